This is an optimization exercise on Yosys and OpenROAD, whose aim is small area, a short achievable clock period and few clock cycles per item, not a production implementation. RTL that was checked went through simulation tests only; none was proved equivalent to the original. Runs are listed by start time; runs that overlapped did not see each other's results, and the first one shown may already differ from the original design. Not every run is shown, and edits may drop behaviour that the tests do not exercise. The RTL of runs 5 to 10, 12 to 15, 19, 20 and 23 to 25 was laid out without a check of its function.

<file path="flow/design.v">
module unsigned_mult #(
parameter DWIDTH = 8  
)(
input  [  DWIDTH -1:0] op1    ,  
input  [  DWIDTH -1:0] op2    ,  
output [2*DWIDTH -1:0] result    
); 
assign result = op1 * op2;   
endmodule  
module signed_mult #(
parameter DWIDTH = 8  
)(
input  [  DWIDTH -1:0] op1    ,  
input  [  DWIDTH -1:0] op2    ,  
output [2*DWIDTH -1:0] result    
); 
wire   [  DWIDTH -1:0] abs_op1    ;   
wire   [  DWIDTH -1:0] abs_op2    ;   
wire   [2*DWIDTH -1:0] abs_result ;   
assign abs_op1 = op1[DWIDTH-1] ? (~op1 + 'd1) : op1;  
assign abs_op2 = op2[DWIDTH-1] ? (~op2 + 'd1) : op2;  
unsigned_mult #(
.DWIDTH (DWIDTH)  
)i_unsigned_mult_1(
 .op1    (abs_op1    ),  
 .op2    (abs_op2    ),  
 .result (abs_result )   
);  
assign result = (op1[DWIDTH-1] ^ op2[DWIDTH-1]) ? (~abs_result + 'd1) : abs_result; 
endmodule  
module comp_mult_1 #(
parameter DWIDTH = 8  
)(
input                              clk      ,  
input                              rst_n    ,  
input                              sw_rst   ,  
input                              op_val   ,  
output reg                         op_rdy   ,  
input      [      2*2*DWIDTH -1:0] op_data  ,  
output reg                         res_val  ,  
input                              res_rdy  ,  
output     [2*2*(DWIDTH + 1) -1:0] res_data    
); 
wire op_ld    ;  
reg  op_ld_d1 ;  
reg  op_ld_d2 ;  
reg  op_ld_d3 ;  
reg  op_ld_d4 ;  
reg  [  DWIDTH -1:0] x1 ;  
reg  [  DWIDTH -1:0] x2 ;  
reg  [  DWIDTH -1:0] y1 ;  
reg  [  DWIDTH -1:0] y2 ;  
reg  [  DWIDTH -1:0] mult_op1 ;  
reg  [  DWIDTH -1:0] mult_op2 ;  
wire [2*DWIDTH -1:0] prod     ;  
reg  [2*DWIDTH -1:0] prod_1_reg ;  
reg  [2*DWIDTH -1:0] prod_3_reg ;  
reg  [2*DWIDTH -1:0] xr         ;  
reg  [2*DWIDTH -1:0] yr         ;  
always @(posedge clk or negedge rst_n)
if(~rst_n)            op_rdy <= 1'b1 ; else
if(sw_rst)            op_rdy <= 1'b1 ; else
if(op_val & op_rdy)   op_rdy <= 1'b0 ; else 
if(res_val & res_rdy) op_rdy <= 1'b1 ; 
assign op_ld = op_val & op_rdy;
always @(posedge clk or negedge rst_n)
if(~rst_n) begin 
    op_ld_d1 <= 1'b0;
    op_ld_d2 <= 1'b0;
    op_ld_d3 <= 1'b0;
    op_ld_d4 <= 1'b0;
end else 
if(sw_rst) begin 
    op_ld_d1 <= 1'b0;
    op_ld_d2 <= 1'b0;
    op_ld_d3 <= 1'b0;
    op_ld_d4 <= 1'b0;
end else begin                        
    op_ld_d1 <= op_ld;     
    op_ld_d2 <= op_ld_d1;  
    op_ld_d3 <= op_ld_d2;  
    op_ld_d4 <= op_ld_d3;  
end 
always @(posedge clk or negedge rst_n)
if(~rst_n)    res_val <= 1'b0 ; else  
if(sw_rst)    res_val <= 1'b0 ; else  
if(op_ld_d4)  res_val <= 1'b1 ; else  
if(res_rdy)   res_val <= 1'b0 ;       
always @(posedge clk or negedge rst_n)
if(~rst_n) begin 
    x1 <= 'd0;
    y1 <= 'd0;
    x2 <= 'd0;
    y2 <= 'd0;
end else 
if(sw_rst) begin 
    x1 <= 'd0;
    y1 <= 'd0;
    x2 <= 'd0;
    y2 <= 'd0;
end else 
if(op_ld) begin                        
    x1 <= op_data[4*DWIDTH -1 -: DWIDTH]; 
    y1 <= op_data[3*DWIDTH -1 -: DWIDTH]; 
    x2 <= op_data[2*DWIDTH -1 -: DWIDTH]; 
    y2 <= op_data[1*DWIDTH -1 -: DWIDTH]; 
end 
always @(*)
casex({op_ld_d1, op_ld_d2, op_ld_d3, op_ld_d4})
4'b1xxx: mult_op1 = x1  ;
4'b01xx: mult_op1 = y1  ;
4'b001x: mult_op1 = x1  ;
4'b0001: mult_op1 = x2  ;
default: mult_op1 = 'd0 ;
endcase 
always @(*)
casex({op_ld_d1, op_ld_d2, op_ld_d3, op_ld_d4})
4'b1xxx: mult_op2 = x2  ;
4'b01xx: mult_op2 = y2  ;
4'b001x: mult_op2 = y2  ;
4'b0001: mult_op2 = y1  ;
default: mult_op2 = 'd0 ;
endcase
signed_mult #(
.DWIDTH (DWIDTH)  
) i_signed_mult (
 .op1    (mult_op1),  
 .op2    (mult_op2),  
 .result (prod    )   
);  
always @(posedge clk or negedge rst_n)
if(~rst_n)   prod_1_reg <= 'b0 ; else 
if(sw_rst)   prod_1_reg <= 'b0 ; else 
if(op_ld_d1) prod_1_reg <= prod;           
always @(posedge clk or negedge rst_n)
if(~rst_n)   xr <= 'b0              ; else 
if(sw_rst)   xr <= 'b0              ; else 
if(op_ld_d2) xr <= prod_1_reg - prod;      
always @(posedge clk or negedge rst_n)
if(~rst_n)   prod_3_reg <= 'b0 ; else 
if(sw_rst)   prod_3_reg <= 'b0 ; else 
if(op_ld_d3) prod_3_reg <= prod;           
always @(posedge clk or negedge rst_n)
if(~rst_n)   yr <= 'b0              ; else 
if(sw_rst)   yr <= 'b0              ; else 
if(op_ld_d4) yr <= prod_3_reg + prod;       
assign res_data = {{{'d2{xr[2*DWIDTH-1]}},xr},
                   {{'d2{yr[2*DWIDTH-1]}},yr}};  
endmodule  
module comp_mult_2 #(
parameter DWIDTH = 8  
)(
input                              clk      ,  
input                              rst_n    ,  
input                              sw_rst   ,  
input                              op_val   ,  
output reg                         op_rdy   ,  
input      [      2*2*DWIDTH -1:0] op_data  ,  
output reg                         res_val  ,  
input                              res_rdy  ,  
output     [2*2*(DWIDTH + 1) -1:0] res_data    
); 
wire op_ld    ;  
reg  op_ld_d1 ;  
reg  op_ld_d2 ;  
reg  [  DWIDTH -1:0] x1 ;  
reg  [  DWIDTH -1:0] x2 ;  
reg  [  DWIDTH -1:0] y1 ;  
reg  [  DWIDTH -1:0] y2 ;  
wire [  DWIDTH -1:0] mult0_op2 ;  
wire [  DWIDTH -1:0] mult1_op2 ;  
wire [2*DWIDTH -1:0] prod1 ;  
wire [2*DWIDTH -1:0] prod2 ;  
reg  [ 2*DWIDTH-1:0] xr ;  
reg  [ 2*DWIDTH-1:0] yr ;  
always @(posedge clk or negedge rst_n)
if(~rst_n)            op_rdy <= 1'b1 ; else
if(sw_rst)            op_rdy <= 1'b1 ; else
if(op_val & op_rdy)   op_rdy <= 1'b0 ; else 
if(res_val & res_rdy) op_rdy <= 1'b1 ; 
assign op_ld = op_val & op_rdy;
always @(posedge clk or negedge rst_n)
if(~rst_n) begin 
    op_ld_d1 <= 1'b0;
    op_ld_d2 <= 1'b0;
end else 
if(sw_rst) begin 
    op_ld_d1 <= 1'b0;
    op_ld_d2 <= 1'b0;
end else begin                        
    op_ld_d1 <= op_ld; 
    op_ld_d2 <= op_ld_d1; 
end 
always @(posedge clk or negedge rst_n)
if(~rst_n)    res_val <= 1'b0 ; else  
if(sw_rst)    res_val <= 1'b0 ; else  
if(op_ld_d2)  res_val <= 1'b1 ; else  
if(res_rdy)   res_val <= 1'b0 ;       
always @(posedge clk or negedge rst_n)
if(~rst_n) begin 
    x1 <= 'd0;
    y1 <= 'd0;
    x2 <= 'd0;
    y2 <= 'd0;
end else 
if(sw_rst) begin 
    x1 <= 'd0;
    y1 <= 'd0;
    x2 <= 'd0;
    y2 <= 'd0;
end else 
if(op_ld) begin                        
    x1 <= op_data[4*DWIDTH -1 -: DWIDTH]; 
    y1 <= op_data[3*DWIDTH -1 -: DWIDTH]; 
    x2 <= op_data[2*DWIDTH -1 -: DWIDTH]; 
    y2 <= op_data[1*DWIDTH -1 -: DWIDTH]; 
end 
assign mult0_op2 = op_ld_d1 ? x2 : y2 ;  
assign mult1_op2 = op_ld_d1 ? y2 : x2 ;  
signed_mult #(
.DWIDTH (DWIDTH)  
)i_signed_mult_0(
 .op1    (x1        ),  
 .op2    (mult0_op2 ),  
 .result (prod1     )   
);  
signed_mult #(
.DWIDTH (DWIDTH)  
)i_signed_mult_1(
 .op1    (y1        ),  
 .op2    (mult1_op2 ),  
 .result (prod2     )   
);  
always @(posedge clk or negedge rst_n)
if(~rst_n)   xr <= 'b0             ; else 
if(sw_rst)   xr <= 'b0             ; else 
if(op_ld_d1) xr <= prod1 - prod2 ;       
always @(posedge clk or negedge rst_n)
if(~rst_n)   yr <= 'b0           ; else 
if(sw_rst)   yr <= 'b0           ; else 
if(op_ld_d2) yr <= prod1 + prod2 ;       
assign res_data = {{{'d2{xr[2*DWIDTH-1]}},xr},
                   {{'d2{yr[2*DWIDTH-1]}},yr}};  
endmodule  
module comp_mult_4 #(
parameter DWIDTH = 8  
)(
input                              clk      ,  
input                              rst_n    ,  
input                              sw_rst   ,  
input                              op_val   ,  
output reg                         op_rdy   ,  
input      [      2*2*DWIDTH -1:0] op_data  ,  
output reg                         res_val  ,  
input                              res_rdy  ,  
output     [2*2*(DWIDTH + 1) -1:0] res_data    
); 
wire op_ld;  
wire [  DWIDTH -1:0] x1 ;  
wire [  DWIDTH -1:0] x2 ;  
wire [  DWIDTH -1:0] y1 ;  
wire [  DWIDTH -1:0] y2 ;  
wire [2*DWIDTH -1:0] prod1  ;  
wire [2*DWIDTH -1:0] prod2  ;  
wire [2*DWIDTH -1:0] prod3  ;  
wire [2*DWIDTH -1:0] prod4  ;  
reg  [2*DWIDTH-1 :0] xr ;  
reg  [2*DWIDTH-1 :0] yr ;  
always @(posedge clk or negedge rst_n)
if(~rst_n)            op_rdy <= 1'b1 ; else
if(sw_rst)            op_rdy <= 1'b1 ; else
if(op_val & op_rdy)   op_rdy <= 1'b0 ; else 
if(res_rdy)           op_rdy <= 1'b1 ; 
assign op_ld = op_val & op_rdy;
always @(posedge clk or negedge rst_n)
if(~rst_n)              res_val <= 1'b0 ; else  
if(sw_rst)              res_val <= 1'b0 ; else  
if(op_ld)               res_val <= 1'b1 ; else  
if(res_rdy)             res_val <= 1'b0 ;       
assign x1 = op_data[4*DWIDTH -1 -: DWIDTH]; 
assign y1 = op_data[3*DWIDTH -1 -: DWIDTH]; 
assign x2 = op_data[2*DWIDTH -1 -: DWIDTH]; 
assign y2 = op_data[1*DWIDTH -1 -: DWIDTH]; 
signed_mult #(
.DWIDTH (DWIDTH)  
)i_signed_mult_0(
 .op1    (x1     ),  
 .op2    (x2     ),  
 .result (prod1  )   
);  
signed_mult #(
.DWIDTH (DWIDTH)  
)i_signed_mult_1(
 .op1    (x1     ),  
 .op2    (y2     ),  
 .result (prod2  )   
);  
signed_mult #(
.DWIDTH (DWIDTH)  
)i_signed_mult_2(
 .op1    (x2     ),  
 .op2    (y1     ),  
 .result (prod3  )   
);  
signed_mult #(
.DWIDTH (DWIDTH)  
)i_signed_mult_3(
 .op1    (y1     ),  
 .op2    (y2     ),  
 .result (prod4  )   
);  
always @(posedge clk or negedge rst_n)
if(~rst_n)   xr <= 'b0           ; else 
if(sw_rst)   xr <= 'b0           ; else 
if(op_ld)    xr <= prod1 - prod4 ;       
always @(posedge clk or negedge rst_n)
if(~rst_n)   yr <= 'b0           ; else 
if(sw_rst)   yr <= 'b0           ; else 
if(op_ld)    yr <= prod2 + prod3 ;       
assign res_data = {{{'d2{xr[2*DWIDTH-1]}},xr},
                   {{'d2{yr[2*DWIDTH-1]}},yr}};  
endmodule  
module comp_mult_wrapper #(
parameter DWIDTH  = 8 ,  
parameter NO_MULT = 4    
)(
input                          clk      ,  
input                          rst_n    ,  
input                          sw_rst   ,  
input                          op_val   ,  
output                         op_rdy   ,  
input  [      2*2*DWIDTH -1:0] op_data  ,  
output                         res_val  ,  
input                          res_rdy  ,  
output [2*2*(DWIDTH + 1) -1:0] res_data    
); 
generate 
    if(NO_MULT == 4) begin : GEN_4_MULTS
        comp_mult_4 #(
        .DWIDTH (DWIDTH)  
        )i_comp_mult_4 (
        .clk      (clk      ),  
        .rst_n    (rst_n    ),  
        .sw_rst   (sw_rst   ),  
        .op_val   (op_val   ),  
        .op_rdy   (op_rdy   ),  
        .op_data  (op_data  ),  
        .res_val  (res_val  ),  
        .res_rdy  (res_rdy  ),  
        .res_data (res_data )   
        ); 
    end
    else if(NO_MULT == 2) begin : GEN_2_MULTS
        comp_mult_2 #(
        .DWIDTH (DWIDTH)  
        )i_comp_mult_2 (
        .clk      (clk      ),  
        .rst_n    (rst_n    ),  
        .sw_rst   (sw_rst   ),  
        .op_val   (op_val   ),  
        .op_rdy   (op_rdy   ),  
        .op_data  (op_data  ),  
        .res_val  (res_val  ),  
        .res_rdy  (res_rdy  ),  
        .res_data (res_data )   
        ); 
    end else if(NO_MULT == 1) begin : GEN_1_MULT
        comp_mult_1 #(
        .DWIDTH (DWIDTH)  
        )i_comp_mult_1 (
        .clk      (clk      ),  
        .rst_n    (rst_n    ),  
        .sw_rst   (sw_rst   ),  
        .op_val   (op_val   ),  
        .op_rdy   (op_rdy   ),  
        .op_data  (op_data  ),  
        .res_val  (res_val  ),  
        .res_rdy  (res_rdy  ),  
        .res_data (res_data )   
        ); 
    end
    else begin : ERROR
        initial begin 
            $display("%M ERROR: Invalid number of multipliers, NO_MULT should be 1, 2 or 4 \n");
            $stop;
        end 
    end 
endgenerate 
endmodule  
module comp_mult_top #(
parameter NO_MULT   = 4     ,  
parameter APB_BADDR = 0     ,  
parameter SYS_AW    = 16    ,  
parameter REG_DW    = 16       
)(
input                    clk         ,  
input                    rst_n       ,  
input      [ SYS_AW-1:0] apb_paddr   ,  
input                    apb_psel    ,  
input                    apb_penable ,  
input                    apb_pwrite  ,  
input      [REG_DW -1:0] apb_pwdata  ,  
output                   apb_pready  ,  
output reg [REG_DW -1:0] apb_prdata  ,  
output reg               apb_pslverr ,  
output reg               mem_ce      ,  
output reg               mem_we      ,  
output reg [SYS_AW -1:0] mem_addr    ,  
output reg [     8 -1:0] mem_wr_data ,  
input      [     8 -1:0] mem_rd_data    
);
localparam DWIDTH = 8 ;
localparam IDLE   = 2'b00;  
localparam RD_OPS = 2'b01;  
localparam WORK   = 2'b10;  
localparam WR_RES = 2'b11;  
reg  [       REG_DW -1:0] op1_addr      ;  
reg  [       REG_DW -1:0] op2_addr      ;  
reg  [       REG_DW -1:0] res_addr      ;  
reg  [       REG_DW -1:0] no_op         ;  
reg  [       REG_DW -1:0] cfg_start     ;  
reg  [       REG_DW -1:0] sts_stop      ;  
wire                      wr_op1_addr   ;  
wire                      wr_op2_addr   ;  
wire                      wr_res_addr   ;  
wire                      wr_no_op      ;  
wire                      wr_cfg_start  ;  
wire                      wr_sts_stop   ;  
wire                      rd_sts_stop   ;  
wire                      rd_sts_state  ;  
wire                      sel_regs      ;  
reg                       op_val        ;  
wire                      op_rdy        ;  
wire [   2*2*DWIDTH -1:0] op_data       ;  
wire                      res_val       ;  
reg                       res_rdy       ;  
wire [2*2*(DWIDTH+1)-1:0] res_data      ;  
wire                      set_res_rdy   ;  
reg  [     3*DWIDTH -1:0] data_reg      ;  
reg  [            2 -1:0] sts_cstate    ;  
wire                      start         ;  
wire                      sw_rst        ;  
wire                      byte_rd_done  ;  
wire                      byte_wr_done  ;  
wire                      finish        ;  
wire                      next_op       ;  
reg                       mem_ce_d      ;  
reg                       mem_we_d      ;  
wire                      set_mem_ce    ;  
wire                      set_mem_we    ;  
reg  [            3 -1:0] byte_cnt      ;  
reg  [       REG_DW -1:0] op_cnt        ;  
comp_mult_wrapper #(
.DWIDTH  (DWIDTH  ),  
.NO_MULT (NO_MULT )   
) i_comp_mult_wrapper (
.clk      (clk     ),  
.rst_n    (rst_n   ),  
.sw_rst   (sw_rst  ),  
.op_val   (op_val  ),  
.op_rdy   (op_rdy  ),  
.op_data  (op_data ),  
.res_val  (res_val ),  
.res_rdy  (res_rdy ),  
.res_data (res_data)   
); 
assign apb_pready = 1'b1;  
assign wr_op1_addr  = apb_psel & apb_penable &  apb_pwrite & (apb_paddr == APB_BADDR + 0); 
assign wr_op2_addr  = apb_psel & apb_penable &  apb_pwrite & (apb_paddr == APB_BADDR + 1); 
assign wr_res_addr  = apb_psel & apb_penable &  apb_pwrite & (apb_paddr == APB_BADDR + 2); 
assign wr_no_op     = apb_psel & apb_penable &  apb_pwrite & (apb_paddr == APB_BADDR + 3); 
assign wr_cfg_start = apb_psel & apb_penable &  apb_pwrite & (apb_paddr == APB_BADDR + 4); 
assign wr_sts_stop  = apb_psel & apb_penable &  apb_pwrite & (apb_paddr == APB_BADDR + 5);  
assign rd_sts_stop  = apb_psel & apb_penable & ~apb_pwrite & (apb_paddr == APB_BADDR + 5);  
assign rd_sts_state = apb_psel & apb_penable & ~apb_pwrite & (apb_paddr == APB_BADDR + 6);  
assign sel_regs = wr_op1_addr  |
                  wr_op2_addr  |
                  wr_res_addr  |
                  wr_no_op     |
                  wr_cfg_start |
                  wr_sts_stop  |
                  rd_sts_stop  |
                  rd_sts_state ;
always @(posedge clk or negedge rst_n)
if(~rst_n)        apb_pslverr <= 'd0         ; else   
if(apb_pslverr)   apb_pslverr <= 'd0         ; else   
if(apb_penable)   apb_pslverr <= ~sel_regs   ;        
always @(posedge clk or negedge rst_n)
if(~rst_n)          op1_addr  <= 'd0            ; else  
if(wr_op1_addr)     op1_addr  <= apb_pwdata     ; else  
if(byte_rd_done)    op1_addr  <= op1_addr + 'd2 ;
always @(posedge clk or negedge rst_n)
if(~rst_n)          op2_addr  <= 'd0            ; else  
if(wr_op2_addr)     op2_addr  <= apb_pwdata     ; else  
if(byte_rd_done)    op2_addr  <= op2_addr + 'd2 ;
always @(posedge clk or negedge rst_n)
if(~rst_n)          res_addr  <= 'd0            ; else  
if(wr_res_addr)     res_addr  <= apb_pwdata     ; else  
if(byte_wr_done)    res_addr  <= res_addr + 'd6 ;
always @(posedge clk or negedge rst_n)
if(~rst_n)          no_op     <= 'd0            ; else  
if(wr_no_op)        no_op     <= apb_pwdata     ;       
always @(posedge clk or negedge rst_n)              
if(~rst_n)          cfg_start <= 'd0            ; else  
if(~sw_rst & start) cfg_start <= 'd0            ; else  
if(wr_cfg_start)    cfg_start <= apb_pwdata     ;       
always @(posedge clk or negedge rst_n)        
if(~rst_n)          sts_stop  <= 'd0            ; else  
if(wr_sts_stop)     sts_stop  <= apb_pwdata     ; else  
if(finish)          sts_stop  <= {{REG_DW-1{1'b0}}, 1'b1} ;  
always @(posedge clk or negedge rst_n)
if(~rst_n)          apb_prdata <= 'd0                            ; else  
if(rd_sts_stop)     apb_prdata <= sts_stop                       ; else  
if(rd_sts_state)    apb_prdata <= {{REG_DW-2{1'b0}}, sts_cstate} ;       
assign start  = cfg_start[0] & (no_op > 'd0);
assign sw_rst = cfg_start[1];
always @(posedge clk or negedge rst_n)
if(~rst_n) 
    sts_cstate <= IDLE;      
else if(sw_rst) 
    sts_cstate <= IDLE; 
else begin 
    case(sts_cstate)
        IDLE    : if(start)                 
                    sts_cstate <= RD_OPS;   
                  else
                    sts_cstate <= IDLE;
        RD_OPS  : if(byte_rd_done)  
                    sts_cstate <= WORK;     
                  else 
                    sts_cstate <= RD_OPS;
        WORK    : if(res_val)
                    sts_cstate <= WR_RES;   
                  else 
                    sts_cstate <= WORK;
        default : if(finish) 
                    sts_cstate <= IDLE;     
                  else if(next_op)
                    sts_cstate <= RD_OPS;   
                  else 
                    sts_cstate <= WR_RES;
    endcase 
end   
assign byte_rd_done = (sts_cstate == RD_OPS) & (byte_cnt == 3'd3);   
assign byte_wr_done = (sts_cstate == WR_RES) & (byte_cnt == 3'd5);   
assign next_op      = byte_wr_done & (op_cnt != (no_op - 'd1));      
assign finish       = byte_wr_done & (op_cnt == (no_op - 'd1));      
always @(posedge clk or negedge rst_n)
if(~rst_n)          byte_cnt <= 3'd0            ; else  
if(byte_rd_done)    byte_cnt <= 3'd0            ; else  
if(byte_wr_done)    byte_cnt <= 3'd0            ; else  
if(mem_ce)          byte_cnt <= byte_cnt + 3'd1 ;       
always @(posedge clk or negedge rst_n)
if(~rst_n)          op_cnt <= 'd0          ; else  
if(finish)          op_cnt <= 'd0          ; else  
if(next_op)         op_cnt <= op_cnt + 'd1 ;       
always @(posedge clk or negedge rst_n)
if(~rst_n)          op_val <= 1'b0; else   
if(byte_rd_done)    op_val <= 1'b1; else   
if(op_val & op_rdy) op_val <= 1'b0;        
always @(posedge clk or negedge rst_n)
if(~rst_n)          data_reg <= 'd0; else   
if(mem_ce_d & ~mem_we_d) begin              
    case(byte_cnt)
        3'b001 :    data_reg[3*DWIDTH-1 : 2*DWIDTH] <= mem_rd_data;  
        3'b010 :    data_reg[2*DWIDTH-1 : 1*DWIDTH] <= mem_rd_data;  
        3'b011 :    data_reg[1*DWIDTH-1 : 0       ] <= mem_rd_data;  
        default:    data_reg                        <= data_reg; 
    endcase 
end 
assign op_data = {data_reg, mem_rd_data};  
assign set_res_rdy = (sts_cstate == WR_RES) & (byte_cnt == 3'd4);  
always @(posedge clk or negedge rst_n)
if(~rst_n)       res_rdy <= 1'b0; else   
if(set_res_rdy)  res_rdy <= 1'b1; else   
if(byte_wr_done) res_rdy <= 1'b0;        
always @(*) 
    if(sts_cstate == RD_OPS)
        if(byte_cnt < 3'd2) mem_addr = op1_addr + byte_cnt       ; else  
                            mem_addr = op2_addr + byte_cnt - 'd2 ;       
    else  
                            mem_addr = res_addr + byte_cnt;              
always @(*)
    case(byte_cnt)
        3'b000  : mem_wr_data <= res_data[25:18];           
        3'b001  : mem_wr_data <= res_data[33:26];           
        3'b010  : mem_wr_data <= {6'd0, res_data[35:34]};   
        3'b011  : mem_wr_data <= res_data[ 7:0 ];           
        3'b100  : mem_wr_data <= res_data[15:8 ];           
        default : mem_wr_data <= {6'd0, res_data[17:16]};   
    endcase 
assign set_mem_ce = ((sts_cstate == IDLE)   & start   ) |   
                    ((sts_cstate == WR_RES) & next_op ) |   
                    ((sts_cstate == WORK)   & res_val ) ;   
always @(posedge clk or negedge rst_n)
if(~rst_n)        mem_ce <= 1'b0; else  
if(set_mem_ce)    mem_ce <= 1'b1; else  
if(byte_rd_done | byte_wr_done) 
                  mem_ce <= 1'b0;       
assign set_mem_we = (sts_cstate == WORK) & res_val;  
always @(posedge clk or negedge rst_n)
if(~rst_n)        mem_we <= 1'b0; else     
if(set_mem_we)    mem_we <= 1'b1; else     
if(byte_wr_done)  mem_we <= 1'b0;          
always @(posedge clk or negedge rst_n)
if(~rst_n) mem_ce_d <= 1'b0   ; else       
if(sw_rst) mem_ce_d <= 1'b0   ; else       
           mem_ce_d <= mem_ce ;        
always @(posedge clk or negedge rst_n)    
if(~rst_n) mem_we_d <= 1'b0   ; else       
if(sw_rst) mem_we_d <= 1'b0   ; else       
           mem_we_d <= mem_we ;
endmodule  
</file>
<file path="flow/config.mk">
export PLATFORM = sky130hd
export DESIGN_NAME = comp_mult_top
export DESIGN_NICKNAME = comp_mult_top
export VERILOG_FILES = /design/flow/design.v
export SDC_FILE = /design/flow/constraint.sdc
export NUM_CORES = 4
export LEC_CHECK = 0
export CAP_MARGIN = 20
export CORE_MARGIN = 2
export CORE_UTILIZATION = 40
export SLEW_MARGIN = 20
</file>
<file path="flow/constraint.sdc">
create_clock -name core_clock -period 10.0 [get_ports {clk}]
set_input_delay 2.0000 -clock core_clock [delete_from_list [all_inputs] [get_ports {clk}]]
set_output_delay 2.0000 -clock core_clock [all_outputs]
set_load 0.01 [all_outputs]
</file>
<file path="flow/run.sh">
#!/bin/bash
# synth_recipe.tcl (not shown) runs the flow's synth.tcl, then flattens the netlist and writes it again
# the make line also repeats each setting of config.mk as NAME=value (left out here)
make -C /OpenROAD-flow-scripts/flow DESIGN_CONFIG=/design/flow/config.mk WORK_HOME=/design/flow/orfs CLKGATE_MAP_FILE= SYNTH_SCRIPT=/design/flow/synth_recipe.tcl finish
</file>
==> qor.log, run 1 <==
[outcome] status complete, no violations
[setup_path] dominant delay contributor by cell family on the critical path adder cells
[placed_design] DP HPWL 44.6 mm
[clock_network] Reg clk slew, reported paths 0.08 ns
[drt] initial drt markers 951
[synthesis] Synth warnings 2
[clock_network] number of clock sinks 184
[sta] Slew Limit Fails 0
[synthesis] sequential cell area fraction in the yosys report 0.215
[sta] headroom to the max-slew limit 0.297
[floorplan] Die Footprint 0.0553 mm^2
[sta] Total Neg Setup Slack 0 ns
[drt] Vias 17.6k
[drt] number of search-and-repair iterations in the first detailed-routing pass 5
[flow_run] number of max-cap violations 0
[floorplan] Starting Density 0.406
[floorplan] Chip Height 235 um
[clock_network] count of instances resized after the clock tree is built 0
[synthesis] synth unique cells 85
[layout] total area of multi-input combinational cells 0.0153 mm^2
[setup_path] CP max stage cell sky130_fd_sc_hd__or4b_2
[synthesis] EDFF count, synth 0
[setup_path] critical path required time 10.35 ns
[clock_network] Worst-Skew Late Latency 0.47 ns
[synthesis] Mapped Cells 2497
[setup_path] sort of element at the end of the critical path flop
[drt] Routed Wire Length 56.1 mm
[clock_network] quantity of hold-fixing buffers added after cts 0
[placed_design] placer congestion estimate 0.880
[sta] total setup violations reported at the end of the flow 0
[setup_path] Crit path largest cell delay 0.68 ns
[global_route] total routing resource utilization after global routing 0.204
[drt] wire length per cell after detailed routing 17.3 um
[hold_path] number of cells on the worst hold path 1
[sta] slew of the pin with the lowest slew margin 1.02 ns
[sta] FMAX 108 MHz
[placed_design] port bufs 87
[global_route] vias in the first global route 17.7k
[global_route] largest net degree at the start of global routing 117
[clock_network] number of buffers created by CTS 17
[synthesis] fraction of post-synthesis cell area in the top cell type by area 0.214
[drt] number of vias per cell 5.42
[clock_network] clock tree from TritonCTS yes
[layout] total inserted antenna cells 0
[layout] share of layout cells above drive strength 1 0.0732
[synthesis] Post-Synthesis Mean Instance Area 8.56 um^2
[synthesis] Synth area leaders sky130_fd_sc_hd__dfrtp_1 21%, sky130_fd_sc_hd__fa_1 14%, sky130_fd_sc_hd__ha_1 13%
[setup_path] Max FO, Critical Path 6
[drt] drt drc 0
[synthesis] flops & latches, synth 184
[floorplan] Die X-Extent 235 um
[clock_network] post-CTS setup-driven buffer insertion count 0
[clock_network] H-tree depth 4
[hold_path] worst min path class flop to flop
[layout] Layout Nets 2964
[sta] count of final hold-check violations 0
[floorplan] Core Area 0.0527 mm^2
[setup_path] data arrival at the endpoint of the critical path 9.63 ns
[clock_network] buffer type at the clock tree root sky130_fd_sc_hd__clkbuf_16
[global_route] global-route wire length before repair 91.8 mm
[global_route] initial antenna violation count 0
[sta] setup repair after global routing missed its margin no
[synthesis] Mapped Area 0.0214 mm^2
[synthesis] top flip-flop cell by instance count after synthesis sky130_fd_sc_hd__dfrtp_1
[setup_path] critical path depth 27
[layout] flip-flop count of the largest register, all copies and words added 24
[synthesis] leading cell types by count after synthesis 331 x sky130_fd_sc_hd__nor2_1, 291 x sky130_fd_sc_hd__inv_1, 227 x sky130_fd_sc_hd__ha_1, 183 x sky130_fd_sc_hd__dfrtp_1, 178 x sky130_fd_sc_hd__nand2_1
[clock_network] Max Buffers Root-to-Sink 2
[floorplan] I/O pin cnt 89
[layout] area growth from synthesis to layout 10.7%
[setup_path] worst setup path category input pin to flop
[sta] Setup Skew 0.0189 ns
[synthesis] Synth area leader sky130_fd_sc_hd__dfrtp_1
[floorplan] row cnt 84
[setup_path] cells on worst reg2reg path 27
[layout] # fillers 5129
[drt] remaining number of nets flagged by the antenna check after routing 0
[setup_path] buffers and inverters on the worst path 6
[global_route] overflow left after global routing 0
[sta] share of the clock period used by the worst path after layout 0.928
[layout] register area 0.00461 mm^2
[sta] clock period minus final worst setup slack 9.28 ns
[synthesis] share of flip-flops with an asynchronous set or reset 1.00
[synthesis] most instantiated library cell after synthesis sky130_fd_sc_hd__nor2_1
[setup_path] nature of the critical path startpoint input pin
[synthesis] Post-Synthesis Net Count 2918
final timing paths:
kind / end / start / slack [ns]
max: flop / mem_rd_data[2] / 0.72
max in group asynchronous: op2_addr[15] / rst_n / 6.93
max reg2reg: flop / data_reg[16] / 1.66
min: apb_pslverr / apb_pslverr / 0.43
min reg2reg: apb_pslverr / apb_pslverr / 0.43
min in group asynchronous: no_op[12] / rst_n / 1.59
cell usage in the layout, fill, tap and decap left out, types with 35 or more instances in the layout:
cell type	instances
sky130_fd_sc_hd__nor2_1	330
sky130_fd_sc_hd__inv_1	291
sky130_fd_sc_hd__ha_1	227
sky130_fd_sc_hd__dfrtp_1	183
sky130_fd_sc_hd__nand2_1	178
sky130_fd_sc_hd__xnor2_1	157
sky130_fd_sc_hd__fa_1	149
sky130_fd_sc_hd__o21ai_0	147
sky130_fd_sc_hd__a21oi_1	94
sky130_fd_sc_hd__xor2_1	90
sky130_fd_sc_hd__clkdlybuf4s50_1	86
sky130_fd_sc_hd__mux2_2	45
sky130_fd_sc_hd__nand3_1	40
sky130_fd_sc_hd__a22o_1	40
sky130_fd_sc_hd__buf_4	40
sky130_fd_sc_hd__nor3_1	35
cell families (layout without fill, tap and decap cells):
kind of cell,after synthesis,count (layout),synth area share
xor+xnor,251,251,0.103
simple gates,768,768,0.165
compound gates,470,470,0.145
mux,56,56,0.0288
fa+ha+maj,376,376,0.272
other cells,1,1,0.000175
buf+inv,391,450,0.0703
flops,184,184,0.215
metal layers:
metal  GRT usage  vias to the layer above  wire length, um
li1            -                     8486                -
met1       0.265                     8599            24900
met2       0.343                      388            26400
met3      0.0301                       94             2550
met4      0.0814                        0             2230
met5           0                        -                0
final cells by class:
type                       instances  area share
inverter                         291      0.0461
clock buffer                      17      0.0180
tap                              688      0.0363
clock inverter                    15     0.00798
multi-input combinational       1922       0.648
timing repair buffer             127      0.0496
sequential                       184       0.194
through the flow:
| stage | instances | hold WS [ns] | setup WS, ns | util | cell area [um^2] |
|---|---|---|---|---|---|
| 3_3_place_gp | 3212 | 0.422 | 0.422 | 0.438 | 23100 |
| 6_report | 3244 | 0.433 | 0.724 | 0.450 | 23700 |
| 3_5_place_dp | 3212 | 0.423 | 0.243 | 0.438 | 23100 |
| 4_1_cts | 3244 | 0.434 | 0.725 | 0.450 | 23700 |
| 5_1_grt | 3244 | 0.463 | 0.287 | 0.450 | 23700 |
| 2_1_floorplan | 2497 | 0.438 | 0.918 | - | 21400 |
Testbench counts, summed over its fixed seeds: cycles 16,412, items 1,337.
Power of run 1 is not shown: the default activity estimate is doubtful for this run.
==> inputs of run 2 (changes only) <==
==> flow/design.v (replaced) <==
module comp_mult_top #(
parameter NO_MULT   = 4     ,  
parameter APB_BADDR = 0     ,  
parameter SYS_AW    = 16    ,  
parameter REG_DW    = 16       
)(
input                    clk         ,
input                    rst_n       ,
input      [ SYS_AW-1:0] apb_paddr   ,
input                    apb_psel    ,
input                    apb_penable ,
input                    apb_pwrite  ,
input      [REG_DW -1:0] apb_pwdata  ,
output                   apb_pready  ,
output reg [REG_DW -1:0] apb_prdata  ,
output reg               apb_pslverr ,
output reg               mem_ce      ,
output reg               mem_we      ,
output reg [SYS_AW -1:0] mem_addr    ,
output reg [     8 -1:0] mem_wr_data ,
input      [     8 -1:0] mem_rd_data
);
assign apb_pready = 1'b1;
wire acc   = apb_psel & apb_penable;
wire wr    = acc &  apb_pwrite;
wire rd    = acc & ~apb_pwrite;
wire a0 = (apb_paddr == APB_BADDR + 0);
wire a1 = (apb_paddr == APB_BADDR + 1);
wire a2 = (apb_paddr == APB_BADDR + 2);
wire a3 = (apb_paddr == APB_BADDR + 3);
wire a4 = (apb_paddr == APB_BADDR + 4);
wire a5 = (apb_paddr == APB_BADDR + 5);
wire a6 = (apb_paddr == APB_BADDR + 6);
wire wr_op1 = wr & a0;
wire wr_op2 = wr & a1;
wire wr_res = wr & a2;
wire wr_nop = wr & a3;
wire wr_cfg = wr & a4;
wire wr_sts = wr & a5;
wire rd_sts = rd & a5;
wire rd_st6 = rd & a6;
wire valid  = (wr & (a0 | a1 | a2 | a3 | a4 | a5)) | rd_sts | rd_st6;
reg  [15:0] op1_ptr, op2_ptr, res_ptr;    
reg  [15:0] no_op;
reg         cfg0, cfg1;                   
reg  [15:0] sts_stop;
reg  [ 4:0] jc;                           
reg         rv;                           
reg         cv;                           
reg         wv2;                          
reg  [15:0] cnt;                          
wire busy = rv | cv | wv2;
wire ph0 = ~jc[4] & ~jc[0];
wire ph1 =  jc[0] & ~jc[1];
wire ph2 =  jc[1] & ~jc[2];
wire ph3 =  jc[2] & ~jc[3];
wire ph4 =  jc[3] & ~jc[4];
wire ph5 =  jc[4] &  jc[0];
wire ph6 = ~jc[0] &  jc[1];
wire ph7 = ~jc[1] &  jc[2];
wire ph8 = ~jc[2] &  jc[3];
wire ph9 = ~jc[3] &  jc[4];
wire start_req = cfg0 & ~cfg1 & (no_op != 16'd0);
wire start_go  = start_req & ~busy;
wire finish    = busy & ph1 & ~rv & ~cv;
always @(posedge clk or negedge rst_n)
if (~rst_n)        apb_pslverr <= 1'b0;
else               apb_pslverr <= acc & ~valid;
wire [15:0] addr_inc = mem_addr + 16'd1;
wire reg_op1 = ph2 | ph3;
wire reg_op2 = ph4 | ph7;
wire reg_res = ~(reg_op1 | reg_op2);
always @(posedge clk or negedge rst_n)
if (~rst_n)                  op1_ptr <= 16'd0;
else if (wr_op1)             op1_ptr <= apb_pwdata;
else if (mem_ce & reg_op1)   op1_ptr <= addr_inc;
always @(posedge clk or negedge rst_n)
if (~rst_n)                  op2_ptr <= 16'd0;
else if (wr_op2)             op2_ptr <= apb_pwdata;
else if (mem_ce & reg_op2)   op2_ptr <= addr_inc;
always @(posedge clk or negedge rst_n)
if (~rst_n)                  res_ptr <= 16'd0;
else if (wr_res)             res_ptr <= apb_pwdata;
else if (mem_ce & reg_res)   res_ptr <= addr_inc;
always @(posedge clk or negedge rst_n)
if (~rst_n)                  no_op <= 16'd0;
else if (wr_nop)             no_op <= apb_pwdata;
always @(posedge clk or negedge rst_n)
if (~rst_n)                  begin cfg0 <= 1'b0; cfg1 <= 1'b0; end
else if (start_req)          begin cfg0 <= 1'b0; cfg1 <= 1'b0; end
else if (wr_cfg)             begin cfg0 <= apb_pwdata[0]; cfg1 <= apb_pwdata[1]; end
always @(posedge clk or negedge rst_n)
if (~rst_n)                  sts_stop <= 16'd0;
else if (wr_sts)             sts_stop <= apb_pwdata;
else if (finish)             sts_stop <= 16'd1;
always @(posedge clk or negedge rst_n)
if (~rst_n)                  apb_prdata <= 16'd0;
else if (rd_sts)             apb_prdata <= sts_stop;
else if (rd_st6)             apb_prdata <= {15'd0, busy};
always @(posedge clk or negedge rst_n)
if (~rst_n)                  jc <= 5'b00000;
else if (start_go)           jc <= 5'b00011;                  
else                         jc <= {jc[3:0], ~jc[4]};
always @(posedge clk or negedge rst_n)
if (~rst_n)                  begin rv <= 1'b0; cv <= 1'b0; wv2 <= 1'b0; end
else if (start_go)           begin rv <= 1'b1; cv <= 1'b0; wv2 <= 1'b0; end
else if (finish)             wv2 <= 1'b0;
else if (ph9) begin
                             rv  <= rv & (cnt != no_op);
                             cv  <= rv;
                             wv2 <= cv;
end
always @(posedge clk)
if (start_go)                cnt <= 16'd1;
else if (ph9)                cnt <= cnt + 16'd1;
wire nx_rd = ph1 | ph2 | ph3 | ph6;                           
wire nx_wc = ph4 | ph5 | ph7 | ph8;                           
always @(posedge clk or negedge rst_n)
if (~rst_n)                  begin mem_ce <= 1'b0; mem_we <= 1'b0; end
else if (start_go)           begin mem_ce <= 1'b1; mem_we <= 1'b0; end
else begin
    mem_ce <= (nx_rd & rv) | (nx_wc & cv) | (ph9 & cv) | (ph0 & wv2);
    mem_we <= ~nx_rd;
end
always @(posedge clk)
if (start_go | ph1 )         mem_addr <= op1_ptr;
else if (ph3 | ph6)          mem_addr <= op2_ptr;
else if (ph4 | ph7)          mem_addr <= res_ptr;
else                         mem_addr <= addr_inc;
reg  [7:0] x1, y1;            
reg  [7:0] qa, qb;            
reg        pa, pb;            
reg  [8:0] ra, rb;            
wire step  = cv & (ph0 | ph1 | ph2 | ph3);
wire first = ph0;
wire nx_ = qa[1];
wire ox_ = qa[0] ^ pa;
wire tx_ = (qa[1] & ~qa[0] & ~pa) | (~qa[1] & qa[0] & pa);
wire ny_ = qb[1];
wire oy_ = qb[0] ^ pb;
wire ty_ = (qb[1] & ~qb[0] & ~pb) | (~qb[1] & qb[0] & pb);
function [10:0] mag;
    input [7:0] m;
    input       one, two;
    mag = two ? {{2{m[7]}}, m, 1'b0} : (one ? {{3{m[7]}}, m} : 11'd0);
endfunction
wire [10:0] ma1 = mag(x1, ox_, tx_);
wire [10:0] ma2 = mag(y1, oy_, ty_);
wire [10:0] mb1 = mag(x1, oy_, ty_);
wire [10:0] mb2 = mag(y1, ox_, tx_);
wire        na1 =  nx_;
wire        na2 = ~ny_;
wire        nb1 =  ny_;
wire        nb2 =  nx_;
wire [10:0] ra1 = ma1 ^ {11{na1}};
wire [10:0] ra2 = ma2 ^ {11{na2}};
wire [10:0] rb1 = mb1 ^ {11{nb1}};
wire [10:0] rb2 = mb2 ^ {11{nb2}};
wire [10:0] acc_a = first ? 11'd0 : {{2{ra[8]}}, ra};
wire [10:0] acc_b = first ? 11'd0 : {{2{rb[8]}}, rb};
wire [10:0] sa_s = acc_a ^ ra1 ^ ra2;
wire [10:0] sa_c = (acc_a & ra1) | (acc_a & ra2) | (ra1 & ra2);
wire [10:0] sb_s = acc_b ^ rb1 ^ rb2;
wire [10:0] sb_c = (acc_b & rb1) | (acc_b & rb2) | (rb1 & rb2);
wire [10:0] suma = sa_s + {sa_c[9:0], na1} + {10'd0, na2};
wire [10:0] sumb = sb_s + {sb_c[9:0], nb1} + {10'd0, nb2};
always @(posedge clk) begin
    if (ph3 & rv)            x1 <= mem_rd_data;
    if (ph4 & rv)            y1 <= mem_rd_data;
    if (ph5 & rv)            begin qa <= mem_rd_data; pa <= 1'b0; end
    else if (step)           begin qa <= {suma[1:0], qa[7:2]}; pa <= qa[1]; end
    if (ph8 & rv)            begin qb <= mem_rd_data; pb <= 1'b0; end
    else if (step)           begin qb <= {sumb[1:0], qb[7:2]}; pb <= qb[1]; end
    if (step)                begin ra <= suma[10:2]; rb <= sumb[10:2]; end
end
always @(posedge clk)
if (ph4)                     mem_wr_data <= qa;                                    
else if (ph5)                mem_wr_data <= ra[7:0];                               
else if (ph7 | ph0)          mem_wr_data <= {6'd0, mem_wr_data[7], mem_wr_data[7]};  
else if (ph8)                mem_wr_data <= qb;                                    
else if (ph9)                mem_wr_data <= rb[7:0];                               
endmodule  
==> run 2 against run 1 <==
  * Worst setup slack better by 4.7 ns
  * Sequential cell count up 17
  * Area after synthesis down 44%
  * Register-to-register slack improved by 3.8 ns
  * Sequential share of layout area rose by 18 points
  * Clock skew shrank 0.0090 ns
  * Worst hold slack improved by 0.044 ns
  * Cell count is 45% lower
  * Still clean on timing, DRC and antenna
  * Maximum frequency rose by 100%
==> qor.log, run 2 <==
[synthesis] Post-Synth XOR/XNOR Area 0.0488 [-0.0547]
[drt] number of vias per cell 5.54 [+2.4%]
[global_route] met3 GRT Util 0.0345 [+0.00435]
[setup_path] destination of the worst register-to-register timing path rb[7]
[drt] Vias 9859 [-44%]
[floorplan] Core Area 0.0296 mm^2 [-44%]
[synthesis] flops & latches, synth 201 [+9.2%]
[hold_path] worst min path class flop to flop
[synthesis] sequential cell area fraction in the yosys report 0.428 [+0.213]
[sta] headroom to the max-slew limit 0.310 [+0.0127]
[placed_design] port bufs 87 [unchanged]
[clock_network] number of clock sinks 201 [+9.2%]
[sta] total setup violations reported at the end of the flow 0 [unchanged]
[sta] FMAX 219 MHz [+100%]
[placed_design] placer congestion estimate 0.820 [-6.8%]
[global_route] overflow left after global routing 0 [unchanged]
[synthesis] Post-Synthesis Net Count 1424 [-51%]
[synthesis] simple logic cell fraction of the synthesized area 0.173 [+0.00838]
[global_route] vias in the first global route 9316 [-47%]
[layout] # fillers 2851 [-44%]
[floorplan] I/O pin cnt 89 [unchanged]
[outcome] status complete, no violations
[layout] total inserted antenna cells 0 [unchanged]
[setup_path] data arrival at the endpoint of the critical path 4.94 ns [-4.69 ns]
[flow_run] number of max-cap violations 0 [unchanged]
[sta] Total Neg Setup Slack 0 ns [unchanged]
[synthesis] Synth area leader sky130_fd_sc_hd__dfrtp_1
[sta] clock period minus final worst setup slack 4.57 ns [-4.70 ns]
[layout] Final Core Density 0.469 [+0.0190]
[drt] Routed Wire Length 32.7 mm [-42%]
[synthesis] Mapped Cells 1337 [-46%]
[layout] most frequent cells in the layout 218 x sky130_fd_sc_hd__nand2_1, 109 x sky130_fd_sc_hd__dfrtp_1, 103 x sky130_fd_sc_hd__nor2_1, 90 x sky130_fd_sc_hd__o21ai_0, 86 x sky130_fd_sc_hd__clkdlybuf4s50_1
[synthesis] multiplexer area fraction after synthesis 0.0371 [+0.00828]
[clock_network] buffer type at the clock tree root sky130_fd_sc_hd__clkbuf_16
[setup_path] internal reg-to-reg setup slack 5.43 ns [+3.77 ns]
[placed_design] DP HPWL 22.8 mm [-49%]
[setup_path] nature of the critical path startpoint flop
[clock_network] count of instances resized after the clock tree is built 0 [unchanged]
[clock_network] quantity of hold-fixing buffers added after cts 0 [unchanged]
[sta] Setup Skew 0.00991 ns [-0.00901 ns]
[clock_network] H-tree depth 1 [-3]
[sta] Slew Limit Fails 0 [unchanged]
[synthesis] combinational family with the most area after synthesis compound AO/OA/AOI/OAI gates
[setup_path] Crit path largest cell delay 0.84 ns [+0.16 ns]
[sta] Hold Slack 0.477 ns [+0.0443 ns]
[setup_path] critical path required time 10.37 ns [+0.02 ns]
[synthesis] Adder-Cell Fraction of Synth Area 0.0807 [-0.192]
[global_route] global routing's busiest layer met1
[drt] number of search-and-repair iterations in the first detailed-routing pass 5 [unchanged]
[synthesis] Synth warnings 1 [-1]
[setup_path] worst setup path category flop to flop
[clock_network] Reg clk slew, reported paths 0.06 ns [-0.02 ns]
[sta] count of final hold-check violations 0 [unchanged]
[drt] drt drc 0 [unchanged]
[synthesis] post-synthesis compound-gate area fraction 0.182 [+0.0373]
[synthesis] share of flip-flops with an asynchronous set or reset 0.542 [-0.458]
[floorplan] row cnt 63 [-25%]
[setup_path] start of the worst register-to-register path qb[0]
[global_route] met2 usage in global routing 0.310 [-0.0323]
[global_route] global-route wire length before repair 52.6 mm [-43%]
[synthesis] Mapped Area 0.0120 mm^2 [-44%]
[clock_network] Max Buffers Root-to-Sink 3 [+1]
[synthesis] most instantiated library cell after synthesis sky130_fd_sc_hd__nand2_1
[hold_path] Hold Path End mem_addr[14]
[layout] register area 0.00515 mm^2 [+12%]
[setup_path] CP max stage cell sky130_fd_sc_hd__nor2_1
[floorplan] Die Footprint 0.0315 mm^2 [-43%]
[global_route] total routing resource utilization after global routing 0.212 [+0.00782]
[global_route] initial antenna violation count 0 [unchanged]
[global_route] largest net degree at the start of global routing 59 [-50%]
[clock_network] Worst-Skew Late Latency 0.53 ns [+0.06 ns]
[sta] share of the clock period used by the worst path after layout 0.457 [-0.470]
[sta] slew of the pin with the lowest slew margin 1.03 ns [+0.00641 ns]
[sta] setup repair after global routing missed its margin no
[synthesis] EDFF count, synth 58 [+58]
[drt] remaining number of nets flagged by the antenna check after routing 0 [unchanged]
[drt] wire length per cell after detailed routing 18.4 um [+6.3%]
[layout] most common library cell in the layout ignoring fill and taps sky130_fd_sc_hd__nand2_1
[setup_path] critical path, cell by cell buf_4 -> inv_1 -> nor2_1 -> a221oi_1 -> o22ai_1 -> fa_1 -> inv_1 -> ha_1 -> nor2b_1 -> o2111ai_1 -> nand3_1 -> or4_1 -> a2111o_1 -> o211ai_1
[hold_path] startpoint of the lowest-slack hold path op1_ptr[14]
[setup_path] Max FO, Critical Path 32 [+26]
[global_route] met1 track demand over resource 0.327 [+0.0623]
[synthesis] top flip-flop cell by instance count after synthesis sky130_fd_sc_hd__dfrtp_1
[synthesis] leading cell types by count after synthesis 218 x sky130_fd_sc_hd__nand2_1, 109 x sky130_fd_sc_hd__dfrtp_1, 103 x sky130_fd_sc_hd__nor2_1, 90 x sky130_fd_sc_hd__o21ai_0, 84 x sky130_fd_sc_hd__a21oi_1
[layout] area growth from synthesis to layout 15.5%
[drt] initial drt markers 693 [-27%]
[clock_network] clock tree from TritonCTS yes
[synthesis] fraction of post-synthesis cell area in the top cell type by area 0.227 [+0.0126]
[setup_path] dominant cell type by count on the critical path sky130_fd_sc_hd__inv_1
[clock_network] post-CTS setup-driven buffer insertion count 0 [unchanged]
[floorplan] Die X-Extent 177 um [-25%]
[layout] share of layout cells above drive strength 1 0.0692 [-0.00400]
[setup_path] sort of element at the end of the critical path flop
[synthesis] Synth area leaders sky130_fd_sc_hd__dfrtp_1 23%, sky130_fd_sc_hd__edfxtp_1 14%, sky130_fd_sc_hd__nand2_1 6.8%
[floorplan] Chip Height 177 um [-25%]
[setup_path] cells on worst reg2reg path 14 [-48%]
[clock_network] number of buffers created by CTS 25 [+8]
[layout] Layout Nets 1456 [-51%]
[synthesis] Post-Synthesis Mean Instance Area 9.00 um^2 [+5.1%]
[layout] total area of multi-input combinational cells 0.00630 mm^2 [-59%]
[hold_path] number of cells on the worst hold path 2 [+1]
[floorplan] Starting Density 0.406 [about the same]
[synthesis] synth unique cells 68 [-20%]
-- run 2: cell count changes after synthesis, sizes merged, moves of 45 or more --
cell	delta
inv	-239
o21ai	-45
ha	-207
nor2	-227
xnor2	-113
edfxtp	+58
dfrtp	-74
fa	-127
xor2	-70
-- run 2: area by class of cell --
type,instances,area share
Multi-Input combinational cell,987,0.453
Sequential cell,201,0.371
Timing Repair Buffer,101,0.0701
Clock buffer,33,0.0516
Tap cell,390,0.0351
Inverter,53,0.0143
Clock inverter,13,0.00495
-- run 2: worst max-delay path, delay by kind of cell, from the launching register on --
family / cells / cell delay, ns
flops: 1 / 0.32
compound gates: 5 / 1.08
simple gates: 4 / 1.55
buf+inv: 3 / 0.73
fa+ha+maj: 2 / 0.73
-- run 2: worst max path at each step --
stage	start	to	cells past startpoint
6_report	qb[0]	rb[7]	14
2_1_floorplan	qb[0]	rb[8]	14
4_1_cts	qb[0]	rb[7]	14
5_1_grt	qa[1]	rb[7]	14
3_5_place_dp	apb_paddr[5]	sts_stop[9]	6
3_3_place_gp	apb_paddr[5]	sts_stop[12]	6
-- run 2: layer usage --
layer	share of wire	wire (um)	vias to the layer above
met5	0	0	-
met4	0.019	629	0
met3	0.062	2020	33
met2	0.43	14100	278
met1	0.49	15900	4765
li1	-	-	4783
-- run 2: stage by stage --
stage | std cells | worst slack (ns) | instance area [um^2]
after floorplan | 1337 | 6.18 | 12000
after global placement | 1732 | 5.29 | 13100
after detailed placement | 1732 | 5.28 | 13100
after CTS | 1778 | 5.46 | 13900
after global routing | 1778 | 5.02 | 13900
final | 1778 | 5.43 | 13900
-- run 2: cell families (layout without fill, tap and decap cells) --
| group | after synthesis | count (layout) |
|---|---|---|
| simple gates | 463 | 463 |
| buf+inv | 149 | 200 |
| fa+ha+maj | 70 | 70 |
| mux | 41 | 41 |
| compound gates | 345 | 345 |
| other cells | 1 | 1 |
| xor+xnor | 67 | 67 |
| flops | 201 | 201 |
Testbench counts for the RTL of run 2, summed over its fixed seeds: cycles 14,058, items 1,337.
Power of run 2 is not shown: the default activity estimate is doubtful for this run.
==> inputs of run 3 (changes only) <==
--- a/flow/config.mk
+++ b/flow/config.mk
@@ -6,4 +6,5 @@
 export NUM_CORES = 4
 export LEC_CHECK = 0
+export ABC_AREA = 1
 export CAP_MARGIN = 20
 export CORE_MARGIN = 2
==> run 3 against run 2 <==
  * Critical endpoint is now rb[6]
  * Via count up 2.0%
  * Register-to-register slack better by 0.54 ns
  * Wire length down 1.2%
  * Still clean
  * Sequential share of layout area up 0.78 points
  * Die area down 2.4%
  * Clock-buffer cell count up 3
  * Non-clock buffer count down 10
  * Global-route usage down 0.27 points
  * Sequential cell count unchanged
  * Highest routed layer is now met5
  * Area after synthesis down 2.5%
  * First-iteration DRC count up 33%
  * Synthesized cell count up 12%
==> qor.log, run 3 <==
[layout] register area 0.00515 mm^2 [unchanged]
[synthesis] most instantiated library cell after synthesis sky130_fd_sc_hd__nand2_1
[sta] FMAX 248 MHz [+13%]
[layout] share of layout cells above drive strength 1 0.0650 [-0.00418]
[outcome] status complete, no violations
[floorplan] row cnt 62 [-1.6%]
[synthesis] EDFF count, synth 58 [unchanged]
[drt] number of search-and-repair iterations in the first detailed-routing pass 6 [+1]
[placed_design] placer congestion estimate 0.889 [+8.5%]
[drt] Vias 10.1k [+2.0%]
[sta] slew of the pin with the lowest slew margin 1.04 ns [+0.00539 ns]
[placed_design] port bufs 87 [unchanged]
[synthesis] sequential cell area fraction in the yosys report 0.439 [+0.0109]
[setup_path] Max FO, Critical Path 14 [-56%]
[synthesis] top flip-flop cell by instance count after synthesis sky130_fd_sc_hd__dfrtp_1
[drt] initial drt markers 924 [+33%]
[sta] Setup Skew 0.00936 ns [-0.000549 ns]
[drt] Routed Wire Length 32.3 mm [-1.2%]
[sta] headroom to the max-slew limit 0.304 [-0.00569]
[setup_path] nature of the critical path startpoint flop
[sta] Slew Limit Fails 0 [unchanged]
[sta] share of the clock period used by the worst path after layout 0.403 [-0.0537]
[layout] most frequent cells in the layout 460 x sky130_fd_sc_hd__nand2_1, 185 x sky130_fd_sc_hd__inv_1, 124 x sky130_fd_sc_hd__nor2_1, 109 x sky130_fd_sc_hd__dfrtp_1, 86 x sky130_fd_sc_hd__clkdlybuf4s50_1
[clock_network] Worst-Skew Late Latency 0.52 ns [about the same]
[clock_network] quantity of hold-fixing buffers added after cts 0 [unchanged]
[clock_network] H-tree depth 1 [unchanged]
[flow_run] number of max-cap violations 0 [unchanged]
[clock_network] Max Buffers Root-to-Sink 3 [unchanged]
[placed_design] DP HPWL 23.7 mm [+4.0%]
[clock_network] Reg clk slew, reported paths 0.06 ns [about the same]
[floorplan] I/O pin cnt 89 [unchanged]
[global_route] global-route wire length before repair 51.3 mm [-2.4%]
[sta] Total Neg Setup Slack 0 ns [unchanged]
[floorplan] Starting Density 0.408 [+0.00172]
[global_route] initial antenna violation count 2 [+2]
[sta] clock period minus final worst setup slack 4.03 ns [-0.537 ns]
[drt] remaining number of nets flagged by the antenna check after routing 0 [unchanged]
[floorplan] Die X-Extent 175 um [-1.2%]
[synthesis] Post-Synthesis Mean Instance Area 7.86 um^2 [-13%]
[synthesis] fraction of post-synthesis cell area in the top cell type by area 0.233 [+0.00578]
[synthesis] Synth area leader sky130_fd_sc_hd__dfrtp_1
[clock_network] buffer type at the clock tree root sky130_fd_sc_hd__clkbuf_16
[synthesis] Mapped Area 0.0117 mm^2 [-2.5%]
[synthesis] Mapped Cells 1493 [+12%]
[sta] setup repair after global routing missed its margin no
[synthesis] Synth area leaders sky130_fd_sc_hd__dfrtp_1 23%, sky130_fd_sc_hd__edfxtp_1 15%, sky130_fd_sc_hd__nand2_1 15%
[sta] count of final hold-check violations 0 [unchanged]
[clock_network] post-CTS setup-driven buffer insertion count 0 [unchanged]
[synthesis] synth unique cells 45 [-34%]
[clock_network] clock tree from TritonCTS yes
[clock_network] count of instances resized after the clock tree is built 0 [unchanged]
[layout] # fillers 2864 [+0.46%]
[clock_network] number of buffers created by CTS 24 [-4.0%]
[global_route] overflow left after global routing 0 [unchanged]
[hold_path] worst min path class flop to flop
[clock_network] number of clock sinks 201 [unchanged]
[drt] wire length per cell after detailed routing 16.4 um [-11%]
[drt] number of vias per cell 5.10 [-8.0%]
[layout] total area of multi-input combinational cells 0.00557 mm^2 [-12%]
[global_route] vias in the first global route 9447 [+1.4%]
[global_route] largest net degree at the start of global routing 65 [+10%]
[sta] total setup violations reported at the end of the flow 0 [unchanged]
[layout] Layout Nets 1654 [+14%]
[floorplan] Die Footprint 0.0307 mm^2 [-2.4%]
[global_route] total routing resource utilization after global routing 0.209 [-0.00269]
[synthesis] share of flip-flops with an asynchronous set or reset 0.542 [unchanged]
[synthesis] Post-Synthesis Net Count 1580 [+11%]
[floorplan] Core Area 0.0288 mm^2 [-2.9%]
[setup_path] data arrival at the endpoint of the critical path 4.30 ns [-0.64 ns]
[layout] area growth from synthesis to layout 16.0%
[setup_path] sort of element at the end of the critical path flop
[setup_path] critical path required time 10.27 ns [-0.10 ns]
[floorplan] Chip Height 175 um [-1.2%]
[setup_path] worst setup path category flop to flop
[synthesis] leading cell types by count after synthesis 460 x sky130_fd_sc_hd__nand2_1, 185 x sky130_fd_sc_hd__inv_1, 124 x sky130_fd_sc_hd__nor2_1, 109 x sky130_fd_sc_hd__dfrtp_1, 75 x sky130_fd_sc_hd__o21ai_0
[layout] most common library cell in the layout ignoring fill and taps sky130_fd_sc_hd__nand2_1
[synthesis] flops & latches, synth 201 [unchanged]
[synthesis] Synth warnings 1 [unchanged]
[drt] drt drc 0 [unchanged]
[run 3: changes by cell type in the layout (fill, tap and decap cells not counted), sizes merged, moves of 28 or more]
cell / before / now
a21oi: 84 / 26
inv: 53 / 204
maj3: 28 / 0
mux2: 29 / 0
nand2: 218 / 484
nand3: 31 / 61
nor2: 104 / 136
nor2b: 35 / 0
xor2: 21 / 49
[run 3: final cells by class]
type | instances | share of cell area
multi-input combinational | 1045 | 0.409
sequential | 201 | 0.379
timing repair buffer | 91 | 0.0663
inverter | 204 | 0.0563
clock buffer | 36 | 0.0505
tap | 384 | 0.0353
clock inverter | 8 | 0.00349
antenna | 1 | 0.000184
[run 3: final timing paths]
kind                                 start              to  slack (ns)  depth (start not counted)
worst max-delay path                 qb[1]           rb[6]        5.97                         12
worst min-delay path            op1_ptr[6]     mem_addr[6]        0.47                          2
worst max register to register       qb[1]           rb[6]        5.97                         12
worst min register to register  op1_ptr[6]     mem_addr[6]        0.47                          2
max in group asynchronous            rst_n  apb_prdata[10]        7.23                          2
min in group asynchronous            rst_n     res_ptr[10]        1.50                          1
[run 3: per-layer routing]
layer | global-route usage | vias to the layer above | part of all wire
met4 | 0.0472 | 2 | 0.018
met1 | 0.292 | 4778 | 0.46
li1 | - | 4940 | -
met3 | 0.0329 | 53 | 0.056
met5 | 0 | - | 0.00053
met2 | 0.344 | 280 | 0.47
[run 3: per-stage QoR]
stage | hold slack [ns] | util | setup WS [ns] | instances | instance area [um^2]
after floorplan | 0.443 | - | 6.49 | 1493 | 11700
after CTS | 0.471 | 0.472 | 6.01 | 1968 | 13600
final | 0.469 | 0.473 | 5.97 | 1970 | 13600
after global routing | 0.495 | 0.473 | 5.76 | 1969 | 13600
after detailed placement | 0.456 | 0.447 | 5.71 | 1924 | 12900
after global placement | 0.456 | 0.447 | 5.79 | 1924 | 12900
[run 3: kinds of logic after synthesis]
| logic type | Yosys count | synth area share |
|---|---|---|
| xor gates and xnor gates | 68 | 0.0508 |
| DFF | 201 | 0.439 |
| AOI/OAI and AO/OA | 223 | 0.111 |
| buffers and inverters | 247 | 0.0862 |
| and+or+nand+nor | 711 | 0.253 |
| other | 1 | 0.000320 |
| adders and majority gates | 42 | 0.0589 |
[run 3: critical path, cell delays in order (launching register included)]
cell and delay [ns]:
sky130_fd_sc_hd__edfxtp_1 0.64, sky130_fd_sc_hd__o21ai_1 0.91, sky130_fd_sc_hd__o22ai_1 0.20, sky130_fd_sc_hd__xor2_1 0.22
sky130_fd_sc_hd__fa_1 0.55, sky130_fd_sc_hd__inv_1 0.04, sky130_fd_sc_hd__ha_1 0.34, sky130_fd_sc_hd__a21oi_1 0.19
sky130_fd_sc_hd__o21ai_0 0.17, sky130_fd_sc_hd__a21oi_1 0.27, sky130_fd_sc_hd__o21ai_0 0.12, sky130_fd_sc_hd__nand2_1 0.07
sky130_fd_sc_hd__nand2_1 0.05
Power of run 3 is not shown: the default activity estimate is doubtful for this run.
==> inputs of run 4 (changes only) <==
--- a/flow/config.mk
+++ b/flow/config.mk
@@ -6,5 +6,5 @@
 export NUM_CORES = 4
 export LEC_CHECK = 0
-export ABC_AREA = 1
+export ABC_CLOCK_PERIOD_IN_PS = 3000
 export CAP_MARGIN = 20
 export CORE_MARGIN = 2
==> run 4 against run 3 <==
  * Worst setup slack worse by 0.54 ns
  * Register-to-register slack worse by 0.54 ns
  * Wire length is 1.2% higher
  * Non-clock buffer count is 10 higher
  * Cell count is 9.7% lower
  * Worst hold slack better by 0.0084 ns
  * Sequential cell count stayed put
  * Global-route usage is 0.27 points higher
  * Critical endpoint is now rb[7]
  * Largest cell class unchanged
==> qor.log, run 4 <==
[layout] most frequent cells in the layout 218 x sky130_fd_sc_hd__nand2_1, 109 x sky130_fd_sc_hd__dfrtp_1, 103 x sky130_fd_sc_hd__nor2_1, 90 x sky130_fd_sc_hd__o21ai_0, 86 x sky130_fd_sc_hd__clkdlybuf4s50_1
[floorplan] I/O pin cnt 89 [unchanged]
[layout] area growth from synthesis to layout 15.5%
[setup_path] critical path required time 10.37 ns [+0.10 ns]
[drt] sum of met3 wire segment lengths after detailed routing 2.02 mm [+11%]
[sta] Slew Limit Fails 0 [unchanged]
[clock_network] number of buffers created by CTS 25 [+4.2%]
[flow_run] number of max-cap violations 0 [unchanged]
[synthesis] sequential cell area fraction in the yosys report 0.428 [-0.0109]
[hold_path] worst min path class flop to flop
[drt] highest metal layer with signal wires met4
[synthesis] most instantiated library cell after synthesis sky130_fd_sc_hd__nand2_1
[sta] clock period minus final worst setup slack 4.57 ns [+0.537 ns]
[drt] wire length per cell after detailed routing 18.4 um [+12%]
[floorplan] Starting Density 0.406 [-0.00172]
[sta] slew of the pin with the lowest slew margin 1.03 ns [-0.00539 ns]
[sta] total setup violations reported at the end of the flow 0 [unchanged]
[clock_network] Max Buffers Root-to-Sink 3 [unchanged]
[synthesis] leading cell types by count after synthesis 218 x sky130_fd_sc_hd__nand2_1, 109 x sky130_fd_sc_hd__dfrtp_1, 103 x sky130_fd_sc_hd__nor2_1, 90 x sky130_fd_sc_hd__o21ai_0, 84 x sky130_fd_sc_hd__a21oi_1
[floorplan] row cnt 63 [+1.6%]
[placed_design] port bufs 87 [unchanged]
[synthesis] Post-Synthesis Net Count 1424 [-9.9%]
[floorplan] Chip Height 177 um [+1.2%]
[sta] FMAX 219 MHz [-12%]
[synthesis] Synth area leaders sky130_fd_sc_hd__dfrtp_1 23%, sky130_fd_sc_hd__edfxtp_1 14%, sky130_fd_sc_hd__nand2_1 6.8%
[setup_path] nature of the critical path startpoint flop
[sta] headroom to the max-slew limit 0.310 [+0.00569]
[setup_path] start of the worst register-to-register path qb[0]
[global_route] largest net degree at the start of global routing 59 [-9.2%]
[clock_network] clock tree from TritonCTS yes
[outcome] status complete, no violations
[synthesis] share of flip-flops with an asynchronous set or reset 0.542 [unchanged]
[setup_path] data arrival at the endpoint of the critical path 4.94 ns [+0.64 ns]
[global_route] overflow left after global routing 0 [unchanged]
[setup_path] CP endpoint rb[7]
[global_route] global-route wire length before repair 52.6 mm [+2.5%]
[synthesis] Post-Synthesis Mean Instance Area 9.00 um^2 [+15%]
[setup_path] sort of element at the end of the critical path flop
[synthesis] top flip-flop cell by instance count after synthesis sky130_fd_sc_hd__dfrtp_1
[drt] remaining number of nets flagged by the antenna check after routing 0 [unchanged]
[drt] drt drc 0 [unchanged]
[clock_network] number of clock sinks 201 [unchanged]
[drt] Routed Wire Length 32.7 mm [+1.2%]
[synthesis] Mapped Area 0.0120 mm^2 [+2.5%]
[drt] Vias 9859 [-1.9%]
[synthesis] fraction of post-synthesis cell area in the top cell type by area 0.227 [-0.00578]
[setup_path] internal reg-to-reg setup slack 5.43 ns [-0.54 ns]
[layout] Layout Nets 1456 [-12%]
[setup_path] Max FO, Critical Path 32 [+18]
[sta] share of the clock period used by the worst path after layout 0.457 [+0.0537]
[clock_network] Worst-Skew Late Latency 0.53 ns [about the same]
[setup_path] worst setup path category flop to flop
[drt] met1 wire length 15.9 mm [+7.4%]
[sta] count of final hold-check violations 0 [unchanged]
[drt] initial drt markers 693 [-25%]
[sta] Setup Skew 0.00991 ns [+0.000549 ns]
[clock_network] post-CTS setup-driven buffer insertion count 0 [unchanged]
[clock_network] count of instances resized after the clock tree is built 0 [unchanged]
[drt] met2 routed wirelength 14.1 mm [-6.3%]
[setup_path] cells on worst reg2reg path 14 [+2]
[placed_design] DP HPWL 22.8 mm [-3.9%]
[global_route] total routing resource utilization after global routing 0.212 [+0.00269]
[floorplan] Die X-Extent 177 um [+1.2%]
[clock_network] buffer type at the clock tree root sky130_fd_sc_hd__clkbuf_16
[layout] total inserted antenna cells 0 [-1]
[layout] most common library cell in the layout ignoring fill and taps sky130_fd_sc_hd__nand2_1
[placed_design] placer congestion estimate 0.820 [-7.8%]
[drt] number of search-and-repair iterations in the first detailed-routing pass 5 [-1]
[clock_network] H-tree depth 1 [unchanged]
[synthesis] Synth warnings 1 [unchanged]
[synthesis] EDFF count, synth 58 [unchanged]
[setup_path] worst setup path startpoint qb[0]
[synthesis] Mapped Cells 1337 [-10%]
[sta] Total Neg Setup Slack 0 ns [unchanged]
[drt] number of vias per cell 5.54 [+8.7%]
[global_route] vias in the first global route 9316 [-1.4%]
[synthesis] flops & latches, synth 201 [unchanged]
[global_route] initial antenna violation count 0 [-2]
[setup_path] destination of the worst register-to-register timing path rb[7]
[floorplan] Core Area 0.0296 mm^2 [+3.0%]
[layout] share of layout cells above drive strength 1 0.0692 [+0.00418]
[floorplan] Die Footprint 0.0315 mm^2 [+2.5%]
[synthesis] Synth area leader sky130_fd_sc_hd__dfrtp_1
[clock_network] quantity of hold-fixing buffers added after cts 0 [unchanged]
[clock_network] Reg clk slew, reported paths 0.06 ns [about the same]
[synthesis] synth unique cells 68 [+51%]
[sta] setup repair after global routing missed its margin no
==> run 4: cell families after synthesis <==
| kind of cell | synth area share |
|---|---|
| xor+xnor | 0.0488 |
| fa+ha+maj | 0.0807 |
| flops | 0.428 |
| compound gates | 0.182 |
| other cells | 0.000312 |
| simple gates | 0.173 |
| mux | 0.0371 |
| buf+inv | 0.0498 |
==> run 4: critical path, stage by stage (launching register included) <==
cell,delay (ns)
sky130_fd_sc_hd__edfxtp_1,0.32
sky130_fd_sc_hd__buf_4,0.32
sky130_fd_sc_hd__inv_1,0.33
sky130_fd_sc_hd__nor2_1,0.84
sky130_fd_sc_hd__a221oi_1,0.17
sky130_fd_sc_hd__o22ai_1,0.27
sky130_fd_sc_hd__fa_1,0.51
sky130_fd_sc_hd__inv_1,0.08
sky130_fd_sc_hd__ha_1,0.22
sky130_fd_sc_hd__nor2b_1,0.14
sky130_fd_sc_hd__o2111ai_1,0.17
sky130_fd_sc_hd__nand3_1,0.12
sky130_fd_sc_hd__or4_1,0.45
sky130_fd_sc_hd__a2111o_1,0.38
sky130_fd_sc_hd__o211ai_1,0.09
==> run 4: cell type report <==
type,instances,area [um^2]
clock buffers,33,717
well taps,390,488
flip-flops and latches,201,5150
inverters,53,199
repair buffers,101,973
fillers,2851,15700
multi-input cells,987,6300
clock inverters,13,68.8
==> run 4: worst min path at each step <==
stage	start	endpoint	cells past startpoint
floorplan	op1_ptr[14]	mem_addr[14]	2
global placement	op1_ptr[3]	mem_addr[3]	2
detailed placement	op1_ptr[2]	mem_addr[2]	2
CTS	op1_ptr[2]	mem_addr[2]	2
global route	op1_ptr[14]	mem_addr[14]	2
finish	op1_ptr[14]	mem_addr[14]	2
==> run 4: layer usage <==
layer  global-route usage  vias to the layer above
li1                     -                     4783
met1                0.327                     4765
met2                0.310                      278
met3               0.0345                       33
met4               0.0454                        0
met5                    0                        -
==> run 4: metrics by stage <==
stage | cell area [um^2] | cells | worst slack (ns) | utilization | hold slack (ns)
5_1_grt | 13900 | 1778 | 5.02 | 0.469 | 0.499
6_report | 13900 | 1778 | 5.43 | 0.469 | 0.477
4_1_cts | 13900 | 1778 | 5.46 | 0.469 | 0.475
2_1_floorplan | 12000 | 1337 | 6.18 | - | 0.436
3_5_place_dp | 13100 | 1732 | 5.28 | 0.442 | 0.460
3_3_place_gp | 13100 | 1732 | 5.29 | 0.442 | 0.455
Power of run 4 is not shown: the default activity estimate is doubtful for this run.
==> inputs of run 5 (changes only) <==
--- a/flow/design.v
+++ b/flow/design.v
@@ -22,23 +22,29 @@
 );
 assign apb_pready = 1'b1;
-wire acc   = apb_psel & apb_penable;
-wire wr    = acc &  apb_pwrite;
-wire rd    = acc & ~apb_pwrite;
-wire a0 = (apb_paddr == APB_BADDR + 0);
-wire a1 = (apb_paddr == APB_BADDR + 1);
-wire a2 = (apb_paddr == APB_BADDR + 2);
-wire a3 = (apb_paddr == APB_BADDR + 3);
-wire a4 = (apb_paddr == APB_BADDR + 4);
-wire a5 = (apb_paddr == APB_BADDR + 5);
-wire a6 = (apb_paddr == APB_BADDR + 6);
-wire wr_op1 = wr & a0;
-wire wr_op2 = wr & a1;
-wire wr_res = wr & a2;
-wire wr_nop = wr & a3;
-wire wr_cfg = wr & a4;
-wire wr_sts = wr & a5;
-wire rd_sts = rd & a5;
-wire rd_st6 = rd & a6;
-wire valid  = (wr & (a0 | a1 | a2 | a3 | a4 | a5)) | rd_sts | rd_st6;
+wire        setup  = apb_psel & ~apb_penable;
+wire [15:0] offs   = apb_paddr - APB_BADDR;
+reg         wq, rq;                       
+reg  [ 2:0] aq;                           
+reg         okq;                          
+always @(posedge clk or negedge rst_n)
+if (~rst_n)                  begin wq <= 1'b0; rq <= 1'b0; end
+else                         begin wq <= setup & apb_pwrite; rq <= setup & ~apb_pwrite; end
+always @(posedge clk)        begin aq <= offs[2:0]; okq <= (offs[15:3] == 13'd0); end
+wire a0 = okq & (aq == 3'd0);
+wire a1 = okq & (aq == 3'd1);
+wire a2 = okq & (aq == 3'd2);
+wire a3 = okq & (aq == 3'd3);
+wire a4 = okq & (aq == 3'd4);
+wire a5 = okq & (aq == 3'd5);
+wire a6 = okq & (aq == 3'd6);
+wire wr_op1 = wq & a0;
+wire wr_op2 = wq & a1;
+wire wr_res = wq & a2;
+wire wr_nop = wq & a3;
+wire wr_cfg = wq & a4;
+wire wr_sts = wq & a5;
+wire rd_sts = rq & a5;
+wire rd_st6 = rq & a6;
+wire valid  = (wq & okq & (aq != 3'd6) & (aq != 3'd7)) | rd_sts | rd_st6;
 reg  [15:0] op1_ptr, op2_ptr, res_ptr;    
 reg  [15:0] no_op;
@@ -66,5 +72,5 @@
 always @(posedge clk or negedge rst_n)
 if (~rst_n)        apb_pslverr <= 1'b0;
-else               apb_pslverr <= acc & ~valid;
+else               apb_pslverr <= (wq | rq) & ~valid;
 wire [15:0] addr_inc = mem_addr + 16'd1;
 wire reg_op1 = ph2 | ph3;
@@ -130,53 +136,59 @@
 reg  [7:0] x1, y1;            
 reg  [7:0] qa, qb;            
-reg        pa, pb;            
-reg  [8:0] ra, rb;            
-wire step  = cv & (ph0 | ph1 | ph2 | ph3);
-wire first = ph0;
-wire nx_ = qa[1];
-wire ox_ = qa[0] ^ pa;
-wire tx_ = (qa[1] & ~qa[0] & ~pa) | (~qa[1] & qa[0] & pa);
-wire ny_ = qb[1];
-wire oy_ = qb[0] ^ pb;
-wire ty_ = (qb[1] & ~qb[0] & ~pb) | (~qb[1] & qb[0] & pb);
-function [10:0] mag;
+reg        nx, ox, tx;        
+reg        ny, oy, ty;        
+reg  [8:0] sa, ca, sb, cb;    
+reg        ka, kb;            
+wire step = cv & (ph0 | ph1 | ph2 | ph3);
+function [10:0] row;          
     input [7:0] m;
-    input       one, two;
-    mag = two ? {{2{m[7]}}, m, 1'b0} : (one ? {{3{m[7]}}, m} : 11'd0);
+    input       one, two, neg;
+    row = (two ? {{2{m[7]}}, m, 1'b0} : (one ? {{3{m[7]}}, m} : 11'd0)) ^ {11{neg}};
 endfunction
-wire [10:0] ma1 = mag(x1, ox_, tx_);
-wire [10:0] ma2 = mag(y1, oy_, ty_);
-wire [10:0] mb1 = mag(x1, oy_, ty_);
-wire [10:0] mb2 = mag(y1, ox_, tx_);
-wire        na1 =  nx_;
-wire        na2 = ~ny_;
-wire        nb1 =  ny_;
-wire        nb2 =  nx_;
-wire [10:0] ra1 = ma1 ^ {11{na1}};
-wire [10:0] ra2 = ma2 ^ {11{na2}};
-wire [10:0] rb1 = mb1 ^ {11{nb1}};
-wire [10:0] rb2 = mb2 ^ {11{nb2}};
-wire [10:0] acc_a = first ? 11'd0 : {{2{ra[8]}}, ra};
-wire [10:0] acc_b = first ? 11'd0 : {{2{rb[8]}}, rb};
-wire [10:0] sa_s = acc_a ^ ra1 ^ ra2;
-wire [10:0] sa_c = (acc_a & ra1) | (acc_a & ra2) | (ra1 & ra2);
-wire [10:0] sb_s = acc_b ^ rb1 ^ rb2;
-wire [10:0] sb_c = (acc_b & rb1) | (acc_b & rb2) | (rb1 & rb2);
-wire [10:0] suma = sa_s + {sa_c[9:0], na1} + {10'd0, na2};
-wire [10:0] sumb = sb_s + {sb_c[9:0], nb1} + {10'd0, nb2};
+wire [10:0] ra1 = row(x1, ox, tx,  nx);
+wire [10:0] ra2 = row(y1, oy, ty, ~ny);
+wire [10:0] rb1 = row(x1, oy, ty,  ny);
+wire [10:0] rb2 = row(y1, ox, tx,  nx);
+wire [10:0] sae = {{2{sa[8]}}, sa}, cae = {{2{ca[8]}}, ca};
+wire [10:0] sbe = {{2{sb[8]}}, sb}, cbe = {{2{cb[8]}}, cb};
+wire [10:0] sa1 = sae ^ cae ^ ra1;
+wire [10:0] ca1 = {((sae & cae) | (sae & ra1) | (cae & ra1)), nx} ;
+wire [10:0] sa2 = sa1 ^ ca1 ^ ra2;
+wire [10:0] ca2 = {((sa1 & ca1) | (sa1 & ra2) | (ca1 & ra2)), ~ny};
+wire [ 2:0] la  = {1'b0, sa2[1:0]} + {1'b0, ca2[1:0]} + {2'b0, ka};
+wire [10:0] sb1 = sbe ^ cbe ^ rb1;
+wire [10:0] cb1 = {((sbe & cbe) | (sbe & rb1) | (cbe & rb1)), ny} ;
+wire [10:0] sb2 = sb1 ^ cb1 ^ rb2;
+wire [10:0] cb2 = {((sb1 & cb1) | (sb1 & rb2) | (cb1 & rb2)), nx};
+wire [ 2:0] lb  = {1'b0, sb2[1:0]} + {1'b0, cb2[1:0]} + {2'b0, kb};
 always @(posedge clk) begin
     if (ph3 & rv)            x1 <= mem_rd_data;
     if (ph4 & rv)            y1 <= mem_rd_data;
-    if (ph5 & rv)            begin qa <= mem_rd_data; pa <= 1'b0; end
-    else if (step)           begin qa <= {suma[1:0], qa[7:2]}; pa <= qa[1]; end
-    if (ph8 & rv)            begin qb <= mem_rd_data; pb <= 1'b0; end
-    else if (step)           begin qb <= {sumb[1:0], qb[7:2]}; pb <= qb[1]; end
-    if (step)                begin ra <= suma[10:2]; rb <= sumb[10:2]; end
+    if (ph5 & rv) begin
+                             qa <= mem_rd_data;
+                             nx <= mem_rd_data[1]; ox <= mem_rd_data[0]; tx <= mem_rd_data[1] & ~mem_rd_data[0];
+    end else if (step) begin
+                             qa <= {la[1:0], qa[7:2]};
+                             nx <= qa[3]; ox <= qa[2] ^ qa[1]; tx <= (qa[3] & ~qa[2] & ~qa[1]) | (~qa[3] & qa[2] & qa[1]);
+    end
+    if (ph8 & rv) begin
+                             qb <= mem_rd_data;
+                             ny <= mem_rd_data[1]; oy <= mem_rd_data[0]; ty <= mem_rd_data[1] & ~mem_rd_data[0];
+    end else if (step) begin
+                             qb <= {lb[1:0], qb[7:2]};
+                             ny <= qb[3]; oy <= qb[2] ^ qb[1]; ty <= (qb[3] & ~qb[2] & ~qb[1]) | (~qb[3] & qb[2] & qb[1]);
+    end
+    if (step)                begin sa <= sa2[10:2]; ca <= ca2[10:2]; ka <= la[2];
+                                   sb <= sb2[10:2]; cb <= cb2[10:2]; kb <= lb[2]; end
+    else if (ph9)            begin sa <= 9'd0; ca <= 9'd0; ka <= 1'b0;         
+                                   sb <= 9'd0; cb <= 9'd0; kb <= 1'b0; end
 end
+wire [7:0] xr_hi = sa[7:0] + ca[7:0] + {7'd0, ka};
+wire [7:0] yr_hi = sb[7:0] + cb[7:0] + {7'd0, kb};
 always @(posedge clk)
 if (ph4)                     mem_wr_data <= qa;                                    
-else if (ph5)                mem_wr_data <= ra[7:0];                               
+else if (ph5)                mem_wr_data <= xr_hi;                                 
 else if (ph7 | ph0)          mem_wr_data <= {6'd0, mem_wr_data[7], mem_wr_data[7]};  
 else if (ph8)                mem_wr_data <= qb;                                    
-else if (ph9)                mem_wr_data <= rb[7:0];                               
+else if (ph9)                mem_wr_data <= yr_hi;                                 
 endmodule  
--- a/flow/config.mk
+++ b/flow/config.mk
@@ -6,5 +6,5 @@
 export NUM_CORES = 4
 export LEC_CHECK = 0
-export ABC_CLOCK_PERIOD_IN_PS = 3000
+export ABC_AREA = 1
 export CAP_MARGIN = 20
 export CORE_MARGIN = 2
==> run 5 against run 4 <==
  * Die area is 3.6% higher
  * Wire length up 3.4%
  * First-iteration DRC count increased by 2.7%
  * Clock skew rose by 0.017 ns
  * Core utilization up 0.89 points
  * Cell area grew 5.4%
  * Global-route usage shrank 0.40 points
  * Area after synthesis up 3.7%
  * Via count is 0.75% higher
  * Critical path depth fell by 13
  * Clock-buffer cell count did not move
  * Worst hold slack got worse by 0.0033 ns
==> qor.log, run 5 <==
[outcome] status complete, no violations
[floorplan] Die Footprint 0.0326 mm^2 [+3.6%]
[floorplan] Starting Density 0.407 [+0.000879]
[sta] clock period minus final worst setup slack 3.69 ns [-0.880 ns]
[setup_path] data arrival at the endpoint of the critical path 1.69 ns [-3.25 ns]
[placed_design] placer congestion estimate 0.913 [+11%]
[setup_path] critical path depth 1 [-13]
[clock_network] clock tree from TritonCTS yes
[clock_network] post-CTS setup-driven buffer insertion count 0 [unchanged]
[setup_path] buffers and inverters on the worst path 1 [-2]
[drt] initial drt markers 712 [+2.7%]
[floorplan] Chip Height 181 um [+1.8%]
[floorplan] row cnt 64 [+1.6%]
[synthesis] flops & latches, synth 227 [+13%]
[clock_network] Reg clk slew, reported paths 0.06 ns [about the same]
[clock_network] count of instances resized after the clock tree is built 0 [unchanged]
[synthesis] EDFF count, synth 80 [+38%]
[floorplan] I/O pin cnt 89 [unchanged]
[setup_path] worst setup path category flop to output port
[clock_network] quantity of hold-fixing buffers added after cts 0 [unchanged]
[drt] number of search-and-repair iterations in the first detailed-routing pass 5 [unchanged]
[clock_network] buffer type at the clock tree root sky130_fd_sc_hd__clkbuf_16
[global_route] largest net degree at the start of global routing 71 [+20%]
[setup_path] critical path, cell by cell clkdlybuf4s50_1
[setup_path] nature of the critical path startpoint flop
[synthesis] Post-Synthesis Net Count 1537 [+7.9%]
[synthesis] synth unique cells 49 [-28%]
[synthesis] most instantiated library cell after synthesis sky130_fd_sc_hd__nand2_1
[synthesis] sequential cell area fraction in the yosys report 0.473 [+0.0449]
[sta] setup repair after global routing missed its margin no
[setup_path] critical path required time 8.00 ns [-2.37 ns]
[clock_network] Max Buffers Root-to-Sink 3 [unchanged]
[drt] drt drc 0 [unchanged]
[layout] most common library cell in the layout ignoring fill and taps sky130_fd_sc_hd__nand2_1
[global_route] initial antenna violation count 0 [unchanged]
[placed_design] port bufs 87 [unchanged]
[layout] share of layout cells above drive strength 1 0.0568 [-0.0124]
[floorplan] Core Area 0.0307 mm^2 [+3.5%]
[global_route] global-route wire length before repair 53.9 mm [+2.5%]
[layout] total inserted antenna cells 0 [unchanged]
[setup_path] dominant delay contributor by cell family on the critical path buffers and inverters
[drt] remaining number of nets flagged by the antenna check after routing 0 [unchanged]
[global_route] total routing resource utilization after global routing 0.208 [-0.00404]
[global_route] vias in the first global route 9866 [+5.9%]
[synthesis] Mapped Area 0.0125 mm^2 [+3.7%]
[synthesis] Synth area leaders sky130_fd_sc_hd__dfrtp_1 22%, sky130_fd_sc_hd__edfxtp_1 19%, sky130_fd_sc_hd__nand2_1 10%
[sta] Setup Skew 0.0269 ns [+0.0170 ns]
[synthesis] leading cell types by count after synthesis 343 x sky130_fd_sc_hd__nand2_1, 235 x sky130_fd_sc_hd__inv_1, 117 x sky130_fd_sc_hd__nor2_1, 111 x sky130_fd_sc_hd__dfrtp_1, 80 x sky130_fd_sc_hd__edfxtp_1
[drt] number of vias per cell 5.15 [-7.1%]
[setup_path] Max FO, Critical Path 7 [-78%]
[layout] # fillers 2952 [+3.5%]
[setup_path] cells on worst reg2reg path 8 [-6]
[sta] FMAX 271 MHz [+24%]
[flow_run] number of max-cap violations 0 [unchanged]
[floorplan] Die X-Extent 181 um [+1.8%]
[synthesis] top flip-flop cell by instance count after synthesis sky130_fd_sc_hd__dfrtp_1
[drt] wire length per cell after detailed routing 17.5 um [-4.7%]
[drt] Vias 9933 [+0.75%]
[setup_path] sort of element at the end of the critical path output port
[sta] share of the clock period used by the worst path after layout 0.369 [-0.0880]
[hold_path] worst min path class flop to flop
[clock_network] H-tree depth 1 [unchanged]
[sta] slew of the pin with the lowest slew margin 1.02 ns [-0.0134 ns]
[sta] headroom to the max-slew limit 0.319 [+0.00899]
[clock_network] Worst-Skew Late Latency 0.56 ns [+0.03 ns]
[placed_design] DP HPWL 24.2 mm [+5.8%]
[clock_network] number of buffers created by CTS 27 [+8.0%]
[synthesis] Post-Synthesis Mean Instance Area 8.72 um^2 [-3.0%]
[clock_network] number of clock sinks 227 [+13%]
[sta] total setup violations reported at the end of the flow 0 [unchanged]
[synthesis] Synth area leader sky130_fd_sc_hd__dfrtp_1
[synthesis] fraction of post-synthesis cell area in the top cell type by area 0.223 [-0.00408]
[global_route] overflow left after global routing 0 [unchanged]
[layout] Layout Nets 1618 [+11%]
[synthesis] Synth warnings 1 [unchanged]
[setup_path] Crit path largest cell delay 0.61 ns [-0.23 ns]
[synthesis] Mapped Cells 1430 [+7.0%]
[sta] Total Neg Setup Slack 0 ns [unchanged]
[sta] count of final hold-check violations 0 [unchanged]
[synthesis] share of flip-flops with an asynchronous set or reset 0.489 [-0.0533]
[sta] Slew Limit Fails 0 [unchanged]
[setup_path] CP max stage cell sky130_fd_sc_hd__clkdlybuf4s50_1
[drt] Routed Wire Length 33.8 mm [+3.4%]
[layout] most frequent cells in the layout 343 x sky130_fd_sc_hd__nand2_1, 235 x sky130_fd_sc_hd__inv_1, 117 x sky130_fd_sc_hd__nor2_1, 111 x sky130_fd_sc_hd__dfrtp_1, 86 x sky130_fd_sc_hd__clkdlybuf4s50_1
[layout] area growth from synthesis to layout 17.4%
[hold_path] number of cells on the worst hold path 2 [unchanged]
==> run 5: cell families after synthesis <==
| logic type | count (synthesis) | synth area share |
|---|---|---|
| xor+xnor | 56 | 0.0393 |
| flops | 227 | 0.473 |
| fa+ha+maj | 62 | 0.0899 |
| compound gates | 236 | 0.117 |
| other cells | 1 | 0.000301 |
| simple gates | 565 | 0.191 |
| buf+inv | 283 | 0.0902 |
==> run 5: worst paths after layout <==
kind / from / end / slack (ns)
worst max register to register: qb[1] / qb[7] / 6.55
worst max-delay path: mem_addr[0] / mem_addr[0] / 6.31
min in group asynchronous: rst_n / op2_ptr[9] / 1.43
worst min register to register: op1_ptr[9] / mem_addr[9] / 0.47
worst min-delay path: op1_ptr[9] / mem_addr[9] / 0.47
max in group asynchronous: rst_n / mem_we / 7.24
==> run 5: area by class of cell <==
| cell class | count | area (um^2) | area share |
|---|---|---|---|
| Clock buffer | 33 | 708 | 0.0483 |
| Sequential cell | 227 | 5900 | 0.403 |
| Multi-Input combinational cell | 920 | 5460 | 0.372 |
| Tap cell | 396 | 495 | 0.0338 |
| Inverter | 245 | 920 | 0.0628 |
| Clock inverter | 17 | 279 | 0.0190 |
| Timing Repair Buffer | 90 | 891 | 0.0608 |
==> run 5: per-stage QoR <==
stage	util	std cells	cell area (um^2)	setup slack, ns	hold WS, ns
6_report	0.478	1928	14700	6.31	0.474
5_1_grt	0.478	1928	14700	6.26	0.498
4_1_cts	0.478	1928	14700	6.31	0.479
3_5_place_dp	0.445	1878	13700	6.54	0.465
3_3_place_gp	0.445	1878	13700	6.60	0.459
2_1_floorplan	-	1430	12500	6.69	0.443
==> run 5: layer usage <==
metal,vias up,routed length (um),track usage
met4,0,1270,0.0745
met5,-,0,0
met1,4724,14600,0.272
li1,4810,-,-
met2,327,15900,0.348
met3,72,2080,0.0362
Power of run 5 is not shown: the default activity estimate is doubtful for this run.
==> inputs of run 6 (changes only) <==
--- a/flow/config.mk
+++ b/flow/config.mk
@@ -6,5 +6,4 @@
 export NUM_CORES = 4
 export LEC_CHECK = 0
-export ABC_AREA = 1
 export CAP_MARGIN = 20
 export CORE_MARGIN = 2
==> run 6 against run 5 <==
  * Worst hold slack improved by 0.026 ns
  * Synthesized cell count decreased by 19%
  * Die area decreased by 1.0%
  * Area after synthesis decreased by 1.1%
  * Worst setup slack got worse by 0.39 ns
  * Critical path depth increased by 8
  * Wire length decreased by 5.0%
  * Still clean on timing, DRC and antenna
  * Non-clock buffer count increased by 11
  * Maximum frequency decreased by 9.5%
  * First-iteration DRC count decreased by 8.0%
  * Critical endpoint is now qb[7]
==> qor.log, run 6 <==
[outcome] status complete, no violations
[sta] Total Neg Setup Slack 0 ns [unchanged]
[setup_path] worst setup path category flop to flop
[synthesis] most instantiated library cell after synthesis sky130_fd_sc_hd__nand2_1
[clock_network] clock tree from TritonCTS yes
[placed_design] DP HPWL 22.1 mm [-8.4%]
[setup_path] dominant cell type by count on the critical path sky130_fd_sc_hd__fa_1
[synthesis] flops & latches, synth 227 [unchanged]
[sta] crit path setup slack, layout 5.92 ns [-0.389 ns]
[floorplan] Core Area 0.0305 mm^2 [-0.52%]
[hold_path] worst min path class flop to flop
[synthesis] EDFF count, synth 80 [unchanged]
[placed_design] port bufs 87 [unchanged]
[clock_network] Worst-Skew Late Latency 0.54 ns [-0.02 ns]
[setup_path] sort of element at the end of the critical path flop
[sta] slew of the pin with the lowest slew margin 1.04 ns [+0.0238 ns]
[sta] setup repair after global routing missed its margin no
[sta] total setup violations reported at the end of the flow 0 [unchanged]
[layout] area growth from synthesis to layout 17.4% [about the same]
[clock_network] Max Buffers Root-to-Sink 3 [unchanged]
[setup_path] buffers and inverters on the worst path 1 [unchanged]
[sta] headroom to the max-slew limit 0.306 [-0.0133]
[sta] clock period minus final worst setup slack 4.08 ns [+0.389 ns]
[layout] most common library cell in the layout ignoring fill and taps sky130_fd_sc_hd__nand2_1
[layout] Layout Nets 1328 [-18%]
[drt] Vias 9020 [-9.2%]
[drt] number of vias per cell 5.51 [+7.0%]
[synthesis] share of flip-flops with an asynchronous set or reset 0.489 [unchanged]
[global_route] vias in the first global route 8925 [-9.5%]
[setup_path] nature of the critical path startpoint flop
[drt] number of search-and-repair iterations in the first detailed-routing pass 5 [unchanged]
[drt] Routed Wire Length 32.1 mm [-5.0%]
[synthesis] fraction of post-synthesis cell area in the top cell type by area 0.225 [+0.00237]
[placed_design] placer congestion estimate 0.856 [-6.3%]
[sta] Slew Limit Fails 0 [unchanged]
[setup_path] dominant delay contributor by cell family on the critical path adder cells
[setup_path] start of the worst register-to-register path ty
[sta] count of final hold-check violations 0 [unchanged]
[floorplan] I/O pin cnt 89 [unchanged]
[clock_network] Reg clk slew, reported paths 0.06 ns [about the same]
[clock_network] number of clock sinks 227 [unchanged]
[clock_network] quantity of hold-fixing buffers added after cts 0 [unchanged]
[floorplan] Die Footprint 0.0323 mm^2 [-1.0%]
[floorplan] Starting Density 0.405 [-0.00217]
[synthesis] Mapped Area 0.0123 mm^2 [-1.1%]
[layout] most frequent cells in the layout 112 x sky130_fd_sc_hd__nand2_1, 111 x sky130_fd_sc_hd__dfrtp_1, 86 x sky130_fd_sc_hd__clkdlybuf4s50_1, 81 x sky130_fd_sc_hd__o21ai_0, 80 x sky130_fd_sc_hd__edfxtp_1
[synthesis] synth unique cells 67 [+37%]
[global_route] largest net degree at the start of global routing 69 [-2.8%]
[setup_path] CP max stage cell sky130_fd_sc_hd__nor2b_1
[sta] share of the clock period used by the worst path after layout 0.408 [+0.0389]
[drt] initial drt markers 655 [-8.0%]
[synthesis] Synth area leader sky130_fd_sc_hd__dfrtp_1
[hold_path] number of cells on the worst hold path 1 [-1]
[drt] drt drc 0 [unchanged]
[global_route] global-route wire length before repair 50.7 mm [-6.0%]
[drt] remaining number of nets flagged by the antenna check after routing 0 [unchanged]
[synthesis] top flip-flop cell by instance count after synthesis sky130_fd_sc_hd__dfrtp_1
[clock_network] post-CTS setup-driven buffer insertion count 0 [unchanged]
[layout] total inserted antenna cells 0 [unchanged]
[global_route] overflow left after global routing 0 [unchanged]
[synthesis] leading cell types by count after synthesis 112 x sky130_fd_sc_hd__nand2_1, 111 x sky130_fd_sc_hd__dfrtp_1, 81 x sky130_fd_sc_hd__o21ai_0, 80 x sky130_fd_sc_hd__edfxtp_1, 77 x sky130_fd_sc_hd__nor2_1
[synthesis] Synth warnings 1 [unchanged]
[setup_path] data arrival at the endpoint of the critical path 4.36 ns [+2.67 ns]
[setup_path] critical path required time 10.28 ns [+2.28 ns]
[floorplan] row cnt 64 [unchanged]
[global_route] initial antenna violation count 0 [unchanged]
[clock_network] H-tree depth 1 [unchanged]
[clock_network] count of instances resized after the clock tree is built 0 [unchanged]
[drt] wire length per cell after detailed routing 19.6 um [+12%]
[synthesis] Mapped Cells 1155 [-19%]
[sta] Setup Skew 0.0106 ns [-0.0163 ns]
[synthesis] Post-Synthesis Net Count 1262 [-18%]
[placed_design] Placement Setup Slack 5.97 ns [-0.574 ns]
[clock_network] number of buffers created by CTS 26 [-3.7%]
[flow_run] number of max-cap violations 0 [unchanged]
[layout] share of layout cells above drive strength 1 0.0911 [+0.0343]
[global_route] total routing resource utilization after global routing 0.197 [-0.0110]
[setup_path] critical path, cell by cell nor2b_1 -> nand2_1 -> xor2_1 -> fa_1 -> inv_1 -> fa_1 -> fa_1 -> fa_1 -> mux2_2
[floorplan] Die X-Extent 180 um [-0.52%]
[sta] FMAX 245 MHz [-9.5%]
[synthesis] sequential cell area fraction in the yosys report 0.478 [+0.00503]
[setup_path] Crit path largest cell delay 0.76 ns [+0.15 ns]
[floorplan] Chip Height 180 um [-0.52%]
[setup_path] destination of the worst register-to-register timing path qb[7]
[setup_path] Max FO, Critical Path 18 [+11]
[setup_path] cells on worst reg2reg path 9 [+1]
[hold_path] startpoint of the lowest-slack hold path sts_stop[8]
[synthesis] Post-Synthesis Mean Instance Area 10.7 um^2 [+23%]
[clock_network] buffer type at the clock tree root sky130_fd_sc_hd__clkbuf_16
[synthesis] Synth area leaders sky130_fd_sc_hd__dfrtp_1 23%, sky130_fd_sc_hd__edfxtp_1 19%, sky130_fd_sc_hd__fa_1 7.5%
[hold_path] Hold Path End sts_stop[8]
[setup_path] internal reg-to-reg setup slack 5.92 ns [-0.63 ns]
run 6: worst max path at each step:
| stage | startpoint | to | depth (start not counted) |
|---|---|---|---|
| final | ty | qb[7] | 9 |
| after global routing | ty | qb[7] | 9 |
| after CTS | ty | qb[7] | 9 |
| after detailed placement | ty | qb[7] | 9 |
| after global placement | ty | qb[7] | 9 |
| after floorplan | ty | qb[7] | 11 |
run 6: cells by family after synthesis:
family                     after synthesis  share of synthesized area
DFF                                    227                      0.478
xor gates and xnor gates                84                     0.0596
AOI/OAI and AO/OA                      262                      0.140
muxes                                   69                     0.0593
buffers and inverters                   95                     0.0302
and+or+nand+nor                        355                      0.142
other                                    1                   0.000304
adders and majority gates               62                     0.0908
run 6: layer usage:
layer | part of all wire | track usage
met1 | 0.46 | 0.277
met5 | 0 | 0
met3 | 0.047 | 0.0271
met2 | 0.46 | 0.318
met4 | 0.030 | 0.0582
run 6: final cells by class:
type	count	area, um^2
clock inverters	7	62.6
repair buffers	101	973
multi-input cells	833	6090
fillers	2795	16000
clock buffers	41	850
inverters	32	120
well taps	396	495
flip-flops and latches	227	5900
run 6: stage by stage:
stage | std cells | hold WS (ns) | area (um^2) | util
floorplan | 1155 | 0.446 | 12300 | -
global placement | 1589 | 0.477 | 13600 | 0.445
detailed placement | 1589 | 0.485 | 13600 | 0.445
CTS | 1637 | 0.500 | 14500 | 0.475
global route | 1637 | 0.509 | 14500 | 0.475
finish | 1637 | 0.500 | 14500 | 0.475
Power of run 6 is not shown: the default activity estimate is doubtful for this run.
==> inputs of run 7 (changes only) <==
==> flow/flow/run.sh (new file) <==
#!/bin/bash
# Standard layout, with the port buffers made of sky130_fd_sc_hd__buf_2 instead of the resizer's default choice.
set -euo pipefail
export BUFFER_PORTS_ARGS="-buffer_cell sky130_fd_sc_hd__buf_2"
bash standard.sh > standard_flow.log 2>&1
==> flow/standard.sh (new file) <==
#!/bin/bash
# synth_recipe.tcl (not shown) runs the flow's synth.tcl, then flattens the netlist and writes it again
# the make line also repeats each setting of config.mk as NAME=value (left out here)
make -C /OpenROAD-flow-scripts/flow DESIGN_CONFIG=/design/flow/config.mk WORK_HOME=/design/flow/orfs CLKGATE_MAP_FILE= SYNTH_SCRIPT=/design/flow/synth_recipe.tcl "${@:-finish}"
--- a/flow/config.mk
+++ b/flow/config.mk
@@ -6,4 +6,5 @@
 export NUM_CORES = 4
 export LEC_CHECK = 0
+export ABC_AREA = 1
 export CAP_MARGIN = 20
 export CORE_MARGIN = 2
removed: flow/run.sh
==> run 7 against run 6 <==
  * Non-clock buffer count down 11
  * Register-to-register slack better by 0.60 ns
  * Area after synthesis up 1.1%
  * Critical path type unchanged
  * Global-route usage up 1.5 points
  * Die area up 1.0%
  * Sequential cell count unchanged
  * Largest cell class is now registers
  * First-iteration DRC count up 16%
  * Critical path depth down 1
  * Wire length up 5.5%
  * Maximum frequency up 17%
  * Worst hold slack worse by 0.025 ns
  * Sequential share of layout area up 1.0 points
==> qor.log, run 7 <==
[drt] drt drc 0 [unchanged]
[drt] Routed Wire Length 33.9 mm [+5.5%]
[synthesis] Post-Synth XOR/XNOR Area 0.0393 [-0.0203]
[floorplan] Die Footprint 0.0326 mm^2 [+1.0%]
[floorplan] Starting Density 0.407 [+0.00217]
[floorplan] I/O pin cnt 89 [unchanged]
[sta] setup repair after global routing missed its margin no
[synthesis] synth unique cells 49 [-27%]
[drt] highest metal layer with signal wires met4
[setup_path] cells on worst reg2reg path 8 [-1]
[setup_path] worst setup path category flop to flop
[layout] total inserted antenna cells 0 [unchanged]
[clock_network] quantity of hold-fixing buffers added after cts 0 [unchanged]
[synthesis] multiplexer area fraction after synthesis 0 [-0.0593]
[synthesis] share of flip-flops with an asynchronous set or reset 0.489 [unchanged]
[setup_path] destination of the worst register-to-register timing path qb[7]
[drt] sum of met3 wire segment lengths after detailed routing 2.01 mm [+33%]
[floorplan] Die X-Extent 181 um [+0.52%]
[layout] share of layout cells above drive strength 1 0.111 [+0.0201]
[sta] total setup violations reported at the end of the flow 0 [unchanged]
[drt] number of vias per cell 5.18 [-6.0%]
[drt] met1 wire length 14.8 mm [about the same]
[drt] remaining number of nets flagged by the antenna check after routing 0 [unchanged]
[drt] initial drt markers 759 [+16%]
[clock_network] number of buffers created by CTS 26 [unchanged]
[synthesis] Synth area leaders sky130_fd_sc_hd__dfrtp_1 22%, sky130_fd_sc_hd__edfxtp_1 19%, sky130_fd_sc_hd__nand2_1 10%
[synthesis] leading cell types by count after synthesis 343 x sky130_fd_sc_hd__nand2_1, 235 x sky130_fd_sc_hd__inv_1, 117 x sky130_fd_sc_hd__nor2_1, 111 x sky130_fd_sc_hd__dfrtp_1, 80 x sky130_fd_sc_hd__edfxtp_1
[setup_path] Max FO, Critical Path 18 [unchanged]
[clock_network] Max Buffers Root-to-Sink 3 [unchanged]
[sta] clock period minus final worst setup slack 3.48 ns [-0.595 ns]
[drt] met2 routed wirelength 16.0 mm [+8.1%]
[synthesis] Post-Synthesis Mean Instance Area 8.72 um^2 [-18%]
[placed_design] DP HPWL 24.2 mm [+9.3%]
[floorplan] Core Area 0.0307 mm^2 [+0.52%]
[global_route] initial antenna violation count 0 [unchanged]
[clock_network] post-CTS setup-driven buffer insertion count 0 [unchanged]
[layout] most frequent cells in the layout 343 x sky130_fd_sc_hd__nand2_1, 235 x sky130_fd_sc_hd__inv_1, 117 x sky130_fd_sc_hd__nor2_1, 111 x sky130_fd_sc_hd__dfrtp_1, 86 x sky130_fd_sc_hd__buf_2
[hold_path] Hold Path End mem_addr[9]
[hold_path] startpoint of the lowest-slack hold path op1_ptr[9]
[synthesis] Mapped Area 0.0125 mm^2 [+1.1%]
[hold_path] number of cells on the worst hold path 2 [+1]
[synthesis] flops & latches, synth 227 [unchanged]
[global_route] largest net degree at the start of global routing 78 [+13%]
[flow_run] number of max-cap violations 0 [unchanged]
[setup_path] critical path required time 10.28 ns [about the same]
[clock_network] count of instances resized after the clock tree is built 0 [unchanged]
[sta] Setup Skew 0.0286 ns [+0.0180 ns]
[global_route] vias in the first global route 9883 [+11%]
[clock_network] H-tree depth 1 [unchanged]
[synthesis] most instantiated library cell after synthesis sky130_fd_sc_hd__nand2_1
[synthesis] top flip-flop cell by instance count after synthesis sky130_fd_sc_hd__dfrtp_1
[synthesis] Adder-Cell Fraction of Synth Area 0.0899 [-0.000956]
[drt] number of search-and-repair iterations in the first detailed-routing pass 5 [unchanged]
[placed_design] port bufs 87 [unchanged]
[clock_network] clock tree from TritonCTS yes
[synthesis] simple logic cell fraction of the synthesized area 0.191 [+0.0485]
[synthesis] post-synthesis compound-gate area fraction 0.117 [-0.0229]
[clock_network] Worst-Skew Late Latency 0.56 ns [+0.02 ns]
[sta] count of final hold-check violations 0 [unchanged]
[synthesis] Synth area leader sky130_fd_sc_hd__dfrtp_1
[synthesis] combinational family with the most area after synthesis simple AND/OR/NAND/NOR gates
[floorplan] Chip Height 181 um [+0.52%]
[placed_design] placer congestion estimate 0.936 [+9.4%]
[setup_path] nature of the critical path startpoint flop
[floorplan] row cnt 64 [unchanged]
[setup_path] start of the worst register-to-register path qb[1]
[hold_path] worst min path class flop to flop
[setup_path] internal reg-to-reg setup slack 6.52 ns [+0.60 ns]
[global_route] global-route wire length before repair 54.9 mm [+8.4%]
[clock_network] buffer type at the clock tree root sky130_fd_sc_hd__clkbuf_16
[synthesis] fraction of post-synthesis cell area in the top cell type by area 0.223 [-0.00237]
[sta] share of the clock period used by the worst path after layout 0.348 [-0.0595]
[synthesis] Post-Synthesis Net Count 1537 [+22%]
[setup_path] data arrival at the endpoint of the critical path 3.77 ns [-0.59 ns]
[drt] Vias 9972 [+11%]
[layout] area growth from synthesis to layout 13.3%
[global_route] total routing resource utilization after global routing 0.212 [+0.0153]
[setup_path] sort of element at the end of the critical path flop
[synthesis] EDFF count, synth 80 [unchanged]
[drt] wire length per cell after detailed routing 17.6 um [-10%]
[sta] Slew Limit Fails 0 [unchanged]
[global_route] overflow left after global routing 0 [unchanged]
[synthesis] sequential cell area fraction in the yosys report 0.473 [-0.00503]
[layout] most common library cell in the layout ignoring fill and taps sky130_fd_sc_hd__nand2_1
[clock_network] Reg clk slew, reported paths 0.06 ns [about the same]
[sta] FMAX 287 MHz [+17%]
[layout] Layout Nets 1617 [+22%]
[synthesis] Synth warnings 1 [unchanged]
[sta] Total Neg Setup Slack 0 ns [unchanged]
[clock_network] number of clock sinks 227 [unchanged]
[sta] slew of the pin with the lowest slew margin 1.05 ns [+0.00464 ns]
[outcome] status complete, no violations
[sta] headroom to the max-slew limit 0.300 [-0.00567]
[synthesis] Mapped Cells 1430 [+24%]
-- run 7: cell types whose count changed in the layout (fill, tap and decap cells not counted), moves of 36 or more --
cell	delta
sky130_fd_sc_hd__nand2_1	+231
sky130_fd_sc_hd__inv_1	+203
sky130_fd_sc_hd__buf_2	+86
sky130_fd_sc_hd__clkdlybuf4s50_1	-86
sky130_fd_sc_hd__o22ai_1	+60
sky130_fd_sc_hd__and2_1	-47
sky130_fd_sc_hd__nor2_1	+44
sky130_fd_sc_hd__mux2i_1	-36
-- run 7: per-stage QoR --
step / setup slack, ns / cell area (um^2) / std cells / hold slack (ns) / utilization
global route: 6.35 / 14100 / 1926 / 0.501 / 0.461
global placement: 6.61 / 13200 / 1878 / 0.454 / 0.431
CTS: 6.52 / 14100 / 1926 / 0.473 / 0.461
detailed placement: 6.53 / 13200 / 1878 / 0.456 / 0.431
floorplan: 6.69 / 12500 / 1430 / 0.443 / -
finish: 6.52 / 14100 / 1926 / 0.475 / 0.461
-- run 7: worst max-delay path by stage --
stage | start | to | depth (start not counted)
final | qb[1] | qb[7] | 8
after global placement | rst_n | no_op[10] | 2
after global routing | qb[1] | qb[7] | 8
after detailed placement | qb[1] | qb[7] | 8
after floorplan | qb[1] | qb[7] | 10
after CTS | qb[1] | qb[7] | 8
-- run 7: final cells by class --
class | instances | area (um^2)
Fill cell | 2978 | 16500
Sequential cell | 227 | 5900
Multi-Input combinational cell | 920 | 5460
Inverter | 245 | 920
Clock buffer | 36 | 728
Tap cell | 396 | 495
Timing Repair Buffer | 90 | 460
Clock inverter | 12 | 174
-- run 7: critical path: stages (launching register included) --
cell and delay, ns:
sky130_fd_sc_hd__edfxtp_1 0.97, sky130_fd_sc_hd__xor2_1 0.19, sky130_fd_sc_hd__fa_1 0.52, sky130_fd_sc_hd__inv_1 0.05
sky130_fd_sc_hd__fa_1 0.45, sky130_fd_sc_hd__fa_1 0.40, sky130_fd_sc_hd__fa_1 0.48, sky130_fd_sc_hd__nand2_1 0.07
sky130_fd_sc_hd__o21ai_0 0.08
-- run 7: cell families after synthesis --
family          after synthesis
compound gates              236
xor+xnor                     56
fa+ha+maj                    62
buf+inv                     283
flops                       227
other cells                   1
simple gates                565
-- run 7: routing by layer --
| layer | vias to the layer above | global-route usage |
|---|---|---|
| met4 | 0 | 0.0687 |
| met5 | - | 0 |
| met1 | 4755 | 0.286 |
| met2 | 348 | 0.354 |
| li1 | 4801 | - |
| met3 | 68 | 0.0299 |
Power of run 7 is not shown: the default activity estimate is doubtful for this run.
==> inputs of run 8 (changes only) <==
==> flow/flow/run.sh (replaced) <==
#!/bin/bash
# Standard layout, with the port buffers made of sky130_fd_sc_hd__buf_4 instead of the resizer's default choice.
set -euo pipefail
export BUFFER_PORTS_ARGS="-buffer_cell sky130_fd_sc_hd__buf_4"
bash standard.sh > standard_flow.log 2>&1
==> run 8 against run 7 <==
  * Sequential share of layout area decreased by 0.42 points
  * Highest routed layer unchanged
  * Cell area increased by 1.0%
  * Worst hold slack got worse by 0.015 ns
  * Still clean on timing, DRC and antenna
  * Sequential cell count unchanged
==> qor.log, run 8 <==
[synthesis] sequential cell area fraction in the yosys report 0.473 [unchanged]
[synthesis] top flip-flop cell by instance count after synthesis sky130_fd_sc_hd__dfrtp_1
[setup_path] internal reg-to-reg setup slack 6.53 ns [about the same]
[synthesis] Synth area leader sky130_fd_sc_hd__dfrtp_1
[clock_network] clock tree from TritonCTS yes
[layout] total inserted antenna cells 0 [unchanged]
[synthesis] share of flip-flops with an asynchronous set or reset 0.489 [unchanged]
[floorplan] Die Footprint 0.0326 mm^2 [unchanged]
[synthesis] multiplexer area fraction after synthesis 0 [unchanged]
[synthesis] post-synthesis compound-gate area fraction 0.117 [unchanged]
[clock_network] number of clock sinks 227 [unchanged]
[setup_path] Max FO, Critical Path 18 [unchanged]
[global_route] vias in the first global route 9780 [-1.0%]
[layout] area growth from synthesis to layout 14.5%
[global_route] initial antenna violation count 0 [unchanged]
[sta] FMAX 288 MHz [+0.26%]
[floorplan] Starting Density 0.407 [unchanged]
[setup_path] data arrival at the endpoint of the critical path 3.75 ns [-0.02 ns]
[flow_run] number of max-cap violations 0 [unchanged]
[setup_path] start of the worst register-to-register path qb[1]
[synthesis] Post-Synthesis Mean Instance Area 8.72 um^2 [unchanged]
[hold_path] worst min path class flop to flop
[setup_path] worst setup path startpoint qb[1]
[setup_path] cells on worst reg2reg path 8 [unchanged]
[drt] Vias 9900 [-0.72%]
[setup_path] CP endpoint qb[7]
[synthesis] Mapped Cells 1430 [unchanged]
[placed_design] Placement Setup Slack 6.56 ns [+0.0229 ns]
[clock_network] Reg clk slew, reported paths 0.06 ns [about the same]
[layout] share of layout cells above drive strength 1 0.111 [-0.000509]
[sta] count of final hold-check violations 0 [unchanged]
[clock_network] Max Buffers Root-to-Sink 3 [unchanged]
[setup_path] sort of element at the end of the critical path flop
[sta] headroom to the max-slew limit 0.352 [+0.0522]
[floorplan] I/O pin cnt 89 [unchanged]
[synthesis] leading cell types by count after synthesis 343 x sky130_fd_sc_hd__nand2_1, 235 x sky130_fd_sc_hd__inv_1, 117 x sky130_fd_sc_hd__nor2_1, 111 x sky130_fd_sc_hd__dfrtp_1, 80 x sky130_fd_sc_hd__edfxtp_1
[drt] drt drc 0 [unchanged]
[sta] clock period minus final worst setup slack 3.47 ns [-0.00919 ns]
[global_route] total routing resource utilization after global routing 0.208 [-0.00456]
[floorplan] Die X-Extent 181 um [unchanged]
[synthesis] fraction of post-synthesis cell area in the top cell type by area 0.223 [unchanged]
[clock_network] buffer type at the clock tree root sky130_fd_sc_hd__clkbuf_16
[clock_network] Worst-Skew Late Latency 0.55 ns [about the same]
[clock_network] count of instances resized after the clock tree is built 0 [unchanged]
[sta] total setup violations reported at the end of the flow 0 [unchanged]
[synthesis] EDFF count, synth 80 [unchanged]
[setup_path] worst setup path category flop to flop
[floorplan] Core Area 0.0307 mm^2 [unchanged]
[clock_network] quantity of hold-fixing buffers added after cts 0 [unchanged]
[sta] Setup Skew 0.0264 ns [-0.00216 ns]
[placed_design] placer congestion estimate 0.921 [-1.6%]
[setup_path] destination of the worst register-to-register timing path qb[7]
[placed_design] Cells after DPL 1878 [unchanged]
[drt] number of vias per cell 5.15 [-0.62%]
[layout] # fillers 2933 [-1.5%]
[layout] non-filler instance count after layout 1924 [-0.10%]
[drt] number of search-and-repair iterations in the first detailed-routing pass 5 [unchanged]
[synthesis] Adder-Cell Fraction of Synth Area 0.0899 [unchanged]
[sta] slew of the pin with the lowest slew margin 0.968 ns [-0.0780 ns]
[sta] Slew Limit Fails 0 [unchanged]
[setup_path] critical path required time 10.28 ns [about the same]
[layout] Layout Nets 1616 [-0.062%]
[synthesis] combinational family with the most area after synthesis simple AND/OR/NAND/NOR gates
[synthesis] Synth warnings 1 [unchanged]
[sta] share of the clock period used by the worst path after layout 0.347 [-0.000919]
[drt] wire length per cell after detailed routing 17.5 um [-0.36%]
[synthesis] Post-Synthesis Net Count 1537 [unchanged]
[global_route] overflow left after global routing 0 [unchanged]
[drt] remaining number of nets flagged by the antenna check after routing 0 [unchanged]
[layout] most frequent cells in the layout 343 x sky130_fd_sc_hd__nand2_1, 235 x sky130_fd_sc_hd__inv_1, 116 x sky130_fd_sc_hd__nor2_1, 111 x sky130_fd_sc_hd__dfrtp_1, 90 x sky130_fd_sc_hd__buf_4
[synthesis] simple logic cell fraction of the synthesized area 0.191 [unchanged]
[sta] Total Neg Setup Slack 0 ns [unchanged]
[layout] most common library cell in the layout ignoring fill and taps sky130_fd_sc_hd__nand2_1
[floorplan] Chip Height 181 um [unchanged]
[synthesis] Post-Synth XOR/XNOR Area 0.0393 [unchanged]
[synthesis] synth unique cells 49 [unchanged]
[synthesis] flops & latches, synth 227 [unchanged]
[sta] setup repair after global routing missed its margin no
[setup_path] nature of the critical path startpoint flop
[drt] initial drt markers 833 [+9.7%]
[global_route] global-route wire length before repair 53.5 mm [-2.6%]
[synthesis] Mapped Area 0.0125 mm^2 [unchanged]
[synthesis] most instantiated library cell after synthesis sky130_fd_sc_hd__nand2_1
[clock_network] post-CTS setup-driven buffer insertion count 0 [unchanged]
[clock_network] number of buffers created by CTS 25 [-3.8%]
[floorplan] row cnt 64 [unchanged]
[global_route] largest net degree at the start of global routing 75 [-3.8%]
[outcome] status complete, no violations
[placed_design] DP HPWL 24.3 mm [+0.58%]
[sta] crit path setup slack, layout 6.53 ns [+0.00919 ns]
[clock_network] H-tree depth 1 [unchanged]
[placed_design] port bufs 87 [unchanged]
[drt] Routed Wire Length 33.7 mm [-0.47%]
[synthesis] Synth area leaders sky130_fd_sc_hd__dfrtp_1 22%, sky130_fd_sc_hd__edfxtp_1 19%, sky130_fd_sc_hd__nand2_1 10%
==> run 8: kinds of logic (layout without fill, tap and decap cells) <==
group,count (synthesis),in the layout
xor+xnor,56,56
fa+ha+maj,62,62
simple gates,565,565
compound gates,236,236
other cells,1,1
buf+inv,283,381
flops,227,227
==> run 8: routing by layer <==
layer  vias to the layer above  GRT usage  part of all wire
li1                       4805          -                 -
met1                      4722      0.276              0.43
met2                       308      0.346              0.47
met3                        65     0.0299             0.056
met4                         0     0.0761             0.039
met5                         -          0                 0
==> run 8: worst max-delay path: stages (launching register included) <==
cell and delay (ns):
sky130_fd_sc_hd__edfxtp_1 0.97, sky130_fd_sc_hd__xor2_1 0.18, sky130_fd_sc_hd__fa_1 0.51, sky130_fd_sc_hd__inv_1 0.04, sky130_fd_sc_hd__fa_1 0.46, sky130_fd_sc_hd__fa_1 0.42, sky130_fd_sc_hd__fa_1 0.48, sky130_fd_sc_hd__nand2_1 0.07
sky130_fd_sc_hd__o21ai_0 0.08
==> run 8: worst min path at each step <==
stage | startpoint | to | slack (ns) | depth (start not counted)
final | op1_ptr[0] | mem_addr[0] | 0.46 | 2
after global routing | op1_ptr[0] | mem_addr[0] | 0.50 | 2
after CTS | op1_ptr[0] | mem_addr[0] | 0.47 | 2
after detailed placement | op1_ptr[0] | mem_addr[0] | 0.45 | 2
after global placement | op1_ptr[11] | mem_addr[11] | 0.46 | 2
after floorplan | op1_ptr[2] | mem_addr[2] | 0.44 | 2
==> run 8: final cells by class <==
type	instances	area (um^2)	area share
Inverter	245	920	0.0644
Multi-Input combinational cell	920	5460	0.382
Clock inverter	7	80.1	0.00561
Tap cell	396	495	0.0347
Sequential cell	227	5900	0.413
Clock buffer	39	748	0.0524
Timing Repair Buffer	90	676	0.0473
==> run 8: through the flow <==
| step | utilization | area [um^2] | hold WS (ns) |
|---|---|---|---|
| after global placement | 0.438 | 13400 | 0.457 |
| after detailed placement | 0.438 | 13400 | 0.451 |
| final | 0.466 | 14300 | 0.460 |
| after global routing | 0.466 | 14300 | 0.503 |
| after floorplan | - | 12500 | 0.443 |
| after CTS | 0.465 | 14300 | 0.470 |
Power of run 8 is not shown: the default activity estimate is doubtful for this run.
==> inputs of run 9 (changes only) <==
==> flow/flow/run.sh (replaced) <==
#!/bin/bash
# Standard layout, with the port buffers made of sky130_fd_sc_hd__buf_2 and a larger setup repair margin.
set -euo pipefail
export BUFFER_PORTS_ARGS="-buffer_cell sky130_fd_sc_hd__buf_2"
export SETUP_SLACK_MARGIN=6.7
bash standard.sh > standard_flow.log 2>&1
==> run 9 against run 8 <==
  * Still clean on timing, DRC and antenna
  * Worst hold slack better by 0.013 ns
  * Die area unchanged
  * Cell count is 0.42% higher
  * Clock-buffer cell count shrank 5
  * Sequential share of layout area up 0.19 points
  * Synthesized cell count is the same
  * Sequential cell count unchanged
  * Wire length increased by 0.23%
  * Critical path depth decreased by 7
  * Highest routed layer unchanged
==> qor.log, run 9 <==
[sta] Setup Skew 0.0401 ns [+0.0136 ns]
[sta] slew of the pin with the lowest slew margin 1.04 ns [+0.0765 ns]
[clock_network] Max Buffers Root-to-Sink 3 [unchanged]
[synthesis] Post-Synthesis Net Count 1537 [unchanged]
[layout] most frequent cells in the layout 343 x sky130_fd_sc_hd__nand2_1, 235 x sky130_fd_sc_hd__inv_1, 116 x sky130_fd_sc_hd__nor2_1, 111 x sky130_fd_sc_hd__dfrtp_1, 86 x sky130_fd_sc_hd__buf_2
[setup_path] critical path, cell by cell buf_2
[outcome] status complete, no violations
[layout] Layout Nets 1623 [+0.43%]
[layout] # fillers 2985 [+1.8%]
[floorplan] Die X-Extent 181 um [unchanged]
[sta] Slew Limit Fails 0 [unchanged]
[setup_path] buffers and inverters on the worst path 1 [unchanged]
[sta] clock period minus final worst setup slack 3.26 ns [-0.216 ns]
[floorplan] I/O pin cnt 89 [unchanged]
[drt] Vias 10.1k [+1.6%]
[global_route] global-route wire length before repair 54.5 mm [+1.9%]
[floorplan] Chip Height 181 um [unchanged]
[sta] setup repair after global routing missed its margin no
[synthesis] EDFF count, synth 80 [unchanged]
[setup_path] nature of the critical path startpoint flop
[drt] drt drc 0 [unchanged]
[sta] share of the clock period used by the worst path after layout 0.326 [-0.0216]
[setup_path] dominant delay contributor by cell family on the critical path flip-flops
[sta] Total Neg Setup Slack 0 ns [unchanged]
[setup_path] CP max stage cell sky130_fd_sc_hd__dfrtp_1
[synthesis] Synth area leader sky130_fd_sc_hd__dfrtp_1
[drt] remaining number of nets flagged by the antenna check after routing 0 [unchanged]
[floorplan] Die Footprint 0.0326 mm^2 [unchanged]
[clock_network] buffer type at the clock tree root sky130_fd_sc_hd__clkbuf_16
[placed_design] placer congestion estimate 0.901 [-2.1%]
[global_route] vias in the first global route 9971 [+2.0%]
[layout] share of layout cells above drive strength 1 0.118 [+0.00724]
[floorplan] Core Area 0.0307 mm^2 [unchanged]
[flow_run] number of max-cap violations 0 [unchanged]
[drt] Routed Wire Length 33.8 mm [+0.23%]
[setup_path] critical path required time 8.00 ns [-2.28 ns]
[synthesis] sequential cell area fraction in the yosys report 0.473 [unchanged]
[setup_path] Crit path largest cell delay 0.49 ns [-0.48 ns]
[clock_network] Reg clk slew, reported paths 0.06 ns [about the same]
[global_route] total routing resource utilization after global routing 0.210 [+0.00219]
[synthesis] leading cell types by count after synthesis 343 x sky130_fd_sc_hd__nand2_1, 235 x sky130_fd_sc_hd__inv_1, 117 x sky130_fd_sc_hd__nor2_1, 111 x sky130_fd_sc_hd__dfrtp_1, 80 x sky130_fd_sc_hd__edfxtp_1
[clock_network] number of clock sinks 227 [unchanged]
[synthesis] share of flip-flops with an asynchronous set or reset 0.489 [unchanged]
[global_route] largest net degree at the start of global routing 67 [-11%]
[clock_network] H-tree depth 1 [unchanged]
[setup_path] Max FO, Critical Path 6 [-12]
[drt] number of vias per cell 5.20 [+1.2%]
[synthesis] Synth area leaders sky130_fd_sc_hd__dfrtp_1 22%, sky130_fd_sc_hd__edfxtp_1 19%, sky130_fd_sc_hd__nand2_1 10%
[drt] initial drt markers 602 [-28%]
[drt] wire length per cell after detailed routing 17.5 um [-0.19%]
[sta] total setup violations reported at the end of the flow 0 [unchanged]
[layout] area growth from synthesis to layout 14.0%
[floorplan] Starting Density 0.407 [unchanged]
[synthesis] synth unique cells 49 [unchanged]
[setup_path] sort of element at the end of the critical path output port
[synthesis] flops & latches, synth 227 [unchanged]
[floorplan] row cnt 64 [unchanged]
[global_route] overflow left after global routing 0 [unchanged]
[synthesis] Synth warnings 1 [unchanged]
[synthesis] most instantiated library cell after synthesis sky130_fd_sc_hd__nand2_1
[drt] number of search-and-repair iterations in the first detailed-routing pass 5 [unchanged]
[synthesis] Post-Synthesis Mean Instance Area 8.72 um^2 [unchanged]
[placed_design] DP HPWL 24.2 mm [-0.41%]
[hold_path] worst min path class flop to flop
[sta] count of final hold-check violations 0 [unchanged]
[global_route] initial antenna violation count 0 [unchanged]
[synthesis] Mapped Cells 1430 [unchanged]
[sta] FMAX 307 MHz [+6.6%]
[setup_path] worst setup path category flop to output port
[placed_design] port bufs 87 [unchanged]
[clock_network] clock tree from TritonCTS yes
[sta] headroom to the max-slew limit 0.301 [-0.0512]
[setup_path] data arrival at the endpoint of the critical path 1.26 ns [-2.49 ns]
[layout] most common library cell in the layout ignoring fill and taps sky130_fd_sc_hd__nand2_1
[clock_network] quantity of hold-fixing buffers added after cts 0 [unchanged]
[clock_network] Worst-Skew Late Latency 0.56 ns [about the same]
[synthesis] top flip-flop cell by instance count after synthesis sky130_fd_sc_hd__dfrtp_1
[layout] total inserted antenna cells 0 [unchanged]
[synthesis] Mapped Area 0.0125 mm^2 [unchanged]
[clock_network] number of buffers created by CTS 26 [+4.0%]
[synthesis] fraction of post-synthesis cell area in the top cell type by area 0.223 [unchanged]
[run 9: cell counts after synthesis]
No cell type changed its count.
[run 9: repair_timing]
| action | in CTS | in global routing |
|---|---|---|
| buffers inserted | 5 | 0 |
| setup endpoints to repair | 3 | 2 |
| gates resized for setup | 0 | 2 |
| pin swaps | 0 | 0 |
[run 9: layout make-up]
class,instances,area (um^2),share of cell area
repair buffers,96,505,0.0356
clock inverters,14,201,0.0142
inverters,245,920,0.0647
well taps,396,495,0.0348
clock buffers,34,741,0.0521
flip-flops and latches,227,5900,0.415
multi-input cells,920,5450,0.384
[run 9: routing by layer]
metal  part of all wire  track usage  up-vias
met1               0.43        0.276     4894
li1                   -            -     4820
met3              0.052       0.0301       62
met2               0.48        0.359      280
met5                  0            0        -
met4              0.033       0.0665        0
[run 9: cells by family after synthesis]
logic type	count (synthesis)	synth area share
AOI/OAI and AO/OA	236	0.117
other	1	0.000301
xor gates and xnor gates	56	0.0393
and+or+nand+nor	565	0.191
buffers and inverters	283	0.0902
adders and majority gates	62	0.0899
DFF	227	0.473
[run 9: metrics by stage]
stage,area [um^2],util,hold slack (ns),instances,setup slack (ns)
after floorplan,12500,-,0.443,1430,6.77
after global placement,13200,0.431,0.459,1878,6.62
after detailed placement,13200,0.432,0.457,1879,6.55
after CTS,14200,0.463,0.473,1932,6.72
after global routing,14200,0.464,0.496,1932,6.68
final,14200,0.464,0.473,1932,6.74
[run 9: path summary, 6_finish.rpt]
check / startpoint / endpoint / slack, ns / depth (start not counted)
worst max-delay path: mem_ce / mem_ce / 6.74 / 1
max in group asynchronous: rst_n / jc[4] / 7.27 / 2
worst max register to register: tx / qa[7] / 6.85 / 12
min in group asynchronous: rst_n / op1_ptr[9] / 1.43 / 1
worst min-delay path: op1_ptr[2] / mem_addr[2] / 0.47 / 2
worst min register to register: op1_ptr[2] / mem_addr[2] / 0.47 / 2
Power of run 9 is not shown: the default activity estimate is doubtful for this run.
==> inputs of run 10 (changes only) <==
--- a/flow/flow/run.sh
+++ b/flow/flow/run.sh
@@ -3,4 +3,4 @@
 set -euo pipefail
 export BUFFER_PORTS_ARGS="-buffer_cell sky130_fd_sc_hd__buf_2"
-export SETUP_SLACK_MARGIN=6.7
+export SETUP_SLACK_MARGIN=7.2
 bash standard.sh > standard_flow.log 2>&1
==> run 10 against run 9 <==
  * Area after synthesis unchanged
  * Highest routed layer unchanged
  * Cell area increased by 3.1%
  * Clock skew decreased by 0.019 ns
  * Critical path depth unchanged
  * Register-to-register slack improved by 0.09 ns
  * Global-route usage decreased by 0.060 points
==> qor.log, run 10 <==
[outcome] status complete, no violations
[drt] drt drc 0 [unchanged]
[sta] Total Neg Setup Slack 0 ns [unchanged]
[global_route] initial antenna violation count 0 [unchanged]
[placed_design] Cells after DPL 1878 [-0.053%]
[setup_path] cells on worst reg2reg path 12 [unchanged]
[synthesis] EDFF count, synth 80 [unchanged]
[floorplan] Chip Height 181 um [unchanged]
[placed_design] DP HPWL 24.0 mm [-1.0%]
[synthesis] Synth area leaders sky130_fd_sc_hd__dfrtp_1 22%, sky130_fd_sc_hd__edfxtp_1 19%, sky130_fd_sc_hd__nand2_1 10%
[clock_network] clock tree from TritonCTS yes
[floorplan] Die Footprint 0.0326 mm^2 [unchanged]
[setup_path] Crit path largest cell delay 0.45 ns [-0.04 ns]
[sta] Setup Skew 0.0210 ns [-0.0191 ns]
[layout] share of layout cells above drive strength 1 0.153 [+0.0355]
[hold_path] Hold Path End mem_addr[7]
[synthesis] share of flip-flops with an asynchronous set or reset 0.489 [unchanged]
[flow_run] number of max-cap violations 0 [unchanged]
[layout] most frequent cells in the layout 341 x sky130_fd_sc_hd__nand2_1, 231 x sky130_fd_sc_hd__inv_1, 114 x sky130_fd_sc_hd__nor2_1, 110 x sky130_fd_sc_hd__dfrtp_1, 80 x sky130_fd_sc_hd__edfxtp_1
[synthesis] Post-Synthesis Mean Instance Area 8.72 um^2 [unchanged]
[setup_path] critical path, cell by cell buf_6
[drt] Routed Wire Length 33.9 mm [+0.28%]
[sta] slew of the pin with the lowest slew margin 0.981 ns [-0.0640 ns]
[synthesis] synth unique cells 49 [unchanged]
[setup_path] dominant delay contributor by cell family on the critical path flip-flops
[global_route] overflow left after global routing 0 [unchanged]
[clock_network] Reg clk slew, reported paths 0.06 ns [about the same]
[synthesis] fraction of post-synthesis cell area in the top cell type by area 0.223 [unchanged]
[setup_path] worst setup path category flop to output port
[floorplan] Core Area 0.0307 mm^2 [unchanged]
[hold_path] worst min path class flop to flop
[synthesis] sequential cell area fraction in the yosys report 0.473 [unchanged]
[drt] remaining number of nets flagged by the antenna check after routing 0 [unchanged]
[synthesis] most instantiated library cell after synthesis sky130_fd_sc_hd__nand2_1
[setup_path] nature of the critical path startpoint flop
[global_route] largest net degree at the start of global routing 65 [-3.0%]
[layout] area growth from synthesis to layout 17.5%
[sta] Slew Limit Fails 0 [unchanged]
[drt] wire length per cell after detailed routing 17.3 um [-1.2%]
[sta] share of the clock period used by the worst path after layout 0.314 [-0.0120]
[clock_network] number of buffers created by CTS 26 [unchanged]
[synthesis] Synth area leader sky130_fd_sc_hd__dfrtp_1
[placed_design] port bufs 87 [unchanged]
[setup_path] Max FO, Critical Path 2 [-4]
[layout] Layout Nets 1652 [+1.8%]
[floorplan] row cnt 64 [unchanged]
[layout] most common library cell in the layout ignoring fill and taps sky130_fd_sc_hd__nand2_1
[layout] non-filler instance count after layout 1961 [+1.5%]
[floorplan] I/O pin cnt 89 [unchanged]
[drt] initial drt markers 624 [+3.7%]
[sta] count of final hold-check violations 0 [unchanged]
[global_route] total routing resource utilization after global routing 0.209 [-0.000599]
[synthesis] Mapped Area 0.0125 mm^2 [unchanged]
[setup_path] critical path required time 8.00 ns [about the same]
[setup_path] sort of element at the end of the critical path output port
[floorplan] Die X-Extent 181 um [unchanged]
[floorplan] Starting Density 0.407 [unchanged]
[setup_path] start of the worst register-to-register path tx
[clock_network] Worst-Skew Late Latency 0.56 ns [about the same]
[drt] number of search-and-repair iterations in the first detailed-routing pass 5 [unchanged]
[drt] number of vias per cell 5.15 [-1.0%]
[sta] FMAX 319 MHz [+3.8%]
[setup_path] CP max stage cell sky130_fd_sc_hd__dfrtp_2
[hold_path] number of cells on the worst hold path 2 [unchanged]
[synthesis] leading cell types by count after synthesis 343 x sky130_fd_sc_hd__nand2_1, 235 x sky130_fd_sc_hd__inv_1, 117 x sky130_fd_sc_hd__nor2_1, 111 x sky130_fd_sc_hd__dfrtp_1, 80 x sky130_fd_sc_hd__edfxtp_1
[clock_network] H-tree depth 1 [unchanged]
[clock_network] Max Buffers Root-to-Sink 3 [unchanged]
[layout] Final Core Density 0.478 [+0.0143]
[clock_network] buffer type at the clock tree root sky130_fd_sc_hd__clkbuf_16
[sta] clock period minus final worst setup slack 3.14 ns [-0.120 ns]
[global_route] global-route wire length before repair 54.4 mm [-0.13%]
[synthesis] top flip-flop cell by instance count after synthesis sky130_fd_sc_hd__dfrtp_1
[synthesis] flops & latches, synth 227 [unchanged]
[clock_network] number of clock sinks 227 [unchanged]
[sta] setup repair after global routing missed its margin yes
[setup_path] data arrival at the endpoint of the critical path 1.14 ns [-0.12 ns]
[setup_path] destination of the worst register-to-register timing path qa[7]
[synthesis] Mapped Cells 1430 [unchanged]
[synthesis] Synth warnings 1 [unchanged]
[setup_path] internal reg-to-reg setup slack 6.94 ns [+0.09 ns]
[sta] headroom to the max-slew limit 0.344 [+0.0429]
[synthesis] Post-Synthesis Net Count 1537 [unchanged]
[placed_design] placer congestion estimate 0.908 [+0.78%]
[layout] total inserted antenna cells 0 [unchanged]
[hold_path] startpoint of the lowest-slack hold path op1_ptr[7]
[sta] total setup violations reported at the end of the flow 0 [unchanged]
[drt] Vias 10.1k [+0.45%]
[setup_path] buffers and inverters on the worst path 1 [unchanged]
[global_route] vias in the first global route 10.1k [+1.1%]
[run 10: how the worst max path moves through the flow]
stage | cells past startpoint | end | slack, ns | start
2_1_floorplan | 10 | qb[7] | 6.95 | qb[1]
3_3_place_gp | 2 | mem_we | 6.60 | rst_n
3_5_place_dp | 2 | jc[3] | 6.60 | rst_n
4_1_cts | 1 | mem_ce | 6.85 | mem_ce
5_1_grt | 12 | qa[7] | 6.84 | tx
6_report | 1 | mem_ce | 6.86 | mem_ce
[run 10: layout make-up]
type | instances | area, um^2
fill | 2978 | 16000
sequential | 227 | 5940
multi-input combinational | 920 | 5520
inverter | 245 | 927
timing repair buffer | 125 | 902
clock buffer | 30 | 676
tap | 396 | 495
clock inverter | 18 | 195
[run 10: per-layer routing]
metal  GRT usage  part of all wire  up-vias
met5           0                 0        -
met4      0.0832             0.045        0
met3      0.0291             0.053       80
met2       0.354              0.47      337
met1       0.272              0.43     4807
li1            -                 -     4877
[run 10: kinds of logic after synthesis]
| logic type | Yosys count | synth area share |
|---|---|---|
| compound gates | 236 | 0.117 |
| xor+xnor | 56 | 0.0393 |
| other cells | 1 | 0.000301 |
| fa+ha+maj | 62 | 0.0899 |
| flops | 227 | 0.473 |
| buf+inv | 283 | 0.0902 |
| simple gates | 565 | 0.191 |
[run 10: what timing repair did]
action                     in CTS  in global routing
pin swaps                       6                  6
setup buffers                  24                 10
hold buffers                    0                  0
setup endpoints to repair      75                 59
cloned                          0                  1
gates resized for setup        56                 16
[run 10: through the flow]
step                hold WS, ns  worst slack (ns)  cell area (um^2)
floorplan                 0.443              6.95             12500
global placement          0.450              6.60             13200
detailed placement        0.456              6.60             13200
CTS                       0.473              6.85             14500
global route              0.503              6.84             14700
finish                    0.469              6.86             14700
Power of run 10 is not shown: the default activity estimate is doubtful for this run.
==> inputs of run 11 (changes only) <==
--- a/flow/design.v
+++ b/flow/design.v
@@ -100,8 +100,6 @@
 else if (wr_sts)             sts_stop <= apb_pwdata;
 else if (finish)             sts_stop <= 16'd1;
-always @(posedge clk or negedge rst_n)
-if (~rst_n)                  apb_prdata <= 16'd0;
-else if (rd_sts)             apb_prdata <= sts_stop;
-else if (rd_st6)             apb_prdata <= {15'd0, busy};
+always @(posedge clk)
+apb_prdata <= ({16{rd_sts}} & sts_stop) | {15'd0, rd_st6 & busy};
 always @(posedge clk or negedge rst_n)
 if (~rst_n)                  jc <= 5'b00000;
@@ -189,6 +187,7 @@
 if (ph4)                     mem_wr_data <= qa;                                    
 else if (ph5)                mem_wr_data <= xr_hi;                                 
-else if (ph7 | ph0)          mem_wr_data <= {6'd0, mem_wr_data[7], mem_wr_data[7]};  
+else if (ph7)                mem_wr_data <= {6'd0, xr_hi[7], xr_hi[7]};            
 else if (ph8)                mem_wr_data <= qb;                                    
 else if (ph9)                mem_wr_data <= yr_hi;                                 
+else                         mem_wr_data <= {6'd0, mem_wr_data[7], mem_wr_data[7]};  
 endmodule  
==> run 11 against run 10 <==
  * Sequential cell count stayed put
  * Worst hold slack improved by 0.014 ns
  * Critical path depth did not move
  * Area after synthesis fell by 1.3%
  * First-iteration DRC count grew 65%
  * Via count shrank 1.9%
  * Worst setup slack improved by 0.013 ns
  * Synthesized cell count is 1.8% lower
  * Cell area shrank 0.44%
  * Die area down 1.3%
  * Largest cell class unchanged
  * Highest routed layer unchanged
==> qor.log, run 11 <==
[synthesis] synth unique cells 48 [-2.0%]
[hold_path] worst min path class flop to flop
[synthesis] most instantiated library cell after synthesis sky130_fd_sc_hd__nand2_1
[synthesis] Synth area leader sky130_fd_sc_hd__dfrtp_1
[setup_path] critical path, cell by cell buf_6
[drt] remaining number of nets flagged by the antenna check after routing 0 [unchanged]
[setup_path] sort of element at the end of the critical path output port
[global_route] initial antenna violation count 0 [unchanged]
[flow_run] number of max-cap violations 0 [unchanged]
[floorplan] Core Area 0.0304 mm^2 [-0.78%]
[synthesis] flops & latches, synth 227 [unchanged]
[layout] # fillers 2881 [-3.3%]
[synthesis] Synth area leaders sky130_fd_sc_hd__dfrtp_1 19%, sky130_fd_sc_hd__edfxtp_1 18%, sky130_fd_sc_hd__nand2_1 9.9%
[sta] headroom to the max-slew limit 0.425 [+0.0809]
[drt] Routed Wire Length 33.0 mm [-2.6%]
[sta] Setup Skew 0.0208 ns [-0.000207 ns]
[synthesis] post-synthesis compound-gate area fraction 0.108 [-0.00873]
[outcome] status complete, no violations
[synthesis] Synth warnings 1 [unchanged]
[setup_path] worst setup path category flop to output port
[setup_path] dominant delay contributor by cell family on the critical path flip-flops
[sta] count of final hold-check violations 0 [unchanged]
[setup_path] data arrival at the endpoint of the critical path 1.13 ns [about the same]
[layout] total inserted antenna cells 0 [unchanged]
[clock_network] Max Buffers Root-to-Sink 3 [unchanged]
[sta] Slew Limit Fails 0 [unchanged]
[drt] drt drc 0 [unchanged]
[layout] share of layout cells above drive strength 1 0.177 [+0.0233]
[setup_path] critical path required time 8.00 ns [about the same]
[sta] slew of the pin with the lowest slew margin 0.860 ns [-0.121 ns]
[synthesis] sequential cell area fraction in the yosys report 0.466 [-0.00681]
[setup_path] Max FO, Critical Path 2 [unchanged]
[setup_path] Crit path largest cell delay 0.44 ns [about the same]
[synthesis] EDFF count, synth 72 [-10%]
[floorplan] Die Footprint 0.0322 mm^2 [-1.3%]
[global_route] vias in the first global route 9586 [-4.9%]
[global_route] overflow left after global routing 0 [unchanged]
[layout] most common library cell in the layout ignoring fill and taps sky130_fd_sc_hd__nand2_1
[synthesis] Post-Synthesis Net Count 1511 [-1.7%]
[sta] FMAX 320 MHz [+0.41%]
[layout] most frequent cells in the layout 323 x sky130_fd_sc_hd__nand2_1, 215 x sky130_fd_sc_hd__inv_1, 122 x sky130_fd_sc_hd__nor2_1, 94 x sky130_fd_sc_hd__dfrtp_1, 72 x sky130_fd_sc_hd__edfxtp_1
[synthesis] multiplexer area fraction after synthesis 0 [unchanged]
[synthesis] Post-Synthesis Mean Instance Area 8.77 um^2 [+0.53%]
[sta] setup repair after global routing missed its margin yes
[drt] number of vias per cell 5.12 [-0.65%]
[drt] Vias 9907 [-1.9%]
[synthesis] Post-Synth XOR/XNOR Area 0.0455 [+0.00621]
[global_route] total routing resource utilization after global routing 0.205 [-0.00411]
[clock_network] number of buffers created by CTS 27 [+3.8%]
[layout] Layout Nets 1626 [-1.6%]
[global_route] global-route wire length before repair 53.3 mm [-2.0%]
[clock_network] quantity of hold-fixing buffers added after cts 0 [unchanged]
[synthesis] Mapped Cells 1404 [-1.8%]
[floorplan] Die X-Extent 179 um [-0.63%]
[synthesis] Adder-Cell Fraction of Synth Area 0.0910 [+0.00118]
[clock_network] Worst-Skew Late Latency 0.55 ns [about the same]
[synthesis] fraction of post-synthesis cell area in the top cell type by area 0.193 [-0.0296]
[sta] clock period minus final worst setup slack 3.13 ns [-0.0127 ns]
[clock_network] number of clock sinks 227 [unchanged]
[sta] share of the clock period used by the worst path after layout 0.313 [-0.00127]
[synthesis] simple logic cell fraction of the synthesized area 0.200 [+0.00880]
[drt] initial drt markers 1028 [+65%]
[setup_path] buffers and inverters on the worst path 1 [unchanged]
[placed_design] DP HPWL 23.3 mm [-2.8%]
[clock_network] buffer type at the clock tree root sky130_fd_sc_hd__clkbuf_16
[floorplan] row cnt 64 [unchanged]
[clock_network] Reg clk slew, reported paths 0.06 ns [about the same]
[placed_design] port bufs 87 [unchanged]
[floorplan] I/O pin cnt 89 [unchanged]
[synthesis] share of flip-flops with an asynchronous set or reset 0.419 [-0.0705]
[setup_path] CP max stage cell sky130_fd_sc_hd__dfrtp_2
[drt] wire length per cell after detailed routing 17.1 um [-1.3%]
[sta] total setup violations reported at the end of the flow 0 [unchanged]
[floorplan] Starting Density 0.405 [-0.00209]
[drt] number of search-and-repair iterations in the first detailed-routing pass 6 [+1]
[placed_design] placer congestion estimate 0.906 [-0.19%]
[sta] Total Neg Setup Slack 0 ns [unchanged]
[synthesis] leading cell types by count after synthesis 326 x sky130_fd_sc_hd__nand2_1, 221 x sky130_fd_sc_hd__inv_1, 124 x sky130_fd_sc_hd__nor2_1, 95 x sky130_fd_sc_hd__dfrtp_1, 72 x sky130_fd_sc_hd__edfxtp_1
[floorplan] Chip Height 179 um [-0.63%]
[synthesis] combinational family with the most area after synthesis simple AND/OR/NAND/NOR gates
[clock_network] H-tree depth 1 [unchanged]
[setup_path] nature of the critical path startpoint flop
[synthesis] Mapped Area 0.0123 mm^2 [-1.3%]
[layout] area growth from synthesis to layout 18.5%
[clock_network] clock tree from TritonCTS yes
[synthesis] top flip-flop cell by instance count after synthesis sky130_fd_sc_hd__dfrtp_1
[global_route] largest net degree at the start of global routing 61 [-6.2%]
==> run 11: cell types whose count changed after synthesis, sizes merged, moves of 4 or more <==
cell    change
dfrtp      -16
dfxtp      +24
nand2      -13
nor2       +11
xnor2       +9
inv        -11
nand3b      -4
a21oi       -5
nor3        +6
a31oi       -4
edfxtp      -8
o22ai      -15
==> run 11: routing by layer <==
metal | vias to the layer above | share of wire | GRT usage
met3 | 44 | 0.063 | 0.0219
met1 | 4766 | 0.48 | 0.313
met4 | 0 | 0.018 | 0.0468
li1 | 4773 | - | -
met5 | - | 0 | 0
met2 | 324 | 0.44 | 0.315
==> run 11: cell families (layout without fill, tap and decap cells) <==
| family | count (synthesis) | in the layout |
|---|---|---|
| other cells | 1 | 1 |
| xor+xnor | 64 | 64 |
| flops | 227 | 227 |
| buf+inv | 273 | 409 |
| compound gates | 211 | 211 |
| simple gates | 566 | 566 |
| fa+ha+maj | 62 | 62 |
==> run 11: through the flow <==
stage | worst slack, ns | area [um^2] | instances | hold WS, ns | utilization
2_1_floorplan | 6.92 | 12400 | 1404 | 0.419 | -
3_3_place_gp | 6.37 | 13100 | 1852 | 0.460 | 0.431
3_5_place_dp | 6.25 | 13100 | 1852 | 0.457 | 0.431
4_1_cts | 6.86 | 14400 | 1929 | 0.476 | 0.474
5_1_grt | 6.85 | 14600 | 1936 | 0.486 | 0.480
6_report | 6.87 | 14600 | 1936 | 0.483 | 0.480
==> run 11: worst paths after layout <==
kind | start | end | slack [ns] | depth (start not counted)
setup / recovery | mem_ce | mem_ce | 6.87 | 1
min in group asynchronous | rst_n | no_op[10] | 1.40 | 1
max in group asynchronous | rst_n | res_ptr[14] | 7.43 | 2
setup reg to reg | tx | qa[7] | 6.97 | 11
hold reg to reg | op1_ptr[10] | mem_addr[10] | 0.48 | 2
hold / removal | op1_ptr[10] | mem_addr[10] | 0.48 | 2
==> run 11: cell type report <==
cell class	instances	area, um^2	area share
sequential	227	5800	0.397
tap	396	495	0.0340
inverter	235	898	0.0616
clock buffer	38	777	0.0532
multi-input combinational	904	5570	0.381
clock inverter	12	131	0.00900
timing repair buffer	124	927	0.0635
==> run 11: repair_timing <==
item	in CTS	in global routing
setup buffers	27	6
pin swaps	10	9
gates resized for setup	61	24
setup endpoints to repair	73	47
==> run 11: worst register-to-register path, delay by kind of cell, from the launching register on <==
kind | cells | cell delay [ns]
compound gates | 1 | 0.06
fa+ha+maj | 4 | 1.72
buf+inv | 2 | 0.17
simple gates | 3 | 0.21
flops | 1 | 0.43
xor+xnor | 1 | 0.17
Testbench counts for the RTL of run 11, summed over its fixed seeds: cycles 14,058, items 1,337.
Power of run 11 is not shown: the default activity estimate is doubtful for this run.
==> inputs of run 12 (changes only) <==
--- a/flow/design.v
+++ b/flow/design.v
@@ -137,6 +137,9 @@
 reg        ny, oy, ty;        
 reg  [8:0] sa, ca, sb, cb;    
+reg  [1:0] psa, pca, psb, pcb;  
 reg        ka, kb;            
-wire step = cv & (ph0 | ph1 | ph2 | ph3);
+wire step  = cv & (ph0 | ph1 | ph2 | ph3);    
+wire shift = cv & (ph0 | ph1 | ph2 | ph3 | ph4);  
+wire lowok = ph1 | ph2 | ph3 | ph4;           
 function [10:0] row;          
     input [7:0] m;
@@ -154,36 +157,37 @@
 wire [10:0] sa2 = sa1 ^ ca1 ^ ra2;
 wire [10:0] ca2 = {((sa1 & ca1) | (sa1 & ra2) | (ca1 & ra2)), ~ny};
-wire [ 2:0] la  = {1'b0, sa2[1:0]} + {1'b0, ca2[1:0]} + {2'b0, ka};
 wire [10:0] sb1 = sbe ^ cbe ^ rb1;
 wire [10:0] cb1 = {((sbe & cbe) | (sbe & rb1) | (cbe & rb1)), ny} ;
 wire [10:0] sb2 = sb1 ^ cb1 ^ rb2;
 wire [10:0] cb2 = {((sb1 & cb1) | (sb1 & rb2) | (cb1 & rb2)), nx};
-wire [ 2:0] lb  = {1'b0, sb2[1:0]} + {1'b0, cb2[1:0]} + {2'b0, kb};
+wire [ 2:0] la  = {1'b0, psa} + {1'b0, pca} + {2'b0, ka};
+wire [ 2:0] lb  = {1'b0, psb} + {1'b0, pcb} + {2'b0, kb};
 always @(posedge clk) begin
     if (ph3 & rv)            x1 <= mem_rd_data;
     if (ph4 & rv)            y1 <= mem_rd_data;
+    if (ph5 & rv)            qa <= mem_rd_data;
+    else if (shift)          qa <= {la[1:0], qa[7:2]};
+    if (ph8 & rv)            qb <= mem_rd_data;
+    else if (shift)          qb <= {lb[1:0], qb[7:2]};
     if (ph5 & rv) begin
-                             qa <= mem_rd_data;
                              nx <= mem_rd_data[1]; ox <= mem_rd_data[0]; tx <= mem_rd_data[1] & ~mem_rd_data[0];
     end else if (step) begin
-                             qa <= {la[1:0], qa[7:2]};
                              nx <= qa[3]; ox <= qa[2] ^ qa[1]; tx <= (qa[3] & ~qa[2] & ~qa[1]) | (~qa[3] & qa[2] & qa[1]);
     end
     if (ph8 & rv) begin
-                             qb <= mem_rd_data;
                              ny <= mem_rd_data[1]; oy <= mem_rd_data[0]; ty <= mem_rd_data[1] & ~mem_rd_data[0];
     end else if (step) begin
-                             qb <= {lb[1:0], qb[7:2]};
                              ny <= qb[3]; oy <= qb[2] ^ qb[1]; ty <= (qb[3] & ~qb[2] & ~qb[1]) | (~qb[3] & qb[2] & qb[1]);
     end
-    if (step)                begin sa <= sa2[10:2]; ca <= ca2[10:2]; ka <= la[2];
-                                   sb <= sb2[10:2]; cb <= cb2[10:2]; kb <= lb[2]; end
-    else if (ph9)            begin sa <= 9'd0; ca <= 9'd0; ka <= 1'b0;         
-                                   sb <= 9'd0; cb <= 9'd0; kb <= 1'b0; end
+    if (step)                begin sa <= sa2[10:2]; ca <= ca2[10:2]; psa <= sa2[1:0]; pca <= ca2[1:0];
+                                   sb <= sb2[10:2]; cb <= cb2[10:2]; psb <= sb2[1:0]; pcb <= cb2[1:0]; end
+    else if (ph9)            begin sa <= 9'd0; ca <= 9'd0; sb <= 9'd0; cb <= 9'd0; end    
+    if (lowok)               begin ka <= la[2]; kb <= lb[2]; end
+    else if (ph9)            begin ka <= 1'b0;  kb <= 1'b0;  end
 end
 wire [7:0] xr_hi = sa[7:0] + ca[7:0] + {7'd0, ka};
 wire [7:0] yr_hi = sb[7:0] + cb[7:0] + {7'd0, kb};
 always @(posedge clk)
-if (ph4)                     mem_wr_data <= qa;                                    
+if (ph4)                     mem_wr_data <= {la[1:0], qa[7:2]};                    
 else if (ph5)                mem_wr_data <= xr_hi;                                 
 else if (ph7)                mem_wr_data <= {6'd0, xr_hi[7], xr_hi[7]};            
--- a/flow/config.mk
+++ b/flow/config.mk
@@ -10,3 +10,4 @@
 export CORE_MARGIN = 2
 export CORE_UTILIZATION = 40
+export CTS_BUF_LIST = sky130_fd_sc_hd__clkbuf_8
 export SLEW_MARGIN = 20
==> run 12 against run 11 <==
  * Critical path depth did not move
  * Sequential share of layout area rose by 2.2 points
  * Cell area fell by 0.82%
  * Via count fell by 0.91%
  * Register-to-register slack improved by 0.39 ns
  * Critical endpoint is now mem_we
==> qor.log, run 12 <==
[synthesis] synth unique cells 47 [-2.1%]
[sta] share of the clock period used by the worst path after layout 0.315 [+0.00220]
[setup_path] critical path, cell by cell buf_2
[layout] most frequent cells in the layout 310 x sky130_fd_sc_hd__nand2_1, 230 x sky130_fd_sc_hd__inv_1, 138 x sky130_fd_sc_hd__nor2_1, 94 x sky130_fd_sc_hd__dfrtp_1, 81 x sky130_fd_sc_hd__edfxtp_1
[clock_network] Worst-Skew Late Latency 0.60 ns [+0.05 ns]
[setup_path] data arrival at the endpoint of the critical path 1.15 ns [+0.02 ns]
[outcome] status complete, no violations
[sta] Total Neg Setup Slack 0 ns [unchanged]
[sta] FMAX 318 MHz [-0.70%]
[drt] remaining number of nets flagged by the antenna check after routing 0 [unchanged]
[sta] total setup violations reported at the end of the flow 0 [unchanged]
[setup_path] dominant delay contributor by cell family on the critical path flip-flops
[synthesis] EDFF count, synth 81 [+13%]
[setup_path] Max FO, Critical Path 1 [-1]
[layout] area growth from synthesis to layout 16.5%
[drt] wire length per cell after detailed routing 16.8 um [-1.3%]
[setup_path] nature of the critical path startpoint flop
[global_route] global-route wire length before repair 52.9 mm [-0.81%]
[drt] number of search-and-repair iterations in the first detailed-routing pass 5 [-1]
[clock_network] Reg clk slew, reported paths 0.06 ns [about the same]
[clock_network] quantity of hold-fixing buffers added after cts 0 [unchanged]
[synthesis] Post-Synthesis Mean Instance Area 8.87 um^2 [+1.1%]
[clock_network] number of buffers created by CTS 43 [+59%]
[sta] Setup Skew 0.0666 ns [+0.0458 ns]
[clock_network] H-tree depth 2 [+1]
[layout] share of layout cells above drive strength 1 0.154 [-0.0225]
[sta] headroom to the max-slew limit 0.346 [-0.0790]
[drt] number of vias per cell 5.04 [-1.5%]
[synthesis] fraction of post-synthesis cell area in the top cell type by area 0.196 [+0.00270]
[layout] most common library cell in the layout ignoring fill and taps sky130_fd_sc_hd__nand2_1
[floorplan] Die X-Extent 180 um [+0.44%]
[setup_path] worst setup path category flop to output port
[synthesis] Mapped Cells 1401 [-0.21%]
[setup_path] sort of element at the end of the critical path output port
[sta] Slew Limit Fails 0 [unchanged]
[placed_design] port bufs 87 [unchanged]
[global_route] overflow left after global routing 0 [unchanged]
[synthesis] share of flip-flops with an asynchronous set or reset 0.403 [-0.0160]
[synthesis] Synth area leaders sky130_fd_sc_hd__edfxtp_1 20%, sky130_fd_sc_hd__dfrtp_1 19%, sky130_fd_sc_hd__dfxtp_1 9.7%
[drt] drt drc 0 [unchanged]
[synthesis] most instantiated library cell after synthesis sky130_fd_sc_hd__nand2_1
[global_route] initial antenna violation count 0 [unchanged]
[flow_run] number of max-cap violations 0 [unchanged]
[hold_path] worst min path class flop to flop
[clock_network] Max Buffers Root-to-Sink 3 [unchanged]
[synthesis] sequential cell area fraction in the yosys report 0.484 [+0.0176]
[clock_network] number of clock sinks 236 [+4.0%]
[synthesis] Synth warnings 1 [unchanged]
[global_route] largest net degree at the start of global routing 63 [+3.3%]
[synthesis] top flip-flop cell by instance count after synthesis sky130_fd_sc_hd__dfrtp_1
[global_route] total routing resource utilization after global routing 0.205 [-0.000481]
[synthesis] Post-Synthesis Net Count 1508 [-0.20%]
[drt] Vias 9817 [-0.91%]
[floorplan] Chip Height 180 um [+0.44%]
[setup_path] buffers and inverters on the worst path 1 [unchanged]
[sta] count of final hold-check violations 0 [unchanged]
[setup_path] critical path required time 8.00 ns [about the same]
[clock_network] clock tree from TritonCTS yes
[layout] Layout Nets 1624 [-0.12%]
[clock_network] buffer type at the clock tree root sky130_fd_sc_hd__clkbuf_8
[global_route] vias in the first global route 9779 [+2.0%]
[synthesis] flops & latches, synth 236 [+4.0%]
[sta] setup repair after global routing missed its margin yes
[placed_design] placer congestion estimate 0.857 [-5.4%]
[floorplan] Core Area 0.0306 mm^2 [+0.53%]
[synthesis] Synth area leader sky130_fd_sc_hd__edfxtp_1
[floorplan] Starting Density 0.406 [+0.00152]
[layout] total inserted antenna cells 0 [unchanged]
[drt] initial drt markers 657 [-36%]
[floorplan] I/O pin cnt 89 [unchanged]
[floorplan] row cnt 64 [unchanged]
[setup_path] CP max stage cell sky130_fd_sc_hd__dfrtp_1
[placed_design] DP HPWL 23.0 mm [-1.5%]
[sta] clock period minus final worst setup slack 3.15 ns [+0.0220 ns]
[setup_path] Crit path largest cell delay 0.40 ns [-0.04 ns]
[synthesis] Mapped Area 0.0124 mm^2 [+0.90%]
[sta] slew of the pin with the lowest slew margin 0.979 ns [+0.119 ns]
[drt] Routed Wire Length 32.8 mm [-0.79%]
[synthesis] leading cell types by count after synthesis 313 x sky130_fd_sc_hd__nand2_1, 216 x sky130_fd_sc_hd__inv_1, 138 x sky130_fd_sc_hd__nor2_1, 95 x sky130_fd_sc_hd__dfrtp_1, 81 x sky130_fd_sc_hd__edfxtp_1
[floorplan] Die Footprint 0.0325 mm^2 [+0.88%]
run 12: changes by cell type after synthesis, moves of 6 or more:
cell / change
sky130_fd_sc_hd__edfxtp_1: +9
sky130_fd_sc_hd__nand2_1: -13
sky130_fd_sc_hd__nand3_1: -7
sky130_fd_sc_hd__nor2_1: +14
sky130_fd_sc_hd__o21ai_0: +13
sky130_fd_sc_hd__a21oi_1: +6
run 12: timing repair:
item | 4_1_cts | 5_1_grt
endpoints found under the hold margin | 0 | 0
resized for setup | 63 | 17
pin swaps | 0 | 0
gates cloned | 0 | 0
setup endpoints to repair | 90 | 64
setup buffers | 15 | 6
run 12: logic make-up (layout without fill, tap and decap cells):
kind of cell             count (synthesis)  count (layout)  synth area share
buffers and inverters                  265             415            0.0843
flip-flops                             236             236             0.484
AO/OA/AOI/OAI                          224             224             0.112
other                                    1               1          0.000302
AND/OR/NAND/NOR                        548             548             0.183
XOR/XNOR                                65              65            0.0458
adder cells (fa/ha/maj)                 62              62            0.0902
run 12: worst paths after layout:
path	start	to	slack [ns]	depth (start not counted)
setup / recovery	mem_we	mem_we	6.85	1
min in group asynchronous	rst_n	sts_stop[10]	1.34	1
hold reg to reg	sts_stop[2]	apb_prdata[2]	0.48	2
setup reg to reg	ty	sb[4]	7.36	8
max in group asynchronous	rst_n	mem_ce	7.42	2
hold / removal	sts_stop[2]	apb_prdata[2]	0.48	2
run 12: through the flow:
step / util / hold slack, ns / instances / worst slack (ns) / area [um^2]
5_1_grt: 0.473 / 0.511 / 1947 / 6.80 / 14500
4_1_cts: 0.470 / 0.482 / 1941 / 6.82 / 14400
3_5_place_dp: 0.431 / 0.465 / 1847 / 6.70 / 13200
6_report: 0.473 / 0.480 / 1947 / 6.85 / 14500
3_3_place_gp: 0.431 / 0.464 / 1847 / 6.79 / 13200
2_1_floorplan: - / 0.443 / 1401 / 7.31 / 12400
run 12: cell type report:
| cell class | instances | area [um^2] |
|---|---|---|
| clock buffers | 49 | 674 |
| clock inverters | 30 | 175 |
| fillers | 2932 | 16100 |
| inverters | 224 | 851 |
| multi-input cells | 900 | 5400 |
| flip-flops and latches | 236 | 6070 |
| well taps | 396 | 495 |
| repair buffers | 112 | 813 |
run 12: per-layer routing:
metal  global-route usage  part of all wire  wire length (um)
met1                0.285              0.45             14700
met3               0.0329             0.059              1940
met5                    0                 0                 0
met4               0.0703             0.030               970
met2                0.326              0.46             15100
Power of run 12 is not shown: the default activity estimate is doubtful for this run.
==> inputs of run 13 (changes only) <==
--- a/flow/config.mk
+++ b/flow/config.mk
@@ -9,5 +9,5 @@
 export CAP_MARGIN = 20
 export CORE_MARGIN = 2
-export CORE_UTILIZATION = 40
+export CORE_UTILIZATION = 75
 export CTS_BUF_LIST = sky130_fd_sc_hd__clkbuf_8
 export SLEW_MARGIN = 20
==> run 13 against run 12 <==
  * First-iteration DRC count rose by 85%
  * Cell area shrank 1.9%
  * Worst setup slack better by 0.066 ns
  * Core utilization grew 39 points
  * Critical path depth is the same
  * Synthesized cell count did not move
  * Maximum frequency grew 2.1%
  * Via count increased by 8.7%
  * Area after synthesis did not move
  * Largest cell class unchanged
  * Highest routed layer unchanged
==> qor.log, run 13 <==
[outcome] status complete, no violations
[floorplan] Die X-Extent 133 um [-26%]
[sta] headroom to the max-slew limit 0.341 [-0.00513]
[synthesis] Adder-Cell Fraction of Synth Area 0.0902 [unchanged]
[layout] # fillers 884 [-70%]
[global_route] vias in the first global route 9891 [+1.1%]
[setup_path] nature of the critical path startpoint flop
[drt] number of vias per cell 6.02 [+19%]
[synthesis] Post-Synth XOR/XNOR Area 0.0458 [unchanged]
[synthesis] flops & latches, synth 236 [unchanged]
[synthesis] share of flip-flops with an asynchronous set or reset 0.403 [unchanged]
[setup_path] CP max stage cell sky130_fd_sc_hd__dfrtp_2
[floorplan] row cnt 47 [-27%]
[clock_network] number of clock sinks 236 [unchanged]
[global_route] overflow left after global routing 0 [unchanged]
[layout] most frequent cells in the layout 310 x sky130_fd_sc_hd__nand2_1, 233 x sky130_fd_sc_hd__inv_1, 138 x sky130_fd_sc_hd__nor2_1, 94 x sky130_fd_sc_hd__dfrtp_1, 81 x sky130_fd_sc_hd__edfxtp_1
[synthesis] simple logic cell fraction of the synthesized area 0.183 [unchanged]
[hold_path] startpoint of the lowest-slack hold path op1_ptr[0]
[clock_network] clock tree from TritonCTS yes
[setup_path] dominant delay contributor by cell family on the critical path flip-flops
[global_route] total routing resource utilization after global routing 0.375 [+0.170]
[sta] FMAX 325 MHz [+2.1%]
[hold_path] worst min path class flop to flop
[setup_path] worst setup path category flop to output port
[clock_network] quantity of hold-fixing buffers added after cts 0 [unchanged]
[synthesis] top flip-flop cell by instance count after synthesis sky130_fd_sc_hd__dfrtp_1
[floorplan] Core Area 0.0164 mm^2 [-46%]
[clock_network] number of buffers created by CTS 39 [-9.3%]
[floorplan] Die Footprint 0.0176 mm^2 [-46%]
[floorplan] Chip Height 133 um [-26%]
[sta] clock period minus final worst setup slack 3.08 ns [-0.0662 ns]
[sta] setup repair after global routing missed its margin yes
[global_route] initial antenna violation count 0 [unchanged]
[placed_design] port bufs 87 [unchanged]
[drt] Routed Wire Length 33.4 mm [+1.8%]
[synthesis] Post-Synthesis Net Count 1508 [unchanged]
[clock_network] Worst-Skew Late Latency 0.55 ns [-0.05 ns]
[drt] drt drc 0 [unchanged]
[synthesis] post-synthesis compound-gate area fraction 0.112 [unchanged]
[synthesis] most instantiated library cell after synthesis sky130_fd_sc_hd__nand2_1
[synthesis] leading cell types by count after synthesis 313 x sky130_fd_sc_hd__nand2_1, 216 x sky130_fd_sc_hd__inv_1, 138 x sky130_fd_sc_hd__nor2_1, 95 x sky130_fd_sc_hd__dfrtp_1, 81 x sky130_fd_sc_hd__edfxtp_1
[sta] Slew Limit Fails 0 [unchanged]
[drt] initial drt markers 1215 [+85%]
[placed_design] DP HPWL 22.4 mm [-2.6%]
[setup_path] internal reg-to-reg setup slack 7.35 ns [about the same]
[sta] count of final hold-check violations 0 [unchanged]
[sta] Total Neg Setup Slack 0 ns [unchanged]
[synthesis] Synth warnings 1 [unchanged]
[hold_path] number of cells on the worst hold path 1 [-1]
[layout] Final Core Density 0.865 [+0.392]
[layout] share of layout cells above drive strength 1 0.151 [-0.00332]
[flow_run] number of max-cap violations 0 [unchanged]
[synthesis] Synth area leader sky130_fd_sc_hd__edfxtp_1
[hold_path] Hold Path End mem_addr[0]
[drt] wire length per cell after detailed routing 18.8 um [+12%]
[global_route] largest net degree at the start of global routing 58 [-7.9%]
[sta] share of the clock period used by the worst path after layout 0.308 [-0.00662]
[setup_path] buffers and inverters on the worst path 1 [unchanged]
[drt] remaining number of nets flagged by the antenna check after routing 0 [unchanged]
[clock_network] buffer type at the clock tree root sky130_fd_sc_hd__clkbuf_8
[drt] Vias 10.7k [+8.7%]
[synthesis] EDFF count, synth 81 [unchanged]
[setup_path] data arrival at the endpoint of the critical path 1.08 ns [-0.07 ns]
[setup_path] cells on worst reg2reg path 8 [unchanged]
[layout] register area 0.00606 mm^2 [-0.12%]
[synthesis] Mapped Cells 1401 [unchanged]
[sta] Setup Skew 0.0250 ns [-0.0416 ns]
[setup_path] start of the worst register-to-register path tx
[floorplan] Starting Density 0.757 [+0.351]
[sta] crit path setup slack, layout 6.92 ns [+0.0662 ns]
[synthesis] Mapped Area 0.0124 mm^2 [unchanged]
[layout] total inserted antenna cells 0 [unchanged]
[synthesis] sequential cell area fraction in the yosys report 0.484 [unchanged]
[synthesis] Post-Synthesis Mean Instance Area 8.87 um^2 [unchanged]
[drt] highest metal layer with signal wires met4
[layout] most common library cell in the layout ignoring fill and taps sky130_fd_sc_hd__nand2_1
[sta] total setup violations reported at the end of the flow 0 [unchanged]
[drt] met2 routed wirelength 15.4 mm [+1.9%]
[setup_path] destination of the worst register-to-register timing path sa[5]
[placed_design] placer congestion estimate 0.948 [+11%]
[setup_path] Crit path largest cell delay 0.41 ns [about the same]
[layout] area growth from synthesis to layout 14.2%
[drt] number of search-and-repair iterations in the first detailed-routing pass 6 [+1]
[floorplan] I/O pin cnt 89 [unchanged]
[placed_design] Placement Setup Slack 6.82 ns [+0.119 ns]
[layout] total area of multi-input combinational cells 0.00540 mm^2 [unchanged]
[layout] Layout Nets 1628 [+0.25%]
[synthesis] fraction of post-synthesis cell area in the top cell type by area 0.196 [unchanged]
[setup_path] sort of element at the end of the critical path output port
[synthesis] multiplexer area fraction after synthesis 0 [unchanged]
[global_route] global-route wire length before repair 51.2 mm [-3.2%]
[synthesis] combinational family with the most area after synthesis simple AND/OR/NAND/NOR gates
[setup_path] critical path required time 8.00 ns [about the same]
[clock_network] Max Buffers Root-to-Sink 3 [unchanged]
[synthesis] synth unique cells 47 [unchanged]
[sta] slew of the pin with the lowest slew margin 0.985 ns [+0.00642 ns]
[synthesis] Synth area leaders sky130_fd_sc_hd__edfxtp_1 20%, sky130_fd_sc_hd__dfrtp_1 19%, sky130_fd_sc_hd__dfxtp_1 9.7%
[clock_network] Reg clk slew, reported paths 0.07 ns [about the same]
[setup_path] Max FO, Critical Path 2 [+1]
[drt] sum of met3 wire segment lengths after detailed routing 3.89 mm [+100%]
[drt] met1 wire length 13.1 mm [-11%]
[clock_network] H-tree depth 2 [unchanged]
[setup_path] critical path, cell by cell buf_6
[run 13: cell counts after synthesis]
Identical to the previous run, type by type.
[run 13: area by class of cell]
cell class                      instances  area share
Timing Repair Buffer                  120      0.0593
Clock buffer                           49      0.0475
Inverter                              224      0.0599
Tap cell                              220      0.0194
Multi-Input combinational cell        900       0.380
Clock inverter                         23     0.00687
Sequential cell                       236       0.427
[run 13: cells by family (layout without fill, tap and decap cells)]
| family | count (synthesis) | after routing |
|---|---|---|
| and+or+nand+nor | 548 | 548 |
| AOI/OAI and AO/OA | 224 | 224 |
| other | 1 | 1 |
| DFF | 236 | 236 |
| xor gates and xnor gates | 65 | 65 |
| adders and majority gates | 62 | 62 |
| buffers and inverters | 265 | 416 |
[run 13: stage by stage]
stage / area (um^2) / hold slack, ns / instances
floorplan: 12400 / 0.443 / 1401
global placement: 13000 / 0.457 / 1671
detailed placement: 13000 / 0.460 / 1671
CTS: 14000 / 0.481 / 1756
global route: 14200 / 0.499 / 1772
finish: 14200 / 0.483 / 1772
[run 13: worst max path at each step]
stage / startpoint / to / slack [ns] / depth (start not counted)
3_3_place_gp: rst_n / op1_ptr[9] / 6.88 / 2
2_1_floorplan: apb_paddr[12] / okq / 7.31 / 2
5_1_grt: mem_ce / mem_ce / 6.89 / 1
6_report: mem_ce / mem_ce / 6.92 / 1
4_1_cts: mem_ce / mem_ce / 6.91 / 1
3_5_place_dp: cv / mem_addr[15] / 6.82 / 6
[run 13: what timing repair did]
action,CTS,global route
resized for setup,57,8
endpoints found under the hold margin,0,0
endpoints found under the setup margin,90,72
setup buffers,13,16
[run 13: metal layers]
layer,vias up,GRT usage
met5,-,0
li1,4795,-
met4,0,0.122
met1,5048,0.528
met3,99,0.100
met2,728,0.575
Power of run 13 is not shown: the default activity estimate is doubtful for this run.
==> inputs of run 14 (changes only) <==
--- a/flow/config.mk
+++ b/flow/config.mk
@@ -9,5 +9,5 @@
 export CAP_MARGIN = 20
 export CORE_MARGIN = 2
-export CORE_UTILIZATION = 75
+export CORE_UTILIZATION = 60
 export CTS_BUF_LIST = sky130_fd_sc_hd__clkbuf_8
 export SLEW_MARGIN = 20
==> run 14 against run 13 <==
  * Still clean on timing, DRC and antenna
  * Worst setup slack better by 0.0058 ns
  * First-iteration DRC count shrank 29%
  * Area after synthesis unchanged
  * Cell area rose by 1.4%
  * Register-to-register slack got worse by 0.02 ns
  * Critical path depth stayed put
  * Non-clock buffer count shrank 1
  * Worst hold slack lost 0.0086 ns
  * Via count shrank 5.0%
  * Largest cell class unchanged
  * Wire length shrank 2.6%
==> qor.log, run 14 <==
[layout] area growth from synthesis to layout 15.8%
[sta] total setup violations reported at the end of the flow 0 [unchanged]
[synthesis] multiplexer area fraction after synthesis 0 [unchanged]
[synthesis] Synth area leader sky130_fd_sc_hd__edfxtp_1
[synthesis] Post-Synthesis Mean Instance Area 8.87 um^2 [unchanged]
[setup_path] Max FO, Critical Path 2 [unchanged]
[setup_path] start of the worst register-to-register path ty
[global_route] vias in the first global route 9901 [+0.10%]
[global_route] global-route wire length before repair 51.8 mm [+1.1%]
[hold_path] worst min path class flop to flop
[global_route] initial antenna violation count 0 [unchanged]
[floorplan] Die Footprint 0.0219 mm^2 [+24%]
[synthesis] Synth area leaders sky130_fd_sc_hd__edfxtp_1 20%, sky130_fd_sc_hd__dfrtp_1 19%, sky130_fd_sc_hd__dfxtp_1 9.7%
[floorplan] row cnt 52 [+11%]
[placed_design] placer congestion estimate 0.886 [-6.6%]
[synthesis] Mapped Area 0.0124 mm^2 [unchanged]
[setup_path] worst setup path category flop to output port
[setup_path] destination of the worst register-to-register timing path sb[4]
[setup_path] sort of element at the end of the critical path output port
[clock_network] H-tree depth 2 [unchanged]
[global_route] largest net degree at the start of global routing 55 [-5.2%]
[setup_path] Crit path largest cell delay 0.41 ns [about the same]
[layout] total inserted antenna cells 0 [unchanged]
[drt] remaining number of nets flagged by the antenna check after routing 0 [unchanged]
[clock_network] buffer type at the clock tree root sky130_fd_sc_hd__clkbuf_8
[sta] clock period minus final worst setup slack 3.08 ns [-0.00583 ns]
[synthesis] Adder-Cell Fraction of Synth Area 0.0902 [unchanged]
[drt] number of vias per cell 5.55 [-7.8%]
[synthesis] Post-Synth XOR/XNOR Area 0.0458 [unchanged]
[placed_design] DP HPWL 22.5 mm [+0.38%]
[synthesis] combinational family with the most area after synthesis simple AND/OR/NAND/NOR gates
[sta] Slew Limit Fails 0 [unchanged]
[synthesis] share of flip-flops with an asynchronous set or reset 0.403 [unchanged]
[placed_design] Cells after DPL 1722 [+3.1%]
[synthesis] fraction of post-synthesis cell area in the top cell type by area 0.196 [unchanged]
[drt] drt drc 0 [unchanged]
[synthesis] simple logic cell fraction of the synthesized area 0.183 [unchanged]
[placed_design] port bufs 87 [unchanged]
[outcome] status complete, no violations
[sta] FMAX 325 MHz [+0.19%]
[synthesis] top flip-flop cell by instance count after synthesis sky130_fd_sc_hd__dfrtp_1
[hold_path] Hold Path End mem_addr[3]
[synthesis] post-synthesis compound-gate area fraction 0.112 [unchanged]
[global_route] total routing resource utilization after global routing 0.304 [-0.0706]
[clock_network] Reg clk slew, reported paths 0.06 ns [about the same]
[hold_path] startpoint of the lowest-slack hold path op1_ptr[3]
[global_route] overflow left after global routing 0 [unchanged]
[sta] headroom to the max-slew limit 0.347 [+0.00615]
[synthesis] Synth warnings 1 [unchanged]
[setup_path] nature of the critical path startpoint flop
[drt] Vias 10.1k [-5.0%]
[clock_network] clock tree from TritonCTS yes
[drt] initial drt markers 866 [-29%]
[synthesis] Mapped Cells 1401 [unchanged]
[sta] setup repair after global routing missed its margin yes
[setup_path] critical path required time 8.00 ns [about the same]
[layout] Layout Nets 1629 [+0.061%]
[sta] Total Neg Setup Slack 0 ns [unchanged]
[floorplan] Die X-Extent 148 um [+11%]
[clock_network] Worst-Skew Late Latency 0.55 ns [about the same]
[sta] count of final hold-check violations 0 [unchanged]
[clock_network] number of clock sinks 236 [unchanged]
[floorplan] Chip Height 148 um [+11%]
[setup_path] cells on worst reg2reg path 8 [unchanged]
[clock_network] number of buffers created by CTS 41 [+5.1%]
[setup_path] critical path, cell by cell buf_6
[sta] share of the clock period used by the worst path after layout 0.308 [-0.000583]
[synthesis] Post-Synthesis Net Count 1508 [unchanged]
[hold_path] number of cells on the worst hold path 2 [+1]
[floorplan] I/O pin cnt 89 [unchanged]
[sta] slew of the pin with the lowest slew margin 0.978 ns [-0.00794 ns]
[synthesis] leading cell types by count after synthesis 313 x sky130_fd_sc_hd__nand2_1, 216 x sky130_fd_sc_hd__inv_1, 138 x sky130_fd_sc_hd__nor2_1, 95 x sky130_fd_sc_hd__dfrtp_1, 81 x sky130_fd_sc_hd__edfxtp_1
[synthesis] EDFF count, synth 81 [unchanged]
[sta] Setup Skew 0.0233 ns [-0.00163 ns]
[setup_path] internal reg-to-reg setup slack 7.33 ns [-0.02 ns]
[setup_path] data arrival at the endpoint of the critical path 1.08 ns [about the same]
[drt] wire length per cell after detailed routing 17.8 um [-5.5%]
[drt] Routed Wire Length 32.5 mm [-2.6%]
[flow_run] number of max-cap violations 0 [unchanged]
[synthesis] sequential cell area fraction in the yosys report 0.484 [unchanged]
[synthesis] most instantiated library cell after synthesis sky130_fd_sc_hd__nand2_1
[floorplan] Core Area 0.0203 mm^2 [+24%]
[setup_path] CP max stage cell sky130_fd_sc_hd__dfrtp_2
[setup_path] buffers and inverters on the worst path 1 [unchanged]
[layout] share of layout cells above drive strength 1 0.162 [+0.0113]
[layout] total area of multi-input combinational cells 0.00539 mm^2 [-0.19%]
[layout] non-filler instance count after layout 1825 [+3.0%]
[clock_network] quantity of hold-fixing buffers added after cts 0 [unchanged]
[synthesis] synth unique cells 47 [unchanged]
[layout] most frequent cells in the layout 310 x sky130_fd_sc_hd__nand2_1, 223 x sky130_fd_sc_hd__inv_1, 138 x sky130_fd_sc_hd__nor2_1, 94 x sky130_fd_sc_hd__dfrtp_1, 81 x sky130_fd_sc_hd__edfxtp_1
[setup_path] dominant delay contributor by cell family on the critical path flip-flops
[floorplan] Starting Density 0.612 [-0.145]
[layout] register area 0.00607 mm^2 [about the same]
[layout] most common library cell in the layout ignoring fill and taps sky130_fd_sc_hd__nand2_1
[clock_network] Max Buffers Root-to-Sink 3 [unchanged]
[layout] # fillers 1672 [+89%]
[sta] Hold Slack 0.474 ns [-0.00863 ns]
[drt] number of search-and-repair iterations in the first detailed-routing pass 5 [-1]
[synthesis] flops & latches, synth 236 [unchanged]
[layout] Final Core Density 0.709 [-0.156]
## run 14: cell counts after synthesis
No cell type changed its count.
## run 14: how the worst max path moves through the flow
stage             startpoint  slack, ns      to  depth (start not counted)
3_3_place_gp           rst_n       6.82   jc[4]                          2
2_1_floorplan  apb_paddr[12]       7.31     okq                          2
3_5_place_dp           rst_n       6.81   jc[4]                          2
6_report              mem_ce       6.92  mem_ce                          1
4_1_cts               mem_ce       6.91  mem_ce                          1
5_1_grt               mem_ce       6.89  mem_ce                          1
## run 14: layout make-up
cell class | instances | area share
inverter | 224 | 0.0591
sequential | 236 | 0.422
timing repair buffer | 119 | 0.0600
clock inverter | 23 | 0.0109
tap | 270 | 0.0235
multi-input combinational | 900 | 0.374
clock buffer | 53 | 0.0507
## run 14: repair_timing
action                     in CTS  in global routing
gates cloned                    0                  0
gates resized for setup        55                 20
setup buffers                  14                 13
setup endpoints to repair      78                 79
pin swaps                       0                  0
## run 14: cell families (layout without fill, tap and decap cells)
family / after synthesis / after routing
AOI/OAI and AO/OA: 224 / 224
xor gates and xnor gates: 65 / 65
adders and majority gates: 62 / 62
buffers and inverters: 265 / 419
DFF: 236 / 236
other: 1 / 1
and+or+nand+nor: 548 / 548
## run 14: metal layers
metal  part of all wire  up-vias  global-route usage
li1                   -     4802                   -
met1               0.45     4832               0.458
met2               0.43      445               0.444
met3              0.090       58              0.0707
met4              0.022        0              0.0852
met5                  0        -                   0
## run 14: stage by stage
stage,setup slack (ns),area [um^2]
floorplan,7.31,12400
global placement,6.82,13000
detailed placement,6.81,13000
CTS,6.91,14200
global route,6.89,14400
finish,6.92,14400
Power of run 14 is not shown: the default activity estimate is doubtful for this run.
==> inputs of run 15 (changes only) <==
--- a/flow/design.v
+++ b/flow/design.v
@@ -47,5 +47,6 @@
 wire rd_st6 = rq & a6;
 wire valid  = (wq & okq & (aq != 3'd6) & (aq != 3'd7)) | rd_sts | rd_st6;
-reg  [15:0] op1_ptr, op2_ptr, res_ptr;    
+reg  [15:0] pp1, pp2;
+reg         sw;                           
 reg  [15:0] no_op;
 reg         cfg0, cfg1;                   
@@ -73,20 +74,22 @@
 if (~rst_n)        apb_pslverr <= 1'b0;
 else               apb_pslverr <= (wq | rq) & ~valid;
-wire [15:0] addr_inc = mem_addr + 16'd1;
-wire reg_op1 = ph2 | ph3;
-wire reg_op2 = ph4 | ph7;
-wire reg_res = ~(reg_op1 | reg_op2);
+wire [15:0] addr_nx = mem_addr + {15'd0, mem_ce};    
+wire t_a  = start_go | (rv & (ph1 | ph4 | ph6 | ph7));
+wire t_b  = rv & ph3;
+wire sel1 = sw ? t_b : t_a;
+wire sel2 = sw ? t_a : t_b;
+wire wr_p1 = sw ? wr_op2 : wr_op1;
+wire wr_p2 = sw ? wr_op1 : wr_op2;
 always @(posedge clk or negedge rst_n)
-if (~rst_n)                  op1_ptr <= 16'd0;
-else if (wr_op1)             op1_ptr <= apb_pwdata;
-else if (mem_ce & reg_op1)   op1_ptr <= addr_inc;
+if (~rst_n)                  pp1 <= 16'd0;
+else if (wr_p1)              pp1 <= apb_pwdata;
+else if (sel1)               pp1 <= addr_nx;
 always @(posedge clk or negedge rst_n)
-if (~rst_n)                  op2_ptr <= 16'd0;
-else if (wr_op2)             op2_ptr <= apb_pwdata;
-else if (mem_ce & reg_op2)   op2_ptr <= addr_inc;
+if (~rst_n)                  pp2 <= 16'd0;
+else if (wr_p2)              pp2 <= apb_pwdata;
+else if (sel2)               pp2 <= addr_nx;
 always @(posedge clk or negedge rst_n)
-if (~rst_n)                  res_ptr <= 16'd0;
-else if (wr_res)             res_ptr <= apb_pwdata;
-else if (mem_ce & reg_res)   res_ptr <= addr_inc;
+if (~rst_n)                  sw <= 1'b0;
+else if (rv & ph9)           sw <= ~sw;                       
 always @(posedge clk or negedge rst_n)
 if (~rst_n)                  no_op <= 16'd0;
@@ -127,19 +130,16 @@
     mem_we <= ~nx_rd;
 end
-always @(posedge clk)
-if (start_go | ph1 )         mem_addr <= op1_ptr;
-else if (ph3 | ph6)          mem_addr <= op2_ptr;
-else if (ph4 | ph7)          mem_addr <= res_ptr;
-else                         mem_addr <= addr_inc;
+always @(posedge clk or negedge rst_n)
+if (~rst_n)                  mem_addr <= 16'd0;
+else if (wr_res)             mem_addr <= apb_pwdata;
+else if (sel1)               mem_addr <= pp1;
+else if (sel2)               mem_addr <= pp2;
+else                         mem_addr <= addr_nx;
 reg  [7:0] x1, y1;            
 reg  [7:0] qa, qb;            
 reg        nx, ox, tx;        
 reg        ny, oy, ty;        
-reg  [8:0] sa, ca, sb, cb;    
-reg  [1:0] psa, pca, psb, pcb;  
-reg        ka, kb;            
+reg  [8:0] ra, rb;            
 wire step  = cv & (ph0 | ph1 | ph2 | ph3);    
-wire shift = cv & (ph0 | ph1 | ph2 | ph3 | ph4);  
-wire lowok = ph1 | ph2 | ph3 | ph4;           
 function [10:0] row;          
     input [7:0] m;
@@ -151,23 +151,19 @@
 wire [10:0] rb1 = row(x1, oy, ty,  ny);
 wire [10:0] rb2 = row(y1, ox, tx,  nx);
-wire [10:0] sae = {{2{sa[8]}}, sa}, cae = {{2{ca[8]}}, ca};
-wire [10:0] sbe = {{2{sb[8]}}, sb}, cbe = {{2{cb[8]}}, cb};
-wire [10:0] sa1 = sae ^ cae ^ ra1;
-wire [10:0] ca1 = {((sae & cae) | (sae & ra1) | (cae & ra1)), nx} ;
-wire [10:0] sa2 = sa1 ^ ca1 ^ ra2;
-wire [10:0] ca2 = {((sa1 & ca1) | (sa1 & ra2) | (ca1 & ra2)), ~ny};
-wire [10:0] sb1 = sbe ^ cbe ^ rb1;
-wire [10:0] cb1 = {((sbe & cbe) | (sbe & rb1) | (cbe & rb1)), ny} ;
-wire [10:0] sb2 = sb1 ^ cb1 ^ rb2;
-wire [10:0] cb2 = {((sb1 & cb1) | (sb1 & rb2) | (cb1 & rb2)), nx};
-wire [ 2:0] la  = {1'b0, psa} + {1'b0, pca} + {2'b0, ka};
-wire [ 2:0] lb  = {1'b0, psb} + {1'b0, pcb} + {2'b0, kb};
+wire [10:0] ae  = {{2{ra[8]}}, ra};
+wire [10:0] be  = {{2{rb[8]}}, rb};
+wire [10:0] sa1 = ae ^ ra1 ^ ra2;
+wire [10:0] ca1 = {((ae & ra1) | (ae & ra2) | (ra1 & ra2)), nx};
+wire [10:0] sb1 = be ^ rb1 ^ rb2;
+wire [10:0] cb1 = {((be & rb1) | (be & rb2) | (rb1 & rb2)), ny};
+wire [10:0] suma = sa1 + ca1 + {10'd0, ~ny};
+wire [10:0] sumb = sb1 + cb1 + {10'd0, nx};
 always @(posedge clk) begin
     if (ph3 & rv)            x1 <= mem_rd_data;
     if (ph4 & rv)            y1 <= mem_rd_data;
     if (ph5 & rv)            qa <= mem_rd_data;
-    else if (shift)          qa <= {la[1:0], qa[7:2]};
+    else if (step)           qa <= {suma[1:0], qa[7:2]};
     if (ph8 & rv)            qb <= mem_rd_data;
-    else if (shift)          qb <= {lb[1:0], qb[7:2]};
+    else if (step)           qb <= {sumb[1:0], qb[7:2]};
     if (ph5 & rv) begin
                              nx <= mem_rd_data[1]; ox <= mem_rd_data[0]; tx <= mem_rd_data[1] & ~mem_rd_data[0];
@@ -180,14 +176,11 @@
                              ny <= qb[3]; oy <= qb[2] ^ qb[1]; ty <= (qb[3] & ~qb[2] & ~qb[1]) | (~qb[3] & qb[2] & qb[1]);
     end
-    if (step)                begin sa <= sa2[10:2]; ca <= ca2[10:2]; psa <= sa2[1:0]; pca <= ca2[1:0];
-                                   sb <= sb2[10:2]; cb <= cb2[10:2]; psb <= sb2[1:0]; pcb <= cb2[1:0]; end
-    else if (ph9)            begin sa <= 9'd0; ca <= 9'd0; sb <= 9'd0; cb <= 9'd0; end    
-    if (lowok)               begin ka <= la[2]; kb <= lb[2]; end
-    else if (ph9)            begin ka <= 1'b0;  kb <= 1'b0;  end
+    if (step)                begin ra <= suma[10:2]; rb <= sumb[10:2]; end
+    else if (ph9)            begin ra <= 9'd0; rb <= 9'd0; end    
 end
-wire [7:0] xr_hi = sa[7:0] + ca[7:0] + {7'd0, ka};
-wire [7:0] yr_hi = sb[7:0] + cb[7:0] + {7'd0, kb};
+wire [7:0] xr_hi = ra[7:0];
+wire [7:0] yr_hi = rb[7:0];
 always @(posedge clk)
-if (ph4)                     mem_wr_data <= {la[1:0], qa[7:2]};                    
+if (ph4)                     mem_wr_data <= qa;                                    
 else if (ph5)                mem_wr_data <= xr_hi;                                 
 else if (ph7)                mem_wr_data <= {6'd0, xr_hi[7], xr_hi[7]};            
==> run 15 against run 14 <==
  * Critical endpoint is now ra[6]
  * Wire length decreased by 5.4%
  * Cell area shrank 9.7%
  * First-iteration DRC count decreased by 5.1%
  * Critical path type is now flop to flop
  * Area after synthesis decreased by 12%
  * Die area fell by 12%
==> qor.log, run 15 <==
[placed_design] DP HPWL 21.8 mm [-3.0%]
[synthesis] Synth area leaders sky130_fd_sc_hd__dfrtp_1 22%, sky130_fd_sc_hd__edfxtp_1 15%, sky130_fd_sc_hd__nand2_1 8.7%
[sta] total setup violations reported at the end of the flow 0 [unchanged]
[clock_network] Worst-Skew Late Latency 0.50 ns [-0.05 ns]
[sta] headroom to the max-slew limit 0.312 [-0.0352]
[setup_path] buffers and inverters on the worst path 4 [+3]
[clock_network] H-tree depth 4 [+2]
[setup_path] Crit path largest cell delay 0.49 ns [+0.08 ns]
[synthesis] Post-Synthesis Mean Instance Area 8.21 um^2 [-7.4%]
[setup_path] sort of element at the end of the critical path flop
[setup_path] critical path, cell by cell inv_4 -> buf_6 -> buf_12 -> buf_16 -> o22ai_2 -> xor2_1 -> fa_1 -> ha_4 -> a21oi_2 -> nand2_4 -> a31oi_4 -> o21ai_2 -> o21ai_1 -> a21oi_1
[drt] number of vias per cell 5.62 [+1.2%]
[clock_network] buffer type at the clock tree root sky130_fd_sc_hd__clkbuf_8
[sta] Setup Skew 0.0182 ns [-0.00512 ns]
[drt] wire length per cell after detailed routing 18.1 um [+1.8%]
[sta] Total Neg Setup Slack 0 ns [unchanged]
[synthesis] Mapped Cells 1329 [-5.1%]
[synthesis] Post-Synthesis Net Count 1417 [-6.0%]
[clock_network] number of buffers created by CTS 17 [-59%]
[clock_network] Max Buffers Root-to-Sink 2 [-1]
[hold_path] worst min path class flop to flop
[layout] most frequent cells in the layout 247 x sky130_fd_sc_hd__nand2_1, 207 x sky130_fd_sc_hd__inv_1, 97 x sky130_fd_sc_hd__nor2_1, 96 x sky130_fd_sc_hd__dfrtp_1, 87 x sky130_fd_sc_hd__nand3_1
[floorplan] Chip Height 139 um [-6.1%]
[sta] share of the clock period used by the worst path after layout 0.321 [+0.0130]
[setup_path] critical path required time 10.25 ns [+2.25 ns]
[floorplan] row cnt 49 [-5.8%]
[setup_path] CP max stage cell sky130_fd_sc_hd__fa_1
[floorplan] Core Area 0.0179 mm^2 [-12%]
[outcome] status complete, no violations
[sta] crit path setup slack, layout 6.79 ns [-0.130 ns]
[synthesis] synth unique cells 51 [+8.5%]
[synthesis] fraction of post-synthesis cell area in the top cell type by area 0.220 [+0.0244]
[floorplan] I/O pin cnt 89 [unchanged]
[global_route] global-route wire length before repair 47.9 mm [-7.5%]
[setup_path] worst setup path startpoint ty
[synthesis] share of flip-flops with an asynchronous set or reset 0.495 [+0.0923]
[synthesis] Synth area leader sky130_fd_sc_hd__dfrtp_1
[sta] clock period minus final worst setup slack 3.21 ns [+0.130 ns]
[synthesis] most instantiated library cell after synthesis sky130_fd_sc_hd__nand2_1
[synthesis] sequential cell area fraction in the yosys report 0.449 [-0.0343]
[sta] setup repair after global routing missed its margin yes
[setup_path] nature of the critical path startpoint flop
[setup_path] Max FO, Critical Path 5 [+3]
[synthesis] flops & latches, synth 194 [-18%]
[clock_network] Reg clk slew, reported paths 0.11 ns [+0.05 ns]
[drt] Routed Wire Length 30.8 mm [-5.4%]
[floorplan] Die X-Extent 139 um [-6.1%]
[placed_design] Placement Setup Slack 6.35 ns [-0.459 ns]
[synthesis] EDFF count, synth 54 [-33%]
[layout] share of layout cells above drive strength 1 0.214 [+0.0518]
[layout] total area of multi-input combinational cells 0.00550 mm^2 [+2.1%]
[setup_path] data arrival at the endpoint of the critical path 3.46 ns [+2.38 ns]
[global_route] overflow left after global routing 0 [unchanged]
[drt] Vias 9542 [-5.9%]
[sta] slew of the pin with the lowest slew margin 1.03 ns [+0.0523 ns]
[global_route] total routing resource utilization after global routing 0.317 [+0.0128]
[setup_path] dominant delay contributor by cell family on the critical path compound AO/OA/AOI/OAI gates
[layout] total inserted antenna cells 0 [unchanged]
[layout] area growth from synthesis to layout 19.1%
[floorplan] Starting Density 0.610 [-0.00253]
[drt] number of search-and-repair iterations in the first detailed-routing pass 6 [+1]
[layout] Layout Nets 1543 [-5.3%]
[hold_path] startpoint of the lowest-slack hold path sts_stop[14]
[drt] drt drc 0 [unchanged]
[sta] FMAX 312 MHz [-4.1%]
[clock_network] number of clock sinks 194 [-18%]
[layout] # fillers 1391 [-17%]
[drt] initial drt markers 822 [-5.1%]
[global_route] vias in the first global route 8970 [-9.4%]
[placed_design] placer congestion estimate 0.953 [+7.6%]
[clock_network] clock tree from TritonCTS yes
[drt] remaining number of nets flagged by the antenna check after routing 0 [unchanged]
[sta] Hold Slack 0.506 ns [+0.0318 ns]
[flow_run] number of max-cap violations 0 [unchanged]
[synthesis] Mapped Area 0.0109 mm^2 [-12%]
[placed_design] port bufs 87 [unchanged]
[setup_path] worst setup path category flop to flop
[synthesis] Synth warnings 1 [unchanged]
[synthesis] top flip-flop cell by instance count after synthesis sky130_fd_sc_hd__dfrtp_1
[setup_path] start of the worst register-to-register path ty
[layout] register area 0.00492 mm^2 [-19%]
[layout] most common library cell in the layout ignoring fill and taps sky130_fd_sc_hd__nand2_1
[sta] count of final hold-check violations 0 [unchanged]
[global_route] largest net degree at the start of global routing 55 [unchanged]
[global_route] initial antenna violation count 0 [unchanged]
[synthesis] leading cell types by count after synthesis 253 x sky130_fd_sc_hd__nand2_1, 217 x sky130_fd_sc_hd__inv_1, 106 x sky130_fd_sc_hd__nor2_1, 96 x sky130_fd_sc_hd__dfrtp_1
[sta] Slew Limit Fails 0 [unchanged]
[floorplan] Die Footprint 0.0193 mm^2 [-12%]
## run 15: final timing paths
path                             endpoint  slack (ns)  depth (start not counted)
setup / recovery                    ra[6]        6.79                         14
hold / removal             apb_prdata[14]        0.51                          2
setup reg to reg                    ra[6]        6.79                         14
hold reg to reg            apb_prdata[14]        0.51                          2
max in group asynchronous     sts_stop[3]        7.63                          2
min in group asynchronous        no_op[5]        1.47                          1
## run 15: kinds of logic after synthesis
| logic type | count (synthesis) | synth area share |
|---|---|---|
| simple gates | 522 | 0.211 |
| buf+inv | 265 | 0.0952 |
| compound gates | 246 | 0.133 |
| flops | 194 | 0.449 |
| xor+xnor | 58 | 0.0465 |
| fa+ha+maj | 43 | 0.0644 |
| other cells | 1 | 0.000344 |
## run 15: what timing repair did
| action | CTS | global route |
|---|---|---|
| setup endpoints to repair | 91 | 148 |
| buffers inserted | 42 | 13 |
| cloned | 2 | 0 |
| pin swaps | 29 | 28 |
| hold buffers | 0 | 0 |
| resized for setup | 67 | 56 |
## run 15: per-stage QoR
stage | utilization | instances | instance area, um^2
after floorplan | - | 1329 | 11000
after global placement | 0.646 | 1608 | 11600
after detailed placement | 0.646 | 1608 | 11600
after CTS | 0.706 | 1684 | 12600
after global routing | 0.726 | 1697 | 13000
final | 0.726 | 1697 | 13000
## run 15: layout make-up
| type | count | share of cell area |
|---|---|---|
| multi-input cells | 871 | 0.423 |
| clock buffers | 17 | 0.0180 |
| inverters | 224 | 0.0654 |
| clock inverters | 15 | 0.0132 |
| well taps | 229 | 0.0220 |
| flip-flops and latches | 194 | 0.378 |
| repair buffers | 147 | 0.0800 |
## run 15: worst register-to-register path: cells and delay by family (launching register included)
family | cells | cell delay [ns]
XOR/XNOR | 1 | 0.23
adder cells (fa/ha/maj) | 2 | 0.78
AND/OR/NAND/NOR | 1 | 0.10
AO/OA/AOI/OAI | 6 | 0.96
flip-flops | 1 | 0.45
buffers and inverters | 4 | 0.46
## run 15: routing by layer
layer,routed length [um],up-vias,part of all wire,global-route usage
met5,0,-,0,0
met4,1570,0,0.051,0.145
met3,1900,100,0.062,0.0559
met2,15400,392,0.50,0.540
met1,11800,4479,0.38,0.396
li1,-,4571,-,-
Power of run 15 is not shown: the default activity estimate is doubtful for this run.
==> inputs of run 16 (changes only) <==
--- a/flow/design.v
+++ b/flow/design.v
@@ -140,4 +140,6 @@
 reg        nx, ox, tx;        
 reg        ny, oy, ty;        
+reg        nxb, oxb, txb;     
+reg        nyb, oyb, tyb;
 reg  [8:0] ra, rb;            
 wire step  = cv & (ph0 | ph1 | ph2 | ph3);    
@@ -149,14 +151,15 @@
 wire [10:0] ra1 = row(x1, ox, tx,  nx);
 wire [10:0] ra2 = row(y1, oy, ty, ~ny);
-wire [10:0] rb1 = row(x1, oy, ty,  ny);
-wire [10:0] rb2 = row(y1, ox, tx,  nx);
-wire [10:0] ae  = {{2{ra[8]}}, ra};
-wire [10:0] be  = {{2{rb[8]}}, rb};
+wire [10:0] rb1 = row(x1, ~oyb, ~tyb, ~nyb);
+wire [10:0] rb2 = row(y1, ~oxb, ~txb, ~nxb);
+wire        first = ph0;      
+wire [10:0] ae  = first ? 11'd0 : {{2{ra[8]}}, ra};
+wire [10:0] be  = first ? 11'd0 : {{2{rb[8]}}, rb};
 wire [10:0] sa1 = ae ^ ra1 ^ ra2;
 wire [10:0] ca1 = {((ae & ra1) | (ae & ra2) | (ra1 & ra2)), nx};
 wire [10:0] sb1 = be ^ rb1 ^ rb2;
-wire [10:0] cb1 = {((be & rb1) | (be & rb2) | (rb1 & rb2)), ny};
+wire [10:0] cb1 = {((be & rb1) | (be & rb2) | (rb1 & rb2)), ~nyb};
 wire [10:0] suma = sa1 + ca1 + {10'd0, ~ny};
-wire [10:0] sumb = sb1 + cb1 + {10'd0, nx};
+wire [10:0] sumb = sb1 + cb1 + {10'd0, ~nxb};
 always @(posedge clk) begin
     if (ph3 & rv)            x1 <= mem_rd_data;
@@ -167,15 +170,18 @@
     else if (step)           qb <= {sumb[1:0], qb[7:2]};
     if (ph5 & rv) begin
-                             nx <= mem_rd_data[1]; ox <= mem_rd_data[0]; tx <= mem_rd_data[1] & ~mem_rd_data[0];
+                             nx  <=  mem_rd_data[1]; ox  <=  mem_rd_data[0]; tx  <=   mem_rd_data[1] & ~mem_rd_data[0];
+                             nxb <= ~mem_rd_data[1]; oxb <= ~mem_rd_data[0]; txb <= ~(mem_rd_data[1] & ~mem_rd_data[0]);
     end else if (step) begin
-                             nx <= qa[3]; ox <= qa[2] ^ qa[1]; tx <= (qa[3] & ~qa[2] & ~qa[1]) | (~qa[3] & qa[2] & qa[1]);
+                             nx  <=  qa[3]; ox  <=   qa[2] ^ qa[1];  tx  <=   (qa[3] & ~qa[2] & ~qa[1]) | (~qa[3] & qa[2] & qa[1]);
+                             nxb <= ~qa[3]; oxb <= ~(qa[2] ^ qa[1]); txb <= ~((qa[3] & ~qa[2] & ~qa[1]) | (~qa[3] & qa[2] & qa[1]));
     end
     if (ph8 & rv) begin
-                             ny <= mem_rd_data[1]; oy <= mem_rd_data[0]; ty <= mem_rd_data[1] & ~mem_rd_data[0];
+                             ny  <=  mem_rd_data[1]; oy  <=  mem_rd_data[0]; ty  <=   mem_rd_data[1] & ~mem_rd_data[0];
+                             nyb <= ~mem_rd_data[1]; oyb <= ~mem_rd_data[0]; tyb <= ~(mem_rd_data[1] & ~mem_rd_data[0]);
     end else if (step) begin
-                             ny <= qb[3]; oy <= qb[2] ^ qb[1]; ty <= (qb[3] & ~qb[2] & ~qb[1]) | (~qb[3] & qb[2] & qb[1]);
+                             ny  <=  qb[3]; oy  <=   qb[2] ^ qb[1];  ty  <=   (qb[3] & ~qb[2] & ~qb[1]) | (~qb[3] & qb[2] & qb[1]);
+                             nyb <= ~qb[3]; oyb <= ~(qb[2] ^ qb[1]); tyb <= ~((qb[3] & ~qb[2] & ~qb[1]) | (~qb[3] & qb[2] & qb[1]));
     end
     if (step)                begin ra <= suma[10:2]; rb <= sumb[10:2]; end
-    else if (ph9)            begin ra <= 9'd0; rb <= 9'd0; end    
 end
 wire [7:0] xr_hi = ra[7:0];
--- a/flow/config.mk
+++ b/flow/config.mk
@@ -9,5 +9,4 @@
 export CAP_MARGIN = 20
 export CORE_MARGIN = 2
-export CORE_UTILIZATION = 60
-export CTS_BUF_LIST = sky130_fd_sc_hd__clkbuf_8
+export CORE_UTILIZATION = 50
 export SLEW_MARGIN = 20
==> run 16 against run 15 <==
  * Non-clock buffer count is 4 lower
  * Sequential share of layout area is 1.2 points higher
  * Cell area is 0.46% higher
  * First-iteration DRC count is 33% lower
  * Global-route usage is 6.1 points lower
  * Sequential cell count is 6 higher
  * Core utilization is 13 points lower
==> qor.log, run 16 <==
[clock_network] Max Buffers Root-to-Sink 2 [unchanged]
[synthesis] Post-Synthesis Net Count 1431 [+0.99%]
[synthesis] Synth warnings 1 [unchanged]
[outcome] status complete, no violations
[synthesis] Synth area leader sky130_fd_sc_hd__dfrtp_1
[placed_design] DP HPWL 21.1 mm [-3.1%]
[sta] slew of the pin with the lowest slew margin 0.994 ns [-0.0354 ns]
[synthesis] fraction of post-synthesis cell area in the top cell type by area 0.216 [-0.00411]
[setup_path] internal reg-to-reg setup slack 6.94 ns [+0.14 ns]
[sta] count of final hold-check violations 0 [unchanged]
[setup_path] critical path required time 10.19 ns [-0.06 ns]
[floorplan] Core Area 0.0218 mm^2 [+22%]
[setup_path] worst setup path category flop to flop
[setup_path] destination of the worst register-to-register timing path ra[6]
[synthesis] share of flip-flops with an asynchronous set or reset 0.480 [-0.0148]
[setup_path] Max FO, Critical Path 3 [-2]
[floorplan] Die Footprint 0.0235 mm^2 [+22%]
[setup_path] critical path, cell by cell inv_1 -> nor2_2 -> xor2_1 -> fa_1 -> inv_2 -> fa_2 -> fa_2 -> nand3_2 -> nand3_2 -> nand2_1 -> nand2_1 -> a21oi_2 -> o21ai_2 -> xor2_1
[global_route] overflow left after global routing 0 [unchanged]
[global_route] global-route wire length before repair 46.8 mm [-2.3%]
[drt] wire length per cell after detailed routing 17.0 um [-6.2%]
[layout] total inserted antenna cells 0 [unchanged]
[clock_network] Worst-Skew Late Latency 0.44 ns [-0.06 ns]
[synthesis] Post-Synthesis Mean Instance Area 8.28 um^2 [+0.84%]
[clock_network] number of clock sinks 200 [+3.1%]
[hold_path] worst min path class flop to flop
[synthesis] flops & latches, synth 200 [+3.1%]
[clock_network] Reg clk slew, reported paths 0.08 ns [-0.03 ns]
[clock_network] number of buffers created by CTS 17 [unchanged]
[synthesis] Mapped Area 0.0111 mm^2 [+1.9%]
[drt] Routed Wire Length 29.8 mm [-3.0%]
[floorplan] Starting Density 0.510 [-0.100]
[flow_run] number of max-cap violations 0 [unchanged]
[synthesis] leading cell types by count after synthesis 294 x sky130_fd_sc_hd__nand2_1, 218 x sky130_fd_sc_hd__inv_1, 108 x sky130_fd_sc_hd__nor2_1, 96 x sky130_fd_sc_hd__dfrtp_1, 80 x sky130_fd_sc_hd__nand3_1
[sta] share of the clock period used by the worst path after layout 0.306 [-0.0142]
[global_route] vias in the first global route 9006 [+0.40%]
[sta] Setup Skew 0.0188 ns [+0.000544 ns]
[clock_network] clock tree from TritonCTS yes
[clock_network] buffer type at the clock tree root sky130_fd_sc_hd__clkbuf_16
[hold_path] number of cells on the worst hold path 2 [unchanged]
[layout] most common library cell in the layout ignoring fill and taps sky130_fd_sc_hd__nand2_1
[synthesis] EDFF count, synth 60 [+11%]
[sta] headroom to the max-slew limit 0.335 [+0.0237]
[sta] Total Neg Setup Slack 0 ns [unchanged]
[clock_network] quantity of hold-fixing buffers added after cts 0 [unchanged]
[synthesis] synth unique cells 49 [-3.9%]
[floorplan] Chip Height 153 um [+10%]
[global_route] largest net degree at the start of global routing 52 [-5.5%]
[sta] total setup violations reported at the end of the flow 0 [unchanged]
[hold_path] Hold Path End apb_prdata[13]
[setup_path] sort of element at the end of the critical path flop
[placed_design] port bufs 87 [unchanged]
[sta] FMAX 326 MHz [+4.6%]
[drt] number of vias per cell 5.25 [-6.6%]
[global_route] initial antenna violation count 0 [unchanged]
[layout] Layout Nets 1551 [+0.52%]
[drt] initial drt markers 547 [-33%]
[global_route] total routing resource utilization after global routing 0.256 [-0.0607]
[hold_path] startpoint of the lowest-slack hold path sts_stop[13]
[clock_network] H-tree depth 4 [unchanged]
[synthesis] Mapped Cells 1343 [+1.1%]
[drt] drt drc 0 [unchanged]
[setup_path] start of the worst register-to-register path y1[0]
[sta] Slew Limit Fails 0 [unchanged]
[synthesis] sequential cell area fraction in the yosys report 0.457 [+0.00781]
[floorplan] Die X-Extent 153 um [+10%]
[setup_path] cells on worst reg2reg path 14 [unchanged]
[drt] remaining number of nets flagged by the antenna check after routing 0 [unchanged]
[setup_path] data arrival at the endpoint of the critical path 3.26 ns [-0.20 ns]
[layout] area growth from synthesis to layout 17.4%
[floorplan] I/O pin cnt 89 [unchanged]
[sta] setup repair after global routing missed its margin yes
[drt] number of search-and-repair iterations in the first detailed-routing pass 7 [+1]
[setup_path] CP max stage cell sky130_fd_sc_hd__fa_1
[setup_path] nature of the critical path startpoint flop
[floorplan] row cnt 54 [+10%]
[sta] clock period minus final worst setup slack 3.06 ns [-0.142 ns]
[layout] share of layout cells above drive strength 1 0.193 [-0.0208]
[setup_path] Crit path largest cell delay 0.56 ns [+0.07 ns]
[synthesis] Synth area leaders sky130_fd_sc_hd__dfrtp_1 22%, sky130_fd_sc_hd__edfxtp_1 16%, sky130_fd_sc_hd__nand2_1 9.9%
[synthesis] top flip-flop cell by instance count after synthesis sky130_fd_sc_hd__dfrtp_1
[synthesis] most instantiated library cell after synthesis sky130_fd_sc_hd__nand2_1
[drt] Vias 9227 [-3.3%]
[placed_design] placer congestion estimate 0.887 [-7.0%]
[layout] most frequent cells in the layout 287 x sky130_fd_sc_hd__nand2_1, 208 x sky130_fd_sc_hd__inv_1, 102 x sky130_fd_sc_hd__nor2_1, 92 x sky130_fd_sc_hd__dfrtp_1, 77 x sky130_fd_sc_hd__nand3_1
==> run 16: routing by layer <==
| layer | global-route usage | part of all wire | routed length [um] |
|---|---|---|---|
| met1 | 0.322 | 0.43 | 12700 |
| met2 | 0.446 | 0.49 | 14800 |
| met3 | 0.0349 | 0.046 | 1380 |
| met4 | 0.103 | 0.033 | 992 |
| met5 | 0 | 0 | 0 |
==> run 16: cell type report <==
| type | instances | area, um^2 |
|---|---|---|
| Fill cell | 1996 | 8760 |
| Multi-Input combinational cell | 876 | 5220 |
| Sequential cell | 200 | 5100 |
| Timing Repair Buffer | 143 | 968 |
| Inverter | 225 | 850 |
| Clock buffer | 18 | 429 |
| Tap cell | 280 | 350 |
| Clock inverter | 14 | 135 |
==> run 16: logic make-up (layout without fill, tap and decap cells) <==
logic type | Yosys count | count (layout) | share of synthesized area
buf+inv | 267 | 400 | 0.0961
fa+ha+maj | 43 | 43 | 0.0632
xor+xnor | 76 | 76 | 0.0599
simple gates | 541 | 541 | 0.209
compound gates | 215 | 215 | 0.115
other cells | 1 | 1 | 0.000337
flops | 200 | 200 | 0.457
==> run 16: worst max path at each step <==
stage                     start  slack (ns)     to  cells past startpoint
after global routing        oxb        6.78  rb[8]                     14
after floorplan              tx        7.00  ra[6]                     16
after CTS                    tx        6.90  ra[6]                     16
after global placement    jc[4]        6.69  rb[8]                     14
final                     y1[0]        6.94  ra[6]                     14
after detailed placement  jc[4]        6.67  rb[8]                     14
==> run 16: timing repair <==
item,CTS,global route
pin swaps,15,25
gates cloned,0,0
setup buffers,38,12
setup endpoints to repair,88,132
gates resized for setup,34,46
==> run 16: through the flow <==
stage	utilization	instance area (um^2)	hold slack (ns)	std cells	worst slack [ns]
after global placement	0.540	11800	0.464	1674	6.69
final	0.598	13100	0.483	1756	6.94
after detailed placement	0.540	11800	0.470	1674	6.67
after global routing	0.598	13100	0.507	1756	6.78
after floorplan	-	11200	0.443	1343	7.00
after CTS	0.585	12800	0.491	1744	6.90
==> run 16: critical path: cells and delay by family (launching register included) <==
kind	cells	cell delay, ns
adders and majority gates	3	1.28
DFF	1	0.42
and+or+nand+nor	5	0.34
xor gates and xnor gates	2	0.30
AOI/OAI and AO/OA	2	0.26
buffers and inverters	2	0.22
Testbench counts for the RTL of run 16, summed over its fixed seeds: cycles 14,058, items 1,337.
Power of run 16 is not shown: the default activity estimate is doubtful for this run.
==> inputs of run 17 (changes only) <==
--- a/flow/flow/run.sh
+++ b/flow/flow/run.sh
@@ -3,4 +3,4 @@
 set -euo pipefail
 export BUFFER_PORTS_ARGS="-buffer_cell sky130_fd_sc_hd__buf_2"
-export SETUP_SLACK_MARGIN=7.2
+export SETUP_SLACK_MARGIN=6.95
 bash standard.sh > standard_flow.log 2>&1
==> run 17 against run 16 <==
  * Global-route usage is 0.39 points lower
  * Still clean
  * Critical endpoint is now rb[8]
  * Clock-buffer cell count shrank 1
  * Register-to-register slack about the same
  * Sequential share of layout area up 0.80 points
  * Largest cell class unchanged
  * Area after synthesis unchanged
==> qor.log, run 17 <==
[clock_network] number of buffers created by CTS 17 [unchanged]
[setup_path] Crit path largest cell delay 0.46 ns [-0.10 ns]
[synthesis] Synth area leader sky130_fd_sc_hd__dfrtp_1
[layout] Final Core Density 0.585 [-0.0138]
[floorplan] row cnt 54 [unchanged]
[floorplan] I/O pin cnt 89 [unchanged]
[layout] total area of multi-input combinational cells 0.00513 mm^2 [-1.7%]
[floorplan] Starting Density 0.510 [unchanged]
[synthesis] EDFF count, synth 60 [unchanged]
[layout] register area 0.00509 mm^2 [-0.29%]
[placed_design] Cells after DPL 1673 [-0.060%]
[setup_path] dominant cell type by count on the critical path sky130_fd_sc_hd__nand2_1
[global_route] initial antenna violation count 0 [unchanged]
[sta] Slew Limit Fails 0 [unchanged]
[sta] clock period minus final worst setup slack 3.07 ns [+0.00935 ns]
[setup_path] sort of element at the end of the critical path flop
[hold_path] worst min path class flop to flop
[synthesis] flops & latches, synth 200 [unchanged]
[sta] Setup Skew 0.0147 ns [-0.00404 ns]
[setup_path] critical path, cell by cell nor2_2 -> nand2_2 -> xnor2_2 -> fa_1 -> fa_2 -> fa_2 -> o21ai_2 -> nand2_1 -> nand2_2 -> a21oi_2 -> o21ai_2 -> nand2_1 -> nand2_1 -> nand2_1
[global_route] total routing resource utilization after global routing 0.252 [-0.00386]
[layout] total inserted antenna cells 0 [unchanged]
[drt] Routed Wire Length 29.2 mm [-2.1%]
[synthesis] most instantiated library cell after synthesis sky130_fd_sc_hd__nand2_1
[clock_network] buffer type at the clock tree root sky130_fd_sc_hd__clkbuf_16
[clock_network] number of clock sinks 200 [unchanged]
[floorplan] Die Footprint 0.0235 mm^2 [unchanged]
[setup_path] buffers and inverters on the worst path 0 [-2]
[floorplan] Chip Height 153 um [unchanged]
[synthesis] Synth warnings 1 [unchanged]
[clock_network] Max Buffers Root-to-Sink 2 [unchanged]
[drt] Vias 9113 [-1.2%]
[synthesis] leading cell types by count after synthesis 294 x sky130_fd_sc_hd__nand2_1, 218 x sky130_fd_sc_hd__inv_1, 108 x sky130_fd_sc_hd__nor2_1, 96 x sky130_fd_sc_hd__dfrtp_1, 80 x sky130_fd_sc_hd__nand3_1
[sta] total setup violations reported at the end of the flow 0 [unchanged]
[floorplan] Core Area 0.0218 mm^2 [unchanged]
[drt] initial drt markers 752 [+37%]
[placed_design] DP HPWL 20.6 mm [-2.2%]
[synthesis] synth unique cells 49 [unchanged]
[clock_network] H-tree depth 4 [unchanged]
[synthesis] Post-Synthesis Mean Instance Area 8.28 um^2 [unchanged]
[global_route] overflow left after global routing 0 [unchanged]
[sta] crit path setup slack, layout 6.93 ns [-0.00935 ns]
[clock_network] clock tree from TritonCTS yes
[setup_path] worst setup path category flop to flop
[synthesis] sequential cell area fraction in the yosys report 0.457 [unchanged]
[synthesis] Mapped Area 0.0111 mm^2 [unchanged]
[drt] number of search-and-repair iterations in the first detailed-routing pass 8 [+1]
[sta] Total Neg Setup Slack 0 ns [unchanged]
[drt] drt drc 0 [unchanged]
[clock_network] Reg clk slew, reported paths 0.08 ns [about the same]
[setup_path] data arrival at the endpoint of the critical path 3.29 ns [+0.03 ns]
[global_route] vias in the first global route 8746 [-2.9%]
[sta] FMAX 325 MHz [-0.30%]
[global_route] global-route wire length before repair 46.5 mm [-0.72%]
[sta] count of final hold-check violations 0 [unchanged]
[layout] most common library cell in the layout ignoring fill and taps sky130_fd_sc_hd__nand2_1
[global_route] largest net degree at the start of global routing 83 [+60%]
[placed_design] placer congestion estimate 0.895 [+0.99%]
[sta] headroom to the max-slew limit 0.347 [+0.0118]
[flow_run] number of max-cap violations 0 [unchanged]
[synthesis] Mapped Cells 1343 [unchanged]
[synthesis] top flip-flop cell by instance count after synthesis sky130_fd_sc_hd__dfrtp_1
[sta] setup repair after global routing missed its margin yes
[synthesis] Synth area leaders sky130_fd_sc_hd__dfrtp_1 22%, sky130_fd_sc_hd__edfxtp_1 16%, sky130_fd_sc_hd__nand2_1 9.9%
[sta] share of the clock period used by the worst path after layout 0.307 [+0.000935]
[setup_path] dominant delay contributor by cell family on the critical path adder cells
[setup_path] CP max stage cell sky130_fd_sc_hd__fa_1
[sta] slew of the pin with the lowest slew margin 0.977 ns [-0.0177 ns]
[placed_design] port bufs 87 [unchanged]
[clock_network] quantity of hold-fixing buffers added after cts 0 [unchanged]
[setup_path] Max FO, Critical Path 2 [-1]
[setup_path] critical path required time 10.22 ns [+0.03 ns]
[synthesis] fraction of post-synthesis cell area in the top cell type by area 0.216 [unchanged]
[layout] share of layout cells above drive strength 1 0.163 [-0.0305]
[layout] # fillers 2019 [+1.2%]
[clock_network] Worst-Skew Late Latency 0.46 ns [+0.02 ns]
[drt] remaining number of nets flagged by the antenna check after routing 0 [unchanged]
[synthesis] Post-Synthesis Net Count 1431 [unchanged]
[floorplan] Die X-Extent 153 um [unchanged]
[synthesis] share of flip-flops with an asynchronous set or reset 0.480 [unchanged]
[placed_design] Placement Setup Slack 6.24 ns [-0.431 ns]
[layout] Layout Nets 1533 [-1.2%]
[drt] wire length per cell after detailed routing 16.8 um [-1.1%]
[layout] most frequent cells in the layout 290 x sky130_fd_sc_hd__nand2_1, 215 x sky130_fd_sc_hd__inv_1, 102 x sky130_fd_sc_hd__nor2_1, 92 x sky130_fd_sc_hd__dfrtp_1, 86 x sky130_fd_sc_hd__buf_2
[outcome] status complete, no violations
[drt] number of vias per cell 5.24 [-0.21%]
[setup_path] nature of the critical path startpoint flop
[layout] non-filler instance count after layout 1738 [-1.0%]
[layout] area growth from synthesis to layout 14.7%
-- run 17: worst paths after layout --
path	startpoint	end	slack [ns]	cells after the start
worst max-delay path	oyb	rb[8]	6.93	14
worst min-delay path	sts_stop[8]	apb_prdata[8]	0.49	2
worst max register to register	oyb	rb[8]	6.93	14
worst min register to register	sts_stop[8]	apb_prdata[8]	0.49	2
max in group asynchronous	rst_n	mem_addr[3]	7.56	2
min in group asynchronous	rst_n	apb_pslverr	1.38	1
-- run 17: cell type report --
class                   instances  share of cell area
clock buffers                  17              0.0333
clock inverters                15              0.0146
inverters                     225              0.0666
multi-input cells             876               0.402
flip-flops and latches        200               0.399
well taps                     280              0.0275
repair buffers                125              0.0570
-- run 17: through the flow --
| stage | hold WS [ns] | area (um^2) |
|---|---|---|
| 5_1_grt | 0.515 | 12800 |
| 4_1_cts | 0.488 | 12600 |
| 3_5_place_dp | 0.465 | 11800 |
| 3_3_place_gp | 0.465 | 11800 |
| 2_1_floorplan | 0.443 | 11200 |
| 6_report | 0.485 | 12800 |
-- run 17: repair_timing --
action,in CTS,in global routing
buffers inserted,28,5
pin swaps,11,16
setup endpoints to repair,31,38
gates resized for setup,17,19
-- run 17: kinds of logic after synthesis --
group | synth area share
adders and majority gates | 0.0632
DFF | 0.457
buffers and inverters | 0.0961
and+or+nand+nor | 0.209
AOI/OAI and AO/OA | 0.115
other | 0.000337
xor gates and xnor gates | 0.0599
-- run 17: worst min-delay path: cells and delay by family, from the launching register on --
family	cells	cell delay, ns
buffers and inverters	1	0.05
DFF	1	0.33
and+or+nand+nor	1	0.08
-- run 17: layer usage --
metal,vias up,global-route usage,share of wire
met5,-,0,0
met4,0,0.0913,0.030
met1,4289,0.330,0.43
met3,53,0.0380,0.049
met2,248,0.427,0.49
li1,4523,-,-
Power of run 17 is not shown: the default activity estimate is doubtful for this run.
==> inputs of run 18 (changes only) <==
==> flow/flow/run.sh (replaced) <==
#!/bin/bash
set -euo pipefail
export BUFFER_PORTS_ARGS="-buffer_cell sky130_fd_sc_hd__buf_2"
export SETUP_SLACK_MARGIN=6.95
bash standard.sh > standard_flow.log 2>&1
==> run 18 against run 17 <==
  * Worst hold slack unchanged
  * Core utilization unchanged
  * Non-clock buffer count did not move
  * Area after synthesis stayed put
  * Critical path depth unchanged
  * Synthesized cell count is the same
  * Cell count unchanged
  * Global-route usage stayed put
  * Largest cell class unchanged
==> qor.log, run 18 <==
[outcome] status complete, no violations
[synthesis] Post-Synthesis Mean Instance Area 8.28 um^2 [unchanged]
[sta] Setup Skew 0.0147 ns [unchanged]
[setup_path] destination of the worst register-to-register timing path rb[8]
[setup_path] nature of the critical path startpoint flop
[drt] Routed Wire Length 29.2 mm [unchanged]
[layout] total area of multi-input combinational cells 0.00513 mm^2 [unchanged]
[hold_path] number of cells on the worst hold path 2 [unchanged]
[synthesis] synth unique cells 49 [unchanged]
[layout] # fillers 2019 [unchanged]
[layout] Final Core Density 0.585 [unchanged]
[sta] FMAX 325 MHz [unchanged]
[global_route] initial antenna violation count 0 [unchanged]
[setup_path] worst setup path category flop to flop
[sta] headroom to the max-slew limit 0.347 [unchanged]
[layout] most common library cell in the layout ignoring fill and taps sky130_fd_sc_hd__nand2_1
[sta] setup repair after global routing missed its margin yes
[clock_network] number of clock sinks 200 [unchanged]
[synthesis] Post-Synthesis Net Count 1431 [unchanged]
[synthesis] Mapped Area 0.0111 mm^2 [unchanged]
[sta] Total Neg Setup Slack 0 ns [unchanged]
[drt] drt drc 0 [unchanged]
[sta] Slew Limit Fails 0 [unchanged]
[placed_design] port bufs 87 [unchanged]
[placed_design] DP HPWL 20.6 mm [unchanged]
[global_route] overflow left after global routing 0 [unchanged]
[synthesis] Mapped Cells 1343 [unchanged]
[hold_path] worst min path class flop to flop
[layout] register area 0.00509 mm^2 [unchanged]
[synthesis] top flip-flop cell by instance count after synthesis sky130_fd_sc_hd__dfrtp_1
[floorplan] Core Area 0.0218 mm^2 [unchanged]
[synthesis] share of flip-flops with an asynchronous set or reset 0.480 [unchanged]
[floorplan] Die X-Extent 153 um [unchanged]
[sta] total setup violations reported at the end of the flow 0 [unchanged]
[synthesis] Synth area leaders sky130_fd_sc_hd__dfrtp_1 22%, sky130_fd_sc_hd__edfxtp_1 16%, sky130_fd_sc_hd__nand2_1 9.9%
[setup_path] data arrival at the endpoint of the critical path 3.29 ns [about the same]
[drt] wire length per cell after detailed routing 16.8 um [unchanged]
[setup_path] internal reg-to-reg setup slack 6.93 ns [about the same]
[clock_network] Worst-Skew Late Latency 0.46 ns [about the same]
[sta] clock period minus final worst setup slack 3.07 ns [unchanged]
[clock_network] Reg clk slew, reported paths 0.08 ns [about the same]
[floorplan] I/O pin cnt 89 [unchanged]
[clock_network] H-tree depth 4 [unchanged]
[drt] initial drt markers 752 [unchanged]
[global_route] total routing resource utilization after global routing 0.252 [unchanged]
[layout] total inserted antenna cells 0 [unchanged]
[sta] slew of the pin with the lowest slew margin 0.977 ns [unchanged]
[clock_network] number of buffers created by CTS 17 [unchanged]
[synthesis] sequential cell area fraction in the yosys report 0.457 [unchanged]
[synthesis] most instantiated library cell after synthesis sky130_fd_sc_hd__nand2_1
[setup_path] Max FO, Critical Path 2 [unchanged]
[sta] share of the clock period used by the worst path after layout 0.307 [unchanged]
[global_route] global-route wire length before repair 46.5 mm [unchanged]
[sta] count of final hold-check violations 0 [unchanged]
[synthesis] fraction of post-synthesis cell area in the top cell type by area 0.216 [unchanged]
[floorplan] Chip Height 153 um [unchanged]
[synthesis] leading cell types by count after synthesis 294 x sky130_fd_sc_hd__nand2_1, 218 x sky130_fd_sc_hd__inv_1, 108 x sky130_fd_sc_hd__nor2_1, 96 x sky130_fd_sc_hd__dfrtp_1, 80 x sky130_fd_sc_hd__nand3_1
[synthesis] Synth warnings 1 [unchanged]
[setup_path] critical path required time 10.22 ns [about the same]
[placed_design] Cells after DPL 1673 [unchanged]
[drt] number of vias per cell 5.24 [unchanged]
[clock_network] Max Buffers Root-to-Sink 2 [unchanged]
[setup_path] sort of element at the end of the critical path flop
[layout] non-filler instance count after layout 1738 [unchanged]
[layout] area growth from synthesis to layout 14.7% [unchanged]
[clock_network] quantity of hold-fixing buffers added after cts 0 [unchanged]
[layout] share of layout cells above drive strength 1 0.163 [unchanged]
[floorplan] Die Footprint 0.0235 mm^2 [unchanged]
[setup_path] start of the worst register-to-register path oyb
[setup_path] worst setup path startpoint oyb
[flow_run] number of max-cap violations 0 [unchanged]
[floorplan] row cnt 54 [unchanged]
[floorplan] Starting Density 0.510 [unchanged]
[layout] most frequent cells in the layout 290 x sky130_fd_sc_hd__nand2_1, 215 x sky130_fd_sc_hd__inv_1, 102 x sky130_fd_sc_hd__nor2_1, 92 x sky130_fd_sc_hd__dfrtp_1, 86 x sky130_fd_sc_hd__buf_2
[global_route] vias in the first global route 8746 [unchanged]
[synthesis] EDFF count, synth 60 [unchanged]
[drt] number of search-and-repair iterations in the first detailed-routing pass 8 [unchanged]
[setup_path] cells on worst reg2reg path 14 [unchanged]
[clock_network] buffer type at the clock tree root sky130_fd_sc_hd__clkbuf_16
[drt] remaining number of nets flagged by the antenna check after routing 0 [unchanged]
[global_route] largest net degree at the start of global routing 83 [unchanged]
[hold_path] Hold Path End apb_prdata[8]
[drt] Vias 9113 [unchanged]
[placed_design] placer congestion estimate 0.895 [unchanged]
[layout] Layout Nets 1533 [unchanged]
[synthesis] flops & latches, synth 200 [unchanged]
[synthesis] Synth area leader sky130_fd_sc_hd__dfrtp_1
[hold_path] startpoint of the lowest-slack hold path sts_stop[8]
[clock_network] clock tree from TritonCTS yes
run 18: worst max-delay path by stage:
stage / cells past startpoint / slack, ns / end
after global placement: 14 / 6.36 / rb[8]
after floorplan: 16 / 6.92 / ra[6]
final: 14 / 6.93 / rb[8]
after detailed placement: 14 / 6.24 / rb[8]
after global routing: 14 / 6.74 / rb[8]
after CTS: 14 / 6.89 / rb[8]
run 18: layer usage:
layer  global-route usage  vias up  share of wire
met5                    0        -              0
met4               0.0913        0          0.030
met3               0.0380       53          0.049
met2                0.427      248           0.49
met1                0.330     4289           0.43
li1                     -     4523              -
run 18: critical path, stage by stage, from the launching register on:
cell and delay (ns):
sky130_fd_sc_hd__edfxtp_1 0.44, sky130_fd_sc_hd__nor2_2 0.18, sky130_fd_sc_hd__nand2_2 0.10, sky130_fd_sc_hd__xnor2_2 0.19, sky130_fd_sc_hd__fa_1 0.46, sky130_fd_sc_hd__fa_2 0.37, sky130_fd_sc_hd__fa_2 0.39, sky130_fd_sc_hd__o21ai_2 0.18
sky130_fd_sc_hd__nand2_1 0.08, sky130_fd_sc_hd__nand2_2 0.07, sky130_fd_sc_hd__a21oi_2 0.06, sky130_fd_sc_hd__o21ai_2 0.15, sky130_fd_sc_hd__nand2_1 0.07, sky130_fd_sc_hd__nand2_1 0.06, sky130_fd_sc_hd__nand2_1 0.04
run 18: cell families after synthesis:
logic type / count (synthesis) / share of synthesized area
AND/OR/NAND/NOR: 541 / 0.209
buffers and inverters: 267 / 0.0961
AO/OA/AOI/OAI: 215 / 0.115
flip-flops: 200 / 0.457
XOR/XNOR: 76 / 0.0599
adder cells (fa/ha/maj): 43 / 0.0632
other: 1 / 0.000337
run 18: layout make-up:
type	instances	area share
Inverter	225	0.0666
Clock buffer	17	0.0333
Sequential cell	200	0.399
Clock inverter	15	0.0146
Tap cell	280	0.0275
Multi-Input combinational cell	876	0.402
Timing Repair Buffer	125	0.0570
run 18: through the flow:
step                      instance area, um^2  setup slack, ns  hold WS, ns
after floorplan                         11200             6.92        0.443
after global placement                  11800             6.36        0.465
after detailed placement                11800             6.24        0.465
after CTS                               12600             6.89        0.488
after global routing                    12800             6.74        0.515
final                                   12800             6.93        0.485
run 18: timing repair:
| action | CTS | global route |
|---|---|---|
| endpoints found under the setup margin | 31 | 38 |
| buffers inserted | 28 | 5 |
| pin swaps | 11 | 16 |
| gates resized for setup | 17 | 19 |
Power of run 18 is not shown: the default activity estimate is doubtful for this run.
==> inputs of run 19 (changes only) <==
--- a/flow/design.v
+++ b/flow/design.v
@@ -169,17 +169,14 @@
     if (ph8 & rv)            qb <= mem_rd_data;
     else if (step)           qb <= {sumb[1:0], qb[7:2]};
-    if (ph5 & rv) begin
-                             nx  <=  mem_rd_data[1]; ox  <=  mem_rd_data[0]; tx  <=   mem_rd_data[1] & ~mem_rd_data[0];
-                             nxb <= ~mem_rd_data[1]; oxb <= ~mem_rd_data[0]; txb <= ~(mem_rd_data[1] & ~mem_rd_data[0]);
-    end else if (step) begin
+    if (step) begin
                              nx  <=  qa[3]; ox  <=   qa[2] ^ qa[1];  tx  <=   (qa[3] & ~qa[2] & ~qa[1]) | (~qa[3] & qa[2] & qa[1]);
                              nxb <= ~qa[3]; oxb <= ~(qa[2] ^ qa[1]); txb <= ~((qa[3] & ~qa[2] & ~qa[1]) | (~qa[3] & qa[2] & qa[1]));
-    end
-    if (ph8 & rv) begin
-                             ny  <=  mem_rd_data[1]; oy  <=  mem_rd_data[0]; ty  <=   mem_rd_data[1] & ~mem_rd_data[0];
-                             nyb <= ~mem_rd_data[1]; oyb <= ~mem_rd_data[0]; tyb <= ~(mem_rd_data[1] & ~mem_rd_data[0]);
-    end else if (step) begin
                              ny  <=  qb[3]; oy  <=   qb[2] ^ qb[1];  ty  <=   (qb[3] & ~qb[2] & ~qb[1]) | (~qb[3] & qb[2] & qb[1]);
                              nyb <= ~qb[3]; oyb <= ~(qb[2] ^ qb[1]); tyb <= ~((qb[3] & ~qb[2] & ~qb[1]) | (~qb[3] & qb[2] & qb[1]));
+    end else begin
+                             nx  <=  qa[1]; ox  <=  qa[0]; tx  <=   qa[1] & ~qa[0];
+                             nxb <= ~qa[1]; oxb <= ~qa[0]; txb <= ~(qa[1] & ~qa[0]);
+                             ny  <=  qb[1]; oy  <=  qb[0]; ty  <=   qb[1] & ~qb[0];
+                             nyb <= ~qb[1]; oyb <= ~qb[0]; tyb <= ~(qb[1] & ~qb[0]);
     end
     if (step)                begin ra <= suma[10:2]; rb <= sumb[10:2]; end
==> run 19 against run 18 <==
  * Sequential cell count rose by 2
  * First-iteration DRC count fell by 8.6%
  * Still clean
  * Clock skew rose by 0.0063 ns
  * Critical endpoint is now mem_addr[13]
  * Maximum frequency fell by 0.55%
==> qor.log, run 19 <==
[sta] share of the clock period used by the worst path after layout 0.309 [+0.00168]
[placed_design] placer congestion estimate 0.861 [-3.9%]
[layout] total inserted antenna cells 0 [unchanged]
[drt] sum of met3 wire segment lengths after detailed routing 1.30 mm [-9.8%]
[clock_network] H-tree depth 1 [-3]
[hold_path] worst min path class flop to flop
[flow_run] number of max-cap violations 0 [unchanged]
[layout] post-route standard cell area excluding fillers 0.0129 mm^2 [+0.99%]
[floorplan] Core Area 0.0218 mm^2 [unchanged]
[drt] Routed Wire Length 29.2 mm [about the same]
[floorplan] row cnt 54 [unchanged]
[synthesis] Synth warnings 1 [unchanged]
[sta] Total Neg Setup Slack 0 ns [unchanged]
[outcome] status complete, no violations
[floorplan] I/O pin cnt 89 [unchanged]
[drt] remaining number of nets flagged by the antenna check after routing 0 [unchanged]
[setup_path] critical path required time 8.00 ns [-2.22 ns]
[synthesis] Mapped Area 0.0111 mm^2 [-0.27%]
[layout] Layout Nets 1507 [-1.7%]
[setup_path] data arrival at the endpoint of the critical path 1.09 ns [-2.20 ns]
[global_route] largest net degree at the start of global routing 51 [-39%]
[drt] met2 routed wirelength 14.8 mm [+3.2%]
[layout] most common library cell in the layout ignoring fill and taps sky130_fd_sc_hd__nand2_1
[drt] Vias 9022 [-1.0%]
[clock_network] quantity of hold-fixing buffers added after cts 0 [unchanged]
[synthesis] flops & latches, synth 202 [+1.0%]
[floorplan] Chip Height 153 um [-0.13%]
[synthesis] Mapped Cells 1309 [-2.5%]
[clock_network] number of clock sinks 202 [+1.0%]
[clock_network] buffer type at the clock tree root sky130_fd_sc_hd__clkbuf_16
[synthesis] synth unique cells 57 [+16%]
[layout] most frequent cells in the layout 264 x sky130_fd_sc_hd__nand2_1, 216 x sky130_fd_sc_hd__inv_1, 95 x sky130_fd_sc_hd__nor2_1, 93 x sky130_fd_sc_hd__dfrtp_1, 84 x sky130_fd_sc_hd__buf_2
[setup_path] Crit path largest cell delay 0.42 ns [-0.04 ns]
[global_route] initial antenna violation count 0 [unchanged]
[clock_network] Worst-Skew Late Latency 0.51 ns [+0.05 ns]
[sta] slew of the pin with the lowest slew margin 0.925 ns [-0.0513 ns]
[floorplan] Die X-Extent 153 um [-0.13%]
[layout] area growth from synthesis to layout 16.2%
[setup_path] sort of element at the end of the critical path output port
[global_route] overflow left after global routing 0 [unchanged]
[drt] wire length per cell after detailed routing 17.1 um [+1.4%]
[synthesis] EDFF count, synth 50 [-17%]
[floorplan] Die Footprint 0.0234 mm^2 [-0.26%]
[drt] number of vias per cell 5.26 [+0.39%]
[clock_network] Max Buffers Root-to-Sink 3 [+1]
[synthesis] Post-Synthesis Net Count 1397 [-2.4%]
[sta] setup repair after global routing missed its margin yes
[synthesis] top flip-flop cell by instance count after synthesis sky130_fd_sc_hd__dfrtp_1
[placed_design] port bufs 87 [unchanged]
[layout] non-filler instance count after layout 1714 [-1.4%]
[global_route] total routing resource utilization after global routing 0.245 [-0.00760]
[synthesis] Synth area leader sky130_fd_sc_hd__dfrtp_1
[synthesis] fraction of post-synthesis cell area in the top cell type by area 0.217 [+0.000585]
[synthesis] share of flip-flops with an asynchronous set or reset 0.475 [-0.00475]
[clock_network] number of buffers created by CTS 23 [+6]
[synthesis] most instantiated library cell after synthesis sky130_fd_sc_hd__nand2_1
[sta] FMAX 324 MHz [-0.55%]
[placed_design] DP HPWL 21.2 mm [+2.8%]
[drt] initial drt markers 687 [-8.6%]
[setup_path] buffers and inverters on the worst path 1 [+1]
[drt] drt drc 0 [unchanged]
[layout] share of layout cells above drive strength 1 0.179 [+0.0160]
[setup_path] Max FO, Critical Path 3 [+1]
[sta] total setup violations reported at the end of the flow 0 [unchanged]
[setup_path] critical path, cell by cell buf_2
[clock_network] clock tree from TritonCTS yes
[setup_path] nature of the critical path startpoint flop
[drt] highest metal layer with signal wires met4
[placed_design] total placed instance area 0.0117 mm^2 [-0.32%]
[sta] clock period minus final worst setup slack 3.09 ns [+0.0168 ns]
[synthesis] sequential cell area fraction in the yosys report 0.453 [-0.00418]
[synthesis] Post-Synthesis Mean Instance Area 8.47 um^2 [+2.3%]
[setup_path] dominant delay contributor by cell family on the critical path flip-flops
[drt] met1 wire length 12.0 mm [-4.0%]
[placed_design] Cells after DPL 1641 [-1.9%]
[global_route] vias in the first global route 8814 [+0.78%]
[synthesis] leading cell types by count after synthesis 269 x sky130_fd_sc_hd__nand2_1, 222 x sky130_fd_sc_hd__inv_1, 101 x sky130_fd_sc_hd__nor2_1, 96 x sky130_fd_sc_hd__dfrtp_1, 72 x sky130_fd_sc_hd__nand3_1
[floorplan] Starting Density 0.508 [-0.00138]
[setup_path] CP max stage cell sky130_fd_sc_hd__dfrtp_1
[sta] count of final hold-check violations 0 [unchanged]
[drt] number of search-and-repair iterations in the first detailed-routing pass 5 [-3]
[sta] headroom to the max-slew limit 0.381 [+0.0343]
[global_route] global-route wire length before repair 45.9 mm [-1.3%]
[synthesis] Synth area leaders sky130_fd_sc_hd__dfrtp_1 22%, sky130_fd_sc_hd__edfxtp_1 14%, sky130_fd_sc_hd__dfxtp_1 10%
[sta] Slew Limit Fails 0 [unchanged]
[setup_path] worst setup path category flop to output port
[sta] Setup Skew 0.0210 ns [+0.00628 ns]
[clock_network] Reg clk slew, reported paths 0.06 ns [-0.02 ns]
==> run 19: what timing repair did <==
item / in CTS / in global routing
pin swaps: 3 / 17
resized for setup: 19 / 32
buffers inserted: 17 / 16
setup endpoints to repair: 22 / 56
==> run 19: routing by layer <==
metal  up-vias  track usage
li1       4465            -
met1      4233        0.301
met2       257        0.439
met3        67       0.0312
met4         0       0.0926
met5         -            0
==> run 19: final cells by class <==
cell class / count / area [um^2]
clock buffers: 33 / 683
fillers: 1989 / 8940
clock inverters: 7 / 58.8
inverters: 229 / 878
repair buffers: 123 / 721
well taps: 280 / 350
multi-input cells: 840 / 5160
flip-flops and latches: 202 / 5040
==> run 19: worst paths after layout <==
| check | start | depth (start not counted) | slack, ns | endpoint |
|---|---|---|---|---|
| max in group asynchronous | rst_n | 2 | 7.36 | mem_addr[10] |
| min | sts_stop[3] | 2 | 0.48 | apb_prdata[3] |
| max | mem_addr[13] | 1 | 6.91 | mem_addr[13] |
| min reg2reg | sts_stop[3] | 2 | 0.48 | apb_prdata[3] |
| min in group asynchronous | rst_n | 1 | 1.50 | no_op[8] |
| max reg2reg | txb | 14 | 6.96 | rb[6] |
==> run 19: cell families after synthesis <==
group / synth area share
muxes: 0.00102
adders and majority gates: 0.0634
DFF: 0.453
AOI/OAI and AO/OA: 0.131
xor gates and xnor gates: 0.0576
and+or+nand+nor: 0.199
other: 0.000338
buffers and inverters: 0.0952
==> run 19: worst register-to-register path, stage by stage (launching register included) <==
cell	delay, ns
sky130_fd_sc_hd__dfxtp_4	0.37
sky130_fd_sc_hd__inv_2	0.05
sky130_fd_sc_hd__nor2_4	0.11
sky130_fd_sc_hd__nand2_2	0.07
sky130_fd_sc_hd__xnor2_2	0.15
sky130_fd_sc_hd__fa_1	0.51
sky130_fd_sc_hd__fa_2	0.42
sky130_fd_sc_hd__fa_2	0.42
sky130_fd_sc_hd__o21ai_2	0.16
sky130_fd_sc_hd__nand2_1	0.07
sky130_fd_sc_hd__nand2_1	0.08
sky130_fd_sc_hd__a21oi_2	0.07
sky130_fd_sc_hd__o21ai_1	0.15
sky130_fd_sc_hd__buf_4	0.13
sky130_fd_sc_hd__xor2_1	0.05
==> run 19: per-stage QoR <==
step                utilization  setup WS (ns)  hold WS, ns
global placement          0.537           6.73        0.466
CTS                       0.579           6.90        0.483
finish                    0.590           6.91        0.481
detailed placement        0.537           6.64        0.465
global route              0.590           6.83        0.501
floorplan                     -           6.96        0.450
Power of run 19 is not shown: the default activity estimate is doubtful for this run.
==> inputs of run 20 (changes only) <==
==> flow/flow/run.sh (replaced) <==
#!/bin/bash
set -euo pipefail
export BUFFER_PORTS_ARGS="-buffer_cell sky130_fd_sc_hd__buf_2"
export SETUP_SLACK_MARGIN=6.85
bash standard.sh > standard_flow.log 2>&1
==> run 20 against run 19 <==
  * Still clean
  * Worst hold slack gained 0.0036 ns
  * Via count down 1.7%
  * Worst setup slack worse by 0.024 ns
  * Wire length decreased by 2.5%
  * First-iteration DRC count shrank 23%
  * Largest cell class unchanged
  * Highest routed layer unchanged
==> qor.log, run 20 <==
[clock_network] number of buffers created by CTS 23 [unchanged]
[synthesis] Post-Synthesis Net Count 1397 [unchanged]
[setup_path] worst setup path startpoint mem_ce
[synthesis] fraction of post-synthesis cell area in the top cell type by area 0.217 [unchanged]
[clock_network] Max Buffers Root-to-Sink 3 [unchanged]
[synthesis] Synth area leader sky130_fd_sc_hd__dfrtp_1
[layout] area growth from synthesis to layout 13.7%
[synthesis] Synth warnings 1 [unchanged]
[clock_network] buffer type at the clock tree root sky130_fd_sc_hd__clkbuf_16
[floorplan] row cnt 54 [unchanged]
[setup_path] critical path required time 8.00 ns [about the same]
[global_route] largest net degree at the start of global routing 51 [unchanged]
[sta] count of final hold-check violations 0 [unchanged]
[clock_network] clock tree from TritonCTS yes
[global_route] global-route wire length before repair 45.0 mm [-1.9%]
[synthesis] Mapped Cells 1309 [unchanged]
[floorplan] I/O pin cnt 89 [unchanged]
[drt] drt drc 0 [unchanged]
[synthesis] leading cell types by count after synthesis 269 x sky130_fd_sc_hd__nand2_1, 222 x sky130_fd_sc_hd__inv_1, 101 x sky130_fd_sc_hd__nor2_1, 96 x sky130_fd_sc_hd__dfrtp_1, 72 x sky130_fd_sc_hd__nand3_1
[sta] slew of the pin with the lowest slew margin 0.967 ns [+0.0413 ns]
[setup_path] critical path depth 1 [unchanged]
[sta] Slew Limit Fails 0 [unchanged]
[sta] share of the clock period used by the worst path after layout 0.311 [+0.00244]
[drt] Vias 8869 [-1.7%]
[global_route] vias in the first global route 8566 [-2.8%]
[sta] clock period minus final worst setup slack 3.11 ns [+0.0244 ns]
[setup_path] start of the worst register-to-register path tyb
[layout] total inserted antenna cells 0 [unchanged]
[setup_path] cells on worst reg2reg path 15 [+1]
[setup_path] CP endpoint mem_ce
[clock_network] H-tree depth 1 [unchanged]
[layout] most frequent cells in the layout 267 x sky130_fd_sc_hd__nand2_1, 220 x sky130_fd_sc_hd__inv_1, 98 x sky130_fd_sc_hd__nor2_1, 93 x sky130_fd_sc_hd__dfrtp_1, 86 x sky130_fd_sc_hd__buf_2
[layout] # fillers 2052 [+3.2%]
[synthesis] synth unique cells 57 [unchanged]
[sta] total setup violations reported at the end of the flow 0 [unchanged]
[clock_network] Reg clk slew, reported paths 0.06 ns [about the same]
[synthesis] most instantiated library cell after synthesis sky130_fd_sc_hd__nand2_1
[setup_path] Max FO, Critical Path 2 [-1]
[placed_design] DP HPWL 20.9 mm [-1.2%]
[placed_design] placer congestion estimate 0.881 [+2.3%]
[setup_path] Crit path largest cell delay 0.43 ns [about the same]
[drt] initial drt markers 526 [-23%]
[synthesis] flops & latches, synth 202 [unchanged]
[outcome] status complete, no violations
[drt] number of search-and-repair iterations in the first detailed-routing pass 5 [unchanged]
[layout] most common library cell in the layout ignoring fill and taps sky130_fd_sc_hd__nand2_1
[clock_network] number of clock sinks 202 [unchanged]
[placed_design] Cells after DPL 1641 [unchanged]
[synthesis] EDFF count, synth 50 [unchanged]
[layout] share of layout cells above drive strength 1 0.150 [-0.0282]
[flow_run] number of max-cap violations 0 [unchanged]
[sta] headroom to the max-slew limit 0.354 [-0.0276]
[synthesis] Synth area leaders sky130_fd_sc_hd__dfrtp_1 22%, sky130_fd_sc_hd__edfxtp_1 14%, sky130_fd_sc_hd__dfxtp_1 10%
[drt] number of vias per cell 5.25 [-0.30%]
[synthesis] Mapped Area 0.0111 mm^2 [unchanged]
[setup_path] destination of the worst register-to-register timing path rb[8]
[global_route] total routing resource utilization after global routing 0.241 [-0.00374]
[synthesis] sequential cell area fraction in the yosys report 0.453 [unchanged]
[layout] Layout Nets 1481 [-1.7%]
[synthesis] share of flip-flops with an asynchronous set or reset 0.475 [unchanged]
[floorplan] Chip Height 153 um [unchanged]
[drt] Routed Wire Length 28.5 mm [-2.5%]
[clock_network] Worst-Skew Late Latency 0.52 ns [about the same]
[setup_path] dominant delay contributor by cell family on the critical path flip-flops
[setup_path] internal reg-to-reg setup slack 6.98 ns [+0.02 ns]
[sta] setup repair after global routing missed its margin yes
[drt] remaining number of nets flagged by the antenna check after routing 0 [unchanged]
[hold_path] worst min path class flop to flop
[global_route] initial antenna violation count 0 [unchanged]
[setup_path] buffers and inverters on the worst path 1 [unchanged]
[hold_path] number of cells on the worst hold path 2 [unchanged]
[global_route] overflow left after global routing 0 [unchanged]
[sta] Total Neg Setup Slack 0 ns [unchanged]
[floorplan] Die X-Extent 153 um [unchanged]
[synthesis] top flip-flop cell by instance count after synthesis sky130_fd_sc_hd__dfrtp_1
[setup_path] nature of the critical path startpoint flop
[sta] FMAX 321 MHz [-0.78%]
[layout] non-filler instance count after layout 1690 [-1.4%]
[setup_path] CP max stage cell sky130_fd_sc_hd__dfrtp_1
[drt] wire length per cell after detailed routing 16.9 um [-1.1%]
[setup_path] critical path, cell by cell buf_2
[sta] Setup Skew 0.0129 ns [-0.00808 ns]
[floorplan] Die Footprint 0.0234 mm^2 [unchanged]
[setup_path] data arrival at the endpoint of the critical path 1.11 ns [+0.02 ns]
[floorplan] Core Area 0.0218 mm^2 [unchanged]
[setup_path] worst setup path category flop to output port
[floorplan] Starting Density 0.508 [unchanged]
[synthesis] Post-Synthesis Mean Instance Area 8.47 um^2 [unchanged]
[setup_path] sort of element at the end of the critical path output port
[placed_design] port bufs 87 [unchanged]
[run 20: cell counts after synthesis]
No cell type changed its count.
[run 20: worst min-delay path by stage]
stage,start,end,slack [ns]
floorplan,pp1[11],pp1[11],0.45
detailed placement,sts_stop[2],apb_prdata[2],0.47
global route,sts_stop[10],apb_prdata[10],0.51
CTS,cnt[15],cnt[15],0.48
finish,sts_stop[8],apb_prdata[8],0.48
global placement,sts_stop[5],apb_prdata[5],0.47
[run 20: cell type report]
class                           instances  area [um^2]  area share
Clock buffer                           34          657      0.0521
Clock inverter                          8         95.1     0.00754
Multi-Input combinational cell        840         5080       0.403
Inverter                              229          876      0.0694
Tap cell                              280          350      0.0278
Sequential cell                       202         5040       0.399
Timing Repair Buffer                   97          513      0.0407
[run 20: what timing repair did]
item                                    CTS  global route
hold buffers                              0             0
setup buffers                             1             6
pin swaps                                 2             1
endpoints found under the setup margin    6            35
gates resized for setup                  17            18
[run 20: per-layer routing]
layer	vias up	wire (um)	track usage	part of all wire
li1	4413	-	-	-
met1	4179	12000	0.301	0.42
met2	216	14300	0.432	0.50
met3	61	1220	0.0309	0.043
met4	0	979	0.0811	0.034
met5	-	0	0	0
[run 20: cells by family (layout without fill, tap and decap cells)]
logic type	after synthesis	in the layout	share of synthesized area
XOR/XNOR	73	73	0.0576
multiplexers	1	1	0.00102
adder cells (fa/ha/maj)	43	43	0.0634
other	1	1	0.000338
buffers and inverters	267	368	0.0952
AND/OR/NAND/NOR	500	500	0.199
flip-flops	202	202	0.453
AO/OA/AOI/OAI	222	222	0.131
[run 20: per-stage QoR]
stage | util | worst slack (ns) | hold WS, ns | area, um^2
after global placement | 0.536 | 6.52 | 0.466 | 11700
after floorplan | - | 6.84 | 0.450 | 11100
after detailed placement | 0.536 | 6.45 | 0.466 | 11700
final | 0.578 | 6.89 | 0.484 | 12600
after global routing | 0.578 | 6.78 | 0.512 | 12600
after CTS | 0.573 | 6.86 | 0.483 | 12500
Power of run 20 is not shown: the default activity estimate is doubtful for this run.
==> inputs of run 21 (changes only) <==
--- a/flow/design.v
+++ b/flow/design.v
@@ -140,6 +140,4 @@
 reg        nx, ox, tx;        
 reg        ny, oy, ty;        
-reg        nxb, oxb, txb;     
-reg        nyb, oyb, tyb;
 reg  [8:0] ra, rb;            
 wire step  = cv & (ph0 | ph1 | ph2 | ph3);    
@@ -151,6 +149,6 @@
 wire [10:0] ra1 = row(x1, ox, tx,  nx);
 wire [10:0] ra2 = row(y1, oy, ty, ~ny);
-wire [10:0] rb1 = row(x1, ~oyb, ~tyb, ~nyb);
-wire [10:0] rb2 = row(y1, ~oxb, ~txb, ~nxb);
+wire [10:0] rb1 = row(x1, oy, ty, ny);
+wire [10:0] rb2 = row(y1, ox, tx, nx);
 wire        first = ph0;      
 wire [10:0] ae  = first ? 11'd0 : {{2{ra[8]}}, ra};
@@ -159,7 +157,7 @@
 wire [10:0] ca1 = {((ae & ra1) | (ae & ra2) | (ra1 & ra2)), nx};
 wire [10:0] sb1 = be ^ rb1 ^ rb2;
-wire [10:0] cb1 = {((be & rb1) | (be & rb2) | (rb1 & rb2)), ~nyb};
+wire [10:0] cb1 = {((be & rb1) | (be & rb2) | (rb1 & rb2)), ny};
 wire [10:0] suma = sa1 + ca1 + {10'd0, ~ny};
-wire [10:0] sumb = sb1 + cb1 + {10'd0, ~nxb};
+wire [10:0] sumb = sb1 + cb1 + {10'd0, nx};
 always @(posedge clk) begin
     if (ph3 & rv)            x1 <= mem_rd_data;
@@ -171,12 +169,8 @@
     if (step) begin
                              nx  <=  qa[3]; ox  <=   qa[2] ^ qa[1];  tx  <=   (qa[3] & ~qa[2] & ~qa[1]) | (~qa[3] & qa[2] & qa[1]);
-                             nxb <= ~qa[3]; oxb <= ~(qa[2] ^ qa[1]); txb <= ~((qa[3] & ~qa[2] & ~qa[1]) | (~qa[3] & qa[2] & qa[1]));
                              ny  <=  qb[3]; oy  <=   qb[2] ^ qb[1];  ty  <=   (qb[3] & ~qb[2] & ~qb[1]) | (~qb[3] & qb[2] & qb[1]);
-                             nyb <= ~qb[3]; oyb <= ~(qb[2] ^ qb[1]); tyb <= ~((qb[3] & ~qb[2] & ~qb[1]) | (~qb[3] & qb[2] & qb[1]));
     end else begin
                              nx  <=  qa[1]; ox  <=  qa[0]; tx  <=   qa[1] & ~qa[0];
-                             nxb <= ~qa[1]; oxb <= ~qa[0]; txb <= ~(qa[1] & ~qa[0]);
                              ny  <=  qb[1]; oy  <=  qb[0]; ty  <=   qb[1] & ~qb[0];
-                             nyb <= ~qb[1]; oyb <= ~qb[0]; tyb <= ~(qb[1] & ~qb[0]);
     end
     if (step)                begin ra <= suma[10:2]; rb <= sumb[10:2]; end
==> flow/flow/run.sh (replaced) <==
#!/bin/bash
set -euo pipefail
export BUFFER_PORTS_ARGS="-buffer_cell sky130_fd_sc_hd__buf_2"
export SETUP_SLACK_MARGIN=6.95
bash standard.sh > standard_flow.log 2>&1
==> run 21 against run 20 <==
  * Critical path depth unchanged
  * Worst setup slack better by 0.083 ns
  * Maximum frequency up 2.7%
  * Sequential share of layout area down 0.52 points
  * Worst hold slack better by 0.0014 ns
  * Largest cell class unchanged
==> qor.log, run 21 <==
[synthesis] top flip-flop cell by instance count after synthesis sky130_fd_sc_hd__dfrtp_1
[drt] Vias 8889 [+0.23%]
[clock_network] number of clock sinks 196 [-3.0%]
[setup_path] buffers and inverters on the worst path 1 [unchanged]
[placed_design] Cells after DPL 1611 [-1.8%]
[sta] share of the clock period used by the worst path after layout 0.303 [-0.00833]
[layout] Layout Nets 1466 [-1.0%]
[drt] drt drc 0 [unchanged]
[sta] total setup violations reported at the end of the flow 0 [unchanged]
[global_route] total routing resource utilization after global routing 0.252 [+0.0112]
[floorplan] Die Footprint 0.0230 mm^2 [-1.7%]
[sta] Setup Skew 0.0145 ns [+0.00152 ns]
[synthesis] fraction of post-synthesis cell area in the top cell type by area 0.220 [+0.00375]
[synthesis] share of flip-flops with an asynchronous set or reset 0.490 [+0.0145]
[synthesis] Mapped Area 0.0109 mm^2 [-1.7%]
[sta] clock period minus final worst setup slack 3.03 ns [-0.0833 ns]
[synthesis] Post-Synthesis Mean Instance Area 8.53 um^2 [+0.68%]
[synthesis] Synth area leader sky130_fd_sc_hd__dfrtp_1
[global_route] global-route wire length before repair 43.9 mm [-2.5%]
[clock_network] clock tree from TritonCTS yes
[synthesis] Post-Synthesis Net Count 1366 [-2.2%]
[clock_network] Max Buffers Root-to-Sink 2 [-1]
[synthesis] leading cell types by count after synthesis 246 x sky130_fd_sc_hd__nand2_1, 199 x sky130_fd_sc_hd__inv_1, 96 x sky130_fd_sc_hd__dfrtp_1, 96 x sky130_fd_sc_hd__nor2_1, 75 x sky130_fd_sc_hd__nand3_1
[setup_path] worst setup path category flop to output port
[drt] Routed Wire Length 28.3 mm [-0.56%]
[setup_path] Crit path largest cell delay 0.43 ns [about the same]
[drt] remaining number of nets flagged by the antenna check after routing 0 [unchanged]
[clock_network] Worst-Skew Late Latency 0.44 ns [-0.08 ns]
[setup_path] Max FO, Critical Path 4 [+2]
[hold_path] worst min path class flop to flop
[layout] share of layout cells above drive strength 1 0.185 [+0.0344]
[sta] setup repair after global routing missed its margin yes
[synthesis] flops & latches, synth 196 [-3.0%]
[synthesis] synth unique cells 54 [-5.3%]
[layout] register area 0.00491 mm^2 [-2.5%]
[sta] FMAX 330 MHz [+2.7%]
[drt] wire length per cell after detailed routing 17.0 um [+0.51%]
[sta] headroom to the max-slew limit 0.361 [+0.00739]
[global_route] vias in the first global route 8165 [-4.7%]
[synthesis] Mapped Cells 1278 [-2.4%]
[sta] Total Neg Setup Slack 0 ns [unchanged]
[clock_network] buffer type at the clock tree root sky130_fd_sc_hd__clkbuf_16
[placed_design] DP HPWL 20.2 mm [-3.5%]
[sta] crit path setup slack, layout 6.97 ns [+0.0833 ns]
[floorplan] I/O pin cnt 89 [unchanged]
[synthesis] EDFF count, synth 50 [unchanged]
[placed_design] Placement Setup Slack 6.39 ns [-0.0617 ns]
[clock_network] H-tree depth 4 [+3]
[synthesis] sequential cell area fraction in the yosys report 0.450 [-0.00317]
[placed_design] port bufs 87 [unchanged]
[drt] initial drt markers 574 [+9.1%]
[global_route] largest net degree at the start of global routing 52 [+2.0%]
[layout] most frequent cells in the layout 242 x sky130_fd_sc_hd__nand2_1, 193 x sky130_fd_sc_hd__inv_1, 96 x sky130_fd_sc_hd__dfrtp_1, 93 x sky130_fd_sc_hd__nor2_1, 86 x sky130_fd_sc_hd__buf_2
[floorplan] Chip Height 152 um [-0.83%]
[global_route] overflow left after global routing 0 [unchanged]
[synthesis] Synth warnings 1 [unchanged]
[synthesis] most instantiated library cell after synthesis sky130_fd_sc_hd__nand2_1
[clock_network] number of buffers created by CTS 17 [-26%]
[synthesis] Synth area leaders sky130_fd_sc_hd__dfrtp_1 22%, sky130_fd_sc_hd__edfxtp_1 14%, sky130_fd_sc_hd__dfxtp_1 9.2%
[clock_network] Reg clk slew, reported paths 0.08 ns [+0.02 ns]
[setup_path] critical path required time 8.00 ns [about the same]
[layout] area growth from synthesis to layout 14.3%
[floorplan] Starting Density 0.504 [-0.00397]
[floorplan] Die X-Extent 152 um [-0.83%]
[placed_design] placer congestion estimate 0.900 [+2.2%]
[sta] slew of the pin with the lowest slew margin 0.956 ns [-0.0111 ns]
[drt] number of vias per cell 5.32 [+1.3%]
[layout] # fillers 1990 [-3.0%]
[setup_path] dominant delay contributor by cell family on the critical path flip-flops
[outcome] status complete, no violations
[setup_path] nature of the critical path startpoint flop
[sta] count of final hold-check violations 0 [unchanged]
[floorplan] Core Area 0.0216 mm^2 [-0.93%]
[sta] Slew Limit Fails 0 [unchanged]
[clock_network] quantity of hold-fixing buffers added after cts 0 [unchanged]
[drt] number of search-and-repair iterations in the first detailed-routing pass 7 [+2]
[flow_run] number of max-cap violations 0 [unchanged]
[floorplan] row cnt 54 [unchanged]
[setup_path] CP max stage cell sky130_fd_sc_hd__dfrtp_1
[global_route] initial antenna violation count 0 [unchanged]
[layout] non-filler instance count after layout 1672 [-1.1%]
[layout] most common library cell in the layout ignoring fill and taps sky130_fd_sc_hd__nand2_1
[setup_path] data arrival at the endpoint of the critical path 1.03 ns [-0.08 ns]
[layout] total area of multi-input combinational cells 0.00513 mm^2 [+0.96%]
[setup_path] sort of element at the end of the critical path output port
[setup_path] critical path, cell by cell buf_2
==> run 21: tightest hold or removal path, stage by stage, from the launching register on <==
cell and delay (ns):
sky130_fd_sc_hd__dfrtp_1 0.32, sky130_fd_sc_hd__inv_1 0.05, sky130_fd_sc_hd__nor2_1 0.09
==> run 21: per-stage QoR <==
stage,hold WS [ns],utilization,area (um^2)
4_1_cts,0.477,0.563,12200
3_5_place_dp,0.467,0.533,11500
2_1_floorplan,0.450,-,10900
3_3_place_gp,0.463,0.533,11500
5_1_grt,0.514,0.576,12500
6_report,0.486,0.577,12500
==> run 21: metal layers <==
metal,track usage,wire [um],part of all wire,vias up
li1,-,-,-,4362
met1,0.325,12000,0.42,4200
met2,0.431,14200,0.50,278
met3,0.0410,1500,0.053,49
met4,0.0861,638,0.023,0
met5,0,0,0,-
==> run 21: cell type report <==
type | instances | area share
clock inverter | 11 | 0.00733
inverter | 210 | 0.0643
tap | 280 | 0.0281
timing repair buffer | 119 | 0.0554
sequential | 196 | 0.394
multi-input combinational | 834 | 0.412
antenna | 1 | 0.000201
clock buffer | 21 | 0.0385
==> run 21: cells by family (layout without fill, tap and decap cells) <==
logic type	Yosys count	after routing	share of synthesized area
adders and majority gates	43	43	0.0645
muxes	3	3	0.00310
and+or+nand+nor	492	492	0.202
AOI/OAI and AO/OA	217	217	0.126
buffers and inverters	248	361	0.0920
other	1	2	0.000344
DFF	196	196	0.450
xor gates and xnor gates	78	78	0.0627
==> run 21: path summary, 6_finish.rpt <==
check	from	to	slack, ns	depth (start not counted)
max in group asynchronous	rst_n	sts_stop[6]	7.34	2
setup reg to reg	tx	rb[5]	6.98	14
min in group asynchronous	rst_n	jc[3]	1.59	1
hold reg to reg	sts_stop[6]	apb_prdata[6]	0.49	2
setup / recovery	mem_addr[13]	mem_addr[13]	6.97	1
hold / removal	sts_stop[6]	apb_prdata[6]	0.49	2
==> run 21: what timing repair did <==
item,4_1_cts,5_1_grt
setup endpoints to repair,16,14
pin swaps,3,13
resized for setup,19,25
buffers inserted,3,25
hold endpoints to repair,0,0
Testbench counts for the RTL of run 21, summed over its fixed seeds: cycles 14,058, items 1,337.
Power of run 21 is not shown: the default activity estimate is doubtful for this run.
==> inputs of run 22 (changes only) <==
==> flow/flow/run.sh (replaced) <==
#!/bin/bash
set -euo pipefail
export BUFFER_PORTS_ARGS="-buffer_cell sky130_fd_sc_hd__buf_2"
export SETUP_SLACK_MARGIN=6.85
bash standard.sh > standard_flow.log 2>&1
==> run 22 against run 21 <==
  * Worst setup slack got worse by 0.0069 ns
  * Register-to-register slack improved by 0.02 ns
  * Area after synthesis did not move
  * Still clean
  * Critical path depth did not move
  * Critical endpoint is now mem_addr[11]
==> qor.log, run 22 <==
[sta] Setup Skew 0.0125 ns [-0.00199 ns]
[hold_path] number of cells on the worst hold path 2 [unchanged]
[synthesis] Post-Synthesis Mean Instance Area 8.53 um^2 [unchanged]
[setup_path] buffers and inverters on the worst path 1 [unchanged]
[drt] initial drt markers 480 [-16%]
[clock_network] Worst-Skew Late Latency 0.44 ns [about the same]
[setup_path] destination of the worst register-to-register timing path rb[8]
[sta] count of final hold-check violations 0 [unchanged]
[layout] share of layout cells above drive strength 1 0.168 [-0.0168]
[sta] total setup violations reported at the end of the flow 0 [unchanged]
[layout] total inserted antenna cells 0 [-1]
[synthesis] flops & latches, synth 196 [unchanged]
[floorplan] Die X-Extent 152 um [unchanged]
[setup_path] Max FO, Critical Path 5 [+1]
[synthesis] share of flip-flops with an asynchronous set or reset 0.490 [unchanged]
[global_route] total routing resource utilization after global routing 0.248 [-0.00419]
[setup_path] start of the worst register-to-register path ty
[floorplan] Core Area 0.0216 mm^2 [unchanged]
[placed_design] port bufs 87 [unchanged]
[setup_path] critical path required time 8.00 ns [about the same]
[setup_path] CP max stage cell sky130_fd_sc_hd__dfrtp_1
[hold_path] Hold Path End apb_prdata[8]
[clock_network] quantity of hold-fixing buffers added after cts 0 [unchanged]
[sta] headroom to the max-slew limit 0.367 [+0.00621]
[global_route] met2 usage in global routing 0.416 [-0.0146]
[synthesis] post-synthesis compound-gate area fraction 0.126 [unchanged]
[global_route] largest net degree at the start of global routing 65 [+25%]
[layout] area growth from synthesis to layout 13.0%
[global_route] met3 GRT Util 0.0275 [-0.0135]
[setup_path] sort of element at the end of the critical path output port
[outcome] status complete, no violations
[synthesis] EDFF count, synth 50 [unchanged]
[sta] clock period minus final worst setup slack 3.04 ns [+0.00685 ns]
[synthesis] synth unique cells 54 [unchanged]
[setup_path] Crit path largest cell delay 0.44 ns [about the same]
[clock_network] clock tree from TritonCTS yes
[hold_path] worst min path class flop to flop
[hold_path] startpoint of the lowest-slack hold path sts_stop[8]
[synthesis] Post-Synth XOR/XNOR Area 0.0627 [unchanged]
[floorplan] Die Footprint 0.0230 mm^2 [unchanged]
[drt] number of vias per cell 5.24 [-1.3%]
[drt] Vias 8649 [-2.7%]
[layout] most common library cell in the layout ignoring fill and taps sky130_fd_sc_hd__nand2_1
[synthesis] Mapped Cells 1278 [unchanged]
[placed_design] DP HPWL 20.1 mm [-0.48%]
[synthesis] most instantiated library cell after synthesis sky130_fd_sc_hd__nand2_1
[drt] number of search-and-repair iterations in the first detailed-routing pass 5 [-2]
[setup_path] dominant delay contributor by cell family on the critical path flip-flops
[global_route] met1 track demand over resource 0.342 [+0.0166]
[global_route] overflow left after global routing 0 [unchanged]
[drt] remaining number of nets flagged by the antenna check after routing 0 [unchanged]
[floorplan] I/O pin cnt 89 [unchanged]
[sta] FMAX 329 MHz [-0.23%]
[clock_network] Reg clk slew, reported paths 0.07 ns [about the same]
[global_route] initial antenna violation count 0 [unchanged]
[synthesis] combinational family with the most area after synthesis simple AND/OR/NAND/NOR gates
[synthesis] Adder-Cell Fraction of Synth Area 0.0645 [unchanged]
[setup_path] cells on worst reg2reg path 16 [+2]
[layout] # fillers 2010 [+1.0%]
[synthesis] fraction of post-synthesis cell area in the top cell type by area 0.220 [unchanged]
[clock_network] buffer type at the clock tree root sky130_fd_sc_hd__clkbuf_16
[global_route] global routing's busiest layer met2
[drt] drt drc 0 [unchanged]
[sta] slew of the pin with the lowest slew margin 0.946 ns [-0.00929 ns]
[sta] setup repair after global routing missed its margin yes
[sta] share of the clock period used by the worst path after layout 0.304 [+0.000685]
[synthesis] leading cell types by count after synthesis 246 x sky130_fd_sc_hd__nand2_1, 199 x sky130_fd_sc_hd__inv_1, 96 x sky130_fd_sc_hd__dfrtp_1, 96 x sky130_fd_sc_hd__nor2_1, 75 x sky130_fd_sc_hd__nand3_1
[setup_path] internal reg-to-reg setup slack 7.00 ns [+0.02 ns]
[floorplan] Chip Height 152 um [unchanged]
[synthesis] sequential cell area fraction in the yosys report 0.450 [unchanged]
[floorplan] Starting Density 0.504 [unchanged]
[setup_path] worst setup path category flop to output port
[synthesis] multiplexer area fraction after synthesis 0.00310 [unchanged]
[drt] Routed Wire Length 28.0 mm [-1.4%]
[setup_path] data arrival at the endpoint of the critical path 1.04 ns [about the same]
[clock_network] H-tree depth 4 [unchanged]
[synthesis] Synth area leaders sky130_fd_sc_hd__dfrtp_1 22%, sky130_fd_sc_hd__edfxtp_1 14%, sky130_fd_sc_hd__dfxtp_1 9.2%
[synthesis] top flip-flop cell by instance count after synthesis sky130_fd_sc_hd__dfrtp_1
[floorplan] row cnt 54 [unchanged]
[placed_design] placer congestion estimate 0.919 [+2.1%]
[setup_path] nature of the critical path startpoint flop
[sta] Total Neg Setup Slack 0 ns [unchanged]
[clock_network] number of clock sinks 196 [unchanged]
[global_route] vias in the first global route 7967 [-2.4%]
[flow_run] number of max-cap violations 0 [unchanged]
[setup_path] critical path, cell by cell buf_2
[drt] wire length per cell after detailed routing 17.0 um [about the same]
[sta] Slew Limit Fails 0 [unchanged]
[setup_path] worst setup path startpoint mem_addr[11]
[synthesis] simple logic cell fraction of the synthesized area 0.202 [unchanged]
[synthesis] Post-Synthesis Net Count 1366 [unchanged]
[clock_network] Max Buffers Root-to-Sink 2 [unchanged]
[synthesis] Mapped Area 0.0109 mm^2 [unchanged]
[layout] most frequent cells in the layout 243 x sky130_fd_sc_hd__nand2_1, 195 x sky130_fd_sc_hd__inv_1, 96 x sky130_fd_sc_hd__dfrtp_1, 93 x sky130_fd_sc_hd__nor2_1, 86 x sky130_fd_sc_hd__buf_2
[global_route] global-route wire length before repair 43.3 mm [-1.4%]
[layout] Layout Nets 1444 [-1.5%]
[clock_network] number of buffers created by CTS 17 [unchanged]
[synthesis] Synth area leader sky130_fd_sc_hd__dfrtp_1
[synthesis] Synth warnings 1 [unchanged]
run 22: cell counts after synthesis:
No cell type changed its count.
run 22: final cells by class:
class,instances,area (um^2),area share
tap,280,350,0.0284
sequential,196,4910,0.399
multi-input combinational,834,5110,0.415
timing repair buffer,97,513,0.0417
inverter,210,801,0.0650
clock inverter,12,138,0.0112
clock buffer,20,489,0.0397
run 22: per-layer routing:
layer / vias up / share of wire
met3: 28 / 0.043
met5: - / 0
met2: 219 / 0.50
met1: 4089 / 0.44
li1: 4313 / -
met4: 0 / 0.014
run 22: worst max-delay path by stage:
stage / end / slack (ns) / depth (start not counted)
floorplan: rb[8] / 6.87 / 16
global placement: ra[8] / 6.33 / 18
detailed placement: ra[8] / 6.25 / 18
CTS: ra[8] / 6.84 / 18
global route: ra[5] / 6.81 / 13
finish: mem_addr[11] / 6.96 / 1
run 22: cells by family (layout without fill, tap and decap cells):
group | after synthesis | count (layout)
AND/OR/NAND/NOR | 492 | 492
buffers and inverters | 248 | 339
AO/OA/AOI/OAI | 217 | 217
flip-flops | 196 | 196
XOR/XNOR | 78 | 78
adder cells (fa/ha/maj) | 43 | 43
multiplexers | 3 | 3
other | 1 | 1
run 22: timing repair:
action | CTS | global route
resized for setup | 17 | 21
setup buffers | 2 | 4
pin swaps | 1 | 5
endpoints found under the setup margin | 16 | 6
run 22: metrics by stage:
step / hold slack, ns / utilization / std cells / cell area, um^2 / worst slack [ns]
floorplan: 0.450 / - / 1278 / 10900 / 6.87
global placement: 0.465 / 0.532 / 1611 / 11500 / 6.33
detailed placement: 0.469 / 0.532 / 1611 / 11500 / 6.25
CTS: 0.488 / 0.564 / 1645 / 12200 / 6.84
global route: 0.505 / 0.570 / 1649 / 12300 / 6.81
finish: 0.484 / 0.570 / 1649 / 12300 / 6.96
Power of run 22 is not shown: the default activity estimate is doubtful for this run.
==> inputs of run 23 (changes only) <==
--- a/flow/design.v
+++ b/flow/design.v
@@ -165,4 +165,5 @@
     if (ph5 & rv)            qa <= mem_rd_data;
     else if (step)           qa <= {suma[1:0], qa[7:2]};
+    else                     qa <= {qa[1:0], qa[7:2]};
     if (ph8 & rv)            qb <= mem_rd_data;
     else if (step)           qb <= {sumb[1:0], qb[7:2]};
@@ -171,5 +172,5 @@
                              ny  <=  qb[3]; oy  <=   qb[2] ^ qb[1];  ty  <=   (qb[3] & ~qb[2] & ~qb[1]) | (~qb[3] & qb[2] & qb[1]);
     end else begin
-                             nx  <=  qa[1]; ox  <=  qa[0]; tx  <=   qa[1] & ~qa[0];
+                             nx  <=  qa[3]; ox  <=  qa[2]; tx  <=   qa[3] & ~qa[2];    
                              ny  <=  qb[1]; oy  <=  qb[0]; ty  <=   qb[1] & ~qb[0];
     end
==> run 23 against run 22 <==
  * Critical endpoint is now mem_addr[3]
  * Clock-buffer cell count unchanged
  * Critical path type unchanged
  * Sequential share of layout area down 0.37 points
  * First-iteration DRC count up 4.2%
  * Still clean
  * Highest routed layer unchanged
  * Synthesized cell count up 0.39%
  * Die area down 0.74%
  * Sequential cell count unchanged
  * Global-route usage down 0.11 points
  * Core utilization up 0.84 points
  * Area after synthesis down 0.76%
  * Register-to-register slack about the same
  * Critical path depth unchanged
==> qor.log, run 23 <==
[outcome] status complete, no violations
[synthesis] EDFF count, synth 42 [-16%]
[layout] area growth from synthesis to layout 13.0% [about the same]
[sta] Setup Skew 0.0164 ns [+0.00391 ns]
[sta] clock period minus final worst setup slack 3.07 ns [+0.0269 ns]
[global_route] largest net degree at the start of global routing 59 [-9.2%]
[synthesis] synth unique cells 52 [-3.7%]
[drt] remaining number of nets flagged by the antenna check after routing 0 [unchanged]
[synthesis] flops & latches, synth 196 [unchanged]
[setup_path] critical path, cell by cell buf_2
[drt] Routed Wire Length 27.2 mm [-2.7%]
[floorplan] I/O pin cnt 89 [unchanged]
[sta] FMAX 326 MHz [-0.88%]
[drt] initial drt markers 500 [+4.2%]
[clock_network] Reg clk slew, reported paths 0.07 ns [about the same]
[floorplan] Die Footprint 0.0228 mm^2 [-0.74%]
[drt] wire length per cell after detailed routing 16.4 um [-3.2%]
[drt] highest metal layer with signal wires met4
[drt] met1 wire length 11.9 mm [-4.4%]
[setup_path] nature of the critical path startpoint flop
[sta] setup repair after global routing missed its margin yes
[synthesis] top flip-flop cell by instance count after synthesis sky130_fd_sc_hd__dfrtp_1
[floorplan] Starting Density 0.511 [+0.00722]
[synthesis] leading cell types by count after synthesis 261 x sky130_fd_sc_hd__nand2_1, 202 x sky130_fd_sc_hd__inv_1, 100 x sky130_fd_sc_hd__nor2_1, 96 x sky130_fd_sc_hd__dfrtp_1, 72 x sky130_fd_sc_hd__nand3_1
[synthesis] Synth area leaders sky130_fd_sc_hd__dfrtp_1 22%, sky130_fd_sc_hd__edfxtp_1 12%, sky130_fd_sc_hd__dfxtp_1 11%
[synthesis] Post-Synthesis Net Count 1371 [+0.37%]
[layout] total inserted antenna cells 0 [unchanged]
[setup_path] data arrival at the endpoint of the critical path 1.07 ns [+0.03 ns]
[layout] Layout Nets 1457 [+0.90%]
[synthesis] sequential cell area fraction in the yosys report 0.446 [-0.00397]
[floorplan] Core Area 0.0212 mm^2 [-2.2%]
[clock_network] H-tree depth 4 [unchanged]
[layout] most frequent cells in the layout 259 x sky130_fd_sc_hd__nand2_1, 199 x sky130_fd_sc_hd__inv_1, 99 x sky130_fd_sc_hd__nor2_1, 96 x sky130_fd_sc_hd__dfrtp_1, 86 x sky130_fd_sc_hd__buf_2
[synthesis] share of flip-flops with an asynchronous set or reset 0.490 [unchanged]
[layout] share of layout cells above drive strength 1 0.158 [-0.0103]
[clock_network] number of clock sinks 196 [unchanged]
[layout] Final Core Density 0.578 [+0.00843]
[setup_path] buffers and inverters on the worst path 1 [unchanged]
[sta] Total Neg Setup Slack 0 ns [unchanged]
[floorplan] Chip Height 151 um [-0.37%]
[clock_network] Max Buffers Root-to-Sink 2 [unchanged]
[drt] number of vias per cell 5.22 [-0.41%]
[clock_network] buffer type at the clock tree root sky130_fd_sc_hd__clkbuf_16
[floorplan] Die X-Extent 151 um [-0.37%]
[drt] drt drc 0 [unchanged]
[clock_network] Worst-Skew Late Latency 0.44 ns [about the same]
[synthesis] fraction of post-synthesis cell area in the top cell type by area 0.222 [+0.00168]
[global_route] total routing resource utilization after global routing 0.247 [-0.00105]
[drt] number of search-and-repair iterations in the first detailed-routing pass 7 [+2]
[setup_path] worst setup path category flop to output port
[flow_run] number of max-cap violations 0 [unchanged]
[sta] slew of the pin with the lowest slew margin 1.01 ns [+0.0607 ns]
[placed_design] DP HPWL 19.9 mm [-0.93%]
[drt] sum of met3 wire segment lengths after detailed routing 1.15 mm [-5.1%]
[floorplan] row cnt 53 [-1.9%]
[placed_design] placer congestion estimate 0.888 [-3.3%]
[setup_path] dominant delay contributor by cell family on the critical path flip-flops
[setup_path] critical path required time 8.00 ns [about the same]
[drt] met2 routed wirelength 13.7 mm [-1.7%]
[global_route] global-route wire length before repair 43.0 mm [-0.73%]
[setup_path] Max FO, Critical Path 4 [-1]
[sta] share of the clock period used by the worst path after layout 0.307 [+0.00269]
[sta] total setup violations reported at the end of the flow 0 [unchanged]
[setup_path] sort of element at the end of the critical path output port
[synthesis] Mapped Cells 1283 [+0.39%]
[setup_path] Crit path largest cell delay 0.46 ns [+0.02 ns]
[hold_path] worst min path class flop to flop
[synthesis] Synth warnings 1 [unchanged]
[synthesis] most instantiated library cell after synthesis sky130_fd_sc_hd__nand2_1
[global_route] initial antenna violation count 0 [unchanged]
[drt] Vias 8655 [+0.069%]
[layout] # fillers 1969 [-2.0%]
[clock_network] number of buffers created by CTS 17 [unchanged]
[placed_design] port bufs 87 [unchanged]
[synthesis] Mapped Area 0.0108 mm^2 [-0.76%]
[sta] count of final hold-check violations 0 [unchanged]
[sta] Slew Limit Fails 0 [unchanged]
[global_route] overflow left after global routing 0 [unchanged]
[clock_network] clock tree from TritonCTS yes
[setup_path] CP max stage cell sky130_fd_sc_hd__dfrtp_1
[synthesis] Synth area leader sky130_fd_sc_hd__dfrtp_1
[synthesis] Post-Synthesis Mean Instance Area 8.43 um^2 [-1.1%]
[layout] most common library cell in the layout ignoring fill and taps sky130_fd_sc_hd__nand2_1
[sta] headroom to the max-slew limit 0.329 [-0.0388]
[global_route] vias in the first global route 8179 [+2.7%]
run 23: cell count changes in the layout (fill, tap and decap cells not counted), moves of 6 or more:
cell / change
sky130_fd_sc_hd__dfxtp_1: +8
sky130_fd_sc_hd__nand2_1: +16
sky130_fd_sc_hd__o21ai_1: -11
sky130_fd_sc_hd__nor2_1: +6
sky130_fd_sc_hd__o21ai_0: +8
sky130_fd_sc_hd__edfxtp_1: -8
sky130_fd_sc_hd__nand2_2: -9
sky130_fd_sc_hd__buf_4: +7
sky130_fd_sc_hd__nand4_1: +6
run 23: cell families after synthesis:
group / share of synthesized area
other: 0.000347
buffers and inverters: 0.0927
flip-flops: 0.446
adder cells (fa/ha/maj): 0.0650
AND/OR/NAND/NOR: 0.199
AO/OA/AOI/OAI: 0.133
XOR/XNOR: 0.0631
run 23: worst paths after layout:
path,start,end,slack [ns],depth (start not counted)
min in group asynchronous,rst_n,sts_stop[0],1.53,1
max in group asynchronous,rst_n,pp2[8],7.33,2
worst min register to register,qa[3],nx,0.44,0
worst max register to register,tx,rb[8],7.01,15
worst min-delay path,qa[3],nx,0.44,0
worst max-delay path,mem_addr[3],mem_addr[3],6.93,1
run 23: through the flow:
stage	cell area, um^2	hold slack (ns)	setup slack (ns)	cells
after floorplan	10800	0.376	6.81	1283
after global placement	11400	0.434	6.22	1610
after detailed placement	11400	0.421	6.12	1610
after CTS	12100	0.429	6.85	1648
after global routing	12200	0.442	6.79	1657
final	12200	0.442	6.93	1657
run 23: what timing repair did:
action                                  in CTS  in global routing
pin swaps                                    3                  4
gates resized for setup                     18                 12
hold buffers                                 0                  0
buffers inserted                             6                  8
endpoints found under the setup margin      16                  7
run 23: layout make-up:
| class | instances | area, um^2 | area share |
|---|---|---|---|
| clock buffer | 20 | 468 | 0.0383 |
| clock inverter | 12 | 109 | 0.00890 |
| inverter | 213 | 823 | 0.0673 |
| multi-input combinational | 836 | 5070 | 0.415 |
| sequential | 196 | 4830 | 0.395 |
| tap | 275 | 344 | 0.0281 |
| timing repair buffer | 105 | 581 | 0.0475 |
run 23: metal layers:
layer / vias up / track usage
met3: 34 / 0.0398
met5: - / 0
met2: 222 / 0.432
li1: 4339 / -
met1: 4060 / 0.316
met4: 0 / 0.0710
Power of run 23 is not shown: the default activity estimate is doubtful for this run.
==> inputs of run 24 (changes only) <==
--- a/flow/design.v
+++ b/flow/design.v
@@ -68,7 +68,9 @@
 wire ph8 = ~jc[2] &  jc[3];
 wire ph9 = ~jc[3] &  jc[4];
-wire start_req = cfg0 & ~cfg1 & (no_op != 16'd0);
-wire start_go  = start_req & ~busy;
-wire finish    = busy & ph1 & ~rv & ~cv;
+wire nz_op     = (no_op != 16'd0);
+wire start_req = cfg0 & ~cfg1 & nz_op;                                    
+wire start_wr  = wr_cfg & apb_pwdata[0] & ~apb_pwdata[1] & nz_op;       
+wire start_go  = (start_req | start_wr) & ~busy;
+wire finish    = busy & ph0 & ~rv & ~cv;
 always @(posedge clk or negedge rst_n)
 if (~rst_n)        apb_pslverr <= 1'b0;
@@ -97,5 +99,5 @@
 always @(posedge clk or negedge rst_n)
 if (~rst_n)                  begin cfg0 <= 1'b0; cfg1 <= 1'b0; end
-else if (start_req)          begin cfg0 <= 1'b0; cfg1 <= 1'b0; end
+else if (start_req | start_wr) begin cfg0 <= 1'b0; cfg1 <= 1'b0; end
 else if (wr_cfg)             begin cfg0 <= apb_pwdata[0]; cfg1 <= apb_pwdata[1]; end
 always @(posedge clk or negedge rst_n)
==> run 24 against run 23 <==
  * Wire length increased by 5.9%
  * Core utilization increased by 0.31 points
  * Via count increased by 4.4%
  * Synthesized cell count increased by 4.6%
  * First-iteration DRC count increased by 51%
  * Clock-buffer cell count increased by 1
  * Area after synthesis increased by 1.3%
  * Non-clock buffer count increased by 7
  * Highest routed layer unchanged
  * Critical path depth increased by 15
  * Largest cell class unchanged
==> qor.log, run 24 <==
[outcome] status complete, no violations
[sta] total setup violations reported at the end of the flow 0 [unchanged]
[floorplan] Die X-Extent 152 um [+0.65%]
[synthesis] Post-Synthesis Mean Instance Area 8.17 um^2 [-3.1%]
[global_route] global-route wire length before repair 45.5 mm [+5.9%]
[setup_path] sort of element at the end of the critical path flop
[synthesis] Synth warnings 1 [unchanged]
[drt] wire length per cell after detailed routing 16.7 um [+1.5%]
[global_route] total routing resource utilization after global routing 0.248 [+0.00160]
[sta] count of final hold-check violations 0 [unchanged]
[floorplan] Die Footprint 0.0231 mm^2 [+1.3%]
[synthesis] fraction of post-synthesis cell area in the top cell type by area 0.219 [-0.00291]
[setup_path] Crit path largest cell delay 0.50 ns [+0.04 ns]
[layout] area growth from synthesis to layout 15.0%
[sta] FMAX 321 MHz [-1.7%]
[floorplan] Starting Density 0.505 [-0.00596]
[setup_path] CP max stage cell sky130_fd_sc_hd__fa_1
[clock_network] number of buffers created by CTS 17 [unchanged]
[sta] slew of the pin with the lowest slew margin 1.08 ns [+0.0715 ns]
[synthesis] Mapped Area 0.0110 mm^2 [+1.3%]
[floorplan] Core Area 0.0217 mm^2 [+2.5%]
[layout] most frequent cells in the layout 272 x sky130_fd_sc_hd__nand2_1, 211 x sky130_fd_sc_hd__inv_1, 100 x sky130_fd_sc_hd__nor2_1, 94 x sky130_fd_sc_hd__dfrtp_1, 86 x sky130_fd_sc_hd__buf_2
[layout] most common library cell in the layout ignoring fill and taps sky130_fd_sc_hd__nand2_1
[setup_path] worst setup path category flop to flop
[placed_design] DP HPWL 21.1 mm [+6.1%]
[clock_network] Reg clk slew, reported paths 0.07 ns [about the same]
[drt] initial drt markers 757 [+51%]
[setup_path] data arrival at the endpoint of the critical path 3.31 ns [+2.24 ns]
[setup_path] buffers and inverters on the worst path 3 [+2]
[clock_network] Worst-Skew Late Latency 0.44 ns [about the same]
[synthesis] sequential cell area fraction in the yosys report 0.440 [-0.00585]
[sta] Setup Skew 0.0115 ns [-0.00491 ns]
[drt] number of search-and-repair iterations in the first detailed-routing pass 6 [-1]
[global_route] vias in the first global route 8439 [+3.2%]
[synthesis] EDFF count, synth 42 [unchanged]
[global_route] largest net degree at the start of global routing 72 [+22%]
[sta] share of the clock period used by the worst path after layout 0.312 [+0.00543]
[floorplan] row cnt 54 [+1.9%]
[hold_path] number of cells on the worst hold path 0 [unchanged]
[synthesis] synth unique cells 51 [-1.9%]
[clock_network] clock tree from TritonCTS yes
[global_route] overflow left after global routing 0 [unchanged]
[layout] Final Core Density 0.581 [+0.00307]
[synthesis] Synth area leader sky130_fd_sc_hd__dfrtp_1
[setup_path] critical path required time 10.19 ns [+2.19 ns]
[floorplan] Chip Height 152 um [+0.65%]
[drt] number of vias per cell 5.23 [about the same]
[synthesis] Post-Synthesis Net Count 1430 [+4.3%]
[clock_network] H-tree depth 4 [unchanged]
[hold_path] worst min path class flop to flop
[synthesis] Synth area leaders sky130_fd_sc_hd__dfrtp_1 22%, sky130_fd_sc_hd__edfxtp_1 12%, sky130_fd_sc_hd__dfxtp_1 11%
[setup_path] cells on worst reg2reg path 16 [+1]
[flow_run] number of max-cap violations 0 [unchanged]
[clock_network] buffer type at the clock tree root sky130_fd_sc_hd__clkbuf_16
[synthesis] share of flip-flops with an asynchronous set or reset 0.490 [unchanged]
[sta] Total Neg Setup Slack 0 ns [unchanged]
[placed_design] port bufs 87 [unchanged]
[drt] Vias 9036 [+4.4%]
[setup_path] Max FO, Critical Path 11 [+7]
[placed_design] total placed instance area 0.0116 mm^2 [+1.1%]
[drt] remaining number of nets flagged by the antenna check after routing 0 [unchanged]
[synthesis] flops & latches, synth 196 [unchanged]
[setup_path] critical path, cell by cell clkinvlp_4 -> nand2_8 -> nor2_1 -> xor2_1 -> inv_1 -> fa_1 -> fa_2 -> inv_2 -> fa_2 -> nand3_1 -> nand2_2 -> a31oi_4 -> o21ai_2 -> nand2_1 -> nand3_1 -> o21ai_0
[layout] share of layout cells above drive strength 1 0.170 [+0.0120]
[clock_network] quantity of hold-fixing buffers added after cts 0 [unchanged]
[layout] total inserted antenna cells 0 [unchanged]
[clock_network] number of clock sinks 196 [unchanged]
[synthesis] top flip-flop cell by instance count after synthesis sky130_fd_sc_hd__dfrtp_1
[layout] post-route standard cell area excluding fillers 0.0126 mm^2 [+3.1%]
[synthesis] most instantiated library cell after synthesis sky130_fd_sc_hd__nand2_1
[drt] drt drc 0 [unchanged]
[setup_path] critical path depth 16 [+15]
[placed_design] Cells after DPL 1671 [+3.8%]
[drt] Routed Wire Length 28.8 mm [+5.9%]
[global_route] initial antenna violation count 0 [unchanged]
[layout] non-filler instance count after layout 1729 [+4.3%]
[sta] Slew Limit Fails 0 [unchanged]
[synthesis] Mapped Cells 1342 [+4.6%]
[floorplan] I/O pin cnt 89 [unchanged]
[synthesis] leading cell types by count after synthesis 277 x sky130_fd_sc_hd__nand2_1, 216 x sky130_fd_sc_hd__inv_1, 103 x sky130_fd_sc_hd__nor2_1, 96 x sky130_fd_sc_hd__dfrtp_1, 81 x sky130_fd_sc_hd__nand3_1
[layout] Layout Nets 1524 [+4.6%]
[sta] headroom to the max-slew limit 0.278 [-0.0503]
[setup_path] dominant delay contributor by cell family on the critical path adder cells
[setup_path] nature of the critical path startpoint flop
[layout] # fillers 1945 [-1.2%]
[placed_design] placer congestion estimate 0.939 [+5.7%]
[clock_network] Max Buffers Root-to-Sink 2 [unchanged]
[sta] setup repair after global routing missed its margin yes
[sta] clock period minus final worst setup slack 3.12 ns [+0.0543 ns]
==> run 24: metal layers <==
metal / vias up / share of wire / global-route usage
met3: 40 / 0.053 / 0.0368
met2: 269 / 0.48 / 0.404
li1: 4513 / - / -
met1: 4214 / 0.44 / 0.346
met5: - / 0 / 0
met4: 0 / 0.019 / 0.0761
==> run 24: cells by family after synthesis <==
kind of cell    share of synthesized area
fa+ha+maj                          0.0641
simple gates                        0.218
other cells                      0.000342
xor+xnor                           0.0607
flops                               0.440
compound gates                      0.119
buf+inv                            0.0985
==> run 24: area by class of cell <==
cell class	instances	area, um^2	share of cell area
clock inverter	11	136	0.0108
sequential	196	4840	0.384
inverter	225	870	0.0690
multi-input combinational	884	5290	0.420
clock buffer	21	483	0.0383
tap	280	350	0.0278
timing repair buffer	112	637	0.0505
==> run 24: final timing paths <==
check	slack, ns	to	start
setup / recovery	6.88	rb[8]	ty
hold / removal	0.42	nx	qa[3]
setup reg to reg	6.88	rb[8]	ty
hold reg to reg	0.42	nx	qa[3]
max in group asynchronous	7.22	mem_addr[4]	rst_n
min in group asynchronous	1.47	sts_stop[3]	rst_n
==> run 24: repair_timing <==
item,CTS,global route
setup endpoints to repair,66,56
gates cloned,1,4
gates resized for setup,25,33
buffers inserted,5,16
hold endpoints to repair,0,0
pin swaps,2,12
==> run 24: stage by stage <==
step / hold WS, ns / worst slack, ns
after floorplan: 0.376 / 6.82
after global placement: 0.424 / 6.11
after detailed placement: 0.421 / 6.04
after CTS: 0.434 / 6.85
after global routing: 0.447 / 6.72
final: 0.422 / 6.88
Power of run 24 is not shown: the default activity estimate is doubtful for this run.
==> inputs of run 25 (changes only) <==
==> flow/flow/run.sh (replaced) <==
#!/bin/bash
set -euo pipefail
export BUFFER_PORTS_ARGS="-buffer_cell sky130_fd_sc_hd__buf_2"
export SETUP_SLACK_MARGIN=6.7
bash standard.sh > standard_flow.log 2>&1
==> run 25 against run 24 <==
  * Sequential cell count is the same
  * Still clean
  * Cell count shrank 0.81%
  * Highest routed layer unchanged
  * Wire length grew 0.49%
  * Synthesized cell count is the same
  * Global-route usage is essentially flat
  * Core utilization shrank 1.2 points
==> qor.log, run 25 <==
[outcome] status complete, no violations
[clock_network] number of buffers created by CTS 17 [unchanged]
[synthesis] top flip-flop cell by instance count after synthesis sky130_fd_sc_hd__dfrtp_1
[clock_network] Max Buffers Root-to-Sink 2 [unchanged]
[synthesis] Mapped Cells 1342 [unchanged]
[clock_network] H-tree depth 4 [unchanged]
[sta] setup repair after global routing missed its margin yes
[floorplan] Starting Density 0.505 [unchanged]
[sta] share of the clock period used by the worst path after layout 0.316 [+0.00437]
[drt] number of vias per cell 5.28 [+1.1%]
[sta] Slew Limit Fails 0 [unchanged]
[setup_path] sort of element at the end of the critical path flop
[synthesis] flops & latches, synth 196 [unchanged]
[synthesis] most instantiated library cell after synthesis sky130_fd_sc_hd__nand2_1
[synthesis] Synth area leaders sky130_fd_sc_hd__dfrtp_1 22%, sky130_fd_sc_hd__edfxtp_1 12%, sky130_fd_sc_hd__dfxtp_1 11%
[synthesis] EDFF count, synth 42 [unchanged]
[setup_path] CP max stage cell sky130_fd_sc_hd__buf_4
[drt] number of search-and-repair iterations in the first detailed-routing pass 5 [-1]
[synthesis] Synth area leader sky130_fd_sc_hd__dfrtp_1
[clock_network] Reg clk slew, reported paths 0.07 ns [about the same]
[clock_network] buffer type at the clock tree root sky130_fd_sc_hd__clkbuf_16
[drt] initial drt markers 745 [-1.6%]
[drt] Routed Wire Length 28.9 mm [+0.49%]
[sta] FMAX 316 MHz [-1.4%]
[sta] Setup Skew 0.0143 ns [+0.00280 ns]
[clock_network] clock tree from TritonCTS yes
[drt] remaining number of nets flagged by the antenna check after routing 0 [unchanged]
[sta] clock period minus final worst setup slack 3.16 ns [+0.0437 ns]
[setup_path] worst setup path category input pin to flop
[layout] area growth from synthesis to layout 12.5%
[global_route] total routing resource utilization after global routing 0.249 [+0.000321]
[drt] drt drc 0 [unchanged]
[sta] total setup violations reported at the end of the flow 0 [unchanged]
[setup_path] data arrival at the endpoint of the critical path 3.51 ns [+0.20 ns]
[synthesis] Mapped Area 0.0110 mm^2 [unchanged]
[global_route] global-route wire length before repair 45.6 mm [+0.17%]
[setup_path] Crit path largest cell delay 0.21 ns [-0.29 ns]
[layout] share of layout cells above drive strength 1 0.150 [-0.0199]
[floorplan] row cnt 54 [unchanged]
[setup_path] dominant delay contributor by cell family on the critical path simple AND/OR/NAND/NOR gates
[synthesis] Post-Synthesis Mean Instance Area 8.17 um^2 [unchanged]
[layout] most frequent cells in the layout 275 x sky130_fd_sc_hd__nand2_1, 213 x sky130_fd_sc_hd__inv_1, 103 x sky130_fd_sc_hd__nor2_1, 95 x sky130_fd_sc_hd__dfrtp_1, 86 x sky130_fd_sc_hd__buf_2
[synthesis] fraction of post-synthesis cell area in the top cell type by area 0.219 [unchanged]
[setup_path] critical path required time 10.35 ns [+0.16 ns]
[synthesis] Synth warnings 1 [unchanged]
[flow_run] number of max-cap violations 0 [unchanged]
[synthesis] sequential cell area fraction in the yosys report 0.440 [unchanged]
[global_route] overflow left after global routing 0 [unchanged]
[global_route] vias in the first global route 8457 [+0.21%]
[placed_design] port bufs 87 [unchanged]
[clock_network] Worst-Skew Late Latency 0.45 ns [about the same]
[drt] wire length per cell after detailed routing 16.9 um [+1.3%]
[layout] most common library cell in the layout ignoring fill and taps sky130_fd_sc_hd__nand2_1
[floorplan] Core Area 0.0217 mm^2 [unchanged]
[sta] headroom to the max-slew limit 0.311 [+0.0328]
[placed_design] DP HPWL 21.5 mm [+1.7%]
[global_route] initial antenna violation count 0 [unchanged]
[sta] count of final hold-check violations 0 [unchanged]
[hold_path] worst min path class flop to flop
[clock_network] number of clock sinks 196 [unchanged]
[floorplan] Die Footprint 0.0231 mm^2 [unchanged]
[setup_path] nature of the critical path startpoint input pin
[floorplan] I/O pin cnt 89 [unchanged]
[floorplan] Die X-Extent 152 um [unchanged]
[layout] Layout Nets 1510 [-0.92%]
[synthesis] share of flip-flops with an asynchronous set or reset 0.490 [unchanged]
[sta] slew of the pin with the lowest slew margin 1.03 ns [-0.0490 ns]
[global_route] largest net degree at the start of global routing 56 [-22%]
[synthesis] synth unique cells 51 [unchanged]
[layout] total inserted antenna cells 0 [unchanged]
[synthesis] leading cell types by count after synthesis 277 x sky130_fd_sc_hd__nand2_1, 216 x sky130_fd_sc_hd__inv_1, 103 x sky130_fd_sc_hd__nor2_1, 96 x sky130_fd_sc_hd__dfrtp_1, 81 x sky130_fd_sc_hd__nand3_1
[setup_path] critical path, cell by cell buf_2 -> inv_1 -> nand4_1 -> nand2_2 -> nand3_4 -> nand3_4 -> buf_4 -> nand3_1 -> nand2_1 -> inv_1 -> a21oi_1
[synthesis] Post-Synthesis Net Count 1430 [unchanged]
[drt] Vias 9061 [+0.28%]
[floorplan] Chip Height 152 um [unchanged]
[setup_path] Max FO, Critical Path 16 [+5]
[setup_path] buffers and inverters on the worst path 4 [+1]
[sta] Total Neg Setup Slack 0 ns [unchanged]
[placed_design] placer congestion estimate 0.882 [-6.1%]
## run 25: cell counts after synthesis
Identical to the previous run, type by type.
## run 25: metal layers
layer / GRT usage / vias to the layer above / share of wire
li1: - / 4487 / -
met5: 0 / - / 0
met3: 0.0328 / 58 / 0.058
met4: 0.0881 / 0 / 0.033
met2: 0.409 / 323 / 0.47
met1: 0.340 / 4193 / 0.44
## run 25: path summary, 6_finish.rpt
path                                from            to  slack [ns]  depth (start not counted)
max                        apb_pwdata[1]  mem_addr[14]        6.84                         11
min                                qa[3]            nx        0.42                          0
max reg2reg                           ty         rb[5]        6.88                         13
min reg2reg                        qa[3]            nx        0.42                          0
max in group asynchronous          rst_n       pp1[12]        7.33                          2
min in group asynchronous          rst_n   sts_stop[2]        1.61                          1
## run 25: per-stage QoR
stage / instance area (um^2) / setup slack (ns) / std cells / hold WS, ns / utilization
3_3_place_gp: 11600 / 6.09 / 1671 / 0.418 / 0.533
2_1_floorplan: 11000 / 6.75 / 1342 / 0.376 / -
3_5_place_dp: 11600 / 6.02 / 1671 / 0.411 / 0.533
6_report: 12300 / 6.84 / 1715 / 0.423 / 0.569
4_1_cts: 12200 / 6.71 / 1707 / 0.424 / 0.562
5_1_grt: 12300 / 6.66 / 1715 / 0.437 / 0.569
## run 25: kinds of logic (layout without fill, tap and decap cells)
family / count (synthesis) / after routing / synth area share
AO/OA/AOI/OAI: 222 / 222 / 0.119
other: 1 / 1 / 0.000342
flip-flops: 196 / 196 / 0.440
XOR/XNOR: 76 / 76 / 0.0607
AND/OR/NAND/NOR: 537 / 539 / 0.218
adder cells (fa/ha/maj): 43 / 43 / 0.0641
buffers and inverters: 267 / 358 / 0.0985
## run 25: final cells by class
class	instances	area (um^2)
Multi-Input combinational cell	881	5180
Clock buffer	19	433
Clock inverter	13	123
Tap cell	280	350
Fill cell	2045	9360
Inverter	225	870
Timing Repair Buffer	101	543
Sequential cell	196	4830
## run 25: worst register-to-register path: cells and delay by family, from the launching register on
family	cells	cell delay, ns
DFF	1	0.36
adders and majority gates	2	0.88
buffers and inverters	5	0.63
AOI/OAI and AO/OA	3	0.51
xor gates and xnor gates	2	0.23
and+or+nand+nor	1	0.25
## run 25: timing repair
action                     in CTS  in global routing
cloned                          0                  2
setup endpoints to repair      45                 54
pin swaps                       1                  2
hold buffers                    0                  0
setup buffers                   4                  6
gates resized for setup        14                 22
hold endpoints to repair        0                  0
Power of run 25 is not shown: the default activity estimate is doubtful for this run.
==> inputs of run 26 (changes only) <==
--- a/flow/design.v
+++ b/flow/design.v
@@ -68,9 +68,8 @@
 wire ph8 = ~jc[2] &  jc[3];
 wire ph9 = ~jc[3] &  jc[4];
-wire nz_op     = (no_op != 16'd0);
-wire start_req = cfg0 & ~cfg1 & nz_op;                                    
-wire start_wr  = wr_cfg & apb_pwdata[0] & ~apb_pwdata[1] & nz_op;       
-wire start_go  = (start_req | start_wr) & ~busy;
-wire finish    = busy & ph0 & ~rv & ~cv;
+wire start_req = cfg0 & ~cfg1 & (no_op != 16'd0);
+wire start_go  = start_req & ~busy;
+wire last      = cv & ~rv;
+wire finish    = last & ph9;
 always @(posedge clk or negedge rst_n)
 if (~rst_n)        apb_pslverr <= 1'b0;
@@ -99,5 +98,5 @@
 always @(posedge clk or negedge rst_n)
 if (~rst_n)                  begin cfg0 <= 1'b0; cfg1 <= 1'b0; end
-else if (start_req | start_wr) begin cfg0 <= 1'b0; cfg1 <= 1'b0; end
+else if (start_req)          begin cfg0 <= 1'b0; cfg1 <= 1'b0; end
 else if (wr_cfg)             begin cfg0 <= apb_pwdata[0]; cfg1 <= apb_pwdata[1]; end
 always @(posedge clk or negedge rst_n)
@@ -114,5 +113,5 @@
 if (~rst_n)                  begin rv <= 1'b0; cv <= 1'b0; wv2 <= 1'b0; end
 else if (start_go)           begin rv <= 1'b1; cv <= 1'b0; wv2 <= 1'b0; end
-else if (finish)             wv2 <= 1'b0;
+else if (finish)             begin rv <= 1'b0; cv <= 1'b0; wv2 <= 1'b0; end
 else if (ph9) begin
                              rv  <= rv & (cnt != no_op);
@@ -129,6 +128,6 @@
 else if (start_go)           begin mem_ce <= 1'b1; mem_we <= 1'b0; end
 else begin
-    mem_ce <= (nx_rd & rv) | (nx_wc & cv) | (ph9 & cv) | (ph0 & wv2);
-    mem_we <= ~nx_rd;
+    mem_ce <= (nx_rd & rv) | (nx_wc & cv) | (ph9 & cv) | (ph0 & wv2) | (ph6 & last);
+    mem_we <= ~nx_rd | (ph6 & last);
 end
 always @(posedge clk or negedge rst_n)
@@ -184,7 +183,7 @@
 if (ph4)                     mem_wr_data <= qa;                                    
 else if (ph5)                mem_wr_data <= xr_hi;                                 
-else if (ph7)                mem_wr_data <= {6'd0, xr_hi[7], xr_hi[7]};            
-else if (ph8)                mem_wr_data <= qb;                                    
-else if (ph9)                mem_wr_data <= yr_hi;                                 
+else if (last ? ph6 : ph7)   mem_wr_data <= {6'd0, xr_hi[7], xr_hi[7]};            
+else if (last ? ph7 : ph8)   mem_wr_data <= qb;                                    
+else if (last ? ph8 : ph9)   mem_wr_data <= yr_hi;                                 
 else                         mem_wr_data <= {6'd0, mem_wr_data[7], mem_wr_data[7]};  
 endmodule  
==> run 26 against run 25 <==
  * First-iteration DRC count shrank 30%
  * Area after synthesis is essentially flat
  * Worst hold slack gained 0.028 ns
  * Clock skew grew 0.00086 ns
  * Sequential cell count is the same
  * Synthesized cell count shrank 2.1%
  * Die area is essentially flat
  * Maximum frequency grew 1.6%
  * Sequential share of layout area grew 0.26 points
  * Critical path type is now flop to flop
==> qor.log, run 26 <==
[synthesis] synth unique cells 52 [+2.0%]
[global_route] vias in the first global route 8629 [+2.0%]
[sta] total setup violations reported at the end of the flow 0 [unchanged]
[layout] total inserted antenna cells 0 [unchanged]
[setup_path] critical path, cell by cell inv_2 -> nand2_1 -> buf_6 -> nand2_1 -> fa_1 -> inv_1 -> fa_2 -> inv_1 -> fa_2 -> o21ai_2 -> nand2_1 -> nand2_1 -> a21oi_1 -> o21ai_1 -> nand2_1 -> nand2_1 -> nand2_1
[sta] count of final hold-check violations 0 [unchanged]
[synthesis] Post-Synthesis Mean Instance Area 8.34 um^2 [+2.1%]
[layout] area growth from synthesis to layout 11.7%
[synthesis] sequential cell area fraction in the yosys report 0.440 [about the same]
[synthesis] EDFF count, synth 42 [unchanged]
[setup_path] sort of element at the end of the critical path flop
[drt] Vias 8883 [-2.0%]
[sta] headroom to the max-slew limit 0.304 [-0.00754]
[placed_design] DP HPWL 21.3 mm [-0.75%]
[synthesis] Synth area leaders sky130_fd_sc_hd__dfrtp_1 22%, sky130_fd_sc_hd__edfxtp_1 12%, sky130_fd_sc_hd__dfxtp_1 11%
[sta] Setup Skew 0.0151 ns [+0.000864 ns]
[clock_network] Reg clk slew, reported paths 0.08 ns [about the same]
[sta] clock period minus final worst setup slack 3.11 ns [-0.0511 ns]
[sta] FMAX 321 MHz [+1.6%]
[sta] Slew Limit Fails 0 [unchanged]
[synthesis] share of flip-flops with an asynchronous set or reset 0.490 [unchanged]
[clock_network] number of buffers created by CTS 17 [unchanged]
[setup_path] data arrival at the endpoint of the critical path 3.31 ns [-0.20 ns]
[synthesis] Mapped Area 0.0110 mm^2 [about the same]
[floorplan] I/O pin cnt 89 [unchanged]
[setup_path] worst setup path category flop to flop
[placed_design] placer congestion estimate 0.893 [+1.3%]
[setup_path] critical path required time 10.20 ns [-0.15 ns]
[hold_path] worst min path class flop to flop
[layout] share of layout cells above drive strength 1 0.146 [-0.00401]
[drt] drt drc 0 [unchanged]
[floorplan] Die X-Extent 152 um [about the same]
[sta] share of the clock period used by the worst path after layout 0.311 [-0.00511]
[setup_path] buffers and inverters on the worst path 4 [unchanged]
[sta] slew of the pin with the lowest slew margin 1.04 ns [+0.0122 ns]
[drt] initial drt markers 521 [-30%]
[setup_path] CP max stage cell sky130_fd_sc_hd__fa_1
[floorplan] row cnt 54 [unchanged]
[global_route] overflow left after global routing 0 [unchanged]
[drt] Routed Wire Length 28.8 mm [-0.35%]
[clock_network] H-tree depth 4 [unchanged]
[floorplan] Core Area 0.0217 mm^2 [unchanged]
[synthesis] Mapped Cells 1314 [-2.1%]
[setup_path] Crit path largest cell delay 0.47 ns [+0.26 ns]
[global_route] initial antenna violation count 0 [unchanged]
[clock_network] buffer type at the clock tree root sky130_fd_sc_hd__clkbuf_16
[floorplan] Die Footprint 0.0231 mm^2 [about the same]
[clock_network] number of clock sinks 196 [unchanged]
[drt] wire length per cell after detailed routing 17.2 um [+1.8%]
[synthesis] most instantiated library cell after synthesis sky130_fd_sc_hd__nand2_1
[clock_network] Max Buffers Root-to-Sink 2 [unchanged]
[clock_network] Worst-Skew Late Latency 0.44 ns [about the same]
[setup_path] dominant cell type by count on the critical path sky130_fd_sc_hd__nand2_1
[sta] Total Neg Setup Slack 0 ns [unchanged]
[floorplan] Starting Density 0.506 [about the same]
[layout] most common library cell in the layout ignoring fill and taps sky130_fd_sc_hd__nand2_1
[synthesis] Post-Synthesis Net Count 1402 [-2.0%]
[setup_path] nature of the critical path startpoint flop
[layout] most frequent cells in the layout 251 x sky130_fd_sc_hd__nand2_1, 212 x sky130_fd_sc_hd__inv_1, 97 x sky130_fd_sc_hd__nor2_1, 96 x sky130_fd_sc_hd__dfrtp_1, 90 x sky130_fd_sc_hd__nand3_1
[floorplan] Chip Height 152 um [about the same]
[drt] remaining number of nets flagged by the antenna check after routing 0 [unchanged]
[synthesis] leading cell types by count after synthesis 253 x sky130_fd_sc_hd__nand2_1, 215 x sky130_fd_sc_hd__inv_1, 99 x sky130_fd_sc_hd__nor2_1, 96 x sky130_fd_sc_hd__dfrtp_1, 90 x sky130_fd_sc_hd__nand3_1
[drt] number of vias per cell 5.29 [+0.14%]
[global_route] global-route wire length before repair 45.6 mm [+0.15%]
[layout] Layout Nets 1474 [-2.4%]
[flow_run] number of max-cap violations 0 [unchanged]
[outcome] status complete, no violations
[synthesis] flops & latches, synth 196 [unchanged]
[global_route] largest net degree at the start of global routing 55 [-1.8%]
[global_route] total routing resource utilization after global routing 0.250 [+0.00160]
[placed_design] port bufs 87 [unchanged]
[setup_path] Max FO, Critical Path 20 [+4]
[setup_path] dominant delay contributor by cell family on the critical path adder cells
[clock_network] quantity of hold-fixing buffers added after cts 0 [unchanged]
[sta] setup repair after global routing missed its margin no
[clock_network] clock tree from TritonCTS yes
[drt] number of search-and-repair iterations in the first detailed-routing pass 7 [+2]
[synthesis] Synth area leader sky130_fd_sc_hd__dfrtp_1
[synthesis] fraction of post-synthesis cell area in the top cell type by area 0.219 [about the same]
[synthesis] top flip-flop cell by instance count after synthesis sky130_fd_sc_hd__dfrtp_1
[synthesis] Synth warnings 1 [unchanged]
run 26: cells by family (layout without fill, tap and decap cells):
group	Yosys count	count (layout)	synth area share
compound gates	230	230	0.130
buf+inv	267	352	0.0979
xor+xnor	75	75	0.0599
other cells	1	1	0.000342
flops	196	196	0.440
fa+ha+maj	43	43	0.0641
simple gates	502	502	0.208
run 26: routing by layer:
layer,up-vias,global-route usage,part of all wire
li1,4404,-,-
met1,4235,0.312,0.43
met2,215,0.457,0.52
met3,29,0.0311,0.037
met4,0,0.0676,0.012
met5,-,0,0
run 26: worst reg2reg max path, cell delays in order, from the launching register on:
cell and delay, ns:
sky130_fd_sc_hd__dfrtp_1 0.38, sky130_fd_sc_hd__inv_2 0.10, sky130_fd_sc_hd__nand2_1 0.09, sky130_fd_sc_hd__buf_6 0.20
sky130_fd_sc_hd__nand2_1 0.11, sky130_fd_sc_hd__fa_1 0.47, sky130_fd_sc_hd__inv_1 0.08, sky130_fd_sc_hd__fa_2 0.22
sky130_fd_sc_hd__inv_1 0.07, sky130_fd_sc_hd__fa_2 0.37, sky130_fd_sc_hd__o21ai_2 0.16, sky130_fd_sc_hd__nand2_1 0.07
sky130_fd_sc_hd__nand2_1 0.08, sky130_fd_sc_hd__a21oi_1 0.10, sky130_fd_sc_hd__o21ai_1 0.22, sky130_fd_sc_hd__nand2_1 0.08
sky130_fd_sc_hd__nand2_1 0.06, sky130_fd_sc_hd__nand2_1 0.04
run 26: path summary, 6_finish.rpt:
path                       start     endpoint  slack [ns]  cells past startpoint
max                        jc[4]        ra[8]        6.89                     17
min                        qa[3]           nx        0.45                      0
max reg2reg                jc[4]        ra[8]        6.89                     17
min reg2reg                qa[3]           nx        0.45                      0
max in group asynchronous  rst_n    no_op[12]        7.30                      2
min in group asynchronous  rst_n  sts_stop[2]        1.56                      1
run 26: layout make-up:
cell class / instances / area [um^2]
clock inverters: 14 / 139
well taps: 280 / 350
multi-input cells: 851 / 5120
fillers: 2044 / 9440
repair buffers: 94 / 494
inverters: 226 / 858
flip-flops and latches: 196 / 4830
clock buffers: 18 / 450
run 26: stage by stage:
step | worst slack [ns] | std cells | util | hold WS (ns) | instance area (um^2)
after global placement | 6.03 | 1645 | 0.533 | 0.444 | 11600
after CTS | 6.72 | 1679 | 0.562 | 0.458 | 12200
final | 6.89 | 1679 | 0.565 | 0.452 | 12200
after floorplan | 6.74 | 1314 | - | 0.376 | 11000
after detailed placement | 6.03 | 1645 | 0.533 | 0.440 | 11600
after global routing | 6.69 | 1679 | 0.565 | 0.473 | 12200
run 26: repair_timing:
action / in CTS / in global routing
pin swaps: 0 / 2
setup buffers: 2 / 0
gates resized for setup: 10 / 18
endpoints found under the setup margin: 23 / 6
endpoints found under the hold margin: 0 / 0
Testbench counts for the RTL of run 26, summed over its fixed seeds: cycles 13,994, items 1,337.
Power of run 26 is not shown: the default activity estimate is doubtful for this run.
==> inputs of run 27 (changes only) <==
==> flow/flow/run.sh (replaced) <==
#!/bin/bash
set -euo pipefail
export BUFFER_PORTS_ARGS="-buffer_cell sky130_fd_sc_hd__buf_2"
export SETUP_SLACK_MARGIN=6.85
bash standard.sh > standard_flow.log 2>&1
==> run 27 against run 26 <==
  * Clock-buffer cell count is 3 higher
  * Die area stayed put
  * Via count is 0.46% lower
  * Still clean
  * Worst setup slack better by 0.057 ns
  * Critical path depth is 16 lower
==> qor.log, run 27 <==
[layout] non-filler instance count after layout 1686 [+0.42%]
[setup_path] nature of the critical path startpoint flop
[layout] total inserted antenna cells 0 [unchanged]
[synthesis] Synth warnings 1 [unchanged]
[setup_path] buffers and inverters on the worst path 1 [-3]
[layout] Layout Nets 1481 [+0.47%]
[placed_design] DP HPWL 21.1 mm [-1.3%]
[setup_path] Max FO, Critical Path 5 [-75%]
[placed_design] port bufs 87 [unchanged]
[drt] number of search-and-repair iterations in the first detailed-routing pass 5 [-2]
[hold_path] number of cells on the worst hold path 0 [unchanged]
[synthesis] combinational family with the most area after synthesis simple AND/OR/NAND/NOR gates
[synthesis] Mapped Cells 1314 [unchanged]
[synthesis] sequential cell area fraction in the yosys report 0.440 [unchanged]
[synthesis] share of flip-flops with an asynchronous set or reset 0.490 [unchanged]
[placed_design] placer congestion estimate 0.886 [-0.77%]
[synthesis] fraction of post-synthesis cell area in the top cell type by area 0.219 [unchanged]
[layout] share of layout cells above drive strength 1 0.149 [+0.00354]
[layout] Final Core Density 0.567 [+0.00248]
[sta] Setup Skew 0.0153 ns [+0.000138 ns]
[synthesis] EDFF count, synth 42 [unchanged]
[sta] headroom to the max-slew limit 0.337 [+0.0337]
[synthesis] Post-Synthesis Mean Instance Area 8.34 um^2 [unchanged]
[synthesis] simple logic cell fraction of the synthesized area 0.208 [unchanged]
[global_route] overflow left after global routing 0 [unchanged]
[layout] register area 0.00483 mm^2 [about the same]
[synthesis] top flip-flop cell by instance count after synthesis sky130_fd_sc_hd__dfrtp_1
[setup_path] cells on worst reg2reg path 14 [-3]
[floorplan] Chip Height 152 um [unchanged]
[sta] share of the clock period used by the worst path after layout 0.305 [-0.00575]
[hold_path] worst min path class flop to flop
[layout] most frequent cells in the layout 250 x sky130_fd_sc_hd__nand2_1, 211 x sky130_fd_sc_hd__inv_1, 98 x sky130_fd_sc_hd__nor2_1, 96 x sky130_fd_sc_hd__dfrtp_1, 90 x sky130_fd_sc_hd__nand3_1
[sta] setup repair after global routing missed its margin yes
[clock_network] Max Buffers Root-to-Sink 2 [unchanged]
[sta] slew of the pin with the lowest slew margin 0.991 ns [-0.0504 ns]
[placed_design] Cells after DPL 1644 [-0.061%]
[floorplan] row cnt 54 [unchanged]
[drt] Routed Wire Length 28.3 mm [-1.7%]
[outcome] status complete, no violations
[drt] drt drc 0 [unchanged]
[global_route] initial antenna violation count 0 [unchanged]
[synthesis] Synth area leaders sky130_fd_sc_hd__dfrtp_1 22%, sky130_fd_sc_hd__edfxtp_1 12%, sky130_fd_sc_hd__dfxtp_1 11%
[global_route] vias in the first global route 8594 [-0.41%]
[synthesis] Mapped Area 0.0110 mm^2 [unchanged]
[setup_path] data arrival at the endpoint of the critical path 1.05 ns [-2.26 ns]
[floorplan] Die X-Extent 152 um [unchanged]
[synthesis] multiplexer area fraction after synthesis 0 [unchanged]
[clock_network] number of clock sinks 196 [unchanged]
[clock_network] number of buffers created by CTS 17 [unchanged]
[synthesis] Adder-Cell Fraction of Synth Area 0.0641 [unchanged]
[layout] most common library cell in the layout ignoring fill and taps sky130_fd_sc_hd__nand2_1
[layout] # fillers 2080 [+1.8%]
[flow_run] number of max-cap violations 0 [unchanged]
[global_route] global-route wire length before repair 45.4 mm [-0.47%]
[setup_path] critical path required time 8.00 ns [-2.20 ns]
[synthesis] post-synthesis compound-gate area fraction 0.130 [unchanged]
[clock_network] quantity of hold-fixing buffers added after cts 0 [unchanged]
[setup_path] CP max stage cell sky130_fd_sc_hd__dfrtp_1
[sta] Hold Slack 0.430 ns [-0.0217 ns]
[synthesis] Post-Synth XOR/XNOR Area 0.0599 [unchanged]
[sta] count of final hold-check violations 0 [unchanged]
[setup_path] worst setup path category flop to output port
[synthesis] synth unique cells 52 [unchanged]
[drt] initial drt markers 467 [-10%]
[setup_path] Crit path largest cell delay 0.44 ns [-0.03 ns]
[drt] wire length per cell after detailed routing 16.8 um [-2.1%]
[sta] Total Neg Setup Slack 0 ns [unchanged]
[setup_path] critical path depth 1 [-16]
[global_route] total routing resource utilization after global routing 0.248 [-0.00195]
[layout] area growth from synthesis to layout 12.2%
[floorplan] I/O pin cnt 89 [unchanged]
[synthesis] Synth area leader sky130_fd_sc_hd__dfrtp_1
[drt] number of vias per cell 5.24 [-0.87%]
[setup_path] sort of element at the end of the critical path output port
[global_route] largest net degree at the start of global routing 71 [+29%]
[clock_network] buffer type at the clock tree root sky130_fd_sc_hd__clkbuf_16
[synthesis] Post-Synthesis Net Count 1402 [unchanged]
[synthesis] leading cell types by count after synthesis 253 x sky130_fd_sc_hd__nand2_1, 215 x sky130_fd_sc_hd__inv_1, 99 x sky130_fd_sc_hd__nor2_1, 96 x sky130_fd_sc_hd__dfrtp_1, 90 x sky130_fd_sc_hd__nand3_1
[clock_network] clock tree from TritonCTS yes
[sta] FMAX 327 MHz [+1.9%]
[drt] remaining number of nets flagged by the antenna check after routing 0 [unchanged]
[synthesis] flops & latches, synth 196 [unchanged]
[setup_path] dominant delay contributor by cell family on the critical path flip-flops
[sta] clock period minus final worst setup slack 3.05 ns [-0.0575 ns]
[drt] Vias 8842 [-0.46%]
[floorplan] Core Area 0.0217 mm^2 [unchanged]
[layout] total area of multi-input combinational cells 0.00513 mm^2 [+0.20%]
[clock_network] Reg clk slew, reported paths 0.08 ns [about the same]
[sta] Slew Limit Fails 0 [unchanged]
[clock_network] Worst-Skew Late Latency 0.44 ns [about the same]
[sta] total setup violations reported at the end of the flow 0 [unchanged]
[synthesis] most instantiated library cell after synthesis sky130_fd_sc_hd__nand2_1
[floorplan] Die Footprint 0.0231 mm^2 [unchanged]
[setup_path] critical path, cell by cell buf_2
[floorplan] Starting Density 0.506 [unchanged]
[clock_network] H-tree depth 4 [unchanged]
==> run 27: cell counts after synthesis <==
Identical to the previous run, type by type.
==> run 27: logic make-up after synthesis <==
logic type               after synthesis
other                                  1
XOR/XNOR                              75
flip-flops                           196
buffers and inverters                267
AND/OR/NAND/NOR                      502
adder cells (fa/ha/maj)               43
AO/OA/AOI/OAI                        230
==> run 27: layout make-up <==
class | count | share of cell area
Inverter | 226 | 0.0698
Tap cell | 280 | 0.0285
Multi-Input combinational cell | 851 | 0.417
Clock buffer | 21 | 0.0374
Clock inverter | 11 | 0.0102
Timing Repair Buffer | 101 | 0.0441
Sequential cell | 196 | 0.393
==> run 27: path summary, 6_finish.rpt <==
path | from | endpoint | slack, ns
worst max register to register | tx | ra[6] | 7.00
worst min register to register | qa[3] | nx | 0.43
worst max-delay path | mem_addr[13] | mem_addr[13] | 6.95
min in group asynchronous | rst_n | mem_addr[5] | 1.47
max in group asynchronous | rst_n | sts_stop[15] | 7.30
worst min-delay path | qa[3] | nx | 0.43
==> run 27: stage by stage <==
step | instance area, um^2 | worst slack, ns
6_report | 12300 | 6.95
5_1_grt | 12300 | 6.80
4_1_cts | 12200 | 6.81
3_5_place_dp | 11600 | 6.20
3_3_place_gp | 11600 | 6.28
2_1_floorplan | 11000 | 6.88
==> run 27: per-layer routing <==
layer | GRT usage | vias to the layer above | wire [um]
met5 | 0 | - | 0
met4 | 0.0819 | 0 | 705
met3 | 0.0351 | 53 | 875
met2 | 0.446 | 212 | 14600
met1 | 0.308 | 4158 | 12200
li1 | - | 4419 | -
==> run 27: timing repair <==
action	CTS	global route
pin swaps	2	4
endpoints found under the setup margin	27	17
buffers inserted	3	7
cloned	0	0
resized for setup	20	9
Power of run 27 is not shown: the default activity estimate is doubtful for this run.

==> separate check: timing with driven ports <==
How much do the figures lean on ideal ports? The routed layouts below were timed once more, with nothing changed but the port constraints. Step 1, drivers: a clkbuf_16 drives clk and a buf_2 each remaining input, both assumed. Step 2 times the ports against the registers' clock, not the clock port: input delays grow and output delays shrink by t, the midpoint of the rising clock arrivals with the driver on. Slacks: no drivers / after step 1 / after step 2; pairs: no drivers / after step 1.
| run | t (ns) | setup WS [ns] | latest minus earliest clock arrival (ns) | worst slew at a driven data input, ns |
|---|---|---|---|---|
| run 1 | 0.514 | 0.724 / 0.759 / 0.245 | 0.019 / 0.019 | 0.07 |
| run 2 | 0.570 | 5.429 / 5.429 / 5.284 | 0.010 / 0.010 | 0.04 |
| run 3 | 0.569 | 5.966 / 5.966 / 5.944 | 0.009 / 0.010 | 0.06 |
| run 4 | 0.570 | 5.429 / 5.429 / 5.284 | 0.010 / 0.010 | 0.04 |
| run 5 | 0.593 | 6.309 / 6.260 / 6.553 | 0.027 / 0.027 | 0.05 |
| run 6 | 0.581 | 5.921 / 5.921 / 5.921 | 0.010 / 0.011 | 0.04 |
| run 7 | 0.603 | 6.516 / 6.516 / 6.516 | 0.029 / 0.029 | 0.05 |
| run 8 | 0.595 | 6.525 / 6.525 / 6.525 | 0.028 / 0.028 | 0.06 |
| run 9 | 0.594 | 6.742 / 6.690 / 6.701 | 0.040 / 0.040 | 0.05 |
| run 10 | 0.601 | 6.861 / 6.809 / 6.933 | 0.022 / 0.023 | 0.05 |
| run 11 | 0.595 | 6.874 / 6.821 / 6.853 | 0.025 / 0.025 | 0.03 |
| run 12 | 0.614 | 6.852 / 6.803 / 6.834 | 0.067 / 0.066 | 0.04 |
| run 13 | 0.574 | 6.918 / 6.878 / 6.898 | 0.025 / 0.025 | 0.03 |
| run 14 | 0.583 | 6.924 / 6.881 / 7.000 | 0.023 / 0.023 | 0.04 |
| run 15 | 0.531 | 6.794 / 6.794 / 6.794 | 0.018 / 0.018 | 0.04 |
| run 16 | 0.484 | 6.936 / 6.936 / 6.936 | 0.019 / 0.018 | 0.04 |
| run 17 | 0.497 | 6.926 / 6.925 / 6.926 | 0.017 / 0.016 | 0.06 |
| run 18 | 0.497 | 6.926 / 6.925 / 6.926 | 0.017 / 0.016 | 0.06 |
| run 19 | 0.546 | 6.910 / 6.863 / 6.834 | 0.021 / 0.021 | 0.03 |
| run 20 | 0.557 | 6.885 / 6.838 / 6.858 | 0.013 / 0.014 | 0.03 |
| run 21 | 0.486 | 6.968 / 6.920 / 6.878 | 0.015 / 0.014 | 0.03 |
| run 22 | 0.477 | 6.962 / 6.914 / 6.791 | 0.012 / 0.013 | 0.07 |
| run 23 | 0.472 | 6.935 / 6.890 / 6.875 | 0.016 / 0.017 | 0.05 |
| run 24 | 0.479 | 6.880 / 6.861 / 6.484 | 0.011 / 0.012 | 0.05 |
| run 25 | 0.483 | 6.837 / 6.830 / 6.367 | 0.015 / 0.015 | 0.04 |
| run 26 | 0.480 | 6.888 / 6.888 / 6.844 | 0.015 / 0.015 | 0.06 |
| run 27 | 0.483 | 6.945 / 6.899 / 6.835 | 0.018 / 0.017 | 0.04 |
After both steps setup and hold are still met in every run listed. The setup slack of run 1, which loses most, moves by +0.035 ns with the drivers and by -0.479 ns with both steps. The worst setup slack also covers recovery checks on asynchronous resets.
